Source: an optimization exercise on an open RTL-to-GDS flow (aim: small area and a short achievable clock period). Production flows keep margins and buffers that such runs may drop.
Where RTL was checked, it was by simulation tests only, not by an equivalence proof against the original.
Order is by start time. A run may have started before the one above it ended, and the first run may already hold edits.
Not every run is shown, and edits may drop behaviour that the tests do not exercise.
No functional check of the RTL was part of runs 4, 5, 10, 13 to 15, 18, 26 to 28, 31 and 32.
In runs 24 to 36 the design's own scripts or RTL, not TritonCTS, make the clock network.
No driver is modelled on the clock port, so clock power and skew are understated where the tree is cut down; a real chip needs a root buffer or a tree.

==> design.v <==
module Division(
	input         clock,
	input         start,
	input  [31:0] a,
	input  [31:0] b,
	output reg [31:0] q,
	output reg [31:0] r
);
 reg [31:0] rtemp;
 integer i;
	always @(posedge clock)
		begin
          if(start) begin  
			r = 32'd0;
			q = 32'd0;
			i = 31;
				end
		else begin 
             if(i >= 0) begin  
		     rtemp = 2 * r + a[i];
                if (rtemp < b) begin
                    q[i] = 0; r = rtemp; 
                end
                else begin 
                    q[i] = 1; r = rtemp - b; 
                end 
                i = i-1;
	        end 
             else begin end
	     end
     end
endmodule
==> run.sh <==
#!/bin/bash
# synth_recipe.tcl (not shown) runs the flow's synth.tcl, then flattens the netlist and writes it again
# the make line also repeats each setting of config.mk as NAME=value (left out here)
make -C /OpenROAD-flow-scripts/flow DESIGN_CONFIG=/design/flow/config.mk WORK_HOME=/design/flow/orfs CLKGATE_MAP_FILE= SYNTH_SCRIPT=/design/flow/synth_recipe.tcl finish
==> config.mk <==
export PLATFORM = sky130hd
export DESIGN_NAME = Division
export DESIGN_NICKNAME = Division
export VERILOG_FILES = /design/flow/design.v
export SDC_FILE = /design/flow/constraint.sdc
export NUM_CORES = 4
export LEC_CHECK = 0
export CAP_MARGIN = 20
export CORE_MARGIN = 2
export CORE_UTILIZATION = 40
export PLACE_DENSITY = 0.6
export SLEW_MARGIN = 20
==> constraint.sdc <==
create_clock -name core_clock -period 6.0 [get_ports {clock}]
set_input_delay 1.2000 -clock core_clock [delete_from_list [all_inputs] [get_ports {clock}]]
set_output_delay 1.2000 -clock core_clock [all_outputs]
set_load 0.01 [all_outputs]
==> metrics.csv, run 1 <==
stage;metric;value;unit
status;status;no timing/DRC/antenna violations;
logic_synthesis;adder-cell area share of the yosys netlist;6.19;%
clock_network;CTS Sinks;96;
logic_synthesis;Seq/Total Area, Yosys;26.0;%
layout;design area;0.00907;mm2
logic_synthesis;net count after synthesis;1051;
drt;DRT Pass-1 Iters;22;
setup_path;CP cell instances;clkdlybuf4s50_1, mux4_2, mux4_2, mux2i_1, or3_1, ha_1, fa_1, nor2b_1, o31a_1, o31ai_1, a21oi_1, nor4_1, buf_4, a211o_1, a21o_1, buf_12, or3_1, a311oi_1;
clock_network;post_cts resized;0;
grt;first-pass GRT wire length;33.9;mm
grt;initial antenna violation count;0;
logic_synthesis;top cells by area, synth;dfxtp_1 26%, nor2_1 6.6%, ha_1 5.9%;
clock_network;CTS hold repair buffers;0;
logic_synthesis;Synth top area share;26.0;%
logic_synthesis;post-synthesis compound-gate area fraction;17.0;%
place;port buffer count;129;
floorplanning;core area;0.0181;mm2
floorplanning;Starting Density;40.9;%
drt;DRC errors left;0;
floorplanning;io pins;130;
place;Setup Slack @ Placement;0.311;ns
grt;Tot GR Track Use;20.9;%
logic_synthesis;Syn Area/Cell;7.80;um2
sta;RSZ-0062 raised after global routing;false;
clock_network;CTS tree;yes;
setup_path;r2r setup slk;0.89;ns
layout;Layout Nets;1133;
clock_network;CTS Buffer Depth;2;
layout;layout cells sized above 1;5.41;%
drt;Avg WL per Cell;16.0;um
logic_synthesis;Cell variety after synth;79;
logic_synthesis;cell taking the most area after synthesis;dfxtp_1;
setup_path;type of origin of the critical path;primary input;
setup_path;Worst Path Buf+Inv;3;
drt;number of routed nets with antenna violations;0;
logic_synthesis;#FFs+latches synth;96;
logic_synthesis;Synth Instances;949;
setup_path;Critical Setup Path Class;primary input to register;
layout;post-synthesis to final-layout area growth;22.5;%
sta;min Tclk post-route;5.30;ns
clock_network;clk slew on worst S/H paths;0.08;ns
place;Placed Area;0.00877;mm2
setup_path;FF-to-FF End;r[0]$_SDFFE_PP0P_;
flow_run;Max Cap Viol;0;
logic_synthesis;simple logic cell fraction of the synthesized area;26.1;%
logic_synthesis;Synth top cells by count;130 x nor2_1, 96 x dfxtp_1, 82 x nand2_1;
sta;Max Clock Freq;189;MHz
grt;gr ovfl total;0;
clock_network;CTS H-Tree Depth;3;
logic_synthesis;Top FF cell, synth;dfxtp_1;
floorplanning;die height;140;um
sta;worst-margin pin slew;0.971;ns
setup_path;Worst setup EP type;register;
logic_synthesis;Post-synth EDFFs;0;
setup_path;R2R cell count;18;
hold_path;hold crit path type;register to register;
place;global placement routability congestion;0.833;
sta;setup ws final;0.701;ns
sta;clk_skew;0.0105;ns
clock_network;worst skew pair latency;0.36;ns
floorplanning;Die W;140;um
logic_synthesis;top-count cell post-synth;nor2_1;
grt;largest net degree at the start of global routing;88;
drt;vias per cell;5.54;
clock_network;clock root buffer;clkbuf_16;
floorplanning;Die Area;0.0196;mm2
sta;Fin. Hold Viols;0;
sta;Period Utilization, post-route;88.3;%
sta;Slew headroom;35.3;%
setup_path;slowest stage delay, CP;0.47;ns
setup_path;Worst Setup EP;r[3]$_SDFFE_PP0P_;
sta;final setup vio count;0;
logic_synthesis;largest family of logic cells by synthesized area;simple AND/OR/NAND/NOR gates;
floorplanning;row cnt;49;
sta;Slew Limit Fails;0;
drt;wirelength, routed;20.2;mm
setup_path;delay-heaviest family, CP;compound AO/OA/AOI/OAI gates;
clock_network;cts bufs inserted;9;
logic_synthesis;Synth Area in XOR/XNOR;8.86;%
setup_path;Worst EP arrival;5.56;ns
setup_path;CP max FO;28;
sta;Setup TNS;0;ns
logic_synthesis;synthesized area;0.00740;mm2
logic_synthesis;post-synthesis async set-or-reset flop share;0;%
drt;initial DRC count;408;
clock_network;post-CTS setup buffer count;0;
layout;number of diodes;0;
setup_path;critical path required time;6.27;ns
logic_synthesis;mux contribution to synthesized area;8.70;%
setup_path;RR Startpoint;i[0]$_SDFFE_PP1P_;
logic_synthesis;Ys Warns;1;
setup_path;Crit-path slowest cell;clkdlybuf4s50_1;
setup_path;CP Depth;18;
drt;Vias;7005;
place;hpwl dp;14.4;mm
grt;vias in the first global route;6766;
setup_path;CP startpoint;a[0];
worst min-delay path: stages, from the launching register on:
cell and delay (ns):
dfxtp_1 0.33, mux2i_1 0.07, nor2_1 0.07
through the flow:
| stage | std cells | util (%) | hold WS (ns) |
|---|---|---|---|
| global route | 1265 | 50.2 | 0.531 |
| detailed placement | 1249 | 48.5 | 0.484 |
| floorplan | 949 | - | 0.510 |
| global placement | 1249 | 48.5 | 0.475 |
| finish | 1265 | 50.2 | 0.497 |
| CTS | 1265 | 50.2 | 0.504 |
worst min path at each step:
| stage | depth (start not counted) | from | endpoint | slack [ns] |
|---|---|---|---|---|
| 3_5_place_dp | 2 | register | register | 0.48 |
| 5_1_grt | 2 | register | register | 0.53 |
| 2_1_floorplan | 2 | r[28]$_SDFFE_PP0P_ | r[28]$_SDFFE_PP0P_ | 0.51 |
| 6_report | 2 | register | register | 0.50 |
| 4_1_cts | 2 | register | register | 0.50 |
| 3_3_place_gp | 2 | register | register | 0.48 |
cell type report:
cell class	instances	area, um2
clock buffers	9	225
well taps	229	287
fillers	1782	9010
multi-input cells	730	4950
flip-flops and latches	96	1920
inverters	51	191
clock inverters	7	75.1
repair buffers	143	1420
logic make-up (layout without fill, tap and decap cells):
kind of cell	Yosys count	after routing
mux	50	50
fa+ha+maj	36	36
buf+inv	123	210
flops	96	96
xor+xnor	74	74
simple gates	388	388
compound gates	182	182
per-layer routing:
metal / wire length [um] / track usage (%)
met2: 9120 / 33.8
met4: 210 / 4.94
met3: 1110 / 4.10
met1: 9760 / 28.8
met5: 0 / 0
layout by cell type, fill, tap and decap left out, types with 12 or more instances in the layout:
| master | n |
|---|---|
| nor2_1 | 130 |
| clkdlybuf4s50_1 | 128 |
| dfxtp_1 | 96 |
| nand2_1 | 82 |
| nand3_1 | 53 |
| inv_1 | 51 |
| xnor2_1 | 43 |
| a21oi_1 | 41 |
| mux2i_1 | 40 |
| ha_1 | 35 |
| xor2_1 | 30 |
| o21ai_0 | 29 |
| nor3_1 | 25 |
| nand4_1 | 21 |
| a311oi_1 | 16 |
| nor4_1 | 13 |
| a21o_1 | 12 |
| o21a_1 | 12 |
| buf_4 | 12 |
Power of run 1 is not shown: the default activity estimate is doubtful for this run.
==> run 2: changes to the inputs <==
==> design.v (replaced) <==
module Division(
	input         clock,
	input         start,
	input  [31:0] a,
	input  [31:0] b,
	output reg [31:0] q,
	output reg [31:0] r
);
  reg [31:0] bq;
  reg [4:0]  cnt;
  reg        run;
  wire [32:0] rs   = {r, q[31]};
  wire [33:0] diff = {1'b0, rs} - {2'b00, bq};
  wire        ge   = ~diff[33];
  always @(posedge clock) begin
    bq <= b;
    if (start) begin
      r   <= 32'd0;
      q   <= a;
      cnt <= 5'd0;
      run <= 1'b1;
    end else if (run) begin
      r   <= ge ? diff[31:0] : rs[31:0];
      q   <= {q[30:0], ge};
      cnt <= cnt + 5'd1;
      if (cnt == 5'd31) run <= 1'b0;
    end
  end
endmodule
==> metrics.csv, run 2 <==
stage;metric;value;unit;change
status;status;no timing/DRC/antenna violations;;unchanged
drt;Avg WL per Cell;15.4;um;was 16.0 um
grt;first-pass GRT wire length;22.2;mm;was 33.9 mm
logic_synthesis;#FFs+latches synth;102;;was 96
logic_synthesis;top cells by area, synth;dfxtp_1 25%, edfxtp_1 17%, ha_1 7.7%;;was dfxtp_1 26%, nor2_1 6.6%, ha_1 5.9%
layout;biggest registers after layout;bq: 32 flops, q: 32 flops, r: 32 flops;;
floorplanning;io pins;130;;unchanged
floorplanning;Starting Density;40.5;%;was 40.9%
setup_path;cell mode on critical path;inv_1;;
setup_path;slowest stage delay, CP;0.66;ns;was 0.47 ns
setup_path;R2R cell count;12;;was 18
layout;number of diodes;0;;unchanged
grt;initial antenna violation count;0;;unchanged
logic_synthesis;post-synthesis async set-or-reset flop share;0;%;unchanged
clock_network;worst skew pair latency;0.36;ns;about the same
clock_network;clk slew on worst S/H paths;0.08;ns;about the same
layout;most frequent cells in the layout;128 x clkdlybuf4s50_1, 69 x dfxtp_1, 68 x nand2_1;;was 130 x nor2_1, 128 x clkdlybuf4s50_1, 96 x dfxtp_1
logic_synthesis;Cell variety after synth;60;;was 79
layout;post-synthesis to final-layout area growth;30.2;%;was 22.5%
drt;Vias;4588;;was 7005
logic_synthesis;Synth top cells by count;70 x dfxtp_1, 68 x nand2_1, 48 x nor2_1;;was 130 x nor2_1, 96 x dfxtp_1, 82 x nand2_1
clock_network;post_cts resized;0;;unchanged
layout;layout cells sized above 1;8.99;%;was 5.41%
drt;vias per cell;5.21;;was 5.54
logic_synthesis;Synth Instances;584;;was 949
hold_path;Hold Crit Depth;2;;unchanged
layout;multi-input logic area;0.00288;mm2;was 0.00495 mm2
layout;Layout Nets;797;;was 1133
grt;largest net degree at the start of global routing;67;;was 88
drt;DRC errors left;0;;unchanged
drt;wirelength, routed;13.6;mm;was 20.2 mm
setup_path;Worst EP arrival;3.64;ns;was 5.56 ns
place;port buffer count;129;;unchanged
grt;gr ovfl total;0;;unchanged
sta;Setup TNS;0;ns;unchanged
sta;Period Utilization, post-route;56.2;%;was 88.3%
setup_path;critical path required time;6.27;ns;about the same
setup_path;CP max FO;4;;was 28
setup_path;FF-to-FF End;r[30]$_SDFFE_PP0P_;;was r[0]$_SDFFE_PP0P_
grt;vias in the first global route;4489;;was 6766
sta;min Tclk post-route;3.37;ns;was 5.30 ns
setup_path;type of origin of the critical path;register;;was primary input
sta;clk_skew;0.0169;ns;was 0.0105 ns
place;global placement routability congestion;0.900;;was 0.833
floorplanning;die height;122;um;was 140 um
floorplanning;core area;0.0137;mm2;was 0.0181 mm2
logic_synthesis;top-count cell post-synth;dfxtp_1;;was nor2_1
clock_network;CTS hold repair buffers;0;;unchanged
layout;commonest non-fill, non-tap cell in the layout;clkdlybuf4s50_1;;was nor2_1
logic_synthesis;net count after synthesis;685;;was 1051
logic_synthesis;Synth top area share;25.2;%;was 26.0%
logic_synthesis;Seq/Total Area, Yosys;42.5;%;was 26.0%
clock_network;post-CTS setup buffer count;0;;unchanged
logic_synthesis;Post-synth EDFFs;32;;was 0
grt;Tot GR Track Use;18.9;%;was 20.9%
sta;worst-margin pin slew;0.869;ns;was 0.971 ns
logic_synthesis;Top FF cell, synth;dfxtp_1;;unchanged
setup_path;CP cell instances;inv_1, ha_1, inv_1, fa_1, a211oi_1, o21a_1, or2_2, a21oi_1, o31ai_1, a311o_1, o21ai_1, a311oi_1;;was clkdlybuf4s50_1, mux4_2, mux4_2, mux2i_1, or3_1, ha_1, fa_1, nor2b_1, o31a_1, o31ai_1, a21oi_1, nor4_1, buf_4, a211o_1, a21o_1, buf_12, or3_1, a311oi_1
sta;final setup vio count;0;;unchanged
clock_network;cts bufs inserted;9;;unchanged
layout;Sequential Area;0.00237;mm2;was 0.00192 mm2
flow_run;Max Cap Viol;0;;unchanged
logic_synthesis;Syn Area/Cell;9.51;um2;was 7.80 um2
setup_path;r2r setup slk;2.63;ns;was 0.89 ns
clock_network;CTS tree;yes;;unchanged
logic_synthesis;Ys Warns;1;;unchanged
drt;number of routed nets with antenna violations;0;;unchanged
floorplanning;Die Area;0.0148;mm2;was 0.0196 mm2
sta;RSZ-0062 raised after global routing;false;;unchanged
clock_network;CTS H-Tree Depth;3;;unchanged
clock_network;CTS Sinks;102;;was 96
sta;Fin. Hold Viols;0;;unchanged
sta;Slew Limit Fails;0;;unchanged
layout;fillers;1283;;was 1782
clock_network;CTS Buffer Depth;2;;unchanged
floorplanning;row cnt;43;;was 49
setup_path;Worst setup EP type;register;;unchanged
sta;Slew headroom;41.9;%;was 35.3%
floorplanning;Die W;122;um;was 140 um
sta;Max Clock Freq;297;MHz;was 189 MHz
logic_synthesis;synthesized area;0.00555;mm2;was 0.00740 mm2
hold_path;Endpoint, Worst Hold;r[18]$_SDFFE_PP0P_;;
drt;initial DRC count;301;;was 408
place;hpwl dp;9.88;mm;was 14.4 mm
logic_synthesis;cell taking the most area after synthesis;dfxtp_1;;unchanged
clock_network;clock root buffer;clkbuf_16;;unchanged
hold_path;hold crit path type;register to register;;unchanged
setup_path;RR Startpoint;q[31]$_DFFE_PP_;;was i[0]$_SDFFE_PP1P_
setup_path;Critical Setup Path Class;register to register;;was primary input to register
setup_path;Crit-path slowest cell;o31ai_1;;was clkdlybuf4s50_1
hold_path;HP Start;r[17]$_SDFFE_PP0P_;;
drt;DRT Pass-1 Iters;4;;was 22
-- run 2: cell count changes in the layout (fill, tap and decap cells not counted), sizes merged, moves of 10 or more --
cell    delta
mux2      +32
mux4      -10
edfxtp    +32
nor2      -83
nor3      -19
nand3     -47
xnor2     -30
dfxtp     -26
nand2     -15
nand4     -16
xor2      -19
mux2i     -32
nor4      -16
buf       -13
-- run 2: critical path, delay by kind of cell, from the launching register on --
family,cells,cell delay [ns]
buffers and inverters,2,0.14
flip-flops,1,0.39
AO/OA/AOI/OAI,7,2.03
AND/OR/NAND/NOR,1,0.13
adder cells (fa/ha/maj),2,0.59
-- run 2: routing by layer --
layer	track usage (%)	vias to the layer above	wire, um
met4	4.81	0	151
met2	30.3	124	6480
met3	5.76	12	812
met1	24.9	2118	6140
met5	0	-	0
li1	-	2334	-
-- run 2: kinds of logic (layout without fill, tap and decap cells) --
kind of cell / Yosys count / after routing / share of synthesized area, %
AND/OR/NAND/NOR: 154 / 154 / 11.9
buffers and inverters: 72 / 189 / 5.61
flip-flops: 102 / 102 / 42.5
XOR/XNOR: 25 / 25 / 3.94
AO/OA/AOI/OAI: 156 / 156 / 20.0
multiplexers: 40 / 40 / 7.93
adder cells (fa/ha/maj): 35 / 35 / 8.02
-- run 2: worst max path at each step --
| stage | endpoint | slack, ns | start |
|---|---|---|---|
| 2_1_floorplan | r[26]$_SDFFE_PP0P_ | 3.14 | q[31]$_DFFE_PP_ |
| 3_3_place_gp | q[24]$_DFFE_PP_ | 2.46 | start |
| 3_5_place_dp | r[30]$_SDFFE_PP0P_ | 2.69 | q[31]$_DFFE_PP_ |
| 4_1_cts | r[30]$_SDFFE_PP0P_ | 2.64 | q[31]$_DFFE_PP_ |
| 5_1_grt | r[26]$_SDFFE_PP0P_ | 2.37 | q[31]$_DFFE_PP_ |
| 6_report | r[30]$_SDFFE_PP0P_ | 2.63 | q[31]$_DFFE_PP_ |
-- run 2: cell type report --
class,instances,share of cell area [%]
clock inverters,7,1.09
clock buffers,9,3.11
multi-input cells,410,39.8
inverters,43,2.23
well taps,180,3.11
flip-flops and latches,102,32.7
repair buffers,130,17.9
-- run 2: metrics by stage --
step	cell area, um2	setup WS (ns)	hold WS, ns	cells	utilization (%)
6_report	7230	2.63	0.512	881	52.7
5_1_grt	7230	2.37	0.550	881	52.7
4_1_cts	7230	2.64	0.521	881	52.7
3_5_place_dp	6920	2.69	0.503	865	50.5
3_3_place_gp	6920	2.46	0.481	865	50.5
2_1_floorplan	5550	3.14	0.467	584	-
Power of run 2 is not shown: the default activity estimate is doubtful for this run.
==> run 3: changes to the inputs <==
--- a/config.mk
+++ b/config.mk
@@ -9,4 +9,5 @@
 export CORE_MARGIN = 2
 export CORE_UTILIZATION = 40
 export PLACE_DENSITY = 0.6
+export SETUP_SLACK_MARGIN = 4
 export SLEW_MARGIN = 20
==> metrics.csv, run 3 <==
stage;metric;value;unit;change
floorplanning;Starting Density;40.5;%;unchanged
layout;Layout Nets;918;;was 797
grt;met3 usage;6.74;%;was 5.76%
setup_path;RR Startpoint;bq[15]$_DFF_P_;;was q[31]$_DFFE_PP_
grt;most used routing layer;met2;;unchanged
clock_network;CTS H-Tree Depth;3;;unchanged
place;Placed Area;0.00738;mm2;was 0.00692 mm2
place;global placement routability congestion;0.884;;was 0.900
logic_synthesis;Synth top area share;25.2;%;unchanged
setup_path;Worst EP arrival;2.99;ns;was 3.64 ns
setup_path;CP max FO;5;;was 4
sta;Max Clock Freq;368;MHz;was 297 MHz
clock_network;cts bufs inserted;9;;unchanged
hold_path;HP Start;cnt[4]$_SDFFE_PP0P_;;was r[17]$_SDFFE_PP0P_
hold_path;hold crit path type;register to register;;unchanged
place;hpwl dp;10.3;mm;was 9.88 mm
logic_synthesis;Cell variety after synth;60;;unchanged
setup_path;Crit-path slowest cell;o31ai_1;;unchanged
drt;vias per cell;5.46;;was 5.21
grt;gr ovfl total;0;;unchanged
sta;setup ws final;3.28;ns;was 2.63 ns
clock_network;CTS Sinks;102;;unchanged
sta;RSZ-0062 raised after global routing;true;;was false
layout;most frequent cells in the layout;75 x buf_4, 71 x buf_6, 64 x clkdlybuf4s50_1;;was 128 x clkdlybuf4s50_1, 69 x dfxtp_1, 68 x nand2_1
sta;min Tclk post-route;2.72;ns;was 3.37 ns
grt;first-pass GRT wire length;26.0;mm;was 22.2 mm
setup_path;Worst setup EP type;register;;unchanged
layout;multi-input logic area;0.00375;mm2;was 0.00288 mm2
layout;design area;0.00924;mm2;was 0.00723 mm2
logic_synthesis;cell taking the most area after synthesis;dfxtp_1;;unchanged
setup_path;slowest stage delay, CP;0.37;ns;was 0.66 ns
logic_synthesis;Post-synth EDFFs;32;;unchanged
drt;initial DRC count;308;;was 301
layout;layout cells sized above 1;47.6;%;was 8.99%
floorplanning;core area;0.0137;mm2;unchanged
drt;Vias;5469;;was 4588
hold_path;Endpoint, Worst Hold;cnt[4]$_SDFFE_PP0P_;;was r[18]$_SDFFE_PP0P_
logic_synthesis;synthesized area;0.00555;mm2;unchanged
floorplanning;Die W;122;um;unchanged
logic_synthesis;top-count cell post-synth;dfxtp_1;;unchanged
logic_synthesis;Synth top cells by count;70 x dfxtp_1, 68 x nand2_1, 48 x nor2_1;;unchanged
setup_path;CP cell instances;inv_1, ha_4, buf_4, nand2_1, o31ai_1, o2111ai_1, a21oi_4, o31ai_4, buf_4, o31ai_1, o21ai_1, a311oi_1;;was inv_1, ha_1, inv_1, fa_1, a211oi_1, o21a_1, or2_2, a21oi_1, o31ai_1, a311o_1, o21ai_1, a311oi_1
sta;clk_skew;0.0132;ns;was 0.0169 ns
floorplanning;row cnt;43;;unchanged
layout;fillers;1095;;was 1283
floorplanning;Die Area;0.0148;mm2;unchanged
place;Setup Slack @ Placement;2.77;ns;was 2.69 ns
logic_synthesis;Seq/Total Area, Yosys;42.5;%;unchanged
clock_network;clk slew on worst S/H paths;0.08;ns;about the same
logic_synthesis;Synth Instances;584;;unchanged
grt;initial antenna violation count;0;;unchanged
drt;DRC errors left;0;;unchanged
setup_path;FF-to-FF End;r[30]$_SDFFE_PP0P_;;unchanged
sta;Slew Limit Fails;0;;unchanged
drt;number of routed nets with antenna violations;0;;unchanged
grt;vias in the first global route;5152;;was 4489
clock_network;worst skew pair latency;0.36;ns;about the same
logic_synthesis;top cells by area, synth;dfxtp_1 25%, edfxtp_1 17%, ha_1 7.7%;;unchanged
sta;worst-margin pin slew;0.665;ns;was 0.869 ns
sta;Fin. Hold Viols;0;;unchanged
grt;grt met1 use;27.0;%;was 24.9%
logic_synthesis;Top FF cell, synth;dfxtp_1;;unchanged
status;status;no timing/DRC/antenna violations;;unchanged
sta;Period Utilization, post-route;45.3;%;was 56.2%
floorplanning;io pins;130;;unchanged
setup_path;Critical Setup Path Class;register to register;;unchanged
flow_run;Max Cap Viol;0;;unchanged
setup_path;R2R cell count;12;;unchanged
place;port buffer count;129;;unchanged
logic_synthesis;Syn Area/Cell;9.51;um2;unchanged
floorplanning;die height;122;um;unchanged
layout;biggest registers after layout;bq: 32 flops, q: 32 flops, r: 32 flops;;unchanged
setup_path;critical path required time;6.27;ns;about the same
sta;Setup TNS;0;ns;unchanged
drt;Avg WL per Cell;17.2;um;was 15.4 um
grt;largest net degree at the start of global routing;57;;was 67
layout;number of diodes;0;;unchanged
clock_network;CTS tree;yes;;unchanged
setup_path;Worst Path Buf+Inv;3;;was 2
drt;DRT Pass-1 Iters;5;;was 4
logic_synthesis;Ys Warns;1;;unchanged
logic_synthesis;net count after synthesis;685;;unchanged
setup_path;type of origin of the critical path;register;;unchanged
drt;wirelength, routed;17.3;mm;was 13.6 mm
layout;Sequential Area;0.00249;mm2;was 0.00237 mm2
sta;Slew headroom;55.6;%;was 41.9%
grt;GR Layer Usage met2;37.7;%;was 30.3%
sta;final setup vio count;0;;unchanged
setup_path;delay-heaviest family, CP;compound AO/OA/AOI/OAI gates;;unchanged
clock_network;CTS Buffer Depth;2;;unchanged
grt;Tot GR Track Use;22.5;%;was 18.9%
layout;post-synthesis to final-layout area growth;66.3;%;was 30.2%
layout;commonest non-fill, non-tap cell in the layout;buf_4;;was clkdlybuf4s50_1
logic_synthesis;#FFs+latches synth;102;;unchanged
setup_path;r2r setup slk;3.28;ns;was 2.63 ns
hold_path;Hold Crit Depth;2;;unchanged
clock_network;clock root buffer;clkbuf_16;;unchanged
logic_synthesis;post-synthesis async set-or-reset flop share;0;%;unchanged
run 3: cell counts after synthesis:
Identical to the previous run, type by type.
run 3: layer usage:
| layer | vias up | routed length [um] |
|---|---|---|
| li1 | 2601 | - |
| met1 | 2641 | 7060 |
| met2 | 189 | 8570 |
| met3 | 38 | 1190 |
| met4 | 0 | 456 |
| met5 | - | 0 |
run 3: worst max-delay path by stage:
stage               cells after the start       startpoint            endpoint
global placement                        4            start     q[13]$_DFFE_PP_
finish                                 12   bq[15]$_DFF_P_  r[30]$_SDFFE_PP0P_
detailed placement                      4            start      q[9]$_DFFE_PP_
CTS                                    12  q[31]$_DFFE_PP_  r[28]$_SDFFE_PP0P_
global route                           14  q[31]$_DFFE_PP_  r[14]$_SDFFE_PP0P_
floorplan                              12  q[31]$_DFFE_PP_  r[16]$_SDFFE_PP0P_
run 3: cells by family after synthesis:
logic type | Yosys count | synth area share, %
AOI/OAI and AO/OA | 156 | 20.0
xor gates and xnor gates | 25 | 3.94
adders and majority gates | 35 | 8.02
buffers and inverters | 72 | 5.61
DFF | 102 | 42.5
muxes | 40 | 7.93
and+or+nand+nor | 154 | 11.9
run 3: cell type report:
| cell class | count | area share [%] |
|---|---|---|
| clock buffers | 12 | 2.67 |
| clock inverters | 4 | 0.339 |
| inverters | 43 | 2.03 |
| multi-input cells | 413 | 40.6 |
| flip-flops and latches | 102 | 26.9 |
| well taps | 180 | 2.44 |
| repair buffers | 248 | 25.0 |
run 3: stage by stage:
stage	utilization, %	hold slack [ns]	cells
6_report	67.3	0.506	1002
5_1_grt	67.3	0.534	1002
2_1_floorplan	-	0.467	584
4_1_cts	63.7	0.504	970
3_5_place_dp	53.8	0.494	866
3_3_place_gp	53.8	0.480	866
run 3: repair_timing:
action	4_1_cts	5_1_grt
cloned	4	0
resized for setup	393	72
setup buffers	84	32
endpoints found under the setup margin	161	129
hold buffers	0	0
pin swaps	59	41
run 3: worst reg2reg max path: stages (launching register included):
cell and delay (ns):
dfxtp_1 0.32, inv_1 0.06, ha_4 0.29, buf_4 0.12, nand2_1 0.07, o31ai_1 0.37
o2111ai_1 0.24, a21oi_4 0.24, o31ai_4 0.13, buf_4 0.16, o31ai_1 0.24, o21ai_1 0.12
a311oi_1 0.26
Power of run 3 is not shown: the default activity estimate is doubtful for this run.
==> run 4: changes to the inputs <==
==> design.v (replaced) <==
module Division(
	input         clock,
	input         start,
	input  [31:0] a,
	input  [31:0] b,
	output reg [31:0] q,
	output reg [31:0] r
);
  reg [31:0] bq;
  reg [5:0]  cnt;
  wire        run  = ~cnt[5];
  wire [32:0] rs   = {r, q[31]};
  wire [33:0] diff = {1'b0, rs} - {2'b00, bq};
  wire        ge   = ~diff[33];
  always @(posedge clock) begin
    bq <= b;
    if (start) begin
      r   <= 32'd0;
      q   <= a;
      cnt <= 6'd0;
    end else if (run) begin
      r   <= ge ? diff[31:0] : rs[31:0];
      q   <= {q[30:0], ge};
      cnt <= cnt + 6'd1;
    end
  end
endmodule
==> flow/run.sh (new file) <==
#!/bin/bash
# Standard ORFS layout (standard.sh) with two changes:
#  - the port buffers are the smallest buffer (buf_1) instead of the one buffer_ports picks;
#  - the full-adder extraction step in synthesis is skipped, so ABC maps the adder logic itself.
# Each tool's output goes to the logs under orfs/logs; make's output goes to standard.log.
export BUFFER_PORTS_ARGS="-buffer_cell sky130_fd_sc_hd__buf_1"
export ADDER_MAP_FILE=
bash standard.sh > standard.log 2>&1
==> standard.sh (new file) <==
#!/bin/bash
# synth_recipe.tcl (not shown) runs the flow's synth.tcl, then flattens the netlist and writes it again
# the make line also repeats each setting of config.mk as NAME=value (left out here)
make -C /OpenROAD-flow-scripts/flow DESIGN_CONFIG=/design/flow/config.mk WORK_HOME=/design/flow/orfs CLKGATE_MAP_FILE= SYNTH_SCRIPT=/design/flow/synth_recipe.tcl "${@:-finish}"
--- a/config.mk
+++ b/config.mk
@@ -9,5 +9,5 @@
 export CORE_MARGIN = 2
 export CORE_UTILIZATION = 40
 export PLACE_DENSITY = 0.6
-export SETUP_SLACK_MARGIN = 4
+export SETUP_SLACK_MARGIN = 3.6
 export SLEW_MARGIN = 20
removed: run.sh
==> metrics.csv, run 4 <==
stage;metric;value;unit;change
status;status;no timing/DRC/antenna violations;;unchanged
drt;DRT Pass-1 Iters;4;;was 5
drt;number of routed nets with antenna violations;0;;unchanged
floorplanning;Die W;120;um;was 122 um
logic_synthesis;adder-cell area share of the yosys netlist;3.02;%;was 8.02%
sta;Fin. Hold Viols;0;;unchanged
logic_synthesis;Post-synth EDFFs;32;;unchanged
clock_network;CTS tree;yes;;unchanged
setup_path;type of origin of the critical path;register;;unchanged
clock_network;cts bufs inserted;9;;unchanged
sta;min Tclk post-route;3.08;ns;was 2.72 ns
setup_path;Worst EP arrival;3.33;ns;was 2.99 ns
clock_network;clock root buffer;clkbuf_16;;unchanged
floorplanning;io pins;130;;unchanged
place;hpwl dp;9.03;mm;was 10.3 mm
drt;DRC errors left;0;;unchanged
flow_run;Max Cap Viol;0;;unchanged
logic_synthesis;post-synthesis compound-gate area fraction;12.4;%;was 20.0%
layout;commonest non-fill, non-tap cell in the layout;buf_1;;was buf_4
grt;Tot GR Track Use;20.5;%;was 22.5%
clock_network;CTS Buffer Depth;2;;unchanged
logic_synthesis;top-count cell post-synth;dfxtp_1;;unchanged
place;port buffer count;129;;unchanged
setup_path;Worst setup EP type;register;;unchanged
grt;vias in the first global route;4543;;was 5152
layout;post-synthesis to final-layout area growth;34.0;%;was 66.3%
clock_network;CTS Sinks;102;;unchanged
hold_path;hold crit path type;register to register;;unchanged
logic_synthesis;top cells by area, synth;dfxtp_1 26%, edfxtp_1 18%, mux2_2 6.5%;;was dfxtp_1 25%, edfxtp_1 17%, ha_1 7.7%
sta;Max Clock Freq;325;MHz;was 368 MHz
logic_synthesis;Ys Warns;1;;unchanged
layout;most frequent cells in the layout;128 x buf_1, 53 x dfxtp_1, 35 x buf_4;;was 75 x buf_4, 71 x buf_6, 64 x clkdlybuf4s50_1
sta;Period Utilization, post-route;51.3;%;was 45.3%
hold_path;Hold Crit Depth;2;;unchanged
sta;worst-margin pin slew;0.623;ns;was 0.665 ns
sta;final setup vio count;0;;unchanged
setup_path;Critical Setup Path Class;register to register;;unchanged
logic_synthesis;#FFs+latches synth;102;;unchanged
sta;Setup TNS;0;ns;unchanged
clock_network;worst skew pair latency;0.36;ns;about the same
grt;gr ovfl total;0;;unchanged
drt;wirelength, routed;14.6;mm;was 17.3 mm
layout;Final Util;54.6;%;was 67.3%
floorplanning;Starting Density;40.7;%;was 40.5%
logic_synthesis;Synth top cells by count;70 x dfxtp_1, 46 x nor2_1, 33 x nand2_1, 33 x xnor2_1, 33 x xor2_1;;was 70 x dfxtp_1, 68 x nand2_1, 48 x nor2_1
layout;Layout Nets;782;;was 918
logic_synthesis;Synth Area in XOR/XNOR;10.8;%;was 3.94%
drt;initial DRC count;278;;was 308
logic_synthesis;Syn Area/Cell;9.72;um2;was 9.51 um2
logic_synthesis;Synth top area share;26.2;%;was 25.2%
logic_synthesis;net count after synthesis;616;;was 685
logic_synthesis;cell taking the most area after synthesis;dfxtp_1;;unchanged
grt;first-pass GRT wire length;23.0;mm;was 26.0 mm
setup_path;R2R cell count;11;;was 12
grt;largest net degree at the start of global routing;41;;was 57
sta;setup ws final;2.92;ns;was 3.28 ns
layout;biggest registers after layout;bq: 32 flops, q: 32 flops, r: 32 flops;;unchanged
sta;Slew Limit Fails;0;;unchanged
clock_network;clk slew on worst S/H paths;0.07;ns;was 0.08 ns
layout;number of diodes;0;;unchanged
floorplanning;core area;0.0131;mm2;was 0.0137 mm2
place;Setup Slack @ Placement;2.47;ns;was 2.77 ns
sta;clk_skew;0.0127;ns;was 0.0132 ns
floorplanning;Die Area;0.0143;mm2;was 0.0148 mm2
logic_synthesis;Cell variety after synth;59;;was 60
setup_path;CP max FO;7;;was 5
logic_synthesis;Synth Instances;550;;was 584
logic_synthesis;synthesized area;0.00535;mm2;was 0.00555 mm2
logic_synthesis;post-synthesis async set-or-reset flop share;0;%;unchanged
sta;RSZ-0062 raised after global routing;true;;unchanged
setup_path;critical path required time;6.25;ns;was 6.27 ns
logic_synthesis;simple logic cell fraction of the synthesized area;19.2;%;was 11.9%
logic_synthesis;Seq/Total Area, Yosys;44.2;%;was 42.5%
drt;vias per cell;5.20;;was 5.46
grt;initial antenna violation count;0;;unchanged
sta;Slew headroom;58.2;%;was 55.6%
logic_synthesis;Top FF cell, synth;dfxtp_1;;unchanged
place;global placement routability congestion;0.830;;was 0.884
drt;Vias;4664;;was 5469
layout;layout cells sized above 1;26.1;%;was 47.6%
floorplanning;row cnt;42;;was 43
logic_synthesis;mux contribution to synthesized area;7.09;%;was 7.93%
clock_network;CTS H-Tree Depth;3;;unchanged
floorplanning;die height;120;um;was 122 um
logic_synthesis;largest family of logic cells by synthesized area;simple AND/OR/NAND/NOR gates;;was compound AO/OA/AOI/OAI gates
drt;Avg WL per Cell;16.3;um;was 17.2 um
run 4: cell count changes after synthesis, sizes merged, moves of 21 or more:
cell / previous run / this run
ha: 34 / 0
nand2: 68 / 33
nor2b: 5 / 28
xor2: 11 / 33
nand2b: 1 / 28
inv: 43 / 22
run 4: per-layer routing:
layer	routed length (um)	up-vias	track usage, %
met2	7290	147	35.0
met1	6220	2220	24.9
met5	0	-	0
li1	-	2281	-
met4	138	0	5.29
met3	985	16	6.80
run 4: what timing repair did:
item,CTS,global route
endpoints found under the setup margin,79,65
hold buffers,0,0
gates resized for setup,58,45
pin swaps,40,34
setup buffers,27,11
gates cloned,6,0
run 4: logic make-up (layout without fill, tap and decap cells):
family,after synthesis,count (layout)
AO/OA/AOI/OAI,98,103
XOR/XNOR,66,66
adder cells (fa/ha/maj),16,16
buffers and inverters,43,208
flip-flops,102,102
multiplexers,34,34
AND/OR/NAND/NOR,191,192
run 4: final cells by class:
| class | instances | area (um2) |
|---|---|---|
| Tap cell | 176 | 220 |
| Timing Repair Buffer | 170 | 843 |
| Inverter | 22 | 82.6 |
| Clock inverter | 6 | 68.8 |
| Sequential cell | 102 | 2390 |
| Multi-Input combinational cell | 411 | 3320 |
| Clock buffer | 10 | 239 |
| Fill cell | 1188 | 5970 |
run 4: path summary, 6_finish.rpt:
kind,start,end,slack [ns]
worst max-delay path,r[11]$_SDFFE_PP0N_,r[28]$_SDFFE_PP0N_,2.92
worst min-delay path,cnt[0]$_SDFFE_PP0N_,cnt[0]$_SDFFE_PP0N_,0.50
worst max register to register,r[11]$_SDFFE_PP0N_,r[28]$_SDFFE_PP0N_,2.92
worst min register to register,cnt[0]$_SDFFE_PP0N_,cnt[0]$_SDFFE_PP0N_,0.50
run 4: worst max-delay path, cell delays in order, from the launching register on:
cell	delay, ns
dfxtp_2	0.35
nor2b_2	0.18
or3b_4	0.42
o31ai_4	0.20
o21a_1	0.20
or3b_4	0.17
buf_6	0.10
a31oi_4	0.10
buf_4	0.18
o41a_4	0.43
or4_1	0.47
and3_1	0.17
run 4: per-stage QoR:
stage / area [um2] / hold WS [ns] / instances
final: 7170 / 0.496 / 897
after global routing: 7170 / 0.531 / 897
after CTS: 6900 / 0.499 / 886
after detailed placement: 6040 / 0.485 / 837
after global placement: 6040 / 0.480 / 837
after floorplan: 5420 / 0.465 / 550
Power of run 4 is not shown: the default activity estimate is doubtful for this run.
==> run 5: changes to the inputs <==
--- a/config.mk
+++ b/config.mk
@@ -9,5 +9,4 @@
 export CORE_MARGIN = 2
 export CORE_UTILIZATION = 40
 export PLACE_DENSITY = 0.6
-export SETUP_SLACK_MARGIN = 3.6
 export SLEW_MARGIN = 20
==> metrics.csv, run 5 <==
stage;metric;value;unit;change
setup_path;type of origin of the critical path;register;;unchanged
layout;biggest registers after layout;bq: 32 flops, q: 32 flops, r: 32 flops;;unchanged
layout;fillers;1255;;was 1188
sta;clk_skew;0.0121;ns;was 0.0127 ns
sta;Max Clock Freq;276;MHz;was 325 MHz
place;global placement routability congestion;0.900;;was 0.830
clock_network;CTS hold repair buffers;0;;unchanged
layout;Sequential Area;0.00236;mm2;was 0.00239 mm2
hold_path;Hold Crit Depth;2;;unchanged
clock_network;CTS Buffer Depth;2;;unchanged
grt;vias in the first global route;4109;;was 4543
setup_path;critical path required time;6.27;ns;was 6.25 ns
layout;Layout Nets;740;;was 782
clock_network;CTS tree;yes;;unchanged
setup_path;Worst setup EP type;register;;unchanged
hold_path;hold crit path type;register to register;;unchanged
logic_synthesis;top-count cell post-synth;dfxtp_1;;unchanged
drt;Vias;4270;;was 4664
setup_path;CP max FO;30;;was 7
logic_synthesis;Ys Warns;1;;unchanged
floorplanning;Starting Density;40.7;%;unchanged
floorplanning;Die W;120;um;unchanged
floorplanning;Die Area;0.0143;mm2;unchanged
logic_synthesis;Seq/Total Area, Yosys;44.2;%;unchanged
clock_network;CTS H-Tree Depth;3;;unchanged
sta;Period Utilization, post-route;60.4;%;was 51.3%
floorplanning;io pins;130;;unchanged
sta;Slew headroom;49.2;%;was 58.2%
sta;min Tclk post-route;3.63;ns;was 3.08 ns
clock_network;post-CTS setup buffer count;0;;was 27
place;port buffer count;129;;unchanged
sta;Fin. Hold Viols;0;;unchanged
sta;worst-margin pin slew;0.762;ns;was 0.623 ns
sta;Slew Limit Fails;0;;unchanged
logic_synthesis;#FFs+latches synth;102;;unchanged
setup_path;Critical Setup Path Class;register to register;;unchanged
logic_synthesis;Synth top cells by count;70 x dfxtp_1, 46 x nor2_1, 33 x nand2_1, 33 x xnor2_1, 33 x xor2_1;;unchanged
clock_network;post_cts resized;0;;was 58
grt;gr ovfl total;0;;unchanged
logic_synthesis;Synth top area share;26.2;%;unchanged
floorplanning;die height;120;um;unchanged
setup_path;Worst EP arrival;3.90;ns;was 3.33 ns
drt;DRT Pass-1 Iters;4;;unchanged
drt;initial DRC count;187;;was 278
layout;post-synthesis to final-layout area growth;18.1;%;was 34.0%
clock_network;cts bufs inserted;9;;unchanged
logic_synthesis;top cells by area, synth;dfxtp_1 26%, edfxtp_1 18%, mux2_2 6.5%;;unchanged
logic_synthesis;net count after synthesis;616;;unchanged
sta;RSZ-0062 raised after global routing;false;;was true
logic_synthesis;cell taking the most area after synthesis;dfxtp_1;;unchanged
drt;Avg WL per Cell;14.1;um;was 16.3 um
layout;number of diodes;0;;unchanged
logic_synthesis;Cell variety after synth;59;;unchanged
grt;largest net degree at the start of global routing;40;;was 41
layout;commonest non-fill, non-tap cell in the layout;buf_1;;unchanged
floorplanning;row cnt;42;;unchanged
drt;number of routed nets with antenna violations;0;;unchanged
logic_synthesis;Post-synth EDFFs;32;;unchanged
flow_run;Max Cap Viol;0;;unchanged
setup_path;R2R cell count;12;;was 11
status;status;no timing/DRC/antenna violations;;unchanged
logic_synthesis;Synth Instances;550;;unchanged
drt;wirelength, routed;12.0;mm;was 14.6 mm
grt;initial antenna violation count;0;;unchanged
layout;most frequent cells in the layout;128 x buf_1, 70 x dfxtp_1, 46 x nor2_1;;was 128 x buf_1, 53 x dfxtp_1, 35 x buf_4
logic_synthesis;Syn Area/Cell;9.72;um2;unchanged
logic_synthesis;synthesized area;0.00535;mm2;unchanged
clock_network;clock root buffer;clkbuf_16;;unchanged
layout;layout cells sized above 1;9.57;%;was 26.1%
clock_network;CTS Sinks;102;;unchanged
floorplanning;core area;0.0131;mm2;unchanged
clock_network;clk slew on worst S/H paths;0.08;ns;was 0.07 ns
drt;DRC errors left;0;;unchanged
sta;final setup vio count;0;;unchanged
layout;multi-input logic area;0.00281;mm2;was 0.00332 mm2
clock_network;worst skew pair latency;0.36;ns;about the same
grt;Tot GR Track Use;17.0;%;was 20.5%
place;hpwl dp;8.65;mm;was 9.03 mm
sta;Setup TNS;0;ns;unchanged
drt;vias per cell;4.99;;was 5.20
grt;first-pass GRT wire length;19.4;mm;was 23.0 mm
logic_synthesis;post-synthesis async set-or-reset flop share;0;%;unchanged
logic_synthesis;Top FF cell, synth;dfxtp_1;;unchanged
[run 5: routing by layer]
metal | up-vias | part of all wire, % | GRT usage, %
met1 | 1996 | 45 | 20.8
li1 | 2169 | - | -
met4 | 0 | 1.7 | 6.84
met2 | 88 | 49 | 28.5
met5 | - | 0 | 0
met3 | 17 | 4.2 | 4.37
[run 5: layout make-up]
type	instances	area share (%)
tap	176	3.49
clock inverter	7	1.54
sequential	102	37.4
timing repair buffer	134	8.28
clock buffer	9	3.57
inverter	22	1.31
multi-input combinational	405	44.4
[run 5: path summary, 6_finish.rpt]
| kind | from | to | slack, ns |
|---|---|---|---|
| max | r[9]$_SDFFE_PP0N_ | r[24]$_SDFFE_PP0N_ | 2.37 |
| min reg2reg | cnt[0]$_SDFFE_PP0N_ | cnt[0]$_SDFFE_PP0N_ | 0.50 |
| max reg2reg | r[9]$_SDFFE_PP0N_ | r[24]$_SDFFE_PP0N_ | 2.37 |
| min | cnt[0]$_SDFFE_PP0N_ | cnt[0]$_SDFFE_PP0N_ | 0.50 |
[run 5: metrics by stage]
stage,setup slack [ns],hold WS [ns],cell area [um2],instances,util [%]
6_report,2.37,0.498,6320,855,48.1
5_1_grt,2.10,0.521,6320,855,48.1
4_1_cts,2.38,0.500,6320,855,48.1
3_5_place_dp,2.42,0.489,5990,839,45.6
3_3_place_gp,2.48,0.480,5990,839,45.6
2_1_floorplan,2.94,0.465,5350,550,-
[run 5: logic make-up after synthesis]
family	after synthesis	synth area share, %
and+or+nand+nor	191	19.2
DFF	102	44.2
AOI/OAI and AO/OA	98	12.4
xor gates and xnor gates	66	10.8
buffers and inverters	43	3.35
muxes	34	7.09
adders and majority gates	16	3.02
[run 5: critical path, cell delays in order, from the launching register on]
cell	delay [ns]
dfxtp_1	0.36
nand2b_1	0.20
a21o_1	0.19
o221a_1	0.24
o21a_1	0.24
or3b_4	0.44
a31oi_1	0.26
o41a_1	0.64
buf_4	0.42
nor2b_1	0.08
mux2i_1	0.17
xor2_1	0.08
a211oi_1	0.22
Power of run 5 is not shown: the default activity estimate is doubtful for this run.
==> run 6: changes to the inputs <==
==> design.v (replaced) <==
module Division(
	input         clock,
	input         start,
	input  [31:0] a,
	input  [31:0] b,
	output reg [31:0] q,
	output reg [31:0] r
);
  reg [31:0] bq;
  reg [5:0]  cnt;
  wire        run = ~cnt[5];
  wire [31:0] x   = {r[30:0], q[31]};
  wire [31:0] t;       
  wire g0, g1, g2, g3, g4, g5, g6, g7, g8, g9, g10, g11, g12, g13, g14, g15, g16, g17, g18, g19, g20, g21, g22, g23, g24, g25, g26, g27, g28, g29, g30, g31;
  wire G1_1, G1_3, P1_3, G1_5, P1_5, G1_7, P1_7, G1_9, P1_9, G1_11, P1_11, G1_13;
  wire P1_13, G1_15, P1_15, G1_17, P1_17, G1_19, P1_19, G1_21, P1_21, G1_23, P1_23, G1_25;
  wire P1_25, G1_27, P1_27, G1_29, P1_29, G1_31, P1_31, G2_2, G2_3, G2_6, P2_6, G2_7;
  wire P2_7, G2_10, P2_10, G2_11, P2_11, G2_14, P2_14, G2_15, P2_15, G2_18, P2_18, G2_19;
  wire P2_19, G2_22, P2_22, G2_23, P2_23, G2_26, P2_26, G2_27, P2_27, G2_30, P2_30, G2_31;
  wire P2_31, G3_4, G3_5, G3_6, G3_7, G3_12, P3_12, G3_13, P3_13, G3_14, P3_14, G3_15;
  wire P3_15, G3_20, P3_20, G3_21, P3_21, G3_22, P3_22, G3_23, P3_23, G3_28, P3_28, G3_29;
  wire P3_29, G3_30, P3_30, G3_31, P3_31, G4_8, G4_9, G4_10, G4_11, G4_12, G4_13, G4_14;
  wire G4_15, G4_24, P4_24, G4_25, P4_25, G4_26, P4_26, G4_27, P4_27, G4_28, P4_28, G4_29;
  wire P4_29, G4_30, P4_30, G4_31, P4_31, G5_16, G5_17, G5_18, G5_19, G5_20, G5_21, G5_22;
  wire G5_23, G5_24, G5_25, G5_26, G5_27, G5_28, G5_29, G5_30, G5_31;
  div_pg0 pg0 (.x(x[0]), .b(bq[0]), .g(g0), .t(t[0]));
  div_pg  pg1 (.x(x[1]), .b(bq[1]), .g(g1), .t(t[1]));
  div_pg  pg2 (.x(x[2]), .b(bq[2]), .g(g2), .t(t[2]));
  div_pg  pg3 (.x(x[3]), .b(bq[3]), .g(g3), .t(t[3]));
  div_pg  pg4 (.x(x[4]), .b(bq[4]), .g(g4), .t(t[4]));
  div_pg  pg5 (.x(x[5]), .b(bq[5]), .g(g5), .t(t[5]));
  div_pg  pg6 (.x(x[6]), .b(bq[6]), .g(g6), .t(t[6]));
  div_pg  pg7 (.x(x[7]), .b(bq[7]), .g(g7), .t(t[7]));
  div_pg  pg8 (.x(x[8]), .b(bq[8]), .g(g8), .t(t[8]));
  div_pg  pg9 (.x(x[9]), .b(bq[9]), .g(g9), .t(t[9]));
  div_pg  pg10 (.x(x[10]), .b(bq[10]), .g(g10), .t(t[10]));
  div_pg  pg11 (.x(x[11]), .b(bq[11]), .g(g11), .t(t[11]));
  div_pg  pg12 (.x(x[12]), .b(bq[12]), .g(g12), .t(t[12]));
  div_pg  pg13 (.x(x[13]), .b(bq[13]), .g(g13), .t(t[13]));
  div_pg  pg14 (.x(x[14]), .b(bq[14]), .g(g14), .t(t[14]));
  div_pg  pg15 (.x(x[15]), .b(bq[15]), .g(g15), .t(t[15]));
  div_pg  pg16 (.x(x[16]), .b(bq[16]), .g(g16), .t(t[16]));
  div_pg  pg17 (.x(x[17]), .b(bq[17]), .g(g17), .t(t[17]));
  div_pg  pg18 (.x(x[18]), .b(bq[18]), .g(g18), .t(t[18]));
  div_pg  pg19 (.x(x[19]), .b(bq[19]), .g(g19), .t(t[19]));
  div_pg  pg20 (.x(x[20]), .b(bq[20]), .g(g20), .t(t[20]));
  div_pg  pg21 (.x(x[21]), .b(bq[21]), .g(g21), .t(t[21]));
  div_pg  pg22 (.x(x[22]), .b(bq[22]), .g(g22), .t(t[22]));
  div_pg  pg23 (.x(x[23]), .b(bq[23]), .g(g23), .t(t[23]));
  div_pg  pg24 (.x(x[24]), .b(bq[24]), .g(g24), .t(t[24]));
  div_pg  pg25 (.x(x[25]), .b(bq[25]), .g(g25), .t(t[25]));
  div_pg  pg26 (.x(x[26]), .b(bq[26]), .g(g26), .t(t[26]));
  div_pg  pg27 (.x(x[27]), .b(bq[27]), .g(g27), .t(t[27]));
  div_pg  pg28 (.x(x[28]), .b(bq[28]), .g(g28), .t(t[28]));
  div_pg  pg29 (.x(x[29]), .b(bq[29]), .g(g29), .t(t[29]));
  div_pg  pg30 (.x(x[30]), .b(bq[30]), .g(g30), .t(t[30]));
  div_pg  pg31 (.x(x[31]), .b(bq[31]), .g(g31), .t(t[31]));
  div_ntt n1_1 (.gh(g1), .ph(t[1]), .gl(g0), .go(G1_1));
  div_nttp n1_3 (.gh(g3), .ph(t[3]), .gl(g2), .pl(t[2]), .go(G1_3), .po(P1_3));
  div_nttp n1_5 (.gh(g5), .ph(t[5]), .gl(g4), .pl(t[4]), .go(G1_5), .po(P1_5));
  div_nttp n1_7 (.gh(g7), .ph(t[7]), .gl(g6), .pl(t[6]), .go(G1_7), .po(P1_7));
  div_nttp n1_9 (.gh(g9), .ph(t[9]), .gl(g8), .pl(t[8]), .go(G1_9), .po(P1_9));
  div_nttp n1_11 (.gh(g11), .ph(t[11]), .gl(g10), .pl(t[10]), .go(G1_11), .po(P1_11));
  div_nttp n1_13 (.gh(g13), .ph(t[13]), .gl(g12), .pl(t[12]), .go(G1_13), .po(P1_13));
  div_nttp n1_15 (.gh(g15), .ph(t[15]), .gl(g14), .pl(t[14]), .go(G1_15), .po(P1_15));
  div_nttp n1_17 (.gh(g17), .ph(t[17]), .gl(g16), .pl(t[16]), .go(G1_17), .po(P1_17));
  div_nttp n1_19 (.gh(g19), .ph(t[19]), .gl(g18), .pl(t[18]), .go(G1_19), .po(P1_19));
  div_nttp n1_21 (.gh(g21), .ph(t[21]), .gl(g20), .pl(t[20]), .go(G1_21), .po(P1_21));
  div_nttp n1_23 (.gh(g23), .ph(t[23]), .gl(g22), .pl(t[22]), .go(G1_23), .po(P1_23));
  div_nttp n1_25 (.gh(g25), .ph(t[25]), .gl(g24), .pl(t[24]), .go(G1_25), .po(P1_25));
  div_nttp n1_27 (.gh(g27), .ph(t[27]), .gl(g26), .pl(t[26]), .go(G1_27), .po(P1_27));
  div_nttp n1_29 (.gh(g29), .ph(t[29]), .gl(g28), .pl(t[28]), .go(G1_29), .po(P1_29));
  div_nttp n1_31 (.gh(g31), .ph(t[31]), .gl(g30), .pl(t[30]), .go(G1_31), .po(P1_31));
  div_nti n2_2 (.gh(g2), .ph(t[2]), .gl(G1_1), .go(G2_2));
  div_nii n2_3 (.gh(G1_3), .ph(P1_3), .gl(G1_1), .go(G2_3));
  div_ntip n2_6 (.gh(g6), .ph(t[6]), .gl(G1_5), .pl(P1_5), .go(G2_6), .po(P2_6));
  div_niip n2_7 (.gh(G1_7), .ph(P1_7), .gl(G1_5), .pl(P1_5), .go(G2_7), .po(P2_7));
  div_ntip n2_10 (.gh(g10), .ph(t[10]), .gl(G1_9), .pl(P1_9), .go(G2_10), .po(P2_10));
  div_niip n2_11 (.gh(G1_11), .ph(P1_11), .gl(G1_9), .pl(P1_9), .go(G2_11), .po(P2_11));
  div_ntip n2_14 (.gh(g14), .ph(t[14]), .gl(G1_13), .pl(P1_13), .go(G2_14), .po(P2_14));
  div_niip n2_15 (.gh(G1_15), .ph(P1_15), .gl(G1_13), .pl(P1_13), .go(G2_15), .po(P2_15));
  div_ntip n2_18 (.gh(g18), .ph(t[18]), .gl(G1_17), .pl(P1_17), .go(G2_18), .po(P2_18));
  div_niip n2_19 (.gh(G1_19), .ph(P1_19), .gl(G1_17), .pl(P1_17), .go(G2_19), .po(P2_19));
  div_ntip n2_22 (.gh(g22), .ph(t[22]), .gl(G1_21), .pl(P1_21), .go(G2_22), .po(P2_22));
  div_niip n2_23 (.gh(G1_23), .ph(P1_23), .gl(G1_21), .pl(P1_21), .go(G2_23), .po(P2_23));
  div_ntip n2_26 (.gh(g26), .ph(t[26]), .gl(G1_25), .pl(P1_25), .go(G2_26), .po(P2_26));
  div_niip n2_27 (.gh(G1_27), .ph(P1_27), .gl(G1_25), .pl(P1_25), .go(G2_27), .po(P2_27));
  div_ntip n2_30 (.gh(g30), .ph(t[30]), .gl(G1_29), .pl(P1_29), .go(G2_30), .po(P2_30));
  div_niip n2_31 (.gh(G1_31), .ph(P1_31), .gl(G1_29), .pl(P1_29), .go(G2_31), .po(P2_31));
  div_ntt n3_4 (.gh(g4), .ph(t[4]), .gl(G2_3), .go(G3_4));
  div_nit n3_5 (.gh(G1_5), .ph(P1_5), .gl(G2_3), .go(G3_5));
  div_nit n3_6 (.gh(G2_6), .ph(P2_6), .gl(G2_3), .go(G3_6));
  div_ntt n3_7 (.gh(G2_7), .ph(P2_7), .gl(G2_3), .go(G3_7));
  div_nttp n3_12 (.gh(g12), .ph(t[12]), .gl(G2_11), .pl(P2_11), .go(G3_12), .po(P3_12));
  div_nitp n3_13 (.gh(G1_13), .ph(P1_13), .gl(G2_11), .pl(P2_11), .go(G3_13), .po(P3_13));
  div_nitp n3_14 (.gh(G2_14), .ph(P2_14), .gl(G2_11), .pl(P2_11), .go(G3_14), .po(P3_14));
  div_nttp n3_15 (.gh(G2_15), .ph(P2_15), .gl(G2_11), .pl(P2_11), .go(G3_15), .po(P3_15));
  div_nttp n3_20 (.gh(g20), .ph(t[20]), .gl(G2_19), .pl(P2_19), .go(G3_20), .po(P3_20));
  div_nitp n3_21 (.gh(G1_21), .ph(P1_21), .gl(G2_19), .pl(P2_19), .go(G3_21), .po(P3_21));
  div_nitp n3_22 (.gh(G2_22), .ph(P2_22), .gl(G2_19), .pl(P2_19), .go(G3_22), .po(P3_22));
  div_nttp n3_23 (.gh(G2_23), .ph(P2_23), .gl(G2_19), .pl(P2_19), .go(G3_23), .po(P3_23));
  div_nttp n3_28 (.gh(g28), .ph(t[28]), .gl(G2_27), .pl(P2_27), .go(G3_28), .po(P3_28));
  div_nitp n3_29 (.gh(G1_29), .ph(P1_29), .gl(G2_27), .pl(P2_27), .go(G3_29), .po(P3_29));
  div_nitp n3_30 (.gh(G2_30), .ph(P2_30), .gl(G2_27), .pl(P2_27), .go(G3_30), .po(P3_30));
  div_nttp n3_31 (.gh(G2_31), .ph(P2_31), .gl(G2_27), .pl(P2_27), .go(G3_31), .po(P3_31));
  div_nti n4_8 (.gh(g8), .ph(t[8]), .gl(G3_7), .go(G4_8));
  div_nii n4_9 (.gh(G1_9), .ph(P1_9), .gl(G3_7), .go(G4_9));
  div_nii n4_10 (.gh(G2_10), .ph(P2_10), .gl(G3_7), .go(G4_10));
  div_nti n4_11 (.gh(G2_11), .ph(P2_11), .gl(G3_7), .go(G4_11));
  div_nii n4_12 (.gh(G3_12), .ph(P3_12), .gl(G3_7), .go(G4_12));
  div_nti n4_13 (.gh(G3_13), .ph(P3_13), .gl(G3_7), .go(G4_13));
  div_nti n4_14 (.gh(G3_14), .ph(P3_14), .gl(G3_7), .go(G4_14));
  div_nii n4_15 (.gh(G3_15), .ph(P3_15), .gl(G3_7), .go(G4_15));
  div_ntip n4_24 (.gh(g24), .ph(t[24]), .gl(G3_23), .pl(P3_23), .go(G4_24), .po(P4_24));
  div_niip n4_25 (.gh(G1_25), .ph(P1_25), .gl(G3_23), .pl(P3_23), .go(G4_25), .po(P4_25));
  div_niip n4_26 (.gh(G2_26), .ph(P2_26), .gl(G3_23), .pl(P3_23), .go(G4_26), .po(P4_26));
  div_ntip n4_27 (.gh(G2_27), .ph(P2_27), .gl(G3_23), .pl(P3_23), .go(G4_27), .po(P4_27));
  div_niip n4_28 (.gh(G3_28), .ph(P3_28), .gl(G3_23), .pl(P3_23), .go(G4_28), .po(P4_28));
  div_ntip n4_29 (.gh(G3_29), .ph(P3_29), .gl(G3_23), .pl(P3_23), .go(G4_29), .po(P4_29));
  div_ntip n4_30 (.gh(G3_30), .ph(P3_30), .gl(G3_23), .pl(P3_23), .go(G4_30), .po(P4_30));
  div_niip n4_31 (.gh(G3_31), .ph(P3_31), .gl(G3_23), .pl(P3_23), .go(G4_31), .po(P4_31));
  div_ntt n5_16 (.gh(g16), .ph(t[16]), .gl(G4_15), .go(G5_16));
  div_nit n5_17 (.gh(G1_17), .ph(P1_17), .gl(G4_15), .go(G5_17));
  div_nit n5_18 (.gh(G2_18), .ph(P2_18), .gl(G4_15), .go(G5_18));
  div_ntt n5_19 (.gh(G2_19), .ph(P2_19), .gl(G4_15), .go(G5_19));
  div_nit n5_20 (.gh(G3_20), .ph(P3_20), .gl(G4_15), .go(G5_20));
  div_ntt n5_21 (.gh(G3_21), .ph(P3_21), .gl(G4_15), .go(G5_21));
  div_ntt n5_22 (.gh(G3_22), .ph(P3_22), .gl(G4_15), .go(G5_22));
  div_nit n5_23 (.gh(G3_23), .ph(P3_23), .gl(G4_15), .go(G5_23));
  div_nit n5_24 (.gh(G4_24), .ph(P4_24), .gl(G4_15), .go(G5_24));
  div_ntt n5_25 (.gh(G4_25), .ph(P4_25), .gl(G4_15), .go(G5_25));
  div_ntt n5_26 (.gh(G4_26), .ph(P4_26), .gl(G4_15), .go(G5_26));
  div_nit n5_27 (.gh(G4_27), .ph(P4_27), .gl(G4_15), .go(G5_27));
  div_ntt n5_28 (.gh(G4_28), .ph(P4_28), .gl(G4_15), .go(G5_28));
  div_nit n5_29 (.gh(G4_29), .ph(P4_29), .gl(G4_15), .go(G5_29));
  div_nit n5_30 (.gh(G4_30), .ph(P4_30), .gl(G4_15), .go(G5_30));
  div_ntt n5_31 (.gh(G4_31), .ph(P4_31), .gl(G4_15), .go(G5_31));
  wire [31:0] c;
  assign c[0] = g0;
  assign c[1] = ~G1_1;
  assign c[2] = ~G2_2;
  assign c[3] = G2_3;
  assign c[4] = ~G3_4;
  assign c[5] = G3_5;
  assign c[6] = G3_6;
  assign c[7] = ~G3_7;
  assign c[8] = ~G4_8;
  assign c[9] = G4_9;
  assign c[10] = G4_10;
  assign c[11] = ~G4_11;
  assign c[12] = G4_12;
  assign c[13] = ~G4_13;
  assign c[14] = ~G4_14;
  assign c[15] = G4_15;
  assign c[16] = ~G5_16;
  assign c[17] = G5_17;
  assign c[18] = G5_18;
  assign c[19] = ~G5_19;
  assign c[20] = G5_20;
  assign c[21] = ~G5_21;
  assign c[22] = ~G5_22;
  assign c[23] = G5_23;
  assign c[24] = G5_24;
  assign c[25] = ~G5_25;
  assign c[26] = ~G5_26;
  assign c[27] = G5_27;
  assign c[28] = ~G5_28;
  assign c[29] = G5_29;
  assign c[30] = G5_30;
  assign c[31] = ~G5_31;
  wire        ge = r[31] | c[31];
  wire [31:0] d;
  div_xor dx0 (.a(t[0]), .b(1'b1), .y(d[0]));
  div_xor dx1 (.a(t[1]), .b(g0), .y(d[1]));
  div_xorn dx2 (.a(t[2]), .b(G1_1), .y(d[2]));
  div_xorn dx3 (.a(t[3]), .b(G2_2), .y(d[3]));
  div_xor dx4 (.a(t[4]), .b(G2_3), .y(d[4]));
  div_xorn dx5 (.a(t[5]), .b(G3_4), .y(d[5]));
  div_xor dx6 (.a(t[6]), .b(G3_5), .y(d[6]));
  div_xor dx7 (.a(t[7]), .b(G3_6), .y(d[7]));
  div_xorn dx8 (.a(t[8]), .b(G3_7), .y(d[8]));
  div_xorn dx9 (.a(t[9]), .b(G4_8), .y(d[9]));
  div_xor dx10 (.a(t[10]), .b(G4_9), .y(d[10]));
  div_xor dx11 (.a(t[11]), .b(G4_10), .y(d[11]));
  div_xorn dx12 (.a(t[12]), .b(G4_11), .y(d[12]));
  div_xor dx13 (.a(t[13]), .b(G4_12), .y(d[13]));
  div_xorn dx14 (.a(t[14]), .b(G4_13), .y(d[14]));
  div_xorn dx15 (.a(t[15]), .b(G4_14), .y(d[15]));
  div_xor dx16 (.a(t[16]), .b(G4_15), .y(d[16]));
  div_xorn dx17 (.a(t[17]), .b(G5_16), .y(d[17]));
  div_xor dx18 (.a(t[18]), .b(G5_17), .y(d[18]));
  div_xor dx19 (.a(t[19]), .b(G5_18), .y(d[19]));
  div_xorn dx20 (.a(t[20]), .b(G5_19), .y(d[20]));
  div_xor dx21 (.a(t[21]), .b(G5_20), .y(d[21]));
  div_xorn dx22 (.a(t[22]), .b(G5_21), .y(d[22]));
  div_xorn dx23 (.a(t[23]), .b(G5_22), .y(d[23]));
  div_xor dx24 (.a(t[24]), .b(G5_23), .y(d[24]));
  div_xor dx25 (.a(t[25]), .b(G5_24), .y(d[25]));
  div_xorn dx26 (.a(t[26]), .b(G5_25), .y(d[26]));
  div_xorn dx27 (.a(t[27]), .b(G5_26), .y(d[27]));
  div_xor dx28 (.a(t[28]), .b(G5_27), .y(d[28]));
  div_xorn dx29 (.a(t[29]), .b(G5_28), .y(d[29]));
  div_xor dx30 (.a(t[30]), .b(G5_29), .y(d[30]));
  div_xor dx31 (.a(t[31]), .b(G5_30), .y(d[31]));
  wire en    = run & ~start;
  wire sel_d = en & ge;
  wire sel_x = en & ~ge;
  wire hold  = ~run & ~start;
  wire [31:0] rn, qn;
  wire [31:0] qs = {q[30:0], ge};
  genvar i;
  generate
    for (i = 0; i < 32; i = i + 1) begin : sel
      div_sel3 ur (.s0(sel_d), .d0(d[i]), .s1(sel_x), .d1(x[i]), .s2(hold), .d2(r[i]), .y(rn[i]));
      div_sel3 uq (.s0(start), .d0(a[i]), .s1(en),    .d1(qs[i]), .s2(hold), .d2(q[i]), .y(qn[i]));
    end
  endgenerate
  always @(posedge clock) begin
    bq  <= b;
    r   <= rn;
    q   <= qn;
    cnt <= start ? 6'd0 : cnt + {5'd0, run};
  end
endmodule
module div_pg(input x, input b, output g, output t);
  assign g = x & ~b;
  assign t = ~(x ^ b);
endmodule
module div_pg0(input x, input b, output g, output t);
  assign g = x | ~b;
  assign t = ~(x ^ b);
endmodule
module div_xor(input a, input b, output y);
  assign y = a ^ b;
endmodule
module div_xorn(input a, input b, output y);
  assign y = ~(a ^ b);
endmodule
module div_sel3(input s0, input d0, input s1, input d1, input s2, input d2, output y);
  assign y = (s0 & d0) | (s1 & d1) | (s2 & d2);
endmodule
module div_ntt(input gh, input ph, input gl, output go);
  assign go = ~(gh | (ph & gl));
endmodule
module div_nttp(input gh, input ph, input gl, input pl, output go, output po);
  assign go = ~(gh | (ph & gl));
  assign po = ~(ph & pl);
endmodule
module div_nti(input gh, input ph, input gl, output go);
  assign go = ~(gh | (ph & ~gl));
endmodule
module div_ntip(input gh, input ph, input gl, input pl, output go, output po);
  assign go = ~(gh | (ph & ~gl));
  assign po = ~(ph & ~pl);
endmodule
module div_nit(input gh, input ph, input gl, output go);
  assign go = ~gh | (~ph & gl);
endmodule
module div_nitp(input gh, input ph, input gl, input pl, output go, output po);
  assign go = ~gh | (~ph & gl);
  assign po = ~ph & pl;
endmodule
module div_nii(input gh, input ph, input gl, output go);
  assign go = ~gh | (~ph & ~gl);
endmodule
module div_niip(input gh, input ph, input gl, input pl, output go, output po);
  assign go = ~gh | (~ph & ~gl);
  assign po = ~ph & ~pl;
endmodule
==> flow/run.sh (replaced) <==
#!/bin/bash
# Standard ORFS layout (standard.sh) with these changes:
#  - the port buffers are the smallest buffer (buf_1) instead of the one buffer_ports picks;
#  - the full-adder extraction step in synthesis is skipped, so ABC maps the adder logic itself;
#  - ABC sizes cells for a 1 fF load instead of 5 fF (smaller cells; the placer's repair sizes up).
# Each tool's output goes to the logs under orfs/logs; make's output goes to standard.log.
export BUFFER_PORTS_ARGS="-buffer_cell sky130_fd_sc_hd__buf_1"
export ADDER_MAP_FILE=
bash standard.sh ABC_LOAD_IN_FF=1 finish > standard.log 2>&1
--- a/config.mk
+++ b/config.mk
@@ -9,4 +9,7 @@
 export CORE_MARGIN = 2
 export CORE_UTILIZATION = 40
 export PLACE_DENSITY = 0.6
+export SETUP_SLACK_MARGIN = 4.2
 export SLEW_MARGIN = 20
+export SYNTH_HIERARCHICAL = 1
+export SYNTH_MINIMUM_KEEP_SIZE = 0
==> metrics.csv, run 6 <==
stage;metric;value;unit;change
grt;first-pass GRT wire length;22.3;mm;was 19.4 mm
layout;biggest registers after layout;bq: 32 flops, q: 32 flops, r: 32 flops;;unchanged
drt;number of routed nets with antenna violations;0;;unchanged
sta;RSZ-0062 raised after global routing;true;;was false
sta;setup ws final;3.72;ns;was 2.37 ns
setup_path;CP max FO;5;;was 30
floorplanning;core area;0.0113;mm2;was 0.0131 mm2
sta;worst-margin pin slew;0.697;ns;was 0.762 ns
sta;final setup vio count;0;;unchanged
setup_path;Critical Setup Path Class;register to primary output;;was register to register
logic_synthesis;cell taking the most area after synthesis;dfxtp_1;;unchanged
logic_synthesis;net count after synthesis;577;;was 616
setup_path;CP cell instances;buf_4, buf_6, buf_6;;was nand2b_1, a21o_1, o221a_1, o21a_1, or3b_4, a31oi_1, o41a_1, buf_4, nor2b_1, mux2i_1, xor2_1, a211oi_1
clock_network;CTS hold repair buffers;0;;unchanged
sta;Setup TNS;0;ns;unchanged
layout;layout cells sized above 1;46.7;%;was 9.57%
floorplanning;Die W;111;um;was 120 um
sta;Max Clock Freq;438;MHz;was 276 MHz
logic_synthesis;post-synthesis async set-or-reset flop share;0;%;unchanged
layout;post-route insts no fill;888;;was 855
hold_path;hold crit path type;register to register;;unchanged
floorplanning;die height;111;um;was 120 um
logic_synthesis;Ys Warns;7;;was 1
hold_path;Hold Crit Depth;2;;unchanged
logic_synthesis;Synth Instances;511;;was 550
layout;most frequent cells in the layout;95 x inv_1, 71 x buf_6, 70 x buf_4;;was 128 x buf_1, 70 x dfxtp_1, 46 x nor2_1
setup_path;CP startpoint;r[2]$_DFF_P_;;was r[9]$_SDFFE_PP0N_
setup_path;r2r setup slk;3.74;ns;was 2.37 ns
logic_synthesis;synthesized area;0.00459;mm2;was 0.00535 mm2
logic_synthesis;Top FF cell, synth;dfxtp_1;;unchanged
sta;min Tclk post-route;2.28;ns;was 3.63 ns
sta;Slew Limit Fails;0;;unchanged
setup_path;slowest stage delay, CP;0.38;ns;was 0.64 ns
drt;DRT Pass-1 Iters;7;;was 4
place;DP Cell Count;784;;was 839
setup_path;R2R cell count;11;;was 12
place;global placement routability congestion;0.833;;was 0.900
grt;largest net degree at the start of global routing;37;;was 40
sta;clk_skew;0.00942;ns;was 0.0121 ns
grt;initial antenna violation count;0;;unchanged
floorplanning;row cnt;39;;was 42
drt;vias per cell;5.37;;was 4.99
drt;DRC errors left;0;;unchanged
drt;Vias;4769;;was 4270
logic_synthesis;top-count cell post-synth;dfxtp_1;;unchanged
floorplanning;io pins;130;;unchanged
place;port buffer count;129;;unchanged
logic_synthesis;Seq/Total Area, Yosys;44.5;%;was 44.2%
floorplanning;Die Area;0.0124;mm2;was 0.0143 mm2
grt;gr ovfl total;0;;unchanged
layout;fillers;810;;was 1255
sta;Period Utilization, post-route;38.0;%;was 60.4%
drt;Avg WL per Cell;16.9;um;was 14.1 um
layout;commonest non-fill, non-tap cell in the layout;inv_1;;was buf_1
place;hpwl dp;7.81;mm;was 8.65 mm
clock_network;clock root buffer;clkbuf_16;;unchanged
clock_network;cts bufs inserted;9;;unchanged
logic_synthesis;top cells by area, synth;dfxtp_1 44%, a222oi_1 14%, xnor2_1 9.3%;;was dfxtp_1 26%, edfxtp_1 18%, mux2_2 6.5%
clock_network;CTS H-Tree Depth;3;;unchanged
clock_network;CTS Sinks;102;;unchanged
setup_path;cell mode on critical path;buf_6;;
logic_synthesis;Post-synth EDFFs;0;;was 32
setup_path;critical path required time;4.80;ns;was 6.27 ns
setup_path;Worst setup EP type;primary output;;was register
hold_path;HP Start;q[16]$_DFF_P_;;was cnt[0]$_SDFFE_PP0N_
drt;wirelength, routed;15.0;mm;was 12.0 mm
logic_synthesis;Synth top area share;44.5;%;was 26.2%
grt;Tot GR Track Use;22.5;%;was 17.0%
floorplanning;Starting Density;40.6;%;was 40.7%
setup_path;type of origin of the critical path;register;;unchanged
clock_network;worst skew pair latency;0.36;ns;about the same
layout;post-synthesis to final-layout area growth;70.7;%;was 18.1%
grt;vias in the first global route;4626;;was 4109
sta;Fin. Hold Viols;0;;unchanged
flow_run;Max Cap Viol;0;;unchanged
status;status;no timing/DRC/antenna violations;;unchanged
setup_path;Worst EP arrival;1.08;ns;was 3.90 ns
clock_network;clk slew on worst S/H paths;0.07;ns;was 0.08 ns
clock_network;CTS tree;yes;;unchanged
logic_synthesis;Synth top cells by count;102 x dfxtp_1, 97 x inv_1, 64 x a222oi_1;;was 70 x dfxtp_1, 46 x nor2_1, 33 x nand2_1, 33 x xnor2_1, 33 x xor2_1
logic_synthesis;Cell variety after synth;21;;was 59
clock_network;CTS Buffer Depth;2;;unchanged
sta;Slew headroom;53.5;%;was 49.2%
layout;number of diodes;0;;unchanged
layout;Final Util;69.2;%;was 48.1%
logic_synthesis;Syn Area/Cell;8.99;um2;was 9.72 um2
place;Setup Slack @ Placement;2.69;ns;was 2.42 ns
layout;Layout Nets;806;;was 740
logic_synthesis;#FFs+latches synth;102;;unchanged
drt;initial DRC count;549;;was 187
setup_path;Crit-path slowest cell;dfxtp_4;;was o41a_1
setup_path;RR Startpoint;r[13]$_DFF_P_;;was r[9]$_SDFFE_PP0N_
-- run 6: cell types whose count changed in the layout (fill, tap and decap cells not counted), moves of 29 or more --
| cell | before | now |
|---|---|---|
| inv_1 | 22 | 95 |
| buf_6 | 0 | 71 |
| buf_4 | 5 | 70 |
| a222oi_1 | 0 | 64 |
| buf_1 | 128 | 64 |
| dfxtp_2 | 0 | 52 |
| dfxtp_1 | 70 | 21 |
| nor2_1 | 46 | 8 |
| edfxtp_1 | 32 | 0 |
| mux2_2 | 31 | 0 |
| dfxtp_4 | 0 | 29 |
-- run 6: final timing paths --
path	end
max	r[2]
min	q[17]$_DFF_P_
max reg2reg	r[25]$_DFF_P_
min reg2reg	q[17]$_DFF_P_
-- run 6: through the flow --
stage	hold slack, ns	cell area, um2
CTS	0.494	7250
global route	0.527	7840
finish	0.506	7840
global placement	0.469	5400
detailed placement	0.479	5400
floorplan	0.509	4740
-- run 6: modules after synthesis (local to each module, per instance), excerpt --
| module | cell area (um2) | cells | times used |
|---|---|---|---|
| div_nitp | 15.0 | 3 | 6 |
| div_nit | 8.76 | 2 | 10 |
| div_xor | 8.76 | 1 | 17 |
| div_xorn | 8.76 | 1 | 15 |
| div_ntt | 5.00 | 1 | 11 |
| div_nttp | 8.76 | 2 | 21 |
| div_nii | 5.00 | 1 | 5 |
| div_niip | 8.76 | 2 | 11 |
| div_sel3 | 13.8 | 2 | 64 |
| div_nti | 8.76 | 2 | 5 |
-- run 6: metal layers --
layer | vias to the layer above | global-route usage [%] | wire length [um]
li1 | 2278 | - | -
met1 | 2271 | 26.3 | 6090
met2 | 176 | 38.8 | 7550
met3 | 44 | 5.36 | 796
met4 | 0 | 10.5 | 535
met5 | - | 0 | 0
-- run 6: critical path, delay by kind of cell (launching register included) --
| family | cells | cell delay [ns] |
|---|---|---|
| flip-flops | 1 | 0.38 |
| buffers and inverters | 3 | 0.35 |
-- run 6: cell type report --
class / count / area, um2 / area share (%)
clock buffers: 11 / 233 / 2.97
clock inverters: 5 / 67.6 / 0.862
inverters: 97 / 364 / 4.64
multi-input cells: 316 / 3090 / 39.4
flip-flops and latches: 102 / 2220 / 28.3
well taps: 143 / 179 / 2.28
repair buffers: 214 / 1690 / 21.5
-- run 6: cells by family after synthesis --
family	count (synthesis)	share of synthesized area (%)
xor gates and xnor gates	67	12.8
AOI/OAI and AO/OA	145	22.8
other	1	0.0817
DFF	102	44.5
buffers and inverters	98	8.01
and+or+nand+nor	97	11.6
muxes	1	0.245
-- run 6: what timing repair did --
item,CTS,global route
endpoints found under the setup margin,130,115
gates cloned,6,2
setup buffers,63,17
pin swaps,38,43
gates resized for setup,295,84
Power of run 6 is not shown: the default activity estimate is doubtful for this run.
==> run 7: changes to the inputs <==
--- a/config.mk
+++ b/config.mk
@@ -9,7 +9,7 @@
 export CORE_MARGIN = 2
 export CORE_UTILIZATION = 40
 export PLACE_DENSITY = 0.6
-export SETUP_SLACK_MARGIN = 4.2
+export SETUP_SLACK_MARGIN = 3.8
 export SLEW_MARGIN = 20
 export SYNTH_HIERARCHICAL = 1
 export SYNTH_MINIMUM_KEEP_SIZE = 0
==> metrics.csv, run 7 <==
stage;metric;value;unit;change
clock_network;cts bufs inserted;9;;unchanged
setup_path;CP startpoint;r[11]$_DFF_P_;;was r[2]$_DFF_P_
layout;post-synthesis to final-layout area growth;47.8;%;was 70.7%
setup_path;Crit-path slowest cell;dfxtp_4;;unchanged
logic_synthesis;cell taking the most area after synthesis;dfxtp_1;;unchanged
sta;min Tclk post-route;2.25;ns;was 2.28 ns
setup_path;Worst EP arrival;2.49;ns;was 1.08 ns
logic_synthesis;Synth top cells by count;102 x dfxtp_1, 97 x inv_1, 64 x a222oi_1;;unchanged
logic_synthesis;synthesized area;0.00459;mm2;unchanged
setup_path;Worst setup EP type;register;;was primary output
grt;gr ovfl total;0;;unchanged
clock_network;CTS Sinks;102;;unchanged
logic_synthesis;post-synthesis async set-or-reset flop share;0;%;unchanged
setup_path;CP max FO;8;;was 5
place;port buffer count;129;;unchanged
clock_network;CTS hold repair buffers;0;;unchanged
floorplanning;core area;0.0113;mm2;unchanged
setup_path;slowest stage delay, CP;0.38;ns;about the same
logic_synthesis;top-count cell post-synth;dfxtp_1;;unchanged
setup_path;r2r setup slk;3.75;ns;was 3.74 ns
place;global placement routability congestion;0.833;;unchanged
drt;Vias;4435;;was 4769
grt;Tot GR Track Use;20.4;%;was 22.5%
flow_run;Max Cap Viol;0;;unchanged
setup_path;type of origin of the critical path;register;;unchanged
sta;Period Utilization, post-route;37.6;%;was 38.0%
clock_network;worst skew pair latency;0.36;ns;about the same
logic_synthesis;top cells by area, synth;dfxtp_1 44%, a222oi_1 14%, xnor2_1 9.3%;;unchanged
layout;Layout Nets;756;;was 806
sta;Setup TNS;0;ns;unchanged
sta;Slew headroom;55.1;%;was 53.5%
sta;RSZ-0062 raised after global routing;true;;unchanged
sta;clk_skew;0.0115;ns;was 0.00942 ns
layout;biggest registers after layout;bq: 32 flops, q: 32 flops, r: 32 flops;;unchanged
grt;initial antenna violation count;0;;unchanged
drt;number of routed nets with antenna violations;0;;unchanged
setup_path;RR Startpoint;r[11]$_DFF_P_;;was r[13]$_DFF_P_
floorplanning;io pins;130;;unchanged
grt;largest net degree at the start of global routing;44;;was 37
setup_path;CP Depth;10;;was 3
logic_synthesis;Synth top area share;44.5;%;unchanged
logic_synthesis;Seq/Total Area, Yosys;44.5;%;unchanged
floorplanning;die height;111;um;unchanged
drt;DRC errors left;0;;unchanged
layout;number of diodes;0;;unchanged
drt;vias per cell;5.29;;was 5.37
clock_network;CTS Buffer Depth;2;;unchanged
logic_synthesis;Synth Instances;511;;unchanged
logic_synthesis;Post-synth EDFFs;0;;unchanged
hold_path;Hold Crit Depth;2;;unchanged
setup_path;Critical Setup Path Class;register to register;;was register to primary output
clock_network;clock root buffer;clkbuf_16;;unchanged
layout;most frequent cells in the layout;127 x buf_1, 97 x inv_1, 64 x a222oi_1;;was 95 x inv_1, 71 x buf_6, 70 x buf_4
layout;commonest non-fill, non-tap cell in the layout;buf_1;;was inv_1
drt;DRT Pass-1 Iters;9;;was 7
logic_synthesis;Cell variety after synth;21;;unchanged
logic_synthesis;Ys Warns;7;;unchanged
grt;first-pass GRT wire length;20.3;mm;was 22.3 mm
clock_network;clk slew on worst S/H paths;0.07;ns;about the same
logic_synthesis;#FFs+latches synth;102;;unchanged
layout;layout cells sized above 1;27.3;%;was 46.7%
setup_path;critical path required time;6.24;ns;was 4.80 ns
clock_network;CTS H-Tree Depth;3;;unchanged
sta;worst-margin pin slew;0.672;ns;was 0.697 ns
setup_path;Worst Path Buf+Inv;1;;was 3
drt;Avg WL per Cell;15.9;um;was 16.9 um
logic_synthesis;Top FF cell, synth;dfxtp_1;;unchanged
layout;Final Util;59.9;%;was 69.2%
drt;wirelength, routed;13.3;mm;was 15.0 mm
floorplanning;row cnt;39;;unchanged
setup_path;delay-heaviest family, CP;compound AO/OA/AOI/OAI gates;;was flip-flops
setup_path;cell mode on critical path;a21oi_2;;was buf_6
drt;initial DRC count;485;;was 549
setup_path;R2R cell count;10;;was 11
hold_path;hold crit path type;register to register;;unchanged
hold_path;HP Start;q[3]$_DFF_P_;;was q[16]$_DFF_P_
sta;Slew Limit Fails;0;;unchanged
floorplanning;Die W;111;um;unchanged
sta;Max Clock Freq;444;MHz;was 438 MHz
sta;Fin. Hold Viols;0;;unchanged
logic_synthesis;Syn Area/Cell;8.99;um2;unchanged
floorplanning;Die Area;0.0124;mm2;unchanged
layout;post-route insts no fill;838;;was 888
status;status;no timing/DRC/antenna violations;;unchanged
clock_network;CTS tree;yes;;unchanged
floorplanning;Starting Density;40.6;%;unchanged
grt;vias in the first global route;4162;;was 4626
logic_synthesis;net count after synthesis;577;;unchanged
setup_path;CP cell instances;nor2b_1, a21oi_2, o21ai_2, a21oi_2, o21ai_4, a21oi_2, nand2b_4, and2_2, a222oi_1, inv_1;;was buf_4, buf_6, buf_6
place;DP Cell Count;784;;unchanged
sta;final setup vio count;0;;unchanged
place;hpwl dp;7.81;mm;unchanged
==> run 7: changes by cell type in the layout (fill, tap and decap cells not counted), moves of 3 or more <==
cell	before	now
a21oi_1	27	31
buf_1	64	127
buf_4	70	30
buf_6	71	2
dfxtp_1	21	57
dfxtp_2	52	34
dfxtp_4	29	11
nor2b_2	5	1
xnor2_2	8	11
xnor2_4	23	20
==> run 7: cells by family (layout without fill, tap and decap cells) <==
group	count (synthesis)	in the layout	share of synthesized area [%]
buffers and inverters	98	277	8.01
other	1	1	0.0817
AO/OA/AOI/OAI	145	145	22.8
multiplexers	1	1	0.245
XOR/XNOR	67	67	12.8
flip-flops	102	102	44.5
AND/OR/NAND/NOR	97	102	11.6
==> run 7: worst reg2reg max path: stages (launching register included) <==
cell      delay [ns]
dfxtp_4         0.38
nor2b_1         0.17
a21oi_2         0.22
o21ai_2         0.09
a21oi_2         0.16
o21ai_4         0.12
a21oi_2         0.19
nand2b_4        0.12
and2_2          0.28
a222oi_1        0.36
inv_1           0.06
==> run 7: metrics by stage <==
| stage | instance area [um2] | worst slack, ns | hold WS [ns] |
|---|---|---|---|
| floorplan | 4740 | 3.57 | 0.509 |
| global placement | 5400 | 2.76 | 0.469 |
| detailed placement | 5400 | 2.69 | 0.479 |
| CTS | 6270 | 3.77 | 0.498 |
| global route | 6790 | 3.61 | 0.524 |
| finish | 6790 | 3.75 | 0.497 |
==> run 7: final timing paths <==
kind	to
max	r[26]$_DFF_P_
min reg2reg	q[4]$_DFF_P_
min	q[4]$_DFF_P_
max reg2reg	r[26]$_DFF_P_
==> run 7: timing repair <==
action | 4_1_cts | 5_1_grt
cloned | 4 | 3
pin swaps | 23 | 41
resized for setup | 92 | 76
setup buffers | 15 | 16
setup endpoints to repair | 66 | 42
==> run 7: per-layer routing <==
layer,vias to the layer above,track usage (%),share of wire (%)
li1,2182,-,-
met1,2106,24.8,40
met2,120,35.3,52
met3,27,4.76,5.2
met4,0,7.65,2.9
met5,-,0,0
==> run 7: cell type report <==
| cell class | instances | area (um2) |
|---|---|---|
| Clock buffer | 11 | 233 |
| Clock inverter | 5 | 67.6 |
| Fill cell | 989 | 4530 |
| Inverter | 97 | 364 |
| Multi-Input combinational cell | 316 | 3020 |
| Sequential cell | 102 | 2130 |
| Tap cell | 143 | 179 |
| Timing Repair Buffer | 164 | 793 |
==> run 7: per-module statistics from Yosys, one instance, submodules excluded, excerpt <==
module	cells inside	flip-flops and latches	copies in the design	area [um2]
div_nti	2	0	5	8.76
div_pg0	2	0	1	15.0
div_pg	2	0	31	15.0
div_xorn	1	0	15	8.76
div_niip	2	0	11	8.76
div_sel3	2	0	64	13.8
div_xor	1	0	17	8.76
div_nitp	3	0	6	15.0
div_nttp	2	0	21	8.76
div_ntt	1	0	11	5.00
Division	126	102	1	2200
Power of run 7 is not shown: the default activity estimate is doubtful for this run.
==> run 8: changes to the inputs <==
==> design.v (replaced) <==
module Division(
	input         clock,
	input         start,
	input  [31:0] a,
	input  [31:0] b,
	output reg [31:0] q,
	output reg [31:0] r
);
  reg [31:0] bq;
  reg [5:0]  cnt;
  wire        run = ~cnt[5];
  wire [31:0] x   = {r[30:0], q[31]};
  wire [31:0] t;       
  wire ng0, ng1, ng2, ng3, ng4, ng5, ng6, ng7, ng8, ng9, ng10, ng11, ng12, ng13, ng14, ng15, ng16, ng17, ng18, ng19, ng20, ng21, ng22, ng23, ng24, ng25, ng26, ng27, ng28, ng29, ng30, ng31;
  wire np1, np2, np3, np4, np5, np6, np7, np8, np9, np10, np11, np12, np13, np14, np15, np16, np17, np18, np19, np20, np21, np22, np23, np24, np25, np26, np27, np28, np29, np30, np31;
  wire G1_1, G1_3, P1_3, G1_5, P1_5, G1_7, P1_7, G1_9, P1_9, G1_11, P1_11, G1_13;
  wire P1_13, G1_15, P1_15, G1_17, P1_17, G1_19, P1_19, G1_21, P1_21, G1_23, P1_23, G1_25;
  wire P1_25, G1_27, P1_27, G1_29, P1_29, G1_31, P1_31, G2_2, G2_3, G2_6, P2_6, G2_7;
  wire P2_7, G2_10, P2_10, G2_11, P2_11, G2_14, P2_14, G2_15, P2_15, G2_18, P2_18, G2_19;
  wire P2_19, G2_22, P2_22, G2_23, P2_23, G2_26, P2_26, G2_27, P2_27, G2_30, P2_30, G2_31;
  wire P2_31, G3_4, G3_5, G3_6, G3_7, G3_12, P3_12, G3_13, P3_13, G3_14, P3_14, G3_15;
  wire P3_15, G3_20, P3_20, G3_21, P3_21, G3_22, P3_22, G3_23, P3_23, G3_28, P3_28, G3_29;
  wire P3_29, G3_30, P3_30, G3_31, P3_31, G4_8, G4_9, G4_10, G4_11, G4_12, G4_13, G4_14;
  wire G4_15, G4_24, P4_24, G4_25, P4_25, G4_26, P4_26, G4_27, P4_27, G4_28, P4_28, G4_29;
  wire P4_29, G4_30, P4_30, G4_31, P4_31, G5_16, G5_17, G5_18, G5_19, G5_20, G5_21, G5_22;
  wire G5_23, G5_24, G5_25, G5_26, G5_27, G5_28, G5_29, G5_30, G5_31;
  div_pg0 pg0 (.x(x[0]), .b(bq[0]), .ng(ng0), .t(t[0]));
  div_pg  pg1 (.x(x[1]), .b(bq[1]), .ng(ng1), .np(np1), .t(t[1]));
  div_pg  pg2 (.x(x[2]), .b(bq[2]), .ng(ng2), .np(np2), .t(t[2]));
  div_pg  pg3 (.x(x[3]), .b(bq[3]), .ng(ng3), .np(np3), .t(t[3]));
  div_pg  pg4 (.x(x[4]), .b(bq[4]), .ng(ng4), .np(np4), .t(t[4]));
  div_pg  pg5 (.x(x[5]), .b(bq[5]), .ng(ng5), .np(np5), .t(t[5]));
  div_pg  pg6 (.x(x[6]), .b(bq[6]), .ng(ng6), .np(np6), .t(t[6]));
  div_pg  pg7 (.x(x[7]), .b(bq[7]), .ng(ng7), .np(np7), .t(t[7]));
  div_pg  pg8 (.x(x[8]), .b(bq[8]), .ng(ng8), .np(np8), .t(t[8]));
  div_pg  pg9 (.x(x[9]), .b(bq[9]), .ng(ng9), .np(np9), .t(t[9]));
  div_pg  pg10 (.x(x[10]), .b(bq[10]), .ng(ng10), .np(np10), .t(t[10]));
  div_pg  pg11 (.x(x[11]), .b(bq[11]), .ng(ng11), .np(np11), .t(t[11]));
  div_pg  pg12 (.x(x[12]), .b(bq[12]), .ng(ng12), .np(np12), .t(t[12]));
  div_pg  pg13 (.x(x[13]), .b(bq[13]), .ng(ng13), .np(np13), .t(t[13]));
  div_pg  pg14 (.x(x[14]), .b(bq[14]), .ng(ng14), .np(np14), .t(t[14]));
  div_pg  pg15 (.x(x[15]), .b(bq[15]), .ng(ng15), .np(np15), .t(t[15]));
  div_pg  pg16 (.x(x[16]), .b(bq[16]), .ng(ng16), .np(np16), .t(t[16]));
  div_pg  pg17 (.x(x[17]), .b(bq[17]), .ng(ng17), .np(np17), .t(t[17]));
  div_pg  pg18 (.x(x[18]), .b(bq[18]), .ng(ng18), .np(np18), .t(t[18]));
  div_pg  pg19 (.x(x[19]), .b(bq[19]), .ng(ng19), .np(np19), .t(t[19]));
  div_pg  pg20 (.x(x[20]), .b(bq[20]), .ng(ng20), .np(np20), .t(t[20]));
  div_pg  pg21 (.x(x[21]), .b(bq[21]), .ng(ng21), .np(np21), .t(t[21]));
  div_pg  pg22 (.x(x[22]), .b(bq[22]), .ng(ng22), .np(np22), .t(t[22]));
  div_pg  pg23 (.x(x[23]), .b(bq[23]), .ng(ng23), .np(np23), .t(t[23]));
  div_pg  pg24 (.x(x[24]), .b(bq[24]), .ng(ng24), .np(np24), .t(t[24]));
  div_pg  pg25 (.x(x[25]), .b(bq[25]), .ng(ng25), .np(np25), .t(t[25]));
  div_pg  pg26 (.x(x[26]), .b(bq[26]), .ng(ng26), .np(np26), .t(t[26]));
  div_pg  pg27 (.x(x[27]), .b(bq[27]), .ng(ng27), .np(np27), .t(t[27]));
  div_pg  pg28 (.x(x[28]), .b(bq[28]), .ng(ng28), .np(np28), .t(t[28]));
  div_pg  pg29 (.x(x[29]), .b(bq[29]), .ng(ng29), .np(np29), .t(t[29]));
  div_pg  pg30 (.x(x[30]), .b(bq[30]), .ng(ng30), .np(np30), .t(t[30]));
  div_pg  pg31 (.x(x[31]), .b(bq[31]), .ng(ng31), .np(np31), .t(t[31]));
  div_nii n1_1 (.gh(ng1), .ph(np1), .gl(ng0), .go(G1_1));
  div_niip n1_3 (.gh(ng3), .ph(np3), .gl(ng2), .pl(np2), .go(G1_3), .po(P1_3));
  div_niip n1_5 (.gh(ng5), .ph(np5), .gl(ng4), .pl(np4), .go(G1_5), .po(P1_5));
  div_niip n1_7 (.gh(ng7), .ph(np7), .gl(ng6), .pl(np6), .go(G1_7), .po(P1_7));
  div_niip n1_9 (.gh(ng9), .ph(np9), .gl(ng8), .pl(np8), .go(G1_9), .po(P1_9));
  div_niip n1_11 (.gh(ng11), .ph(np11), .gl(ng10), .pl(np10), .go(G1_11), .po(P1_11));
  div_niip n1_13 (.gh(ng13), .ph(np13), .gl(ng12), .pl(np12), .go(G1_13), .po(P1_13));
  div_niip n1_15 (.gh(ng15), .ph(np15), .gl(ng14), .pl(np14), .go(G1_15), .po(P1_15));
  div_niip n1_17 (.gh(ng17), .ph(np17), .gl(ng16), .pl(np16), .go(G1_17), .po(P1_17));
  div_niip n1_19 (.gh(ng19), .ph(np19), .gl(ng18), .pl(np18), .go(G1_19), .po(P1_19));
  div_niip n1_21 (.gh(ng21), .ph(np21), .gl(ng20), .pl(np20), .go(G1_21), .po(P1_21));
  div_niip n1_23 (.gh(ng23), .ph(np23), .gl(ng22), .pl(np22), .go(G1_23), .po(P1_23));
  div_niip n1_25 (.gh(ng25), .ph(np25), .gl(ng24), .pl(np24), .go(G1_25), .po(P1_25));
  div_niip n1_27 (.gh(ng27), .ph(np27), .gl(ng26), .pl(np26), .go(G1_27), .po(P1_27));
  div_niip n1_29 (.gh(ng29), .ph(np29), .gl(ng28), .pl(np28), .go(G1_29), .po(P1_29));
  div_niip n1_31 (.gh(ng31), .ph(np31), .gl(ng30), .pl(np30), .go(G1_31), .po(P1_31));
  div_nit n2_2 (.gh(ng2), .ph(np2), .gl(G1_1), .go(G2_2));
  div_ntt n2_3 (.gh(G1_3), .ph(P1_3), .gl(G1_1), .go(G2_3));
  div_nitp n2_6 (.gh(ng6), .ph(np6), .gl(G1_5), .pl(P1_5), .go(G2_6), .po(P2_6));
  div_nttp n2_7 (.gh(G1_7), .ph(P1_7), .gl(G1_5), .pl(P1_5), .go(G2_7), .po(P2_7));
  div_nitp n2_10 (.gh(ng10), .ph(np10), .gl(G1_9), .pl(P1_9), .go(G2_10), .po(P2_10));
  div_nttp n2_11 (.gh(G1_11), .ph(P1_11), .gl(G1_9), .pl(P1_9), .go(G2_11), .po(P2_11));
  div_nitp n2_14 (.gh(ng14), .ph(np14), .gl(G1_13), .pl(P1_13), .go(G2_14), .po(P2_14));
  div_nttp n2_15 (.gh(G1_15), .ph(P1_15), .gl(G1_13), .pl(P1_13), .go(G2_15), .po(P2_15));
  div_nitp n2_18 (.gh(ng18), .ph(np18), .gl(G1_17), .pl(P1_17), .go(G2_18), .po(P2_18));
  div_nttp n2_19 (.gh(G1_19), .ph(P1_19), .gl(G1_17), .pl(P1_17), .go(G2_19), .po(P2_19));
  div_nitp n2_22 (.gh(ng22), .ph(np22), .gl(G1_21), .pl(P1_21), .go(G2_22), .po(P2_22));
  div_nttp n2_23 (.gh(G1_23), .ph(P1_23), .gl(G1_21), .pl(P1_21), .go(G2_23), .po(P2_23));
  div_nitp n2_26 (.gh(ng26), .ph(np26), .gl(G1_25), .pl(P1_25), .go(G2_26), .po(P2_26));
  div_nttp n2_27 (.gh(G1_27), .ph(P1_27), .gl(G1_25), .pl(P1_25), .go(G2_27), .po(P2_27));
  div_nitp n2_30 (.gh(ng30), .ph(np30), .gl(G1_29), .pl(P1_29), .go(G2_30), .po(P2_30));
  div_nttp n2_31 (.gh(G1_31), .ph(P1_31), .gl(G1_29), .pl(P1_29), .go(G2_31), .po(P2_31));
  div_nii n3_4 (.gh(ng4), .ph(np4), .gl(G2_3), .go(G3_4));
  div_nti n3_5 (.gh(G1_5), .ph(P1_5), .gl(G2_3), .go(G3_5));
  div_nti n3_6 (.gh(G2_6), .ph(P2_6), .gl(G2_3), .go(G3_6));
  div_nii n3_7 (.gh(G2_7), .ph(P2_7), .gl(G2_3), .go(G3_7));
  div_niip n3_12 (.gh(ng12), .ph(np12), .gl(G2_11), .pl(P2_11), .go(G3_12), .po(P3_12));
  div_ntip n3_13 (.gh(G1_13), .ph(P1_13), .gl(G2_11), .pl(P2_11), .go(G3_13), .po(P3_13));
  div_ntip n3_14 (.gh(G2_14), .ph(P2_14), .gl(G2_11), .pl(P2_11), .go(G3_14), .po(P3_14));
  div_niip n3_15 (.gh(G2_15), .ph(P2_15), .gl(G2_11), .pl(P2_11), .go(G3_15), .po(P3_15));
  div_niip n3_20 (.gh(ng20), .ph(np20), .gl(G2_19), .pl(P2_19), .go(G3_20), .po(P3_20));
  div_ntip n3_21 (.gh(G1_21), .ph(P1_21), .gl(G2_19), .pl(P2_19), .go(G3_21), .po(P3_21));
  div_ntip n3_22 (.gh(G2_22), .ph(P2_22), .gl(G2_19), .pl(P2_19), .go(G3_22), .po(P3_22));
  div_niip n3_23 (.gh(G2_23), .ph(P2_23), .gl(G2_19), .pl(P2_19), .go(G3_23), .po(P3_23));
  div_niip n3_28 (.gh(ng28), .ph(np28), .gl(G2_27), .pl(P2_27), .go(G3_28), .po(P3_28));
  div_ntip n3_29 (.gh(G1_29), .ph(P1_29), .gl(G2_27), .pl(P2_27), .go(G3_29), .po(P3_29));
  div_ntip n3_30 (.gh(G2_30), .ph(P2_30), .gl(G2_27), .pl(P2_27), .go(G3_30), .po(P3_30));
  div_niip n3_31 (.gh(G2_31), .ph(P2_31), .gl(G2_27), .pl(P2_27), .go(G3_31), .po(P3_31));
  div_nit n4_8 (.gh(ng8), .ph(np8), .gl(G3_7), .go(G4_8));
  div_ntt n4_9 (.gh(G1_9), .ph(P1_9), .gl(G3_7), .go(G4_9));
  div_ntt n4_10 (.gh(G2_10), .ph(P2_10), .gl(G3_7), .go(G4_10));
  div_nit n4_11 (.gh(G2_11), .ph(P2_11), .gl(G3_7), .go(G4_11));
  div_ntt n4_12 (.gh(G3_12), .ph(P3_12), .gl(G3_7), .go(G4_12));
  div_nit n4_13 (.gh(G3_13), .ph(P3_13), .gl(G3_7), .go(G4_13));
  div_nit n4_14 (.gh(G3_14), .ph(P3_14), .gl(G3_7), .go(G4_14));
  div_ntt n4_15 (.gh(G3_15), .ph(P3_15), .gl(G3_7), .go(G4_15));
  div_nitp n4_24 (.gh(ng24), .ph(np24), .gl(G3_23), .pl(P3_23), .go(G4_24), .po(P4_24));
  div_nttp n4_25 (.gh(G1_25), .ph(P1_25), .gl(G3_23), .pl(P3_23), .go(G4_25), .po(P4_25));
  div_nttp n4_26 (.gh(G2_26), .ph(P2_26), .gl(G3_23), .pl(P3_23), .go(G4_26), .po(P4_26));
  div_nitp n4_27 (.gh(G2_27), .ph(P2_27), .gl(G3_23), .pl(P3_23), .go(G4_27), .po(P4_27));
  div_nttp n4_28 (.gh(G3_28), .ph(P3_28), .gl(G3_23), .pl(P3_23), .go(G4_28), .po(P4_28));
  div_nitp n4_29 (.gh(G3_29), .ph(P3_29), .gl(G3_23), .pl(P3_23), .go(G4_29), .po(P4_29));
  div_nitp n4_30 (.gh(G3_30), .ph(P3_30), .gl(G3_23), .pl(P3_23), .go(G4_30), .po(P4_30));
  div_nttp n4_31 (.gh(G3_31), .ph(P3_31), .gl(G3_23), .pl(P3_23), .go(G4_31), .po(P4_31));
  div_nii n5_16 (.gh(ng16), .ph(np16), .gl(G4_15), .go(G5_16));
  div_nti n5_17 (.gh(G1_17), .ph(P1_17), .gl(G4_15), .go(G5_17));
  div_nti n5_18 (.gh(G2_18), .ph(P2_18), .gl(G4_15), .go(G5_18));
  div_nii n5_19 (.gh(G2_19), .ph(P2_19), .gl(G4_15), .go(G5_19));
  div_nti n5_20 (.gh(G3_20), .ph(P3_20), .gl(G4_15), .go(G5_20));
  div_nii n5_21 (.gh(G3_21), .ph(P3_21), .gl(G4_15), .go(G5_21));
  div_nii n5_22 (.gh(G3_22), .ph(P3_22), .gl(G4_15), .go(G5_22));
  div_nti n5_23 (.gh(G3_23), .ph(P3_23), .gl(G4_15), .go(G5_23));
  div_nti n5_24 (.gh(G4_24), .ph(P4_24), .gl(G4_15), .go(G5_24));
  div_nii n5_25 (.gh(G4_25), .ph(P4_25), .gl(G4_15), .go(G5_25));
  div_nii n5_26 (.gh(G4_26), .ph(P4_26), .gl(G4_15), .go(G5_26));
  div_nti n5_27 (.gh(G4_27), .ph(P4_27), .gl(G4_15), .go(G5_27));
  div_nii n5_28 (.gh(G4_28), .ph(P4_28), .gl(G4_15), .go(G5_28));
  div_nti n5_29 (.gh(G4_29), .ph(P4_29), .gl(G4_15), .go(G5_29));
  div_nti n5_30 (.gh(G4_30), .ph(P4_30), .gl(G4_15), .go(G5_30));
  div_nii n5_31 (.gh(G4_31), .ph(P4_31), .gl(G4_15), .go(G5_31));
  wire [31:0] c;
  assign c[0] = ~ng0;
  assign c[1] = G1_1;
  assign c[2] = G2_2;
  assign c[3] = ~G2_3;
  assign c[4] = G3_4;
  assign c[5] = ~G3_5;
  assign c[6] = ~G3_6;
  assign c[7] = G3_7;
  assign c[8] = G4_8;
  assign c[9] = ~G4_9;
  assign c[10] = ~G4_10;
  assign c[11] = G4_11;
  assign c[12] = ~G4_12;
  assign c[13] = G4_13;
  assign c[14] = G4_14;
  assign c[15] = ~G4_15;
  assign c[16] = G5_16;
  assign c[17] = ~G5_17;
  assign c[18] = ~G5_18;
  assign c[19] = G5_19;
  assign c[20] = ~G5_20;
  assign c[21] = G5_21;
  assign c[22] = G5_22;
  assign c[23] = ~G5_23;
  assign c[24] = ~G5_24;
  assign c[25] = G5_25;
  assign c[26] = G5_26;
  assign c[27] = ~G5_27;
  assign c[28] = G5_28;
  assign c[29] = ~G5_29;
  assign c[30] = ~G5_30;
  assign c[31] = G5_31;
  wire        ge = r[31] | c[31];
  wire [31:0] nd;      
  assign nd[0] = t[0];
  div_xor dx1 (.a(t[1]), .b(ng0), .y(nd[1]));
  div_xorn dx2 (.a(t[2]), .b(G1_1), .y(nd[2]));
  div_xorn dx3 (.a(t[3]), .b(G2_2), .y(nd[3]));
  div_xor dx4 (.a(t[4]), .b(G2_3), .y(nd[4]));
  div_xorn dx5 (.a(t[5]), .b(G3_4), .y(nd[5]));
  div_xor dx6 (.a(t[6]), .b(G3_5), .y(nd[6]));
  div_xor dx7 (.a(t[7]), .b(G3_6), .y(nd[7]));
  div_xorn dx8 (.a(t[8]), .b(G3_7), .y(nd[8]));
  div_xorn dx9 (.a(t[9]), .b(G4_8), .y(nd[9]));
  div_xor dx10 (.a(t[10]), .b(G4_9), .y(nd[10]));
  div_xor dx11 (.a(t[11]), .b(G4_10), .y(nd[11]));
  div_xorn dx12 (.a(t[12]), .b(G4_11), .y(nd[12]));
  div_xor dx13 (.a(t[13]), .b(G4_12), .y(nd[13]));
  div_xorn dx14 (.a(t[14]), .b(G4_13), .y(nd[14]));
  div_xorn dx15 (.a(t[15]), .b(G4_14), .y(nd[15]));
  div_xor dx16 (.a(t[16]), .b(G4_15), .y(nd[16]));
  div_xorn dx17 (.a(t[17]), .b(G5_16), .y(nd[17]));
  div_xor dx18 (.a(t[18]), .b(G5_17), .y(nd[18]));
  div_xor dx19 (.a(t[19]), .b(G5_18), .y(nd[19]));
  div_xorn dx20 (.a(t[20]), .b(G5_19), .y(nd[20]));
  div_xor dx21 (.a(t[21]), .b(G5_20), .y(nd[21]));
  div_xorn dx22 (.a(t[22]), .b(G5_21), .y(nd[22]));
  div_xorn dx23 (.a(t[23]), .b(G5_22), .y(nd[23]));
  div_xor dx24 (.a(t[24]), .b(G5_23), .y(nd[24]));
  div_xor dx25 (.a(t[25]), .b(G5_24), .y(nd[25]));
  div_xorn dx26 (.a(t[26]), .b(G5_25), .y(nd[26]));
  div_xorn dx27 (.a(t[27]), .b(G5_26), .y(nd[27]));
  div_xor dx28 (.a(t[28]), .b(G5_27), .y(nd[28]));
  div_xorn dx29 (.a(t[29]), .b(G5_28), .y(nd[29]));
  div_xor dx30 (.a(t[30]), .b(G5_29), .y(nd[30]));
  div_xor dx31 (.a(t[31]), .b(G5_30), .y(nd[31]));
  wire en   = run & ~start;
  wire hold = ~run & ~start;
  wire gs   = en & ge;
  wire [31:0] rn, qn, ny;
  wire [31:0] qs = {q[30:0], ge};
  genvar i;
  generate
    for (i = 0; i < 32; i = i + 1) begin : sel
      div_sel2n uy (.s0(en), .d0(x[i]), .s1(hold), .d1(r[i]), .y(ny[i]));
      div_mux2i ur (.s(gs), .a1n(nd[i]), .a0n(ny[i]), .y(rn[i]));
      div_sel3  uq (.s0(start), .d0(a[i]), .s1(en), .d1(qs[i]), .s2(hold), .d2(q[i]), .y(qn[i]));
    end
  endgenerate
  always @(posedge clock) begin
    bq  <= b;
    r   <= rn;
    q   <= qn;
    cnt <= start ? 6'd0 : cnt + {5'd0, run};
  end
endmodule
module div_pg(input x, input b, output ng, output np, output t);
  assign ng = ~(x & ~b);
  assign np = ~(x | ~b);
  assign t  = ~(x ^ b);
endmodule
module div_pg0(input x, input b, output ng, output t);
  assign ng = ~(x | ~b);
  assign t  = ~(x ^ b);
endmodule
module div_xor(input a, input b, output y);
  assign y = a ^ b;
endmodule
module div_xorn(input a, input b, output y);
  assign y = ~(a ^ b);
endmodule
module div_sel2n(input s0, input d0, input s1, input d1, output y);
  assign y = ~((s0 & d0) | (s1 & d1));
endmodule
module div_mux2i(input s, input a1n, input a0n, output y);
  assign y = ~(s ? a1n : a0n);
endmodule
module div_sel3(input s0, input d0, input s1, input d1, input s2, input d2, output y);
  assign y = (s0 & d0) | (s1 & d1) | (s2 & d2);
endmodule
module div_ntt(input gh, input ph, input gl, output go);
  assign go = ~(gh | (ph & gl));
endmodule
module div_nttp(input gh, input ph, input gl, input pl, output go, output po);
  assign go = ~(gh | (ph & gl));
  assign po = ~(ph & pl);
endmodule
module div_nti(input gh, input ph, input gl, output go);
  assign go = ~(gh | (ph & ~gl));
endmodule
module div_ntip(input gh, input ph, input gl, input pl, output go, output po);
  assign go = ~(gh | (ph & ~gl));
  assign po = ~(ph & ~pl);
endmodule
module div_nit(input gh, input ph, input gl, output go);
  assign go = ~gh | (~ph & gl);
endmodule
module div_nitp(input gh, input ph, input gl, input pl, output go, output po);
  assign go = ~gh | (~ph & gl);
  assign po = ~ph & pl;
endmodule
module div_nii(input gh, input ph, input gl, output go);
  assign go = ~gh | (~ph & ~gl);
endmodule
module div_niip(input gh, input ph, input gl, input pl, output go, output po);
  assign go = ~gh | (~ph & ~gl);
  assign po = ~ph & ~pl;
endmodule
--- a/config.mk
+++ b/config.mk
@@ -8,8 +8,10 @@
 export CAP_MARGIN = 20
 export CORE_MARGIN = 2
 export CORE_UTILIZATION = 40
+export CTS_CLUSTER_DIAMETER = 150
+export CTS_CLUSTER_SIZE = 60
 export PLACE_DENSITY = 0.6
-export SETUP_SLACK_MARGIN = 3.8
+export SETUP_SLACK_MARGIN = 3.9
 export SLEW_MARGIN = 20
 export SYNTH_HIERARCHICAL = 1
 export SYNTH_MINIMUM_KEEP_SIZE = 0
==> metrics.csv, run 8 <==
stage;metric;value;unit;change
flow_run;Max Cap Viol;0;;unchanged
floorplanning;Die Area;0.0131;mm2;was 0.0124 mm2
drt;Vias;4551;;was 4435
status;status;no timing/DRC/antenna violations;;unchanged
setup_path;delay-heaviest family, CP;flip-flops;;was compound AO/OA/AOI/OAI gates
grt;vias in the first global route;4230;;was 4162
sta;clk_skew;0.00875;ns;was 0.0115 ns
setup_path;R2R cell count;10;;unchanged
setup_path;Worst setup EP type;primary output;;was register
hold_path;hold crit path type;register to register;;unchanged
setup_path;Critical Setup Path Class;register to primary output;;was register to register
floorplanning;row cnt;40;;was 39
layout;Layout Nets;782;;was 756
sta;Slew headroom;63.3;%;was 55.1%
clock_network;CTS H-Tree Depth;3;;unchanged
drt;wirelength, routed;12.8;mm;was 13.3 mm
logic_synthesis;top-count cell post-synth;dfxtp_1;;unchanged
setup_path;critical path required time;4.80;ns;was 6.24 ns
logic_synthesis;Synth Area in XOR/XNOR;11.8;%;was 12.8%
place;global placement routability congestion;0.808;;was 0.833
logic_synthesis;Synth top area share;41.8;%;was 44.5%
logic_synthesis;post-synthesis compound-gate area fraction;19.8;%;was 22.8%
drt;initial DRC count;278;;was 485
logic_synthesis;Top FF cell, synth;dfxtp_1;;unchanged
layout;post-synthesis to final-layout area growth;38.6;%;was 47.8%
grt;first-pass GRT wire length;19.7;mm;was 20.3 mm
setup_path;slowest stage delay, CP;0.36;ns;was 0.38 ns
setup_path;Worst Path Buf+Inv;1;;unchanged
clock_network;CTS tree;yes;;unchanged
logic_synthesis;Synth Instances;538;;was 511
drt;Avg WL per Cell;14.7;um;was 15.9 um
drt;DRT Pass-1 Iters;6;;was 9
clock_network;worst skew pair latency;0.35;ns;was 0.36 ns
clock_network;cts bufs inserted;9;;unchanged
grt;initial antenna violation count;0;;unchanged
setup_path;type of origin of the critical path;register;;unchanged
grt;Tot GR Track Use;18.8;%;was 20.4%
floorplanning;io pins;130;;unchanged
layout;commonest non-fill, non-tap cell in the layout;buf_1;;unchanged
logic_synthesis;synthesized area;0.00488;mm2;was 0.00459 mm2
layout;number of diodes;0;;unchanged
logic_synthesis;top cells by area, synth;dfxtp_1 42%, xnor2_1 8.8%, a222oi_1 6.6%;;was dfxtp_1 44%, a222oi_1 14%, xnor2_1 9.3%
sta;final setup vio count;0;;unchanged
logic_synthesis;cell taking the most area after synthesis;dfxtp_1;;unchanged
logic_synthesis;Post-synth EDFFs;0;;unchanged
setup_path;CP cell instances;buf_1;;was nor2b_1, a21oi_2, o21ai_2, a21oi_2, o21ai_4, a21oi_2, nand2b_4, and2_2, a222oi_1, inv_1
drt;vias per cell;5.24;;was 5.29
clock_network;CTS Buffer Depth;2;;unchanged
logic_synthesis;Synth top cells by count;102 x dfxtp_1, 65 x inv_1, 49 x xnor2_1;;was 102 x dfxtp_1, 97 x inv_1, 64 x a222oi_1
drt;DRC errors left;0;;unchanged
layout;fillers;1086;;was 989
logic_synthesis;simple logic cell fraction of the synthesized area;14.8;%;was 11.6%
grt;gr ovfl total;0;;unchanged
setup_path;Worst EP arrival;0.88;ns;was 2.49 ns
floorplanning;Starting Density;40.8;%;was 40.6%
sta;worst-margin pin slew;0.548;ns;was 0.672 ns
floorplanning;die height;115;um;was 111 um
sta;RSZ-0062 raised after global routing;true;;unchanged
place;port buffer count;129;;unchanged
sta;Period Utilization, post-route;34.6;%;was 37.6%
sta;Fin. Hold Viols;0;;unchanged
sta;Max Clock Freq;482;MHz;was 444 MHz
floorplanning;Die W;115;um;was 111 um
place;hpwl dp;7.81;mm;about the same
hold_path;Hold Crit Depth;2;;unchanged
sta;Setup TNS;0;ns;unchanged
clock_network;clock root buffer;clkbuf_16;;unchanged
setup_path;CP Depth;1;;was 10
logic_synthesis;adder-cell area share of the yosys netlist;0;%;unchanged
logic_synthesis;largest family of logic cells by synthesized area;compound AO/OA/AOI/OAI gates;;unchanged
logic_synthesis;Seq/Total Area, Yosys;41.8;%;was 44.5%
clock_network;CTS Sinks;102;;unchanged
layout;layout cells sized above 1;29.8;%;was 27.3%
sta;Slew Limit Fails;0;;unchanged
grt;largest net degree at the start of global routing;43;;was 44
sta;min Tclk post-route;2.08;ns;was 2.25 ns
drt;number of routed nets with antenna violations;0;;unchanged
logic_synthesis;Ys Warns;7;;unchanged
setup_path;CP max FO;3;;was 8
setup_path;Crit-path slowest cell;dfxtp_1;;was dfxtp_4
logic_synthesis;net count after synthesis;604;;was 577
logic_synthesis;mux contribution to synthesized area;6.79;%;was 0.245%
logic_synthesis;Cell variety after synth;22;;was 21
floorplanning;core area;0.0120;mm2;was 0.0113 mm2
clock_network;CTS hold repair buffers;0;;unchanged
layout;most frequent cells in the layout;67 x buf_1, 65 x inv_1, 59 x dfxtp_1;;was 127 x buf_1, 97 x inv_1, 64 x a222oi_1
clock_network;clk slew on worst S/H paths;0.07;ns;about the same
layout;biggest registers after layout;bq: 32 flops, q: 32 flops, r: 32 flops;;unchanged
logic_synthesis;post-synthesis async set-or-reset flop share;0;%;unchanged
logic_synthesis;#FFs+latches synth;102;;unchanged
logic_synthesis;Syn Area/Cell;9.08;um2;was 8.99 um2
-- run 8: changes by cell type in the layout (fill, tap and decap cells not counted), moves of 18 or more --
cell	delta
mux2i_1	+32
xnor2_4	-20
buf_2	+18
a222oi_1	-32
dfxtp_2	-23
dfxtp_4	+21
inv_1	-32
xnor2_1	+31
nand2b_1	+26
a22oi_1	+32
clkbuf_2	+25
buf_1	-60
o21ai_1	+19
-- run 8: kinds of logic (layout without fill, tap and decap cells) --
group	after synthesis	after routing
AND/OR/NAND/NOR	127	131
flip-flops	102	102
XOR/XNOR	66	66
buffers and inverters	65	244
multiplexers	33	33
AO/OA/AOI/OAI	145	145
-- run 8: per-layer routing --
layer	global-route usage (%)	wire length, um	vias up
met4	5.45	190	0
met2	33.5	6520	100
met5	0	0	-
li1	-	-	2246
met3	5.35	713	17
met1	21.8	5330	2188
-- run 8: path summary, 6_finish.rpt --
check,from,end,slack (ns)
setup / recovery,q[29]$_DFF_P_,q[29],3.92
hold / removal,q[4]$_DFF_P_,q[5]$_DFF_P_,0.48
hold reg to reg,q[4]$_DFF_P_,q[5]$_DFF_P_,0.48
setup reg to reg,bq[5]$_DFF_P_,r[2]$_DFF_P_,3.98
-- run 8: final cells by class --
cell class | instances | area, um2 | share of cell area [%]
clock buffer | 9 | 225 | 3.33
clock inverter | 7 | 63.8 | 0.942
multi-input combinational | 375 | 2880 | 42.5
timing repair buffer | 163 | 1000 | 14.8
inverter | 65 | 244 | 3.60
tap | 147 | 184 | 2.72
sequential | 102 | 2180 | 32.1
-- run 8: per-module statistics from Yosys, one instance, submodules excluded, a selection --
| module | cell area [um2] | times used |
|---|---|---|
| div_nii | 5.00 | 11 |
| div_nti | 8.76 | 10 |
| div_xorn | 8.76 | 15 |
| div_xor | 8.76 | 16 |
| div_nit | 8.76 | 5 |
| div_nitp | 15.0 | 11 |
| div_sel2n | 7.51 | 32 |
| div_pg | 21.3 | 31 |
| div_ntip | 15.0 | 6 |
-- run 8: stage by stage --
stage / cell area, um2 / hold slack [ns] / util (%) / instances / setup slack (ns)
after floorplan: 4920 / 0.509 / - / 538 / 3.20
after global placement: 5610 / 0.471 / 46.9 / 816 / 2.67
after detailed placement: 5610 / 0.481 / 46.9 / 816 / 2.60
after CTS: 6330 / 0.499 / 52.9 / 849 / 3.90
after global routing: 6770 / 0.517 / 56.6 / 868 / 3.84
final: 6770 / 0.478 / 56.6 / 868 / 3.92
-- run 8: repair_timing --
item | in CTS | in global routing
setup buffers | 12 | 19
endpoints found under the setup margin | 102 | 94
cloned | 5 | 0
resized for setup | 111 | 113
pin swaps | 7 | 8
Power of run 8 is not shown: the default activity estimate is doubtful for this run.
==> run 9: changes to the inputs <==
--- a/config.mk
+++ b/config.mk
@@ -8,10 +8,8 @@
 export CAP_MARGIN = 20
 export CORE_MARGIN = 2
 export CORE_UTILIZATION = 40
-export CTS_CLUSTER_DIAMETER = 150
-export CTS_CLUSTER_SIZE = 60
 export PLACE_DENSITY = 0.6
-export SETUP_SLACK_MARGIN = 3.9
+export SETUP_SLACK_MARGIN = 3.8
 export SLEW_MARGIN = 20
 export SYNTH_HIERARCHICAL = 1
 export SYNTH_MINIMUM_KEEP_SIZE = 0
==> metrics.csv, run 9 <==
stage;metric;value;unit;change
sta;RSZ-0062 raised after global routing;true;;unchanged
drt;initial DRC count;281;;was 278
setup_path;critical path required time;4.80;ns;about the same
sta;Period Utilization, post-route;35.7;%;was 34.6%
drt;vias per cell;5.26;;was 5.24
logic_synthesis;post-synthesis compound-gate area fraction;19.8;%;unchanged
clock_network;CTS tree;yes;;unchanged
grt;largest net degree at the start of global routing;65;;was 43
logic_synthesis;adder-cell area share of the yosys netlist;0;%;unchanged
setup_path;Critical Setup Path Class;register to primary output;;unchanged
floorplanning;io pins;130;;unchanged
setup_path;R2R cell count;10;;unchanged
logic_synthesis;mux contribution to synthesized area;6.79;%;unchanged
logic_synthesis;top cells by area, synth;dfxtp_1 42%, xnor2_1 8.8%, a222oi_1 6.6%;;unchanged
layout;most frequent cells in the layout;124 x buf_1, 70 x dfxtp_1, 65 x inv_1;;was 67 x buf_1, 65 x inv_1, 59 x dfxtp_1
hold_path;HP Start;q[15]$_DFF_P_;;was q[4]$_DFF_P_
logic_synthesis;net count after synthesis;604;;unchanged
sta;clk_skew;0.00893;ns;was 0.00875 ns
layout;Layout Nets;767;;was 782
logic_synthesis;Synth top cells by count;102 x dfxtp_1, 65 x inv_1, 49 x xnor2_1;;unchanged
grt;gr ovfl total;0;;unchanged
hold_path;Hold Crit Depth;2;;unchanged
logic_synthesis;Post-synth EDFFs;0;;unchanged
logic_synthesis;Ys Warns;7;;unchanged
logic_synthesis;Syn Area/Cell;9.08;um2;unchanged
sta;worst-margin pin slew;0.546;ns;was 0.548 ns
logic_synthesis;Top FF cell, synth;dfxtp_1;;unchanged
setup_path;Worst setup EP type;primary output;;unchanged
setup_path;Worst Path Buf+Inv;1;;unchanged
grt;Tot GR Track Use;18.6;%;was 18.8%
sta;final setup vio count;0;;unchanged
logic_synthesis;Seq/Total Area, Yosys;41.8;%;unchanged
sta;Slew headroom;63.4;%;was 63.3%
drt;DRT Pass-1 Iters;5;;was 6
place;Setup Slack @ Placement;2.60;ns;unchanged
sta;Slew Limit Fails;0;;unchanged
clock_network;worst skew pair latency;0.35;ns;about the same
floorplanning;core area;0.0120;mm2;unchanged
setup_path;RR Startpoint;bq[0]$_DFF_P_;;was bq[5]$_DFF_P_
clock_network;clk slew on worst S/H paths;0.08;ns;was 0.07 ns
logic_synthesis;Synth Area in XOR/XNOR;11.8;%;unchanged
layout;biggest registers after layout;bq: 32 flops, q: 32 flops, r: 32 flops;;unchanged
grt;vias in the first global route;4219;;was 4230
place;hpwl dp;7.81;mm;unchanged
drt;wirelength, routed;12.3;mm;was 12.8 mm
clock_network;cts bufs inserted;9;;unchanged
layout;commonest non-fill, non-tap cell in the layout;buf_1;;unchanged
setup_path;CP cell instances;buf_1;;unchanged
floorplanning;row cnt;40;;unchanged
clock_network;clock root buffer;clkbuf_16;;unchanged
drt;Avg WL per Cell;14.5;um;was 14.7 um
layout;layout cells sized above 1;16.1;%;was 29.8%
logic_synthesis;simple logic cell fraction of the synthesized area;14.8;%;unchanged
logic_synthesis;Synth top area share;41.8;%;unchanged
clock_network;CTS Sinks;102;;unchanged
floorplanning;Starting Density;40.8;%;unchanged
setup_path;CP startpoint;r[17]$_DFF_P_;;was q[29]$_DFF_P_
clock_network;CTS Buffer Depth;2;;unchanged
hold_path;hold crit path type;register to register;;unchanged
floorplanning;Die W;115;um;unchanged
setup_path;type of origin of the critical path;register;;unchanged
setup_path;CP max FO;6;;was 3
floorplanning;die height;115;um;unchanged
layout;number of diodes;0;;unchanged
logic_synthesis;Cell variety after synth;22;;unchanged
status;status;no timing/DRC/antenna violations;;unchanged
logic_synthesis;largest family of logic cells by synthesized area;compound AO/OA/AOI/OAI gates;;unchanged
floorplanning;Die Area;0.0131;mm2;unchanged
layout;Final Util;52.7;%;was 56.6%
place;port buffer count;129;;unchanged
logic_synthesis;post-synthesis async set-or-reset flop share;0;%;unchanged
setup_path;slowest stage delay, CP;0.40;ns;was 0.36 ns
place;global placement routability congestion;0.808;;unchanged
sta;Setup TNS;0;ns;unchanged
logic_synthesis;Synth Instances;538;;unchanged
drt;Vias;4484;;was 4551
layout;post-synthesis to final-layout area growth;29.0;%;was 38.6%
flow_run;Max Cap Viol;0;;unchanged
logic_synthesis;synthesized area;0.00488;mm2;unchanged
logic_synthesis;#FFs+latches synth;102;;unchanged
drt;DRC errors left;0;;unchanged
grt;initial antenna violation count;0;;unchanged
sta;Fin. Hold Viols;0;;unchanged
setup_path;Worst EP arrival;0.94;ns;was 0.88 ns
grt;first-pass GRT wire length;19.5;mm;was 19.7 mm
logic_synthesis;top-count cell post-synth;dfxtp_1;;unchanged
hold_path;Endpoint, Worst Hold;q[16]$_DFF_P_;;was q[5]$_DFF_P_
setup_path;Crit-path slowest cell;dfxtp_2;;was dfxtp_1
clock_network;CTS H-Tree Depth;3;;unchanged
setup_path;r2r setup slk;3.94;ns;was 3.98 ns
sta;min Tclk post-route;2.14;ns;was 2.08 ns
setup_path;delay-heaviest family, CP;flip-flops;;unchanged
sta;Max Clock Freq;466;MHz;was 482 MHz
logic_synthesis;cell taking the most area after synthesis;dfxtp_1;;unchanged
sta;setup ws final;3.86;ns;was 3.92 ns
setup_path;FF-to-FF End;r[14]$_DFF_P_;;was r[2]$_DFF_P_
drt;number of routed nets with antenna violations;0;;unchanged
-- run 9: cell counts after synthesis --
Identical to the previous run, type by type.
-- run 9: kinds of logic (layout without fill, tap and decap cells) --
logic type | Yosys count | count (layout)
compound gates | 145 | 145
flops | 102 | 102
simple gates | 127 | 131
mux | 33 | 33
buf+inv | 65 | 229
xor+xnor | 66 | 66
-- run 9: stage by stage --
| stage | area (um2) | hold WS (ns) | std cells |
|---|---|---|---|
| 2_1_floorplan | 4920 | 0.509 | 538 |
| 3_3_place_gp | 5610 | 0.471 | 816 |
| 3_5_place_dp | 5610 | 0.481 | 816 |
| 4_1_cts | 6130 | 0.499 | 844 |
| 5_1_grt | 6300 | 0.522 | 853 |
| 6_report | 6300 | 0.497 | 853 |
-- run 9: per-module statistics from Yosys (local to each module, per instance), a selection --
module | times used | cell area (um2) | cells inside | flops+latches
div_ntip | 6 | 15.0 | 3 | 0
div_nii | 11 | 5.00 | 1 | 0
div_nit | 5 | 8.76 | 2 | 0
div_sel2n | 32 | 7.51 | 1 | 0
div_ntt | 5 | 5.00 | 1 | 0
div_nttp | 11 | 8.76 | 2 | 0
div_nti | 10 | 8.76 | 2 | 0
Division | 1 | 2190 | 123 | 102
div_nitp | 11 | 15.0 | 3 | 0
div_mux2i | 32 | 10.0 | 1 | 0
-- run 9: layout make-up --
class,count,area (um2)
fillers,1161,5660
multi-input cells,375,2790
flip-flops and latches,102,2080
repair buffers,148,707
inverters,65,244
clock buffers,9,225
well taps,147,184
clock inverters,7,63.8
-- run 9: how the worst max path moves through the flow --
stage                                to  slack [ns]  cells past startpoint
after floorplan            r[0]$_DFF_P_        3.20                      3
after global placement    r[25]$_DFF_P_        2.67                      5
after detailed placement   r[8]$_DFF_P_        2.60                      5
after CTS                 r[18]$_DFF_P_        3.80                      9
after global routing       r[6]$_DFF_P_        3.78                      9
final                             r[17]        3.86                      1
-- run 9: worst register-to-register path, stage by stage, from the launching register on --
cell     delay (ns)
dfxtp_1        0.36
nor2b_4        0.18
o21ai_2        0.11
a21oi_4        0.24
o21ai_4        0.10
a21oi_4        0.16
o21ai_1        0.09
or2_4          0.28
and2_4         0.18
buf_12         0.14
mux2i_1        0.11
-- run 9: repair_timing --
action,in CTS,in global routing
resized for setup,35,45
pin swaps,5,5
gates cloned,4,1
setup endpoints to repair,79,68
hold buffers,0,0
setup buffers,8,8
-- run 9: metal layers --
metal	up-vias	track usage (%)	share of wire, %
met5	-	0	0
met4	0	5.45	1.3
met3	15	5.40	6.4
met2	116	32.7	50
met1	2136	21.8	42
li1	2217	-	-
Power of run 9 is not shown: the default activity estimate is doubtful for this run.
==> run 10: changes to the inputs <==
--- a/design.v
+++ b/design.v
@@ -205,14 +205,15 @@
   div_xor dx31 (.a(t[31]), .b(G5_30), .y(nd[31]));
   wire en   = run & ~start;
   wire hold = ~run & ~start;
-  wire gs   = en & ge;
+  wire ngs;             
   wire [31:0] rn, qn, ny;
   wire [31:0] qs = {q[30:0], ge};
+  div_gsel ugs (.r31(r[31]), .g(c[31]), .en(en), .ngs(ngs));
   genvar i;
   generate
     for (i = 0; i < 32; i = i + 1) begin : sel
       div_sel2n uy (.s0(en), .d0(x[i]), .s1(hold), .d1(r[i]), .y(ny[i]));
-      div_mux2i ur (.s(gs), .a1n(nd[i]), .a0n(ny[i]), .y(rn[i]));
+      div_mux2i ur (.s(ngs), .a1n(ny[i]), .a0n(nd[i]), .y(rn[i]));
       div_sel3  uq (.s0(start), .d0(a[i]), .s1(en), .d1(qs[i]), .s2(hold), .d2(q[i]), .y(qn[i]));
     end
   endgenerate
@@ -241,6 +242,9 @@
 module div_sel2n(input s0, input d0, input s1, input d1, output y);
   assign y = ~((s0 & d0) | (s1 & d1));
 endmodule
+module div_gsel(input r31, input g, input en, output ngs);
+  assign ngs = ~(en & (r31 | g));
+endmodule
 module div_mux2i(input s, input a1n, input a0n, output y);
   assign y = ~(s ? a1n : a0n);
 endmodule
==> metrics.csv, run 10 <==
stage;metric;value;unit;change
status;status;no timing/DRC/antenna violations;;unchanged
clock_network;clk slew on worst S/H paths;0.07;ns;was 0.08 ns
floorplanning;core area;0.0120;mm2;unchanged
setup_path;type of origin of the critical path;register;;unchanged
drt;Vias;4470;;was 4484
logic_synthesis;top cells by area, synth;dfxtp_1 42%, xnor2_1 8.8%, a222oi_1 6.6%;;unchanged
logic_synthesis;Synth top cells by count;102 x dfxtp_1, 65 x inv_1, 49 x o21ai_1, 49 x xnor2_1, 46 x nor2b_1;;was 102 x dfxtp_1, 65 x inv_1, 49 x xnor2_1
grt;first-pass GRT wire length;18.7;mm;was 19.5 mm
logic_synthesis;Synth top area share;41.8;%;about the same
sta;Period Utilization, post-route;35.9;%;was 35.7%
place;port buffer count;129;;unchanged
drt;vias per cell;5.21;;was 5.26
hold_path;hold crit path type;register to register;;unchanged
setup_path;Crit-path slowest cell;dfxtp_1;;was dfxtp_2
logic_synthesis;cell taking the most area after synthesis;dfxtp_1;;unchanged
grt;grt met1 use;21.4;%;was 21.8%
logic_synthesis;post-synthesis async set-or-reset flop share;0;%;unchanged
logic_synthesis;#FFs+latches synth;102;;unchanged
place;hpwl dp;7.96;mm;was 7.81 mm
layout;post-synthesis to final-layout area growth;30.8;%;was 29.0%
logic_synthesis;synthesized area;0.00488;mm2;about the same
logic_synthesis;net count after synthesis;604;;unchanged
logic_synthesis;Synth Instances;538;;unchanged
layout;number of diodes;0;;unchanged
clock_network;CTS H-Tree Depth;3;;unchanged
layout;Layout Nets;772;;was 767
sta;Slew Limit Fails;0;;unchanged
sta;Slew headroom;71.2;%;was 63.4%
drt;number of routed nets with antenna violations;0;;unchanged
layout;commonest non-fill, non-tap cell in the layout;buf_1;;unchanged
setup_path;slowest stage delay, CP;0.42;ns;was 0.40 ns
clock_network;CTS tree;yes;;unchanged
setup_path;CP max FO;4;;was 6
logic_synthesis;Top FF cell, synth;dfxtp_1;;unchanged
logic_synthesis;Syn Area/Cell;9.08;um2;about the same
clock_network;CTS Buffer Depth;2;;unchanged
clock_network;cts bufs inserted;9;;unchanged
floorplanning;row cnt;40;;unchanged
setup_path;delay-heaviest family, CP;flip-flops;;unchanged
sta;RSZ-0062 raised after global routing;true;;unchanged
floorplanning;Die W;114;um;was 115 um
drt;DRC errors left;0;;unchanged
logic_synthesis;Ys Warns;7;;unchanged
setup_path;Worst Path Buf+Inv;1;;unchanged
grt;most used routing layer;met2;;unchanged
clock_network;worst skew pair latency;0.36;ns;was 0.35 ns
sta;Setup TNS;0;ns;unchanged
setup_path;critical path required time;4.80;ns;about the same
hold_path;Hold Crit Depth;2;;unchanged
setup_path;CP cell instances;buf_1;;unchanged
floorplanning;die height;114;um;was 115 um
layout;biggest registers after layout;bq: 32 flops, q: 32 flops, r: 32 flops;;unchanged
drt;wirelength, routed;12.5;mm;was 12.3 mm
sta;Max Clock Freq;464;MHz;was 466 MHz
logic_synthesis;Seq/Total Area, Yosys;41.8;%;about the same
sta;final setup vio count;0;;unchanged
logic_synthesis;Cell variety after synth;21;;was 22
drt;Avg WL per Cell;14.6;um;was 14.5 um
floorplanning;Starting Density;40.8;%;about the same
setup_path;CP Depth;1;;unchanged
drt;initial DRC count;360;;was 281
grt;vias in the first global route;3996;;was 4219
flow_run;Max Cap Viol;0;;unchanged
floorplanning;io pins;130;;unchanged
grt;gr ovfl total;0;;unchanged
grt;largest net degree at the start of global routing;58;;was 65
place;global placement routability congestion;0.795;;was 0.808
grt;Tot GR Track Use;18.1;%;was 18.6%
sta;min Tclk post-route;2.16;ns;was 2.14 ns
layout;most frequent cells in the layout;125 x buf_1, 65 x inv_1, 65 x dfxtp_1;;was 124 x buf_1, 70 x dfxtp_1, 65 x inv_1
setup_path;Critical Setup Path Class;register to primary output;;unchanged
sta;Fin. Hold Viols;0;;unchanged
setup_path;R2R cell count;10;;unchanged
sta;clk_skew;0.00754;ns;was 0.00893 ns
clock_network;clock root buffer;clkbuf_16;;unchanged
sta;worst-margin pin slew;0.431;ns;was 0.546 ns
floorplanning;Die Area;0.0131;mm2;about the same
layout;layout cells sized above 1;17.2;%;was 16.1%
grt;initial antenna violation count;0;;unchanged
setup_path;Worst setup EP type;primary output;;unchanged
logic_synthesis;top-count cell post-synth;dfxtp_1;;unchanged
grt;GR Layer Usage met2;30.1;%;was 32.7%
clock_network;CTS Sinks;102;;unchanged
setup_path;Worst EP arrival;0.96;ns;was 0.94 ns
grt;met3 usage;6.67;%;was 5.40%
drt;DRT Pass-1 Iters;8;;was 5
logic_synthesis;Post-synth EDFFs;0;;unchanged
-- run 10: cell types whose count changed in the layout (fill, tap and decap cells not counted), moves of 2 or more --
cell | previous run | this run
dfxtp_2 | 32 | 36
dfxtp_1 | 70 | 65
and2_4 | 3 | 0
a21oi_1 | 25 | 22
o21ai_4 | 2 | 4
a21oi_2 | 5 | 8
buf_4 | 14 | 19
nor2b_2 | 16 | 8
nor2b_1 | 29 | 35
buf_6 | 1 | 3
-- run 10: metrics by stage --
step / setup WS [ns] / cells / instance area, um2 / hold WS (ns) / utilization, %
after global routing: 3.77 / 858 / 6390 / 0.530 / 53.4
after detailed placement: 2.64 / 817 / 5630 / 0.482 / 47.1
after CTS: 3.80 / 840 / 6060 / 0.503 / 50.6
final: 3.84 / 858 / 6390 / 0.498 / 53.4
after floorplan: 3.17 / 538 / 4940 / 0.509 / -
after global placement: 2.70 / 817 / 5630 / 0.470 / 47.1
-- run 10: logic make-up after synthesis --
kind of cell           share of synthesized area [%]
buffers and inverters                           5.00
multiplexers                                    6.79
AO/OA/AOI/OAI                                   19.9
XOR/XNOR                                        11.8
flip-flops                                      41.8
AND/OR/NAND/NOR                                 14.6
-- run 10: worst paths after layout --
path	from	slack (ns)	to
worst max-delay path	r[31]$_DFF_P_	3.84	r[31]
worst min-delay path	q[30]$_DFF_P_	0.50	q[31]$_DFF_P_
worst max register to register	bq[17]$_DFF_P_	3.88	r[12]$_DFF_P_
worst min register to register	q[30]$_DFF_P_	0.50	q[31]$_DFF_P_
-- run 10: final cells by class --
class                   count  area [um2]
fillers                  1117        5570
well taps                 147         184
multi-input cells         372        2790
clock buffers              10         239
inverters                  65         244
flip-flops and latches    102        2090
repair buffers            156         786
clock inverters             6        60.1
-- run 10: repair_timing --
action                     in CTS  in global routing
setup buffers                   6                 15
pin swaps                       4                 15
gates cloned                    1                  3
resized for setup              32                 55
setup endpoints to repair      83                 81
hold buffers                    0                  0
-- run 10: per-module statistics from Yosys, one instance, submodules excluded, a selection --
module / area (um2) / times used / cells
div_nttp: 8.76 / 11 / 2
div_pg: 21.3 / 31 / 3
div_nit: 8.76 / 5 / 2
Division: 2180 / 1 / 122
div_ntt: 5.00 / 5 / 1
div_nitp: 15.0 / 11 / 3
div_gsel: 5.00 / 1 / 1
div_nti: 8.76 / 10 / 2
div_sel3: 13.8 / 32 / 2
div_xorn: 8.76 / 15 / 1
div_ntip: 15.0 / 6 / 3
div_niip: 8.76 / 21 / 2
div_xor: 8.76 / 16 / 1
div_mux2i: 10.0 / 32 / 1
-- run 10: per-layer routing --
metal,routed length (um),share of wire [%],vias to the layer above
li1,-,-,2223
met1,5380,43,2098
met2,6060,48,131
met3,848,6.8,18
met4,233,1.9,0
met5,0,0,-
Power of run 10 is not shown: the default activity estimate is doubtful for this run.
==> run 11: changes to the inputs <==
--- a/design.v
+++ b/design.v
@@ -205,15 +205,14 @@
   div_xor dx31 (.a(t[31]), .b(G5_30), .y(nd[31]));
   wire en   = run & ~start;
   wire hold = ~run & ~start;
-  wire ngs;             
+  wire gs   = en & ge;
   wire [31:0] rn, qn, ny;
   wire [31:0] qs = {q[30:0], ge};
-  div_gsel ugs (.r31(r[31]), .g(c[31]), .en(en), .ngs(ngs));
   genvar i;
   generate
     for (i = 0; i < 32; i = i + 1) begin : sel
       div_sel2n uy (.s0(en), .d0(x[i]), .s1(hold), .d1(r[i]), .y(ny[i]));
-      div_mux2i ur (.s(ngs), .a1n(ny[i]), .a0n(nd[i]), .y(rn[i]));
+      div_mux2i ur (.s(gs), .a1n(nd[i]), .a0n(ny[i]), .y(rn[i]));
       div_sel3  uq (.s0(start), .d0(a[i]), .s1(en), .d1(qs[i]), .s2(hold), .d2(q[i]), .y(qn[i]));
     end
   endgenerate
@@ -242,9 +241,6 @@
 module div_sel2n(input s0, input d0, input s1, input d1, output y);
   assign y = ~((s0 & d0) | (s1 & d1));
 endmodule
-module div_gsel(input r31, input g, input en, output ngs);
-  assign ngs = ~(en & (r31 | g));
-endmodule
 module div_mux2i(input s, input a1n, input a0n, output y);
   assign y = ~(s ? a1n : a0n);
 endmodule
--- a/config.mk
+++ b/config.mk
@@ -8,6 +8,7 @@
 export CAP_MARGIN = 20
 export CORE_MARGIN = 2
 export CORE_UTILIZATION = 40
+export CTS_BUF_LIST = sky130_fd_sc_hd__clkbuf_8
 export PLACE_DENSITY = 0.6
 export SETUP_SLACK_MARGIN = 3.8
 export SLEW_MARGIN = 20
==> metrics.csv, run 11 <==
stage;metric;value;unit;change
floorplanning;Die W;115;um;was 114 um
place;port buffer count;129;;unchanged
setup_path;Crit-path slowest cell;dfxtp_2;;was dfxtp_1
sta;worst-margin pin slew;0.528;ns;was 0.431 ns
clock_network;CTS Buffer Depth;2;;unchanged
sta;Setup TNS;0;ns;unchanged
floorplanning;row cnt;40;;unchanged
layout;design area;0.00621;mm2;was 0.00639 mm2
layout;post-synthesis to final-layout area growth;27.1;%;was 30.8%
drt;Avg WL per Cell;14.3;um;was 14.6 um
status;status;no timing/DRC/antenna violations;;unchanged
clock_network;clk slew on worst S/H paths;0.11;ns;was 0.07 ns
place;Placed Area;0.00561;mm2;was 0.00563 mm2
layout;biggest registers after layout;bq: 32 flops, q: 32 flops, r: 32 flops;;unchanged
logic_synthesis;synthesized area;0.00488;mm2;about the same
drt;wirelength, routed;12.2;mm;was 12.5 mm
clock_network;CTS H-Tree Depth;3;;unchanged
logic_synthesis;Synth top cells by count;102 x dfxtp_1, 65 x inv_1, 49 x xnor2_1;;was 102 x dfxtp_1, 65 x inv_1, 49 x o21ai_1, 49 x xnor2_1, 46 x nor2b_1
drt;initial DRC count;295;;was 360
grt;vias in the first global route;4192;;was 3996
grt;initial antenna violation count;0;;unchanged
grt;first-pass GRT wire length;19.3;mm;was 18.7 mm
logic_synthesis;top-count cell post-synth;dfxtp_1;;unchanged
flow_run;Max Cap Viol;0;;unchanged
logic_synthesis;Synth Instances;538;;unchanged
drt;DRT Pass-1 Iters;9;;was 8
sta;min Tclk post-route;2.16;ns;about the same
logic_synthesis;#FFs+latches synth;102;;unchanged
logic_synthesis;Syn Area/Cell;9.08;um2;about the same
sta;Max Clock Freq;464;MHz;about the same
sta;setup ws final;3.84;ns;about the same
logic_synthesis;post-synthesis async set-or-reset flop share;0;%;unchanged
floorplanning;die height;115;um;was 114 um
drt;DRC errors left;0;;unchanged
clock_network;worst skew pair latency;0.38;ns;was 0.36 ns
floorplanning;Starting Density;40.8;%;about the same
drt;Vias;4478;;was 4470
sta;Fin. Hold Viols;0;;unchanged
logic_synthesis;Synth top area share;41.8;%;about the same
setup_path;Worst EP arrival;0.96;ns;about the same
floorplanning;Die Area;0.0131;mm2;about the same
clock_network;CTS hold repair buffers;0;;unchanged
logic_synthesis;cell taking the most area after synthesis;dfxtp_1;;unchanged
layout;Layout Nets;765;;was 772
layout;most frequent cells in the layout;117 x buf_1, 67 x dfxtp_1, 65 x inv_1;;was 125 x buf_1, 65 x inv_1, 65 x dfxtp_1
sta;Period Utilization, post-route;35.9;%;about the same
drt;number of routed nets with antenna violations;0;;unchanged
grt;largest net degree at the start of global routing;65;;was 58
floorplanning;io pins;130;;unchanged
place;hpwl dp;7.81;mm;was 7.96 mm
floorplanning;core area;0.0120;mm2;unchanged
clock_network;cts bufs inserted;9;;unchanged
place;Setup Slack @ Placement;2.60;ns;was 2.64 ns
sta;clk_skew;0.0100;ns;was 0.00754 ns
clock_network;clock root buffer;clkbuf_8;;was clkbuf_16
place;global placement routability congestion;0.808;;was 0.795
setup_path;slowest stage delay, CP;0.42;ns;about the same
clock_network;CTS tree;yes;;unchanged
sta;Slew Limit Fails;0;;unchanged
drt;vias per cell;5.26;;was 5.21
setup_path;CP cell instances;buf_1;;unchanged
setup_path;Worst Path Buf+Inv;1;;unchanged
layout;commonest non-fill, non-tap cell in the layout;buf_1;;unchanged
sta;RSZ-0062 raised after global routing;true;;unchanged
setup_path;delay-heaviest family, CP;flip-flops;;unchanged
grt;gr ovfl total;0;;unchanged
layout;layout cells sized above 1;16.9;%;was 17.2%
logic_synthesis;top cells by area, synth;dfxtp_1 42%, xnor2_1 8.8%, a222oi_1 6.6%;;unchanged
clock_network;CTS Sinks;102;;unchanged
setup_path;CP max FO;6;;was 4
sta;Slew headroom;64.6;%;was 71.2%
setup_path;critical path required time;4.80;ns;about the same
logic_synthesis;Seq/Total Area, Yosys;41.8;%;about the same
setup_path;Worst setup EP type;primary output;;unchanged
setup_path;Critical Setup Path Class;register to primary output;;unchanged
logic_synthesis;net count after synthesis;604;;unchanged
grt;Tot GR Track Use;18.3;%;was 18.1%
logic_synthesis;Cell variety after synth;22;;was 21
layout;number of diodes;0;;unchanged
logic_synthesis;Ys Warns;7;;unchanged
sta;final setup vio count;0;;unchanged
logic_synthesis;Top FF cell, synth;dfxtp_1;;unchanged
logic_synthesis;Post-synth EDFFs;0;;unchanged
hold_path;hold crit path type;register to register;;unchanged
setup_path;type of origin of the critical path;register;;unchanged
-- run 11: cell count changes in the layout (fill, tap and decap cells not counted), moves of 5 or more --
| cell | previous run | this run |
|---|---|---|
| buf_4 | 19 | 14 |
| dfxtp_2 | 36 | 22 |
| dfxtp_4 | 1 | 13 |
| clkbuf_2 | 1 | 7 |
| clkbuf_16 | 11 | 1 |
| buf_1 | 125 | 117 |
| clkbuf_8 | 1 | 9 |
-- run 11: stage by stage --
step	util (%)	std cells	hold slack, ns
after floorplan	-	538	0.509
after global placement	46.9	816	0.471
after detailed placement	46.9	816	0.481
after CTS	50.4	844	0.507
after global routing	51.9	851	0.529
final	51.9	851	0.501
-- run 11: final timing paths --
kind,from,to,slack (ns),depth (start not counted)
hold reg to reg,q[12]$_DFF_P_,q[13]$_DFF_P_,0.50,2
setup reg to reg,bq[1]$_DFF_P_,r[6]$_DFF_P_,3.88,10
hold / removal,q[12]$_DFF_P_,q[13]$_DFF_P_,0.50,2
setup / recovery,r[24]$_DFF_P_,r[24],3.84,1
-- run 11: cell families (layout without fill, tap and decap cells) --
logic type                count (synthesis)  count (layout)  share of synthesized area (%)
xor gates and xnor gates                 66              66                           11.8
muxes                                    33              33                           6.79
buffers and inverters                    65             227                           4.99
AOI/OAI and AO/OA                       145             145                           19.8
DFF                                     102             102                           41.8
and+or+nand+nor                         127             131                           14.8
-- run 11: area by class of cell --
class                      count  area (um2)
fill                        1164        5750
clock buffer                   9         124
clock inverter                 7        63.8
tap                          147         184
multi-input combinational    375        2790
timing repair buffer         146         684
sequential                   102        2120
inverter                      65         244
-- run 11: per-layer routing --
metal,track usage (%),wire (um),vias up,part of all wire [%]
met5,0,0,-,0
met4,5.53,165,0,1.4
met3,5.35,677,15,5.6
met2,31.8,6130,108,50
met1,21.7,5200,2139,43
li1,-,-,2216,-
-- run 11: modules after synthesis (local to each module, per instance), a selection --
module	cells	area [um2]	flops+latches	copies in the design
div_niip	2	8.76	0	21
div_mux2i	1	10.0	0	32
div_nti	2	8.76	0	10
div_ntt	1	5.00	0	5
div_pg0	2	15.0	0	1
div_sel3	2	13.8	0	32
Division	123	2190	102	1
-- run 11: timing repair --
action                                  in CTS  in global routing
endpoints found under the setup margin      97                 62
resized for setup                           55                 44
buffers inserted                             8                  6
gates cloned                                 4                  1
pin swaps                                    6                  6
Power of run 11 is not shown: the default activity estimate is doubtful for this run.
==> run 12: changes to the inputs <==
--- a/config.mk
+++ b/config.mk
@@ -7,9 +7,8 @@
 export LEC_CHECK = 0
 export CAP_MARGIN = 20
 export CORE_MARGIN = 2
-export CORE_UTILIZATION = 40
-export CTS_BUF_LIST = sky130_fd_sc_hd__clkbuf_8
-export PLACE_DENSITY = 0.6
+export CORE_UTILIZATION = 60
+export PLACE_DENSITY = 0.75
 export SETUP_SLACK_MARGIN = 3.8
 export SLEW_MARGIN = 20
 export SYNTH_HIERARCHICAL = 1
==> metrics.csv, run 12 <==
stage;metric;value;unit;change
setup_path;CP max FO;6;;unchanged
sta;Period Utilization, post-route;36.2;%;was 35.9%
drt;vias per cell;5.53;;was 5.26
grt;largest net degree at the start of global routing;43;;was 65
layout;post-route insts no fill;811;;was 851
sta;Slew Limit Fails;0;;unchanged
setup_path;Critical Setup Path Class;register to primary output;;unchanged
setup_path;Worst EP arrival;0.97;ns;was 0.96 ns
status;status;no timing/DRC/antenna violations;;unchanged
logic_synthesis;Synth top cells by count;102 x dfxtp_1, 65 x inv_1, 49 x xnor2_1;;unchanged
place;global placement routability congestion;0.777;;was 0.808
clock_network;CTS H-Tree Depth;3;;unchanged
logic_synthesis;post-synthesis async set-or-reset flop share;0;%;unchanged
drt;DRT Pass-1 Iters;9;;unchanged
sta;Slew headroom;47.7;%;was 64.6%
logic_synthesis;top cells by area, synth;dfxtp_1 42%, xnor2_1 8.8%, a222oi_1 6.6%;;unchanged
sta;clk_skew;0.00859;ns;was 0.0100 ns
layout;post-synthesis to final-layout area growth;27.3;%;was 27.1%
place;Placed Area;0.00556;mm2;was 0.00561 mm2
sta;Max Clock Freq;460;MHz;was 464 MHz
grt;gr ovfl total;0;;unchanged
clock_network;cts bufs inserted;9;;unchanged
logic_synthesis;net count after synthesis;604;;unchanged
layout;design area;0.00622;mm2;was 0.00621 mm2
grt;Tot GR Track Use;27.5;%;was 18.3%
logic_synthesis;Post-synth EDFFs;0;;unchanged
flow_run;Max Cap Viol;0;;unchanged
floorplanning;core area;0.00781;mm2;was 0.0120 mm2
logic_synthesis;Synth top area share;41.8;%;unchanged
setup_path;type of origin of the critical path;register;;unchanged
place;DP Cell Count;772;;was 816
layout;number of diodes;0;;unchanged
logic_synthesis;Ys Warns;7;;unchanged
drt;Avg WL per Cell;15.1;um;was 14.3 um
place;hpwl dp;7.68;mm;was 7.81 mm
layout;commonest non-fill, non-tap cell in the layout;buf_1;;unchanged
setup_path;delay-heaviest family, CP;flip-flops;;unchanged
floorplanning;Starting Density;62.6;%;was 40.8%
logic_synthesis;Top FF cell, synth;dfxtp_1;;unchanged
layout;layout cells sized above 1;17.9;%;was 16.9%
logic_synthesis;Cell variety after synth;22;;unchanged
drt;wirelength, routed;12.2;mm;about the same
logic_synthesis;top-count cell post-synth;dfxtp_1;;unchanged
setup_path;Crit-path slowest cell;dfxtp_2;;unchanged
logic_synthesis;synthesized area;0.00488;mm2;unchanged
sta;Fin. Hold Viols;0;;unchanged
logic_synthesis;Synth Instances;538;;unchanged
grt;first-pass GRT wire length;19.4;mm;was 19.3 mm
layout;fillers;552;;was 1164
setup_path;Worst Path Buf+Inv;1;;unchanged
clock_network;clk slew on worst S/H paths;0.10;ns;was 0.11 ns
sta;min Tclk post-route;2.17;ns;was 2.16 ns
floorplanning;die height;94.2;um;was 115 um
layout;biggest registers after layout;bq: 32 flops, q: 32 flops, r: 32 flops;;unchanged
setup_path;slowest stage delay, CP;0.44;ns;was 0.42 ns
logic_synthesis;cell taking the most area after synthesis;dfxtp_1;;unchanged
setup_path;critical path required time;4.80;ns;about the same
place;port buffer count;129;;unchanged
clock_network;worst skew pair latency;0.36;ns;was 0.38 ns
drt;Vias;4488;;was 4478
floorplanning;Die W;94.2;um;was 115 um
clock_network;CTS tree;yes;;unchanged
sta;worst-margin pin slew;0.781;ns;was 0.528 ns
logic_synthesis;Seq/Total Area, Yosys;41.8;%;unchanged
layout;most frequent cells in the layout;127 x buf_1, 65 x inv_1, 65 x dfxtp_1;;was 117 x buf_1, 67 x dfxtp_1, 65 x inv_1
grt;initial antenna violation count;0;;unchanged
logic_synthesis;Syn Area/Cell;9.08;um2;unchanged
sta;WHS;0.502;ns;was 0.501 ns
drt;initial DRC count;305;;was 295
floorplanning;row cnt;32;;was 40
clock_network;CTS Sinks;102;;unchanged
drt;number of routed nets with antenna violations;0;;unchanged
grt;vias in the first global route;4228;;was 4192
floorplanning;Die Area;0.00888;mm2;was 0.0131 mm2
floorplanning;io pins;130;;unchanged
setup_path;Worst setup EP type;primary output;;unchanged
sta;RSZ-0062 raised after global routing;true;;unchanged
clock_network;clock root buffer;clkbuf_8;;unchanged
sta;Setup TNS;0;ns;unchanged
sta;final setup vio count;0;;unchanged
logic_synthesis;#FFs+latches synth;102;;unchanged
hold_path;hold crit path type;register to register;;unchanged
layout;Layout Nets;770;;was 765
clock_network;CTS Buffer Depth;2;;unchanged
drt;DRC errors left;0;;unchanged
setup_path;CP cell instances;buf_1;;unchanged
==> run 12: per-module statistics from Yosys, one instance, submodules excluded, excerpt <==
module / cell area [um2] / cells inside / flip-flops and latches / times used
div_pg0: 15.0 / 2 / 0 / 1
div_xorn: 8.76 / 1 / 0 / 15
div_sel3: 13.8 / 2 / 0 / 32
div_pg: 21.3 / 3 / 0 / 31
div_nii: 5.00 / 1 / 0 / 11
div_nitp: 15.0 / 3 / 0 / 11
div_nti: 8.76 / 2 / 0 / 10
div_niip: 8.76 / 2 / 0 / 21
==> run 12: worst paths after layout <==
path / start / endpoint / slack (ns) / cells past startpoint
hold / removal: q[15]$_DFF_P_ / q[16]$_DFF_P_ / 0.50 / 2
setup / recovery: r[13]$_DFF_P_ / r[13] / 3.83 / 1
hold reg to reg: q[15]$_DFF_P_ / q[16]$_DFF_P_ / 0.50 / 2
setup reg to reg: bq[3]$_DFF_P_ / r[20]$_DFF_P_ / 3.88 / 10
==> run 12: cells by family (layout without fill, tap and decap cells) <==
group           Yosys count  after routing  share of synthesized area [%]
compound gates          145            145                           19.8
simple gates            127            130                           14.8
flops                   102            102                           41.8
xor+xnor                 66             66                           11.8
buf+inv                  65            233                           4.99
mux                      33             33                           6.79
==> run 12: area by class of cell <==
class	instances	area (um2)	share of cell area, %
Multi-Input combinational cell	374	2840	45.6
Sequential cell	102	2090	33.6
Timing Repair Buffer	152	701	11.3
Inverter	65	244	3.92
Clock buffer	11	141	2.27
Tap cell	102	128	2.05
Clock inverter	5	82.6	1.33
==> run 12: what timing repair did <==
action	4_1_cts	5_1_grt
gates cloned	3	0
setup buffers	14	6
gates resized for setup	38	57
pin swaps	7	8
hold buffers	0	0
endpoints found under the setup margin	86	73
==> run 12: worst reg2reg max path, cell delays in order (launching register included) <==
cell and delay [ns]:
dfxtp_1 0.36, nor2b_1 0.19, o21ai_1 0.14, a21oi_4 0.19
o21ai_4 0.09, a21oi_4 0.14, o21ai_1 0.10, or2_2 0.35
and2_4 0.17, buf_12 0.15, mux2i_1 0.17
==> run 12: routing by layer <==
metal | wire length [um] | GRT usage [%] | vias to the layer above | share of wire, %
met1 | 5190 | 34.2 | 2113 | 42
met5 | 0 | 0 | - | 0
met2 | 6080 | 47.4 | 141 | 50
met3 | 700 | 5.22 | 22 | 5.7
li1 | - | - | 2212 | -
met4 | 256 | 9.78 | 0 | 2.1
==> run 12: per-stage QoR <==
step	setup WS [ns]	utilization, %
3_3_place_gp	2.88	71.2
4_1_cts	3.80	77.1
3_5_place_dp	2.83	71.2
2_1_floorplan	3.20	-
5_1_grt	3.75	79.7
6_report	3.83	79.7
Power of run 12 is not shown: the default activity estimate is doubtful for this run.
==> run 13: changes to the inputs <==
==> design.v (replaced) <==
module Division(
	input         clock,
	input         start,
	input  [31:0] a,
	input  [31:0] b,
	output reg [31:0] q,
	output reg [31:0] r
);
  reg [31:0] bq;
  reg [5:0]  cnt;
  wire        run = ~cnt[5];
  wire [31:0] x   = {r[30:0], q[31]};
  wire [31:0] t;       
  wire ng0, ng1, ng2, ng3, ng4, ng5, ng6, ng7, ng8, ng9, ng10, ng11, ng12, ng13, ng14, ng15, ng16, ng17, ng18, ng19, ng20, ng21, ng22, ng23, ng24, ng25, ng26, ng27, ng28, ng29, ng30, ng31;
  wire np1, np2, np3, np4, np5, np6, np7, np8, np9, np10, np11, np12, np13, np14, np15, np16, np17, np18, np19, np20, np21, np22, np23, np24, np25, np26, np27, np28, np29, np30, np31;
  wire G1_1, G1_3, P1_3, G1_5, P1_5, G1_7, P1_7, G1_9, P1_9, G1_11, P1_11, G1_13;
  wire P1_13, G1_15, P1_15, G1_17, P1_17, G1_19, P1_19, G1_21, P1_21, G1_23, P1_23, G1_25;
  wire P1_25, G1_27, P1_27, G1_29, P1_29, G1_31, P1_31, G2_3, G2_7, P2_7, G2_11, P2_11;
  wire G2_15, P2_15, G2_19, P2_19, G2_23, P2_23, G2_27, P2_27, G2_31, P2_31, G2_3_n, G3_5;
  wire G3_7, G2_11_n, P2_11_n, G3_13, P3_13, G3_15, P3_15, G2_19_n, P2_19_n, G3_21, P3_21, G3_23;
  wire P3_23, G2_27_n, P2_27_n, G3_29, P3_29, G3_31, P3_31, G4_9, G3_7_n, G4_11, G4_13, G4_15;
  wire G4_25, P4_25, G3_23_n, P3_23_n, G4_27, P4_27, G4_29, P4_29, G4_31, P4_31, G4_15_n, G5_17;
  wire G5_19, G5_21, G5_23, G5_25, G5_27, G5_29, G5_31, G1_1_n, G6_2, G6_4, G6_6, G6_8;
  wire G6_10, G4_11_n, G6_12, G4_13_n, G6_14, G6_16, G6_18, G5_19_n, G6_20, G5_21_n, G6_22, G6_24;
  wire G5_25_n, G6_26, G6_28, G6_30;
  div_pg0 pg0 (.x(x[0]), .b(bq[0]), .ng(ng0), .t(t[0]));
  div_pg  pg1 (.x(x[1]), .b(bq[1]), .ng(ng1), .np(np1), .t(t[1]));
  div_pg  pg2 (.x(x[2]), .b(bq[2]), .ng(ng2), .np(np2), .t(t[2]));
  div_pg  pg3 (.x(x[3]), .b(bq[3]), .ng(ng3), .np(np3), .t(t[3]));
  div_pg  pg4 (.x(x[4]), .b(bq[4]), .ng(ng4), .np(np4), .t(t[4]));
  div_pg  pg5 (.x(x[5]), .b(bq[5]), .ng(ng5), .np(np5), .t(t[5]));
  div_pg  pg6 (.x(x[6]), .b(bq[6]), .ng(ng6), .np(np6), .t(t[6]));
  div_pg  pg7 (.x(x[7]), .b(bq[7]), .ng(ng7), .np(np7), .t(t[7]));
  div_pg  pg8 (.x(x[8]), .b(bq[8]), .ng(ng8), .np(np8), .t(t[8]));
  div_pg  pg9 (.x(x[9]), .b(bq[9]), .ng(ng9), .np(np9), .t(t[9]));
  div_pg  pg10 (.x(x[10]), .b(bq[10]), .ng(ng10), .np(np10), .t(t[10]));
  div_pg  pg11 (.x(x[11]), .b(bq[11]), .ng(ng11), .np(np11), .t(t[11]));
  div_pg  pg12 (.x(x[12]), .b(bq[12]), .ng(ng12), .np(np12), .t(t[12]));
  div_pg  pg13 (.x(x[13]), .b(bq[13]), .ng(ng13), .np(np13), .t(t[13]));
  div_pg  pg14 (.x(x[14]), .b(bq[14]), .ng(ng14), .np(np14), .t(t[14]));
  div_pg  pg15 (.x(x[15]), .b(bq[15]), .ng(ng15), .np(np15), .t(t[15]));
  div_pg  pg16 (.x(x[16]), .b(bq[16]), .ng(ng16), .np(np16), .t(t[16]));
  div_pg  pg17 (.x(x[17]), .b(bq[17]), .ng(ng17), .np(np17), .t(t[17]));
  div_pg  pg18 (.x(x[18]), .b(bq[18]), .ng(ng18), .np(np18), .t(t[18]));
  div_pg  pg19 (.x(x[19]), .b(bq[19]), .ng(ng19), .np(np19), .t(t[19]));
  div_pg  pg20 (.x(x[20]), .b(bq[20]), .ng(ng20), .np(np20), .t(t[20]));
  div_pg  pg21 (.x(x[21]), .b(bq[21]), .ng(ng21), .np(np21), .t(t[21]));
  div_pg  pg22 (.x(x[22]), .b(bq[22]), .ng(ng22), .np(np22), .t(t[22]));
  div_pg  pg23 (.x(x[23]), .b(bq[23]), .ng(ng23), .np(np23), .t(t[23]));
  div_pg  pg24 (.x(x[24]), .b(bq[24]), .ng(ng24), .np(np24), .t(t[24]));
  div_pg  pg25 (.x(x[25]), .b(bq[25]), .ng(ng25), .np(np25), .t(t[25]));
  div_pg  pg26 (.x(x[26]), .b(bq[26]), .ng(ng26), .np(np26), .t(t[26]));
  div_pg  pg27 (.x(x[27]), .b(bq[27]), .ng(ng27), .np(np27), .t(t[27]));
  div_pg  pg28 (.x(x[28]), .b(bq[28]), .ng(ng28), .np(np28), .t(t[28]));
  div_pg  pg29 (.x(x[29]), .b(bq[29]), .ng(ng29), .np(np29), .t(t[29]));
  div_pg  pg30 (.x(x[30]), .b(bq[30]), .ng(ng30), .np(np30), .t(t[30]));
  div_pg  pg31 (.x(x[31]), .b(bq[31]), .ng(ng31), .np(np31), .t(t[31]));
  div_ni n1_1 (.gh(ng1), .ph(np1), .gl(ng0), .go(G1_1));
  div_nip n1_3 (.gh(ng3), .ph(np3), .gl(ng2), .pl(np2), .go(G1_3), .po(P1_3));
  div_nip n1_5 (.gh(ng5), .ph(np5), .gl(ng4), .pl(np4), .go(G1_5), .po(P1_5));
  div_nip n1_7 (.gh(ng7), .ph(np7), .gl(ng6), .pl(np6), .go(G1_7), .po(P1_7));
  div_nip n1_9 (.gh(ng9), .ph(np9), .gl(ng8), .pl(np8), .go(G1_9), .po(P1_9));
  div_nip n1_11 (.gh(ng11), .ph(np11), .gl(ng10), .pl(np10), .go(G1_11), .po(P1_11));
  div_nip n1_13 (.gh(ng13), .ph(np13), .gl(ng12), .pl(np12), .go(G1_13), .po(P1_13));
  div_nip n1_15 (.gh(ng15), .ph(np15), .gl(ng14), .pl(np14), .go(G1_15), .po(P1_15));
  div_nip n1_17 (.gh(ng17), .ph(np17), .gl(ng16), .pl(np16), .go(G1_17), .po(P1_17));
  div_nip n1_19 (.gh(ng19), .ph(np19), .gl(ng18), .pl(np18), .go(G1_19), .po(P1_19));
  div_nip n1_21 (.gh(ng21), .ph(np21), .gl(ng20), .pl(np20), .go(G1_21), .po(P1_21));
  div_nip n1_23 (.gh(ng23), .ph(np23), .gl(ng22), .pl(np22), .go(G1_23), .po(P1_23));
  div_nip n1_25 (.gh(ng25), .ph(np25), .gl(ng24), .pl(np24), .go(G1_25), .po(P1_25));
  div_nip n1_27 (.gh(ng27), .ph(np27), .gl(ng26), .pl(np26), .go(G1_27), .po(P1_27));
  div_nip n1_29 (.gh(ng29), .ph(np29), .gl(ng28), .pl(np28), .go(G1_29), .po(P1_29));
  div_nip n1_31 (.gh(ng31), .ph(np31), .gl(ng30), .pl(np30), .go(G1_31), .po(P1_31));
  div_nt n2_3 (.gh(G1_3), .ph(P1_3), .gl(G1_1), .go(G2_3));
  div_ntp n2_7 (.gh(G1_7), .ph(P1_7), .gl(G1_5), .pl(P1_5), .go(G2_7), .po(P2_7));
  div_ntp n2_11 (.gh(G1_11), .ph(P1_11), .gl(G1_9), .pl(P1_9), .go(G2_11), .po(P2_11));
  div_ntp n2_15 (.gh(G1_15), .ph(P1_15), .gl(G1_13), .pl(P1_13), .go(G2_15), .po(P2_15));
  div_ntp n2_19 (.gh(G1_19), .ph(P1_19), .gl(G1_17), .pl(P1_17), .go(G2_19), .po(P2_19));
  div_ntp n2_23 (.gh(G1_23), .ph(P1_23), .gl(G1_21), .pl(P1_21), .go(G2_23), .po(P2_23));
  div_ntp n2_27 (.gh(G1_27), .ph(P1_27), .gl(G1_25), .pl(P1_25), .go(G2_27), .po(P2_27));
  div_ntp n2_31 (.gh(G1_31), .ph(P1_31), .gl(G1_29), .pl(P1_29), .go(G2_31), .po(P2_31));
  assign G2_3_n = ~G2_3;
  div_nt n3_5 (.gh(G1_5), .ph(P1_5), .gl(G2_3_n), .go(G3_5));
  div_ni n3_7 (.gh(G2_7), .ph(P2_7), .gl(G2_3), .go(G3_7));
  assign G2_11_n = ~G2_11;
  assign P2_11_n = ~P2_11;
  div_ntp n3_13 (.gh(G1_13), .ph(P1_13), .gl(G2_11_n), .pl(P2_11_n), .go(G3_13), .po(P3_13));
  div_nip n3_15 (.gh(G2_15), .ph(P2_15), .gl(G2_11), .pl(P2_11), .go(G3_15), .po(P3_15));
  assign G2_19_n = ~G2_19;
  assign P2_19_n = ~P2_19;
  div_ntp n3_21 (.gh(G1_21), .ph(P1_21), .gl(G2_19_n), .pl(P2_19_n), .go(G3_21), .po(P3_21));
  div_nip n3_23 (.gh(G2_23), .ph(P2_23), .gl(G2_19), .pl(P2_19), .go(G3_23), .po(P3_23));
  assign G2_27_n = ~G2_27;
  assign P2_27_n = ~P2_27;
  div_ntp n3_29 (.gh(G1_29), .ph(P1_29), .gl(G2_27_n), .pl(P2_27_n), .go(G3_29), .po(P3_29));
  div_nip n3_31 (.gh(G2_31), .ph(P2_31), .gl(G2_27), .pl(P2_27), .go(G3_31), .po(P3_31));
  div_nt n4_9 (.gh(G1_9), .ph(P1_9), .gl(G3_7), .go(G4_9));
  assign G3_7_n = ~G3_7;
  div_ni n4_11 (.gh(G2_11), .ph(P2_11), .gl(G3_7_n), .go(G4_11));
  div_ni n4_13 (.gh(G3_13), .ph(P3_13), .gl(G3_7_n), .go(G4_13));
  div_nt n4_15 (.gh(G3_15), .ph(P3_15), .gl(G3_7), .go(G4_15));
  div_ntp n4_25 (.gh(G1_25), .ph(P1_25), .gl(G3_23), .pl(P3_23), .go(G4_25), .po(P4_25));
  assign G3_23_n = ~G3_23;
  assign P3_23_n = ~P3_23;
  div_nip n4_27 (.gh(G2_27), .ph(P2_27), .gl(G3_23_n), .pl(P3_23_n), .go(G4_27), .po(P4_27));
  div_nip n4_29 (.gh(G3_29), .ph(P3_29), .gl(G3_23_n), .pl(P3_23_n), .go(G4_29), .po(P4_29));
  div_ntp n4_31 (.gh(G3_31), .ph(P3_31), .gl(G3_23), .pl(P3_23), .go(G4_31), .po(P4_31));
  assign G4_15_n = ~G4_15;
  div_nt n5_17 (.gh(G1_17), .ph(P1_17), .gl(G4_15_n), .go(G5_17));
  div_ni n5_19 (.gh(G2_19), .ph(P2_19), .gl(G4_15), .go(G5_19));
  div_ni n5_21 (.gh(G3_21), .ph(P3_21), .gl(G4_15), .go(G5_21));
  div_nt n5_23 (.gh(G3_23), .ph(P3_23), .gl(G4_15_n), .go(G5_23));
  div_ni n5_25 (.gh(G4_25), .ph(P4_25), .gl(G4_15), .go(G5_25));
  div_nt n5_27 (.gh(G4_27), .ph(P4_27), .gl(G4_15_n), .go(G5_27));
  div_nt n5_29 (.gh(G4_29), .ph(P4_29), .gl(G4_15_n), .go(G5_29));
  div_ni n5_31 (.gh(G4_31), .ph(P4_31), .gl(G4_15), .go(G5_31));
  assign G1_1_n = ~G1_1;
  div_ni n6_2 (.gh(ng2), .ph(np2), .gl(G1_1_n), .go(G6_2));
  div_ni n6_4 (.gh(ng4), .ph(np4), .gl(G2_3), .go(G6_4));
  div_ni n6_6 (.gh(ng6), .ph(np6), .gl(G3_5), .go(G6_6));
  div_ni n6_8 (.gh(ng8), .ph(np8), .gl(G3_7_n), .go(G6_8));
  div_ni n6_10 (.gh(ng10), .ph(np10), .gl(G4_9), .go(G6_10));
  assign G4_11_n = ~G4_11;
  div_ni n6_12 (.gh(ng12), .ph(np12), .gl(G4_11_n), .go(G6_12));
  assign G4_13_n = ~G4_13;
  div_ni n6_14 (.gh(ng14), .ph(np14), .gl(G4_13_n), .go(G6_14));
  div_ni n6_16 (.gh(ng16), .ph(np16), .gl(G4_15), .go(G6_16));
  div_ni n6_18 (.gh(ng18), .ph(np18), .gl(G5_17), .go(G6_18));
  assign G5_19_n = ~G5_19;
  div_ni n6_20 (.gh(ng20), .ph(np20), .gl(G5_19_n), .go(G6_20));
  assign G5_21_n = ~G5_21;
  div_ni n6_22 (.gh(ng22), .ph(np22), .gl(G5_21_n), .go(G6_22));
  div_ni n6_24 (.gh(ng24), .ph(np24), .gl(G5_23), .go(G6_24));
  assign G5_25_n = ~G5_25;
  div_ni n6_26 (.gh(ng26), .ph(np26), .gl(G5_25_n), .go(G6_26));
  div_ni n6_28 (.gh(ng28), .ph(np28), .gl(G5_27), .go(G6_28));
  div_ni n6_30 (.gh(ng30), .ph(np30), .gl(G5_29), .go(G6_30));
  wire [31:0] c;
  assign c[0] = ~ng0;
  assign c[1] = G1_1;
  assign c[2] = G6_2;
  assign c[3] = ~G2_3;
  assign c[4] = G6_4;
  assign c[5] = ~G3_5;
  assign c[6] = G6_6;
  assign c[7] = G3_7;
  assign c[8] = G6_8;
  assign c[9] = ~G4_9;
  assign c[10] = G6_10;
  assign c[11] = G4_11;
  assign c[12] = G6_12;
  assign c[13] = G4_13;
  assign c[14] = G6_14;
  assign c[15] = ~G4_15;
  assign c[16] = G6_16;
  assign c[17] = ~G5_17;
  assign c[18] = G6_18;
  assign c[19] = G5_19;
  assign c[20] = G6_20;
  assign c[21] = G5_21;
  assign c[22] = G6_22;
  assign c[23] = ~G5_23;
  assign c[24] = G6_24;
  assign c[25] = G5_25;
  assign c[26] = G6_26;
  assign c[27] = ~G5_27;
  assign c[28] = G6_28;
  assign c[29] = ~G5_29;
  assign c[30] = G6_30;
  assign c[31] = G5_31;
  wire        ge = r[31] | c[31];
  wire [31:0] nd;      
  assign nd[0] = t[0];
  div_xor dx1 (.a(t[1]), .b(ng0), .y(nd[1]));
  div_xorn dx2 (.a(t[2]), .b(G1_1), .y(nd[2]));
  div_xorn dx3 (.a(t[3]), .b(G6_2), .y(nd[3]));
  div_xor dx4 (.a(t[4]), .b(G2_3), .y(nd[4]));
  div_xorn dx5 (.a(t[5]), .b(G6_4), .y(nd[5]));
  div_xor dx6 (.a(t[6]), .b(G3_5), .y(nd[6]));
  div_xorn dx7 (.a(t[7]), .b(G6_6), .y(nd[7]));
  div_xorn dx8 (.a(t[8]), .b(G3_7), .y(nd[8]));
  div_xorn dx9 (.a(t[9]), .b(G6_8), .y(nd[9]));
  div_xor dx10 (.a(t[10]), .b(G4_9), .y(nd[10]));
  div_xorn dx11 (.a(t[11]), .b(G6_10), .y(nd[11]));
  div_xorn dx12 (.a(t[12]), .b(G4_11), .y(nd[12]));
  div_xorn dx13 (.a(t[13]), .b(G6_12), .y(nd[13]));
  div_xorn dx14 (.a(t[14]), .b(G4_13), .y(nd[14]));
  div_xorn dx15 (.a(t[15]), .b(G6_14), .y(nd[15]));
  div_xor dx16 (.a(t[16]), .b(G4_15), .y(nd[16]));
  div_xorn dx17 (.a(t[17]), .b(G6_16), .y(nd[17]));
  div_xor dx18 (.a(t[18]), .b(G5_17), .y(nd[18]));
  div_xorn dx19 (.a(t[19]), .b(G6_18), .y(nd[19]));
  div_xorn dx20 (.a(t[20]), .b(G5_19), .y(nd[20]));
  div_xorn dx21 (.a(t[21]), .b(G6_20), .y(nd[21]));
  div_xorn dx22 (.a(t[22]), .b(G5_21), .y(nd[22]));
  div_xorn dx23 (.a(t[23]), .b(G6_22), .y(nd[23]));
  div_xor dx24 (.a(t[24]), .b(G5_23), .y(nd[24]));
  div_xorn dx25 (.a(t[25]), .b(G6_24), .y(nd[25]));
  div_xorn dx26 (.a(t[26]), .b(G5_25), .y(nd[26]));
  div_xorn dx27 (.a(t[27]), .b(G6_26), .y(nd[27]));
  div_xor dx28 (.a(t[28]), .b(G5_27), .y(nd[28]));
  div_xorn dx29 (.a(t[29]), .b(G6_28), .y(nd[29]));
  div_xor dx30 (.a(t[30]), .b(G5_29), .y(nd[30]));
  div_xorn dx31 (.a(t[31]), .b(G6_30), .y(nd[31]));
  wire en   = run & ~start;
  wire hold = ~run & ~start;
  wire ngs;             
  div_gsel ugs (.r31(r[31]), .g(G5_31), .en(en), .ngs(ngs));
  wire [31:0] rn, qn, ny;
  wire [31:0] qs = {q[30:0], ge};
  genvar i;
  generate
    for (i = 0; i < 32; i = i + 1) begin : sel
      div_sel2n uy (.s0(en), .d0(x[i]), .s1(hold), .d1(r[i]), .y(ny[i]));
      div_mux2i ur (.s(ngs), .a1n(ny[i]), .a0n(nd[i]), .y(rn[i]));
      div_sel3  uq (.s0(start), .d0(a[i]), .s1(en), .d1(qs[i]), .s2(hold), .d2(q[i]), .y(qn[i]));
    end
  endgenerate
  always @(posedge clock) begin
    bq  <= b;
    r   <= rn;
    q   <= qn;
    cnt <= start ? 6'd0 : cnt + {5'd0, run};
  end
endmodule
module div_pg(input x, input b, output ng, output np, output t);
  assign ng = ~(x & ~b);
  assign np = ~(x | ~b);
  assign t  = ~(x ^ b);
endmodule
module div_pg0(input x, input b, output ng, output t);
  assign ng = ~(x | ~b);
  assign t  = ~(x ^ b);
endmodule
module div_xor(input a, input b, output y);
  assign y = a ^ b;
endmodule
module div_xorn(input a, input b, output y);
  assign y = ~(a ^ b);
endmodule
module div_gsel(input r31, input g, input en, output ngs);
  assign ngs = ~(en & (r31 | g));
endmodule
module div_gseln(input r31, input g, input en, output ngs);
  assign ngs = ~(en & (r31 | ~g));
endmodule
module div_sel2n(input s0, input d0, input s1, input d1, output y);
  assign y = ~((s0 & d0) | (s1 & d1));
endmodule
module div_mux2i(input s, input a1n, input a0n, output y);
  assign y = ~(s ? a1n : a0n);
endmodule
module div_sel3(input s0, input d0, input s1, input d1, input s2, input d2, output y);
  assign y = (s0 & d0) | (s1 & d1) | (s2 & d2);
endmodule
module div_nt(input gh, input ph, input gl, output go);
  assign go = ~(gh | (ph & gl));
endmodule
module div_ntp(input gh, input ph, input gl, input pl, output go, output po);
  assign go = ~(gh | (ph & gl));
  assign po = ~(ph & pl);
endmodule
module div_ni(input gh, input ph, input gl, output go);
  assign go = ~gh | (~ph & ~gl);
endmodule
module div_nip(input gh, input ph, input gl, input pl, output go, output po);
  assign go = ~gh | (~ph & ~gl);
  assign po = ~ph & ~pl;
endmodule
--- a/config.mk
+++ b/config.mk
@@ -7,9 +7,10 @@
 export LEC_CHECK = 0
 export CAP_MARGIN = 20
 export CORE_MARGIN = 2
-export CORE_UTILIZATION = 60
-export PLACE_DENSITY = 0.75
-export SETUP_SLACK_MARGIN = 3.8
+export CORE_UTILIZATION = 40
+export CTS_BUF_LIST = sky130_fd_sc_hd__clkbuf_8
+export PLACE_DENSITY = 0.6
+export SETUP_SLACK_MARGIN = 3.7
 export SLEW_MARGIN = 20
 export SYNTH_HIERARCHICAL = 1
 export SYNTH_MINIMUM_KEEP_SIZE = 0
==> metrics.csv, run 13 <==
stage;metric;value;unit;change
grt;first-pass GRT wire length;17.8;mm;was 19.4 mm
setup_path;critical path required time;4.80;ns;about the same
sta;RSZ-0062 raised after global routing;true;;unchanged
logic_synthesis;Post-synth EDFFs;0;;unchanged
grt;gr ovfl total;0;;unchanged
grt;GR Layer Usage met2;27.5;%;was 47.4%
layout;most frequent cells in the layout;128 x buf_1, 93 x dfxtp_1, 56 x xnor2_1;;was 127 x buf_1, 65 x inv_1, 65 x dfxtp_1
grt;vias in the first global route;3790;;was 4228
grt;most used routing layer;met2;;unchanged
setup_path;Worst Path Buf+Inv;1;;unchanged
logic_synthesis;Synth top cells by count;102 x dfxtp_1, 56 x xnor2_1, 50 x inv_1;;was 102 x dfxtp_1, 65 x inv_1, 49 x xnor2_1
logic_synthesis;post-synthesis async set-or-reset flop share;0;%;unchanged
drt;wirelength, routed;10.6;mm;was 12.2 mm
clock_network;clock root buffer;clkbuf_8;;unchanged
layout;layout cells sized above 1;7.31;%;was 17.9%
clock_network;CTS H-Tree Depth;3;;unchanged
logic_synthesis;Seq/Total Area, Yosys;44.0;%;was 41.8%
flow_run;Max Cap Viol;0;;unchanged
clock_network;clk slew on worst S/H paths;0.09;ns;was 0.10 ns
clock_network;CTS Buffer Depth;2;;unchanged
logic_synthesis;Ys Warns;7;;unchanged
clock_network;cts bufs inserted;9;;unchanged
grt;initial antenna violation count;0;;unchanged
setup_path;type of origin of the critical path;register;;unchanged
logic_synthesis;top-count cell post-synth;dfxtp_1;;unchanged
layout;Layout Nets;704;;was 770
sta;Slew Limit Fails;0;;unchanged
sta;Fin. Hold Viols;0;;unchanged
floorplanning;row cnt;39;;was 32
setup_path;delay-heaviest family, CP;flip-flops;;unchanged
setup_path;Worst setup EP type;primary output;;unchanged
drt;DRC errors left;0;;unchanged
setup_path;slowest stage delay, CP;0.45;ns;was 0.44 ns
sta;final setup vio count;0;;unchanged
drt;DRT Pass-1 Iters;8;;was 9
place;port buffer count;129;;unchanged
grt;grt met1 use;22.3;%;was 34.2%
drt;Vias;4034;;was 4488
setup_path;Crit-path slowest cell;dfxtp_1;;was dfxtp_2
sta;Slew headroom;56.3;%;was 47.7%
sta;worst-margin pin slew;0.652;ns;was 0.781 ns
floorplanning;Starting Density;40.8;%;was 62.6%
sta;clk_skew;0.00537;ns;was 0.00859 ns
setup_path;Worst EP arrival;1.05;ns;was 0.97 ns
drt;number of routed nets with antenna violations;0;;unchanged
drt;vias per cell;5.13;;was 5.53
floorplanning;core area;0.0114;mm2;was 0.00781 mm2
setup_path;Critical Setup Path Class;register to primary output;;unchanged
clock_network;CTS tree;yes;;unchanged
floorplanning;die height;112;um;was 94.2 um
place;global placement routability congestion;0.806;;was 0.777
grt;largest net degree at the start of global routing;65;;was 43
floorplanning;io pins;130;;unchanged
clock_network;CTS Sinks;102;;unchanged
logic_synthesis;Synth top area share;44.0;%;was 41.8%
grt;Tot GR Track Use;17.3;%;was 27.5%
floorplanning;Die W;112;um;was 94.2 um
drt;initial DRC count;369;;was 305
logic_synthesis;Synth Instances;489;;was 538
logic_synthesis;net count after synthesis;555;;was 604
sta;Setup TNS;0;ns;unchanged
logic_synthesis;top cells by area, synth;dfxtp_1 44%, xnor2_1 11%, a222oi_1 6.9%;;was dfxtp_1 42%, xnor2_1 8.8%, a222oi_1 6.6%
sta;Period Utilization, post-route;37.4;%;was 36.2%
sta;min Tclk post-route;2.25;ns;was 2.17 ns
logic_synthesis;cell taking the most area after synthesis;dfxtp_1;;unchanged
drt;Avg WL per Cell;13.5;um;was 15.1 um
grt;met3 usage;3.92;%;was 5.22%
place;hpwl dp;7.43;mm;was 7.68 mm
sta;Max Clock Freq;445;MHz;was 460 MHz
logic_synthesis;Top FF cell, synth;dfxtp_1;;unchanged
layout;biggest registers after layout;bq: 32 flops, q: 32 flops, r: 32 flops;;unchanged
layout;post-synthesis to final-layout area growth;22.7;%;was 27.3%
setup_path;CP max FO;4;;was 6
hold_path;hold crit path type;register to register;;unchanged
logic_synthesis;#FFs+latches synth;102;;unchanged
logic_synthesis;synthesized area;0.00464;mm2;was 0.00488 mm2
floorplanning;Die Area;0.0125;mm2;was 0.00888 mm2
logic_synthesis;Syn Area/Cell;9.48;um2;was 9.08 um2
status;status;no timing/DRC/antenna violations;;unchanged
setup_path;CP cell instances;buf_1;;unchanged
clock_network;worst skew pair latency;0.37;ns;was 0.36 ns
layout;commonest non-fill, non-tap cell in the layout;buf_1;;unchanged
layout;number of diodes;0;;unchanged
logic_synthesis;Cell variety after synth;21;;was 22
## run 13: kinds of logic (layout without fill, tap and decap cells)
| family | after synthesis | in the layout | synth area share [%] |
|---|---|---|---|
| multiplexers | 33 | 33 | 7.15 |
| AO/OA/AOI/OAI | 129 | 129 | 19.2 |
| AND/OR/NAND/NOR | 109 | 110 | 13.1 |
| buffers and inverters | 50 | 203 | 4.05 |
| XOR/XNOR | 66 | 66 | 12.5 |
| flip-flops | 102 | 102 | 44.0 |
## run 13: stage by stage
stage | instances | area [um2] | setup slack, ns | hold slack (ns) | util, %
floorplan | 489 | 4660 | 3.17 | 0.509 | -
global placement | 764 | 5350 | 2.72 | 0.469 | 47.0
detailed placement | 764 | 5350 | 2.61 | 0.477 | 47.0
CTS | 785 | 5640 | 3.71 | 0.499 | 49.6
global route | 786 | 5690 | 3.68 | 0.537 | 50.0
finish | 786 | 5690 | 3.75 | 0.494 | 50.0
## run 13: what timing repair did
item,CTS,global route
pin swaps,3,2
endpoints found under the setup margin,65,37
cloned,1,0
resized for setup,8,18
hold buffers,0,0
buffers inserted,4,1
## run 13: modules after synthesis (local to each module, per instance), excerpt
| module | times used | area [um2] |
|---|---|---|
| div_xorn | 22 | 8.76 |
| div_xor | 9 | 8.76 |
| div_gsel | 1 | 5.00 |
| div_sel2n | 32 | 7.51 |
| div_mux2i | 32 | 10.0 |
| div_pg0 | 1 | 15.0 |
## run 13: cell type report
type | instances | area [um2]
clock buffer | 10 | 138
clock inverter | 6 | 77.6
fill | 1122 | 5680
inverter | 50 | 188
multi-input combinational | 338 | 2480
sequential | 102 | 2050
tap | 143 | 179
timing repair buffer | 137 | 568
## run 13: worst paths after layout
kind | end | slack [ns] | depth (start not counted) | start
setup / recovery | r[31] | 3.75 | 1 | r[31]$_DFF_P_
hold / removal | q[10]$_DFF_P_ | 0.49 | 2 | q[9]$_DFF_P_
setup reg to reg | q[0]$_DFF_P_ | 3.85 | 9 | bq[0]$_DFF_P_
hold reg to reg | q[10]$_DFF_P_ | 0.49 | 2 | q[9]$_DFF_P_
## run 13: per-layer routing
| metal | routed length (um) | share of wire [%] |
|---|---|---|
| met1 | 4860 | 46 |
| met5 | 0 | 0 |
| met2 | 4870 | 46 |
| met3 | 647 | 6.1 |
| met4 | 251 | 2.4 |
Power of run 13 is not shown: the default activity estimate is doubtful for this run.
==> run 14: changes to the inputs <==
--- a/config.mk
+++ b/config.mk
@@ -10,7 +10,7 @@
 export CORE_UTILIZATION = 40
 export CTS_BUF_LIST = sky130_fd_sc_hd__clkbuf_8
 export PLACE_DENSITY = 0.6
-export SETUP_SLACK_MARGIN = 3.7
+export SETUP_SLACK_MARGIN = 3.8
 export SLEW_MARGIN = 20
 export SYNTH_HIERARCHICAL = 1
 export SYNTH_MINIMUM_KEEP_SIZE = 0
==> metrics.csv, run 14 <==
stage;metric;value;unit;change
status;status;no timing/DRC/antenna violations;;unchanged
drt;initial DRC count;377;;was 369
logic_synthesis;mux contribution to synthesized area;7.15;%;unchanged
place;Placed Area;0.00536;mm2;was 0.00535 mm2
setup_path;r2r setup slk;3.93;ns;was 3.85 ns
clock_network;clock root buffer;clkbuf_8;;unchanged
layout;commonest non-fill, non-tap cell in the layout;buf_1;;unchanged
place;hpwl dp;7.80;mm;was 7.43 mm
logic_synthesis;Cell variety after synth;21;;unchanged
drt;DRT Pass-1 Iters;6;;was 8
floorplanning;row cnt;39;;unchanged
logic_synthesis;Synth Instances;489;;unchanged
logic_synthesis;Post-synth EDFFs;0;;unchanged
logic_synthesis;post-synthesis compound-gate area fraction;19.2;%;unchanged
clock_network;CTS Buffer Depth;2;;unchanged
sta;Slew headroom;45.0;%;was 56.3%
clock_network;CTS Sinks;102;;unchanged
flow_run;Max Cap Viol;0;;unchanged
floorplanning;io pins;130;;unchanged
logic_synthesis;Synth Area in XOR/XNOR;12.5;%;unchanged
clock_network;CTS tree;yes;;unchanged
logic_synthesis;cell taking the most area after synthesis;dfxtp_1;;unchanged
drt;Vias;4190;;was 4034
grt;gr ovfl total;0;;unchanged
floorplanning;die height;112;um;unchanged
setup_path;Crit-path slowest cell;dfxtp_2;;was dfxtp_1
sta;RSZ-0062 raised after global routing;true;;unchanged
drt;vias per cell;5.25;;was 5.13
layout;Final Util;52.9;%;was 50.0%
drt;wirelength, routed;11.5;mm;was 10.6 mm
sta;Max Clock Freq;460;MHz;was 445 MHz
floorplanning;Starting Density;40.8;%;unchanged
logic_synthesis;Synth top cells by count;102 x dfxtp_1, 56 x xnor2_1, 50 x inv_1;;unchanged
sta;min Tclk post-route;2.18;ns;was 2.25 ns
layout;number of diodes;0;;unchanged
clock_network;CTS H-Tree Depth;3;;unchanged
drt;Avg WL per Cell;14.4;um;was 13.5 um
logic_synthesis;Syn Area/Cell;9.48;um2;unchanged
grt;first-pass GRT wire length;18.6;mm;was 17.8 mm
setup_path;critical path required time;4.80;ns;about the same
clock_network;clk slew on worst S/H paths;0.10;ns;was 0.09 ns
sta;Period Utilization, post-route;36.3;%;was 37.4%
layout;most frequent cells in the layout;122 x buf_1, 59 x dfxtp_1, 56 x xnor2_1;;was 128 x buf_1, 93 x dfxtp_1, 56 x xnor2_1
logic_synthesis;net count after synthesis;555;;unchanged
setup_path;Worst setup EP type;primary output;;unchanged
logic_synthesis;simple logic cell fraction of the synthesized area;13.1;%;unchanged
grt;largest net degree at the start of global routing;44;;was 65
floorplanning;Die W;112;um;unchanged
grt;Tot GR Track Use;18.2;%;was 17.3%
setup_path;Worst EP arrival;0.98;ns;was 1.05 ns
place;global placement routability congestion;0.848;;was 0.806
logic_synthesis;top-count cell post-synth;dfxtp_1;;unchanged
setup_path;Worst Path Buf+Inv;1;;unchanged
setup_path;delay-heaviest family, CP;flip-flops;;unchanged
logic_synthesis;Top FF cell, synth;dfxtp_1;;unchanged
floorplanning;Die Area;0.0125;mm2;unchanged
grt;vias in the first global route;3948;;was 3790
sta;Slew Limit Fails;0;;unchanged
hold_path;hold crit path type;register to register;;unchanged
layout;layout cells sized above 1;19.7;%;was 7.31%
logic_synthesis;Seq/Total Area, Yosys;44.0;%;unchanged
setup_path;CP cell instances;buf_1;;unchanged
sta;Setup TNS;0;ns;unchanged
logic_synthesis;adder-cell area share of the yosys netlist;0;%;unchanged
logic_synthesis;post-synthesis async set-or-reset flop share;0;%;unchanged
logic_synthesis;synthesized area;0.00464;mm2;unchanged
setup_path;CP max FO;6;;was 4
sta;worst-margin pin slew;0.824;ns;was 0.652 ns
grt;initial antenna violation count;0;;unchanged
layout;design area;0.00601;mm2;was 0.00569 mm2
setup_path;type of origin of the critical path;register;;unchanged
logic_synthesis;#FFs+latches synth;102;;unchanged
clock_network;cts bufs inserted;9;;unchanged
clock_network;worst skew pair latency;0.38;ns;was 0.37 ns
drt;number of routed nets with antenna violations;0;;unchanged
floorplanning;core area;0.0114;mm2;unchanged
setup_path;slowest stage delay, CP;0.42;ns;was 0.45 ns
sta;Fin. Hold Viols;0;;unchanged
sta;clk_skew;0.0151;ns;was 0.00537 ns
logic_synthesis;Synth top area share;44.0;%;unchanged
place;port buffer count;129;;unchanged
logic_synthesis;Ys Warns;7;;unchanged
layout;post-synthesis to final-layout area growth;29.6;%;was 22.7%
layout;biggest registers after layout;bq: 32 flops, q: 32 flops, r: 32 flops;;unchanged
logic_synthesis;largest family of logic cells by synthesized area;compound AO/OA/AOI/OAI gates;;unchanged
drt;DRC errors left;0;;unchanged
sta;final setup vio count;0;;unchanged
setup_path;Critical Setup Path Class;register to primary output;;unchanged
layout;Layout Nets;717;;was 704
logic_synthesis;top cells by area, synth;dfxtp_1 44%, xnor2_1 11%, a222oi_1 6.9%;;unchanged
run 14: cell counts after synthesis:
Identical to the previous run, type by type.
run 14: through the flow:
step,setup slack (ns),hold slack [ns],std cells
2_1_floorplan,3.17,0.509,489
3_3_place_gp,2.75,0.474,765
3_5_place_dp,2.63,0.487,765
4_1_cts,3.79,0.510,792
5_1_grt,3.73,0.543,798
6_report,3.82,0.502,798
run 14: cells by family (layout without fill, tap and decap cells):
kind of cell | Yosys count | in the layout
AO/OA/AOI/OAI | 129 | 129
XOR/XNOR | 66 | 66
buffers and inverters | 50 | 213
flip-flops | 102 | 102
multiplexers | 33 | 33
AND/OR/NAND/NOR | 109 | 112
run 14: area by class of cell:
type / instances / area (um2)
Sequential cell: 102 / 2130
Clock buffer: 10 / 138
Tap cell: 143 / 179
Clock inverter: 5 / 60.1
Multi-Input combinational cell: 340 / 2600
Fill cell: 1060 / 5360
Timing Repair Buffer: 148 / 707
Inverter: 50 / 191
run 14: timing repair:
item / 4_1_cts / 5_1_grt
gates resized for setup: 50 / 64
pin swaps: 4 / 8
buffers inserted: 8 / 6
gates cloned: 4 / 0
hold buffers: 0 / 0
setup endpoints to repair: 98 / 77
run 14: tightest hold or removal path: cells and delay by family (launching register included):
| family | cells | cell delay, ns |
|---|---|---|
| buf+inv | 1 | 0.05 |
| compound gates | 1 | 0.07 |
| flops | 1 | 0.36 |
run 14: routing by layer:
layer / routed length [um] / up-vias / GRT usage (%) / share of wire (%)
li1: - / 2073 / - / -
met1: 4830 / 1999 / 22.1 / 42
met2: 5840 / 104 / 30.7 / 51
met3: 654 / 14 / 5.33 / 5.7
met4: 186 / 0 / 6.42 / 1.6
met5: 0 / - / 0 / 0
run 14: worst paths after layout:
path | start | end | depth (start not counted)
worst min-delay path | q[7]$_DFF_P_ | q[8]$_DFF_P_ | 2
worst max register to register | bq[10]$_DFF_P_ | r[21]$_DFF_P_ | 12
worst min register to register | q[7]$_DFF_P_ | q[8]$_DFF_P_ | 2
worst max-delay path | r[12]$_DFF_P_ | r[12] | 1
run 14: Yosys stat by module (local to each module, per instance), excerpt:
module	area, um2	times used	cells
div_ntp	8.76	12	2
div_sel2n	7.51	32	1
div_xor	8.76	9	1
div_gsel	5.00	1	1
div_pg	21.3	31	3
Division	2250	1	139
div_sel3	13.8	32	2
div_xorn	8.76	22	1
div_mux2i	10.0	32	1
Power of run 14 is not shown: the default activity estimate is doubtful for this run.
==> run 15: changes to the inputs <==
--- a/config.mk
+++ b/config.mk
@@ -10,7 +10,7 @@
 export CORE_UTILIZATION = 40
 export CTS_BUF_LIST = sky130_fd_sc_hd__clkbuf_8
 export PLACE_DENSITY = 0.6
-export SETUP_SLACK_MARGIN = 3.8
+export SETUP_SLACK_MARGIN = 3.5
 export SLEW_MARGIN = 20
 export SYNTH_HIERARCHICAL = 1
 export SYNTH_MINIMUM_KEEP_SIZE = 0
==> metrics.csv, run 15 <==
stage;metric;value;unit;change
clock_network;CTS Sinks;102;;unchanged
logic_synthesis;Top FF cell, synth;dfxtp_1;;unchanged
sta;Slew Limit Fails;0;;unchanged
clock_network;cts bufs inserted;9;;unchanged
layout;layout cells sized above 1;5.13;%;was 19.7%
setup_path;Worst EP arrival;2.60;ns;was 0.98 ns
sta;setup ws final;3.66;ns;was 3.82 ns
hold_path;hold crit path type;register to register;;unchanged
clock_network;CTS Buffer Depth;2;;unchanged
sta;Setup TNS;0;ns;unchanged
logic_synthesis;top-count cell post-synth;dfxtp_1;;unchanged
grt;initial antenna violation count;0;;unchanged
logic_synthesis;Synth top cells by count;102 x dfxtp_1, 56 x xnor2_1, 50 x inv_1;;unchanged
floorplanning;die height;112;um;unchanged
sta;RSZ-0062 raised after global routing;false;;was true
drt;DRC errors left;0;;unchanged
place;hpwl dp;7.43;mm;was 7.80 mm
sta;clk_skew;0.00581;ns;was 0.0151 ns
drt;met3 wire length;688;um;was 654 um
drt;initial DRC count;388;;was 377
place;Setup Slack @ Placement;2.61;ns;was 2.63 ns
drt;Vias;4065;;was 4190
setup_path;Critical Setup Path Class;primary input to register;;was register to primary output
logic_synthesis;Synth Instances;489;;unchanged
sta;final setup vio count;0;;unchanged
layout;post-synthesis to final-layout area growth;21.7;%;was 29.6%
floorplanning;Starting Density;40.8;%;unchanged
sta;Fin. Hold Viols;0;;unchanged
grt;vias in the first global route;3770;;was 3948
grt;gr ovfl total;0;;unchanged
setup_path;type of origin of the critical path;primary input;;was register
floorplanning;core area;0.0114;mm2;unchanged
grt;Tot GR Track Use;17.3;%;was 18.2%
logic_synthesis;Ys Warns;7;;unchanged
layout;number of diodes;0;;unchanged
logic_synthesis;Seq/Total Area, Yosys;44.0;%;unchanged
layout;biggest registers after layout;bq: 32 flops, q: 32 flops, r: 32 flops;;unchanged
sta;Max Clock Freq;428;MHz;was 460 MHz
clock_network;CTS tree;yes;;unchanged
floorplanning;row cnt;39;;unchanged
drt;DRT Pass-1 Iters;5;;was 6
floorplanning;Die Area;0.0125;mm2;unchanged
setup_path;critical path required time;6.26;ns;was 4.80 ns
place;port buffer count;129;;unchanged
sta;worst-margin pin slew;0.757;ns;was 0.824 ns
clock_network;clk slew on worst S/H paths;0.09;ns;was 0.10 ns
layout;commonest non-fill, non-tap cell in the layout;buf_1;;unchanged
logic_synthesis;synthesized area;0.00464;mm2;unchanged
floorplanning;Die W;112;um;unchanged
logic_synthesis;cell taking the most area after synthesis;dfxtp_1;;unchanged
clock_network;CTS H-Tree Depth;3;;unchanged
logic_synthesis;post-synthesis async set-or-reset flop share;0;%;unchanged
status;status;no timing/DRC/antenna violations;;unchanged
drt;Avg WL per Cell;13.4;um;was 14.4 um
layout;most frequent cells in the layout;128 x buf_1, 102 x dfxtp_1, 56 x xnor2_1;;was 122 x buf_1, 59 x dfxtp_1, 56 x xnor2_1
setup_path;Worst setup EP type;register;;was primary output
layout;Layout Nets;704;;was 717
sta;Slew headroom;49.5;%;was 45.0%
drt;vias per cell;5.17;;was 5.25
drt;top routing layer in use;met4;;unchanged
logic_synthesis;Post-synth EDFFs;0;;unchanged
setup_path;CP max FO;64;;was 6
clock_network;clock root buffer;clkbuf_8;;unchanged
sta;Period Utilization, post-route;39.0;%;was 36.3%
drt;M1 WL;4.84;mm;was 4.83 mm
sta;min Tclk post-route;2.34;ns;was 2.18 ns
floorplanning;io pins;130;;unchanged
logic_synthesis;Synth top area share;44.0;%;unchanged
drt;met2 wire length;4.75;mm;was 5.84 mm
flow_run;Max Cap Viol;0;;unchanged
logic_synthesis;Cell variety after synth;21;;unchanged
logic_synthesis;Syn Area/Cell;9.48;um2;unchanged
logic_synthesis;#FFs+latches synth;102;;unchanged
grt;largest net degree at the start of global routing;65;;was 44
clock_network;worst skew pair latency;0.37;ns;was 0.38 ns
drt;number of routed nets with antenna violations;0;;unchanged
place;global placement routability congestion;0.806;;was 0.848
drt;wirelength, routed;10.5;mm;was 11.5 mm
logic_synthesis;top cells by area, synth;dfxtp_1 44%, xnor2_1 11%, a222oi_1 6.9%;;unchanged
logic_synthesis;net count after synthesis;555;;unchanged
grt;first-pass GRT wire length;17.7;mm;was 18.6 mm
run 15: cell types whose count changed in the layout (fill, tap and decap cells not counted), moves of 8 or more:
cell,previous run,this run
dfxtp_4,14,0
a21oi_1,10,18
nor2b_2,12,1
dfxtp_2,29,0
nor2b_1,21,34
dfxtp_1,59,102
run 15: worst paths after layout:
kind / start / end / slack, ns / cells past startpoint
worst max-delay path: start / q[24]$_DFF_P_ / 3.66 / 5
worst min-delay path: q[9]$_DFF_P_ / q[10]$_DFF_P_ / 0.49 / 2
worst min register to register: q[9]$_DFF_P_ / q[10]$_DFF_P_ / 0.49 / 2
worst max register to register: q[31]$_DFF_P_ / q[0]$_DFF_P_ / 3.69 / 9
run 15: through the flow:
stage | cells | instance area, um2 | util, % | hold slack (ns)
after floorplan | 489 | 4660 | - | 0.509
after global placement | 764 | 5350 | 47.0 | 0.469
after detailed placement | 764 | 5350 | 47.0 | 0.477
after CTS | 783 | 5610 | 49.3 | 0.499
after global routing | 786 | 5640 | 49.6 | 0.537
final | 786 | 5640 | 49.6 | 0.492
run 15: modules after synthesis, one instance, submodules excluded, excerpt:
| module | cell area (um2) | cells inside | copies in the design | flip-flops and latches |
|---|---|---|---|---|
| div_nt | 5.00 | 1 | 8 | 0 |
| div_sel2n | 7.51 | 1 | 32 | 0 |
| div_xor | 8.76 | 1 | 9 | 0 |
| div_ntp | 8.76 | 2 | 12 | 0 |
| div_nip | 8.76 | 2 | 20 | 0 |
| Division | 2250 | 139 | 1 | 102 |
| div_sel3 | 13.8 | 2 | 32 | 0 |
| div_mux2i | 10.0 | 1 | 32 | 0 |
| div_pg0 | 15.0 | 2 | 1 | 0 |
| div_gsel | 5.00 | 1 | 1 | 0 |
| div_pg | 21.3 | 3 | 31 | 0 |
run 15: final cells by class:
class | count | area, um2
clock inverter | 6 | 77.6
timing repair buffer | 137 | 557
inverter | 50 | 188
tap | 143 | 179
fill | 1127 | 5730
clock buffer | 10 | 138
sequential | 102 | 2040
multi-input combinational | 338 | 2460
run 15: repair_timing:
action                                  4_1_cts  5_1_grt
gates cloned                                  1        0
hold buffers                                  0        0
setup buffers                                 2        3
gates resized for setup                       4        4
endpoints found under the setup margin       36       57
pin swaps                                     1        2
run 15: cells by family after synthesis:
family                    count (synthesis)  share of synthesized area (%)
AOI/OAI and AO/OA                       129                           19.2
and+or+nand+nor                         109                           13.1
DFF                                     102                           44.0
xor gates and xnor gates                 66                           12.5
buffers and inverters                    50                           4.05
muxes                                    33                           7.15
run 15: routing by layer:
layer	vias up	global-route usage, %
met5	-	0
met4	0	8.48
met3	18	3.92
met2	140	27.2
met1	1871	22.3
li1	2036	-
run 15: worst max-delay path: stages:
cell and delay [ns]:
buf_2 0.58, nor2_4 0.09, buf_6 0.29, a222oi_1 0.35, inv_1 0.07
Power of run 15 is not shown: the default activity estimate is doubtful for this run.
==> run 16: changes to the inputs <==
--- a/design.v
+++ b/design.v
@@ -24,37 +24,68 @@
   wire G6_10, G4_11_n, G6_12, G4_13_n, G6_14, G6_16, G6_18, G5_19_n, G6_20, G5_21_n, G6_22, G6_24;
   wire G5_25_n, G6_26, G6_28, G6_30;
   div_pg0 pg0 (.x(x[0]), .b(bq[0]), .ng(ng0), .t(t[0]));
-  div_pg  pg1 (.x(x[1]), .b(bq[1]), .ng(ng1), .np(np1), .t(t[1]));
-  div_pg  pg2 (.x(x[2]), .b(bq[2]), .ng(ng2), .np(np2), .t(t[2]));
-  div_pg  pg3 (.x(x[3]), .b(bq[3]), .ng(ng3), .np(np3), .t(t[3]));
-  div_pg  pg4 (.x(x[4]), .b(bq[4]), .ng(ng4), .np(np4), .t(t[4]));
-  div_pg  pg5 (.x(x[5]), .b(bq[5]), .ng(ng5), .np(np5), .t(t[5]));
-  div_pg  pg6 (.x(x[6]), .b(bq[6]), .ng(ng6), .np(np6), .t(t[6]));
-  div_pg  pg7 (.x(x[7]), .b(bq[7]), .ng(ng7), .np(np7), .t(t[7]));
-  div_pg  pg8 (.x(x[8]), .b(bq[8]), .ng(ng8), .np(np8), .t(t[8]));
-  div_pg  pg9 (.x(x[9]), .b(bq[9]), .ng(ng9), .np(np9), .t(t[9]));
-  div_pg  pg10 (.x(x[10]), .b(bq[10]), .ng(ng10), .np(np10), .t(t[10]));
-  div_pg  pg11 (.x(x[11]), .b(bq[11]), .ng(ng11), .np(np11), .t(t[11]));
-  div_pg  pg12 (.x(x[12]), .b(bq[12]), .ng(ng12), .np(np12), .t(t[12]));
-  div_pg  pg13 (.x(x[13]), .b(bq[13]), .ng(ng13), .np(np13), .t(t[13]));
-  div_pg  pg14 (.x(x[14]), .b(bq[14]), .ng(ng14), .np(np14), .t(t[14]));
-  div_pg  pg15 (.x(x[15]), .b(bq[15]), .ng(ng15), .np(np15), .t(t[15]));
-  div_pg  pg16 (.x(x[16]), .b(bq[16]), .ng(ng16), .np(np16), .t(t[16]));
-  div_pg  pg17 (.x(x[17]), .b(bq[17]), .ng(ng17), .np(np17), .t(t[17]));
-  div_pg  pg18 (.x(x[18]), .b(bq[18]), .ng(ng18), .np(np18), .t(t[18]));
-  div_pg  pg19 (.x(x[19]), .b(bq[19]), .ng(ng19), .np(np19), .t(t[19]));
-  div_pg  pg20 (.x(x[20]), .b(bq[20]), .ng(ng20), .np(np20), .t(t[20]));
-  div_pg  pg21 (.x(x[21]), .b(bq[21]), .ng(ng21), .np(np21), .t(t[21]));
-  div_pg  pg22 (.x(x[22]), .b(bq[22]), .ng(ng22), .np(np22), .t(t[22]));
-  div_pg  pg23 (.x(x[23]), .b(bq[23]), .ng(ng23), .np(np23), .t(t[23]));
-  div_pg  pg24 (.x(x[24]), .b(bq[24]), .ng(ng24), .np(np24), .t(t[24]));
-  div_pg  pg25 (.x(x[25]), .b(bq[25]), .ng(ng25), .np(np25), .t(t[25]));
-  div_pg  pg26 (.x(x[26]), .b(bq[26]), .ng(ng26), .np(np26), .t(t[26]));
-  div_pg  pg27 (.x(x[27]), .b(bq[27]), .ng(ng27), .np(np27), .t(t[27]));
-  div_pg  pg28 (.x(x[28]), .b(bq[28]), .ng(ng28), .np(np28), .t(t[28]));
-  div_pg  pg29 (.x(x[29]), .b(bq[29]), .ng(ng29), .np(np29), .t(t[29]));
-  div_pg  pg30 (.x(x[30]), .b(bq[30]), .ng(ng30), .np(np30), .t(t[30]));
-  div_pg  pg31 (.x(x[31]), .b(bq[31]), .ng(ng31), .np(np31), .t(t[31]));
+  div_pg  pg1 (.x(x[1]), .b(bq[1]), .ng(ng1), .np(np1));
+  div_t   tt1 (.ng(ng1), .np(np1), .t(t[1]));
+  div_pg  pg2 (.x(x[2]), .b(bq[2]), .ng(ng2), .np(np2));
+  div_t   tt2 (.ng(ng2), .np(np2), .t(t[2]));
+  div_pg  pg3 (.x(x[3]), .b(bq[3]), .ng(ng3), .np(np3));
+  div_t   tt3 (.ng(ng3), .np(np3), .t(t[3]));
+  div_pg  pg4 (.x(x[4]), .b(bq[4]), .ng(ng4), .np(np4));
+  div_t   tt4 (.ng(ng4), .np(np4), .t(t[4]));
+  div_pg  pg5 (.x(x[5]), .b(bq[5]), .ng(ng5), .np(np5));
+  div_t   tt5 (.ng(ng5), .np(np5), .t(t[5]));
+  div_pg  pg6 (.x(x[6]), .b(bq[6]), .ng(ng6), .np(np6));
+  div_t   tt6 (.ng(ng6), .np(np6), .t(t[6]));
+  div_pg  pg7 (.x(x[7]), .b(bq[7]), .ng(ng7), .np(np7));
+  div_t   tt7 (.ng(ng7), .np(np7), .t(t[7]));
+  div_pg  pg8 (.x(x[8]), .b(bq[8]), .ng(ng8), .np(np8));
+  div_t   tt8 (.ng(ng8), .np(np8), .t(t[8]));
+  div_pg  pg9 (.x(x[9]), .b(bq[9]), .ng(ng9), .np(np9));
+  div_t   tt9 (.ng(ng9), .np(np9), .t(t[9]));
+  div_pg  pg10 (.x(x[10]), .b(bq[10]), .ng(ng10), .np(np10));
+  div_t   tt10 (.ng(ng10), .np(np10), .t(t[10]));
+  div_pg  pg11 (.x(x[11]), .b(bq[11]), .ng(ng11), .np(np11));
+  div_t   tt11 (.ng(ng11), .np(np11), .t(t[11]));
+  div_pg  pg12 (.x(x[12]), .b(bq[12]), .ng(ng12), .np(np12));
+  div_t   tt12 (.ng(ng12), .np(np12), .t(t[12]));
+  div_pg  pg13 (.x(x[13]), .b(bq[13]), .ng(ng13), .np(np13));
+  div_t   tt13 (.ng(ng13), .np(np13), .t(t[13]));
+  div_pg  pg14 (.x(x[14]), .b(bq[14]), .ng(ng14), .np(np14));
+  div_t   tt14 (.ng(ng14), .np(np14), .t(t[14]));
+  div_pg  pg15 (.x(x[15]), .b(bq[15]), .ng(ng15), .np(np15));
+  div_t   tt15 (.ng(ng15), .np(np15), .t(t[15]));
+  div_pg  pg16 (.x(x[16]), .b(bq[16]), .ng(ng16), .np(np16));
+  div_t   tt16 (.ng(ng16), .np(np16), .t(t[16]));
+  div_pg  pg17 (.x(x[17]), .b(bq[17]), .ng(ng17), .np(np17));
+  div_t   tt17 (.ng(ng17), .np(np17), .t(t[17]));
+  div_pg  pg18 (.x(x[18]), .b(bq[18]), .ng(ng18), .np(np18));
+  div_t   tt18 (.ng(ng18), .np(np18), .t(t[18]));
+  div_pg  pg19 (.x(x[19]), .b(bq[19]), .ng(ng19), .np(np19));
+  div_t   tt19 (.ng(ng19), .np(np19), .t(t[19]));
+  div_pg  pg20 (.x(x[20]), .b(bq[20]), .ng(ng20), .np(np20));
+  div_t   tt20 (.ng(ng20), .np(np20), .t(t[20]));
+  div_pg  pg21 (.x(x[21]), .b(bq[21]), .ng(ng21), .np(np21));
+  div_t   tt21 (.ng(ng21), .np(np21), .t(t[21]));
+  div_pg  pg22 (.x(x[22]), .b(bq[22]), .ng(ng22), .np(np22));
+  div_t   tt22 (.ng(ng22), .np(np22), .t(t[22]));
+  div_pg  pg23 (.x(x[23]), .b(bq[23]), .ng(ng23), .np(np23));
+  div_t   tt23 (.ng(ng23), .np(np23), .t(t[23]));
+  div_pg  pg24 (.x(x[24]), .b(bq[24]), .ng(ng24), .np(np24));
+  div_t   tt24 (.ng(ng24), .np(np24), .t(t[24]));
+  div_pg  pg25 (.x(x[25]), .b(bq[25]), .ng(ng25), .np(np25));
+  div_t   tt25 (.ng(ng25), .np(np25), .t(t[25]));
+  div_pg  pg26 (.x(x[26]), .b(bq[26]), .ng(ng26), .np(np26));
+  div_t   tt26 (.ng(ng26), .np(np26), .t(t[26]));
+  div_pg  pg27 (.x(x[27]), .b(bq[27]), .ng(ng27), .np(np27));
+  div_t   tt27 (.ng(ng27), .np(np27), .t(t[27]));
+  div_pg  pg28 (.x(x[28]), .b(bq[28]), .ng(ng28), .np(np28));
+  div_t   tt28 (.ng(ng28), .np(np28), .t(t[28]));
+  div_pg  pg29 (.x(x[29]), .b(bq[29]), .ng(ng29), .np(np29));
+  div_t   tt29 (.ng(ng29), .np(np29), .t(t[29]));
+  div_pg  pg30 (.x(x[30]), .b(bq[30]), .ng(ng30), .np(np30));
+  div_t   tt30 (.ng(ng30), .np(np30), .t(t[30]));
+  div_pg  pg31 (.x(x[31]), .b(bq[31]), .ng(ng31), .np(np31));
+  div_t   tt31 (.ng(ng31), .np(np31), .t(t[31]));
   div_ni n1_1 (.gh(ng1), .ph(np1), .gl(ng0), .go(G1_1));
   div_nip n1_3 (.gh(ng3), .ph(np3), .gl(ng2), .pl(np2), .go(G1_3), .po(P1_3));
   div_nip n1_5 (.gh(ng5), .ph(np5), .gl(ng4), .pl(np4), .go(G1_5), .po(P1_5));
@@ -223,10 +254,12 @@
     cnt <= start ? 6'd0 : cnt + {5'd0, run};
   end
 endmodule
-module div_pg(input x, input b, output ng, output np, output t);
+module div_pg(input x, input b, output ng, output np);
   assign ng = ~(x & ~b);
   assign np = ~(x | ~b);
-  assign t  = ~(x ^ b);
+endmodule
+module div_t(input ng, input np, output t);
+  assign t = ng & ~np;
 endmodule
 module div_pg0(input x, input b, output ng, output t);
   assign ng = ~(x | ~b);
--- a/config.mk
+++ b/config.mk
@@ -10,7 +10,7 @@
 export CORE_UTILIZATION = 40
 export CTS_BUF_LIST = sky130_fd_sc_hd__clkbuf_8
 export PLACE_DENSITY = 0.6
-export SETUP_SLACK_MARGIN = 3.5
+export SETUP_SLACK_MARGIN = 3.7
 export SLEW_MARGIN = 20
 export SYNTH_HIERARCHICAL = 1
 export SYNTH_MINIMUM_KEEP_SIZE = 0
==> metrics.csv, run 16 <==
stage;metric;value;unit;change
status;status;no timing/DRC/antenna violations;;unchanged
grt;vias in the first global route;3701;;was 3770
logic_synthesis;Synth top cells by count;102 x dfxtp_1, 66 x nor2b_1, 50 x inv_1;;was 102 x dfxtp_1, 56 x xnor2_1, 50 x inv_1
layout;fillers;1086;;was 1127
setup_path;Critical Setup Path Class;primary input to register;;unchanged
floorplanning;Die W;111;um;was 112 um
clock_network;cts bufs inserted;9;;unchanged
sta;clk_skew;0.00861;ns;was 0.00581 ns
drt;DRT Pass-1 Iters;6;;was 5
layout;most frequent cells in the layout;128 x buf_1, 102 x dfxtp_1, 64 x nor2b_1;;was 128 x buf_1, 102 x dfxtp_1, 56 x xnor2_1
sta;min Tclk post-route;2.21;ns;was 2.34 ns
layout;biggest registers after layout;bq: 32 flops, q: 32 flops, r: 32 flops;;unchanged
clock_network;worst skew pair latency;0.37;ns;about the same
layout;design area;0.00558;mm2;was 0.00564 mm2
logic_synthesis;Cell variety after synth;21;;unchanged
flow_run;Max Cap Viol;0;;unchanged
layout;Layout Nets;704;;unchanged
clock_network;CTS Buffer Depth;2;;unchanged
logic_synthesis;Synth Instances;489;;unchanged
logic_synthesis;Post-synth EDFFs;0;;unchanged
sta;RSZ-0062 raised after global routing;true;;was false
place;global placement routability congestion;0.791;;was 0.806
clock_network;CTS tree;yes;;unchanged
grt;largest net degree at the start of global routing;65;;unchanged
logic_synthesis;top cells by area, synth;dfxtp_1 45%, nor2b_1 9.1%, a222oi_1 7.0%;;was dfxtp_1 44%, xnor2_1 11%, a222oi_1 6.9%
setup_path;CP max FO;41;;was 64
layout;layout cells sized above 1;6.22;%;was 5.13%
clock_network;CTS Sinks;102;;unchanged
floorplanning;Die Area;0.0123;mm2;was 0.0125 mm2
logic_synthesis;Top FF cell, synth;dfxtp_1;;unchanged
clock_network;clk slew on worst S/H paths;0.09;ns;about the same
layout;number of diodes;0;;unchanged
clock_network;clock root buffer;clkbuf_8;;unchanged
layout;commonest non-fill, non-tap cell in the layout;buf_1;;unchanged
sta;Max Clock Freq;453;MHz;was 428 MHz
place;port buffer count;129;;unchanged
logic_synthesis;cell taking the most area after synthesis;dfxtp_1;;unchanged
drt;Avg WL per Cell;13.4;um;about the same
drt;DRC errors left;0;;unchanged
clock_network;CTS H-Tree Depth;3;;unchanged
logic_synthesis;top-count cell post-synth;dfxtp_1;;unchanged
grt;Tot GR Track Use;17.1;%;was 17.3%
grt;first-pass GRT wire length;17.3;mm;was 17.7 mm
sta;Setup TNS;0;ns;unchanged
floorplanning;die height;111;um;was 112 um
drt;wirelength, routed;10.5;mm;about the same
setup_path;critical path required time;6.25;ns;was 6.26 ns
logic_synthesis;Syn Area/Cell;9.32;um2;was 9.48 um2
setup_path;Worst setup EP type;register;;unchanged
setup_path;type of origin of the critical path;primary input;;unchanged
grt;initial antenna violation count;0;;unchanged
logic_synthesis;Synth top area share;44.8;%;was 44.0%
drt;Vias;3986;;was 4065
sta;Fin. Hold Viols;0;;unchanged
floorplanning;core area;0.0110;mm2;was 0.0114 mm2
layout;post-synthesis to final-layout area growth;22.5;%;was 21.7%
drt;initial DRC count;297;;was 388
logic_synthesis;Ys Warns;7;;unchanged
sta;final setup vio count;0;;unchanged
drt;number of routed nets with antenna violations;0;;unchanged
setup_path;Worst EP arrival;2.46;ns;was 2.60 ns
place;Placed Area;0.00527;mm2;was 0.00535 mm2
sta;worst-margin pin slew;0.492;ns;was 0.757 ns
logic_synthesis;post-synthesis async set-or-reset flop share;0;%;unchanged
floorplanning;row cnt;38;;was 39
hold_path;hold crit path type;register to register;;unchanged
logic_synthesis;Seq/Total Area, Yosys;44.8;%;was 44.0%
floorplanning;Starting Density;41.5;%;was 40.8%
logic_synthesis;#FFs+latches synth;102;;unchanged
floorplanning;io pins;130;;unchanged
drt;vias per cell;5.09;;was 5.17
grt;gr ovfl total;0;;unchanged
sta;Period Utilization, post-route;36.8;%;was 39.0%
sta;Slew headroom;67.1;%;was 49.5%
place;hpwl dp;7.39;mm;was 7.43 mm
logic_synthesis;net count after synthesis;555;;unchanged
sta;Slew Limit Fails;0;;unchanged
logic_synthesis;synthesized area;0.00456;mm2;was 0.00464 mm2
## run 16: kinds of logic (layout without fill, tap and decap cells)
| group | after synthesis | after routing | share of synthesized area, % |
|---|---|---|---|
| buffers and inverters | 50 | 203 | 4.12 |
| AND/OR/NAND/NOR | 140 | 141 | 17.6 |
| AO/OA/AOI/OAI | 129 | 129 | 19.5 |
| XOR/XNOR | 35 | 35 | 6.73 |
| flip-flops | 102 | 102 | 44.8 |
| multiplexers | 33 | 33 | 7.27 |
## run 16: modules after synthesis (local to each module, per instance), excerpt
module | cell area, um2 | cells | times used
div_pg | 12.5 | 2 | 31
div_nip | 8.76 | 2 | 20
div_xor | 8.76 | 1 | 9
div_gsel | 5.00 | 1 | 1
div_xorn | 8.76 | 1 | 22
div_sel2n | 7.51 | 1 | 32
Division | 2250 | 139 | 1
div_sel3 | 13.8 | 2 | 32
## run 16: cell type report
| type | instances | area [um2] | area share [%] |
|---|---|---|---|
| clock buffers | 11 | 151 | 2.71 |
| well taps | 140 | 175 | 3.14 |
| repair buffers | 137 | 568 | 10.2 |
| inverters | 50 | 188 | 3.36 |
| flip-flops and latches | 102 | 2040 | 36.6 |
| clock inverters | 5 | 48.8 | 0.874 |
| multi-input cells | 338 | 2410 | 43.2 |
## run 16: worst max-delay path, cell delays in order
cell and delay, ns:
clkbuf_4 0.43, nor2b_4 0.08, buf_4 0.25, a222oi_1 0.41, inv_1 0.08
## run 16: timing repair
action	4_1_cts	5_1_grt
cloned	1	0
setup buffers	4	1
hold buffers	0	0
pin swaps	3	3
gates resized for setup	10	8
endpoints found under the setup margin	65	33
## run 16: metrics by stage
step | util (%) | hold WS [ns] | instances | worst slack [ns]
2_1_floorplan | - | 0.509 | 489 | 3.17
3_3_place_gp | 48.0 | 0.469 | 761 | 2.70
3_5_place_dp | 48.0 | 0.478 | 761 | 2.58
4_1_cts | 50.5 | 0.499 | 782 | 3.73
5_1_grt | 50.8 | 0.528 | 783 | 3.61
6_report | 50.8 | 0.498 | 783 | 3.79
## run 16: metal layers
layer / vias to the layer above / global-route usage (%) / part of all wire [%]
met1: 1831 / 21.3 / 47
met2: 102 / 28.5 / 47
met4: 0 / 6.83 / 1.6
met5: - / 0 / 0
met3: 16 / 3.77 / 5.0
li1: 2037 / - / -
## run 16: final timing paths
kind                                      end  cells after the start     startpoint  slack (ns)
worst max-delay path            q[14]$_DFF_P_                      5          start        3.79
worst min-delay path            q[29]$_DFF_P_                      2  q[28]$_DFF_P_        0.50
worst max register to register  r[19]$_DFF_P_                     10  bq[0]$_DFF_P_        3.81
worst min register to register  q[29]$_DFF_P_                      2  q[28]$_DFF_P_        0.50
Power of run 16 is not shown: the default activity estimate is doubtful for this run.
==> run 17: changes to the inputs <==
--- a/config.mk
+++ b/config.mk
@@ -10,7 +10,7 @@
 export CORE_UTILIZATION = 40
 export CTS_BUF_LIST = sky130_fd_sc_hd__clkbuf_8
 export PLACE_DENSITY = 0.6
-export SETUP_SLACK_MARGIN = 3.7
+export SETUP_SLACK_MARGIN = 3.8
 export SLEW_MARGIN = 20
 export SYNTH_HIERARCHICAL = 1
 export SYNTH_MINIMUM_KEEP_SIZE = 0
==> metrics.csv, run 17 <==
stage;metric;value;unit;change
setup_path;delay-heaviest family, CP;flip-flops;;was buffers and inverters
layout;multi-input logic area;0.00251;mm2;was 0.00241 mm2
drt;DRT Pass-1 Iters;6;;unchanged
setup_path;type of origin of the critical path;register;;was primary input
logic_synthesis;top cells by area, synth;dfxtp_1 45%, nor2b_1 9.1%, a222oi_1 7.0%;;unchanged
drt;initial DRC count;403;;was 297
layout;Layout Nets;717;;was 704
logic_synthesis;Synth top cells by count;102 x dfxtp_1, 66 x nor2b_1, 50 x inv_1;;unchanged
logic_synthesis;#FFs+latches synth;102;;unchanged
clock_network;CTS H-Tree Depth;3;;unchanged
floorplanning;Die W;111;um;unchanged
layout;layout cells sized above 1;17.8;%;was 6.22%
grt;first-pass GRT wire length;18.2;mm;was 17.3 mm
setup_path;critical path required time;4.80;ns;was 6.25 ns
drt;Vias;4147;;was 3986
flow_run;Max Cap Viol;0;;unchanged
sta;WHS;0.501;ns;was 0.498 ns
setup_path;Crit-path slowest cell;dfxtp_1;;was clkbuf_4
clock_network;CTS tree;yes;;unchanged
logic_synthesis;Ys Warns;7;;unchanged
logic_synthesis;Seq/Total Area, Yosys;44.8;%;unchanged
logic_synthesis;Post-synth EDFFs;0;;unchanged
drt;wirelength, routed;11.4;mm;was 10.5 mm
clock_network;clock root buffer;clkbuf_8;;unchanged
sta;Fin. Hold Viols;0;;unchanged
clock_network;CTS Sinks;102;;unchanged
place;hpwl dp;7.57;mm;was 7.39 mm
setup_path;CP max FO;5;;was 41
hold_path;hold crit path type;register to register;;unchanged
status;status;no timing/DRC/antenna violations;;unchanged
sta;setup ws final;3.85;ns;was 3.79 ns
layout;fillers;1015;;was 1086
logic_synthesis;post-synthesis async set-or-reset flop share;0;%;unchanged
setup_path;Worst Path Buf+Inv;1;;was 3
sta;Period Utilization, post-route;35.8;%;was 36.8%
sta;min Tclk post-route;2.15;ns;was 2.21 ns
sta;Slew headroom;58.1;%;was 67.1%
logic_synthesis;cell taking the most area after synthesis;dfxtp_1;;unchanged
drt;DRC errors left;0;;unchanged
grt;Tot GR Track Use;17.8;%;was 17.1%
logic_synthesis;Synth Instances;489;;unchanged
clock_network;worst skew pair latency;0.36;ns;was 0.37 ns
setup_path;Critical Setup Path Class;register to primary output;;was primary input to register
logic_synthesis;synthesized area;0.00456;mm2;unchanged
setup_path;R2R cell count;11;;was 10
grt;gr ovfl total;0;;unchanged
drt;vias per cell;5.21;;was 5.09
logic_synthesis;Synth top area share;44.8;%;unchanged
grt;vias in the first global route;3884;;was 3701
setup_path;CP cell instances;buf_1;;was clkbuf_4, nor2b_4, buf_4, a222oi_1, inv_1
layout;Sequential Area;0.00209;mm2;was 0.00204 mm2
sta;clk_skew;0.00644;ns;was 0.00861 ns
layout;biggest registers after layout;bq: 32 flops, q: 32 flops, r: 32 flops;;unchanged
floorplanning;Die Area;0.0123;mm2;unchanged
sta;Slew Limit Fails;0;;unchanged
layout;Final Util;54.1;%;was 50.8%
grt;largest net degree at the start of global routing;43;;was 65
setup_path;CP Depth;1;;was 5
sta;worst-margin pin slew;0.626;ns;was 0.492 ns
place;Setup Slack @ Placement;2.89;ns;was 2.58 ns
logic_synthesis;top-count cell post-synth;dfxtp_1;;unchanged
sta;final setup vio count;0;;unchanged
layout;post-synthesis to final-layout area growth;30.5;%;was 22.5%
grt;initial antenna violation count;0;;unchanged
layout;most frequent cells in the layout;123 x buf_1, 69 x dfxtp_1, 50 x nor2b_1;;was 128 x buf_1, 102 x dfxtp_1, 64 x nor2b_1
clock_network;CTS hold repair buffers;0;;unchanged
sta;RSZ-0062 raised after global routing;true;;unchanged
sta;Setup TNS;0;ns;unchanged
layout;commonest non-fill, non-tap cell in the layout;buf_1;;unchanged
logic_synthesis;Top FF cell, synth;dfxtp_1;;unchanged
clock_network;CTS Buffer Depth;2;;unchanged
floorplanning;die height;111;um;unchanged
clock_network;clk slew on worst S/H paths;0.10;ns;was 0.09 ns
setup_path;slowest stage delay, CP;0.41;ns;was 0.43 ns
floorplanning;Starting Density;41.5;%;unchanged
place;port buffer count;129;;unchanged
setup_path;Worst setup EP type;primary output;;was register
drt;Avg WL per Cell;14.3;um;was 13.4 um
place;global placement routability congestion;0.896;;was 0.791
floorplanning;row cnt;38;;unchanged
floorplanning;io pins;130;;unchanged
floorplanning;core area;0.0110;mm2;unchanged
logic_synthesis;Cell variety after synth;21;;unchanged
logic_synthesis;Syn Area/Cell;9.32;um2;unchanged
sta;Max Clock Freq;466;MHz;was 453 MHz
logic_synthesis;net count after synthesis;555;;unchanged
layout;number of diodes;0;;unchanged
drt;number of routed nets with antenna violations;0;;unchanged
setup_path;Worst EP arrival;0.95;ns;was 2.46 ns
clock_network;cts bufs inserted;9;;unchanged
hold_path;Hold Crit Depth;2;;unchanged
## run 17: cell count changes in the layout (fill, tap and decap cells not counted), moves of 7 or more
cell	before	now
nor2b_2	1	12
dfxtp_1	102	69
dfxtp_2	0	32
nor2b_1	64	50
buf_4	6	13
## run 17: path summary, 6_finish.rpt
path | to | slack (ns) | start
setup reg to reg | r[29]$_DFF_P_ | 3.91 | r[4]$_DFF_P_
hold / removal | q[17]$_DFF_P_ | 0.50 | q[16]$_DFF_P_
setup / recovery | r[19] | 3.85 | r[19]$_DFF_P_
hold reg to reg | q[17]$_DFF_P_ | 0.50 | q[16]$_DFF_P_
## run 17: kinds of logic after synthesis
kind of cell	count (synthesis)	share of synthesized area, %
and+or+nand+nor	140	17.6
xor gates and xnor gates	35	6.73
muxes	33	7.27
AOI/OAI and AO/OA	129	19.5
DFF	102	44.8
buffers and inverters	50	4.12
## run 17: stage by stage
| stage | instance area, um2 | std cells |
|---|---|---|
| 3_5_place_dp | 5270 | 762 |
| 3_3_place_gp | 5270 | 762 |
| 2_1_floorplan | 4580 | 489 |
| 6_report | 5950 | 796 |
| 5_1_grt | 5950 | 796 |
| 4_1_cts | 5720 | 788 |
## run 17: cell type report
cell class                      instances  share of cell area, %
Multi-Input combinational cell        339                   42.3
Sequential cell                       102                   35.1
Tap cell                              140                   2.95
Timing Repair Buffer                  149                   12.0
Clock buffer                            9                   2.08
Inverter                               50                   3.22
Clock inverter                          7                   2.42
## run 17: Yosys stat by module, one instance, submodules excluded, excerpt
module	area, um2	flip-flops and latches
div_ni	5.00	0
div_sel2n	7.51	0
div_gsel	5.00	0
Division	2250	102
div_xor	8.76	0
div_sel3	13.8	0
div_pg	12.5	0
## run 17: layer usage
metal | vias to the layer above | GRT usage [%] | wire [um]
met5 | - | 0 | 0
met3 | 18 | 3.83 | 709
met1 | 1920 | 23.4 | 5170
met4 | 0 | 6.83 | 199
li1 | 2055 | - | -
met2 | 154 | 28.8 | 5300
## run 17: what timing repair did
action,in CTS,in global routing
cloned,3,2
resized for setup,23,65
setup buffers,7,6
pin swaps,3,9
endpoints found under the setup margin,71,63
Power of run 17 is not shown: the default activity estimate is doubtful for this run.
==> run 18: changes to the inputs <==
--- a/design.v
+++ b/design.v
@@ -238,13 +238,21 @@
   wire ngs;             
   div_gsel ugs (.r31(r[31]), .g(G5_31), .en(en), .ngs(ngs));
   wire [31:0] rn, qn, ny;
-  wire [31:0] qs = {q[30:0], ge};
+  wire [31:0] qs = {q[30:0], 1'b0};
+  wire ngs_q, nyq0, q0n;
+  div_gsel ugq (.r31(r[31]), .g(G5_31), .en(en), .ngs(ngs_q));
+  div_sel2n uyq (.s0(start), .d0(a[0]), .s1(hold), .d1(q[0]), .y(nyq0));
+  assign q0n = ~(ngs_q & nyq0);
   genvar i;
   generate
     for (i = 0; i < 32; i = i + 1) begin : sel
       div_sel2n uy (.s0(en), .d0(x[i]), .s1(hold), .d1(r[i]), .y(ny[i]));
       div_mux2i ur (.s(ngs), .a1n(ny[i]), .a0n(nd[i]), .y(rn[i]));
-      div_sel3  uq (.s0(start), .d0(a[i]), .s1(en), .d1(qs[i]), .s2(hold), .d2(q[i]), .y(qn[i]));
+      if (i == 0) begin : q0
+        assign qn[i] = q0n;
+      end else begin : qi
+        div_sel3  uq (.s0(start), .d0(a[i]), .s1(en), .d1(qs[i]), .s2(hold), .d2(q[i]), .y(qn[i]));
+      end
     end
   endgenerate
   always @(posedge clock) begin
--- a/config.mk
+++ b/config.mk
@@ -10,7 +10,7 @@
 export CORE_UTILIZATION = 40
 export CTS_BUF_LIST = sky130_fd_sc_hd__clkbuf_8
 export PLACE_DENSITY = 0.6
-export SETUP_SLACK_MARGIN = 3.8
+export SETUP_SLACK_MARGIN = 3.7
 export SLEW_MARGIN = 20
 export SYNTH_HIERARCHICAL = 1
 export SYNTH_MINIMUM_KEEP_SIZE = 0
==> metrics.csv, run 18 <==
stage;metric;value;unit;change
clock_network;worst skew pair latency;0.36;ns;about the same
logic_synthesis;Syn Area/Cell;9.31;um2;was 9.32 um2
logic_synthesis;#FFs+latches synth;102;;unchanged
layout;post-route insts no fill;786;;was 796
drt;Vias;3986;;was 4147
floorplanning;Die W;111;um;about the same
clock_network;cts bufs inserted;9;;unchanged
grt;gr ovfl total;0;;unchanged
sta;worst-margin pin slew;0.451;ns;was 0.626 ns
logic_synthesis;adder-cell area share of the yosys netlist;0;%;unchanged
drt;number of routed nets with antenna violations;0;;unchanged
sta;RSZ-0062 raised after global routing;true;;unchanged
layout;post-synthesis to final-layout area growth;24.4;%;was 30.5%
drt;initial DRC count;340;;was 403
layout;commonest non-fill, non-tap cell in the layout;buf_1;;unchanged
status;status;no timing/DRC/antenna violations;;unchanged
hold_path;hold crit path type;register to register;;unchanged
setup_path;Critical Setup Path Class;register to primary output;;unchanged
clock_network;CTS tree;yes;;unchanged
grt;vias in the first global route;3767;;was 3884
grt;initial antenna violation count;0;;unchanged
sta;Period Utilization, post-route;37.2;%;was 35.8%
grt;Tot GR Track Use;16.9;%;was 17.8%
logic_synthesis;Synth top cells by count;102 x dfxtp_1, 66 x nor2b_1, 49 x inv_1;;was 102 x dfxtp_1, 66 x nor2b_1, 50 x inv_1
setup_path;RR Startpoint;bq[0]$_DFF_P_;;was r[4]$_DFF_P_
floorplanning;Die Area;0.0123;mm2;about the same
setup_path;critical path required time;4.80;ns;about the same
logic_synthesis;cell taking the most area after synthesis;dfxtp_1;;unchanged
logic_synthesis;synthesized area;0.00455;mm2;was 0.00456 mm2
clock_network;clock root buffer;clkbuf_8;;unchanged
place;global placement routability congestion;0.785;;was 0.896
floorplanning;Starting Density;41.5;%;about the same
logic_synthesis;Cell variety after synth;20;;was 21
logic_synthesis;top-count cell post-synth;dfxtp_1;;unchanged
clock_network;CTS Buffer Depth;2;;unchanged
clock_network;CTS H-Tree Depth;3;;unchanged
setup_path;type of origin of the critical path;register;;unchanged
sta;Slew Limit Fails;0;;unchanged
logic_synthesis;post-synthesis compound-gate area fraction;19.6;%;was 19.5%
drt;Avg WL per Cell;13.3;um;was 14.3 um
sta;clk_skew;0.00666;ns;was 0.00644 ns
layout;number of diodes;0;;unchanged
logic_synthesis;top cells by area, synth;dfxtp_1 45%, nor2b_1 9.1%, mux2i_1 7.0%;;was dfxtp_1 45%, nor2b_1 9.1%, a222oi_1 7.0%
logic_synthesis;Ys Warns;7;;unchanged
logic_synthesis;Synth Area in XOR/XNOR;6.73;%;about the same
place;hpwl dp;7.39;mm;was 7.57 mm
logic_synthesis;Top FF cell, synth;dfxtp_1;;unchanged
logic_synthesis;simple logic cell fraction of the synthesized area;17.6;%;about the same
logic_synthesis;Seq/Total Area, Yosys;44.8;%;about the same
sta;Setup TNS;0;ns;unchanged
logic_synthesis;Synth top area share;44.8;%;about the same
setup_path;Worst Path Buf+Inv;1;;unchanged
setup_path;slowest stage delay, CP;0.47;ns;was 0.41 ns
drt;vias per cell;5.07;;was 5.21
clock_network;clk slew on worst S/H paths;0.09;ns;was 0.10 ns
place;port buffer count;129;;unchanged
logic_synthesis;largest family of logic cells by synthesized area;compound AO/OA/AOI/OAI gates;;unchanged
logic_synthesis;mux contribution to synthesized area;7.28;%;was 7.27%
sta;Slew headroom;69.9;%;was 58.1%
layout;Layout Nets;707;;was 717
grt;first-pass GRT wire length;17.3;mm;was 18.2 mm
sta;Fin. Hold Viols;0;;unchanged
logic_synthesis;Synth Instances;489;;unchanged
sta;Max Clock Freq;448;MHz;was 466 MHz
drt;wirelength, routed;10.4;mm;was 11.4 mm
floorplanning;row cnt;38;;unchanged
logic_synthesis;Post-synth EDFFs;0;;unchanged
clock_network;CTS hold repair buffers;0;;unchanged
layout;biggest registers after layout;bq: 32 flops, q: 32 flops, r: 32 flops;;unchanged
flow_run;Max Cap Viol;0;;unchanged
place;DP Cell Count;761;;was 762
grt;largest net degree at the start of global routing;65;;was 43
clock_network;CTS Sinks;102;;unchanged
sta;min Tclk post-route;2.23;ns;was 2.15 ns
layout;layout cells sized above 1;6.97;%;was 17.8%
setup_path;Worst setup EP type;primary output;;unchanged
drt;DRC errors left;0;;unchanged
drt;DRT Pass-1 Iters;7;;was 6
setup_path;Crit-path slowest cell;dfxtp_1;;unchanged
floorplanning;io pins;130;;unchanged
logic_synthesis;post-synthesis async set-or-reset flop share;0;%;unchanged
setup_path;delay-heaviest family, CP;flip-flops;;unchanged
sta;final setup vio count;0;;unchanged
setup_path;CP max FO;4;;was 5
setup_path;Worst EP arrival;1.03;ns;was 0.95 ns
hold_path;HP Start;q[16]$_DFF_P_;;unchanged
setup_path;CP cell instances;buf_1;;unchanged
layout;most frequent cells in the layout;128 x buf_1, 100 x dfxtp_1, 61 x nor2b_1;;was 123 x buf_1, 69 x dfxtp_1, 50 x nor2b_1
floorplanning;die height;111;um;about the same
logic_synthesis;net count after synthesis;555;;unchanged
setup_path;r2r setup slk;3.85;ns;was 3.91 ns
floorplanning;core area;0.0110;mm2;unchanged
setup_path;CP startpoint;r[31]$_DFF_P_;;was r[19]$_DFF_P_
[run 18: cell families (layout without fill, tap and decap cells)]
group                     count (synthesis)  count (layout)
DFF                                     102             102
AOI/OAI and AO/OA                       130             130
and+or+nand+nor                         140             140
muxes                                    33              33
buffers and inverters                    49             206
xor gates and xnor gates                 35              35
[run 18: cell type report]
class,instances,area [um2]
multi-input cells,338,2400
inverters,49,184
clock buffers,9,124
repair buffers,141,623
clock inverters,7,114
flip-flops and latches,102,2040
fillers,1056,5320
well taps,140,175
[run 18: through the flow]
stage | utilization, % | instance area, um2 | hold slack, ns | worst slack [ns]
after floorplan | - | 4580 | 0.509 | 3.17
after global placement | 47.9 | 5260 | 0.468 | 2.88
after detailed placement | 47.9 | 5260 | 0.475 | 2.72
after CTS | 50.8 | 5580 | 0.499 | 3.69
after global routing | 51.6 | 5670 | 0.528 | 3.68
final | 51.6 | 5670 | 0.498 | 3.77
[run 18: path summary, 6_finish.rpt]
kind,endpoint,depth (start not counted)
setup / recovery,r[31],1
hold / removal,q[17]$_DFF_P_,2
setup reg to reg,r[1]$_DFF_P_,9
hold reg to reg,q[17]$_DFF_P_,2
[run 18: what timing repair did]
| item | 4_1_cts | 5_1_grt |
|---|---|---|
| gates cloned | 0 | 1 |
| gates resized for setup | 10 | 12 |
| pin swaps | 2 | 2 |
| setup buffers | 5 | 3 |
| endpoints found under the setup margin | 65 | 32 |
[run 18: per-module statistics from Yosys, one instance, submodules excluded, a selection]
module / cells / flip-flops and latches / copies in the design / cell area (um2)
Division: 139 / 102 / 1 / 2250
div_gsel: 1 / 0 / 2 / 5.00
div_mux2i: 1 / 0 / 32 / 10.0
div_ni: 1 / 0 / 23 / 5.00
div_nip: 2 / 0 / 20 / 8.76
div_nt: 1 / 0 / 8 / 5.00
div_ntp: 2 / 0 / 12 / 8.76
div_pg: 2 / 0 / 31 / 12.5
div_pg0: 2 / 0 / 1 / 15.0
div_sel2n: 1 / 0 / 33 / 7.51
div_t: 1 / 0 / 31 / 6.26
div_xor: 1 / 0 / 9 / 8.76
div_xorn: 1 / 0 / 22 / 8.76
[run 18: metal layers]
metal,up-vias,share of wire (%),global-route usage (%),routed length [um]
met5,-,0,0,0
met4,0,0.95,5.25,99
met3,11,6.3,4.26,662
met2,135,46,27.6,4810
met1,1801,47,21.9,4860
li1,2039,-,-,-
Power of run 18 is not shown: the default activity estimate is doubtful for this run.
==> run 19: changes to the inputs <==
--- a/design.v
+++ b/design.v
@@ -238,21 +238,13 @@
   wire ngs;             
   div_gsel ugs (.r31(r[31]), .g(G5_31), .en(en), .ngs(ngs));
   wire [31:0] rn, qn, ny;
-  wire [31:0] qs = {q[30:0], 1'b0};
-  wire ngs_q, nyq0, q0n;
-  div_gsel ugq (.r31(r[31]), .g(G5_31), .en(en), .ngs(ngs_q));
-  div_sel2n uyq (.s0(start), .d0(a[0]), .s1(hold), .d1(q[0]), .y(nyq0));
-  assign q0n = ~(ngs_q & nyq0);
+  wire [31:0] qs = {q[30:0], ge};
   genvar i;
   generate
     for (i = 0; i < 32; i = i + 1) begin : sel
       div_sel2n uy (.s0(en), .d0(x[i]), .s1(hold), .d1(r[i]), .y(ny[i]));
       div_mux2i ur (.s(ngs), .a1n(ny[i]), .a0n(nd[i]), .y(rn[i]));
-      if (i == 0) begin : q0
-        assign qn[i] = q0n;
-      end else begin : qi
-        div_sel3  uq (.s0(start), .d0(a[i]), .s1(en), .d1(qs[i]), .s2(hold), .d2(q[i]), .y(qn[i]));
-      end
+      div_sel3  uq (.s0(start), .d0(a[i]), .s1(en), .d1(qs[i]), .s2(hold), .d2(q[i]), .y(qn[i]));
     end
   endgenerate
   always @(posedge clock) begin
--- a/config.mk
+++ b/config.mk
@@ -10,7 +10,7 @@
 export CORE_UTILIZATION = 40
 export CTS_BUF_LIST = sky130_fd_sc_hd__clkbuf_8
 export PLACE_DENSITY = 0.6
-export SETUP_SLACK_MARGIN = 3.7
+export SETUP_SLACK_MARGIN = 3.6
 export SLEW_MARGIN = 20
 export SYNTH_HIERARCHICAL = 1
 export SYNTH_MINIMUM_KEEP_SIZE = 0
==> metrics.csv, run 19 <==
stage;metric;value;unit;change
floorplanning;row cnt;38;;unchanged
setup_path;RR Startpoint;bq[0]$_DFF_P_;;unchanged
setup_path;type of origin of the critical path;register;;unchanged
clock_network;worst skew pair latency;0.37;ns;was 0.36 ns
drt;vias per cell;5.09;;was 5.07
sta;Slew Limit Fails;0;;unchanged
clock_network;CTS tree;yes;;unchanged
sta;Fin. Hold Viols;0;;unchanged
clock_network;CTS Buffer Depth;2;;unchanged
setup_path;slowest stage delay, CP;0.36;ns;was 0.47 ns
place;Placed Area;0.00527;mm2;was 0.00526 mm2
hold_path;HP Start;q[28]$_DFF_P_;;was q[16]$_DFF_P_
logic_synthesis;net count after synthesis;555;;unchanged
logic_synthesis;post-synthesis async set-or-reset flop share;0;%;unchanged
setup_path;R2R cell count;10;;was 9
floorplanning;Die Area;0.0123;mm2;about the same
grt;vias in the first global route;3696;;was 3767
setup_path;Worst Path Buf+Inv;1;;unchanged
grt;largest net degree at the start of global routing;65;;unchanged
sta;Period Utilization, post-route;37.3;%;was 37.2%
sta;clk_skew;0.00846;ns;was 0.00666 ns
drt;Avg WL per Cell;13.4;um;was 13.3 um
setup_path;CP startpoint;bq[0]$_DFF_P_;;was r[31]$_DFF_P_
clock_network;CTS H-Tree Depth;3;;unchanged
status;status;no timing/DRC/antenna violations;;unchanged
layout;Layout Nets;704;;was 707
sta;Setup TNS;0;ns;unchanged
logic_synthesis;Seq/Total Area, Yosys;44.8;%;about the same
sta;WHS;0.498;ns;about the same
grt;initial antenna violation count;0;;unchanged
setup_path;cell mode on critical path;o21ai_1;;
clock_network;CTS Sinks;102;;unchanged
layout;post-synthesis to final-layout area growth;22.3;%;was 24.4%
hold_path;hold crit path type;register to register;;unchanged
sta;Slew headroom;66.7;%;was 69.9%
logic_synthesis;Post-synth EDFFs;0;;unchanged
setup_path;Worst EP arrival;2.50;ns;was 1.03 ns
setup_path;CP max FO;6;;was 4
clock_network;clk slew on worst S/H paths;0.09;ns;about the same
drt;initial DRC count;294;;was 340
drt;Vias;3983;;was 3986
logic_synthesis;top cells by area, synth;dfxtp_1 45%, nor2b_1 9.1%, a222oi_1 7.0%;;was dfxtp_1 45%, nor2b_1 9.1%, mux2i_1 7.0%
sta;min Tclk post-route;2.24;ns;was 2.23 ns
setup_path;r2r setup slk;3.76;ns;was 3.85 ns
logic_synthesis;synthesized area;0.00456;mm2;was 0.00455 mm2
sta;Max Clock Freq;447;MHz;was 448 MHz
place;port buffer count;129;;unchanged
setup_path;critical path required time;6.26;ns;was 4.80 ns
place;global placement routability congestion;0.791;;was 0.785
drt;number of routed nets with antenna violations;0;;unchanged
logic_synthesis;Synth top area share;44.8;%;about the same
sta;final setup vio count;0;;unchanged
logic_synthesis;Synth Instances;489;;unchanged
logic_synthesis;Synth top cells by count;102 x dfxtp_1, 66 x nor2b_1, 50 x inv_1;;was 102 x dfxtp_1, 66 x nor2b_1, 49 x inv_1
drt;DRT Pass-1 Iters;6;;was 7
setup_path;FF-to-FF End;r[29]$_DFF_P_;;was r[1]$_DFF_P_
grt;gr ovfl total;0;;unchanged
flow_run;Max Cap Viol;0;;unchanged
grt;first-pass GRT wire length;17.3;mm;about the same
drt;wirelength, routed;10.5;mm;was 10.4 mm
layout;biggest registers after layout;bq: 32 flops, q: 32 flops, r: 32 flops;;unchanged
floorplanning;core area;0.0110;mm2;unchanged
logic_synthesis;top-count cell post-synth;dfxtp_1;;unchanged
logic_synthesis;Top FF cell, synth;dfxtp_1;;unchanged
logic_synthesis;Cell variety after synth;21;;was 20
floorplanning;Starting Density;41.5;%;about the same
clock_network;CTS hold repair buffers;0;;unchanged
layout;fillers;1086;;was 1056
setup_path;delay-heaviest family, CP;compound AO/OA/AOI/OAI gates;;was flip-flops
logic_synthesis;cell taking the most area after synthesis;dfxtp_1;;unchanged
drt;DRC errors left;0;;unchanged
setup_path;CP cell instances;nor2b_2, o21ai_1, a21oi_2, o21ai_4, a21oi_4, inv_1, a21oi_1, o21ai_1, xnor2_1, mux2i_1;;was buf_1
layout;commonest non-fill, non-tap cell in the layout;buf_1;;unchanged
clock_network;cts bufs inserted;9;;unchanged
setup_path;CP Depth;10;;was 1
layout;layout cells sized above 1;5.75;%;was 6.97%
floorplanning;Die W;111;um;about the same
clock_network;clock root buffer;clkbuf_8;;unchanged
logic_synthesis;#FFs+latches synth;102;;unchanged
floorplanning;die height;111;um;about the same
sta;worst-margin pin slew;0.499;ns;was 0.451 ns
logic_synthesis;Ys Warns;7;;unchanged
setup_path;Crit-path slowest cell;dfxtp_1;;unchanged
layout;design area;0.00557;mm2;was 0.00567 mm2
setup_path;Critical Setup Path Class;register to register;;was register to primary output
logic_synthesis;Syn Area/Cell;9.32;um2;was 9.31 um2
setup_path;Worst setup EP type;register;;was primary output
layout;most frequent cells in the layout;128 x buf_1, 102 x dfxtp_1, 64 x nor2b_1;;was 128 x buf_1, 100 x dfxtp_1, 61 x nor2b_1
hold_path;Hold Crit Depth;2;;unchanged
layout;number of diodes;0;;unchanged
grt;Tot GR Track Use;17.0;%;was 16.9%
hold_path;Endpoint, Worst Hold;q[29]$_DFF_P_;;was q[17]$_DFF_P_
sta;RSZ-0062 raised after global routing;true;;unchanged
place;hpwl dp;7.39;mm;about the same
floorplanning;io pins;130;;unchanged
run 19: per-layer routing:
layer,wire [um],GRT usage [%]
met3,551,3.77
met2,4920,28.5
met5,0,0
met1,4860,21.3
met4,172,6.83
run 19: layout make-up:
class / instances / area (um2) / area share, %
multi-input combinational: 338 / 2400 / 43.1
sequential: 102 / 2040 / 36.6
timing repair buffer: 137 / 564 / 10.1
inverter: 50 / 188 / 3.37
tap: 140 / 175 / 3.14
clock buffer: 11 / 151 / 2.72
clock inverter: 5 / 48.8 / 0.875
run 19: kinds of logic after synthesis:
logic type             count (synthesis)  synth area share, %
multiplexers                          33                 7.27
flip-flops                           102                 44.8
AND/OR/NAND/NOR                      140                 17.6
AO/OA/AOI/OAI                        129                 19.5
buffers and inverters                 50                 4.12
XOR/XNOR                              35                 6.73
run 19: timing repair:
item	in CTS	in global routing
endpoints found under the setup margin	65	33
resized for setup	10	4
gates cloned	1	0
hold endpoints to repair	0	0
pin swaps	2	3
buffers inserted	3	2
run 19: worst max-delay path by stage:
stage               slack, ns       endpoint
detailed placement       2.58  r[25]$_DFF_P_
global route             3.54   q[0]$_DFF_P_
finish                   3.76  r[29]$_DFF_P_
floorplan                3.17   r[0]$_DFF_P_
global placement         2.70  r[30]$_DFF_P_
CTS                      3.66   q[0]$_DFF_P_
run 19: stage by stage:
step,instances,setup WS (ns),util (%)
finish,783,3.76,50.8
global route,783,3.54,50.8
CTS,781,3.66,50.5
detailed placement,761,2.58,48.0
global placement,761,2.70,48.0
floorplan,489,3.17,-
run 19: worst reg2reg max path, delay by kind of cell, from the launching register on:
kind            cells  cell delay [ns]
simple gates        1             0.18
buf+inv             1             0.14
compound gates      6             1.21
mux                 1             0.08
flops               1             0.36
xor+xnor            1             0.16
run 19: modules after synthesis, one instance, submodules excluded:
module / cell area [um2] / flops+latches / cells / copies in the design
div_pg0: 15.0 / 0 / 2 / 1
div_gsel: 5.00 / 0 / 1 / 1
div_sel3: 13.8 / 0 / 2 / 32
div_nt: 5.00 / 0 / 1 / 8
div_xorn: 8.76 / 0 / 1 / 22
Division: 2250 / 102 / 139 / 1
div_mux2i: 10.0 / 0 / 1 / 32
div_t: 6.26 / 0 / 1 / 31
div_ntp: 8.76 / 0 / 2 / 12
div_xor: 8.76 / 0 / 1 / 9
div_pg: 12.5 / 0 / 2 / 31
div_nip: 8.76 / 0 / 2 / 20
div_sel2n: 7.51 / 0 / 1 / 32
div_ni: 5.00 / 0 / 1 / 23
Power of run 19 is not shown: the default activity estimate is doubtful for this run.
==> run 20: changes to the inputs <==
--- a/config.mk
+++ b/config.mk
@@ -9,8 +9,8 @@
 export CORE_MARGIN = 2
 export CORE_UTILIZATION = 40
 export CTS_BUF_LIST = sky130_fd_sc_hd__clkbuf_8
-export PLACE_DENSITY = 0.6
-export SETUP_SLACK_MARGIN = 3.6
+export PLACE_DENSITY = 0.7
+export SETUP_SLACK_MARGIN = 3.7
 export SLEW_MARGIN = 20
 export SYNTH_HIERARCHICAL = 1
 export SYNTH_MINIMUM_KEEP_SIZE = 0
==> metrics.csv, run 20 <==
stage;metric;value;unit;change
grt;vias in the first global route;3782;;was 3696
clock_network;CTS Buffer Depth;2;;unchanged
logic_synthesis;#FFs+latches synth;102;;unchanged
grt;initial antenna violation count;0;;unchanged
clock_network;CTS H-Tree Depth;3;;unchanged
floorplanning;die height;111;um;unchanged
setup_path;critical path required time;4.80;ns;was 6.26 ns
drt;wirelength, routed;10.5;mm;about the same
logic_synthesis;top cells by area, synth;dfxtp_1 45%, nor2b_1 9.1%, a222oi_1 7.0%;;unchanged
logic_synthesis;cell taking the most area after synthesis;dfxtp_1;;unchanged
floorplanning;core area;0.0110;mm2;unchanged
clock_network;cts bufs inserted;9;;unchanged
setup_path;Worst setup EP type;primary output;;was register
floorplanning;Die Area;0.0123;mm2;unchanged
sta;Period Utilization, post-route;36.9;%;was 37.3%
logic_synthesis;adder-cell area share of the yosys netlist;0;%;unchanged
logic_synthesis;mux contribution to synthesized area;7.27;%;unchanged
logic_synthesis;synthesized area;0.00456;mm2;unchanged
clock_network;clk slew on worst S/H paths;0.10;ns;was 0.09 ns
logic_synthesis;post-synthesis async set-or-reset flop share;0;%;unchanged
layout;Layout Nets;703;;was 704
hold_path;hold crit path type;register to register;;unchanged
logic_synthesis;Top FF cell, synth;dfxtp_1;;unchanged
setup_path;type of origin of the critical path;register;;unchanged
drt;Vias;4054;;was 3983
sta;worst-margin pin slew;0.646;ns;was 0.499 ns
grt;most used routing layer;met2;;unchanged
clock_network;CTS hold repair buffers;0;;unchanged
setup_path;delay-heaviest family, CP;flip-flops;;was compound AO/OA/AOI/OAI gates
sta;min Tclk post-route;2.21;ns;was 2.24 ns
setup_path;CP cell instances;buf_1;;was nor2b_2, o21ai_1, a21oi_2, o21ai_4, a21oi_4, inv_1, a21oi_1, o21ai_1, xnor2_1, mux2i_1
sta;Slew headroom;56.7;%;was 66.7%
setup_path;CP max FO;5;;was 6
grt;Tot GR Track Use;16.8;%;was 17.0%
layout;post-synthesis to final-layout area growth;23.6;%;was 22.3%
logic_synthesis;Synth Instances;489;;unchanged
logic_synthesis;Cell variety after synth;21;;unchanged
sta;final setup vio count;0;;unchanged
floorplanning;row cnt;38;;unchanged
drt;Avg WL per Cell;13.4;um;about the same
setup_path;Worst Path Buf+Inv;1;;unchanged
layout;biggest registers after layout;bq: 32 flops, q: 32 flops, r: 32 flops;;unchanged
sta;RSZ-0062 raised after global routing;false;;was true
drt;DRC errors left;0;;unchanged
logic_synthesis;Ys Warns;7;;unchanged
logic_synthesis;Synth top area share;44.8;%;unchanged
setup_path;Crit-path slowest cell;dfxtp_1;;unchanged
logic_synthesis;simple logic cell fraction of the synthesized area;17.6;%;unchanged
drt;vias per cell;5.18;;was 5.09
drt;initial DRC count;275;;was 294
layout;Final Util;51.3;%;was 50.8%
grt;grt met1 use;21.2;%;was 21.3%
place;Setup Slack @ Placement;2.63;ns;was 2.58 ns
grt;first-pass GRT wire length;17.1;mm;was 17.3 mm
layout;commonest non-fill, non-tap cell in the layout;buf_1;;unchanged
logic_synthesis;net count after synthesis;555;;unchanged
logic_synthesis;largest family of logic cells by synthesized area;compound AO/OA/AOI/OAI gates;;unchanged
logic_synthesis;Synth Area in XOR/XNOR;6.73;%;unchanged
setup_path;Worst EP arrival;1.01;ns;was 2.50 ns
logic_synthesis;post-synthesis compound-gate area fraction;19.5;%;unchanged
place;hpwl dp;7.37;mm;was 7.39 mm
setup_path;Critical Setup Path Class;register to primary output;;was register to register
grt;met3 usage;2.57;%;was 3.77%
status;status;no timing/DRC/antenna violations;;unchanged
clock_network;clock root buffer;clkbuf_8;;unchanged
logic_synthesis;Seq/Total Area, Yosys;44.8;%;unchanged
clock_network;CTS tree;yes;;unchanged
layout;most frequent cells in the layout;129 x buf_1, 98 x dfxtp_1, 58 x nor2b_1;;was 128 x buf_1, 102 x dfxtp_1, 64 x nor2b_1
sta;Slew Limit Fails;0;;unchanged
setup_path;slowest stage delay, CP;0.43;ns;was 0.36 ns
floorplanning;Starting Density;41.5;%;unchanged
clock_network;CTS Sinks;102;;unchanged
layout;layout cells sized above 1;7.63;%;was 5.75%
clock_network;worst skew pair latency;0.36;ns;was 0.37 ns
sta;Max Clock Freq;452;MHz;was 447 MHz
drt;DRT Pass-1 Iters;5;;was 6
grt;gr ovfl total;0;;unchanged
logic_synthesis;top-count cell post-synth;dfxtp_1;;unchanged
layout;number of diodes;0;;unchanged
flow_run;Max Cap Viol;0;;unchanged
floorplanning;io pins;130;;unchanged
logic_synthesis;Post-synth EDFFs;0;;unchanged
logic_synthesis;Synth top cells by count;102 x dfxtp_1, 66 x nor2b_1, 50 x inv_1;;unchanged
floorplanning;Die W;111;um;unchanged
sta;Fin. Hold Viols;0;;unchanged
grt;GR Layer Usage met2;28.8;%;was 28.5%
sta;setup ws final;3.79;ns;was 3.76 ns
sta;clk_skew;0.0113;ns;was 0.00846 ns
drt;number of routed nets with antenna violations;0;;unchanged
place;global placement routability congestion;0.831;;was 0.791
grt;largest net degree at the start of global routing;65;;unchanged
logic_synthesis;Syn Area/Cell;9.32;um2;unchanged
sta;Setup TNS;0;ns;unchanged
place;port buffer count;129;;unchanged
run 20: final timing paths:
path / from / end / cells after the start / slack, ns
worst max-delay path: r[5]$_DFF_P_ / r[5] / 1 / 3.79
worst max register to register: bq[1]$_DFF_P_ / r[23]$_DFF_P_ / 11 / 3.86
worst min-delay path: q[26]$_DFF_P_ / q[27]$_DFF_P_ / 2 / 0.50
worst min register to register: q[26]$_DFF_P_ / q[27]$_DFF_P_ / 2 / 0.50
run 20: cells by family (layout without fill, tap and decap cells):
family	count (synthesis)	count (layout)
muxes	33	33
buffers and inverters	50	202
xor gates and xnor gates	35	35
DFF	102	102
and+or+nand+nor	140	141
AOI/OAI and AO/OA	129	129
run 20: worst min-delay path, stage by stage, from the launching register on:
cell and delay [ns]:
dfxtp_1 0.36, a222oi_1 0.07, inv_1 0.05
run 20: per-module statistics from Yosys (local to each module, per instance), excerpt:
module     flops+latches  cells  cell area, um2  times used
Division             102    139            2250           1
div_xor                0      1            8.76           9
div_mux2i              0      1            10.0          32
div_xorn               0      1            8.76          22
div_nt                 0      1            5.00           8
div_t                  0      1            6.26          31
div_ntp                0      2            8.76          12
div_ni                 0      1            5.00          23
div_pg0                0      2            15.0           1
div_sel2n              0      1            7.51          32
div_gsel               0      1            5.00           1
div_pg                 0      2            12.5          31
run 20: repair_timing:
item,4_1_cts,5_1_grt
buffers inserted,2,1
gates resized for setup,10,18
setup endpoints to repair,34,34
pin swaps,2,1
cloned,1,0
run 20: final cells by class:
type	count	area, um2
Timing Repair Buffer	136	559
Clock buffer	11	151
Fill cell	1019	5350
Tap cell	140	175
Inverter	50	188
Clock inverter	5	81.3
Multi-Input combinational cell	338	2430
Sequential cell	102	2050
run 20: layer usage:
metal	part of all wire, %	up-vias
met3	5.5	10
met4	1.3	0
met1	46	1876
met2	47	138
li1	-	2030
met5	0	-
run 20: stage by stage:
stage / cell area, um2 / hold WS [ns] / cells
floorplan: 4580 / 0.509 / 489
CTS: 5570 / 0.499 / 781
finish: 5640 / 0.497 / 782
detailed placement: 5270 / 0.477 / 762
global placement: 5270 / 0.467 / 762
global route: 5640 / 0.526 / 782
Power of run 20 is not shown: the default activity estimate is doubtful for this run.
==> run 21: changes to the inputs <==
--- a/config.mk
+++ b/config.mk
@@ -9,7 +9,7 @@
 export CORE_MARGIN = 2
 export CORE_UTILIZATION = 40
 export CTS_BUF_LIST = sky130_fd_sc_hd__clkbuf_8
-export PLACE_DENSITY = 0.7
+export PLACE_DENSITY = 0.5
 export SETUP_SLACK_MARGIN = 3.7
 export SLEW_MARGIN = 20
 export SYNTH_HIERARCHICAL = 1
==> metrics.csv, run 21 <==
stage;metric;value;unit;change
clock_network;CTS Sinks;102;;unchanged
logic_synthesis;Ys Warns;7;;unchanged
setup_path;Critical Setup Path Class;register to primary output;;unchanged
sta;Fin. Hold Viols;0;;unchanged
drt;DRC errors left;0;;unchanged
drt;DRT Pass-1 Iters;6;;was 5
setup_path;type of origin of the critical path;register;;unchanged
setup_path;Worst EP arrival;1.02;ns;was 1.01 ns
flow_run;Max Cap Viol;0;;unchanged
hold_path;hold crit path type;register to register;;unchanged
floorplanning;core area;0.0110;mm2;unchanged
place;global placement routability congestion;0.777;;was 0.831
setup_path;Worst setup EP type;primary output;;unchanged
floorplanning;die height;111;um;unchanged
grt;Tot GR Track Use;17.1;%;was 16.8%
drt;vias per cell;5.12;;was 5.18
logic_synthesis;post-synthesis async set-or-reset flop share;0;%;unchanged
clock_network;worst skew pair latency;0.37;ns;was 0.36 ns
logic_synthesis;#FFs+latches synth;102;;unchanged
logic_synthesis;top cells by area, synth;dfxtp_1 45%, nor2b_1 9.1%, a222oi_1 7.0%;;unchanged
logic_synthesis;cell taking the most area after synthesis;dfxtp_1;;unchanged
layout;layout cells sized above 1;8.00;%;was 7.63%
setup_path;Worst Path Buf+Inv;1;;unchanged
floorplanning;Die Area;0.0123;mm2;unchanged
grt;largest net degree at the start of global routing;65;;unchanged
setup_path;Crit-path slowest cell;dfxtp_1;;unchanged
sta;clk_skew;0.00679;ns;was 0.0113 ns
layout;number of diodes;0;;unchanged
drt;wirelength, routed;11.0;mm;was 10.5 mm
logic_synthesis;synthesized area;0.00456;mm2;unchanged
layout;Layout Nets;712;;was 703
sta;Max Clock Freq;450;MHz;was 452 MHz
layout;commonest non-fill, non-tap cell in the layout;buf_1;;unchanged
logic_synthesis;Syn Area/Cell;9.32;um2;unchanged
logic_synthesis;Post-synth EDFFs;0;;unchanged
setup_path;delay-heaviest family, CP;flip-flops;;unchanged
logic_synthesis;Top FF cell, synth;dfxtp_1;;unchanged
sta;Slew headroom;43.0;%;was 56.7%
floorplanning;Starting Density;41.5;%;unchanged
grt;initial antenna violation count;0;;unchanged
clock_network;CTS Buffer Depth;2;;unchanged
setup_path;critical path required time;4.80;ns;about the same
sta;final setup vio count;0;;unchanged
layout;post-synthesis to final-layout area growth;25.9;%;was 23.6%
drt;Vias;4042;;was 4054
sta;worst-margin pin slew;0.851;ns;was 0.646 ns
logic_synthesis;Synth top area share;44.8;%;unchanged
logic_synthesis;Synth top cells by count;102 x dfxtp_1, 66 x nor2b_1, 50 x inv_1;;unchanged
status;status;no timing/DRC/antenna violations;;unchanged
layout;biggest registers after layout;bq: 32 flops, q: 32 flops, r: 32 flops;;unchanged
sta;RSZ-0062 raised after global routing;true;;was false
logic_synthesis;Cell variety after synth;21;;unchanged
clock_network;clk slew on worst S/H paths;0.09;ns;was 0.10 ns
sta;Slew Limit Fails;0;;unchanged
drt;number of routed nets with antenna violations;0;;unchanged
setup_path;CP cell instances;buf_1;;unchanged
grt;first-pass GRT wire length;17.3;mm;was 17.1 mm
drt;initial DRC count;313;;was 275
sta;Setup TNS;0;ns;unchanged
grt;vias in the first global route;3679;;was 3782
clock_network;CTS tree;yes;;unchanged
layout;Sequential Area;0.00204;mm2;was 0.00205 mm2
sta;min Tclk post-route;2.22;ns;was 2.21 ns
clock_network;clock root buffer;clkbuf_8;;unchanged
layout;multi-input logic area;0.00244;mm2;was 0.00243 mm2
setup_path;slowest stage delay, CP;0.44;ns;was 0.43 ns
clock_network;CTS H-Tree Depth;3;;unchanged
sta;Period Utilization, post-route;37.0;%;was 36.9%
floorplanning;row cnt;38;;unchanged
layout;fillers;1085;;was 1019
drt;Avg WL per Cell;13.9;um;was 13.4 um
logic_synthesis;top-count cell post-synth;dfxtp_1;;unchanged
floorplanning;io pins;130;;unchanged
floorplanning;Die W;111;um;unchanged
place;hpwl dp;7.37;mm;about the same
grt;gr ovfl total;0;;unchanged
logic_synthesis;Synth Instances;489;;unchanged
place;port buffer count;129;;unchanged
logic_synthesis;net count after synthesis;555;;unchanged
clock_network;cts bufs inserted;9;;unchanged
setup_path;CP max FO;4;;was 5
layout;most frequent cells in the layout;129 x buf_1, 102 x dfxtp_1, 60 x nor2b_1;;was 129 x buf_1, 98 x dfxtp_1, 58 x nor2b_1
logic_synthesis;Seq/Total Area, Yosys;44.8;%;unchanged
[run 21: cell counts after synthesis]
No cell type changed its count.
[run 21: area by class of cell]
class                      instances  share of cell area [%]
clock buffer                       9                    2.16
clock inverter                     6                    1.37
inverter                          50                    3.27
multi-input combinational        339                    42.5
sequential                       102                    35.6
tap                              140                    3.05
timing repair buffer             144                    12.1
[run 21: what timing repair did]
| action | CTS | global route |
|---|---|---|
| buffers inserted | 3 | 6 |
| gates cloned | 2 | 2 |
| resized for setup | 12 | 15 |
| endpoints found under the setup margin | 42 | 57 |
| hold buffers | 0 | 0 |
| pin swaps | 3 | 2 |
[run 21: modules after synthesis, one instance, submodules excluded, excerpt]
module	cells	times used	cell area, um2	flops+latches
div_sel3	2	32	13.8	0
div_xor	1	9	8.76	0
div_xorn	1	22	8.76	0
div_nt	1	8	5.00	0
div_mux2i	1	32	10.0	0
div_pg0	2	1	15.0	0
div_nip	2	20	8.76	0
[run 21: metal layers]
| metal | wire, um | global-route usage [%] |
|---|---|---|
| met3 | 658 | 3.61 |
| met2 | 4990 | 27.8 |
| met1 | 5180 | 22.0 |
| met5 | 0 | 0 |
| met4 | 176 | 7.42 |
[run 21: kinds of logic (layout without fill, tap and decap cells)]
| family | Yosys count | count (layout) | share of synthesized area (%) |
|---|---|---|---|
| AO/OA/AOI/OAI | 129 | 129 | 19.5 |
| XOR/XNOR | 35 | 35 | 6.73 |
| buffers and inverters | 50 | 209 | 4.12 |
| flip-flops | 102 | 102 | 44.8 |
| multiplexers | 33 | 33 | 7.27 |
| AND/OR/NAND/NOR | 140 | 142 | 17.6 |
[run 21: final timing paths]
check                      from       endpoint  slack, ns  cells after the start
hold reg to reg   q[16]$_DFF_P_  q[17]$_DFF_P_       0.49                      2
hold / removal    q[16]$_DFF_P_  q[17]$_DFF_P_       0.49                      2
setup / recovery  r[31]$_DFF_P_          r[31]       3.78                      1
setup reg to reg   r[4]$_DFF_P_   r[5]$_DFF_P_       3.82                     10
[run 21: stage by stage]
step	hold slack, ns	setup WS, ns	utilization [%]	std cells	instance area, um2
after global routing	0.529	3.67	52.3	790	5740
after floorplan	0.509	3.17	-	489	4580
after detailed placement	0.478	2.44	48.0	762	5270
after global placement	0.472	2.65	48.0	762	5270
final	0.494	3.78	52.3	790	5740
after CTS	0.497	3.70	50.7	782	5570
Power of run 21 is not shown: the default activity estimate is doubtful for this run.
==> run 22: changes to the inputs <==
--- a/design.v
+++ b/design.v
@@ -8,6 +8,7 @@
 );
   reg [31:0] bq;
   reg [5:0]  cnt;
+  reg        f1;
   wire        run = ~cnt[5];
   wire [31:0] x   = {r[30:0], q[31]};
   wire [31:0] t;       
@@ -233,24 +234,42 @@
   div_xorn dx29 (.a(t[29]), .b(G6_28), .y(nd[29]));
   div_xor dx30 (.a(t[30]), .b(G5_29), .y(nd[30]));
   div_xorn dx31 (.a(t[31]), .b(G6_30), .y(nd[31]));
-  wire en   = run & ~start;
-  wire hold = ~run & ~start;
+  wire en   = run & ~f1;
+  wire hold = ~run & ~f1;
+  wire b_is0 = ~|bq;
+  wire b_is1 = (bq == 32'd1);
+  wire ge1   = b_is0 | (b_is1 & a[31]);
+  wire f1r0  = f1 & ~b_is1;
   wire ngs;             
   div_gsel ugs (.r31(r[31]), .g(G5_31), .en(en), .ngs(ngs));
   wire [31:0] rn, qn, ny;
-  wire [31:0] qs = {q[30:0], ge};
+  wire [31:0] qs = {q[30:0], 1'b0};
+  wire [31:0] as = {a[30:0], 1'b0};
+  wire ngs_q, nyq0, q0n;
+  div_gsel ugq (.r31(r[31]), .g(G5_31), .en(en), .ngs(ngs_q));
+  div_sel2n uyq (.s0(f1), .d0(ge1), .s1(hold), .d1(q[0]), .y(nyq0));
+  assign q0n = ~(ngs_q & nyq0);
   genvar i;
   generate
     for (i = 0; i < 32; i = i + 1) begin : sel
-      div_sel2n uy (.s0(en), .d0(x[i]), .s1(hold), .d1(r[i]), .y(ny[i]));
+      if (i == 0) begin : y0
+        div_sel3n uy (.s0(en), .d0(x[i]), .s1(hold), .d1(r[i]), .s2(f1r0), .d2(a[31]), .y(ny[i]));
+      end else begin : yi
+        div_sel2n uy (.s0(en), .d0(x[i]), .s1(hold), .d1(r[i]), .y(ny[i]));
+      end
       div_mux2i ur (.s(ngs), .a1n(ny[i]), .a0n(nd[i]), .y(rn[i]));
-      div_sel3  uq (.s0(start), .d0(a[i]), .s1(en), .d1(qs[i]), .s2(hold), .d2(q[i]), .y(qn[i]));
+      if (i == 0) begin : q0
+        assign qn[i] = q0n;
+      end else begin : qi
+        div_sel3  uq (.s0(f1), .d0(as[i]), .s1(en), .d1(qs[i]), .s2(hold), .d2(q[i]), .y(qn[i]));
+      end
     end
   endgenerate
   always @(posedge clock) begin
     bq  <= b;
     r   <= rn;
     q   <= qn;
+    f1  <= start;
     cnt <= start ? 6'd0 : cnt + {5'd0, run};
   end
 endmodule
@@ -283,6 +302,9 @@
 module div_mux2i(input s, input a1n, input a0n, output y);
   assign y = ~(s ? a1n : a0n);
 endmodule
+module div_sel3n(input s0, input d0, input s1, input d1, input s2, input d2, output y);
+  assign y = ~((s0 & d0) | (s1 & d1) | (s2 & d2));
+endmodule
 module div_sel3(input s0, input d0, input s1, input d1, input s2, input d2, output y);
   assign y = (s0 & d0) | (s1 & d1) | (s2 & d2);
 endmodule
--- a/config.mk
+++ b/config.mk
@@ -9,8 +9,8 @@
 export CORE_MARGIN = 2
 export CORE_UTILIZATION = 40
 export CTS_BUF_LIST = sky130_fd_sc_hd__clkbuf_8
-export PLACE_DENSITY = 0.5
-export SETUP_SLACK_MARGIN = 3.7
+export PLACE_DENSITY = 0.6
+export SETUP_SLACK_MARGIN = 3.8
 export SLEW_MARGIN = 20
 export SYNTH_HIERARCHICAL = 1
 export SYNTH_MINIMUM_KEEP_SIZE = 0
==> metrics.csv, run 22 <==
stage;metric;value;unit;change
status;status;no timing/DRC/antenna violations;;unchanged
setup_path;FF-to-FF End;r[23]$_DFF_P_;;was r[5]$_DFF_P_
logic_synthesis;post-synthesis compound-gate area fraction;19.7;%;was 19.5%
setup_path;delay-heaviest family, CP;flip-flops;;unchanged
place;global placement routability congestion;0.841;;was 0.777
drt;DRT Pass-1 Iters;8;;was 6
grt;initial antenna violation count;0;;unchanged
drt;Vias;4258;;was 4042
sta;clk_skew;0.0159;ns;was 0.00679 ns
sta;min Tclk post-route;2.15;ns;was 2.22 ns
grt;first-pass GRT wire length;19.2;mm;was 17.3 mm
clock_network;CTS Buffer Depth;2;;unchanged
drt;number of routed nets with antenna violations;0;;unchanged
sta;Period Utilization, post-route;35.8;%;was 37.0%
setup_path;Worst Path Buf+Inv;1;;unchanged
logic_synthesis;Post-synth EDFFs;0;;unchanged
setup_path;Critical Setup Path Class;register to primary output;;unchanged
floorplanning;io pins;130;;unchanged
setup_path;CP startpoint;r[9]$_DFF_P_;;was r[31]$_DFF_P_
layout;number of diodes;0;;unchanged
setup_path;RR Startpoint;bq[7]$_DFF_P_;;was r[4]$_DFF_P_
sta;Fin. Hold Viols;0;;unchanged
sta;final setup vio count;0;;unchanged
logic_synthesis;#FFs+latches synth;103;;was 102
logic_synthesis;Seq/Total Area, Yosys;44.2;%;was 44.8%
setup_path;CP max FO;5;;was 4
sta;Setup TNS;0;ns;unchanged
drt;wirelength, routed;12.2;mm;was 11.0 mm
layout;Layout Nets;723;;was 712
logic_synthesis;net count after synthesis;572;;was 555
setup_path;CP Depth;1;;unchanged
clock_network;clock root buffer;clkbuf_8;;unchanged
setup_path;Crit-path slowest cell;dfxtp_2;;was dfxtp_1
clock_network;worst skew pair latency;0.38;ns;was 0.37 ns
floorplanning;row cnt;39;;was 38
sta;RSZ-0062 raised after global routing;false;;was true
logic_synthesis;adder-cell area share of the yosys netlist;0;%;unchanged
sta;Slew Limit Fails;0;;unchanged
layout;post-synthesis to final-layout area growth;24.8;%;was 25.9%
grt;Tot GR Track Use;18.7;%;was 17.1%
logic_synthesis;top cells by area, synth;dfxtp_1 44%, nor2b_1 8.9%, a222oi_1 6.9%;;was dfxtp_1 45%, nor2b_1 9.1%, a222oi_1 7.0%
place;hpwl dp;8.41;mm;was 7.37 mm
sta;Slew headroom;46.6;%;was 43.0%
setup_path;Worst EP arrival;0.95;ns;was 1.02 ns
layout;most frequent cells in the layout;119 x buf_1, 67 x dfxtp_1, 56 x nor2b_1;;was 129 x buf_1, 102 x dfxtp_1, 60 x nor2b_1
flow_run;Max Cap Viol;0;;unchanged
clock_network;CTS tree;yes;;unchanged
clock_network;clk slew on worst S/H paths;0.09;ns;about the same
setup_path;R2R cell count;11;;was 10
layout;commonest non-fill, non-tap cell in the layout;buf_1;;unchanged
grt;vias in the first global route;4025;;was 3679
setup_path;Worst setup EP type;primary output;;unchanged
setup_path;slowest stage delay, CP;0.41;ns;was 0.44 ns
floorplanning;Starting Density;40.8;%;was 41.5%
clock_network;cts bufs inserted;9;;unchanged
logic_synthesis;Ys Warns;7;;unchanged
clock_network;CTS H-Tree Depth;3;;unchanged
place;port buffer count;129;;unchanged
floorplanning;Die W;112;um;was 111 um
layout;biggest registers after layout;bq: 32 flops, q: 32 flops, r: 32 flops;;unchanged
layout;layout cells sized above 1;15.3;%;was 8.00%
clock_network;CTS Sinks;103;;was 102
clock_network;CTS hold repair buffers;0;;unchanged
layout;fillers;1126;;was 1085
logic_synthesis;Synth top area share;44.2;%;was 44.8%
grt;gr ovfl total;0;;unchanged
setup_path;type of origin of the critical path;register;;unchanged
logic_synthesis;top-count cell post-synth;dfxtp_1;;unchanged
floorplanning;Die Area;0.0125;mm2;was 0.0123 mm2
drt;Avg WL per Cell;15.1;um;was 13.9 um
grt;largest net degree at the start of global routing;35;;was 65
sta;worst-margin pin slew;0.800;ns;was 0.851 ns
setup_path;critical path required time;4.80;ns;about the same
logic_synthesis;Syn Area/Cell;9.21;um2;was 9.32 um2
floorplanning;core area;0.0114;mm2;was 0.0110 mm2
logic_synthesis;largest family of logic cells by synthesized area;compound AO/OA/AOI/OAI gates;;unchanged
drt;DRC errors left;0;;unchanged
logic_synthesis;cell taking the most area after synthesis;dfxtp_1;;unchanged
logic_synthesis;mux contribution to synthesized area;6.87;%;was 7.27%
logic_synthesis;simple logic cell fraction of the synthesized area;18.8;%;was 17.6%
floorplanning;die height;112;um;was 111 um
logic_synthesis;Synth Area in XOR/XNOR;6.39;%;was 6.73%
drt;vias per cell;5.30;;was 5.12
setup_path;Worst Setup EP;r[9];;was r[31]
setup_path;CP cell instances;buf_1;;unchanged
logic_synthesis;Cell variety after synth;23;;was 21
logic_synthesis;Synth Instances;506;;was 489
drt;initial DRC count;343;;was 313
sta;Max Clock Freq;465;MHz;was 450 MHz
logic_synthesis;synthesized area;0.00466;mm2;was 0.00456 mm2
hold_path;hold crit path type;register to register;;unchanged
logic_synthesis;Top FF cell, synth;dfxtp_1;;unchanged
setup_path;r2r setup slk;3.94;ns;was 3.82 ns
logic_synthesis;post-synthesis async set-or-reset flop share;0;%;unchanged
logic_synthesis;Synth top cells by count;103 x dfxtp_1, 66 x nor2b_1, 50 x inv_1;;was 102 x dfxtp_1, 66 x nor2b_1, 50 x inv_1
-- run 22: metal layers --
layer	wire length, um	global-route usage [%]	vias up	part of all wire (%)
li1	-	-	2120	-
met1	5530	24.3	2003	45
met2	5690	30.1	113	47
met3	681	6.15	22	5.6
met4	258	5.28	0	2.1
met5	0	0	-	0
-- run 22: how the worst min path moves through the flow --
stage               cells past startpoint               from                end  slack [ns]
floorplan                               2  cnt[3]$_SDFF_PP0_  cnt[3]$_SDFF_PP0_        0.44
global placement                        2  cnt[3]$_SDFF_PP0_  cnt[3]$_SDFF_PP0_        0.46
detailed placement                      2  cnt[3]$_SDFF_PP0_  cnt[3]$_SDFF_PP0_        0.47
CTS                                     2  cnt[3]$_SDFF_PP0_  cnt[3]$_SDFF_PP0_        0.48
global route                            2  cnt[3]$_SDFF_PP0_  cnt[3]$_SDFF_PP0_        0.50
finish                                  2  cnt[3]$_SDFF_PP0_  cnt[3]$_SDFF_PP0_        0.48
-- run 22: through the flow --
step	instance area, um2	hold slack, ns	util, %	setup WS [ns]	cells
2_1_floorplan	4740	0.439	-	3.65	506
3_3_place_gp	5440	0.459	47.6	3.71	782
3_5_place_dp	5440	0.467	47.6	3.62	782
4_1_cts	5660	0.480	49.6	3.77	798
5_1_grt	5820	0.502	51.0	3.78	804
6_report	5820	0.477	51.0	3.85	804
-- run 22: repair_timing --
action,4_1_cts,5_1_grt
cloned,1,2
pin swaps,1,0
setup endpoints to repair,54,53
buffers inserted,0,4
resized for setup,25,39
-- run 22: final cells by class --
cell class | instances | area, um2 | share of cell area [%]
Clock inverter | 6 | 62.6 | 1.08
Inverter | 50 | 188 | 3.23
Clock buffer | 9 | 124 | 2.13
Sequential cell | 103 | 2110 | 36.3
Timing Repair Buffer | 138 | 594 | 10.2
Tap cell | 143 | 179 | 3.08
Multi-Input combinational cell | 355 | 2560 | 43.9
-- run 22: tightest hold or removal path, delay by kind of cell, from the launching register on --
kind               cells  cell delay (ns)
and+or+nand+nor        1             0.06
DFF                    1             0.33
AOI/OAI and AO/OA      1             0.05
-- run 22: modules after synthesis, one instance, submodules excluded, excerpt --
module	cells	flops+latches	area, um2	copies in the design
div_xor	1	0	8.76	9
div_sel3	2	0	13.8	31
div_gsel	1	0	5.00	2
div_nt	1	0	5.00	8
Division	156	103	2350	1
div_mux2i	1	0	10.0	32
div_t	1	0	6.26	31
div_xorn	1	0	8.76	22
div_nip	2	0	8.76	20
div_ntp	2	0	8.76	12
div_ni	1	0	5.00	23
div_pg	2	0	12.5	31
-- run 22: cells by family after synthesis --
kind of cell / Yosys count
and+or+nand+nor: 153
AOI/OAI and AO/OA: 134
DFF: 103
buffers and inverters: 50
xor gates and xnor gates: 34
muxes: 32
Power of run 22 is not shown: the default activity estimate is doubtful for this run.
==> run 23: changes to the inputs <==
--- a/config.mk
+++ b/config.mk
@@ -10,7 +10,7 @@
 export CORE_UTILIZATION = 40
 export CTS_BUF_LIST = sky130_fd_sc_hd__clkbuf_8
 export PLACE_DENSITY = 0.6
-export SETUP_SLACK_MARGIN = 3.8
+export SETUP_SLACK_MARGIN = 3.7
 export SLEW_MARGIN = 20
 export SYNTH_HIERARCHICAL = 1
 export SYNTH_MINIMUM_KEEP_SIZE = 0
==> metrics.csv, run 23 <==
stage;metric;value;unit;change
status;status;no timing/DRC/antenna violations;;unchanged
logic_synthesis;cell taking the most area after synthesis;dfxtp_1;;unchanged
sta;worst-margin pin slew;0.859;ns;was 0.800 ns
clock_network;clock root buffer;clkbuf_8;;unchanged
drt;wirelength, routed;12.0;mm;was 12.2 mm
layout;layout cells sized above 1;7.28;%;was 15.3%
logic_synthesis;#FFs+latches synth;103;;unchanged
grt;largest net degree at the start of global routing;38;;was 35
setup_path;critical path required time;4.80;ns;about the same
layout;number of diodes;0;;unchanged
layout;commonest non-fill, non-tap cell in the layout;buf_1;;unchanged
drt;Vias;4231;;was 4258
grt;initial antenna violation count;0;;unchanged
logic_synthesis;Seq/Total Area, Yosys;44.2;%;unchanged
floorplanning;die height;112;um;unchanged
setup_path;delay-heaviest family, CP;flip-flops;;unchanged
floorplanning;Starting Density;40.8;%;unchanged
place;hpwl dp;8.41;mm;unchanged
sta;setup ws final;3.77;ns;was 3.85 ns
sta;clk_skew;0.0141;ns;was 0.0159 ns
grt;vias in the first global route;3977;;was 4025
clock_network;clk slew on worst S/H paths;0.09;ns;about the same
sta;min Tclk post-route;2.23;ns;was 2.15 ns
layout;fillers;1136;;was 1126
drt;Avg WL per Cell;15.0;um;was 15.1 um
logic_synthesis;top cells by area, synth;dfxtp_1 44%, nor2b_1 8.9%, a222oi_1 6.9%;;unchanged
sta;RSZ-0062 raised after global routing;true;;was false
clock_network;CTS tree;yes;;unchanged
logic_synthesis;post-synthesis async set-or-reset flop share;0;%;unchanged
logic_synthesis;Cell variety after synth;23;;unchanged
setup_path;Crit-path slowest cell;dfxtp_1;;was dfxtp_2
logic_synthesis;Post-synth EDFFs;0;;unchanged
logic_synthesis;Synth Instances;506;;unchanged
clock_network;CTS hold repair buffers;0;;unchanged
logic_synthesis;top-count cell post-synth;dfxtp_1;;unchanged
layout;biggest registers after layout;bq: 32 flops, q: 32 flops, r: 32 flops;;unchanged
flow_run;Max Cap Viol;0;;unchanged
clock_network;worst skew pair latency;0.38;ns;about the same
clock_network;cts bufs inserted;9;;unchanged
floorplanning;Die W;112;um;unchanged
setup_path;slowest stage delay, CP;0.47;ns;was 0.41 ns
grt;gr ovfl total;0;;unchanged
sta;Period Utilization, post-route;37.2;%;was 35.8%
place;port buffer count;129;;unchanged
setup_path;Worst Path Buf+Inv;1;;unchanged
sta;Slew headroom;42.7;%;was 46.6%
layout;Layout Nets;721;;was 723
drt;DRT Pass-1 Iters;6;;was 8
setup_path;CP cell instances;buf_1;;unchanged
sta;Fin. Hold Viols;0;;unchanged
drt;initial DRC count;395;;was 343
clock_network;CTS Buffer Depth;2;;unchanged
setup_path;type of origin of the critical path;register;;unchanged
floorplanning;io pins;130;;unchanged
hold_path;hold crit path type;register to register;;unchanged
logic_synthesis;synthesized area;0.00466;mm2;unchanged
logic_synthesis;net count after synthesis;572;;unchanged
setup_path;Critical Setup Path Class;register to primary output;;unchanged
clock_network;CTS H-Tree Depth;3;;unchanged
grt;first-pass GRT wire length;19.0;mm;was 19.2 mm
setup_path;Worst EP arrival;1.03;ns;was 0.95 ns
logic_synthesis;Synth top cells by count;103 x dfxtp_1, 66 x nor2b_1, 50 x inv_1;;unchanged
drt;vias per cell;5.28;;was 5.30
floorplanning;row cnt;39;;unchanged
grt;Tot GR Track Use;18.4;%;was 18.7%
logic_synthesis;Syn Area/Cell;9.21;um2;unchanged
logic_synthesis;Synth top area share;44.2;%;unchanged
place;Setup Slack @ Placement;3.62;ns;unchanged
setup_path;CP max FO;5;;unchanged
sta;Max Clock Freq;448;MHz;was 465 MHz
sta;Slew Limit Fails;0;;unchanged
floorplanning;core area;0.0114;mm2;unchanged
drt;DRC errors left;0;;unchanged
logic_synthesis;Top FF cell, synth;dfxtp_1;;unchanged
sta;Setup TNS;0;ns;unchanged
layout;post-synthesis to final-layout area growth;22.2;%;was 24.8%
place;global placement routability congestion;0.841;;unchanged
setup_path;Worst setup EP type;primary output;;unchanged
sta;final setup vio count;0;;unchanged
drt;number of routed nets with antenna violations;0;;unchanged
clock_network;CTS Sinks;103;;unchanged
logic_synthesis;Ys Warns;7;;unchanged
layout;most frequent cells in the layout;129 x buf_1, 100 x dfxtp_1, 57 x nor2b_1;;was 119 x buf_1, 67 x dfxtp_1, 56 x nor2b_1
floorplanning;Die Area;0.0125;mm2;unchanged
run 23: cell types whose count changed in the layout (fill, tap and decap cells not counted), moves of 2 or more:
| cell | delta |
|---|---|
| buf_1 | +10 |
| a21oi_2 | -4 |
| o21ai_1 | +2 |
| clkbuf_2 | -3 |
| dfxtp_1 | +33 |
| dfxtp_2 | -32 |
| a21oi_1 | +4 |
| buf_2 | -7 |
run 23: stage by stage:
stage | cell area [um2] | utilization [%] | instances | hold WS [ns]
floorplan | 4740 | - | 506 | 0.439
global placement | 5440 | 47.6 | 782 | 0.459
detailed placement | 5440 | 47.6 | 782 | 0.467
CTS | 5630 | 49.3 | 797 | 0.480
global route | 5700 | 49.9 | 802 | 0.502
finish | 5700 | 49.9 | 802 | 0.479
run 23: per-module statistics from Yosys (local to each module, per instance), a selection:
module / copies in the design / flops+latches / cells
div_xorn: 22 / 0 / 1
div_xor: 9 / 0 / 1
div_pg: 31 / 0 / 2
div_mux2i: 32 / 0 / 1
div_sel3n: 1 / 0 / 1
div_nt: 8 / 0 / 1
div_t: 31 / 0 / 1
div_sel3: 31 / 0 / 2
div_gsel: 2 / 0 / 1
div_sel2n: 32 / 0 / 1
div_pg0: 1 / 0 / 2
div_nip: 20 / 0 / 2
div_ni: 23 / 0 / 1
run 23: path summary, 6_finish.rpt:
path,from,depth (start not counted),to,slack (ns)
max,r[1]$_DFF_P_,1,r[1],3.77
min,cnt[3]$_SDFF_PP0_,2,cnt[3]$_SDFF_PP0_,0.48
max reg2reg,bq[17]$_DFF_P_,9,r[10]$_DFF_P_,3.86
min reg2reg,cnt[3]$_SDFF_PP0_,2,cnt[3]$_SDFF_PP0_,0.48
run 23: timing repair:
action	CTS	global route
cloned	0	2
resized for setup	1	11
setup endpoints to repair	32	32
pin swaps	0	2
buffers inserted	0	3
run 23: area by class of cell:
type                    count  area, um2  area share (%)
flip-flops and latches    103       2070            36.3
clock inverters             6       62.6            1.10
multi-input cells         355       2520            44.3
repair buffers            136        549            9.64
well taps                 143        179            3.14
inverters                  50        188            3.29
clock buffers               9        124            2.17
run 23: kinds of logic (layout without fill, tap and decap cells):
group | after synthesis | in the layout | share of synthesized area (%)
simple gates | 153 | 155 | 18.8
compound gates | 134 | 134 | 19.7
flops | 103 | 103 | 44.2
buf+inv | 50 | 201 | 4.03
xor+xnor | 34 | 34 | 6.39
mux | 32 | 32 | 6.87
run 23: tightest hold or removal path: stages (launching register included):
cell and delay [ns]:
dfxtp_1 0.33, nand2_1 0.06, a21oi_1 0.05
run 23: routing by layer:
metal	GRT usage (%)	vias to the layer above	wire [um]
met3	6.10	6	843
met5	0	-	0
met4	4.07	0	91
met1	23.4	1989	5280
met2	30.7	119	5780
li1	-	2117	-
Power of run 23 is not shown: the default activity estimate is doubtful for this run.
==> run 24: changes to the inputs <==
==> flow/run.sh (replaced) <==
#!/bin/bash
# Standard ORFS layout (standard.sh) with these changes:
#  - the port buffers are the smallest buffer (buf_1) instead of the one buffer_ports picks;
#  - the full-adder extraction step in synthesis is skipped, so ABC maps the adder logic itself;
#  - ABC sizes cells for a 1 fF load instead of 5 fF (smaller cells; the placer's repair sizes up);
#  - the clock tree is one level of four clkbuf_16 (flow/clock_buffers.tcl, via the
#    PRE_CTS_TCL hook) instead of TritonCTS's two levels.
# Each tool's output goes to the logs under orfs/logs; make's output goes to standard.log.
export BUFFER_PORTS_ARGS="-buffer_cell sky130_fd_sc_hd__buf_1"
export ADDER_MAP_FILE=
export PRE_CTS_TCL="$PWD/flow/pre_cts.tcl"
bash standard.sh ABC_LOAD_IN_FF=1 finish > standard.log 2>&1
==> flow/clock_buffers.tcl (new file) <==
# One-level clock tree: the clock port drives four clkbuf_16, each driving the
# flip-flops of one quarter of the core (split by x at the median, then each half
# by y at its median), placed at the centre of its flip-flops. Replaces TritonCTS.
set block [ord::get_db_block]
set db [ord::get_db]
set clk_net [$block findNet clock]
set master [$db findMaster sky130_fd_sc_hd__clkbuf_16]
set sinks {}
foreach it [$clk_net getITerms] {
  set inst [$it getInst]
  if { [[$inst getMaster] isSequential] || [string match "*CLK*" [[$it getMTerm] getName]] } {
    set loc [$inst getLocation]
    lappend sinks [list $it [lindex $loc 0] [lindex $loc 1]]
  }
}
set n [llength $sinks]
puts "clock_buffers: $n sinks"
set byx [lsort -integer -index 1 $sinks]
set h [expr {$n / 2}]
set groups {}
foreach half [list [lrange $byx 0 [expr {$h - 1}]] [lrange $byx $h end]] {
  set byy [lsort -integer -index 2 $half]
  set m [expr {[llength $byy] / 2}]
  lappend groups [lrange $byy 0 [expr {$m - 1}]] [lrange $byy $m end]
}
set k 0
foreach g $groups {
  set net [odb::dbNet_create $block "clknet_q$k"]
  $net setSigType CLOCK
  set buf [odb::dbInst_create $block $master "clkbuf_q$k"]
  set sx 0; set sy 0
  foreach s $g {
    set it [lindex $s 0]
    $it disconnect
    $it connect $net
    incr sx [lindex $s 1]; incr sy [lindex $s 2]
  }
  set cnt [llength $g]
  $buf setLocation [expr {$sx / $cnt}] [expr {$sy / $cnt}]
  $buf setPlacementStatus PLACED
  [$buf findITerm A] connect $clk_net
  [$buf findITerm X] connect $net
  puts "clock_buffers: clkbuf_q$k drives $cnt sinks"
  incr k
}
==> flow/pre_cts.tcl (new file) <==
# Hook run by ORFS's cts.tcl before its clock_tree_synthesis call: builds the
# one-level clock tree of clock_buffers.tcl and turns that call into setting the
# clock propagated, so TritonCTS adds no second level. The rest of cts.tcl
# (legalisation, setup and hold repair) runs as usual.
source [file join [file dirname [info script]] clock_buffers.tcl]
proc clock_tree_synthesis { args } {
  puts "clock_tree_synthesis replaced by flow/clock_buffers.tcl"
  set_propagated_clock [all_clocks]
}
--- a/config.mk
+++ b/config.mk
@@ -8,9 +8,8 @@
 export CAP_MARGIN = 20
 export CORE_MARGIN = 2
 export CORE_UTILIZATION = 40
-export CTS_BUF_LIST = sky130_fd_sc_hd__clkbuf_8
 export PLACE_DENSITY = 0.6
-export SETUP_SLACK_MARGIN = 3.7
+export SETUP_SLACK_MARGIN = 4.0
 export SLEW_MARGIN = 20
 export SYNTH_HIERARCHICAL = 1
 export SYNTH_MINIMUM_KEEP_SIZE = 0
==> metrics.csv, run 24 <==
stage;metric;value;unit;change
sta;Setup TNS;0;ns;unchanged
logic_synthesis;Post-synth EDFFs;0;;unchanged
setup_path;Worst EP arrival;2.14;ns;was 1.03 ns
grt;initial antenna violation count;0;;unchanged
clock_network;clk slew on worst S/H paths;0.10;ns;was 0.09 ns
layout;number of diodes;0;;unchanged
logic_synthesis;Cell variety after synth;23;;unchanged
hold_path;hold crit path type;register to register;;unchanged
sta;Fin. Hold Viols;0;;unchanged
floorplanning;row cnt;39;;unchanged
setup_path;critical path required time;6.09;ns;was 4.80 ns
grt;Tot GR Track Use;18.0;%;was 18.4%
place;hpwl dp;8.41;mm;unchanged
sta;final setup vio count;0;;unchanged
layout;post-synthesis to final-layout area growth;33.4;%;was 22.2%
logic_synthesis;top cells by area, synth;dfxtp_1 44%, nor2b_1 8.9%, a222oi_1 6.9%;;unchanged
setup_path;Worst setup EP type;register;;was primary output
sta;min Tclk post-route;2.06;ns;was 2.23 ns
grt;first-pass GRT wire length;19.4;mm;was 19.0 mm
sta;RSZ-0062 raised after global routing;true;;unchanged
setup_path;CP cell instances;nor2b_4, nor2_1, a21oi_2, o21ai_4, a21oi_2, o21ai_4, o21ai_4, clkbuf_16, mux2i_1;;was buf_1
sta;Slew Limit Fails;0;;unchanged
setup_path;type of origin of the critical path;register;;unchanged
logic_synthesis;Synth top area share;44.2;%;unchanged
logic_synthesis;top-count cell post-synth;dfxtp_1;;unchanged
place;port buffer count;129;;unchanged
drt;Avg WL per Cell;16.1;um;was 15.0 um
grt;gr ovfl total;0;;unchanged
layout;biggest registers after layout;bq: 32 flops, q: 32 flops, r: 32 flops;;unchanged
setup_path;CP max FO;8;;was 5
setup_path;slowest stage delay, CP;0.40;ns;was 0.47 ns
drt;vias per cell;5.45;;was 5.28
setup_path;Crit-path slowest cell;dfxtp_1;;unchanged
sta;Slew headroom;44.8;%;was 42.7%
drt;DRC errors left;0;;unchanged
drt;number of routed nets with antenna violations;0;;unchanged
layout;commonest non-fill, non-tap cell in the layout;buf_1;;unchanged
sta;Period Utilization, post-route;34.3;%;was 37.2%
logic_synthesis;Top FF cell, synth;dfxtp_1;;unchanged
logic_synthesis;Ys Warns;7;;unchanged
place;global placement routability congestion;0.841;;unchanged
logic_synthesis;synthesized area;0.00466;mm2;unchanged
floorplanning;Die W;112;um;unchanged
logic_synthesis;Synth top cells by count;103 x dfxtp_1, 66 x nor2b_1, 50 x inv_1;;unchanged
drt;initial DRC count;389;;was 395
logic_synthesis;post-synthesis async set-or-reset flop share;0;%;unchanged
drt;Vias;4412;;was 4231
floorplanning;die height;112;um;unchanged
layout;layout cells sized above 1;24.3;%;was 7.28%
status;status;no timing/DRC/antenna violations;;unchanged
setup_path;Critical Setup Path Class;register to register;;was register to primary output
drt;DRT Pass-1 Iters;8;;was 6
logic_synthesis;Syn Area/Cell;9.21;um2;unchanged
layout;design area;0.00622;mm2;was 0.00570 mm2
logic_synthesis;net count after synthesis;572;;unchanged
logic_synthesis;#FFs+latches synth;103;;unchanged
sta;clk_skew;0.00695;ns;was 0.0141 ns
place;Placed Area;0.00544;mm2;unchanged
layout;fillers;1077;;was 1136
setup_path;cell mode on critical path;o21ai_4;;
grt;largest net degree at the start of global routing;36;;was 38
layout;most frequent cells in the layout;125 x buf_1, 50 x dfxtp_1, 49 x inv_1;;was 129 x buf_1, 100 x dfxtp_1, 57 x nor2b_1
logic_synthesis;Seq/Total Area, Yosys;44.2;%;unchanged
logic_synthesis;cell taking the most area after synthesis;dfxtp_1;;unchanged
floorplanning;Starting Density;40.8;%;unchanged
sta;Max Clock Freq;486;MHz;was 448 MHz
flow_run;Max Cap Viol;0;;unchanged
layout;Layout Nets;734;;was 721
logic_synthesis;Synth Instances;506;;unchanged
grt;vias in the first global route;3989;;was 3977
floorplanning;io pins;130;;unchanged
floorplanning;Die Area;0.0125;mm2;unchanged
sta;worst-margin pin slew;0.827;ns;was 0.859 ns
drt;wirelength, routed;13.0;mm;was 12.0 mm
clock_network;worst skew pair latency;0.16;ns;was 0.38 ns
floorplanning;core area;0.0114;mm2;unchanged
[run 24: worst paths after layout]
kind / start / to / slack, ns / cells after the start
setup reg to reg: bq[22]$_DFF_P_ / r[30]$_DFF_P_ / 3.94 / 9
hold reg to reg: cnt[3]$_SDFF_PP0_ / cnt[3]$_SDFF_PP0_ / 0.48 / 2
hold / removal: cnt[3]$_SDFF_PP0_ / cnt[3]$_SDFF_PP0_ / 0.48 / 2
setup / recovery: bq[22]$_DFF_P_ / r[30]$_DFF_P_ / 3.94 / 9
[run 24: metrics by stage]
| stage | util, % | setup slack (ns) | instances | hold slack [ns] |
|---|---|---|---|---|
| 2_1_floorplan | - | 3.65 | 506 | 0.439 |
| 3_3_place_gp | 47.6 | 3.71 | 782 | 0.459 |
| 3_5_place_dp | 47.6 | 3.62 | 782 | 0.467 |
| 4_1_cts | 49.5 | 3.96 | 792 | 0.481 |
| 5_1_grt | 54.4 | 3.86 | 809 | 0.503 |
| 6_report | 54.4 | 3.94 | 809 | 0.477 |
[run 24: final cells by class]
cell class | instances | area, um2 | share of cell area, %
multi-input cells | 355 | 2880 | 46.3
flip-flops and latches | 103 | 2140 | 34.4
repair buffers | 154 | 732 | 11.8
inverters | 50 | 188 | 3.02
well taps | 143 | 179 | 2.88
plain buffers | 4 | 100 | 1.61
[run 24: critical path, delay by kind of cell, from the launching register on]
kind / cells / cell delay (ns)
compound gates: 5 / 0.86
buf+inv: 1 / 0.25
mux: 1 / 0.19
simple gates: 2 / 0.28
flops: 1 / 0.40
[run 24: Yosys stat by module (local to each module, per instance), a selection]
module,times used,flops+latches,cells inside
div_sel3,31,0,2
div_xorn,22,0,1
div_sel3n,1,0,1
div_ntp,12,0,2
div_nip,20,0,2
Division,1,103,156
div_mux2i,32,0,1
div_ni,23,0,1
div_t,31,0,1
div_nt,8,0,1
div_sel2n,32,0,1
[run 24: cell families after synthesis]
family / share of synthesized area [%]
flip-flops: 44.2
buffers and inverters: 4.03
XOR/XNOR: 6.39
AND/OR/NAND/NOR: 18.8
AO/OA/AOI/OAI: 19.7
multiplexers: 6.87
[run 24: layer usage]
metal | GRT usage [%] | part of all wire, % | vias to the layer above
met5 | 0 | 0 | -
met4 | 1.30 | 0.71 | 0
met3 | 2.07 | 5.1 | 7
met2 | 31.4 | 50 | 120
met1 | 25.1 | 44 | 2154
li1 | - | - | 2131
[run 24: repair_timing]
item / CTS / global route
setup endpoints to repair: 36 / 58
resized for setup: 20 / 134
pin swaps: 3 / 3
buffers inserted: 3 / 15
gates cloned: 3 / 2
hold buffers: 0 / 0
Power of run 24 is not shown: the default activity estimate is doubtful for this run.
==> run 25: changes to the inputs <==
--- a/config.mk
+++ b/config.mk
@@ -9,7 +9,7 @@
 export CORE_MARGIN = 2
 export CORE_UTILIZATION = 40
 export PLACE_DENSITY = 0.6
-export SETUP_SLACK_MARGIN = 4.0
+export SETUP_SLACK_MARGIN = 3.9
 export SLEW_MARGIN = 20
 export SYNTH_HIERARCHICAL = 1
 export SYNTH_MINIMUM_KEEP_SIZE = 0
==> metrics.csv, run 25 <==
stage;metric;value;unit;change
setup_path;CP max FO;16;;was 8
clock_network;clk slew on worst S/H paths;0.10;ns;about the same
setup_path;r2r setup slk;3.98;ns;was 3.94 ns
setup_path;Worst setup EP type;register;;unchanged
sta;Setup TNS;0;ns;unchanged
hold_path;Endpoint, Worst Hold;cnt[3]$_SDFF_PP0_;;unchanged
logic_synthesis;Cell variety after synth;23;;unchanged
grt;largest net degree at the start of global routing;36;;unchanged
grt;first-pass GRT wire length;19.3;mm;was 19.4 mm
clock_network;CTS hold repair buffers;0;;unchanged
drt;Vias;4210;;was 4412
drt;number of routed nets with antenna violations;0;;unchanged
hold_path;HP Start;cnt[3]$_SDFF_PP0_;;unchanged
sta;setup ws final;3.98;ns;was 3.94 ns
layout;Layout Nets;719;;was 734
sta;clk_skew;0.0114;ns;was 0.00695 ns
floorplanning;Die Area;0.0125;mm2;unchanged
drt;DRT Pass-1 Iters;5;;was 8
sta;worst-margin pin slew;0.807;ns;was 0.827 ns
place;port buffer count;129;;unchanged
floorplanning;io pins;130;;unchanged
setup_path;Critical Setup Path Class;register to register;;unchanged
logic_synthesis;Syn Area/Cell;9.21;um2;unchanged
grt;vias in the first global route;3997;;was 3989
logic_synthesis;Synth top area share;44.2;%;unchanged
setup_path;type of origin of the critical path;register;;unchanged
floorplanning;Die W;112;um;unchanged
status;status;no timing/DRC/antenna violations;;unchanged
floorplanning;die height;112;um;unchanged
drt;Avg WL per Cell;15.1;um;was 16.1 um
setup_path;Worst EP arrival;2.10;ns;was 2.14 ns
setup_path;R2R cell count;9;;unchanged
logic_synthesis;post-synthesis async set-or-reset flop share;0;%;unchanged
layout;layout cells sized above 1;11.5;%;was 24.3%
sta;min Tclk post-route;2.02;ns;was 2.06 ns
logic_synthesis;Synth top cells by count;103 x dfxtp_1, 66 x nor2b_1, 50 x inv_1;;unchanged
grt;Tot GR Track Use;17.9;%;was 18.0%
layout;commonest non-fill, non-tap cell in the layout;buf_1;;unchanged
drt;wirelength, routed;12.0;mm;was 13.0 mm
logic_synthesis;top-count cell post-synth;dfxtp_1;;unchanged
sta;Fin. Hold Viols;0;;unchanged
sta;Slew Limit Fails;0;;unchanged
layout;most frequent cells in the layout;129 x buf_1, 92 x dfxtp_1, 49 x inv_1;;was 125 x buf_1, 50 x dfxtp_1, 49 x inv_1
logic_synthesis;Ys Warns;7;;unchanged
drt;DRC errors left;0;;unchanged
layout;post-synthesis to final-layout area growth;23.4;%;was 33.4%
setup_path;RR Startpoint;bq[7]$_DFF_P_;;was bq[22]$_DFF_P_
drt;initial DRC count;331;;was 389
hold_path;Hold Crit Depth;2;;unchanged
logic_synthesis;synthesized area;0.00466;mm2;unchanged
logic_synthesis;Seq/Total Area, Yosys;44.2;%;unchanged
grt;initial antenna violation count;0;;unchanged
logic_synthesis;cell taking the most area after synthesis;dfxtp_1;;unchanged
sta;RSZ-0062 raised after global routing;true;;unchanged
sta;Slew headroom;46.2;%;was 44.8%
floorplanning;row cnt;39;;unchanged
sta;final setup vio count;0;;unchanged
floorplanning;core area;0.0114;mm2;unchanged
grt;gr ovfl total;0;;unchanged
logic_synthesis;Post-synth EDFFs;0;;unchanged
logic_synthesis;top cells by area, synth;dfxtp_1 44%, nor2b_1 8.9%, a222oi_1 6.9%;;unchanged
sta;Max Clock Freq;495;MHz;was 486 MHz
place;Setup Slack @ Placement;3.62;ns;unchanged
drt;vias per cell;5.30;;was 5.45
sta;Period Utilization, post-route;33.7;%;was 34.3%
clock_network;worst skew pair latency;0.16;ns;about the same
layout;design area;0.00575;mm2;was 0.00622 mm2
logic_synthesis;Top FF cell, synth;dfxtp_1;;unchanged
logic_synthesis;#FFs+latches synth;103;;unchanged
place;Placed Area;0.00544;mm2;unchanged
place;hpwl dp;8.41;mm;unchanged
place;global placement routability congestion;0.841;;unchanged
layout;number of diodes;0;;unchanged
floorplanning;Starting Density;40.8;%;unchanged
logic_synthesis;Synth Instances;506;;unchanged
setup_path;critical path required time;6.08;ns;was 6.09 ns
hold_path;hold crit path type;register to register;;unchanged
layout;biggest registers after layout;bq: 32 flops, q: 32 flops, r: 32 flops;;unchanged
setup_path;FF-to-FF End;r[10]$_DFF_P_;;was r[30]$_DFF_P_
flow_run;Max Cap Viol;0;;unchanged
logic_synthesis;net count after synthesis;572;;unchanged
[run 25: cell counts after synthesis]
No cell type changed its count.
[run 25: final cells by class]
class                           instances  area (um2)
Multi-Input combinational cell        355        2610
Sequential cell                       103        2080
Buffer                                  4         100
Inverter                               50         188
Tap cell                              143         179
Fill cell                            1122        5670
Timing Repair Buffer                  139         589
[run 25: stage by stage]
stage / hold slack, ns / std cells / util, %
2_1_floorplan: 0.439 / 506 / -
3_3_place_gp: 0.459 / 782 / 47.6
3_5_place_dp: 0.467 / 782 / 47.6
4_1_cts: 0.481 / 791 / 49.3
5_1_grt: 0.503 / 794 / 50.4
6_report: 0.477 / 794 / 50.4
[run 25: kinds of logic (layout without fill, tap and decap cells)]
family / Yosys count / after routing / synth area share (%)
mux: 32 / 32 / 6.87
buf+inv: 50 / 193 / 4.03
xor+xnor: 34 / 34 / 6.39
simple gates: 153 / 155 / 18.8
flops: 103 / 103 / 44.2
compound gates: 134 / 134 / 19.7
[run 25: routing by layer]
layer  wire length, um  GRT usage (%)
met5                 0              0
met4               112           1.30
met3               614           2.07
met2              5830           31.3
met1              5460           24.9
[run 25: how the worst max path moves through the flow]
stage / cells after the start / slack (ns) / endpoint / start
after floorplan: 8 / 3.65 / r[0]$_DFF_P_ / q[31]$_DFF_P_
after global placement: 9 / 3.71 / r[5]$_DFF_P_ / bq[9]$_DFF_P_
after detailed placement: 9 / 3.62 / r[10]$_DFF_P_ / r[1]$_DFF_P_
after CTS: 9 / 3.90 / r[6]$_DFF_P_ / bq[9]$_DFF_P_
after global routing: 9 / 3.87 / r[0]$_DFF_P_ / r[12]$_DFF_P_
final: 9 / 3.98 / r[10]$_DFF_P_ / bq[7]$_DFF_P_
[run 25: timing repair]
action | in CTS | in global routing
cloned | 3 | 0
resized for setup | 9 | 41
setup buffers | 2 | 3
pin swaps | 3 | 3
setup endpoints to repair | 32 | 32
[run 25: worst max-delay path, cell delays in order (launching register included)]
cell and delay [ns]:
dfxtp_1 0.39, nor2b_2 0.22, o21ai_1 0.11, a21oi_2 0.15, o21ai_4 0.10, a21oi_4 0.25, o21ai_2 0.11, o21ai_4 0.19
buf_12 0.20, mux2i_1 0.22
[run 25: per-module statistics from Yosys (local to each module, per instance), a selection]
module	cells	times used
div_ntp	2	12
div_ni	1	23
Division	156	1
div_nt	1	8
div_mux2i	1	32
div_xor	1	9
div_pg	2	31
div_pg0	2	1
Power of run 25 is not shown: the default activity estimate is doubtful for this run.
==> run 26: changes to the inputs <==
--- a/design.v
+++ b/design.v
@@ -240,8 +240,11 @@
   wire b_is1 = (bq == 32'd1);
   wire ge1   = b_is0 | (b_is1 & a[31]);
   wire f1r0  = f1 & ~b_is1;
-  wire ngs;             
-  div_gsel ugs (.r31(r[31]), .g(G5_31), .en(en), .ngs(ngs));
+  wire [3:0] ngs;
+  div_gsel ugs0 (.r31(r[31]), .g(G5_31), .en(en), .ngs(ngs[0]));
+  div_gsel ugs1 (.r31(r[31]), .g(G5_31), .en(en), .ngs(ngs[1]));
+  div_gsel ugs2 (.r31(r[31]), .g(G5_31), .en(en), .ngs(ngs[2]));
+  div_gsel ugs3 (.r31(r[31]), .g(G5_31), .en(en), .ngs(ngs[3]));
   wire [31:0] rn, qn, ny;
   wire [31:0] qs = {q[30:0], 1'b0};
   wire [31:0] as = {a[30:0], 1'b0};
@@ -257,7 +260,7 @@
       end else begin : yi
         div_sel2n uy (.s0(en), .d0(x[i]), .s1(hold), .d1(r[i]), .y(ny[i]));
       end
-      div_mux2i ur (.s(ngs), .a1n(ny[i]), .a0n(nd[i]), .y(rn[i]));
+      div_mux2i ur (.s(ngs[i / 8]), .a1n(ny[i]), .a0n(nd[i]), .y(rn[i]));
       if (i == 0) begin : q0
         assign qn[i] = q0n;
       end else begin : qi
==> metrics.csv, run 26 <==
stage;metric;value;unit;change
place;DP Cell Count;783;;was 782
hold_path;hold crit path type;register to register;;unchanged
setup_path;CP max FO;3;;was 16
setup_path;RR Startpoint;bq[13]$_DFF_P_;;was bq[7]$_DFF_P_
sta;Slew headroom;58.8;%;was 46.2%
setup_path;Critical Setup Path Class;register to register;;unchanged
setup_path;FF-to-FF End;r[0]$_DFF_P_;;was r[10]$_DFF_P_
setup_path;R2R cell count;5;;was 9
grt;largest net degree at the start of global routing;41;;was 36
hold_path;HP Start;cnt[3]$_SDFF_PP0_;;unchanged
drt;top routing layer in use;met4;;unchanged
setup_path;Worst EP arrival;2.06;ns;was 2.10 ns
logic_synthesis;Post-synth EDFFs;0;;unchanged
logic_synthesis;post-synthesis async set-or-reset flop share;0;%;unchanged
layout;layout cells sized above 1;16.4;%;was 11.5%
layout;post-synthesis to final-layout area growth;28.6;%;was 23.4%
setup_path;critical path required time;6.04;ns;was 6.08 ns
clock_network;CTS hold repair buffers;0;;unchanged
layout;Layout Nets;725;;was 719
layout;number of diodes;0;;unchanged
logic_synthesis;Top FF cell, synth;dfxtp_1;;unchanged
logic_synthesis;synthesized area;0.00468;mm2;was 0.00466 mm2
drt;initial DRC count;300;;was 331
grt;gr ovfl total;0;;unchanged
floorplanning;core area;0.0114;mm2;unchanged
setup_path;CP Depth;5;;was 9
layout;most frequent cells in the layout;129 x buf_1, 74 x dfxtp_1, 49 x inv_1;;was 129 x buf_1, 92 x dfxtp_1, 49 x inv_1
sta;final setup vio count;0;;unchanged
clock_network;clk slew on worst S/H paths;0.10;ns;about the same
sta;Fin. Hold Viols;0;;unchanged
layout;commonest non-fill, non-tap cell in the layout;buf_1;;unchanged
clock_network;worst skew pair latency;0.16;ns;about the same
setup_path;CP cell instances;nor4_1, nand4_1, o31a_1, a222oi_1, mux2i_1;;was nor2b_2, o21ai_1, a21oi_2, o21ai_4, a21oi_4, o21ai_2, o21ai_4, buf_12, mux2i_1
drt;vias per cell;5.35;;was 5.30
logic_synthesis;Synth top area share;44.1;%;was 44.2%
layout;Final Util;52.7;%;was 50.4%
drt;M1 WL;5.19;mm;was 5.46 mm
setup_path;Worst Path Buf+Inv;0;;was 1
sta;min Tclk post-route;2.02;ns;about the same
logic_synthesis;cell taking the most area after synthesis;dfxtp_1;;unchanged
floorplanning;io pins;130;;unchanged
floorplanning;Die Area;0.0126;mm2;was 0.0125 mm2
logic_synthesis;Seq/Total Area, Yosys;44.1;%;was 44.2%
grt;initial antenna violation count;0;;unchanged
floorplanning;die height;112;um;about the same
drt;Avg WL per Cell;14.6;um;was 15.1 um
drt;met3 wire length;511;um;was 614 um
logic_synthesis;Synth Instances;509;;was 506
floorplanning;row cnt;39;;unchanged
drt;number of routed nets with antenna violations;0;;unchanged
grt;vias in the first global route;4011;;was 3997
sta;Setup TNS;0;ns;unchanged
drt;DRT Pass-1 Iters;5;;unchanged
floorplanning;Starting Density;40.9;%;was 40.8%
setup_path;Worst setup EP type;register;;unchanged
layout;fillers;1107;;was 1122
grt;first-pass GRT wire length;18.5;mm;was 19.3 mm
sta;Period Utilization, post-route;33.6;%;was 33.7%
sta;Slew Limit Fails;0;;unchanged
setup_path;slowest stage delay, CP;0.51;ns;was 0.39 ns
setup_path;delay-heaviest family, CP;simple AND/OR/NAND/NOR gates;;was compound AO/OA/AOI/OAI gates
setup_path;CP startpoint;bq[13]$_DFF_P_;;was bq[7]$_DFF_P_
sta;Max Clock Freq;495;MHz;about the same
sta;RSZ-0062 raised after global routing;true;;unchanged
place;hpwl dp;8.46;mm;was 8.41 mm
place;global placement routability congestion;0.811;;was 0.841
logic_synthesis;Synth top cells by count;103 x dfxtp_1, 66 x nor2b_1, 50 x inv_1;;unchanged
logic_synthesis;#FFs+latches synth;103;;unchanged
place;port buffer count;129;;unchanged
status;status;no timing/DRC/antenna violations;;unchanged
drt;met2 wire length;5.73;mm;was 5.83 mm
logic_synthesis;top-count cell post-synth;dfxtp_1;;unchanged
layout;biggest registers after layout;bq: 32 flops, q: 32 flops, r: 32 flops;;unchanged
floorplanning;Die W;112;um;about the same
drt;Vias;4283;;was 4210
setup_path;Crit-path slowest cell;nor4_1;;was dfxtp_1
setup_path;Worst Setup EP;r[0]$_DFF_P_;;was r[10]$_DFF_P_
sta;worst-margin pin slew;0.615;ns;was 0.807 ns
logic_synthesis;net count after synthesis;575;;was 572
logic_synthesis;Syn Area/Cell;9.19;um2;was 9.21 um2
sta;clk_skew;0.00403;ns;was 0.0114 ns
drt;wirelength, routed;11.7;mm;was 12.0 mm
drt;DRC errors left;0;;unchanged
layout;post-route insts no fill;800;;was 794
flow_run;Max Cap Viol;0;;unchanged
logic_synthesis;Cell variety after synth;23;;unchanged
setup_path;r2r setup slk;3.98;ns;about the same
logic_synthesis;top cells by area, synth;dfxtp_1 44%, nor2b_1 8.8%, a222oi_1 6.9%;;was dfxtp_1 44%, nor2b_1 8.9%, a222oi_1 6.9%
setup_path;type of origin of the critical path;register;;unchanged
logic_synthesis;Ys Warns;7;;unchanged
grt;Tot GR Track Use;16.9;%;was 17.9%
run 26: area by class of cell:
type	count	area (um2)	share of cell area, %
buffer	4	100	1.66
inverter	50	188	3.12
multi-input combinational	358	2780	46.3
sequential	103	2100	35.0
tap	143	179	2.98
timing repair buffer	142	661	11.0
run 26: routing by layer:
layer,vias up,GRT usage [%]
met5,-,0
met4,0,3.33
met3,18,1.51
met2,101,30.0
met1,2035,22.7
li1,2129,-
run 26: cell families (layout without fill, tap and decap cells):
group | after synthesis | after routing | share of synthesized area [%]
simple gates | 153 | 155 | 18.8
compound gates | 137 | 137 | 19.9
flops | 103 | 103 | 44.1
buf+inv | 50 | 196 | 4.01
xor+xnor | 34 | 34 | 6.37
mux | 32 | 32 | 6.85
run 26: modules after synthesis, one instance, submodules excluded, a selection:
| module | cells inside | flip-flops and latches | times used |
|---|---|---|---|
| div_nt | 1 | 0 | 8 |
| div_xorn | 1 | 0 | 22 |
| div_pg | 2 | 0 | 31 |
| div_t | 1 | 0 | 31 |
| div_pg0 | 2 | 0 | 1 |
| div_sel2n | 1 | 0 | 32 |
| div_mux2i | 1 | 0 | 32 |
| div_nip | 2 | 0 | 20 |
| div_ni | 1 | 0 | 23 |
| div_gsel | 1 | 0 | 5 |
| div_xor | 1 | 0 | 9 |
| div_ntp | 2 | 0 | 12 |
| div_sel3 | 2 | 0 | 31 |
| div_sel3n | 1 | 0 | 1 |
run 26: worst min-delay path by stage:
stage	endpoint	cells after the start
global route	cnt[3]$_SDFF_PP0_	2
floorplan	cnt[3]$_SDFF_PP0_	2
finish	cnt[3]$_SDFF_PP0_	2
detailed placement	q[6]$_DFF_P_	2
CTS	cnt[3]$_SDFF_PP0_	2
global placement	cnt[3]$_SDFF_PP0_	2
run 26: repair_timing:
item,CTS,global route
pin swaps,9,6
cloned,1,1
buffers inserted,8,3
endpoints found under the setup margin,34,54
resized for setup,13,81
run 26: worst register-to-register path: stages (launching register included):
cell,delay [ns]
dfxtp_2,0.34
nor4_1,0.51
nand4_1,0.28
o31a_1,0.34
a222oi_1,0.31
mux2i_1,0.12
run 26: per-stage QoR:
step	hold WS [ns]	worst slack [ns]	instance area [um2]
5_1_grt	0.518	3.83	6010
3_5_place_dp	0.474	3.48	5450
4_1_cts	0.490	3.91	5750
3_3_place_gp	0.455	3.62	5450
2_1_floorplan	0.439	3.92	4770
6_report	0.485	3.98	6010
Power of run 26 is not shown: the default activity estimate is doubtful for this run.
==> run 27: changes to the inputs <==
--- a/design.v
+++ b/design.v
@@ -236,8 +236,33 @@
   div_xorn dx31 (.a(t[31]), .b(G6_30), .y(nd[31]));
   wire en   = run & ~f1;
   wire hold = ~run & ~f1;
-  wire b_is0 = ~|bq;
-  wire b_is1 = (bq == 32'd1);
+  wire [15:0] z1;
+  wire [7:0]  z2;
+  wire [3:0]  z3;
+  wire [1:0]  z4;
+  wire        bz;
+  genvar j;
+  generate
+    for (j = 0; j < 16; j = j + 1) begin : zt1
+      if (j == 0) begin : z0
+        div_inv  u (.a(bq[1]), .y(z1[j]));
+      end else begin : zn
+        div_nor2 u (.a(bq[2*j]), .b(bq[2*j+1]), .y(z1[j]));
+      end
+    end
+    for (j = 0; j < 8; j = j + 1) begin : zt2
+      div_nand2 u (.a(z1[2*j]), .b(z1[2*j+1]), .y(z2[j]));
+    end
+    for (j = 0; j < 4; j = j + 1) begin : zt3
+      div_nor2 u (.a(z2[2*j]), .b(z2[2*j+1]), .y(z3[j]));
+    end
+    for (j = 0; j < 2; j = j + 1) begin : zt4
+      div_nand2 u (.a(z3[2*j]), .b(z3[2*j+1]), .y(z4[j]));
+    end
+  endgenerate
+  div_nor2 zt5 (.a(z4[0]), .b(z4[1]), .y(bz));
+  wire b_is0 = bz & ~bq[0];
+  wire b_is1 = bz & bq[0];
   wire ge1   = b_is0 | (b_is1 & a[31]);
   wire f1r0  = f1 & ~b_is1;
   wire [3:0] ngs;
@@ -305,6 +330,15 @@
 module div_mux2i(input s, input a1n, input a0n, output y);
   assign y = ~(s ? a1n : a0n);
 endmodule
+module div_inv(input a, output y);
+  assign y = ~a;
+endmodule
+module div_nor2(input a, input b, output y);
+  assign y = ~(a | b);
+endmodule
+module div_nand2(input a, input b, output y);
+  assign y = ~(a & b);
+endmodule
 module div_sel3n(input s0, input d0, input s1, input d1, input s2, input d2, output y);
   assign y = ~((s0 & d0) | (s1 & d1) | (s2 & d2));
 endmodule
==> metrics.csv, run 27 <==
stage;metric;value;unit;change
setup_path;CP max FO;8;;was 3
drt;DRC errors left;0;;unchanged
grt;initial antenna violation count;0;;unchanged
logic_synthesis;top cells by area, synth;dfxtp_1 44%, nor2b_1 8.6%, a222oi_1 6.8%;;was dfxtp_1 44%, nor2b_1 8.8%, a222oi_1 6.9%
logic_synthesis;Seq/Total Area, Yosys;43.8;%;was 44.1%
grt;Tot GR Track Use;17.1;%;was 16.9%
logic_synthesis;top-count cell post-synth;dfxtp_1;;unchanged
setup_path;type of origin of the critical path;register;;unchanged
layout;number of diodes;0;;unchanged
grt;gr ovfl total;0;;unchanged
sta;worst-margin pin slew;0.795;ns;was 0.615 ns
grt;largest net degree at the start of global routing;69;;was 41
logic_synthesis;#FFs+latches synth;103;;unchanged
clock_network;clk slew on worst S/H paths;0.10;ns;about the same
sta;Period Utilization, post-route;33.9;%;was 33.6%
floorplanning;row cnt;39;;unchanged
layout;most frequent cells in the layout;129 x buf_1, 79 x dfxtp_1, 49 x inv_1;;was 129 x buf_1, 74 x dfxtp_1, 49 x inv_1
logic_synthesis;Synth top cells by count;103 x dfxtp_1, 65 x nor2b_1, 50 x inv_1;;was 103 x dfxtp_1, 66 x nor2b_1, 50 x inv_1
drt;Avg WL per Cell;14.2;um;was 14.6 um
layout;Final Util;51.9;%;was 52.7%
drt;number of routed nets with antenna violations;0;;unchanged
floorplanning;Die W;113;um;was 112 um
grt;first-pass GRT wire length;18.7;mm;was 18.5 mm
logic_synthesis;Cell variety after synth;20;;was 23
status;status;no timing/DRC/antenna violations;;unchanged
drt;DRT Pass-1 Iters;8;;was 5
layout;biggest registers after layout;bq: 32 flops, q: 32 flops, r: 32 flops;;unchanged
sta;Slew headroom;47.0;%;was 58.8%
drt;Vias;4284;;was 4283
logic_synthesis;Synth Instances;527;;was 509
sta;min Tclk post-route;2.03;ns;was 2.02 ns
sta;RSZ-0062 raised after global routing;true;;unchanged
place;global placement routability congestion;0.843;;was 0.811
clock_network;CTS hold repair buffers;0;;unchanged
hold_path;hold crit path type;register to register;;unchanged
layout;commonest non-fill, non-tap cell in the layout;buf_1;;unchanged
place;hpwl dp;8.10;mm;was 8.46 mm
sta;final setup vio count;0;;unchanged
floorplanning;Starting Density;41.1;%;was 40.9%
logic_synthesis;post-synthesis async set-or-reset flop share;0;%;unchanged
layout;layout cells sized above 1;13.8;%;was 16.4%
grt;vias in the first global route;3973;;was 4011
setup_path;Worst EP arrival;2.13;ns;was 2.06 ns
drt;wirelength, routed;11.6;mm;was 11.7 mm
sta;Max Clock Freq;492;MHz;was 495 MHz
sta;Slew Limit Fails;0;;unchanged
flow_run;Max Cap Viol;0;;unchanged
sta;clk_skew;0.0145;ns;was 0.00403 ns
logic_synthesis;Synth top area share;43.8;%;was 44.1%
floorplanning;Die Area;0.0127;mm2;was 0.0126 mm2
floorplanning;core area;0.0115;mm2;was 0.0114 mm2
sta;Setup TNS;0;ns;unchanged
layout;post-synthesis to final-layout area growth;26.4;%;was 28.6%
setup_path;critical path required time;6.09;ns;was 6.04 ns
logic_synthesis;Post-synth EDFFs;0;;unchanged
floorplanning;io pins;130;;unchanged
logic_synthesis;synthesized area;0.00471;mm2;was 0.00468 mm2
drt;vias per cell;5.25;;was 5.35
sta;Fin. Hold Viols;0;;unchanged
logic_synthesis;Syn Area/Cell;8.94;um2;was 9.19 um2
drt;initial DRC count;470;;was 300
place;port buffer count;129;;unchanged
layout;Layout Nets;741;;was 725
logic_synthesis;Ys Warns;7;;unchanged
setup_path;Critical Setup Path Class;register to register;;unchanged
logic_synthesis;Top FF cell, synth;dfxtp_1;;unchanged
logic_synthesis;cell taking the most area after synthesis;dfxtp_1;;unchanged
clock_network;worst skew pair latency;0.17;ns;was 0.16 ns
floorplanning;die height;113;um;was 112 um
logic_synthesis;net count after synthesis;593;;was 575
setup_path;Worst setup EP type;register;;unchanged
## run 27: kinds of logic after synthesis
family	after synthesis	share of synthesized area [%]
AOI/OAI and AO/OA	137	19.9
xor gates and xnor gates	35	6.51
buffers and inverters	50	3.99
DFF	103	43.8
muxes	32	6.80
and+or+nand+nor	170	19.0
## run 27: modules after synthesis, one instance, submodules excluded, excerpt
| module | area (um2) | times used |
|---|---|---|
| div_nand2 | 3.75 | 10 |
| div_t | 6.26 | 31 |
| div_nt | 5.00 | 8 |
| div_sel2n | 7.51 | 32 |
| div_gsel | 5.00 | 5 |
| div_inv | 3.75 | 1 |
| div_mux2i | 10.0 | 32 |
| div_nip | 8.76 | 20 |
| div_ntp | 8.76 | 12 |
| div_nor2 | 3.75 | 20 |
## run 27: stage by stage
stage	setup slack, ns	cell area [um2]	instances	hold WS (ns)
after floorplan	3.92	4810	527	0.472
after global placement	3.62	5490	801	0.471
after detailed placement	3.53	5490	801	0.475
after CTS	3.91	5750	812	0.499
after global routing	3.86	5950	816	0.535
final	3.97	5950	816	0.495
## run 27: worst paths after layout
path / slack, ns / startpoint / endpoint / cells after the start
worst min-delay path: 0.49 / q[3]$_DFF_P_ / q[4]$_DFF_P_ / 2
worst max-delay path: 3.97 / r[4]$_DFF_P_ / r[30]$_DFF_P_ / 10
worst max register to register: 3.97 / r[4]$_DFF_P_ / r[30]$_DFF_P_ / 10
worst min register to register: 0.49 / q[3]$_DFF_P_ / q[4]$_DFF_P_ / 2
## run 27: layout make-up
type | instances | area, um2
buffer | 4 | 100
fill | 1078 | 5510
inverter | 50 | 188
multi-input combinational | 374 | 2750
sequential | 103 | 2100
tap | 143 | 179
timing repair buffer | 142 | 644
## run 27: critical path, cell delays in order (launching register included)
cell	delay, ns
dfxtp_2	0.38
nor2b_4	0.14
o21ai_1	0.11
a21oi_2	0.20
o21ai_4	0.11
a21oi_4	0.31
o21ai_4	0.09
buf_12	0.15
o21ai_4	0.14
buf_12	0.15
mux2i_1	0.19
## run 27: what timing repair did
item,4_1_cts,5_1_grt
gates resized for setup,13,61
endpoints found under the setup margin,34,34
buffers inserted,7,4
pin swaps,7,11
## run 27: layer usage
metal  share of wire, %  track usage [%]  wire length [um]
met4                2.0             2.93               232
met1                 45             23.6              5230
met5                  0                0                 0
met2                 49             29.8              5660
met3                3.8             1.13               437
Power of run 27 is not shown: the default activity estimate is doubtful for this run.
==> run 28: changes to the inputs <==
--- a/config.mk
+++ b/config.mk
@@ -9,7 +9,7 @@
 export CORE_MARGIN = 2
 export CORE_UTILIZATION = 40
 export PLACE_DENSITY = 0.6
-export SETUP_SLACK_MARGIN = 3.9
+export SETUP_SLACK_MARGIN = 4.0
 export SLEW_MARGIN = 20
 export SYNTH_HIERARCHICAL = 1
 export SYNTH_MINIMUM_KEEP_SIZE = 0
==> metrics.csv, run 28 <==
stage;metric;value;unit;change
logic_synthesis;Synth top area share;43.8;%;unchanged
grt;Tot GR Track Use;17.7;%;was 17.1%
status;status;no timing/DRC/antenna violations;;unchanged
sta;min Tclk post-route;2.04;ns;was 2.03 ns
flow_run;Max Cap Viol;0;;unchanged
drt;initial DRC count;358;;was 470
sta;Fin. Hold Viols;0;;unchanged
floorplanning;Die W;113;um;unchanged
drt;DRT Pass-1 Iters;6;;was 8
setup_path;CP startpoint;q[31]$_DFF_P_;;was r[4]$_DFF_P_
layout;post-route insts no fill;823;;was 816
setup_path;slowest stage delay, CP;0.39;ns;was 0.38 ns
layout;number of diodes;0;;unchanged
layout;post-synthesis to final-layout area growth;30.5;%;was 26.4%
logic_synthesis;top cells by area, synth;dfxtp_1 44%, nor2b_1 8.6%, a222oi_1 6.8%;;unchanged
sta;Slew headroom;62.1;%;was 47.0%
logic_synthesis;cell taking the most area after synthesis;dfxtp_1;;unchanged
setup_path;Worst Path Buf+Inv;3;;was 2
drt;Avg WL per Cell;14.2;um;about the same
logic_synthesis;Synth top cells by count;103 x dfxtp_1, 65 x nor2b_1, 50 x inv_1;;unchanged
floorplanning;Starting Density;41.1;%;unchanged
drt;number of routed nets with antenna violations;0;;unchanged
setup_path;CP cell instances;nor2b_4, o21ai_4, a21oi_4, o21ai_4, a21oi_4, buf_12, o21ai_4, buf_12, o21ai_4, buf_12, mux2i_2;;was nor2b_4, o21ai_1, a21oi_2, o21ai_4, a21oi_4, o21ai_4, buf_12, o21ai_4, buf_12, mux2i_1
layout;fillers;1099;;was 1078
drt;vias per cell;5.25;;about the same
grt;vias in the first global route;4118;;was 3973
setup_path;CP max FO;8;;unchanged
layout;Layout Nets;748;;was 741
layout;multi-input logic area;0.00284;mm2;was 0.00275 mm2
sta;clk_skew;0.00879;ns;was 0.0145 ns
logic_synthesis;synthesized area;0.00471;mm2;unchanged
setup_path;Worst Setup EP;r[17]$_DFF_P_;;was r[30]$_DFF_P_
logic_synthesis;net count after synthesis;593;;unchanged
sta;worst-margin pin slew;0.568;ns;was 0.795 ns
floorplanning;row cnt;39;;unchanged
sta;Period Utilization, post-route;34.0;%;was 33.9%
setup_path;r2r setup slk;3.96;ns;was 3.97 ns
floorplanning;Die Area;0.0127;mm2;unchanged
grt;first-pass GRT wire length;19.4;mm;was 18.7 mm
layout;most frequent cells in the layout;128 x buf_1, 60 x dfxtp_1, 49 x inv_1;;was 129 x buf_1, 79 x dfxtp_1, 49 x inv_1
place;port buffer count;129;;unchanged
setup_path;Worst EP arrival;2.13;ns;about the same
setup_path;delay-heaviest family, CP;compound AO/OA/AOI/OAI gates;;unchanged
drt;Vias;4321;;was 4284
setup_path;Critical Setup Path Class;register to register;;unchanged
logic_synthesis;top-count cell post-synth;dfxtp_1;;unchanged
sta;RSZ-0062 raised after global routing;true;;unchanged
clock_network;clk slew on worst S/H paths;0.10;ns;about the same
logic_synthesis;Syn Area/Cell;8.94;um2;unchanged
grt;gr ovfl total;0;;unchanged
setup_path;CP Depth;11;;was 10
floorplanning;io pins;130;;unchanged
setup_path;RR Startpoint;q[31]$_DFF_P_;;was r[4]$_DFF_P_
setup_path;Crit-path slowest cell;dfxtp_4;;was dfxtp_2
layout;layout cells sized above 1;20.1;%;was 13.8%
setup_path;FF-to-FF End;r[17]$_DFF_P_;;was r[30]$_DFF_P_
layout;Sequential Area;0.00213;mm2;was 0.00210 mm2
clock_network;CTS hold repair buffers;0;;unchanged
logic_synthesis;Cell variety after synth;20;;unchanged
place;DP Cell Count;801;;unchanged
sta;Max Clock Freq;490;MHz;was 492 MHz
sta;Setup TNS;0;ns;unchanged
clock_network;worst skew pair latency;0.17;ns;about the same
floorplanning;die height;113;um;unchanged
place;global placement routability congestion;0.828;;was 0.843
logic_synthesis;Post-synth EDFFs;0;;unchanged
sta;Slew Limit Fails;0;;unchanged
grt;initial antenna violation count;0;;unchanged
setup_path;type of origin of the critical path;register;;unchanged
setup_path;R2R cell count;11;;was 10
logic_synthesis;Ys Warns;7;;unchanged
grt;largest net degree at the start of global routing;57;;was 69
logic_synthesis;Synth Instances;527;;unchanged
setup_path;critical path required time;6.09;ns;about the same
drt;DRC errors left;0;;unchanged
layout;commonest non-fill, non-tap cell in the layout;buf_1;;unchanged
layout;Final Util;53.6;%;was 51.9%
layout;biggest registers after layout;bq: 32 flops, q: 32 flops, r: 32 flops;;unchanged
setup_path;cell mode on critical path;o21ai_4;;unchanged
logic_synthesis;Top FF cell, synth;dfxtp_1;;unchanged
logic_synthesis;Seq/Total Area, Yosys;43.8;%;unchanged
logic_synthesis;post-synthesis async set-or-reset flop share;0;%;unchanged
logic_synthesis;#FFs+latches synth;103;;unchanged
hold_path;hold crit path type;register to register;;unchanged
drt;wirelength, routed;11.7;mm;was 11.6 mm
floorplanning;core area;0.0115;mm2;unchanged
place;hpwl dp;8.34;mm;was 8.10 mm
sta;final setup vio count;0;;unchanged
setup_path;Worst setup EP type;register;;unchanged
run 28: cell counts after synthesis:
No cell type changed its count.
run 28: worst min path at each step:
stage / slack [ns] / depth (start not counted) / from / end
2_1_floorplan: 0.47 / 2 / cnt[2]$_SDFF_PP0_ / cnt[2]$_SDFF_PP0_
3_3_place_gp: 0.47 / 2 / q[6]$_DFF_P_ / q[7]$_DFF_P_
3_5_place_dp: 0.48 / 2 / q[17]$_DFF_P_ / q[18]$_DFF_P_
4_1_cts: 0.50 / 2 / q[17]$_DFF_P_ / q[18]$_DFF_P_
5_1_grt: 0.53 / 2 / q[15]$_DFF_P_ / q[16]$_DFF_P_
6_report: 0.51 / 2 / q[13]$_DFF_P_ / q[14]$_DFF_P_
run 28: area by class of cell:
cell class	instances	area share, %
multi-input cells	374	46.2
repair buffers	149	11.6
inverters	50	3.05
well taps	143	2.91
plain buffers	4	1.63
flip-flops and latches	103	34.6
run 28: worst reg2reg max path, delay by kind of cell, from the launching register on:
kind / cells / cell delay, ns
multiplexers: 1 / 0.22
buffers and inverters: 3 / 0.44
flip-flops: 1 / 0.39
AO/OA/AOI/OAI: 6 / 0.76
AND/OR/NAND/NOR: 1 / 0.16
run 28: logic make-up after synthesis:
logic type,Yosys count,share of synthesized area (%)
AO/OA/AOI/OAI,137,19.9
buffers and inverters,50,3.99
flip-flops,103,43.8
AND/OR/NAND/NOR,170,19.0
XOR/XNOR,35,6.51
multiplexers,32,6.80
run 28: modules after synthesis, one instance, submodules excluded, excerpt:
| module | area, um2 | flip-flops and latches | times used | cells |
|---|---|---|---|---|
| div_pg0 | 15.0 | 0 | 1 | 2 |
| div_xor | 8.76 | 0 | 9 | 1 |
| div_sel2n | 7.51 | 0 | 32 | 1 |
| div_sel3 | 13.8 | 0 | 31 | 2 |
| div_xorn | 8.76 | 0 | 22 | 1 |
| div_pg | 12.5 | 0 | 31 | 2 |
| div_t | 6.26 | 0 | 31 | 1 |
| div_nip | 8.76 | 0 | 20 | 2 |
| div_ni | 5.00 | 0 | 23 | 1 |
run 28: layer usage:
metal	GRT usage, %	share of wire, %
met1	23.9	45
met3	1.30	5.1
met2	32.2	49
met4	1.63	1.2
met5	0	0
run 28: what timing repair did:
| action | 4_1_cts | 5_1_grt |
|---|---|---|
| gates resized for setup | 52 | 68 |
| pin swaps | 12 | 15 |
| setup buffers | 12 | 6 |
| endpoints found under the setup margin | 38 | 67 |
run 28: metrics by stage:
stage | instance area (um2) | setup slack, ns | hold WS [ns]
floorplan | 4820 | 4.00 | 0.472
global placement | 5500 | 3.74 | 0.473
detailed placement | 5500 | 3.63 | 0.480
CTS | 5910 | 3.99 | 0.505
global route | 6150 | 3.88 | 0.531
finish | 6150 | 3.96 | 0.505
Power of run 28 is not shown: the default activity estimate is doubtful for this run.
==> run 29: changes to the inputs <==
--- a/design.v
+++ b/design.v
@@ -236,40 +236,12 @@
   div_xorn dx31 (.a(t[31]), .b(G6_30), .y(nd[31]));
   wire en   = run & ~f1;
   wire hold = ~run & ~f1;
-  wire [15:0] z1;
-  wire [7:0]  z2;
-  wire [3:0]  z3;
-  wire [1:0]  z4;
-  wire        bz;
-  genvar j;
-  generate
-    for (j = 0; j < 16; j = j + 1) begin : zt1
-      if (j == 0) begin : z0
-        div_inv  u (.a(bq[1]), .y(z1[j]));
-      end else begin : zn
-        div_nor2 u (.a(bq[2*j]), .b(bq[2*j+1]), .y(z1[j]));
-      end
-    end
-    for (j = 0; j < 8; j = j + 1) begin : zt2
-      div_nand2 u (.a(z1[2*j]), .b(z1[2*j+1]), .y(z2[j]));
-    end
-    for (j = 0; j < 4; j = j + 1) begin : zt3
-      div_nor2 u (.a(z2[2*j]), .b(z2[2*j+1]), .y(z3[j]));
-    end
-    for (j = 0; j < 2; j = j + 1) begin : zt4
-      div_nand2 u (.a(z3[2*j]), .b(z3[2*j+1]), .y(z4[j]));
-    end
-  endgenerate
-  div_nor2 zt5 (.a(z4[0]), .b(z4[1]), .y(bz));
-  wire b_is0 = bz & ~bq[0];
-  wire b_is1 = bz & bq[0];
+  wire b_is0 = ~|bq;
+  wire b_is1 = (bq == 32'd1);
   wire ge1   = b_is0 | (b_is1 & a[31]);
   wire f1r0  = f1 & ~b_is1;
-  wire [3:0] ngs;
-  div_gsel ugs0 (.r31(r[31]), .g(G5_31), .en(en), .ngs(ngs[0]));
-  div_gsel ugs1 (.r31(r[31]), .g(G5_31), .en(en), .ngs(ngs[1]));
-  div_gsel ugs2 (.r31(r[31]), .g(G5_31), .en(en), .ngs(ngs[2]));
-  div_gsel ugs3 (.r31(r[31]), .g(G5_31), .en(en), .ngs(ngs[3]));
+  wire ngs;             
+  div_gsel ugs (.r31(r[31]), .g(G5_31), .en(en), .ngs(ngs));
   wire [31:0] rn, qn, ny;
   wire [31:0] qs = {q[30:0], 1'b0};
   wire [31:0] as = {a[30:0], 1'b0};
@@ -285,7 +257,7 @@
       end else begin : yi
         div_sel2n uy (.s0(en), .d0(x[i]), .s1(hold), .d1(r[i]), .y(ny[i]));
       end
-      div_mux2i ur (.s(ngs[i / 8]), .a1n(ny[i]), .a0n(nd[i]), .y(rn[i]));
+      div_mux2i ur (.s(ngs), .a1n(ny[i]), .a0n(nd[i]), .y(rn[i]));
       if (i == 0) begin : q0
         assign qn[i] = q0n;
       end else begin : qi
@@ -330,15 +302,6 @@
 module div_mux2i(input s, input a1n, input a0n, output y);
   assign y = ~(s ? a1n : a0n);
 endmodule
-module div_inv(input a, output y);
-  assign y = ~a;
-endmodule
-module div_nor2(input a, input b, output y);
-  assign y = ~(a | b);
-endmodule
-module div_nand2(input a, input b, output y);
-  assign y = ~(a & b);
-endmodule
 module div_sel3n(input s0, input d0, input s1, input d1, input s2, input d2, output y);
   assign y = ~((s0 & d0) | (s1 & d1) | (s2 & d2));
 endmodule
--- a/config.mk
+++ b/config.mk
@@ -9,7 +9,7 @@
 export CORE_MARGIN = 2
 export CORE_UTILIZATION = 40
 export PLACE_DENSITY = 0.6
-export SETUP_SLACK_MARGIN = 4.0
+export SETUP_SLACK_MARGIN = 3.95
 export SLEW_MARGIN = 20
 export SYNTH_HIERARCHICAL = 1
 export SYNTH_MINIMUM_KEEP_SIZE = 0
==> metrics.csv, run 29 <==
stage;metric;value;unit;change
setup_path;Worst setup EP type;register;;unchanged
setup_path;Worst Setup EP;r[13]$_DFF_P_;;was r[17]$_DFF_P_
layout;most frequent cells in the layout;129 x buf_1, 52 x dfxtp_1, 49 x inv_1;;was 128 x buf_1, 60 x dfxtp_1, 49 x inv_1
sta;min Tclk post-route;2.05;ns;was 2.04 ns
logic_synthesis;post-synthesis async set-or-reset flop share;0;%;unchanged
grt;initial antenna violation count;0;;unchanged
floorplanning;io pins;130;;unchanged
logic_synthesis;Synth top area share;44.2;%;was 43.8%
setup_path;R2R cell count;9;;was 11
logic_synthesis;#FFs+latches synth;103;;unchanged
floorplanning;Die W;112;um;was 113 um
layout;number of diodes;0;;unchanged
logic_synthesis;Syn Area/Cell;9.21;um2;was 8.94 um2
drt;Vias;4385;;was 4321
logic_synthesis;net count after synthesis;572;;was 593
setup_path;critical path required time;6.09;ns;about the same
layout;layout cells sized above 1;23.6;%;was 20.1%
setup_path;CP cell instances;nor2b_4, nor2_1, a21oi_2, o21ai_4, a21oi_2, o21ai_4, o21ai_4, clkbuf_16, mux2i_1;;was nor2b_4, o21ai_4, a21oi_4, o21ai_4, a21oi_4, buf_12, o21ai_4, buf_12, o21ai_4, buf_12, mux2i_2
setup_path;slowest stage delay, CP;0.40;ns;was 0.39 ns
status;status;no timing/DRC/antenna violations;;unchanged
place;hpwl dp;8.41;mm;was 8.34 mm
grt;Tot GR Track Use;18.0;%;was 17.7%
logic_synthesis;top cells by area, synth;dfxtp_1 44%, nor2b_1 8.9%, a222oi_1 6.9%;;was dfxtp_1 44%, nor2b_1 8.6%, a222oi_1 6.8%
grt;gr ovfl total;0;;unchanged
sta;RSZ-0062 raised after global routing;true;;unchanged
grt;vias in the first global route;3988;;was 4118
setup_path;RR Startpoint;bq[22]$_DFF_P_;;was q[31]$_DFF_P_
setup_path;type of origin of the critical path;register;;unchanged
drt;vias per cell;5.42;;was 5.25
setup_path;CP startpoint;bq[22]$_DFF_P_;;was q[31]$_DFF_P_
place;DP Cell Count;782;;was 801
drt;DRT Pass-1 Iters;6;;unchanged
logic_synthesis;synthesized area;0.00466;mm2;was 0.00471 mm2
sta;Slew Limit Fails;0;;unchanged
sta;Max Clock Freq;488;MHz;was 490 MHz
sta;worst-margin pin slew;0.823;ns;was 0.568 ns
flow_run;Max Cap Viol;0;;unchanged
sta;final setup vio count;0;;unchanged
clock_network;clk slew on worst S/H paths;0.10;ns;about the same
drt;number of routed nets with antenna violations;0;;unchanged
place;global placement routability congestion;0.841;;was 0.828
sta;Period Utilization, post-route;34.1;%;was 34.0%
sta;Setup TNS;0;ns;unchanged
drt;initial DRC count;381;;was 358
floorplanning;die height;112;um;was 113 um
grt;first-pass GRT wire length;19.4;mm;unchanged
setup_path;CP max FO;8;;unchanged
sta;clk_skew;0.00890;ns;was 0.00879 ns
logic_synthesis;Synth Instances;506;;was 527
layout;commonest non-fill, non-tap cell in the layout;buf_1;;unchanged
setup_path;FF-to-FF End;r[13]$_DFF_P_;;was r[17]$_DFF_P_
setup_path;Worst EP arrival;2.14;ns;was 2.13 ns
layout;multi-input logic area;0.00288;mm2;was 0.00284 mm2
floorplanning;Starting Density;40.8;%;was 41.1%
clock_network;CTS hold repair buffers;0;;unchanged
setup_path;r2r setup slk;3.95;ns;was 3.96 ns
layout;post-synthesis to final-layout area growth;33.3;%;was 30.5%
sta;Fin. Hold Viols;0;;unchanged
drt;wirelength, routed;13.0;mm;was 11.7 mm
layout;fillers;1078;;was 1099
drt;Avg WL per Cell;16.1;um;was 14.2 um
layout;post-route insts no fill;809;;was 823
drt;DRC errors left;0;;unchanged
logic_synthesis;Seq/Total Area, Yosys;44.2;%;was 43.8%
logic_synthesis;Post-synth EDFFs;0;;unchanged
floorplanning;Die Area;0.0125;mm2;was 0.0127 mm2
logic_synthesis;Top FF cell, synth;dfxtp_1;;unchanged
setup_path;cell mode on critical path;o21ai_4;;unchanged
place;port buffer count;129;;unchanged
floorplanning;core area;0.0114;mm2;was 0.0115 mm2
layout;Sequential Area;0.00214;mm2;was 0.00213 mm2
sta;Slew headroom;45.1;%;was 62.1%
setup_path;Crit-path slowest cell;dfxtp_1;;was dfxtp_4
logic_synthesis;Cell variety after synth;23;;was 20
layout;Layout Nets;734;;was 748
setup_path;Critical Setup Path Class;register to register;;unchanged
logic_synthesis;top-count cell post-synth;dfxtp_1;;unchanged
logic_synthesis;cell taking the most area after synthesis;dfxtp_1;;unchanged
floorplanning;row cnt;39;;unchanged
logic_synthesis;Synth top cells by count;103 x dfxtp_1, 66 x nor2b_1, 50 x inv_1;;was 103 x dfxtp_1, 65 x nor2b_1, 50 x inv_1
hold_path;hold crit path type;register to register;;unchanged
layout;biggest registers after layout;bq: 32 flops, q: 32 flops, r: 32 flops;;unchanged
clock_network;worst skew pair latency;0.16;ns;was 0.17 ns
logic_synthesis;Ys Warns;7;;unchanged
grt;largest net degree at the start of global routing;36;;was 57
-- run 29: cell count changes in the layout (fill, tap and decap cells not counted), moves of 4 or more --
cell,before,now
nor2_1,36,18
nand2b_1,30,25
dfxtp_2,38,47
buf_12,6,1
dfxtp_1,60,52
nor2b_4,14,25
nor4_1,0,7
nand2_1,22,14
nand2b_4,2,6
buf_4,13,20
nor2b_1,41,35
-- run 29: cell type report --
| type | count | share of cell area [%] |
|---|---|---|
| Sequential cell | 103 | 34.4 |
| Timing Repair Buffer | 154 | 11.8 |
| Multi-Input combinational cell | 355 | 46.4 |
| Buffer | 4 | 1.61 |
| Inverter | 50 | 3.02 |
| Tap cell | 143 | 2.88 |
-- run 29: logic make-up after synthesis --
family / share of synthesized area (%)
AND/OR/NAND/NOR: 18.8
buffers and inverters: 4.03
XOR/XNOR: 6.39
AO/OA/AOI/OAI: 19.7
multiplexers: 6.87
flip-flops: 44.2
-- run 29: worst min-delay path by stage --
stage                       from                end  slack (ns)  cells past startpoint
2_1_floorplan  cnt[3]$_SDFF_PP0_  cnt[3]$_SDFF_PP0_        0.44                      2
3_3_place_gp   cnt[3]$_SDFF_PP0_  cnt[3]$_SDFF_PP0_        0.46                      2
3_5_place_dp   cnt[3]$_SDFF_PP0_  cnt[3]$_SDFF_PP0_        0.47                      2
4_1_cts        cnt[3]$_SDFF_PP0_  cnt[3]$_SDFF_PP0_        0.48                      2
5_1_grt        cnt[3]$_SDFF_PP0_  cnt[3]$_SDFF_PP0_        0.50                      2
6_report       cnt[3]$_SDFF_PP0_  cnt[3]$_SDFF_PP0_        0.48                      2
-- run 29: worst max-delay path: cells and delay by family, from the launching register on --
family / cells / cell delay (ns)
AOI/OAI and AO/OA: 5 / 0.85
buffers and inverters: 1 / 0.24
DFF: 1 / 0.40
muxes: 1 / 0.19
and+or+nand+nor: 2 / 0.28
-- run 29: stage by stage --
| step | hold slack, ns | worst slack (ns) | utilization, % | area, um2 |
|---|---|---|---|---|
| 2_1_floorplan | 0.439 | 3.65 | - | 4740 |
| 3_3_place_gp | 0.459 | 3.71 | 47.6 | 5440 |
| 3_5_place_dp | 0.467 | 3.62 | 47.6 | 5440 |
| 4_1_cts | 0.481 | 3.96 | 49.5 | 5650 |
| 5_1_grt | 0.503 | 3.86 | 54.4 | 6210 |
| 6_report | 0.477 | 3.95 | 54.4 | 6210 |
-- run 29: modules after synthesis, one instance, submodules excluded, a selection --
module / times used / cells
div_t: 31 / 1
div_pg0: 1 / 2
div_xor: 9 / 1
Division: 1 / 156
div_xorn: 22 / 1
div_nip: 20 / 2
div_gsel: 2 / 1
div_ntp: 12 / 2
div_nt: 8 / 1
div_sel3: 31 / 2
-- run 29: per-layer routing --
layer	vias up	part of all wire (%)	track usage [%]
li1	2134	-	-
met1	2141	44	25.1
met2	103	50	31.4
met3	7	5.0	2.07
met4	0	0.70	1.30
met5	-	0	0
-- run 29: what timing repair did --
action	in CTS	in global routing
buffers inserted	3	15
pin swaps	3	3
setup endpoints to repair	32	36
gates resized for setup	19	130
gates cloned	3	2
Power of run 29 is not shown: the default activity estimate is doubtful for this run.
==> run 30: changes to the inputs <==
--- a/config.mk
+++ b/config.mk
@@ -9,7 +9,7 @@
 export CORE_MARGIN = 2
 export CORE_UTILIZATION = 40
 export PLACE_DENSITY = 0.6
-export SETUP_SLACK_MARGIN = 3.95
+export SETUP_SLACK_MARGIN = 3.8
 export SLEW_MARGIN = 20
 export SYNTH_HIERARCHICAL = 1
 export SYNTH_MINIMUM_KEEP_SIZE = 0
==> metrics.csv, run 30 <==
stage;metric;value;unit;change
clock_network;clk slew on worst S/H paths;0.10;ns;about the same
floorplanning;io pins;130;;unchanged
floorplanning;Starting Density;40.8;%;unchanged
logic_synthesis;cell taking the most area after synthesis;dfxtp_1;;unchanged
floorplanning;Die W;112;um;unchanged
grt;initial antenna violation count;0;;unchanged
drt;met2 wire length;5.75;mm;was 6.56 mm
logic_synthesis;top cells by area, synth;dfxtp_1 44%, nor2b_1 8.9%, a222oi_1 6.9%;;unchanged
layout;fillers;1136;;was 1078
grt;first-pass GRT wire length;18.6;mm;was 19.4 mm
sta;Slew Limit Fails;0;;unchanged
logic_synthesis;net count after synthesis;572;;unchanged
status;status;no timing/DRC/antenna violations;;unchanged
layout;commonest non-fill, non-tap cell in the layout;buf_1;;unchanged
logic_synthesis;#FFs+latches synth;103;;unchanged
floorplanning;Die Area;0.0125;mm2;unchanged
layout;biggest registers after layout;bq: 32 flops, q: 32 flops, r: 32 flops;;unchanged
setup_path;cell mode on critical path;o21ai_4;;unchanged
setup_path;Critical Setup Path Class;register to register;;unchanged
sta;min Tclk post-route;2.07;ns;was 2.05 ns
logic_synthesis;Post-synth EDFFs;0;;unchanged
logic_synthesis;Synth top cells by count;103 x dfxtp_1, 66 x nor2b_1, 50 x inv_1;;unchanged
sta;RSZ-0062 raised after global routing;false;;was true
grt;vias in the first global route;3921;;was 3988
layout;Final Util;49.6;%;was 54.4%
sta;Max Clock Freq;484;MHz;was 488 MHz
floorplanning;row cnt;39;;unchanged
sta;Slew headroom;41.1;%;was 45.1%
drt;DRC errors left;0;;unchanged
place;hpwl dp;8.41;mm;unchanged
setup_path;CP cell instances;nor2b_1, nor2_1, a21oi_2, o21ai_4, a21oi_4, o21ai_2, o21ai_4, buf_12, mux2i_1;;was nor2b_4, nor2_1, a21oi_2, o21ai_4, a21oi_2, o21ai_4, o21ai_4, clkbuf_16, mux2i_1
logic_synthesis;Synth top area share;44.2;%;unchanged
sta;Period Utilization, post-route;34.4;%;was 34.1%
sta;clk_skew;0.0106;ns;was 0.00890 ns
setup_path;slowest stage delay, CP;0.37;ns;was 0.40 ns
logic_synthesis;Top FF cell, synth;dfxtp_1;;unchanged
logic_synthesis;Synth Instances;506;;unchanged
sta;Fin. Hold Viols;0;;unchanged
drt;DRT Pass-1 Iters;5;;was 6
setup_path;CP max FO;16;;was 8
sta;Setup TNS;0;ns;unchanged
sta;worst-margin pin slew;0.883;ns;was 0.823 ns
place;port buffer count;129;;unchanged
sta;setup ws final;3.93;ns;was 3.95 ns
logic_synthesis;Seq/Total Area, Yosys;44.2;%;unchanged
layout;post-synthesis to final-layout area growth;21.5;%;was 33.3%
layout;most frequent cells in the layout;129 x buf_1, 99 x dfxtp_1, 57 x nor2b_1;;was 129 x buf_1, 52 x dfxtp_1, 49 x inv_1
setup_path;Worst setup EP type;register;;unchanged
drt;vias per cell;5.31;;was 5.42
place;global placement routability congestion;0.841;;unchanged
logic_synthesis;top-count cell post-synth;dfxtp_1;;unchanged
logic_synthesis;Syn Area/Cell;9.21;um2;unchanged
setup_path;delay-heaviest family, CP;compound AO/OA/AOI/OAI gates;;unchanged
setup_path;Crit-path slowest cell;dfxtp_1;;unchanged
grt;largest net degree at the start of global routing;38;;was 36
logic_synthesis;Cell variety after synth;23;;unchanged
drt;Vias;4203;;was 4385
layout;Layout Nets;717;;was 734
drt;wirelength, routed;11.9;mm;was 13.0 mm
setup_path;Worst Path Buf+Inv;1;;unchanged
drt;top routing layer in use;met4;;unchanged
drt;number of routed nets with antenna violations;0;;unchanged
logic_synthesis;post-synthesis async set-or-reset flop share;0;%;unchanged
clock_network;worst skew pair latency;0.17;ns;was 0.16 ns
clock_network;CTS hold repair buffers;0;;unchanged
flow_run;Max Cap Viol;0;;unchanged
drt;met3 wire length;666;um;was 651 um
setup_path;Worst EP arrival;2.15;ns;was 2.14 ns
place;Setup Slack @ Placement;3.62;ns;unchanged
layout;number of diodes;0;;unchanged
floorplanning;die height;112;um;unchanged
setup_path;type of origin of the critical path;register;;unchanged
drt;Avg WL per Cell;15.1;um;was 16.1 um
sta;final setup vio count;0;;unchanged
floorplanning;core area;0.0114;mm2;unchanged
logic_synthesis;Ys Warns;7;;unchanged
grt;gr ovfl total;0;;unchanged
setup_path;critical path required time;6.09;ns;about the same
drt;initial DRC count;359;;was 381
hold_path;hold crit path type;register to register;;unchanged
drt;M1 WL;5.43;mm;was 5.72 mm
layout;layout cells sized above 1;7.09;%;was 23.6%
grt;Tot GR Track Use;17.1;%;was 18.0%
logic_synthesis;synthesized area;0.00466;mm2;unchanged
run 30: changes by cell type in the layout (fill, tap and decap cells not counted), moves of 5 or more:
cell	previous run	this run
dfxtp_2	47	2
o21ai_1	31	40
nor2b_4	25	3
buf_4	20	6
nor2_2	6	1
dfxtp_1	52	99
nor2b_1	35	57
o21ai_2	8	3
nand2b_1	25	31
nand2b_4	6	0
nor2_1	18	24
run 30: modules after synthesis (local to each module, per instance), a selection:
module / cells / copies in the design / flip-flops and latches
div_mux2i: 1 / 32 / 0
div_pg0: 2 / 1 / 0
Division: 156 / 1 / 103
div_ni: 1 / 23 / 0
div_t: 1 / 31 / 0
div_xorn: 1 / 22 / 0
div_sel3: 2 / 31 / 0
div_gsel: 1 / 2 / 0
div_sel2n: 1 / 32 / 0
div_nt: 1 / 8 / 0
div_pg: 2 / 31 / 0
div_ntp: 2 / 12 / 0
div_sel3n: 1 / 1 / 0
run 30: worst paths after layout:
kind,startpoint,to,slack (ns),cells past startpoint
min reg2reg,cnt[3]$_SDFF_PP0_,cnt[3]$_SDFF_PP0_,0.48,2
max reg2reg,bq[6]$_DFF_P_,r[10]$_DFF_P_,3.93,9
min,cnt[3]$_SDFF_PP0_,cnt[3]$_SDFF_PP0_,0.48,2
max,bq[6]$_DFF_P_,r[10]$_DFF_P_,3.93,9
run 30: metal layers:
| layer | up-vias | global-route usage (%) |
|---|---|---|
| li1 | 2109 | - |
| met1 | 1985 | 23.6 |
| met2 | 100 | 30.0 |
| met3 | 9 | 2.12 |
| met4 | 0 | 1.46 |
| met5 | - | 0 |
run 30: repair_timing:
item / CTS / global route
cloned: 0 / 3
pin swaps: 1 / 2
resized for setup: 3 / 16
setup buffers: 0 / 3
setup endpoints to repair: 32 / 32
run 30: tightest hold or removal path: stages (launching register included):
cell,delay (ns)
dfxtp_1,0.33
nand2_1,0.06
a21oi_1,0.05
run 30: per-stage QoR:
stage,hold slack (ns),cells,area (um2)
2_1_floorplan,0.439,506,4740
3_3_place_gp,0.459,782,5440
3_5_place_dp,0.467,782,5440
4_1_cts,0.481,786,5550
5_1_grt,0.503,792,5660
6_report,0.479,792,5660
run 30: kinds of logic after synthesis:
kind of cell / Yosys count / share of synthesized area (%)
AO/OA/AOI/OAI: 134 / 19.7
XOR/XNOR: 34 / 6.39
buffers and inverters: 50 / 4.03
flip-flops: 103 / 44.2
multiplexers: 32 / 6.87
AND/OR/NAND/NOR: 153 / 18.8
run 30: layout make-up:
| class | instances | area, um2 | area share [%] |
|---|---|---|---|
| inverter | 50 | 188 | 3.31 |
| tap | 143 | 179 | 3.16 |
| multi-input combinational | 355 | 2550 | 45.0 |
| sequential | 103 | 2070 | 36.6 |
| buffer | 4 | 100 | 1.77 |
| timing repair buffer | 137 | 574 | 10.1 |
Power of run 30 is not shown: the default activity estimate is doubtful for this run.
==> run 31: changes to the inputs <==
--- a/design.v
+++ b/design.v
@@ -21,9 +21,11 @@
   wire G3_7, G2_11_n, P2_11_n, G3_13, P3_13, G3_15, P3_15, G2_19_n, P2_19_n, G3_21, P3_21, G3_23;
   wire P3_23, G2_27_n, P2_27_n, G3_29, P3_29, G3_31, P3_31, G4_9, G3_7_n, G4_11, G4_13, G4_15;
   wire G4_25, P4_25, G3_23_n, P3_23_n, G4_27, P4_27, G4_29, P4_29, G4_31, P4_31, G4_15_n, G5_17;
-  wire G5_19, G5_21, G5_23, G5_25, G5_27, G5_29, G5_31, G1_1_n, G6_2, G6_4, G6_6, G6_8;
-  wire G6_10, G4_11_n, G6_12, G4_13_n, G6_14, G6_16, G6_18, G5_19_n, G6_20, G5_21_n, G6_22, G6_24;
-  wire G5_25_n, G6_26, G6_28, G6_30;
+  wire G5_19, G5_21, G5_23, G5_25, G5_27, G5_29, G5_31, GT2_0, GT2_1, PT2_1, GT2_2, PT2_2;
+  wire GT2_3, PT2_3, GT2_4, PT2_4, GT2_5, PT2_5, GT2_6, PT2_6, GT2_7, PT2_7, GT3_0, GT3_1;
+  wire PT3_1, GT3_2, PT3_2, GT3_3, PT3_3, GT4_0, GT4_1, PT4_1, GT5_0, G1_1_n, G6_2, G6_4;
+  wire G6_6, G6_8, G6_10, G4_11_n, G6_12, G4_13_n, G6_14, G6_16, G6_18, G5_19_n, G6_20, G5_21_n;
+  wire G6_22, G6_24, G5_25_n, G6_26, G6_28, G6_30;
   div_pg0 pg0 (.x(x[0]), .b(bq[0]), .ng(ng0), .t(t[0]));
   div_pg  pg1 (.x(x[1]), .b(bq[1]), .ng(ng1), .np(np1));
   div_t   tt1 (.ng(ng1), .np(np1), .t(t[1]));
@@ -110,7 +112,6 @@
   div_ntp n2_19 (.gh(G1_19), .ph(P1_19), .gl(G1_17), .pl(P1_17), .go(G2_19), .po(P2_19));
   div_ntp n2_23 (.gh(G1_23), .ph(P1_23), .gl(G1_21), .pl(P1_21), .go(G2_23), .po(P2_23));
   div_ntp n2_27 (.gh(G1_27), .ph(P1_27), .gl(G1_25), .pl(P1_25), .go(G2_27), .po(P2_27));
-  div_ntp n2_31 (.gh(G1_31), .ph(P1_31), .gl(G1_29), .pl(P1_29), .go(G2_31), .po(P2_31));
   assign G2_3_n = ~G2_3;
   div_nt n3_5 (.gh(G1_5), .ph(P1_5), .gl(G2_3_n), .go(G3_5));
   div_ni n3_7 (.gh(G2_7), .ph(P2_7), .gl(G2_3), .go(G3_7));
@@ -125,7 +126,6 @@
   assign G2_27_n = ~G2_27;
   assign P2_27_n = ~P2_27;
   div_ntp n3_29 (.gh(G1_29), .ph(P1_29), .gl(G2_27_n), .pl(P2_27_n), .go(G3_29), .po(P3_29));
-  div_nip n3_31 (.gh(G2_31), .ph(P2_31), .gl(G2_27), .pl(P2_27), .go(G3_31), .po(P3_31));
   div_nt n4_9 (.gh(G1_9), .ph(P1_9), .gl(G3_7), .go(G4_9));
   assign G3_7_n = ~G3_7;
   div_ni n4_11 (.gh(G2_11), .ph(P2_11), .gl(G3_7_n), .go(G4_11));
@@ -136,7 +136,6 @@
   assign P3_23_n = ~P3_23;
   div_nip n4_27 (.gh(G2_27), .ph(P2_27), .gl(G3_23_n), .pl(P3_23_n), .go(G4_27), .po(P4_27));
   div_nip n4_29 (.gh(G3_29), .ph(P3_29), .gl(G3_23_n), .pl(P3_23_n), .go(G4_29), .po(P4_29));
-  div_ntp n4_31 (.gh(G3_31), .ph(P3_31), .gl(G3_23), .pl(P3_23), .go(G4_31), .po(P4_31));
   assign G4_15_n = ~G4_15;
   div_nt n5_17 (.gh(G1_17), .ph(P1_17), .gl(G4_15_n), .go(G5_17));
   div_ni n5_19 (.gh(G2_19), .ph(P2_19), .gl(G4_15), .go(G5_19));
@@ -145,7 +144,21 @@
   div_ni n5_25 (.gh(G4_25), .ph(P4_25), .gl(G4_15), .go(G5_25));
   div_nt n5_27 (.gh(G4_27), .ph(P4_27), .gl(G4_15_n), .go(G5_27));
   div_nt n5_29 (.gh(G4_29), .ph(P4_29), .gl(G4_15_n), .go(G5_29));
-  div_ni n5_31 (.gh(G4_31), .ph(P4_31), .gl(G4_15), .go(G5_31));
+  div_nt nT2_0 (.gh(G1_3), .ph(P1_3), .gl(G1_1), .go(GT2_0));
+  div_ntp nT2_1 (.gh(G1_7), .ph(P1_7), .gl(G1_5), .pl(P1_5), .go(GT2_1), .po(PT2_1));
+  div_ntp nT2_2 (.gh(G1_11), .ph(P1_11), .gl(G1_9), .pl(P1_9), .go(GT2_2), .po(PT2_2));
+  div_ntp nT2_3 (.gh(G1_15), .ph(P1_15), .gl(G1_13), .pl(P1_13), .go(GT2_3), .po(PT2_3));
+  div_ntp nT2_4 (.gh(G1_19), .ph(P1_19), .gl(G1_17), .pl(P1_17), .go(GT2_4), .po(PT2_4));
+  div_ntp nT2_5 (.gh(G1_23), .ph(P1_23), .gl(G1_21), .pl(P1_21), .go(GT2_5), .po(PT2_5));
+  div_ntp nT2_6 (.gh(G1_27), .ph(P1_27), .gl(G1_25), .pl(P1_25), .go(GT2_6), .po(PT2_6));
+  div_ntp nT2_7 (.gh(G1_31), .ph(P1_31), .gl(G1_29), .pl(P1_29), .go(GT2_7), .po(PT2_7));
+  div_ni nT3_0 (.gh(GT2_1), .ph(PT2_1), .gl(GT2_0), .go(GT3_0));
+  div_nip nT3_1 (.gh(GT2_3), .ph(PT2_3), .gl(GT2_2), .pl(PT2_2), .go(GT3_1), .po(PT3_1));
+  div_nip nT3_2 (.gh(GT2_5), .ph(PT2_5), .gl(GT2_4), .pl(PT2_4), .go(GT3_2), .po(PT3_2));
+  div_nip nT3_3 (.gh(GT2_7), .ph(PT2_7), .gl(GT2_6), .pl(PT2_6), .go(GT3_3), .po(PT3_3));
+  div_nt nT4_0 (.gh(GT3_1), .ph(PT3_1), .gl(GT3_0), .go(GT4_0));
+  div_ntp nT4_1 (.gh(GT3_3), .ph(PT3_3), .gl(GT3_2), .pl(PT3_2), .go(GT4_1), .po(PT4_1));
+  div_ni nT5_0 (.gh(GT4_1), .ph(PT4_1), .gl(GT4_0), .go(GT5_0));
   assign G1_1_n = ~G1_1;
   div_ni n6_2 (.gh(ng2), .ph(np2), .gl(G1_1_n), .go(G6_2));
   div_ni n6_4 (.gh(ng4), .ph(np4), .gl(G2_3), .go(G6_4));
@@ -199,7 +212,7 @@
   assign c[28] = G6_28;
   assign c[29] = ~G5_29;
   assign c[30] = G6_30;
-  assign c[31] = G5_31;
+  assign c[31] = GT5_0;
   wire        ge = r[31] | c[31];
   wire [31:0] nd;      
   assign nd[0] = t[0];
@@ -241,12 +254,12 @@
   wire ge1   = b_is0 | (b_is1 & a[31]);
   wire f1r0  = f1 & ~b_is1;
   wire ngs;             
-  div_gsel ugs (.r31(r[31]), .g(G5_31), .en(en), .ngs(ngs));
+  div_gsel ugs (.r31(r[31]), .g(GT5_0), .en(en), .ngs(ngs));
   wire [31:0] rn, qn, ny;
   wire [31:0] qs = {q[30:0], 1'b0};
   wire [31:0] as = {a[30:0], 1'b0};
   wire ngs_q, nyq0, q0n;
-  div_gsel ugq (.r31(r[31]), .g(G5_31), .en(en), .ngs(ngs_q));
+  div_gsel ugq (.r31(r[31]), .g(GT5_0), .en(en), .ngs(ngs_q));
   div_sel2n uyq (.s0(f1), .d0(ge1), .s1(hold), .d1(q[0]), .y(nyq0));
   assign q0n = ~(ngs_q & nyq0);
   genvar i;
--- a/config.mk
+++ b/config.mk
@@ -9,7 +9,7 @@
 export CORE_MARGIN = 2
 export CORE_UTILIZATION = 40
 export PLACE_DENSITY = 0.6
-export SETUP_SLACK_MARGIN = 3.8
+export SETUP_SLACK_MARGIN = 3.9
 export SLEW_MARGIN = 20
 export SYNTH_HIERARCHICAL = 1
 export SYNTH_MINIMUM_KEEP_SIZE = 0
==> metrics.csv, run 31 <==
stage;metric;value;unit;change
floorplanning;die height;113;um;was 112 um
setup_path;CP max FO;4;;was 16
logic_synthesis;Synth top cells by count;103 x dfxtp_1, 66 x nor2b_1, 50 x inv_1;;unchanged
grt;gr ovfl total;0;;unchanged
setup_path;slowest stage delay, CP;0.34;ns;was 0.37 ns
setup_path;Crit-path slowest cell;dfxtp_1;;unchanged
floorplanning;Starting Density;41.2;%;was 40.8%
sta;final setup vio count;0;;unchanged
layout;commonest non-fill, non-tap cell in the layout;buf_1;;unchanged
logic_synthesis;#FFs+latches synth;103;;unchanged
floorplanning;core area;0.0115;mm2;was 0.0114 mm2
logic_synthesis;Seq/Total Area, Yosys;43.4;%;was 44.2%
layout;number of diodes;0;;unchanged
clock_network;worst skew pair latency;0.17;ns;about the same
grt;Tot GR Track Use;17.8;%;was 17.1%
sta;RSZ-0062 raised after global routing;true;;was false
drt;wirelength, routed;12.7;mm;was 11.9 mm
layout;Layout Nets;740;;was 717
sta;Slew headroom;53.1;%;was 41.1%
setup_path;type of origin of the critical path;register;;unchanged
setup_path;critical path required time;6.06;ns;was 6.09 ns
drt;DRT Pass-1 Iters;16;;was 5
grt;largest net degree at the start of global routing;65;;was 38
floorplanning;io pins;130;;unchanged
setup_path;Worst setup EP type;register;;unchanged
drt;Avg WL per Cell;15.6;um;was 15.1 um
logic_synthesis;Ys Warns;7;;unchanged
sta;min Tclk post-route;2.03;ns;was 2.07 ns
place;global placement routability congestion;0.855;;was 0.841
layout;most frequent cells in the layout;129 x buf_1, 73 x dfxtp_1, 50 x inv_1;;was 129 x buf_1, 99 x dfxtp_1, 57 x nor2b_1
logic_synthesis;cell taking the most area after synthesis;dfxtp_1;;unchanged
floorplanning;row cnt;39;;unchanged
layout;layout cells sized above 1;16.8;%;was 7.09%
floorplanning;Die Area;0.0128;mm2;was 0.0125 mm2
drt;Vias;4429;;was 4203
logic_synthesis;top-count cell post-synth;dfxtp_1;;unchanged
setup_path;Worst Path Buf+Inv;2;;was 1
layout;Final Util;52.6;%;was 49.6%
sta;Max Clock Freq;493;MHz;was 484 MHz
hold_path;hold crit path type;register to register;;unchanged
status;status;no timing/DRC/antenna violations;;unchanged
setup_path;Critical Setup Path Class;register to register;;unchanged
floorplanning;Die W;113;um;was 112 um
drt;number of routed nets with antenna violations;0;;unchanged
logic_synthesis;Synth top area share;43.4;%;was 44.2%
drt;DRC errors left;0;;unchanged
logic_synthesis;Synth Instances;525;;was 506
sta;Slew Limit Fails;0;;unchanged
setup_path;CP cell instances;nor2b_4, o21ai_4, a21oi_4, o21ai_4, a21oi_4, buf_4, o21ai_2, inv_1, o21ai_2, xnor2_1, mux2i_1;;was nor2b_1, nor2_1, a21oi_2, o21ai_4, a21oi_4, o21ai_2, o21ai_4, buf_12, mux2i_1
sta;Period Utilization, post-route;33.8;%;was 34.4%
logic_synthesis;Post-synth EDFFs;0;;unchanged
grt;vias in the first global route;4079;;was 3921
place;hpwl dp;8.89;mm;was 8.41 mm
logic_synthesis;Top FF cell, synth;dfxtp_1;;unchanged
grt;initial antenna violation count;0;;unchanged
setup_path;Worst EP arrival;2.09;ns;was 2.15 ns
sta;clk_skew;0.0172;ns;was 0.0106 ns
grt;first-pass GRT wire length;19.4;mm;was 18.6 mm
sta;worst-margin pin slew;0.704;ns;was 0.883 ns
layout;fillers;1127;;was 1136
logic_synthesis;synthesized area;0.00475;mm2;was 0.00466 mm2
logic_synthesis;post-synthesis async set-or-reset flop share;0;%;unchanged
setup_path;delay-heaviest family, CP;compound AO/OA/AOI/OAI gates;;unchanged
logic_synthesis;net count after synthesis;591;;was 572
logic_synthesis;top cells by area, synth;dfxtp_1 43%, nor2b_1 8.7%, a222oi_1 6.7%;;was dfxtp_1 44%, nor2b_1 8.9%, a222oi_1 6.9%
place;port buffer count;129;;unchanged
sta;Fin. Hold Viols;0;;unchanged
logic_synthesis;Cell variety after synth;23;;unchanged
layout;post-synthesis to final-layout area growth;27.6;%;was 21.5%
drt;initial DRC count;384;;was 359
flow_run;Max Cap Viol;0;;unchanged
layout;biggest registers after layout;bq: 32 flops, q: 32 flops, r: 32 flops;;unchanged
sta;Setup TNS;0;ns;unchanged
drt;vias per cell;5.43;;was 5.31
logic_synthesis;Syn Area/Cell;9.04;um2;was 9.21 um2
clock_network;clk slew on worst S/H paths;0.11;ns;was 0.10 ns
-- run 31: per-layer routing --
| metal | GRT usage [%] | share of wire, % | routed length, um | vias to the layer above |
|---|---|---|---|---|
| met5 | 0 | 0 | 0 | - |
| met4 | 2.60 | 1.9 | 240 | 0 |
| met3 | 1.23 | 4.4 | 560 | 16 |
| met2 | 31.1 | 48 | 6140 | 111 |
| met1 | 24.9 | 45 | 5760 | 2130 |
| li1 | - | - | - | 2172 |
-- run 31: kinds of logic (layout without fill, tap and decap cells) --
logic type,Yosys count,after routing,share of synthesized area [%]
simple gates,161,162,19.1
compound gates,145,145,20.5
flops,103,103,43.4
buf+inv,50,196,3.95
xor+xnor,34,34,6.27
mux,32,32,6.75
-- run 31: per-stage QoR --
stage          hold slack (ns)  area (um2)  setup WS, ns  std cells
6_report                 0.479        6050          3.97        815
5_1_grt                  0.528        6050          3.85        815
4_1_cts                  0.484        5750          3.89        807
3_5_place_dp             0.470        5600          3.48        800
3_3_place_gp             0.457        5600          3.53        800
2_1_floorplan            0.439        4910          3.87        525
-- run 31: final cells by class --
| class | instances | area, um2 | area share, % |
|---|---|---|---|
| Multi-Input combinational cell | 373 | 2810 | 46.4 |
| Sequential cell | 103 | 2110 | 34.8 |
| Timing Repair Buffer | 142 | 672 | 11.1 |
| Inverter | 50 | 188 | 3.10 |
| Tap cell | 143 | 179 | 2.96 |
| Buffer | 4 | 100 | 1.65 |
-- run 31: per-module statistics from Yosys (local to each module, per instance) --
| module | flip-flops and latches | cells inside | copies in the design | cell area (um2) |
|---|---|---|---|---|
| Division | 103 | 156 | 1 | 2350 |
| div_pg0 | 0 | 2 | 1 | 15.0 |
| div_sel3 | 0 | 2 | 31 | 13.8 |
| div_pg | 0 | 2 | 31 | 12.5 |
| div_mux2i | 0 | 1 | 32 | 10.0 |
| div_sel3n | 0 | 1 | 1 | 10.0 |
| div_nip | 0 | 2 | 22 | 8.76 |
| div_ntp | 0 | 2 | 18 | 8.76 |
| div_xor | 0 | 1 | 9 | 8.76 |
| div_xorn | 0 | 1 | 22 | 8.76 |
| div_sel2n | 0 | 1 | 32 | 7.51 |
| div_t | 0 | 1 | 31 | 6.26 |
| div_gsel | 0 | 1 | 2 | 5.00 |
| div_ni | 0 | 1 | 24 | 5.00 |
| div_nt | 0 | 1 | 10 | 5.00 |
-- run 31: worst paths after layout --
check                         start           endpoint  slack (ns)  depth (start not counted)
setup / recovery      bq[1]$_DFF_P_      r[21]$_DFF_P_        3.97                         11
hold reg to reg   cnt[3]$_SDFF_PP0_  cnt[3]$_SDFF_PP0_        0.48                          2
hold / removal    cnt[3]$_SDFF_PP0_  cnt[3]$_SDFF_PP0_        0.48                          2
setup reg to reg      bq[1]$_DFF_P_      r[21]$_DFF_P_        3.97                         11
-- run 31: repair_timing --
item,4_1_cts,5_1_grt
hold buffers,0,0
buffers inserted,3,4
cloned,0,4
resized for setup,6,49
pin swaps,3,5
endpoints found under the setup margin,32,32
-- run 31: worst reg2reg max path, cell delays in order (launching register included) --
cell     delay, ns
dfxtp_1       0.34
nor2b_4       0.14
o21ai_4       0.21
a21oi_4       0.10
o21ai_4       0.23
a21oi_4       0.10
buf_4         0.17
o21ai_2       0.21
inv_1         0.08
o21ai_2       0.16
xnor2_1       0.13
mux2i_1       0.08
Power of run 31 is not shown: the default activity estimate is doubtful for this run.
==> run 32: changes to the inputs <==
--- a/config.mk
+++ b/config.mk
@@ -9,7 +9,7 @@
 export CORE_MARGIN = 2
 export CORE_UTILIZATION = 40
 export PLACE_DENSITY = 0.6
-export SETUP_SLACK_MARGIN = 3.9
+export SETUP_SLACK_MARGIN = 4.0
 export SLEW_MARGIN = 20
 export SYNTH_HIERARCHICAL = 1
 export SYNTH_MINIMUM_KEEP_SIZE = 0
==> metrics.csv, run 32 <==
stage;metric;value;unit;change
hold_path;hold crit path type;register to register;;unchanged
sta;Period Utilization, post-route;32.9;%;was 33.8%
drt;number of routed nets with antenna violations;0;;unchanged
place;global placement routability congestion;0.855;;unchanged
setup_path;RR Startpoint;bq[0]$_DFF_P_;;was bq[1]$_DFF_P_
flow_run;Max Cap Viol;0;;unchanged
drt;Avg WL per Cell;15.6;um;about the same
floorplanning;io pins;130;;unchanged
logic_synthesis;cell taking the most area after synthesis;dfxtp_1;;unchanged
setup_path;CP startpoint;r[18]$_DFF_P_;;was bq[1]$_DFF_P_
setup_path;Worst EP arrival;0.78;ns;was 2.09 ns
place;port buffer count;129;;unchanged
floorplanning;core area;0.0115;mm2;unchanged
floorplanning;Die Area;0.0128;mm2;unchanged
sta;Slew headroom;52.5;%;was 53.1%
layout;biggest registers after layout;bq: 32 flops, q: 32 flops, r: 32 flops;;unchanged
logic_synthesis;synthesized area;0.00475;mm2;unchanged
hold_path;HP Start;cnt[3]$_SDFF_PP0_;;unchanged
setup_path;Worst Path Buf+Inv;1;;was 2
drt;initial DRC count;359;;was 384
layout;post-synthesis to final-layout area growth;33.1;%;was 27.6%
sta;setup ws final;4.02;ns;was 3.97 ns
setup_path;slowest stage delay, CP;0.42;ns;was 0.34 ns
layout;design area;0.00632;mm2;was 0.00605 mm2
logic_synthesis;largest family of logic cells by synthesized area;compound AO/OA/AOI/OAI gates;;unchanged
logic_synthesis;Synth top area share;43.4;%;unchanged
clock_network;clk slew on worst S/H paths;0.11;ns;about the same
sta;RSZ-0062 raised after global routing;true;;unchanged
drt;DRC errors left;0;;unchanged
grt;first-pass GRT wire length;19.8;mm;was 19.4 mm
logic_synthesis;Synth Area in XOR/XNOR;6.27;%;unchanged
setup_path;CP cell instances;buf_1;;was nor2b_4, o21ai_4, a21oi_4, o21ai_4, a21oi_4, buf_4, o21ai_2, inv_1, o21ai_2, xnor2_1, mux2i_1
logic_synthesis;#FFs+latches synth;103;;unchanged
drt;Vias;4467;;was 4429
setup_path;type of origin of the critical path;register;;unchanged
floorplanning;Starting Density;41.2;%;unchanged
logic_synthesis;adder-cell area share of the yosys netlist;0;%;unchanged
floorplanning;die height;113;um;unchanged
grt;initial antenna violation count;0;;unchanged
grt;vias in the first global route;4143;;was 4079
grt;gr ovfl total;0;;unchanged
sta;Setup TNS;0;ns;unchanged
logic_synthesis;net count after synthesis;591;;unchanged
setup_path;Worst setup EP type;primary output;;was register
layout;Layout Nets;749;;was 740
logic_synthesis;post-synthesis compound-gate area fraction;20.5;%;unchanged
logic_synthesis;post-synthesis async set-or-reset flop share;0;%;unchanged
drt;vias per cell;5.42;;was 5.43
logic_synthesis;Post-synth EDFFs;0;;unchanged
layout;layout cells sized above 1;23.8;%;was 16.8%
layout;most frequent cells in the layout;127 x buf_1, 65 x dfxtp_1, 49 x inv_1;;was 129 x buf_1, 73 x dfxtp_1, 50 x inv_1
drt;wirelength, routed;12.9;mm;was 12.7 mm
logic_synthesis;Seq/Total Area, Yosys;43.4;%;unchanged
logic_synthesis;top-count cell post-synth;dfxtp_1;;unchanged
logic_synthesis;top cells by area, synth;dfxtp_1 43%, nor2b_1 8.7%, a222oi_1 6.7%;;unchanged
sta;worst-margin pin slew;0.712;ns;was 0.704 ns
floorplanning;Die W;113;um;unchanged
place;Setup Slack @ Placement;3.48;ns;unchanged
grt;largest net degree at the start of global routing;65;;unchanged
sta;Max Clock Freq;506;MHz;was 493 MHz
logic_synthesis;mux contribution to synthesized area;6.75;%;unchanged
status;status;no timing/DRC/antenna violations;;unchanged
sta;clk_skew;0.0123;ns;was 0.0172 ns
setup_path;critical path required time;4.80;ns;was 6.06 ns
layout;number of diodes;0;;unchanged
place;hpwl dp;8.89;mm;unchanged
sta;final setup vio count;0;;unchanged
logic_synthesis;Cell variety after synth;23;;unchanged
logic_synthesis;Top FF cell, synth;dfxtp_1;;unchanged
logic_synthesis;Syn Area/Cell;9.04;um2;unchanged
clock_network;CTS hold repair buffers;0;;unchanged
drt;DRT Pass-1 Iters;17;;was 16
sta;WHS;0.479;ns;about the same
setup_path;delay-heaviest family, CP;flip-flops;;was compound AO/OA/AOI/OAI gates
logic_synthesis;Synth Instances;525;;unchanged
sta;Slew Limit Fails;0;;unchanged
sta;min Tclk post-route;1.98;ns;was 2.03 ns
clock_network;worst skew pair latency;0.17;ns;about the same
grt;Tot GR Track Use;18.1;%;was 17.8%
setup_path;Crit-path slowest cell;dfxtp_2;;was dfxtp_1
floorplanning;row cnt;39;;unchanged
setup_path;Critical Setup Path Class;register to primary output;;was register to register
logic_synthesis;simple logic cell fraction of the synthesized area;19.1;%;unchanged
sta;Fin. Hold Viols;0;;unchanged
layout;commonest non-fill, non-tap cell in the layout;buf_1;;unchanged
logic_synthesis;Ys Warns;7;;unchanged
place;Placed Area;0.00560;mm2;unchanged
setup_path;CP max FO;5;;was 4
logic_synthesis;Synth top cells by count;103 x dfxtp_1, 66 x nor2b_1, 50 x inv_1;;unchanged
## run 32: cell types whose count changed in the layout (fill, tap and decap cells not counted), sizes merged
cell and delta:
buf +8, clkbuf +1
## run 32: cell families (layout without fill, tap and decap cells)
group	Yosys count	in the layout
buf+inv	50	205
flops	103	103
simple gates	161	162
xor+xnor	34	34
mux	32	32
compound gates	145	145
## run 32: path summary, 6_finish.rpt
kind,end,slack [ns],depth (start not counted)
setup / recovery,r[18],4.02,1
hold / removal,cnt[3]$_SDFF_PP0_,0.48,2
setup reg to reg,r[21]$_DFF_P_,4.06,11
hold reg to reg,cnt[3]$_SDFF_PP0_,0.48,2
## run 32: through the flow
step | instances | utilization [%]
after CTS | 810 | 50.5
after detailed placement | 800 | 48.6
final | 824 | 54.9
after global routing | 824 | 54.9
after floorplan | 525 | -
after global placement | 800 | 48.6
## run 32: final cells by class
type | instances | area (um2)
well taps | 143 | 179
plain buffers | 4 | 100
multi-input cells | 373 | 3000
flip-flops and latches | 103 | 2120
fillers | 1103 | 5200
repair buffers | 151 | 736
inverters | 50 | 188
## run 32: routing by layer
metal | global-route usage, % | wire length, um
met1 | 25.0 | 5780
met5 | 0 | 0
met2 | 31.9 | 6300
met3 | 1.34 | 589
met4 | 2.68 | 220
## run 32: modules after synthesis, one instance, submodules excluded, a selection
module | cell area, um2 | copies in the design | cells inside | flops+latches
div_gsel | 5.00 | 2 | 1 | 0
Division | 2350 | 1 | 156 | 103
div_sel2n | 7.51 | 32 | 1 | 0
div_sel3 | 13.8 | 31 | 2 | 0
div_t | 6.26 | 31 | 1 | 0
div_ntp | 8.76 | 18 | 2 | 0
div_ni | 5.00 | 24 | 1 | 0
div_mux2i | 10.0 | 32 | 1 | 0
div_xorn | 8.76 | 22 | 1 | 0
div_xor | 8.76 | 9 | 1 | 0
div_nip | 8.76 | 22 | 2 | 0
div_pg0 | 15.0 | 1 | 2 | 0
div_sel3n | 10.0 | 1 | 1 | 0
div_nt | 5.00 | 10 | 1 | 0
## run 32: repair_timing
item | in CTS | in global routing
gates resized for setup | 19 | 92
buffers inserted | 5 | 12
cloned | 1 | 2
setup endpoints to repair | 33 | 42
pin swaps | 4 | 25
Power of run 32 is not shown: the default activity estimate is doubtful for this run.
==> run 33: changes to the inputs <==
==> design.v: back to that of run 22 <==
--- a/config.mk
+++ b/config.mk
@@ -8,8 +8,8 @@
 export CAP_MARGIN = 20
 export CORE_MARGIN = 2
 export CORE_UTILIZATION = 40
-export PLACE_DENSITY = 0.6
-export SETUP_SLACK_MARGIN = 4.0
+export PLACE_DENSITY = 0.7
+export SETUP_SLACK_MARGIN = 3.9
 export SLEW_MARGIN = 20
 export SYNTH_HIERARCHICAL = 1
 export SYNTH_MINIMUM_KEEP_SIZE = 0
==> metrics.csv, run 33 <==
stage;metric;value;unit;change
setup_path;CP cell instances;buf_1;;unchanged
drt;wirelength, routed;12.4;mm;was 12.9 mm
logic_synthesis;net count after synthesis;572;;was 591
drt;vias per cell;5.48;;was 5.42
setup_path;Worst EP arrival;0.85;ns;was 0.78 ns
sta;Slew Limit Fails;0;;unchanged
sta;min Tclk post-route;2.05;ns;was 1.98 ns
place;DP Cell Count;782;;was 800
logic_synthesis;Synth top cells by count;103 x dfxtp_1, 66 x nor2b_1, 50 x inv_1;;unchanged
floorplanning;die height;112;um;was 113 um
status;status;no timing/DRC/antenna violations;;unchanged
grt;Tot GR Track Use;17.6;%;was 18.1%
floorplanning;Starting Density;40.8;%;was 41.2%
sta;worst-margin pin slew;0.710;ns;was 0.712 ns
drt;met2 wire length;6.12;mm;was 6.30 mm
setup_path;Worst Setup EP;r[14];;was r[18]
setup_path;Crit-path slowest cell;dfxtp_1;;was dfxtp_2
drt;initial DRC count;478;;was 359
grt;initial antenna violation count;0;;unchanged
drt;DRC errors left;0;;unchanged
layout;biggest registers after layout;bq: 32 flops, q: 32 flops, r: 32 flops;;unchanged
setup_path;Worst setup EP type;primary output;;unchanged
floorplanning;Die Area;0.0125;mm2;was 0.0128 mm2
grt;first-pass GRT wire length;19.1;mm;was 19.8 mm
logic_synthesis;mux contribution to synthesized area;6.87;%;was 6.75%
grt;vias in the first global route;4067;;was 4143
logic_synthesis;Top FF cell, synth;dfxtp_1;;unchanged
setup_path;Worst Path Buf+Inv;1;;unchanged
logic_synthesis;Synth Area in XOR/XNOR;6.39;%;was 6.27%
setup_path;CP Depth;1;;unchanged
layout;most frequent cells in the layout;129 x buf_1, 80 x dfxtp_1, 49 x inv_1;;was 127 x buf_1, 65 x dfxtp_1, 49 x inv_1
setup_path;slowest stage delay, CP;0.46;ns;was 0.42 ns
layout;post-synthesis to final-layout area growth;26.8;%;was 33.1%
setup_path;CP startpoint;r[14]$_DFF_P_;;was r[18]$_DFF_P_
setup_path;r2r setup slk;3.97;ns;was 4.06 ns
layout;number of diodes;0;;unchanged
sta;Slew headroom;52.6;%;was 52.5%
drt;met3 wire length;720;um;was 589 um
drt;Avg WL per Cell;15.6;um;about the same
floorplanning;core area;0.0114;mm2;was 0.0115 mm2
logic_synthesis;cell taking the most area after synthesis;dfxtp_1;;unchanged
layout;fillers;1094;;was 1103
layout;Layout Nets;724;;was 749
layout;post-route insts no fill;799;;was 824
clock_network;worst skew pair latency;0.17;ns;about the same
sta;Period Utilization, post-route;34.1;%;was 32.9%
logic_synthesis;Syn Area/Cell;9.21;um2;was 9.04 um2
setup_path;type of origin of the critical path;register;;unchanged
setup_path;R2R cell count;7;;was 11
setup_path;RR Startpoint;f1$_DFF_P_;;was bq[0]$_DFF_P_
sta;Fin. Hold Viols;0;;unchanged
logic_synthesis;Synth Instances;506;;was 525
layout;layout cells sized above 1;14.3;%;was 23.8%
sta;Max Clock Freq;489;MHz;was 506 MHz
grt;largest net degree at the start of global routing;65;;unchanged
setup_path;FF-to-FF End;r[4]$_DFF_P_;;was r[21]$_DFF_P_
logic_synthesis;simple logic cell fraction of the synthesized area;18.8;%;was 19.1%
logic_synthesis;Seq/Total Area, Yosys;44.2;%;was 43.4%
sta;clk_skew;0.0126;ns;was 0.0123 ns
logic_synthesis;Cell variety after synth;23;;unchanged
place;global placement routability congestion;0.851;;was 0.855
logic_synthesis;Synth top area share;44.2;%;was 43.4%
setup_path;critical path required time;4.80;ns;about the same
setup_path;delay-heaviest family, CP;flip-flops;;unchanged
floorplanning;row cnt;39;;unchanged
logic_synthesis;Ys Warns;7;;unchanged
drt;top routing layer in use;met4;;unchanged
floorplanning;io pins;130;;unchanged
clock_network;CTS hold repair buffers;0;;unchanged
floorplanning;Die W;112;um;was 113 um
place;port buffer count;129;;unchanged
logic_synthesis;post-synthesis async set-or-reset flop share;0;%;unchanged
setup_path;CP max FO;5;;unchanged
drt;Vias;4378;;was 4467
drt;number of routed nets with antenna violations;0;;unchanged
logic_synthesis;largest family of logic cells by synthesized area;compound AO/OA/AOI/OAI gates;;unchanged
sta;final setup vio count;0;;unchanged
logic_synthesis;top-count cell post-synth;dfxtp_1;;unchanged
sta;Setup TNS;0;ns;unchanged
logic_synthesis;adder-cell area share of the yosys netlist;0;%;unchanged
logic_synthesis;Post-synth EDFFs;0;;unchanged
sta;RSZ-0062 raised after global routing;false;;was true
drt;M1 WL;5.34;mm;was 5.78 mm
logic_synthesis;top cells by area, synth;dfxtp_1 44%, nor2b_1 8.9%, a222oi_1 6.9%;;was dfxtp_1 43%, nor2b_1 8.7%, a222oi_1 6.7%
logic_synthesis;synthesized area;0.00466;mm2;was 0.00475 mm2
flow_run;Max Cap Viol;0;;unchanged
logic_synthesis;post-synthesis compound-gate area fraction;19.7;%;was 20.5%
place;hpwl dp;8.59;mm;was 8.89 mm
setup_path;Critical Setup Path Class;register to primary output;;unchanged
grt;gr ovfl total;0;;unchanged
drt;DRT Pass-1 Iters;7;;was 17
layout;commonest non-fill, non-tap cell in the layout;buf_1;;unchanged
logic_synthesis;#FFs+latches synth;103;;unchanged
hold_path;hold crit path type;register to register;;unchanged
clock_network;clk slew on worst S/H paths;0.10;ns;was 0.11 ns
run 33: repair_timing:
action / CTS / global route
setup buffers: 2 / 7
hold endpoints to repair: 0 / 0
setup endpoints to repair: 32 / 32
cloned: 1 / 3
gates resized for setup: 8 / 66
pin swaps: 4 / 7
run 33: worst min-delay path by stage:
stage,from,endpoint,cells past startpoint
6_report,cnt[3]$_SDFF_PP0_,cnt[3]$_SDFF_PP0_,2
5_1_grt,cnt[3]$_SDFF_PP0_,cnt[3]$_SDFF_PP0_,2
4_1_cts,cnt[3]$_SDFF_PP0_,cnt[3]$_SDFF_PP0_,2
3_5_place_dp,q[1]$_DFF_P_,q[2]$_DFF_P_,2
3_3_place_gp,cnt[3]$_SDFF_PP0_,cnt[3]$_SDFF_PP0_,2
2_1_floorplan,cnt[3]$_SDFF_PP0_,cnt[3]$_SDFF_PP0_,2
run 33: per-module statistics from Yosys, one instance, submodules excluded, a selection:
module	area, um2	cells inside
div_sel3n	10.0	1
div_mux2i	10.0	1
div_sel3	13.8	2
div_gsel	5.00	1
div_ntp	8.76	2
div_xor	8.76	1
run 33: final cells by class:
cell class	instances	area, um2	share of cell area (%)
Multi-Input combinational cell	354	2670	45.1
Sequential cell	103	2100	35.5
Timing Repair Buffer	145	679	11.5
Inverter	50	188	3.18
Tap cell	143	179	3.03
Buffer	4	100	1.69
run 33: kinds of logic after synthesis:
group | after synthesis
compound gates | 134
buf+inv | 50
flops | 103
simple gates | 153
xor+xnor | 34
mux | 32
run 33: metrics by stage:
| step | hold slack, ns | utilization, % | area (um2) | setup WS, ns |
|---|---|---|---|---|
| 6_report | 0.484 | 51.7 | 5910 | 3.95 |
| 2_1_floorplan | 0.439 | - | 4740 | 3.65 |
| 4_1_cts | 0.486 | 49.0 | 5600 | 3.90 |
| 3_5_place_dp | 0.469 | 47.6 | 5440 | 3.45 |
| 3_3_place_gp | 0.456 | 47.6 | 5440 | 3.52 |
| 5_1_grt | 0.509 | 51.7 | 5910 | 3.84 |
run 33: layer usage:
layer  GRT usage [%]  vias to the layer above
met5               0                        -
met4            3.66                        0
met3            1.91                       19
met2            31.7                      156
met1            23.0                     2089
li1                -                     2114
Power of run 33 is not shown: the default activity estimate is doubtful for this run.
==> run 34: changes to the inputs <==
--- a/config.mk
+++ b/config.mk
@@ -7,8 +7,8 @@
 export LEC_CHECK = 0
 export CAP_MARGIN = 20
 export CORE_MARGIN = 2
-export CORE_UTILIZATION = 40
-export PLACE_DENSITY = 0.7
+export CORE_UTILIZATION = 50
+export PLACE_DENSITY = 0.6
 export SETUP_SLACK_MARGIN = 3.9
 export SLEW_MARGIN = 20
 export SYNTH_HIERARCHICAL = 1
==> metrics.csv, run 34 <==
stage;metric;value;unit;change
drt;DRC errors left;0;;unchanged
floorplanning;Die Area;0.0101;mm2;was 0.0125 mm2
drt;top routing layer in use;met4;;unchanged
layout;post-synthesis to final-layout area growth;25.0;%;was 26.8%
grt;initial antenna violation count;0;;unchanged
setup_path;R2R cell count;10;;was 7
sta;min Tclk post-route;2.04;ns;was 2.05 ns
sta;Max Clock Freq;490;MHz;was 489 MHz
setup_path;Crit-path slowest cell;dfxtp_1;;unchanged
layout;commonest non-fill, non-tap cell in the layout;buf_1;;unchanged
drt;Vias;4221;;was 4378
grt;gr ovfl total;0;;unchanged
setup_path;CP startpoint;bq[7]$_DFF_P_;;was r[14]$_DFF_P_
layout;Layout Nets;724;;unchanged
floorplanning;core area;0.00915;mm2;was 0.0114 mm2
drt;met2 wire length;5.67;mm;was 6.12 mm
drt;DRT Pass-1 Iters;8;;was 7
setup_path;RR Startpoint;bq[7]$_DFF_P_;;was f1$_DFF_P_
logic_synthesis;Synth Instances;506;;unchanged
drt;number of routed nets with antenna violations;0;;unchanged
logic_synthesis;Ys Warns;7;;unchanged
hold_path;Hold Crit Depth;2;;unchanged
logic_synthesis;Seq/Total Area, Yosys;44.2;%;unchanged
setup_path;CP max FO;7;;was 5
sta;Period Utilization, post-route;34.0;%;was 34.1%
sta;Slew Limit Fails;0;;unchanged
sta;Slew headroom;52.2;%;was 52.6%
layout;biggest registers after layout;bq: 32 flops, q: 32 flops, r: 32 flops;;unchanged
grt;Tot GR Track Use;20.4;%;was 17.6%
flow_run;Max Cap Viol;0;;unchanged
logic_synthesis;Top FF cell, synth;dfxtp_1;;unchanged
clock_network;clk slew on worst S/H paths;0.09;ns;was 0.10 ns
place;global placement routability congestion;0.817;;was 0.851
drt;Avg WL per Cell;15.2;um;was 15.6 um
drt;met3 wire length;479;um;was 720 um
logic_synthesis;top cells by area, synth;dfxtp_1 44%, nor2b_1 8.9%, a222oi_1 6.9%;;unchanged
drt;initial DRC count;264;;was 478
setup_path;critical path required time;6.08;ns;was 4.80 ns
clock_network;worst skew pair latency;0.16;ns;was 0.17 ns
sta;Fin. Hold Viols;0;;unchanged
logic_synthesis;Post-synth EDFFs;0;;unchanged
place;hpwl dp;7.82;mm;was 8.59 mm
floorplanning;Starting Density;50.9;%;was 40.8%
drt;vias per cell;5.50;;was 5.48
layout;most frequent cells in the layout;129 x buf_1, 89 x dfxtp_1, 49 x inv_1;;was 129 x buf_1, 80 x dfxtp_1, 49 x inv_1
setup_path;Worst setup EP type;register;;was primary output
logic_synthesis;cell taking the most area after synthesis;dfxtp_1;;unchanged
logic_synthesis;top-count cell post-synth;dfxtp_1;;unchanged
grt;first-pass GRT wire length;17.4;mm;was 19.1 mm
sta;clk_skew;0.00986;ns;was 0.0126 ns
status;status;no timing/DRC/antenna violations;;unchanged
logic_synthesis;Synth top area share;44.2;%;unchanged
logic_synthesis;#FFs+latches synth;103;;unchanged
floorplanning;io pins;130;;unchanged
setup_path;CP Depth;10;;was 1
floorplanning;die height;101;um;was 112 um
logic_synthesis;Syn Area/Cell;9.21;um2;unchanged
logic_synthesis;Cell variety after synth;23;;unchanged
setup_path;type of origin of the critical path;register;;unchanged
setup_path;r2r setup slk;3.96;ns;was 3.97 ns
sta;Setup TNS;0;ns;unchanged
setup_path;delay-heaviest family, CP;compound AO/OA/AOI/OAI gates;;was flip-flops
hold_path;hold crit path type;register to register;;unchanged
grt;largest net degree at the start of global routing;36;;was 65
layout;layout cells sized above 1;13.1;%;was 14.3%
grt;vias in the first global route;3759;;was 4067
place;port buffer count;129;;unchanged
drt;wirelength, routed;11.6;mm;was 12.4 mm
logic_synthesis;net count after synthesis;572;;unchanged
logic_synthesis;synthesized area;0.00466;mm2;unchanged
setup_path;Worst Setup EP;r[5]$_DFF_P_;;was r[14]
drt;M1 WL;5.32;mm;was 5.34 mm
floorplanning;row cnt;35;;was 39
setup_path;slowest stage delay, CP;0.36;ns;was 0.46 ns
setup_path;Worst Path Buf+Inv;2;;was 1
logic_synthesis;Synth top cells by count;103 x dfxtp_1, 66 x nor2b_1, 50 x inv_1;;unchanged
setup_path;FF-to-FF End;r[5]$_DFF_P_;;was r[4]$_DFF_P_
logic_synthesis;post-synthesis async set-or-reset flop share;0;%;unchanged
sta;final setup vio count;0;;unchanged
setup_path;Worst EP arrival;2.12;ns;was 0.85 ns
setup_path;Critical Setup Path Class;register to register;;was register to primary output
floorplanning;Die W;101;um;was 112 um
clock_network;CTS hold repair buffers;0;;unchanged
sta;RSZ-0062 raised after global routing;true;;was false
layout;number of diodes;0;;unchanged
setup_path;CP cell instances;nor2b_2, o21ai_1, a21oi_2, o21ai_4, a21oi_4, o21ai_2, o21ai_4, buf_12, buf_12, mux2i_1;;was buf_1
sta;worst-margin pin slew;0.714;ns;was 0.710 ns
[run 34: worst min path at each step]
stage	start	endpoint	slack [ns]
finish	cnt[3]$_SDFF_PP0_	cnt[3]$_SDFF_PP0_	0.48
global route	q[3]$_DFF_P_	q[4]$_DFF_P_	0.51
CTS	cnt[3]$_SDFF_PP0_	cnt[3]$_SDFF_PP0_	0.49
detailed placement	cnt[3]$_SDFF_PP0_	cnt[3]$_SDFF_PP0_	0.47
global placement	cnt[3]$_SDFF_PP0_	cnt[3]$_SDFF_PP0_	0.46
floorplan	cnt[3]$_SDFF_PP0_	cnt[3]$_SDFF_PP0_	0.44
[run 34: final cells by class]
type	instances	area (um2)
well taps	111	139
multi-input cells	355	2650
repair buffers	144	668
plain buffers	4	100
inverters	50	188
flip-flops and latches	103	2080
fillers	854	3330
[run 34: stage by stage]
| step | util (%) | hold slack [ns] | instance area [um2] | cells | setup WS, ns |
|---|---|---|---|---|---|
| final | 63.6 | 0.480 | 5820 | 767 | 3.96 |
| after global placement | 58.9 | 0.460 | 5400 | 750 | 3.52 |
| after floorplan | - | 0.439 | 4740 | 506 | 3.65 |
| after global routing | 63.6 | 0.514 | 5820 | 767 | 3.85 |
| after detailed placement | 58.9 | 0.472 | 5400 | 750 | 3.41 |
| after CTS | 60.8 | 0.485 | 5560 | 759 | 3.86 |
[run 34: tightest hold or removal path, cell delays in order (launching register included)]
cell     delay [ns]
dfxtp_1        0.34
nand2_1        0.06
a21oi_1        0.05
[run 34: timing repair]
item / CTS / global route
gates resized for setup: 8 / 51
buffers inserted: 5 / 3
pin swaps: 4 / 3
setup endpoints to repair: 27 / 34
gates cloned: 0 / 5
[run 34: modules after synthesis (local to each module, per instance)]
module	flip-flops and latches	copies in the design	cells
div_xorn	0	22	1
div_pg0	0	1	2
div_sel3n	0	1	1
div_ni	0	23	1
div_pg	0	31	2
Division	103	1	156
div_mux2i	0	32	1
div_t	0	31	1
div_sel3	0	31	2
div_nt	0	8	1
div_gsel	0	2	1
div_ntp	0	12	2
div_sel2n	0	32	1
div_nip	0	20	2
div_xor	0	9	1
[run 34: per-layer routing]
metal / vias up / global-route usage (%)
met2: 100 / 35.8
met4: 0 / 3.27
met5: - / 0
li1: 2110 / -
met3: 11 / 1.53
met1: 2000 / 27.9
[run 34: kinds of logic after synthesis]
kind of cell | after synthesis | synth area share [%]
AO/OA/AOI/OAI | 134 | 19.7
AND/OR/NAND/NOR | 153 | 18.8
XOR/XNOR | 34 | 6.39
flip-flops | 103 | 44.2
multiplexers | 32 | 6.87
buffers and inverters | 50 | 4.03
Power of run 34 is not shown: the default activity estimate is doubtful for this run.
==> run 35: changes to the inputs <==
--- a/config.mk
+++ b/config.mk
@@ -7,9 +7,9 @@
 export LEC_CHECK = 0
 export CAP_MARGIN = 20
 export CORE_MARGIN = 2
-export CORE_UTILIZATION = 50
+export CORE_UTILIZATION = 40
 export PLACE_DENSITY = 0.6
-export SETUP_SLACK_MARGIN = 3.9
+export SETUP_SLACK_MARGIN = 3.85
 export SLEW_MARGIN = 20
 export SYNTH_HIERARCHICAL = 1
 export SYNTH_MINIMUM_KEEP_SIZE = 0
==> metrics.csv, run 35 <==
stage;metric;value;unit;change
setup_path;Worst setup EP type;register;;unchanged
setup_path;CP max FO;8;;was 7
layout;biggest registers after layout;bq: 32 flops, q: 32 flops, r: 32 flops;;unchanged
logic_synthesis;Seq/Total Area, Yosys;44.2;%;unchanged
drt;number of routed nets with antenna violations;0;;unchanged
logic_synthesis;net count after synthesis;572;;unchanged
logic_synthesis;Synth Instances;506;;unchanged
place;Setup Slack @ Placement;3.62;ns;was 3.41 ns
sta;final setup vio count;0;;unchanged
flow_run;Max Cap Viol;0;;unchanged
place;global placement routability congestion;0.841;;was 0.817
logic_synthesis;synthesized area;0.00466;mm2;unchanged
status;status;no timing/DRC/antenna violations;;unchanged
logic_synthesis;cell taking the most area after synthesis;dfxtp_1;;unchanged
clock_network;worst skew pair latency;0.16;ns;about the same
setup_path;Worst Path Buf+Inv;1;;was 2
logic_synthesis;post-synthesis async set-or-reset flop share;0;%;unchanged
drt;initial DRC count;348;;was 264
logic_synthesis;Cell variety after synth;23;;unchanged
floorplanning;die height;112;um;was 101 um
sta;Fin. Hold Viols;0;;unchanged
sta;Max Clock Freq;481;MHz;was 490 MHz
grt;gr ovfl total;0;;unchanged
logic_synthesis;#FFs+latches synth;103;;unchanged
drt;Vias;4302;;was 4221
drt;Avg WL per Cell;15.6;um;was 15.2 um
drt;vias per cell;5.35;;was 5.50
grt;initial antenna violation count;0;;unchanged
sta;RSZ-0062 raised after global routing;false;;was true
layout;layout cells sized above 1;15.4;%;was 13.1%
sta;worst-margin pin slew;0.826;ns;was 0.714 ns
floorplanning;core area;0.0114;mm2;was 0.00915 mm2
sta;Slew headroom;44.9;%;was 52.2%
sta;clk_skew;0.0101;ns;was 0.00986 ns
layout;post-synthesis to final-layout area growth;28.0;%;was 25.0%
setup_path;Critical Setup Path Class;register to register;;unchanged
floorplanning;io pins;130;;unchanged
floorplanning;Starting Density;40.8;%;was 50.9%
layout;number of diodes;0;;unchanged
setup_path;Worst EP arrival;2.17;ns;was 2.12 ns
floorplanning;Die Area;0.0125;mm2;was 0.0101 mm2
setup_path;CP cell instances;nor2b_1, nor2_1, nand2_1, o21ai_1, a21oi_4, o21ai_4, o21ai_4, clkbuf_16, mux2i_1;;was nor2b_2, o21ai_1, a21oi_2, o21ai_4, a21oi_4, o21ai_2, o21ai_4, buf_12, buf_12, mux2i_1
drt;DRC errors left;0;;unchanged
hold_path;hold crit path type;register to register;;unchanged
logic_synthesis;top-count cell post-synth;dfxtp_1;;unchanged
floorplanning;Die W;112;um;was 101 um
place;port buffer count;129;;unchanged
drt;DRT Pass-1 Iters;7;;was 8
logic_synthesis;Synth top area share;44.2;%;unchanged
grt;vias in the first global route;3957;;was 3759
setup_path;cell mode on critical path;o21ai_4;;
logic_synthesis;Top FF cell, synth;dfxtp_1;;unchanged
layout;most frequent cells in the layout;129 x buf_1, 78 x dfxtp_1, 49 x inv_1;;was 129 x buf_1, 89 x dfxtp_1, 49 x inv_1
sta;setup ws final;3.92;ns;was 3.96 ns
logic_synthesis;Ys Warns;7;;unchanged
place;hpwl dp;8.41;mm;was 7.82 mm
grt;first-pass GRT wire length;19.0;mm;was 17.4 mm
setup_path;type of origin of the critical path;register;;unchanged
sta;WHS;0.480;ns;about the same
logic_synthesis;Syn Area/Cell;9.21;um2;unchanged
floorplanning;row cnt;39;;was 35
setup_path;critical path required time;6.09;ns;was 6.08 ns
sta;Setup TNS;0;ns;unchanged
clock_network;clk slew on worst S/H paths;0.10;ns;was 0.09 ns
logic_synthesis;top cells by area, synth;dfxtp_1 44%, nor2b_1 8.9%, a222oi_1 6.9%;;unchanged
layout;commonest non-fill, non-tap cell in the layout;buf_1;;unchanged
setup_path;slowest stage delay, CP;0.39;ns;was 0.36 ns
logic_synthesis;Post-synth EDFFs;0;;unchanged
sta;min Tclk post-route;2.08;ns;was 2.04 ns
grt;Tot GR Track Use;17.6;%;was 20.4%
grt;largest net degree at the start of global routing;35;;was 36
sta;Slew Limit Fails;0;;unchanged
setup_path;Crit-path slowest cell;dfxtp_1;;unchanged
sta;Period Utilization, post-route;34.7;%;was 34.0%
logic_synthesis;Synth top cells by count;103 x dfxtp_1, 66 x nor2b_1, 50 x inv_1;;unchanged
drt;wirelength, routed;12.6;mm;was 11.6 mm
layout;Layout Nets;729;;was 724
setup_path;delay-heaviest family, CP;compound AO/OA/AOI/OAI gates;;unchanged
[run 35: cell counts after synthesis]
No cell type changed its count.
[run 35: what timing repair did]
action,CTS,global route
cloned,2,3
resized for setup,3,79
pin swaps,2,9
setup endpoints to repair,32,34
buffers inserted,1,12
hold buffers,0,0
[run 35: worst paths after layout]
kind | to | start | slack [ns] | cells past startpoint
max reg2reg | r[28]$_DFF_P_ | r[11]$_DFF_P_ | 3.92 | 9
min reg2reg | cnt[3]$_SDFF_PP0_ | cnt[3]$_SDFF_PP0_ | 0.48 | 2
min | cnt[3]$_SDFF_PP0_ | cnt[3]$_SDFF_PP0_ | 0.48 | 2
max | r[28]$_DFF_P_ | r[11]$_DFF_P_ | 3.92 | 9
[run 35: logic make-up (layout without fill, tap and decap cells)]
| logic type | after synthesis | count (layout) | synth area share (%) |
|---|---|---|---|
| AO/OA/AOI/OAI | 134 | 134 | 19.7 |
| XOR/XNOR | 34 | 34 | 6.39 |
| buffers and inverters | 50 | 203 | 4.03 |
| flip-flops | 103 | 103 | 44.2 |
| multiplexers | 32 | 32 | 6.87 |
| AND/OR/NAND/NOR | 153 | 155 | 18.8 |
[run 35: worst min-delay path: cells and delay by family (launching register included)]
kind	cells	cell delay, ns
flip-flops	1	0.33
AND/OR/NAND/NOR	1	0.06
AO/OA/AOI/OAI	1	0.05
[run 35: layout make-up]
cell class	instances	area, um2
fill	1111	5450
timing repair buffer	149	686
buffer	4	100
multi-input combinational	355	2710
tap	143	179
sequential	103	2100
inverter	50	188
[run 35: routing by layer]
metal	wire length, um	up-vias	global-route usage, %
met5	0	-	0
li1	-	2126	-
met2	6170	107	30.7
met3	665	7	2.07
met1	5630	2062	24.5
met4	91	0	1.30
[run 35: per-stage QoR]
| step | std cells | area, um2 | util [%] |
|---|---|---|---|
| 2_1_floorplan | 506 | 4740 | - |
| 3_3_place_gp | 782 | 5440 | 47.6 |
| 3_5_place_dp | 782 | 5440 | 47.6 |
| 4_1_cts | 789 | 5590 | 49.0 |
| 5_1_grt | 804 | 5970 | 52.2 |
| 6_report | 804 | 5970 | 52.2 |
[run 35: per-module statistics from Yosys, one instance, submodules excluded, a selection]
module / flops+latches / times used
div_pg0: 0 / 1
div_sel3: 0 / 31
div_pg: 0 / 31
div_mux2i: 0 / 32
div_xorn: 0 / 22
div_nip: 0 / 20
div_sel2n: 0 / 32
div_t: 0 / 31
div_nt: 0 / 8
Power of run 35 is not shown: the default activity estimate is doubtful for this run.
==> run 36: changes to the inputs <==
--- a/config.mk
+++ b/config.mk
@@ -9,7 +9,8 @@
 export CORE_MARGIN = 2
 export CORE_UTILIZATION = 40
 export PLACE_DENSITY = 0.6
-export SETUP_SLACK_MARGIN = 3.85
+export SETUP_SLACK_MARGIN = 3.9
 export SLEW_MARGIN = 20
 export SYNTH_HIERARCHICAL = 1
 export SYNTH_MINIMUM_KEEP_SIZE = 0
+export TNS_END_PERCENT = 10
==> metrics.csv, run 36 <==
stage;metric;value;unit;change
floorplanning;row cnt;39;;unchanged
logic_synthesis;cell taking the most area after synthesis;dfxtp_1;;unchanged
logic_synthesis;net count after synthesis;572;;unchanged
sta;Period Utilization, post-route;34.6;%;was 34.7%
setup_path;delay-heaviest family, CP;compound AO/OA/AOI/OAI gates;;unchanged
logic_synthesis;Syn Area/Cell;9.21;um2;unchanged
logic_synthesis;Synth Instances;506;;unchanged
drt;vias per cell;5.35;;unchanged
sta;Slew headroom;47.5;%;was 44.9%
floorplanning;die height;112;um;unchanged
sta;min Tclk post-route;2.07;ns;was 2.08 ns
drt;Avg WL per Cell;15.7;um;was 15.6 um
place;hpwl dp;8.41;mm;unchanged
sta;Setup TNS;0;ns;unchanged
logic_synthesis;top cells by area, synth;dfxtp_1 44%, nor2b_1 8.9%, a222oi_1 6.9%;;unchanged
setup_path;slowest stage delay, CP;0.36;ns;was 0.39 ns
setup_path;Critical Setup Path Class;register to register;;unchanged
floorplanning;core area;0.0114;mm2;unchanged
flow_run;Max Cap Viol;0;;unchanged
setup_path;Worst EP arrival;2.17;ns;about the same
logic_synthesis;synthesized area;0.00466;mm2;unchanged
logic_synthesis;post-synthesis async set-or-reset flop share;0;%;unchanged
logic_synthesis;Top FF cell, synth;dfxtp_1;;unchanged
status;status;no timing/DRC/antenna violations;;unchanged
layout;layout cells sized above 1;16.3;%;was 15.4%
grt;initial antenna violation count;0;;unchanged
hold_path;hold crit path type;register to register;;unchanged
layout;fillers;1102;;was 1111
floorplanning;Die Area;0.0125;mm2;unchanged
drt;number of routed nets with antenna violations;0;;unchanged
setup_path;CP cell instances;nor2b_2, nor2_1, a21oi_2, o21ai_4, a21oi_2, o21ai_4, o21ai_4, clkbuf_16, mux2i_1;;was nor2b_1, nor2_1, nand2_1, o21ai_1, a21oi_4, o21ai_4, o21ai_4, clkbuf_16, mux2i_1
layout;number of diodes;0;;unchanged
setup_path;type of origin of the critical path;register;;unchanged
logic_synthesis;Ys Warns;7;;unchanged
logic_synthesis;#FFs+latches synth;103;;unchanged
sta;worst-margin pin slew;0.787;ns;was 0.826 ns
logic_synthesis;Cell variety after synth;23;;unchanged
setup_path;Worst setup EP type;register;;unchanged
layout;most frequent cells in the layout;129 x buf_1, 75 x dfxtp_1, 49 x inv_1;;was 129 x buf_1, 78 x dfxtp_1, 49 x inv_1
sta;RSZ-0062 raised after global routing;true;;was false
drt;initial DRC count;321;;was 348
setup_path;critical path required time;6.10;ns;was 6.09 ns
floorplanning;Die W;112;um;unchanged
logic_synthesis;Post-synth EDFFs;0;;unchanged
layout;post-synthesis to final-layout area growth;28.8;%;was 28.0%
place;global placement routability congestion;0.841;;unchanged
layout;commonest non-fill, non-tap cell in the layout;buf_1;;unchanged
clock_network;clk slew on worst S/H paths;0.10;ns;about the same
clock_network;worst skew pair latency;0.16;ns;about the same
drt;DRT Pass-1 Iters;6;;was 7
setup_path;cell mode on critical path;o21ai_4;;unchanged
grt;largest net degree at the start of global routing;36;;was 35
setup_path;CP max FO;8;;unchanged
logic_synthesis;Seq/Total Area, Yosys;44.2;%;unchanged
logic_synthesis;Synth top area share;44.2;%;unchanged
drt;DRC errors left;0;;unchanged
setup_path;Crit-path slowest cell;dfxtp_1;;unchanged
grt;Tot GR Track Use;17.8;%;was 17.6%
sta;Slew Limit Fails;0;;unchanged
floorplanning;Starting Density;40.8;%;unchanged
layout;Layout Nets;729;;unchanged
sta;Fin. Hold Viols;0;;unchanged
grt;vias in the first global route;3969;;was 3957
grt;first-pass GRT wire length;19.2;mm;was 19.0 mm
drt;wirelength, routed;12.7;mm;was 12.6 mm
logic_synthesis;Synth top cells by count;103 x dfxtp_1, 66 x nor2b_1, 50 x inv_1;;unchanged
logic_synthesis;top-count cell post-synth;dfxtp_1;;unchanged
sta;Max Clock Freq;482;MHz;was 481 MHz
clock_network;CTS hold repair buffers;0;;unchanged
setup_path;Worst Path Buf+Inv;1;;unchanged
layout;biggest registers after layout;bq: 32 flops, q: 32 flops, r: 32 flops;;unchanged
floorplanning;io pins;130;;unchanged
grt;gr ovfl total;0;;unchanged
drt;Vias;4302;;unchanged
sta;clk_skew;0.00896;ns;was 0.0101 ns
place;port buffer count;129;;unchanged
sta;final setup vio count;0;;unchanged
==> run 36: changes by cell type in the layout (fill, tap and decap cells not counted), moves of 2 or more <==
cell     before  now
dfxtp_1      78   75
dfxtp_2      22   24
nor2b_2      11    9
nor2b_4      16   18
o21ai_1      39   37
==> run 36: metrics by stage <==
| stage | setup WS (ns) | std cells | utilization (%) | hold slack (ns) | instance area, um2 |
|---|---|---|---|---|---|
| floorplan | 3.65 | 506 | - | 0.439 | 4740 |
| global placement | 3.71 | 782 | 47.6 | 0.459 | 5440 |
| detailed placement | 3.62 | 782 | 47.6 | 0.467 | 5440 |
| CTS | 3.86 | 790 | 49.1 | 0.481 | 5600 |
| global route | 3.81 | 804 | 52.6 | 0.503 | 6000 |
| finish | 3.93 | 804 | 52.6 | 0.480 | 6000 |
==> run 36: kinds of logic after synthesis <==
family	after synthesis	synth area share [%]
AOI/OAI and AO/OA	134	19.7
muxes	32	6.87
xor gates and xnor gates	34	6.39
and+or+nand+nor	153	18.8
buffers and inverters	50	4.03
DFF	103	44.2
==> run 36: final timing paths <==
| kind | slack [ns] | cells after the start | start | end |
|---|---|---|---|---|
| setup / recovery | 3.93 | 9 | bq[19]$_DFF_P_ | r[28]$_DFF_P_ |
| hold / removal | 0.48 | 2 | cnt[3]$_SDFF_PP0_ | cnt[3]$_SDFF_PP0_ |
| setup reg to reg | 3.93 | 9 | bq[19]$_DFF_P_ | r[28]$_DFF_P_ |
| hold reg to reg | 0.48 | 2 | cnt[3]$_SDFF_PP0_ | cnt[3]$_SDFF_PP0_ |
==> run 36: cell type report <==
cell class | count | area (um2) | share of cell area, %
multi-input combinational | 355 | 2740 | 45.7
tap | 143 | 179 | 2.98
inverter | 50 | 188 | 3.13
sequential | 103 | 2110 | 35.1
buffer | 4 | 100 | 1.67
timing repair buffer | 149 | 686 | 11.4
==> run 36: per-module statistics from Yosys, one instance, submodules excluded <==
module	copies in the design	flops+latches	cell area (um2)
div_ni	23	0	5.00
div_nip	20	0	8.76
div_gsel	2	0	5.00
div_mux2i	32	0	10.0
div_pg	31	0	12.5
div_nt	8	0	5.00
div_xorn	22	0	8.76
Division	1	103	2350
div_t	31	0	6.26
div_xor	9	0	8.76
div_ntp	12	0	8.76
div_sel3	31	0	13.8
div_sel2n	32	0	7.51
div_pg0	1	0	15.0
div_sel3n	1	0	10.0
==> run 36: routing by layer <==
layer,wire [um],global-route usage (%),vias to the layer above
met5,0,0,-
met4,106,1.30,0
met3,633,2.07,11
met2,6280,31.2,104
met1,5640,24.7,2062
li1,-,-,2125
==> run 36: tightest hold or removal path, delay by kind of cell (launching register included) <==
kind	cells	cell delay [ns]
flops	1	0.33
simple gates	1	0.06
compound gates	1	0.05
==> run 36: what timing repair did <==
| action | CTS | global route |
|---|---|---|
| endpoints found under the setup margin | 32 | 32 |
| pin swaps | 2 | 10 |
| gates cloned | 3 | 2 |
| resized for setup | 3 | 89 |
| setup buffers | 1 | 12 |
Power of run 36 is not shown: the default activity estimate is doubtful for this run.

-- what the ideal ports hide --
Ports are ideal in the flow. The routed layouts listed here were re-timed in OpenROAD. Step 1: set_driving_cell puts a clkbuf_16 on clock and a buf_2 on each other input, an assumption about the parent block. Step 2, shift: input delay + t, output delay - t, t = (earliest + latest rising clock arrival at the registers) / 2. This alone moves slack from input paths to output paths. Three values: ideal ports, drivers, drivers and shift; two values: the first two.
run | shift t [ns] | setup WS [ns] | worst setup path at the end | worst data-port slew with drivers (ns)
run 1 | 0.394 | 0.701 / 0.712 / 0.318 | input to register | 0.06
run 2 | 0.392 | 2.628 / 2.628 / 2.628 | register to register | 0.05
run 3 | 0.394 | 3.282 / 3.282 / 3.282 | register to register | 0.05
run 4 | 0.389 | 2.923 / 2.923 / 2.923 | register to register | 0.04
run 5 | 0.400 | 2.374 / 2.374 / 2.374 | register to register | 0.04
run 6 | 0.395 | 3.719 / 3.676 / 3.633 | input to register | 0.14
run 7 | 0.394 | 3.746 / 3.738 / 3.523 | input to register | 0.06
run 8 | 0.386 | 3.923 / 3.885 / 3.600 | input to register | 0.06
run 9 | 0.387 | 3.856 / 3.818 / 3.629 | input to register | 0.06
run 10 | 0.394 | 3.843 / 3.802 / 3.544 | input to register | 0.06
run 11 | 0.407 | 3.844 / 3.810 / 3.518 | input to register | 0.05
run 12 | 0.395 | 3.827 / 3.790 / 3.498 | input to register | 0.05
run 13 | 0.403 | 3.755 / 3.721 / 3.476 | input to register | 0.05
run 14 | 0.407 | 3.824 / 3.792 / 3.455 | input to register | 0.06
run 15 | 0.405 | 3.662 / 3.672 / 3.267 | input to register | 0.05
run 16 | 0.396 | 3.792 / 3.767 / 3.401 | input to register | 0.04
run 17 | 0.393 | 3.853 / 3.822 / 3.478 | input to register | 0.05
run 18 | 0.392 | 3.770 / 3.736 / 3.449 | input to register | 0.04
run 19 | 0.396 | 3.761 / 3.761 / 3.384 | input to register | 0.04
run 20 | 0.390 | 3.789 / 3.753 / 3.439 | input to register | 0.04
run 21 | 0.396 | 3.780 / 3.746 / 3.413 | input to register | 0.04
run 22 | 0.411 | 3.850 / 3.816 / 3.936 | register to register | 0.06
run 23 | 0.409 | 3.770 / 3.735 / 3.859 | register to register | 0.05
run 24 | 0.241 | 3.943 / 3.908 / 3.943 | register to register | 0.05
run 25 | 0.239 | 3.978 / 3.909 / 3.978 | register to register | 0.04
run 26 | 0.237 | 3.982 / 3.915 / 3.982 | register to register | 0.04
run 27 | 0.247 | 3.966 / 3.891 / 3.966 | register to register | 0.05
run 28 | 0.242 | 3.959 / 3.947 / 3.959 | register to register | 0.04
run 29 | 0.241 | 3.951 / 3.891 / 3.951 | register to register | 0.05
run 30 | 0.242 | 3.934 / 3.912 / 3.934 | register to register | 0.04
run 31 | 0.246 | 3.970 / 3.900 / 3.970 | register to register | 0.05
run 32 | 0.245 | 4.025 / 3.941 / 4.059 | register to register | 0.05
run 33 | 0.238 | 3.954 / 3.876 / 3.974 | register to register | 0.07
run 34 | 0.238 | 3.958 / 3.888 / 3.958 | register to register | 0.05
run 35 | 0.242 | 3.921 / 3.877 / 3.920 | register to register | 0.05
run 36 | 0.240 | 3.926 / 3.871 / 3.925 | register to register | 0.04
After both steps every run listed still meets setup and hold. For run 15, which loses most, drivers alone change the setup slack by +0.010 ns; drivers and shift together by -0.395 ns.
